This design comes from an exercise in tuning for small area and a short achievable clock period on the open sky130 flow, not from production work. Where RTL was checked, it was by simulation tests only, not by an equivalence proof against the original. Runs are listed by start time; runs that overlapped did not see each other's results, and the first one shown may already differ from the original design. Not every run is shown, and edits may drop behaviour that the tests do not exercise. No functional check of the RTL was part of runs 3, 9 and 10.

$ cat design/flow/design.v
`timescale 1ns / 1ps
module shift_reg(xin,clk,rst,x0,x1,x2,x3);
    input signed [7:0] xin;
    input clk,rst;
    output reg signed [7:0] x0,x1,x2,x3;
    always@(posedge clk or posedge rst)
    if(rst)
    begin
        x3<=8'd0; 
        x2<=8'd0;
        x1<=8'd0;
        x0<=8'd0;
    end
    else
    begin
        x3<=x2; 
        x2<=x1;
        x1<=x0;
        x0<=xin;
    end
endmodule
`timescale 1ns / 1ps
module dff8(Din,Q,clk,rst); 
    input signed  [7:0]Din;
    input clk,rst;
    output reg signed [7:0] Q;
    always@(posedge clk or posedge rst)
    begin
    if(rst)
    Q<=0;
    else
    Q<=Din;
    end
endmodule
`timescale 1ns / 1ps
module filt_weight_update( clk,rst,xd0,xd1,xd2,xd3,hn0,hn1,hn2,hn3, errr);
    input signed [9:0] errr;
    input clk,rst;
    input signed [7:0] xd0, xd1, xd2, xd3;
    output reg signed [7:0] hn0, hn1, hn2, hn3;
    always@( posedge clk or posedge rst)
    begin
    if(rst)
        begin
         hn0 <= 8'd1;
         hn1 <= 8'd1;
         hn2 <= 8'd1;
         hn3 <= 8'd1;
        end
     else
        begin
         hn0 <= hn0 + (((errr*xd0)>>>4) - ((errr*xd0)>>>6));
         hn1 <= hn1 + (((errr*xd1)>>>4) - ((errr*xd1)>>>6));
         hn2 <= hn2 + (((errr*xd2)>>>4) - ((errr*xd2)>>>6));
         hn3 <= hn3 + (((errr*xd3)>>>4) - ((errr*xd3)>>>6));
        end
    end
endmodule
`timescale 1ns / 1ps
module da8 (clk,rst,x0,x1,x2,x3,h0,h1,h2,h3,filter_out);
	input clk,rst;
    wire [79:0]yy;   
    reg signed [18:0] y_out;   
    input signed [7:0] x0,x1,x2,x3;    
	input signed [7:0] h0,h1,h2,h3;   
	integer i;
	integer j;
	reg signed [18:0] acc;   
	output signed [9:0] filter_out;
	 wire	[3:0]	lut_addr [0:7]  ;
	 assign	lut_addr[0]  = {x3[0],x2[0], x1[0], x0[0]};
     assign	lut_addr[1]  = {x3[1],x2[1], x1[1], x0[1]};
     assign	lut_addr[2]  = {x3[2],x2[2], x1[2], x0[2]};
     assign	lut_addr[3]  = {x3[3],x2[3], x1[3], x0[3]};
     assign	lut_addr[4]  = {x3[4],x2[4], x1[4], x0[4]};
     assign	lut_addr[5]  = {x3[5],x2[5], x1[5], x0[5]};
     assign	lut_addr[6]  = {x3[6],x2[6], x1[6], x0[6]};
     assign lut_addr[7]  = {x3[7],x2[7], x1[7], x0[7]};
      reg signed  [9:0]	C_out [0:7];
	 always @(*)
        begin
            for (i=0 ; i<8 ; i=i+1 )
              begin
                case(lut_addr[i])
                4'b0000:	C_out[i] = 0;
                4'b0001:	C_out[i] = h0;	
                4'b0010:	C_out[i] = h1;
                4'b0011:	C_out[i] = h1+h0;
                4'b0100:	C_out[i] = h2;
                4'b0101:	C_out[i] = h2+h0;
                4'b0110:	C_out[i] = h2+h1;
                4'b0111:	C_out[i] = h2+h1+h0;
                4'b1000:	C_out[i] = h3;
                4'b1001:	C_out[i] = h3+h0;
                4'b1010:	C_out[i] = h3+h1;
                4'b1011:	C_out[i] = h3+h1+h0;
                4'b1100:	C_out[i] = h3+h2;
                4'b1101:	C_out[i] = h3+h2+h0;
                4'b1110:	C_out[i] = h3+h2+h1;
                4'b1111:	C_out[i] = h3+h2+h1+h0;
                default:    C_out[i] = 0;
                endcase
                if( i == 7 )
                 C_out[7] = -C_out[7];
            end
        end
	 assign yy = {C_out[7],C_out[6],C_out[5],C_out[4],C_out[3],C_out[2],C_out[1],C_out[0]};
	 always @(*)
	        begin  
	          acc = 0;
              for(j=10;j<81;j=j+10)
                 begin
                   case(j) 
	                  10: begin
	                       acc = (({yy[10-1:10-10],8'b0})+acc) ;
	                       acc = acc >>> 1;
	                     end  
	                  20: begin
	                       acc = (({yy[20-1:20-10],8'b0})+acc) ;
	                       acc = acc >>> 1;
	                      end  
	                  30: begin
	                        acc = (({yy[30-1:30-10],8'b0})+acc) ;
	                        acc = acc >>> 1;
	                      end  
	                  40: begin
	                        acc = (({yy[40-1:40-10],8'b0})+acc) ;
	                        acc = acc >>> 1;
	                      end  
	                  50: begin
	                       acc = (({yy[50-1:50-10],8'b0})+acc) ;
	                       acc = acc >>> 1;
	                     end  
	                  60: begin
	                       acc = (({yy[60-1:60-10],8'b0})+acc) ;
	                       acc = acc >>> 1;
	                      end  
	                  70: begin
	                        acc = (({yy[70-1:70-10],8'b0})+acc) ;
	                        acc = acc >>> 1;
	                      end  
	                  80: begin
	                        acc = (({yy[80-1:80-10],8'b0})+acc) ;
	                        acc = acc >>> 1;
	                      end
	                  default: acc = acc;
	               endcase
	             end
	        end
	 always @ (posedge clk or posedge rst)
	 begin
	      if(rst)
	       y_out <= 0;
	      else
	       y_out <= acc;
	  end
    assign filter_out = y_out[9:0];
endmodule
`timescale 1ns / 1ps
module lms_adapt_filt_4tap (clk,rst,xin,din,errr,filt_out);
    input signed [7:0] xin;
    input signed [9:0] din;
    input clk,rst;
    output signed [9:0] filt_out;
    output signed [9:0] errr;
    wire signed [7:0] x[0:3] ,xd[0:3];
    wire signed [7:0] hn[0:3], h[0:3];
    wire signed [9:0] y_out0;
    shift_reg ad16(xin,clk,rst,x[0],x[1],x[2],x[3]);
    filt_weight_update co_eff( clk,rst,xd[0],xd[1],xd[2],xd[3],hn[0],hn[1],hn[2],hn[3], errr);
    da8 block0(clk,rst,x[0],x[1],x[2],x[3],hn[0],hn[1],hn[2],hn[3],y_out0);
    dff8 D0(x[0],xd[0],clk,rst);
    dff8 D1(x[1],xd[1],clk,rst);
    dff8 D2(x[2],xd[2],clk,rst);
    dff8 D3(x[3],xd[3],clk,rst);
    assign filt_out = y_out0;
    assign errr = din - filt_out;
endmodule
$ cat design/flow/run.sh
#!/bin/bash
# synth_recipe.tcl (not shown) runs the flow's synth.tcl, then flattens the netlist and writes it again
# the make line also repeats each setting of config.mk as NAME=value (left out here)
make -C /OpenROAD-flow-scripts/flow DESIGN_CONFIG=/design/flow/config.mk WORK_HOME=/design/flow/orfs CLKGATE_MAP_FILE= SYNTH_SCRIPT=/design/flow/synth_recipe.tcl finish
$ cat design/flow/config.mk
export PLATFORM = sky130hd
export DESIGN_NAME = lms_adapt_filt_4tap
export DESIGN_NICKNAME = lms_adapt_filt_4tap
export VERILOG_FILES = /design/flow/design.v
export SDC_FILE = /design/flow/constraint.sdc
export NUM_CORES = 4
export LEC_CHECK = 0
export CAP_MARGIN = 20
export CORE_MARGIN = 2
export CORE_UTILIZATION = 40
export SLEW_MARGIN = 20
$ cat design/flow/constraint.sdc
create_clock -name core_clock -period 12.0 [get_ports {clk}]
set_input_delay 2.4000 -clock core_clock [delete_from_list [all_inputs] [get_ports {clk}]]
set_output_delay 2.4000 -clock core_clock [all_outputs]
set_load 0.01 [all_outputs]
==> reports/qor.yml, run 1 <==
ys_async_sr_fraction_pct: 100.0
synth_xor_area_share_pct: 8.586
cts.clk_slew.worst_paths_ns: 0.09
slew_violations: 0
row_count: 85
cts_buffers: 9
ios: 40
synthCells: 2837
ys_seq_area_share_pct: 9.416
largest_reg_flops: 10
grt_use_met2_pct: 57.28
dieArea_um2: 56500
drtIter0Drc: 3192
clk_latency_ns: 0.42
clock_sinks: 82
dr.pass1.iters: 7
routed-via-count: 23626
synth_area_um2: 21840
min_period_ns: 10.93
area_delta_synth_final_pct: 10.60
tritoncts: "yes"
routed_wl_um: 111500
synth-seq-cells: 82
met3_usage_pct: 11.06
synth_cell_types: 97
hold_viol_final: 0
synthFlopType: "dfrtp_1"
outcome: "timing/DRC/antenna clean"
fin_worst_skew_ns: 0.02448
cp_common_cell: "xnor2_1"
layout-drive-gt1-share_pct: 9.141
muxShareOfSynthArea_pct: 3.334
core_area_um2: 53920
ctsHoldBuffers: 0
grt_pass1_vias: 22773
grt_first_pass_wirelength_um: 160400
start_kind: "primary input"
cts-htree-levels: 3
fmax_ghz: 0.09152
grt_overflow: 0
dieWidth_um: 237.7
critPathArrivalTime_ns: 11.26
cp_slowest_stage_delay_ns: 0.56
top_register: "block0.y_out"
grt_busiest_layer: "met2"
synth_edf_count: 0
finalSetupTns_ns: 0
slew_headroom_pct: 19.26
synth_compound_area_share_pct: 23.98
layout_commonest_cell: "inv_1"
place.gp.congestion: 1.110
portBuffers: 39
finalSetupViolations: 0
final_cell_mix: "inv_1, ha_1, nand2_1"
grt_max_degree: 57
drc_errors: 0
ys_warn_count: 6
critPathSlowestCell: "fa_1"
antenna_found_initial: 3
cts_root_buffer: "clkbuf_16"
post_cts_buffers: 0
via_per_inst: 6.548
wire_per_inst_um: 30.91
synthSimpleGateAreaFrac_pct: 19.20
path_class: "primary input to flip-flop"
grtUsageTotal_pct: 39.27
hp-class: "flip-flop to flip-flop"
synthAdderAreaFrac_pct: 26.98
nets: 3315
use_met1_pct: 48.00
avgSynthCellArea_um2: 7.700
worst_slew_pin_slew_ns: 1.211
hpwl_um: 85550
ant_nets: 0
endpoint_kind: "flip-flop"
clk_path_buf_depth: 2
initial_core_util_pct: 40.51
ctsResizeCount: 0
ff2ff_setup_slack_ns: 1.17
synth_top_family_by_area: "adder cells"
crit_fanout: 13
die_h_um: 237.7
drv_cap: 0
period_share_pct: 91.06
crit_required_ns: 12.33
rsz0062_at_grt: "false"
## synthesized netlist by cell type, types with 43 or more instances
cell type  instances  share of area, %
a21oi_1          188               4.3
a221oi_1          43               1.7
a22oi_1           64               2.2
a31oi_1           44               1.3
and2_1            98               2.8
clkbuf_1         123               2.1
dfrtp_1           78               8.9
fa_1             135                12
ha_1             255                15
inv_1            320               5.5
nand2_1          216               3.7
nand2b_1          52               1.5
nand3_1           58               1.3
nor2_1           202               3.5
nor2b_1           72               2.1
nor3_1            49               1.1
o21ai_0           91               2.1
xnor2_1          152               6.1
## worst max-delay path: cells and delay by family
family,cells,cell delay [ns]
AOI/OAI and AO/OA,10,1.90
adders and majority gates,9,3.80
and+or+nand+nor,1,0.18
xor gates and xnor gates,9,2.15
buffers and inverters,7,0.80
## logic make-up after synthesis
| group | count (synthesis) |
|---|---|
| fa+ha+maj | 390 |
| mux | 59 |
| simple gates | 842 |
| xor+xnor | 201 |
| compound gates | 776 |
| flops | 82 |
| buf+inv | 487 |
## worst paths after layout
path,startpoint,endpoint,cells past startpoint
setup reg to reg,co_eff.hn3[1],block0.y_out[9],42
min in group asynchronous,rst,ad16.x0[0],2
setup / recovery,din[0],co_eff.hn3[7],36
hold / removal,D2.Q[2],D3.Q[2],0
hold reg to reg,D2.Q[2],D3.Q[2],0
max in group asynchronous,rst,D3.Q[2],3
## layer usage
layer | share of wire [%] | routed length (um)
met1 | 37 | 41660
met2 | 41 | 46040
met3 | 11 | 12320
met4 | 10 | 11480
met5 | 0.022 | 25
## area by class of cell
cell class	count	area, um2
antenna	2	5.005
timing repair buffer	211	1682
sequential	82	2058
tap	696	870.8
inverter	333	1252
clock buffer	9	225.2
clock inverter	7	77.57
multi-input combinational	2268	17990
fill	5459	29760
## per-stage QoR
| stage | setup slack, ns | utilization [%] | std cells | instance area, um2 | hold WS (ns) |
|---|---|---|---|---|---|
| after CTS | 0.9487 | 44.77 | 3605 | 24140 | 0.6108 |
| after global placement | 0.9128 | 44.18 | 3589 | 23820 | 0.6055 |
| after detailed placement | 0.5808 | 44.21 | 3589 | 23840 | 0.6013 |
| after global routing | 0.5316 | 44.80 | 3606 | 24150 | 0.6344 |
| final | 1.073 | 44.81 | 3608 | 24160 | 0.6152 |
| after floorplan | 2.005 | - | 2837 | 21840 | 0.3487 |
Power of run 1 is not shown: default switching activity piles up to over one toggle a cycle in this logic, so the estimate is an artifact.
==> run 2, diff against run 1 <==
==> design/flow/design.v (replaced) <==
`timescale 1ns / 1ps
module lms_adapt_filt_4tap (clk,rst,xin,din,errr,filt_out);
    input signed [7:0] xin;
    input signed [9:0] din;
    input clk,rst;
    output signed [9:0] filt_out;
    output signed [9:0] errr;
    reg [7:0] x0, x1, x2, x3, x4;
    reg [9:0] y;
    reg [7:0] hb0, hb1, hb2, hb3;    
    reg [5:0] q0, q1, q2, q3;        
    assign filt_out = y;
    assign errr = din - y;
    wire n1 = x0[0] ^ 1'b0;
    wire n2 = (x0[1] & ~x0[0] & ~1'b0) | (~x0[1] & x0[0] & 1'b0);
    wire n3 = x0[2] ^ x0[1];
    wire n4 = (x0[3] & ~x0[2] & ~x0[1]) | (~x0[3] & x0[2] & x0[1]);
    wire n5 = x0[4] ^ x0[3];
    wire n6 = (x0[5] & ~x0[4] & ~x0[3]) | (~x0[5] & x0[4] & x0[3]);
    wire n7 = x0[6] ^ x0[5];
    wire n8 = (x0[7] & ~x0[6] & ~x0[5]) | (~x0[7] & x0[6] & x0[5]);
    wire n9 = x1[0] ^ 1'b0;
    wire n10 = (x1[1] & ~x1[0] & ~1'b0) | (~x1[1] & x1[0] & 1'b0);
    wire n11 = x1[2] ^ x1[1];
    wire n12 = (x1[3] & ~x1[2] & ~x1[1]) | (~x1[3] & x1[2] & x1[1]);
    wire n13 = x1[4] ^ x1[3];
    wire n14 = (x1[5] & ~x1[4] & ~x1[3]) | (~x1[5] & x1[4] & x1[3]);
    wire n15 = x1[6] ^ x1[5];
    wire n16 = (x1[7] & ~x1[6] & ~x1[5]) | (~x1[7] & x1[6] & x1[5]);
    wire n17 = x2[0] ^ 1'b0;
    wire n18 = (x2[1] & ~x2[0] & ~1'b0) | (~x2[1] & x2[0] & 1'b0);
    wire n19 = x2[2] ^ x2[1];
    wire n20 = (x2[3] & ~x2[2] & ~x2[1]) | (~x2[3] & x2[2] & x2[1]);
    wire n21 = x2[4] ^ x2[3];
    wire n22 = (x2[5] & ~x2[4] & ~x2[3]) | (~x2[5] & x2[4] & x2[3]);
    wire n23 = x2[6] ^ x2[5];
    wire n24 = (x2[7] & ~x2[6] & ~x2[5]) | (~x2[7] & x2[6] & x2[5]);
    wire n25 = x3[0] ^ 1'b0;
    wire n26 = (x3[1] & ~x3[0] & ~1'b0) | (~x3[1] & x3[0] & 1'b0);
    wire n27 = x3[2] ^ x3[1];
    wire n28 = (x3[3] & ~x3[2] & ~x3[1]) | (~x3[3] & x3[2] & x3[1]);
    wire n29 = x3[4] ^ x3[3];
    wire n30 = (x3[5] & ~x3[4] & ~x3[3]) | (~x3[5] & x3[4] & x3[3]);
    wire n31 = x3[6] ^ x3[5];
    wire n32 = (x3[7] & ~x3[6] & ~x3[5]) | (~x3[7] & x3[6] & x3[5]);
    wire n33 = x4[0] ^ 1'b0;
    wire n34 = (x4[1] & ~x4[0] & ~1'b0) | (~x4[1] & x4[0] & 1'b0);
    wire n35 = x4[2] ^ x4[1];
    wire n36 = (x4[3] & ~x4[2] & ~x4[1]) | (~x4[3] & x4[2] & x4[1]);
    wire n37 = x4[4] ^ x4[3];
    wire n38 = (x4[5] & ~x4[4] & ~x4[3]) | (~x4[5] & x4[4] & x4[3]);
    wire n39 = x4[6] ^ x4[5];
    wire n40 = (x4[7] & ~x4[6] & ~x4[5]) | (~x4[7] & x4[6] & x4[5]);
    wire n41 = ~q0[2];
    wire n42 = ~q0[3];
    wire n43 = ~q0[4];
    wire n44 = ~q0[5];
    wire n45s, n45c;
    lms_ha u45 (hb0[0], q0[0], n45s, n45c);
    wire n46s, n46c;
    lms_ha u46 (hb0[1], q0[1], n46s, n46c);
    wire n47s, n47c;
    lms_ha u47 (hb0[2], q0[2], n47s, n47c);
    wire n48s, n48c;
    lms_ha u48 (hb0[3], q0[3], n48s, n48c);
    wire n49s, n49c;
    lms_fa u49 (hb0[4], q0[4], q0[5], n49s, n49c);
    wire n50s, n50c;
    lms_ha u50 (hb0[5], q0[5], n50s, n50c);
    wire n51s, n51c;
    lms_ha u51 (hb0[6], q0[5], n51s, n51c);
    wire n52 = hb0[7] ^ q0[5];
    wire n53s, n53c;
    lms_ha u53 (n41, 1'b1, n53s, n53c);
    wire n54s, n54c;
    lms_fa u54 (n42, n45c, n46s, n54s, n54c);
    wire n55s, n55c;
    lms_fa u55 (n43, n46c, n47s, n55s, n55c);
    wire n56s, n56c;
    lms_fa u56 (n44, n47c, n48s, n56s, n56c);
    wire n57s, n57c;
    lms_fa u57 (1'b1, n48c, n49s, n57s, n57c);
    wire n58s, n58c;
    lms_fa u58 (1'b1, n49c, n50s, n58s, n58c);
    wire n59s, n59c;
    lms_fa u59 (1'b1, n50c, n51s, n59s, n59c);
    wire n60 = 1'b1 ^ n52;
    wire n61 = n51c ^ n60;
    wire [7:0] n62 = {n61, n58c, n57c, n56c, n55c, n54c, n53c, n45s} + {n59c, n59s, n58s, n57s, n56s, n55s, n54s, n53s};
    wire n63 = ~q1[2];
    wire n64 = ~q1[3];
    wire n65 = ~q1[4];
    wire n66 = ~q1[5];
    wire n67s, n67c;
    lms_ha u67 (hb1[0], q1[0], n67s, n67c);
    wire n68s, n68c;
    lms_ha u68 (hb1[1], q1[1], n68s, n68c);
    wire n69s, n69c;
    lms_ha u69 (hb1[2], q1[2], n69s, n69c);
    wire n70s, n70c;
    lms_ha u70 (hb1[3], q1[3], n70s, n70c);
    wire n71s, n71c;
    lms_fa u71 (hb1[4], q1[4], q1[5], n71s, n71c);
    wire n72s, n72c;
    lms_ha u72 (hb1[5], q1[5], n72s, n72c);
    wire n73s, n73c;
    lms_ha u73 (hb1[6], q1[5], n73s, n73c);
    wire n74 = hb1[7] ^ q1[5];
    wire n75s, n75c;
    lms_ha u75 (n63, 1'b1, n75s, n75c);
    wire n76s, n76c;
    lms_fa u76 (n64, n67c, n68s, n76s, n76c);
    wire n77s, n77c;
    lms_fa u77 (n65, n68c, n69s, n77s, n77c);
    wire n78s, n78c;
    lms_fa u78 (n66, n69c, n70s, n78s, n78c);
    wire n79s, n79c;
    lms_fa u79 (1'b1, n70c, n71s, n79s, n79c);
    wire n80s, n80c;
    lms_fa u80 (1'b1, n71c, n72s, n80s, n80c);
    wire n81s, n81c;
    lms_fa u81 (1'b1, n72c, n73s, n81s, n81c);
    wire n82 = 1'b1 ^ n74;
    wire n83 = n73c ^ n82;
    wire [7:0] n84 = {n83, n80c, n79c, n78c, n77c, n76c, n75c, n67s} + {n81c, n81s, n80s, n79s, n78s, n77s, n76s, n75s};
    wire n85 = ~q2[2];
    wire n86 = ~q2[3];
    wire n87 = ~q2[4];
    wire n88 = ~q2[5];
    wire n89s, n89c;
    lms_ha u89 (hb2[0], q2[0], n89s, n89c);
    wire n90s, n90c;
    lms_ha u90 (hb2[1], q2[1], n90s, n90c);
    wire n91s, n91c;
    lms_ha u91 (hb2[2], q2[2], n91s, n91c);
    wire n92s, n92c;
    lms_ha u92 (hb2[3], q2[3], n92s, n92c);
    wire n93s, n93c;
    lms_fa u93 (hb2[4], q2[4], q2[5], n93s, n93c);
    wire n94s, n94c;
    lms_ha u94 (hb2[5], q2[5], n94s, n94c);
    wire n95s, n95c;
    lms_ha u95 (hb2[6], q2[5], n95s, n95c);
    wire n96 = hb2[7] ^ q2[5];
    wire n97s, n97c;
    lms_ha u97 (n85, 1'b1, n97s, n97c);
    wire n98s, n98c;
    lms_fa u98 (n86, n89c, n90s, n98s, n98c);
    wire n99s, n99c;
    lms_fa u99 (n87, n90c, n91s, n99s, n99c);
    wire n100s, n100c;
    lms_fa u100 (n88, n91c, n92s, n100s, n100c);
    wire n101s, n101c;
    lms_fa u101 (1'b1, n92c, n93s, n101s, n101c);
    wire n102s, n102c;
    lms_fa u102 (1'b1, n93c, n94s, n102s, n102c);
    wire n103s, n103c;
    lms_fa u103 (1'b1, n94c, n95s, n103s, n103c);
    wire n104 = 1'b1 ^ n96;
    wire n105 = n95c ^ n104;
    wire [7:0] n106 = {n105, n102c, n101c, n100c, n99c, n98c, n97c, n89s} + {n103c, n103s, n102s, n101s, n100s, n99s, n98s, n97s};
    wire n107 = ~q3[2];
    wire n108 = ~q3[3];
    wire n109 = ~q3[4];
    wire n110 = ~q3[5];
    wire n111s, n111c;
    lms_ha u111 (hb3[0], q3[0], n111s, n111c);
    wire n112s, n112c;
    lms_ha u112 (hb3[1], q3[1], n112s, n112c);
    wire n113s, n113c;
    lms_ha u113 (hb3[2], q3[2], n113s, n113c);
    wire n114s, n114c;
    lms_ha u114 (hb3[3], q3[3], n114s, n114c);
    wire n115s, n115c;
    lms_fa u115 (hb3[4], q3[4], q3[5], n115s, n115c);
    wire n116s, n116c;
    lms_ha u116 (hb3[5], q3[5], n116s, n116c);
    wire n117s, n117c;
    lms_ha u117 (hb3[6], q3[5], n117s, n117c);
    wire n118 = hb3[7] ^ q3[5];
    wire n119s, n119c;
    lms_ha u119 (n107, 1'b1, n119s, n119c);
    wire n120s, n120c;
    lms_fa u120 (n108, n111c, n112s, n120s, n120c);
    wire n121s, n121c;
    lms_fa u121 (n109, n112c, n113s, n121s, n121c);
    wire n122s, n122c;
    lms_fa u122 (n110, n113c, n114s, n122s, n122c);
    wire n123s, n123c;
    lms_fa u123 (1'b1, n114c, n115s, n123s, n123c);
    wire n124s, n124c;
    lms_fa u124 (1'b1, n115c, n116s, n124s, n124c);
    wire n125s, n125c;
    lms_fa u125 (1'b1, n116c, n117s, n125s, n125c);
    wire n126 = 1'b1 ^ n118;
    wire n127 = n117c ^ n126;
    wire [7:0] n128 = {n127, n124c, n123c, n122c, n121c, n120c, n119c, n111s} + {n125c, n125s, n124s, n123s, n122s, n121s, n120s, n119s};
    wire n129;
    lms_bpp u129 (n1, n2, x0[1], n62[0], 1'b0, n129);
    wire n130;
    lms_bpp u130 (n1, n2, x0[1], n62[1], n62[0], n130);
    wire n131;
    lms_bpp u131 (n1, n2, x0[1], n62[2], n62[1], n131);
    wire n132;
    lms_bpp u132 (n1, n2, x0[1], n62[3], n62[2], n132);
    wire n133;
    lms_bpp u133 (n1, n2, x0[1], n62[4], n62[3], n133);
    wire n134;
    lms_bpp u134 (n1, n2, x0[1], n62[5], n62[4], n134);
    wire n135;
    lms_bpp u135 (n1, n2, x0[1], n62[6], n62[5], n135);
    wire n136;
    lms_bpp u136 (n1, n2, x0[1], n62[7], n62[6], n136);
    wire n137;
    lms_bpp u137 (n1, n2, x0[1], n62[7], n62[7], n137);
    wire n138;
    lms_bpp u138 (n1, n2, x0[1], n62[7], n62[7], n138);
    wire n139;
    lms_bpp u139 (n3, n4, x0[3], n62[0], 1'b0, n139);
    wire n140;
    lms_bpp u140 (n3, n4, x0[3], n62[1], n62[0], n140);
    wire n141;
    lms_bpp u141 (n3, n4, x0[3], n62[2], n62[1], n141);
    wire n142;
    lms_bpp u142 (n3, n4, x0[3], n62[3], n62[2], n142);
    wire n143;
    lms_bpp u143 (n3, n4, x0[3], n62[4], n62[3], n143);
    wire n144;
    lms_bpp u144 (n3, n4, x0[3], n62[5], n62[4], n144);
    wire n145;
    lms_bpp u145 (n3, n4, x0[3], n62[6], n62[5], n145);
    wire n146;
    lms_bpp u146 (n3, n4, x0[3], n62[7], n62[6], n146);
    wire n147;
    lms_bpp u147 (n5, n6, x0[5], n62[0], 1'b0, n147);
    wire n148;
    lms_bpp u148 (n5, n6, x0[5], n62[1], n62[0], n148);
    wire n149;
    lms_bpp u149 (n5, n6, x0[5], n62[2], n62[1], n149);
    wire n150;
    lms_bpp u150 (n5, n6, x0[5], n62[3], n62[2], n150);
    wire n151;
    lms_bpp u151 (n5, n6, x0[5], n62[4], n62[3], n151);
    wire n152;
    lms_bpp u152 (n5, n6, x0[5], n62[5], n62[4], n152);
    wire n153;
    lms_bpp u153 (n7, n8, x0[7], n62[0], 1'b0, n153);
    wire n154;
    lms_bpp u154 (n7, n8, x0[7], n62[1], n62[0], n154);
    wire n155;
    lms_bpp u155 (n7, n8, x0[7], n62[2], n62[1], n155);
    wire n156;
    lms_bpp u156 (n7, n8, x0[7], n62[3], n62[2], n156);
    wire n157;
    lms_bpp u157 (n9, n10, x1[1], n84[0], 1'b0, n157);
    wire n158;
    lms_bpp u158 (n9, n10, x1[1], n84[1], n84[0], n158);
    wire n159;
    lms_bpp u159 (n9, n10, x1[1], n84[2], n84[1], n159);
    wire n160;
    lms_bpp u160 (n9, n10, x1[1], n84[3], n84[2], n160);
    wire n161;
    lms_bpp u161 (n9, n10, x1[1], n84[4], n84[3], n161);
    wire n162;
    lms_bpp u162 (n9, n10, x1[1], n84[5], n84[4], n162);
    wire n163;
    lms_bpp u163 (n9, n10, x1[1], n84[6], n84[5], n163);
    wire n164;
    lms_bpp u164 (n9, n10, x1[1], n84[7], n84[6], n164);
    wire n165;
    lms_bpp u165 (n9, n10, x1[1], n84[7], n84[7], n165);
    wire n166;
    lms_bpp u166 (n9, n10, x1[1], n84[7], n84[7], n166);
    wire n167;
    lms_bpp u167 (n11, n12, x1[3], n84[0], 1'b0, n167);
    wire n168;
    lms_bpp u168 (n11, n12, x1[3], n84[1], n84[0], n168);
    wire n169;
    lms_bpp u169 (n11, n12, x1[3], n84[2], n84[1], n169);
    wire n170;
    lms_bpp u170 (n11, n12, x1[3], n84[3], n84[2], n170);
    wire n171;
    lms_bpp u171 (n11, n12, x1[3], n84[4], n84[3], n171);
    wire n172;
    lms_bpp u172 (n11, n12, x1[3], n84[5], n84[4], n172);
    wire n173;
    lms_bpp u173 (n11, n12, x1[3], n84[6], n84[5], n173);
    wire n174;
    lms_bpp u174 (n11, n12, x1[3], n84[7], n84[6], n174);
    wire n175;
    lms_bpp u175 (n13, n14, x1[5], n84[0], 1'b0, n175);
    wire n176;
    lms_bpp u176 (n13, n14, x1[5], n84[1], n84[0], n176);
    wire n177;
    lms_bpp u177 (n13, n14, x1[5], n84[2], n84[1], n177);
    wire n178;
    lms_bpp u178 (n13, n14, x1[5], n84[3], n84[2], n178);
    wire n179;
    lms_bpp u179 (n13, n14, x1[5], n84[4], n84[3], n179);
    wire n180;
    lms_bpp u180 (n13, n14, x1[5], n84[5], n84[4], n180);
    wire n181;
    lms_bpp u181 (n15, n16, x1[7], n84[0], 1'b0, n181);
    wire n182;
    lms_bpp u182 (n15, n16, x1[7], n84[1], n84[0], n182);
    wire n183;
    lms_bpp u183 (n15, n16, x1[7], n84[2], n84[1], n183);
    wire n184;
    lms_bpp u184 (n15, n16, x1[7], n84[3], n84[2], n184);
    wire n185;
    lms_bpp u185 (n17, n18, x2[1], n106[0], 1'b0, n185);
    wire n186;
    lms_bpp u186 (n17, n18, x2[1], n106[1], n106[0], n186);
    wire n187;
    lms_bpp u187 (n17, n18, x2[1], n106[2], n106[1], n187);
    wire n188;
    lms_bpp u188 (n17, n18, x2[1], n106[3], n106[2], n188);
    wire n189;
    lms_bpp u189 (n17, n18, x2[1], n106[4], n106[3], n189);
    wire n190;
    lms_bpp u190 (n17, n18, x2[1], n106[5], n106[4], n190);
    wire n191;
    lms_bpp u191 (n17, n18, x2[1], n106[6], n106[5], n191);
    wire n192;
    lms_bpp u192 (n17, n18, x2[1], n106[7], n106[6], n192);
    wire n193;
    lms_bpp u193 (n17, n18, x2[1], n106[7], n106[7], n193);
    wire n194;
    lms_bpp u194 (n17, n18, x2[1], n106[7], n106[7], n194);
    wire n195;
    lms_bpp u195 (n19, n20, x2[3], n106[0], 1'b0, n195);
    wire n196;
    lms_bpp u196 (n19, n20, x2[3], n106[1], n106[0], n196);
    wire n197;
    lms_bpp u197 (n19, n20, x2[3], n106[2], n106[1], n197);
    wire n198;
    lms_bpp u198 (n19, n20, x2[3], n106[3], n106[2], n198);
    wire n199;
    lms_bpp u199 (n19, n20, x2[3], n106[4], n106[3], n199);
    wire n200;
    lms_bpp u200 (n19, n20, x2[3], n106[5], n106[4], n200);
    wire n201;
    lms_bpp u201 (n19, n20, x2[3], n106[6], n106[5], n201);
    wire n202;
    lms_bpp u202 (n19, n20, x2[3], n106[7], n106[6], n202);
    wire n203;
    lms_bpp u203 (n21, n22, x2[5], n106[0], 1'b0, n203);
    wire n204;
    lms_bpp u204 (n21, n22, x2[5], n106[1], n106[0], n204);
    wire n205;
    lms_bpp u205 (n21, n22, x2[5], n106[2], n106[1], n205);
    wire n206;
    lms_bpp u206 (n21, n22, x2[5], n106[3], n106[2], n206);
    wire n207;
    lms_bpp u207 (n21, n22, x2[5], n106[4], n106[3], n207);
    wire n208;
    lms_bpp u208 (n21, n22, x2[5], n106[5], n106[4], n208);
    wire n209;
    lms_bpp u209 (n23, n24, x2[7], n106[0], 1'b0, n209);
    wire n210;
    lms_bpp u210 (n23, n24, x2[7], n106[1], n106[0], n210);
    wire n211;
    lms_bpp u211 (n23, n24, x2[7], n106[2], n106[1], n211);
    wire n212;
    lms_bpp u212 (n23, n24, x2[7], n106[3], n106[2], n212);
    wire n213;
    lms_bpp u213 (n25, n26, x3[1], n128[0], 1'b0, n213);
    wire n214;
    lms_bpp u214 (n25, n26, x3[1], n128[1], n128[0], n214);
    wire n215;
    lms_bpp u215 (n25, n26, x3[1], n128[2], n128[1], n215);
    wire n216;
    lms_bpp u216 (n25, n26, x3[1], n128[3], n128[2], n216);
    wire n217;
    lms_bpp u217 (n25, n26, x3[1], n128[4], n128[3], n217);
    wire n218;
    lms_bpp u218 (n25, n26, x3[1], n128[5], n128[4], n218);
    wire n219;
    lms_bpp u219 (n25, n26, x3[1], n128[6], n128[5], n219);
    wire n220;
    lms_bpp u220 (n25, n26, x3[1], n128[7], n128[6], n220);
    wire n221;
    lms_bpp u221 (n25, n26, x3[1], n128[7], n128[7], n221);
    wire n222;
    lms_bpp u222 (n25, n26, x3[1], n128[7], n128[7], n222);
    wire n223;
    lms_bpp u223 (n27, n28, x3[3], n128[0], 1'b0, n223);
    wire n224;
    lms_bpp u224 (n27, n28, x3[3], n128[1], n128[0], n224);
    wire n225;
    lms_bpp u225 (n27, n28, x3[3], n128[2], n128[1], n225);
    wire n226;
    lms_bpp u226 (n27, n28, x3[3], n128[3], n128[2], n226);
    wire n227;
    lms_bpp u227 (n27, n28, x3[3], n128[4], n128[3], n227);
    wire n228;
    lms_bpp u228 (n27, n28, x3[3], n128[5], n128[4], n228);
    wire n229;
    lms_bpp u229 (n27, n28, x3[3], n128[6], n128[5], n229);
    wire n230;
    lms_bpp u230 (n27, n28, x3[3], n128[7], n128[6], n230);
    wire n231;
    lms_bpp u231 (n29, n30, x3[5], n128[0], 1'b0, n231);
    wire n232;
    lms_bpp u232 (n29, n30, x3[5], n128[1], n128[0], n232);
    wire n233;
    lms_bpp u233 (n29, n30, x3[5], n128[2], n128[1], n233);
    wire n234;
    lms_bpp u234 (n29, n30, x3[5], n128[3], n128[2], n234);
    wire n235;
    lms_bpp u235 (n29, n30, x3[5], n128[4], n128[3], n235);
    wire n236;
    lms_bpp u236 (n29, n30, x3[5], n128[5], n128[4], n236);
    wire n237;
    lms_bpp u237 (n31, n32, x3[7], n128[0], 1'b0, n237);
    wire n238;
    lms_bpp u238 (n31, n32, x3[7], n128[1], n128[0], n238);
    wire n239;
    lms_bpp u239 (n31, n32, x3[7], n128[2], n128[1], n239);
    wire n240;
    lms_bpp u240 (n31, n32, x3[7], n128[3], n128[2], n240);
    wire n241s, n241c;
    lms_ha u241 (n135, n143, n241s, n241c);
    wire n242s, n242c;
    lms_fa u242 (n133, n141, n147, n242s, n242c);
    wire n243s, n243c;
    lms_ha u243 (x0[5], n161, n243s, n243c);
    wire n244s, n244c;
    lms_ha u244 (n134, n142, n244s, n244c);
    wire n245s, n245c;
    lms_fa u245 (n149, n153, x0[7], n245s, n245c);
    wire n246s, n246c;
    lms_fa u246 (n163, n171, n177, n246s, n246c);
    wire n247s, n247c;
    lms_fa u247 (n181, x1[7], n191, n247s, n247c);
    wire n248s, n248c;
    lms_ha u248 (n199, n205, n248s, n248c);
    wire n249s, n249c;
    lms_fa u249 (n136, n144, n150, n249s, n249c);
    wire n250s, n250c;
    lms_fa u250 (n154, n164, n172, n250s, n250c);
    wire n251s, n251c;
    lms_fa u251 (n178, n182, n192, n251s, n251c);
    wire n252s, n252c;
    lms_fa u252 (n200, n206, n210, n252s, n252c);
    wire n253s, n253c;
    lms_fa u253 (n137, n145, n151, n253s, n253c);
    wire n254s, n254c;
    lms_fa u254 (n155, n165, n173, n254s, n254c);
    wire n255s, n255c;
    lms_fa u255 (n179, n183, n193, n255s, n255c);
    wire n256s, n256c;
    lms_ha u256 (n201, n207, n256s, n256c);
    wire n257 = n138 ^ n146;
    wire n258 = n152 ^ n156;
    wire n259 = n166 ^ n174;
    wire n260 = n180 ^ n184;
    wire n261 = n194 ^ n202;
    wire n262 = n208 ^ n212;
    wire n263 = n222 ^ n230;
    wire n264s, n264c;
    lms_fa u264 (n131, n139, x0[3], n264s, n264c);
    wire n265s, n265c;
    lms_ha u265 (n159, n167, n265s, n265c);
    wire n266s, n266c;
    lms_ha u266 (n132, n140, n266s, n266c);
    wire n267s, n267c;
    lms_fa u267 (n169, n175, x1[5], n267s, n267c);
    wire n268s, n268c;
    lms_fa u268 (n189, n197, n203, n268s, n268c);
    wire n269s, n269c;
    lms_ha u269 (x2[5], n217, n269s, n269c);
    wire n270s, n270c;
    lms_fa u270 (n148, n162, n170, n270s, n270c);
    wire n271s, n271c;
    lms_fa u271 (n176, n190, n198, n271s, n271c);
    wire n272s, n272c;
    lms_fa u272 (n204, n218, n226, n272s, n272c);
    wire n273s, n273c;
    lms_ha u273 (n232, n242c, n273s, n273c);
    wire n274s, n274c;
    lms_fa u274 (n209, x2[7], n219, n274s, n274c);
    wire n275s, n275c;
    lms_fa u275 (n227, n233, n237, n275s, n275c);
    wire n276s, n276c;
    lms_fa u276 (x3[7], n241s, n244c, n276s, n276c);
    wire n277s, n277c;
    lms_fa u277 (n245s, n246s, n247s, n277s, n277c);
    wire n278s, n278c;
    lms_fa u278 (n220, n228, n234, n278s, n278c);
    wire n279s, n279c;
    lms_fa u279 (n238, n241c, n245c, n279s, n279c);
    wire n280s, n280c;
    lms_fa u280 (n246c, n247c, n248c, n280s, n280c);
    wire n281s, n281c;
    lms_fa u281 (n249s, n250s, n251s, n281s, n281c);
    wire n282s, n282c;
    lms_fa u282 (n211, n221, n229, n282s, n282c);
    wire n283s, n283c;
    lms_fa u283 (n235, n239, n249c, n283s, n283c);
    wire n284s, n284c;
    lms_fa u284 (n250c, n251c, n252c, n284s, n284c);
    wire n285s, n285c;
    lms_fa u285 (n253s, n254s, n255s, n285s, n285c);
    wire n286 = n236 ^ n240;
    wire n287 = n257 ^ n258;
    wire n288 = n259 ^ n260;
    wire n289 = n261 ^ n262;
    wire n290 = n263 ^ n253c;
    wire n291 = n254c ^ n255c;
    wire n292 = n256c ^ n286;
    wire n293 = n287 ^ n288;
    wire n294s, n294c;
    lms_fa u294 (n129, x0[1], n157, n294s, n294c);
    wire n295s, n295c;
    lms_fa u295 (x1[3], n187, n195, n295s, n295c);
    wire n296s, n296c;
    lms_ha u296 (x2[3], n215, n296s, n296c);
    wire n297s, n297c;
    lms_fa u297 (n160, n168, n188, n297s, n297c);
    wire n298s, n298c;
    lms_fa u298 (n196, n216, n224, n298s, n298c);
    wire n299s, n299c;
    lms_ha u299 (n264c, n265c, n299s, n299c);
    wire n300s, n300c;
    lms_fa u300 (n225, n231, x3[5], n300s, n300c);
    wire n301s, n301c;
    lms_fa u301 (n242s, n243s, n266c, n301s, n301c);
    wire n302s, n302c;
    lms_fa u302 (n267s, n268s, n269s, n302s, n302c);
    wire n303s, n303c;
    lms_fa u303 (n243c, n244s, n267c, n303s, n303c);
    wire n304s, n304c;
    lms_fa u304 (n268c, n269c, n270s, n304s, n304c);
    wire n305s, n305c;
    lms_fa u305 (n271s, n272s, n273s, n305s, n305c);
    wire n306s, n306c;
    lms_fa u306 (n248s, n270c, n271c, n306s, n306c);
    wire n307s, n307c;
    lms_fa u307 (n272c, n273c, n274s, n307s, n307c);
    wire n308s, n308c;
    lms_fa u308 (n275s, n276s, n277s, n308s, n308c);
    wire n309s, n309c;
    lms_fa u309 (n252s, n274c, n275c, n309s, n309c);
    wire n310s, n310c;
    lms_fa u310 (n276c, n277c, n278s, n310s, n310c);
    wire n311s, n311c;
    lms_fa u311 (n279s, n280s, n281s, n311s, n311c);
    wire n312s, n312c;
    lms_fa u312 (n256s, n278c, n279c, n312s, n312c);
    wire n313s, n313c;
    lms_fa u313 (n280c, n281c, n282s, n313s, n313c);
    wire n314s, n314c;
    lms_fa u314 (n283s, n284s, n285s, n314s, n314c);
    wire n315 = n289 ^ n290;
    wire n316 = n291 ^ n292;
    wire n317 = n293 ^ n282c;
    wire n318 = n283c ^ n284c;
    wire n319 = n285c ^ n315;
    wire n320 = n316 ^ n317;
    wire n321s, n321c;
    lms_fa u321 (x1[1], n185, x2[1], n321s, n321c);
    wire n322s, n322c;
    lms_fa u322 (n130, n158, n186, n322s, n322c);
    wire n323s, n323c;
    lms_fa u323 (n223, x3[3], n264s, n323s, n323c);
    wire n324s, n324c;
    lms_ha u324 (n265s, n295s, n324s, n324c);
    wire n325s, n325c;
    lms_fa u325 (n266s, n295c, n296c, n325s, n325c);
    wire n326s, n326c;
    lms_fa u326 (n297s, n298s, n299s, n326s, n326c);
    wire n327s, n327c;
    lms_fa u327 (n297c, n298c, n299c, n327s, n327c);
    wire n328s, n328c;
    lms_fa u328 (n300s, n301s, n302s, n328s, n328c);
    wire n329s, n329c;
    lms_fa u329 (n300c, n301c, n302c, n329s, n329c);
    wire n330s, n330c;
    lms_fa u330 (n303s, n304s, n305s, n330s, n330c);
    wire n331s, n331c;
    lms_fa u331 (n303c, n304c, n305c, n331s, n331c);
    wire n332s, n332c;
    lms_fa u332 (n306s, n307s, n308s, n332s, n332c);
    wire n333s, n333c;
    lms_fa u333 (n306c, n307c, n308c, n333s, n333c);
    wire n334s, n334c;
    lms_fa u334 (n309s, n310s, n311s, n334s, n334c);
    wire n335s, n335c;
    lms_fa u335 (n309c, n310c, n311c, n335s, n335c);
    wire n336s, n336c;
    lms_fa u336 (n312s, n313s, n314s, n336s, n336c);
    wire n337 = n318 ^ n319;
    wire n338 = n320 ^ n312c;
    wire n339 = n313c ^ n314c;
    wire n340 = n337 ^ n338;
    wire n341s, n341c;
    lms_ha u341 (n213, x3[1], n341s, n341c);
    wire n342s, n342c;
    lms_fa u342 (n214, n294c, n321c, n342s, n342c);
    wire n343s, n343c;
    lms_fa u343 (n296s, n322c, n323s, n343s, n343c);
    wire n344s, n344c;
    lms_fa u344 (n323c, n324c, n325s, n344s, n344c);
    wire n345s, n345c;
    lms_fa u345 (n325c, n326c, n327s, n345s, n345c);
    wire n346s, n346c;
    lms_fa u346 (n327c, n328c, n329s, n346s, n346c);
    wire n347s, n347c;
    lms_fa u347 (n329c, n330c, n331s, n347s, n347c);
    wire n348s, n348c;
    lms_fa u348 (n331c, n332c, n333s, n348s, n348c);
    wire n349s, n349c;
    lms_fa u349 (n333c, n334c, n335s, n349s, n349c);
    wire n350 = n339 ^ n340;
    wire n351 = n335c ^ n336c;
    wire n352s, n352c;
    lms_ha u352 (n294s, n321s, n352s, n352c);
    wire n353s, n353c;
    lms_fa u353 (n322s, n341c, n342s, n353s, n353c);
    wire n354s, n354c;
    lms_fa u354 (n324s, n342c, n343s, n354s, n354c);
    wire n355s, n355c;
    lms_fa u355 (n326s, n343c, n344s, n355s, n355c);
    wire n356s, n356c;
    lms_fa u356 (n328s, n344c, n345s, n356s, n356c);
    wire n357s, n357c;
    lms_fa u357 (n330s, n345c, n346s, n357s, n357c);
    wire n358s, n358c;
    lms_fa u358 (n332s, n346c, n347s, n358s, n358c);
    wire n359s, n359c;
    lms_fa u359 (n334s, n347c, n348s, n359s, n359c);
    wire n360s, n360c;
    lms_fa u360 (n336s, n348c, n349s, n360s, n360c);
    wire n361 = n350 ^ n351;
    wire n362 = n349c ^ n361;
    wire [9:0] n363 = {n362, n359c, n358c, n357c, n356c, n355c, n354c, n353c, n352c, n341s} + {n360c, n360s, n359s, n358s, n357s, n356s, n355s, n354s, n353s, n352s};
    wire n364;
    lms_bpp u364 (n9, n10, x1[1], errr[0], 1'b0, n364);
    wire n365;
    lms_bpp u365 (n9, n10, x1[1], errr[1], errr[0], n365);
    wire n366;
    lms_bpp u366 (n9, n10, x1[1], errr[2], errr[1], n366);
    wire n367;
    lms_bpp u367 (n9, n10, x1[1], errr[3], errr[2], n367);
    wire n368;
    lms_bpp u368 (n9, n10, x1[1], errr[4], errr[3], n368);
    wire n369;
    lms_bpp u369 (n9, n10, x1[1], errr[5], errr[4], n369);
    wire n370;
    lms_bpp u370 (n9, n10, x1[1], errr[6], errr[5], n370);
    wire n371;
    lms_bpp u371 (n9, n10, x1[1], errr[7], errr[6], n371);
    wire n372;
    lms_bpp u372 (n9, n10, x1[1], errr[8], errr[7], n372);
    wire n373;
    lms_bpp u373 (n9, n10, x1[1], errr[9], errr[8], n373);
    wire n374;
    lms_bpp u374 (n11, n12, x1[3], errr[0], 1'b0, n374);
    wire n375;
    lms_bpp u375 (n11, n12, x1[3], errr[1], errr[0], n375);
    wire n376;
    lms_bpp u376 (n11, n12, x1[3], errr[2], errr[1], n376);
    wire n377;
    lms_bpp u377 (n11, n12, x1[3], errr[3], errr[2], n377);
    wire n378;
    lms_bpp u378 (n11, n12, x1[3], errr[4], errr[3], n378);
    wire n379;
    lms_bpp u379 (n11, n12, x1[3], errr[5], errr[4], n379);
    wire n380;
    lms_bpp u380 (n11, n12, x1[3], errr[6], errr[5], n380);
    wire n381;
    lms_bpp u381 (n11, n12, x1[3], errr[7], errr[6], n381);
    wire n382;
    lms_bpp u382 (n13, n14, x1[5], errr[0], 1'b0, n382);
    wire n383;
    lms_bpp u383 (n13, n14, x1[5], errr[1], errr[0], n383);
    wire n384;
    lms_bpp u384 (n13, n14, x1[5], errr[2], errr[1], n384);
    wire n385;
    lms_bpp u385 (n13, n14, x1[5], errr[3], errr[2], n385);
    wire n386;
    lms_bpp u386 (n13, n14, x1[5], errr[4], errr[3], n386);
    wire n387;
    lms_bpp u387 (n13, n14, x1[5], errr[5], errr[4], n387);
    wire n388;
    lms_bpp u388 (n15, n16, x1[7], errr[0], 1'b0, n388);
    wire n389;
    lms_bpp u389 (n15, n16, x1[7], errr[1], errr[0], n389);
    wire n390;
    lms_bpp u390 (n15, n16, x1[7], errr[2], errr[1], n390);
    wire n391;
    lms_bpp u391 (n15, n16, x1[7], errr[3], errr[2], n391);
    wire n392s, n392c;
    lms_ha u392 (n370, n378, n392s, n392c);
    wire n393s, n393c;
    lms_ha u393 (n371, n379, n393s, n393c);
    wire n394s, n394c;
    lms_ha u394 (n372, n380, n394s, n394c);
    wire n395 = n373 ^ n381;
    wire n396s, n396c;
    lms_ha u396 (n368, n376, n396s, n396c);
    wire n397s, n397c;
    lms_ha u397 (n369, n377, n397s, n397c);
    wire n398s, n398c;
    lms_fa u398 (n384, n388, x1[7], n398s, n398c);
    wire n399s, n399c;
    lms_fa u399 (n385, n389, n392c, n399s, n399c);
    wire n400s, n400c;
    lms_fa u400 (n386, n390, n393c, n400s, n400c);
    wire n401 = n387 ^ n391;
    wire n402 = n395 ^ n394c;
    wire n403s, n403c;
    lms_ha u403 (n366, n374, n403s, n403c);
    wire n404s, n404c;
    lms_ha u404 (n367, n375, n404s, n404c);
    wire n405s, n405c;
    lms_fa u405 (n382, x1[5], n396s, n405s, n405c);
    wire n406s, n406c;
    lms_fa u406 (n383, n396c, n397s, n406s, n406c);
    wire n407s, n407c;
    lms_fa u407 (n392s, n397c, n398s, n407s, n407c);
    wire n408s, n408c;
    lms_fa u408 (n393s, n398c, n399s, n408s, n408c);
    wire n409s, n409c;
    lms_fa u409 (n394s, n399c, n400s, n409s, n409c);
    wire n410 = n401 ^ n402;
    wire n411 = n400c ^ n410;
    wire [9:0] n412 = {n411, n408c, n407c, n406c, n405c, n404c, n403c, x1[3], n365, n364} + {n409c, n409s, n408s, n407s, n406s, n405s, n404s, n403s, 1'b0, x1[1]};
    wire [5:0] n413 = n412[9:4];
    wire n414;
    lms_bpp u414 (n17, n18, x2[1], errr[0], 1'b0, n414);
    wire n415;
    lms_bpp u415 (n17, n18, x2[1], errr[1], errr[0], n415);
    wire n416;
    lms_bpp u416 (n17, n18, x2[1], errr[2], errr[1], n416);
    wire n417;
    lms_bpp u417 (n17, n18, x2[1], errr[3], errr[2], n417);
    wire n418;
    lms_bpp u418 (n17, n18, x2[1], errr[4], errr[3], n418);
    wire n419;
    lms_bpp u419 (n17, n18, x2[1], errr[5], errr[4], n419);
    wire n420;
    lms_bpp u420 (n17, n18, x2[1], errr[6], errr[5], n420);
    wire n421;
    lms_bpp u421 (n17, n18, x2[1], errr[7], errr[6], n421);
    wire n422;
    lms_bpp u422 (n17, n18, x2[1], errr[8], errr[7], n422);
    wire n423;
    lms_bpp u423 (n17, n18, x2[1], errr[9], errr[8], n423);
    wire n424;
    lms_bpp u424 (n19, n20, x2[3], errr[0], 1'b0, n424);
    wire n425;
    lms_bpp u425 (n19, n20, x2[3], errr[1], errr[0], n425);
    wire n426;
    lms_bpp u426 (n19, n20, x2[3], errr[2], errr[1], n426);
    wire n427;
    lms_bpp u427 (n19, n20, x2[3], errr[3], errr[2], n427);
    wire n428;
    lms_bpp u428 (n19, n20, x2[3], errr[4], errr[3], n428);
    wire n429;
    lms_bpp u429 (n19, n20, x2[3], errr[5], errr[4], n429);
    wire n430;
    lms_bpp u430 (n19, n20, x2[3], errr[6], errr[5], n430);
    wire n431;
    lms_bpp u431 (n19, n20, x2[3], errr[7], errr[6], n431);
    wire n432;
    lms_bpp u432 (n21, n22, x2[5], errr[0], 1'b0, n432);
    wire n433;
    lms_bpp u433 (n21, n22, x2[5], errr[1], errr[0], n433);
    wire n434;
    lms_bpp u434 (n21, n22, x2[5], errr[2], errr[1], n434);
    wire n435;
    lms_bpp u435 (n21, n22, x2[5], errr[3], errr[2], n435);
    wire n436;
    lms_bpp u436 (n21, n22, x2[5], errr[4], errr[3], n436);
    wire n437;
    lms_bpp u437 (n21, n22, x2[5], errr[5], errr[4], n437);
    wire n438;
    lms_bpp u438 (n23, n24, x2[7], errr[0], 1'b0, n438);
    wire n439;
    lms_bpp u439 (n23, n24, x2[7], errr[1], errr[0], n439);
    wire n440;
    lms_bpp u440 (n23, n24, x2[7], errr[2], errr[1], n440);
    wire n441;
    lms_bpp u441 (n23, n24, x2[7], errr[3], errr[2], n441);
    wire n442s, n442c;
    lms_ha u442 (n420, n428, n442s, n442c);
    wire n443s, n443c;
    lms_ha u443 (n421, n429, n443s, n443c);
    wire n444s, n444c;
    lms_ha u444 (n422, n430, n444s, n444c);
    wire n445 = n423 ^ n431;
    wire n446s, n446c;
    lms_ha u446 (n418, n426, n446s, n446c);
    wire n447s, n447c;
    lms_ha u447 (n419, n427, n447s, n447c);
    wire n448s, n448c;
    lms_fa u448 (n434, n438, x2[7], n448s, n448c);
    wire n449s, n449c;
    lms_fa u449 (n435, n439, n442c, n449s, n449c);
    wire n450s, n450c;
    lms_fa u450 (n436, n440, n443c, n450s, n450c);
    wire n451 = n437 ^ n441;
    wire n452 = n445 ^ n444c;
    wire n453s, n453c;
    lms_ha u453 (n416, n424, n453s, n453c);
    wire n454s, n454c;
    lms_ha u454 (n417, n425, n454s, n454c);
    wire n455s, n455c;
    lms_fa u455 (n432, x2[5], n446s, n455s, n455c);
    wire n456s, n456c;
    lms_fa u456 (n433, n446c, n447s, n456s, n456c);
    wire n457s, n457c;
    lms_fa u457 (n442s, n447c, n448s, n457s, n457c);
    wire n458s, n458c;
    lms_fa u458 (n443s, n448c, n449s, n458s, n458c);
    wire n459s, n459c;
    lms_fa u459 (n444s, n449c, n450s, n459s, n459c);
    wire n460 = n451 ^ n452;
    wire n461 = n450c ^ n460;
    wire [9:0] n462 = {n461, n458c, n457c, n456c, n455c, n454c, n453c, x2[3], n415, n414} + {n459c, n459s, n458s, n457s, n456s, n455s, n454s, n453s, 1'b0, x2[1]};
    wire [5:0] n463 = n462[9:4];
    wire n464;
    lms_bpp u464 (n25, n26, x3[1], errr[0], 1'b0, n464);
    wire n465;
    lms_bpp u465 (n25, n26, x3[1], errr[1], errr[0], n465);
    wire n466;
    lms_bpp u466 (n25, n26, x3[1], errr[2], errr[1], n466);
    wire n467;
    lms_bpp u467 (n25, n26, x3[1], errr[3], errr[2], n467);
    wire n468;
    lms_bpp u468 (n25, n26, x3[1], errr[4], errr[3], n468);
    wire n469;
    lms_bpp u469 (n25, n26, x3[1], errr[5], errr[4], n469);
    wire n470;
    lms_bpp u470 (n25, n26, x3[1], errr[6], errr[5], n470);
    wire n471;
    lms_bpp u471 (n25, n26, x3[1], errr[7], errr[6], n471);
    wire n472;
    lms_bpp u472 (n25, n26, x3[1], errr[8], errr[7], n472);
    wire n473;
    lms_bpp u473 (n25, n26, x3[1], errr[9], errr[8], n473);
    wire n474;
    lms_bpp u474 (n27, n28, x3[3], errr[0], 1'b0, n474);
    wire n475;
    lms_bpp u475 (n27, n28, x3[3], errr[1], errr[0], n475);
    wire n476;
    lms_bpp u476 (n27, n28, x3[3], errr[2], errr[1], n476);
    wire n477;
    lms_bpp u477 (n27, n28, x3[3], errr[3], errr[2], n477);
    wire n478;
    lms_bpp u478 (n27, n28, x3[3], errr[4], errr[3], n478);
    wire n479;
    lms_bpp u479 (n27, n28, x3[3], errr[5], errr[4], n479);
    wire n480;
    lms_bpp u480 (n27, n28, x3[3], errr[6], errr[5], n480);
    wire n481;
    lms_bpp u481 (n27, n28, x3[3], errr[7], errr[6], n481);
    wire n482;
    lms_bpp u482 (n29, n30, x3[5], errr[0], 1'b0, n482);
    wire n483;
    lms_bpp u483 (n29, n30, x3[5], errr[1], errr[0], n483);
    wire n484;
    lms_bpp u484 (n29, n30, x3[5], errr[2], errr[1], n484);
    wire n485;
    lms_bpp u485 (n29, n30, x3[5], errr[3], errr[2], n485);
    wire n486;
    lms_bpp u486 (n29, n30, x3[5], errr[4], errr[3], n486);
    wire n487;
    lms_bpp u487 (n29, n30, x3[5], errr[5], errr[4], n487);
    wire n488;
    lms_bpp u488 (n31, n32, x3[7], errr[0], 1'b0, n488);
    wire n489;
    lms_bpp u489 (n31, n32, x3[7], errr[1], errr[0], n489);
    wire n490;
    lms_bpp u490 (n31, n32, x3[7], errr[2], errr[1], n490);
    wire n491;
    lms_bpp u491 (n31, n32, x3[7], errr[3], errr[2], n491);
    wire n492s, n492c;
    lms_ha u492 (n470, n478, n492s, n492c);
    wire n493s, n493c;
    lms_ha u493 (n471, n479, n493s, n493c);
    wire n494s, n494c;
    lms_ha u494 (n472, n480, n494s, n494c);
    wire n495 = n473 ^ n481;
    wire n496s, n496c;
    lms_ha u496 (n468, n476, n496s, n496c);
    wire n497s, n497c;
    lms_ha u497 (n469, n477, n497s, n497c);
    wire n498s, n498c;
    lms_fa u498 (n484, n488, x3[7], n498s, n498c);
    wire n499s, n499c;
    lms_fa u499 (n485, n489, n492c, n499s, n499c);
    wire n500s, n500c;
    lms_fa u500 (n486, n490, n493c, n500s, n500c);
    wire n501 = n487 ^ n491;
    wire n502 = n495 ^ n494c;
    wire n503s, n503c;
    lms_ha u503 (n466, n474, n503s, n503c);
    wire n504s, n504c;
    lms_ha u504 (n467, n475, n504s, n504c);
    wire n505s, n505c;
    lms_fa u505 (n482, x3[5], n496s, n505s, n505c);
    wire n506s, n506c;
    lms_fa u506 (n483, n496c, n497s, n506s, n506c);
    wire n507s, n507c;
    lms_fa u507 (n492s, n497c, n498s, n507s, n507c);
    wire n508s, n508c;
    lms_fa u508 (n493s, n498c, n499s, n508s, n508c);
    wire n509s, n509c;
    lms_fa u509 (n494s, n499c, n500s, n509s, n509c);
    wire n510 = n501 ^ n502;
    wire n511 = n500c ^ n510;
    wire [9:0] n512 = {n511, n508c, n507c, n506c, n505c, n504c, n503c, x3[3], n465, n464} + {n509c, n509s, n508s, n507s, n506s, n505s, n504s, n503s, 1'b0, x3[1]};
    wire [5:0] n513 = n512[9:4];
    wire n514;
    lms_bpp u514 (n33, n34, x4[1], errr[0], 1'b0, n514);
    wire n515;
    lms_bpp u515 (n33, n34, x4[1], errr[1], errr[0], n515);
    wire n516;
    lms_bpp u516 (n33, n34, x4[1], errr[2], errr[1], n516);
    wire n517;
    lms_bpp u517 (n33, n34, x4[1], errr[3], errr[2], n517);
    wire n518;
    lms_bpp u518 (n33, n34, x4[1], errr[4], errr[3], n518);
    wire n519;
    lms_bpp u519 (n33, n34, x4[1], errr[5], errr[4], n519);
    wire n520;
    lms_bpp u520 (n33, n34, x4[1], errr[6], errr[5], n520);
    wire n521;
    lms_bpp u521 (n33, n34, x4[1], errr[7], errr[6], n521);
    wire n522;
    lms_bpp u522 (n33, n34, x4[1], errr[8], errr[7], n522);
    wire n523;
    lms_bpp u523 (n33, n34, x4[1], errr[9], errr[8], n523);
    wire n524;
    lms_bpp u524 (n35, n36, x4[3], errr[0], 1'b0, n524);
    wire n525;
    lms_bpp u525 (n35, n36, x4[3], errr[1], errr[0], n525);
    wire n526;
    lms_bpp u526 (n35, n36, x4[3], errr[2], errr[1], n526);
    wire n527;
    lms_bpp u527 (n35, n36, x4[3], errr[3], errr[2], n527);
    wire n528;
    lms_bpp u528 (n35, n36, x4[3], errr[4], errr[3], n528);
    wire n529;
    lms_bpp u529 (n35, n36, x4[3], errr[5], errr[4], n529);
    wire n530;
    lms_bpp u530 (n35, n36, x4[3], errr[6], errr[5], n530);
    wire n531;
    lms_bpp u531 (n35, n36, x4[3], errr[7], errr[6], n531);
    wire n532;
    lms_bpp u532 (n37, n38, x4[5], errr[0], 1'b0, n532);
    wire n533;
    lms_bpp u533 (n37, n38, x4[5], errr[1], errr[0], n533);
    wire n534;
    lms_bpp u534 (n37, n38, x4[5], errr[2], errr[1], n534);
    wire n535;
    lms_bpp u535 (n37, n38, x4[5], errr[3], errr[2], n535);
    wire n536;
    lms_bpp u536 (n37, n38, x4[5], errr[4], errr[3], n536);
    wire n537;
    lms_bpp u537 (n37, n38, x4[5], errr[5], errr[4], n537);
    wire n538;
    lms_bpp u538 (n39, n40, x4[7], errr[0], 1'b0, n538);
    wire n539;
    lms_bpp u539 (n39, n40, x4[7], errr[1], errr[0], n539);
    wire n540;
    lms_bpp u540 (n39, n40, x4[7], errr[2], errr[1], n540);
    wire n541;
    lms_bpp u541 (n39, n40, x4[7], errr[3], errr[2], n541);
    wire n542s, n542c;
    lms_ha u542 (n520, n528, n542s, n542c);
    wire n543s, n543c;
    lms_ha u543 (n521, n529, n543s, n543c);
    wire n544s, n544c;
    lms_ha u544 (n522, n530, n544s, n544c);
    wire n545 = n523 ^ n531;
    wire n546s, n546c;
    lms_ha u546 (n518, n526, n546s, n546c);
    wire n547s, n547c;
    lms_ha u547 (n519, n527, n547s, n547c);
    wire n548s, n548c;
    lms_fa u548 (n534, n538, x4[7], n548s, n548c);
    wire n549s, n549c;
    lms_fa u549 (n535, n539, n542c, n549s, n549c);
    wire n550s, n550c;
    lms_fa u550 (n536, n540, n543c, n550s, n550c);
    wire n551 = n537 ^ n541;
    wire n552 = n545 ^ n544c;
    wire n553s, n553c;
    lms_ha u553 (n516, n524, n553s, n553c);
    wire n554s, n554c;
    lms_ha u554 (n517, n525, n554s, n554c);
    wire n555s, n555c;
    lms_fa u555 (n532, x4[5], n546s, n555s, n555c);
    wire n556s, n556c;
    lms_fa u556 (n533, n546c, n547s, n556s, n556c);
    wire n557s, n557c;
    lms_fa u557 (n542s, n547c, n548s, n557s, n557c);
    wire n558s, n558c;
    lms_fa u558 (n543s, n548c, n549s, n558s, n558c);
    wire n559s, n559c;
    lms_fa u559 (n544s, n549c, n550s, n559s, n559c);
    wire n560 = n551 ^ n552;
    wire n561 = n550c ^ n560;
    wire [9:0] n562 = {n561, n558c, n557c, n556c, n555c, n554c, n553c, x4[3], n515, n514} + {n559c, n559s, n558s, n557s, n556s, n555s, n554s, n553s, 1'b0, x4[1]};
    wire [5:0] n563 = n562[9:4];
    always @(posedge clk or posedge rst)
    if (rst) begin
        x0 <= 8'd0; x1 <= 8'd0; x2 <= 8'd0; x3 <= 8'd0; x4 <= 8'd0;
        y  <= 10'd0;
        hb0 <= 8'd1; hb1 <= 8'd1; hb2 <= 8'd1; hb3 <= 8'd1;
        q0 <= 6'd0; q1 <= 6'd0; q2 <= 6'd0; q3 <= 6'd0;
    end else begin
        x0 <= xin; x1 <= x0; x2 <= x1; x3 <= x2; x4 <= x3;
        y  <= n363;
        hb0 <= n62; q0 <= n413;
        hb1 <= n84; q1 <= n463;
        hb2 <= n106; q2 <= n513;
        hb3 <= n128; q3 <= n563;
    end
endmodule
module lms_fa (a, b, c, s, co);
    input a, b, c;
    output s, co;
    assign s = a ^ b ^ c;
    assign co = (a & b) | (a & c) | (b & c);
endmodule
module lms_bpp (one, two, neg, a, a1, pp);
    input one, two, neg, a, a1;
    output pp;
    assign pp = ((one & a) | (two & a1)) ^ neg;
endmodule
module lms_ha (a, b, s, co);
    input a, b;
    output s, co;
    assign s = a ^ b;
    assign co = a & b;
endmodule
--- a/design/flow/config.mk
+++ b/design/flow/config.mk
@@ -11 +11,2 @@
 export SLEW_MARGIN = 20
+export SYNTH_HIERARCHICAL = 1
==> reports/qor.yml, run 2 <==
outcome: "timing/DRC/antenna clean"
cp_slowest_stage_delay_ns: 0.87
core_area_um2: 36520
via_per_inst: 5.361
ctsHoldBuffers: 0
final_cell_mix: "xnor2_1, a22oi_2, fa_1"
initial_core_util_pct: 40.47
slew_headroom_pct: 27.65
synth_cell_types: 33
synth_common_cells: "xnor2_1, a22oi_2, fa_1"
synthFlopType: "dfrtp_1"
dp.cells: 1848
start_kind: "primary input"
antenna_found_initial: 0
drtIter0Drc: 492
ant_nets: 0
cts-htree-levels: 3
pre_cts_slack_ns: 3.950
clock_sinks: 106
dieWidth_um: 196.2
synthTopCellsByArea: "fa_1, a22oi_2, xnor2_1"
grt_overflow: 0
num_antenna_cells: 0
layout-drive-gt1-share_pct: 23.57
fin_cells: 1864
die_h_um: 196.2
dr.pass1.iters: 5
endpoint_kind: "output port"
grtUsageTotal_pct: 19.77
crit_required_ns: 9.60
clk_latency_ns: 0.38
finalSetupTns_ns: 0
ios: 40
dpl-instance-area_um2: 16440
post_cts_buffers: 0
cts.clk_slew.worst_paths_ns: 0.09
synth_area_um2: 14780
dieArea_um2: 38500
slew_violations: 0
yosys.area.top_type: "fa_1"
fin_worst_skew_ns: 0.02158
drv_cap: 0
period_share_pct: 66.94
finalWorstSetupSlack_ns: 3.968
layout_commonest_cell: "xnor2_1"
grt_first_pass_wirelength_um: 58850
finalSetupViolations: 0
worst_slew_pin_slew_ns: 1.084
hp-class: "flip-flop to flip-flop"
synthCells: 1240
hold_viol_final: 0
critPathArrivalTime_ns: 5.63
area_delta_synth_final_pct: 13.56
row_count: 70
finalInstanceArea_um2: 16780
routed_wl_um: 36100
crit_path_cell_trace: "clkdlybuf4s50_1 -> inv_1 -> ha_1 -> nor2b_1 -> o21ai_1 -> a21boi_1 -> o21ai_1 -> a21oi_1 -> xor2_2 -> clkdlybuf4s50_1"
avgSynthCellArea_um2: 11.92
drc_errors: 0
yosys.area.top_type_share_pct: 19.64
synth_edf_count: 0
portBuffers: 39
place.gp.congestion: 0.8034
wire_per_inst_um: 19.37
ys_warn_count: 7
ys_seq_area_share_pct: 17.98
ctsResizeCount: 0
largest_reg_flops: 10
fmax_ghz: 0.1245
grt_max_degree: 59
rsz0062_at_grt: "false"
min_period_ns: 8.032
crit_fanout: 13
cts_buffers: 9
synth-seq-cells: 106
path_class: "primary input to output port"
critPathSlowestCell: "xor2_2"
clk_path_buf_depth: 2
nets: 1700
grt_pass1_vias: 10592
cts_root_buffer: "clkbuf_16"
ys_async_sr_fraction_pct: 100.0
hpwl_um: 27510
top_register: "y"
routed-via-count: 9992
tritoncts: "yes"
synthMostInstantiatedCell: "xnor2_1"
[run 2: cell count changes after synthesis, moves of 156 or more]
cell / previous run / this run
a22oi_2: 0 / 224
xnor2_1: 152 / 314
inv_1: 320 / 55
nor2_1: 202 / 16
a21oi_1: 188 / 32
nand2_1: 216 / 14
[run 2: cells by family after synthesis]
logic type               Yosys count  share of synthesized area, %
other                              2                       0.05081
AO/OA/AOI/OAI                    335                         23.94
buffers and inverters             55                         1.397
XOR/XNOR                         360                         21.33
flip-flops                       106                         17.98
AND/OR/NAND/NOR                   93                         3.471
adder cells (fa/ha/maj)          289                         31.83
[run 2: stage by stage]
step	hold slack, ns	utilization (%)
floorplan	0.4033	-
global placement	0.4269	45.01
detailed placement	0.4324	45.01
CTS	0.4540	45.96
global route	0.4846	45.96
finish	0.4473	45.96
[run 2: path summary, 6_finish.rpt]
kind | startpoint | to | slack (ns) | cells past startpoint
setup reg to reg | hb0[1] | y[9] | 4.58 | 23
max in group asynchronous | rst | hb3[7] | 8.31 | 3
hold reg to reg | x0[4] | x1[4] | 0.45 | 0
min in group asynchronous | rst | x1[1] | 2.46 | 2
hold / removal | x0[4] | x1[4] | 0.45 | 0
setup / recovery | din[0] | errr[7] | 3.97 | 10
[run 2: metal layers]
layer	GRT usage, %	wire length [um]
met1	25.95	16110
met2	33.62	17620
met3	1.685	1049
met4	8.249	1319
met5	0	0
[run 2: worst max-delay path, delay by kind of cell]
family	cells	cell delay, ns
XOR/XNOR	1	0.87
buffers and inverters	3	1.20
AND/OR/NAND/NOR	1	0.12
AO/OA/AOI/OAI	4	0.82
adder cells (fa/ha/maj)	1	0.22
[run 2: final cells by class]
type / count / area, um2
clock buffers: 9 / 225.2
clock inverters: 7 / 121.4
repair buffers: 94 / 803.3
well taps: 468 / 585.6
inverters: 55 / 209.0
multi-input cells: 1125 / 12180
fillers: 3335 / 19740
flip-flops and latches: 106 / 2658
[run 2: per-module statistics from Yosys (local to each module, per instance)]
module               cell area, um2  copies in the design  flops+latches  cells inside
lms_bpp                       21.27                   224              0             2
lms_adapt_filt_4tap            6357                     1            106           583
lms_ha                        12.51                    70              0             1
lms_fa                        20.02                   139              0             1
Power of run 2 is left out for the same reason.
--- run 3: outline of the changes from run 2 ---
design/flow/design.v: 1041 -> 2205 lines; modules unchanged: 3
  lms_adapt_filt_4tap: edited, 1023 -> 2077 lines, shown in part
  lms_ustep: new, 72 lines
  lms_hupd: new, 8 lines
  lms_esub: new, 5 lines
  lms_nsub: new, 5 lines
  lms_aoi: new, 5 lines
  lms_oai: new, 5 lines
  lms_xor: new, 5 lines
  lms_xnor: new, 5 lines
==> module lms_adapt_filt_4tap as of run 3, first 43 of 2077 lines <==
module lms_adapt_filt_4tap (clk,rst,xin,din,errr,filt_out);
    input signed [7:0] xin;
    input signed [9:0] din;
    input clk,rst;
    output signed [9:0] filt_out;
    output signed [9:0] errr;
    reg [7:0] x0, x1, x2, x3, x4;
    reg [9:0] y;
    reg [7:0] hb0, hb1, hb2, hb3;    
    reg [5:0] q0, q1, q2, q3;        
    assign filt_out = y;
    lms_esub se (din, y, errr);
    wire [9:0] errn;
    lms_nsub sn (din, y, errn);
    wire n1 = x0[1] & ~x0[0];
    wire n2 = x0[2] ^ x0[1];
    wire n3 = (x0[3] & ~x0[2] & ~x0[1]) | (~x0[3] & x0[2] & x0[1]);
    wire n4 = x0[4] ^ x0[3];
    wire n5 = (x0[5] & ~x0[4] & ~x0[3]) | (~x0[5] & x0[4] & x0[3]);
    wire n6 = x0[6] ^ x0[5];
    wire n7 = (x0[7] & ~x0[6] & ~x0[5]) | (~x0[7] & x0[6] & x0[5]);
    wire n8 = x1[1] & ~x1[0];
    wire n9 = x1[2] ^ x1[1];
    wire n10 = (x1[3] & ~x1[2] & ~x1[1]) | (~x1[3] & x1[2] & x1[1]);
    wire n11 = x1[4] ^ x1[3];
    wire n12 = (x1[5] & ~x1[4] & ~x1[3]) | (~x1[5] & x1[4] & x1[3]);
    wire n13 = x1[6] ^ x1[5];
    wire n14 = (x1[7] & ~x1[6] & ~x1[5]) | (~x1[7] & x1[6] & x1[5]);
    wire n15 = x2[1] & ~x2[0];
    wire n16 = x2[2] ^ x2[1];
    wire n17 = (x2[3] & ~x2[2] & ~x2[1]) | (~x2[3] & x2[2] & x2[1]);
    wire n18 = x2[4] ^ x2[3];
    wire n19 = (x2[5] & ~x2[4] & ~x2[3]) | (~x2[5] & x2[4] & x2[3]);
    wire n20 = x2[6] ^ x2[5];
    wire n21 = (x2[7] & ~x2[6] & ~x2[5]) | (~x2[7] & x2[6] & x2[5]);
    wire n22 = x3[1] & ~x3[0];
    wire n23 = x3[2] ^ x3[1];
    wire n24 = (x3[3] & ~x3[2] & ~x3[1]) | (~x3[3] & x3[2] & x3[1]);
    wire n25 = x3[4] ^ x3[3];
    wire n26 = (x3[5] & ~x3[4] & ~x3[3]) | (~x3[5] & x3[4] & x3[3]);
    wire n27 = x3[6] ^ x3[5];
    wire n28 = (x3[7] & ~x3[6] & ~x3[5]) | (~x3[7] & x3[6] & x3[5]);
    wire n29 = x4[1] & ~x4[0];
==> module lms_ustep as of run 3 <==
module lms_ustep (q, u);
    input [5:0] q;
    output reg [5:0] u;
    always @(*)
        case (q)
            6'd0: u = 6'd0;
            6'd1: u = 6'd1;
            6'd2: u = 6'd2;
            6'd3: u = 6'd3;
            6'd4: u = 6'd3;
            6'd5: u = 6'd4;
            6'd6: u = 6'd5;
            6'd7: u = 6'd6;
            6'd8: u = 6'd6;
            6'd9: u = 6'd7;
            6'd10: u = 6'd8;
            6'd11: u = 6'd9;
            6'd12: u = 6'd9;
            6'd13: u = 6'd10;
            6'd14: u = 6'd11;
            6'd15: u = 6'd12;
            6'd16: u = 6'd12;
            6'd17: u = 6'd13;
            6'd18: u = 6'd14;
            6'd19: u = 6'd15;
            6'd20: u = 6'd15;
            6'd21: u = 6'd16;
            6'd22: u = 6'd17;
            6'd23: u = 6'd18;
            6'd24: u = 6'd18;
            6'd25: u = 6'd19;
            6'd26: u = 6'd20;
            6'd27: u = 6'd21;
            6'd28: u = 6'd21;
            6'd29: u = 6'd22;
            6'd30: u = 6'd23;
            6'd31: u = 6'd24;
            6'd32: u = 6'd40;
            6'd33: u = 6'd41;
            6'd34: u = 6'd42;
            6'd35: u = 6'd43;
            6'd36: u = 6'd43;
            6'd37: u = 6'd44;
            6'd38: u = 6'd45;
            6'd39: u = 6'd46;
            6'd40: u = 6'd46;
            6'd41: u = 6'd47;
            6'd42: u = 6'd48;
            6'd43: u = 6'd49;
            6'd44: u = 6'd49;
            6'd45: u = 6'd50;
            6'd46: u = 6'd51;
            6'd47: u = 6'd52;
            6'd48: u = 6'd52;
            6'd49: u = 6'd53;
            6'd50: u = 6'd54;
            6'd51: u = 6'd55;
            6'd52: u = 6'd55;
            6'd53: u = 6'd56;
            6'd54: u = 6'd57;
            6'd55: u = 6'd58;
            6'd56: u = 6'd58;
            6'd57: u = 6'd59;
            6'd58: u = 6'd60;
            6'd59: u = 6'd61;
            6'd60: u = 6'd61;
            6'd61: u = 6'd62;
            6'd62: u = 6'd63;
            6'd63: u = 6'd0;
            default: u = 6'd0;
        endcase
endmodule
==> module lms_hupd as of run 3 <==
module lms_hupd (hb, q, h);
    input [7:0] hb;
    input [5:0] q;
    output [7:0] h;
    wire [5:0] u;
    lms_ustep st (q, u);
    assign h = hb + {{2{u[5]}}, u};
endmodule
==> module lms_esub as of run 3 <==
module lms_esub (din, y, e);
    input [9:0] din, y;
    output [9:0] e;
    assign e = din - y;
endmodule
==> module lms_nsub as of run 3 <==
module lms_nsub (din, y, en);
    input [9:0] din, y;
    output [9:0] en;
    assign en = y + ~din;
endmodule
==> module lms_aoi as of run 3 <==
module lms_aoi (a, b, c, d, y);
    input a, b, c, d;
    output y;
    assign y = ~((a & b) | (c & d));
endmodule
==> module lms_oai as of run 3 <==
module lms_oai (a, b, c, d, y);
    input a, b, c, d;
    output y;
    assign y = ~((a | b) & (c | d));
endmodule
==> module lms_xor as of run 3 <==
module lms_xor (a, b, y);
    input a, b;
    output y;
    assign y = a ^ b;
endmodule
==> module lms_xnor as of run 3 <==
module lms_xnor (a, b, y);
    input a, b;
    output y;
    assign y = ~(a ^ b);
endmodule
--- a/design/flow/config.mk
+++ b/design/flow/config.mk
@@ -10,2 +10,3 @@
 export CORE_UTILIZATION = 40
+export SETUP_SLACK_MARGIN = 5
 export SLEW_MARGIN = 20
==> reports/qor.yml, run 3 <==
outcome: "timing/DRC/antenna clean"
initial_core_util_pct: 40.48
crit_required_ns: 12.29
finalSetupTns_ns: 0
drv_cap: 0
top_register: "y"
cts_buffers: 9
core_area_um2: 32450
synthMostInstantiatedCell: "xor2_1"
synthTopCellsByArea: "xor2_1, fa_1, dfrtp_1"
critPathArrivalTime_ns: 7.48
grt_first_pass_wirelength_um: 53490
worst_slew_pin_slew_ns: 1.058
finalSetupViolations: 0
synth-seq-cells: 106
clk_path_buf_depth: 2
routed-via-count: 10046
ys_async_sr_fraction_pct: 100.0
antenna_found_initial: 0
fin_worst_skew_ns: 0.01128
min_period_ns: 7.192
synthAdderAreaFrac_pct: 26.14
fmax_ghz: 0.1391
dr.pass1.iters: 5
ys_warn_count: 7
grt_overflow: 0
hp-class: "flip-flop to flip-flop"
synth_cell_types: 51
largest_reg_flops: 10
drc_errors: 0
layout_commonest_cell: "xor2_1"
period_share_pct: 59.93
cp_common_cell: "xor2_1"
ys_seq_area_share_pct: 20.23
place.gp.congestion: 0.8524
wire_per_inst_um: 18.08
start_kind: "flip-flop"
dieArea_um2: 34310
num_antenna_cells: 0
cts.clk_slew.worst_paths_ns: 0.08
cp_slowest_stage_delay_ns: 0.58
critPathSlowestCell: "fa_1"
tritoncts: "yes"
synth_common_cells: "xor2_1, o22ai_1, fa_1"
cts_root_buffer: "clkbuf_16"
die_h_um: 185.2
synth_xor_area_share_pct: 29.07
hpwl_um: 24980
slew_violations: 0
path_class: "flip-flop to flip-flop"
synthCells: 1312
routed_wl_um: 33270
portBuffers: 39
dp.cells: 1809
grt_pass1_vias: 9963
synth_top_family_by_area: "XOR/XNOR gates"
synth_area_um2: 13140
muxShareOfSynthArea_pct: 0
synth_compound_area_share_pct: 16.39
synth_edf_count: 0
drtIter0Drc: 698
nets: 1610
area_delta_synth_final_pct: 12.66
via_per_inst: 5.460
holdWs_ns: 0.4672
layout-drive-gt1-share_pct: 7.797
ios: 40
yosys.area.top_type_share_pct: 26.94
clock_sinks: 106
dieWidth_um: 185.2
grtUsageTotal_pct: 20.07
synthFlopType: "dfrtp_1"
row_count: 66
cts-htree-levels: 3
synthSimpleGateAreaFrac_pct: 5.058
rsz0062_at_grt: "true"
fin_cells: 1840
crit_fanout: 3
clk_latency_ns: 0.37
final_cell_mix: "xor2_1, o22ai_1, fa_1"
endpoint_kind: "flip-flop"
ant_nets: 0
cp.buffers_inverters: 1
grt_max_degree: 68
avgSynthCellArea_um2: 10.01
crit_family: "adder cells"
yosys.area.top_type: "xor2_1"
hold_viol_final: 0
slew_headroom_pct: 28.97
==> run 3: cell families after synthesis <==
kind of cell               count (synthesis)
xor gates and xnor gates                 436
AOI/OAI and AO/OA                        314
adders and majority gates                197
and+or+nand+nor                          151
buffers and inverters                    107
DFF                                      106
other                                      1
==> run 3: final timing paths <==
kind                          to  startpoint  slack (ns)  cells after the start
hold / removal             x4[2]       x3[2]        0.47                      0
hold reg to reg            x4[2]       x3[2]        0.47                      0
setup reg to reg            y[9]      hb2[1]        4.81                     25
setup / recovery            y[9]      hb2[1]        4.81                     25
min in group asynchronous  x0[1]         rst        2.50                      2
max in group asynchronous  q3[1]         rst        8.18                      3
==> run 3: per-module statistics from Yosys (local to each module, per instance), a selection <==
module               flip-flops and latches  cells  copies in the design  area, um2
lms_oai                                   0      1                   192      6.256
lms_ha                                    0      1                    46      12.51
lms_fa                                    0      1                   127      20.02
lms_nsub                                  0     57                     1      436.7
lms_xor                                   0      1                   376      8.758
lms_adapt_filt_4tap                     106    452                     1       4643
==> run 3: cell type report <==
cell class / instances / area, um2
Inverter: 93 / 351.6
Fill cell: 3108 / 17650
Timing Repair Buffer: 81 / 704.4
Multi-Input combinational cell: 1102 / 10240
Tap cell: 442 / 553.0
Clock buffer: 9 / 225.2
Sequential cell: 106 / 2658
Clock inverter: 7 / 67.56
==> run 3: per-stage QoR <==
step                instance area, um2  setup WS [ns]  util (%)
global route                     14800          4.444     45.60
CTS                              14700          4.776     45.30
floorplan                        13150          5.004         -
global placement                 14260          4.683     43.95
detailed placement               14260          4.580     43.95
finish                           14800          4.808     45.60
==> run 3: routing by layer <==
| layer | vias up | global-route usage (%) | share of wire, % |
|---|---|---|---|
| li1 | 4734 | - | - |
| met5 | - | 0 | 0 |
| met2 | 292 | 32.97 | 47 |
| met3 | 31 | 2.064 | 4.9 |
| met4 | 0 | 4.413 | 1.4 |
| met1 | 4989 | 28.57 | 46 |
==> run 3: timing repair <==
| item | CTS | global route |
|---|---|---|
| pin swaps | 21 | 15 |
| gates resized for setup | 18 | 16 |
| hold buffers | 0 | 0 |
| setup endpoints to repair | 4 | 7 |
| buffers inserted | 12 | 3 |
Power of run 3 is left out for the same reason.
==> run 4, diff against run 3 <==
==> design/flow/design.v (replaced) <==
`timescale 1ns / 1ps
module lms_adapt_filt_4tap (clk,rst,xin,din,errr,filt_out);
    input signed [7:0] xin;
    input signed [9:0] din;
    input clk,rst;
    output signed [9:0] filt_out;
    output signed [9:0] errr;
    reg [7:0] x0, x1, x2, x3, x4;
    reg [9:0] y;
    reg [7:0] hb0, hb1, hb2, hb3;    
    reg [5:0] q0, q1, q2, q3;        
    assign filt_out = y;
    lms_esub se (din, y, errr);
    wire [9:0] errn;
    lms_nsub sn (din, y, errn);
    wire n1 = x0[1] & ~x0[0];
    wire n2 = x0[2] ^ x0[1];
    wire n3 = (x0[3] & ~x0[2] & ~x0[1]) | (~x0[3] & x0[2] & x0[1]);
    wire n4 = x0[4] ^ x0[3];
    wire n5 = (x0[5] & ~x0[4] & ~x0[3]) | (~x0[5] & x0[4] & x0[3]);
    wire n6 = x0[6] ^ x0[5];
    wire n7 = (x0[7] & ~x0[6] & ~x0[5]) | (~x0[7] & x0[6] & x0[5]);
    wire n8 = x1[1] & ~x1[0];
    wire n9 = x1[2] ^ x1[1];
    wire n10 = (x1[3] & ~x1[2] & ~x1[1]) | (~x1[3] & x1[2] & x1[1]);
    wire n11 = x1[4] ^ x1[3];
    wire n12 = (x1[5] & ~x1[4] & ~x1[3]) | (~x1[5] & x1[4] & x1[3]);
    wire n13 = x1[6] ^ x1[5];
    wire n14 = (x1[7] & ~x1[6] & ~x1[5]) | (~x1[7] & x1[6] & x1[5]);
    wire n15 = x2[1] & ~x2[0];
    wire n16 = x2[2] ^ x2[1];
    wire n17 = (x2[3] & ~x2[2] & ~x2[1]) | (~x2[3] & x2[2] & x2[1]);
    wire n18 = x2[4] ^ x2[3];
    wire n19 = (x2[5] & ~x2[4] & ~x2[3]) | (~x2[5] & x2[4] & x2[3]);
    wire n20 = x2[6] ^ x2[5];
    wire n21 = (x2[7] & ~x2[6] & ~x2[5]) | (~x2[7] & x2[6] & x2[5]);
    wire n22 = x3[1] & ~x3[0];
    wire n23 = x3[2] ^ x3[1];
    wire n24 = (x3[3] & ~x3[2] & ~x3[1]) | (~x3[3] & x3[2] & x3[1]);
    wire n25 = x3[4] ^ x3[3];
    wire n26 = (x3[5] & ~x3[4] & ~x3[3]) | (~x3[5] & x3[4] & x3[3]);
    wire n27 = x3[6] ^ x3[5];
    wire n28 = (x3[7] & ~x3[6] & ~x3[5]) | (~x3[7] & x3[6] & x3[5]);
    wire n29 = x4[1] & ~x4[0];
    wire n30 = x4[2] ^ x4[1];
    wire n31 = (x4[3] & ~x4[2] & ~x4[1]) | (~x4[3] & x4[2] & x4[1]);
    wire n32 = x4[4] ^ x4[3];
    wire n33 = (x4[5] & ~x4[4] & ~x4[3]) | (~x4[5] & x4[4] & x4[3]);
    wire n34 = x4[6] ^ x4[5];
    wire n35 = (x4[7] & ~x4[6] & ~x4[5]) | (~x4[7] & x4[6] & x4[5]);
    wire n36 = ~q0[2];
    wire n37 = ~q0[3];
    wire n38 = ~q0[4];
    wire n39 = ~q0[5];
    wire n40_0, n40_1;
    lms_ha u40 (hb0[0], q0[0], n40_0, n40_1);
    wire n41_0, n41_1;
    lms_fa u41 (hb0[1], q0[1], n37, n41_0, n41_1);
    wire n42_0, n42_1;
    lms_fa u42 (hb0[2], q0[2], n38, n42_0, n42_1);
    wire n43_0, n43_1;
    lms_fa u43 (hb0[3], q0[3], n39, n43_0, n43_1);
    wire n44_0, n44_1;
    lms_fa u44 (hb0[4], q0[4], n39, n44_0, n44_1);
    wire n45 = ~hb0[5];
    wire n46 = ~hb0[6];
    wire n47_0;
    lms_xor u47 (hb0[7], 1'b1, n47_0);
    wire n48_0;
    lms_xor u48 (n47_0, hb0[6], n48_0);
    wire n49 = ~(n36 ^ n40_0);
    wire n50 = n36 | n40_0;
    wire n51_0;
    lms_xor u51 (n40_1, n41_0, n51_0);
    wire n52 = n40_1 & n41_0;
    wire n53_0;
    lms_xor u53 (n41_1, n42_0, n53_0);
    wire n54 = n41_1 & n42_0;
    wire n55_0;
    lms_xor u55 (n42_1, n43_0, n55_0);
    wire n56 = n42_1 & n43_0;
    wire n57_0;
    lms_xor u57 (n43_1, n44_0, n57_0);
    wire n58 = n43_1 & n44_0;
    wire n59_0;
    lms_xor u59 (n44_1, n45, n59_0);
    wire n60 = n44_1 & n45;
    wire n61_0;
    lms_xor u61 (hb0[5], n46, n61_0);
    wire n62 = hb0[5] & n46;
    wire n63 = n52 | (n51_0 & n50);
    wire n64 = n54 | (n53_0 & n52);
    wire n65 = n53_0 & n51_0;
    wire n66 = n56 | (n55_0 & n54);
    wire n67 = n55_0 & n53_0;
    wire n68 = n58 | (n57_0 & n56);
    wire n69 = n57_0 & n55_0;
    wire n70 = n60 | (n59_0 & n58);
    wire n71 = n59_0 & n57_0;
    wire n72 = n62 | (n61_0 & n60);
    wire n73 = n61_0 & n59_0;
    wire n74 = n64 | (n65 & n50);
    wire n75 = n66 | (n67 & n63);
    wire n76 = n68 | (n69 & n64);
    wire n77 = n69 & n65;
    wire n78 = n70 | (n71 & n66);
    wire n79 = n71 & n67;
    wire n80 = n72 | (n73 & n68);
    wire n81 = n73 & n69;
    wire n82 = n76 | (n77 & n50);
    wire n83 = n78 | (n79 & n63);
    wire n84 = n80 | (n81 & n74);
    wire n85_0;
    lms_xor u85 (n51_0, n50, n85_0);
    wire n86_0;
    lms_xor u86 (n53_0, n63, n86_0);
    wire n87_0;
    lms_xor u87 (n55_0, n74, n87_0);
    wire n88_0;
    lms_xor u88 (n57_0, n75, n88_0);
    wire n89_0;
    lms_xor u89 (n59_0, n82, n89_0);
    wire n90_0;
    lms_xor u90 (n61_0, n83, n90_0);
    wire n91_0;
    lms_xor u91 (n48_0, n84, n91_0);
    wire [7:0] n92 = {n91_0, n90_0, n89_0, n88_0, n87_0, n86_0, n85_0, n49};
    wire n93 = ~q1[2];
    wire n94 = ~q1[3];
    wire n95 = ~q1[4];
    wire n96 = ~q1[5];
    wire n97_0, n97_1;
    lms_ha u97 (hb1[0], q1[0], n97_0, n97_1);
    wire n98_0, n98_1;
    lms_fa u98 (hb1[1], q1[1], n94, n98_0, n98_1);
    wire n99_0, n99_1;
    lms_fa u99 (hb1[2], q1[2], n95, n99_0, n99_1);
    wire n100_0, n100_1;
    lms_fa u100 (hb1[3], q1[3], n96, n100_0, n100_1);
    wire n101_0, n101_1;
    lms_fa u101 (hb1[4], q1[4], n96, n101_0, n101_1);
    wire n102 = ~hb1[5];
    wire n103 = ~hb1[6];
    wire n104_0;
    lms_xor u104 (hb1[7], 1'b1, n104_0);
    wire n105_0;
    lms_xor u105 (n104_0, hb1[6], n105_0);
    wire n106 = ~(n93 ^ n97_0);
    wire n107 = n93 | n97_0;
    wire n108_0;
    lms_xor u108 (n97_1, n98_0, n108_0);
    wire n109 = n97_1 & n98_0;
    wire n110_0;
    lms_xor u110 (n98_1, n99_0, n110_0);
    wire n111 = n98_1 & n99_0;
    wire n112_0;
    lms_xor u112 (n99_1, n100_0, n112_0);
    wire n113 = n99_1 & n100_0;
    wire n114_0;
    lms_xor u114 (n100_1, n101_0, n114_0);
    wire n115 = n100_1 & n101_0;
    wire n116_0;
    lms_xor u116 (n101_1, n102, n116_0);
    wire n117 = n101_1 & n102;
    wire n118_0;
    lms_xor u118 (hb1[5], n103, n118_0);
    wire n119 = hb1[5] & n103;
    wire n120 = n109 | (n108_0 & n107);
    wire n121 = n111 | (n110_0 & n109);
    wire n122 = n110_0 & n108_0;
    wire n123 = n113 | (n112_0 & n111);
    wire n124 = n112_0 & n110_0;
    wire n125 = n115 | (n114_0 & n113);
    wire n126 = n114_0 & n112_0;
    wire n127 = n117 | (n116_0 & n115);
    wire n128 = n116_0 & n114_0;
    wire n129 = n119 | (n118_0 & n117);
    wire n130 = n118_0 & n116_0;
    wire n131 = n121 | (n122 & n107);
    wire n132 = n123 | (n124 & n120);
    wire n133 = n125 | (n126 & n121);
    wire n134 = n126 & n122;
    wire n135 = n127 | (n128 & n123);
    wire n136 = n128 & n124;
    wire n137 = n129 | (n130 & n125);
    wire n138 = n130 & n126;
    wire n139 = n133 | (n134 & n107);
    wire n140 = n135 | (n136 & n120);
    wire n141 = n137 | (n138 & n131);
    wire n142_0;
    lms_xor u142 (n108_0, n107, n142_0);
    wire n143_0;
    lms_xor u143 (n110_0, n120, n143_0);
    wire n144_0;
    lms_xor u144 (n112_0, n131, n144_0);
    wire n145_0;
    lms_xor u145 (n114_0, n132, n145_0);
    wire n146_0;
    lms_xor u146 (n116_0, n139, n146_0);
    wire n147_0;
    lms_xor u147 (n118_0, n140, n147_0);
    wire n148_0;
    lms_xor u148 (n105_0, n141, n148_0);
    wire [7:0] n149 = {n148_0, n147_0, n146_0, n145_0, n144_0, n143_0, n142_0, n106};
    wire n150 = ~q2[2];
    wire n151 = ~q2[3];
    wire n152 = ~q2[4];
    wire n153 = ~q2[5];
    wire n154_0, n154_1;
    lms_ha u154 (hb2[0], q2[0], n154_0, n154_1);
    wire n155_0, n155_1;
    lms_fa u155 (hb2[1], q2[1], n151, n155_0, n155_1);
    wire n156_0, n156_1;
    lms_fa u156 (hb2[2], q2[2], n152, n156_0, n156_1);
    wire n157_0, n157_1;
    lms_fa u157 (hb2[3], q2[3], n153, n157_0, n157_1);
    wire n158_0, n158_1;
    lms_fa u158 (hb2[4], q2[4], n153, n158_0, n158_1);
    wire n159 = ~hb2[5];
    wire n160 = ~hb2[6];
    wire n161_0;
    lms_xor u161 (hb2[7], 1'b1, n161_0);
    wire n162_0;
    lms_xor u162 (n161_0, hb2[6], n162_0);
    wire n163 = ~(n150 ^ n154_0);
    wire n164 = n150 | n154_0;
    wire n165_0;
    lms_xor u165 (n154_1, n155_0, n165_0);
    wire n166 = n154_1 & n155_0;
    wire n167_0;
    lms_xor u167 (n155_1, n156_0, n167_0);
    wire n168 = n155_1 & n156_0;
    wire n169_0;
    lms_xor u169 (n156_1, n157_0, n169_0);
    wire n170 = n156_1 & n157_0;
    wire n171_0;
    lms_xor u171 (n157_1, n158_0, n171_0);
    wire n172 = n157_1 & n158_0;
    wire n173_0;
    lms_xor u173 (n158_1, n159, n173_0);
    wire n174 = n158_1 & n159;
    wire n175_0;
    lms_xor u175 (hb2[5], n160, n175_0);
    wire n176 = hb2[5] & n160;
    wire n177 = n166 | (n165_0 & n164);
    wire n178 = n168 | (n167_0 & n166);
    wire n179 = n167_0 & n165_0;
    wire n180 = n170 | (n169_0 & n168);
    wire n181 = n169_0 & n167_0;
    wire n182 = n172 | (n171_0 & n170);
    wire n183 = n171_0 & n169_0;
    wire n184 = n174 | (n173_0 & n172);
    wire n185 = n173_0 & n171_0;
    wire n186 = n176 | (n175_0 & n174);
    wire n187 = n175_0 & n173_0;
    wire n188 = n178 | (n179 & n164);
    wire n189 = n180 | (n181 & n177);
    wire n190 = n182 | (n183 & n178);
    wire n191 = n183 & n179;
    wire n192 = n184 | (n185 & n180);
    wire n193 = n185 & n181;
    wire n194 = n186 | (n187 & n182);
    wire n195 = n187 & n183;
    wire n196 = n190 | (n191 & n164);
    wire n197 = n192 | (n193 & n177);
    wire n198 = n194 | (n195 & n188);
    wire n199_0;
    lms_xor u199 (n165_0, n164, n199_0);
    wire n200_0;
    lms_xor u200 (n167_0, n177, n200_0);
    wire n201_0;
    lms_xor u201 (n169_0, n188, n201_0);
    wire n202_0;
    lms_xor u202 (n171_0, n189, n202_0);
    wire n203_0;
    lms_xor u203 (n173_0, n196, n203_0);
    wire n204_0;
    lms_xor u204 (n175_0, n197, n204_0);
    wire n205_0;
    lms_xor u205 (n162_0, n198, n205_0);
    wire [7:0] n206 = {n205_0, n204_0, n203_0, n202_0, n201_0, n200_0, n199_0, n163};
    wire n207 = ~q3[2];
    wire n208 = ~q3[3];
    wire n209 = ~q3[4];
    wire n210 = ~q3[5];
    wire n211_0, n211_1;
    lms_ha u211 (hb3[0], q3[0], n211_0, n211_1);
    wire n212_0, n212_1;
    lms_fa u212 (hb3[1], q3[1], n208, n212_0, n212_1);
    wire n213_0, n213_1;
    lms_fa u213 (hb3[2], q3[2], n209, n213_0, n213_1);
    wire n214_0, n214_1;
    lms_fa u214 (hb3[3], q3[3], n210, n214_0, n214_1);
    wire n215_0, n215_1;
    lms_fa u215 (hb3[4], q3[4], n210, n215_0, n215_1);
    wire n216 = ~hb3[5];
    wire n217 = ~hb3[6];
    wire n218_0;
    lms_xor u218 (hb3[7], 1'b1, n218_0);
    wire n219_0;
    lms_xor u219 (n218_0, hb3[6], n219_0);
    wire n220 = ~(n207 ^ n211_0);
    wire n221 = n207 | n211_0;
    wire n222_0;
    lms_xor u222 (n211_1, n212_0, n222_0);
    wire n223 = n211_1 & n212_0;
    wire n224_0;
    lms_xor u224 (n212_1, n213_0, n224_0);
    wire n225 = n212_1 & n213_0;
    wire n226_0;
    lms_xor u226 (n213_1, n214_0, n226_0);
    wire n227 = n213_1 & n214_0;
    wire n228_0;
    lms_xor u228 (n214_1, n215_0, n228_0);
    wire n229 = n214_1 & n215_0;
    wire n230_0;
    lms_xor u230 (n215_1, n216, n230_0);
    wire n231 = n215_1 & n216;
    wire n232_0;
    lms_xor u232 (hb3[5], n217, n232_0);
    wire n233 = hb3[5] & n217;
    wire n234 = n223 | (n222_0 & n221);
    wire n235 = n225 | (n224_0 & n223);
    wire n236 = n224_0 & n222_0;
    wire n237 = n227 | (n226_0 & n225);
    wire n238 = n226_0 & n224_0;
    wire n239 = n229 | (n228_0 & n227);
    wire n240 = n228_0 & n226_0;
    wire n241 = n231 | (n230_0 & n229);
    wire n242 = n230_0 & n228_0;
    wire n243 = n233 | (n232_0 & n231);
    wire n244 = n232_0 & n230_0;
    wire n245 = n235 | (n236 & n221);
    wire n246 = n237 | (n238 & n234);
    wire n247 = n239 | (n240 & n235);
    wire n248 = n240 & n236;
    wire n249 = n241 | (n242 & n237);
    wire n250 = n242 & n238;
    wire n251 = n243 | (n244 & n239);
    wire n252 = n244 & n240;
    wire n253 = n247 | (n248 & n221);
    wire n254 = n249 | (n250 & n234);
    wire n255 = n251 | (n252 & n245);
    wire n256_0;
    lms_xor u256 (n222_0, n221, n256_0);
    wire n257_0;
    lms_xor u257 (n224_0, n234, n257_0);
    wire n258_0;
    lms_xor u258 (n226_0, n245, n258_0);
    wire n259_0;
    lms_xor u259 (n228_0, n246, n259_0);
    wire n260_0;
    lms_xor u260 (n230_0, n253, n260_0);
    wire n261_0;
    lms_xor u261 (n232_0, n254, n261_0);
    wire n262_0;
    lms_xor u262 (n219_0, n255, n262_0);
    wire [7:0] n263 = {n262_0, n261_0, n260_0, n259_0, n258_0, n257_0, n256_0, n220};
    wire n264 = (x0[0] & n92[0]) ^ x0[1];
    wire n265 = ~n92[1];
    wire n266 = ~x0[0];
    wire n267 = ~n92[0];
    wire n268 = ~n1;
    wire n269_0;
    lms_oai u269 (n265, n266, n267, n268, n269_0);
    wire n270_0;
    lms_xor u270 (n269_0, x0[1], n270_0);
    wire n271 = ~n92[2];
    wire n272_0;
    lms_oai u272 (n271, n266, n265, n268, n272_0);
    wire n273_0;
    lms_xor u273 (n272_0, x0[1], n273_0);
    wire n274 = ~n92[3];
    wire n275_0;
    lms_oai u275 (n274, n266, n271, n268, n275_0);
    wire n276_0;
    lms_xor u276 (n275_0, x0[1], n276_0);
    wire n277 = ~n92[4];
    wire n278_0;
    lms_oai u278 (n277, n266, n274, n268, n278_0);
    wire n279_0;
    lms_xor u279 (n278_0, x0[1], n279_0);
    wire n280 = ~n92[5];
    wire n281_0;
    lms_oai u281 (n280, n266, n277, n268, n281_0);
    wire n282_0;
    lms_xor u282 (n281_0, x0[1], n282_0);
    wire n283 = ~n92[6];
    wire n284_0;
    lms_oai u284 (n283, n266, n280, n268, n284_0);
    wire n285_0;
    lms_xor u285 (n284_0, x0[1], n285_0);
    wire n286 = ~n92[7];
    wire n287_0;
    lms_oai u287 (n286, n266, n283, n268, n287_0);
    wire n288_0;
    lms_xor u288 (n287_0, x0[1], n288_0);
    wire n289_0;
    lms_oai u289 (n286, n266, n286, n268, n289_0);
    wire n290_0;
    lms_xor u290 (n289_0, x0[1], n290_0);
    wire n291_0;
    lms_oai u291 (n286, n266, n286, n268, n291_0);
    wire n292_0;
    lms_xor u292 (n291_0, x0[1], n292_0);
    wire n293 = (n2 & ~n267) ^ x0[3];
    wire n294 = ~n2;
    wire n295 = ~n3;
    wire n296_0;
    lms_oai u296 (n265, n294, n267, n295, n296_0);
    wire n297_0;
    lms_xor u297 (n296_0, x0[3], n297_0);
    wire n298_0;
    lms_oai u298 (n271, n294, n265, n295, n298_0);
    wire n299_0;
    lms_xor u299 (n298_0, x0[3], n299_0);
    wire n300_0;
    lms_oai u300 (n274, n294, n271, n295, n300_0);
    wire n301_0;
    lms_xor u301 (n300_0, x0[3], n301_0);
    wire n302_0;
    lms_oai u302 (n277, n294, n274, n295, n302_0);
    wire n303_0;
    lms_xor u303 (n302_0, x0[3], n303_0);
    wire n304_0;
    lms_oai u304 (n280, n294, n277, n295, n304_0);
    wire n305_0;
    lms_xor u305 (n304_0, x0[3], n305_0);
    wire n306_0;
    lms_oai u306 (n283, n294, n280, n295, n306_0);
    wire n307_0;
    lms_xor u307 (n306_0, x0[3], n307_0);
    wire n308_0;
    lms_oai u308 (n286, n294, n283, n295, n308_0);
    wire n309_0;
    lms_xor u309 (n308_0, x0[3], n309_0);
    wire n310 = (n4 & ~n267) ^ x0[5];
    wire n311 = ~n4;
    wire n312 = ~n5;
    wire n313_0;
    lms_oai u313 (n265, n311, n267, n312, n313_0);
    wire n314_0;
    lms_xor u314 (n313_0, x0[5], n314_0);
    wire n315_0;
    lms_oai u315 (n271, n311, n265, n312, n315_0);
    wire n316_0;
    lms_xor u316 (n315_0, x0[5], n316_0);
    wire n317_0;
    lms_oai u317 (n274, n311, n271, n312, n317_0);
    wire n318_0;
    lms_xor u318 (n317_0, x0[5], n318_0);
    wire n319_0;
    lms_oai u319 (n277, n311, n274, n312, n319_0);
    wire n320_0;
    lms_xor u320 (n319_0, x0[5], n320_0);
    wire n321_0;
    lms_oai u321 (n280, n311, n277, n312, n321_0);
    wire n322_0;
    lms_xor u322 (n321_0, x0[5], n322_0);
    wire n323 = (n6 & ~n267) ^ x0[7];
    wire n324 = ~n6;
    wire n325 = ~n7;
    wire n326_0;
    lms_oai u326 (n265, n324, n267, n325, n326_0);
    wire n327_0;
    lms_xor u327 (n326_0, x0[7], n327_0);
    wire n328_0;
    lms_oai u328 (n271, n324, n265, n325, n328_0);
    wire n329_0;
    lms_xor u329 (n328_0, x0[7], n329_0);
    wire n330_0;
    lms_oai u330 (n274, n324, n271, n325, n330_0);
    wire n331_0;
    lms_xor u331 (n330_0, x0[7], n331_0);
    wire n332 = (x1[0] & n149[0]) ^ x1[1];
    wire n333 = ~n149[1];
    wire n334 = ~x1[0];
    wire n335 = ~n149[0];
    wire n336 = ~n8;
    wire n337_0;
    lms_oai u337 (n333, n334, n335, n336, n337_0);
    wire n338_0;
    lms_xor u338 (n337_0, x1[1], n338_0);
    wire n339 = ~n149[2];
    wire n340_0;
    lms_oai u340 (n339, n334, n333, n336, n340_0);
    wire n341_0;
    lms_xor u341 (n340_0, x1[1], n341_0);
    wire n342 = ~n149[3];
    wire n343_0;
    lms_oai u343 (n342, n334, n339, n336, n343_0);
    wire n344_0;
    lms_xor u344 (n343_0, x1[1], n344_0);
    wire n345 = ~n149[4];
    wire n346_0;
    lms_oai u346 (n345, n334, n342, n336, n346_0);
    wire n347_0;
    lms_xor u347 (n346_0, x1[1], n347_0);
    wire n348 = ~n149[5];
    wire n349_0;
    lms_oai u349 (n348, n334, n345, n336, n349_0);
    wire n350_0;
    lms_xor u350 (n349_0, x1[1], n350_0);
    wire n351 = ~n149[6];
    wire n352_0;
    lms_oai u352 (n351, n334, n348, n336, n352_0);
    wire n353_0;
    lms_xor u353 (n352_0, x1[1], n353_0);
    wire n354 = ~n149[7];
    wire n355_0;
    lms_oai u355 (n354, n334, n351, n336, n355_0);
    wire n356_0;
    lms_xor u356 (n355_0, x1[1], n356_0);
    wire n357_0;
    lms_oai u357 (n354, n334, n354, n336, n357_0);
    wire n358_0;
    lms_xor u358 (n357_0, x1[1], n358_0);
    wire n359_0;
    lms_oai u359 (n354, n334, n354, n336, n359_0);
    wire n360_0;
    lms_xor u360 (n359_0, x1[1], n360_0);
    wire n361 = (n9 & ~n335) ^ x1[3];
    wire n362 = ~n9;
    wire n363 = ~n10;
    wire n364_0;
    lms_oai u364 (n333, n362, n335, n363, n364_0);
    wire n365_0;
    lms_xor u365 (n364_0, x1[3], n365_0);
    wire n366_0;
    lms_oai u366 (n339, n362, n333, n363, n366_0);
    wire n367_0;
    lms_xor u367 (n366_0, x1[3], n367_0);
    wire n368_0;
    lms_oai u368 (n342, n362, n339, n363, n368_0);
    wire n369_0;
    lms_xor u369 (n368_0, x1[3], n369_0);
    wire n370_0;
    lms_oai u370 (n345, n362, n342, n363, n370_0);
    wire n371_0;
    lms_xor u371 (n370_0, x1[3], n371_0);
    wire n372_0;
    lms_oai u372 (n348, n362, n345, n363, n372_0);
    wire n373_0;
    lms_xor u373 (n372_0, x1[3], n373_0);
    wire n374_0;
    lms_oai u374 (n351, n362, n348, n363, n374_0);
    wire n375_0;
    lms_xor u375 (n374_0, x1[3], n375_0);
    wire n376_0;
    lms_oai u376 (n354, n362, n351, n363, n376_0);
    wire n377_0;
    lms_xor u377 (n376_0, x1[3], n377_0);
    wire n378 = (n11 & ~n335) ^ x1[5];
    wire n379 = ~n11;
    wire n380 = ~n12;
    wire n381_0;
    lms_oai u381 (n333, n379, n335, n380, n381_0);
    wire n382_0;
    lms_xor u382 (n381_0, x1[5], n382_0);
    wire n383_0;
    lms_oai u383 (n339, n379, n333, n380, n383_0);
    wire n384_0;
    lms_xor u384 (n383_0, x1[5], n384_0);
    wire n385_0;
    lms_oai u385 (n342, n379, n339, n380, n385_0);
    wire n386_0;
    lms_xor u386 (n385_0, x1[5], n386_0);
    wire n387_0;
    lms_oai u387 (n345, n379, n342, n380, n387_0);
    wire n388_0;
    lms_xor u388 (n387_0, x1[5], n388_0);
    wire n389_0;
    lms_oai u389 (n348, n379, n345, n380, n389_0);
    wire n390_0;
    lms_xor u390 (n389_0, x1[5], n390_0);
    wire n391 = (n13 & ~n335) ^ x1[7];
    wire n392 = ~n13;
    wire n393 = ~n14;
    wire n394_0;
    lms_oai u394 (n333, n392, n335, n393, n394_0);
    wire n395_0;
    lms_xor u395 (n394_0, x1[7], n395_0);
    wire n396_0;
    lms_oai u396 (n339, n392, n333, n393, n396_0);
    wire n397_0;
    lms_xor u397 (n396_0, x1[7], n397_0);
    wire n398_0;
    lms_oai u398 (n342, n392, n339, n393, n398_0);
    wire n399_0;
    lms_xor u399 (n398_0, x1[7], n399_0);
    wire n400 = (x2[0] & n206[0]) ^ x2[1];
    wire n401 = ~n206[1];
    wire n402 = ~x2[0];
    wire n403 = ~n206[0];
    wire n404 = ~n15;
    wire n405_0;
    lms_oai u405 (n401, n402, n403, n404, n405_0);
    wire n406_0;
    lms_xor u406 (n405_0, x2[1], n406_0);
    wire n407 = ~n206[2];
    wire n408_0;
    lms_oai u408 (n407, n402, n401, n404, n408_0);
    wire n409_0;
    lms_xor u409 (n408_0, x2[1], n409_0);
    wire n410 = ~n206[3];
    wire n411_0;
    lms_oai u411 (n410, n402, n407, n404, n411_0);
    wire n412_0;
    lms_xor u412 (n411_0, x2[1], n412_0);
    wire n413 = ~n206[4];
    wire n414_0;
    lms_oai u414 (n413, n402, n410, n404, n414_0);
    wire n415_0;
    lms_xor u415 (n414_0, x2[1], n415_0);
    wire n416 = ~n206[5];
    wire n417_0;
    lms_oai u417 (n416, n402, n413, n404, n417_0);
    wire n418_0;
    lms_xor u418 (n417_0, x2[1], n418_0);
    wire n419 = ~n206[6];
    wire n420_0;
    lms_oai u420 (n419, n402, n416, n404, n420_0);
    wire n421_0;
    lms_xor u421 (n420_0, x2[1], n421_0);
    wire n422 = ~n206[7];
    wire n423_0;
    lms_oai u423 (n422, n402, n419, n404, n423_0);
    wire n424_0;
    lms_xor u424 (n423_0, x2[1], n424_0);
    wire n425_0;
    lms_oai u425 (n422, n402, n422, n404, n425_0);
    wire n426_0;
    lms_xor u426 (n425_0, x2[1], n426_0);
    wire n427_0;
    lms_oai u427 (n422, n402, n422, n404, n427_0);
    wire n428_0;
    lms_xor u428 (n427_0, x2[1], n428_0);
    wire n429 = (n16 & ~n403) ^ x2[3];
    wire n430 = ~n16;
    wire n431 = ~n17;
    wire n432_0;
    lms_oai u432 (n401, n430, n403, n431, n432_0);
    wire n433_0;
    lms_xor u433 (n432_0, x2[3], n433_0);
    wire n434_0;
    lms_oai u434 (n407, n430, n401, n431, n434_0);
    wire n435_0;
    lms_xor u435 (n434_0, x2[3], n435_0);
    wire n436_0;
    lms_oai u436 (n410, n430, n407, n431, n436_0);
    wire n437_0;
    lms_xor u437 (n436_0, x2[3], n437_0);
    wire n438_0;
    lms_oai u438 (n413, n430, n410, n431, n438_0);
    wire n439_0;
    lms_xor u439 (n438_0, x2[3], n439_0);
    wire n440_0;
    lms_oai u440 (n416, n430, n413, n431, n440_0);
    wire n441_0;
    lms_xor u441 (n440_0, x2[3], n441_0);
    wire n442_0;
    lms_oai u442 (n419, n430, n416, n431, n442_0);
    wire n443_0;
    lms_xor u443 (n442_0, x2[3], n443_0);
    wire n444_0;
    lms_oai u444 (n422, n430, n419, n431, n444_0);
    wire n445_0;
    lms_xor u445 (n444_0, x2[3], n445_0);
    wire n446 = (n18 & ~n403) ^ x2[5];
    wire n447 = ~n18;
    wire n448 = ~n19;
    wire n449_0;
    lms_oai u449 (n401, n447, n403, n448, n449_0);
    wire n450_0;
    lms_xor u450 (n449_0, x2[5], n450_0);
    wire n451_0;
    lms_oai u451 (n407, n447, n401, n448, n451_0);
    wire n452_0;
    lms_xor u452 (n451_0, x2[5], n452_0);
    wire n453_0;
    lms_oai u453 (n410, n447, n407, n448, n453_0);
    wire n454_0;
    lms_xor u454 (n453_0, x2[5], n454_0);
    wire n455_0;
    lms_oai u455 (n413, n447, n410, n448, n455_0);
    wire n456_0;
    lms_xor u456 (n455_0, x2[5], n456_0);
    wire n457_0;
    lms_oai u457 (n416, n447, n413, n448, n457_0);
    wire n458_0;
    lms_xor u458 (n457_0, x2[5], n458_0);
    wire n459 = (n20 & ~n403) ^ x2[7];
    wire n460 = ~n20;
    wire n461 = ~n21;
    wire n462_0;
    lms_oai u462 (n401, n460, n403, n461, n462_0);
    wire n463_0;
    lms_xor u463 (n462_0, x2[7], n463_0);
    wire n464_0;
    lms_oai u464 (n407, n460, n401, n461, n464_0);
    wire n465_0;
    lms_xor u465 (n464_0, x2[7], n465_0);
    wire n466_0;
    lms_oai u466 (n410, n460, n407, n461, n466_0);
    wire n467_0;
    lms_xor u467 (n466_0, x2[7], n467_0);
    wire n468 = (x3[0] & n263[0]) ^ x3[1];
    wire n469 = ~n263[1];
    wire n470 = ~x3[0];
    wire n471 = ~n263[0];
    wire n472 = ~n22;
    wire n473_0;
    lms_oai u473 (n469, n470, n471, n472, n473_0);
    wire n474_0;
    lms_xor u474 (n473_0, x3[1], n474_0);
    wire n475 = ~n263[2];
    wire n476_0;
    lms_oai u476 (n475, n470, n469, n472, n476_0);
    wire n477_0;
    lms_xor u477 (n476_0, x3[1], n477_0);
    wire n478 = ~n263[3];
    wire n479_0;
    lms_oai u479 (n478, n470, n475, n472, n479_0);
    wire n480_0;
    lms_xor u480 (n479_0, x3[1], n480_0);
    wire n481 = ~n263[4];
    wire n482_0;
    lms_oai u482 (n481, n470, n478, n472, n482_0);
    wire n483_0;
    lms_xor u483 (n482_0, x3[1], n483_0);
    wire n484 = ~n263[5];
    wire n485_0;
    lms_oai u485 (n484, n470, n481, n472, n485_0);
    wire n486_0;
    lms_xor u486 (n485_0, x3[1], n486_0);
    wire n487 = ~n263[6];
    wire n488_0;
    lms_oai u488 (n487, n470, n484, n472, n488_0);
    wire n489_0;
    lms_xor u489 (n488_0, x3[1], n489_0);
    wire n490 = ~n263[7];
    wire n491_0;
    lms_oai u491 (n490, n470, n487, n472, n491_0);
    wire n492_0;
    lms_xor u492 (n491_0, x3[1], n492_0);
    wire n493_0;
    lms_oai u493 (n490, n470, n490, n472, n493_0);
    wire n494_0;
    lms_xor u494 (n493_0, x3[1], n494_0);
    wire n495_0;
    lms_oai u495 (n490, n470, n490, n472, n495_0);
    wire n496_0;
    lms_xor u496 (n495_0, x3[1], n496_0);
    wire n497 = (n23 & ~n471) ^ x3[3];
    wire n498 = ~n23;
    wire n499 = ~n24;
    wire n500_0;
    lms_oai u500 (n469, n498, n471, n499, n500_0);
    wire n501_0;
    lms_xor u501 (n500_0, x3[3], n501_0);
    wire n502_0;
    lms_oai u502 (n475, n498, n469, n499, n502_0);
    wire n503_0;
    lms_xor u503 (n502_0, x3[3], n503_0);
    wire n504_0;
    lms_oai u504 (n478, n498, n475, n499, n504_0);
    wire n505_0;
    lms_xor u505 (n504_0, x3[3], n505_0);
    wire n506_0;
    lms_oai u506 (n481, n498, n478, n499, n506_0);
    wire n507_0;
    lms_xor u507 (n506_0, x3[3], n507_0);
    wire n508_0;
    lms_oai u508 (n484, n498, n481, n499, n508_0);
    wire n509_0;
    lms_xor u509 (n508_0, x3[3], n509_0);
    wire n510_0;
    lms_oai u510 (n487, n498, n484, n499, n510_0);
    wire n511_0;
    lms_xor u511 (n510_0, x3[3], n511_0);
    wire n512_0;
    lms_oai u512 (n490, n498, n487, n499, n512_0);
    wire n513_0;
    lms_xor u513 (n512_0, x3[3], n513_0);
    wire n514 = (n25 & ~n471) ^ x3[5];
    wire n515 = ~n25;
    wire n516 = ~n26;
    wire n517_0;
    lms_oai u517 (n469, n515, n471, n516, n517_0);
    wire n518_0;
    lms_xor u518 (n517_0, x3[5], n518_0);
    wire n519_0;
    lms_oai u519 (n475, n515, n469, n516, n519_0);
    wire n520_0;
    lms_xor u520 (n519_0, x3[5], n520_0);
    wire n521_0;
    lms_oai u521 (n478, n515, n475, n516, n521_0);
    wire n522_0;
    lms_xor u522 (n521_0, x3[5], n522_0);
    wire n523_0;
    lms_oai u523 (n481, n515, n478, n516, n523_0);
    wire n524_0;
    lms_xor u524 (n523_0, x3[5], n524_0);
    wire n525_0;
    lms_oai u525 (n484, n515, n481, n516, n525_0);
    wire n526_0;
    lms_xor u526 (n525_0, x3[5], n526_0);
    wire n527 = (n27 & ~n471) ^ x3[7];
    wire n528 = ~n27;
    wire n529 = ~n28;
    wire n530_0;
    lms_oai u530 (n469, n528, n471, n529, n530_0);
    wire n531_0;
    lms_xor u531 (n530_0, x3[7], n531_0);
    wire n532_0;
    lms_oai u532 (n475, n528, n469, n529, n532_0);
    wire n533_0;
    lms_xor u533 (n532_0, x3[7], n533_0);
    wire n534_0;
    lms_oai u534 (n478, n528, n475, n529, n534_0);
    wire n535_0;
    lms_xor u535 (n534_0, x3[7], n535_0);
    wire n536_0, n536_1;
    lms_fa u536 (x0[1], x1[1], x2[1], n536_0, n536_1);
    wire n537_0, n537_1;
    lms_fa u537 (x3[1], n536_0, n264, n537_0, n537_1);
    wire n538_0, n538_1;
    lms_fa u538 (n332, n400, n468, n538_0, n538_1);
    wire n539_0, n539_1;
    lms_fa u539 (n536_1, n270_0, n338_0, n539_0, n539_1);
    wire n540_0, n540_1;
    lms_fa u540 (n406_0, n474_0, n537_1, n540_0, n540_1);
    wire n541_0, n541_1;
    lms_ha u541 (n538_1, n539_0, n541_0, n541_1);
    wire n542_0, n542_1;
    lms_fa u542 (x0[3], x1[3], x2[3], n542_0, n542_1);
    wire n543_0, n543_1;
    lms_fa u543 (x3[3], n542_0, n273_0, n543_0, n543_1);
    wire n544_0, n544_1;
    lms_fa u544 (n293, n341_0, n361, n544_0, n544_1);
    wire n545_0, n545_1;
    lms_fa u545 (n409_0, n429, n477_0, n545_0, n545_1);
    wire n546_0, n546_1;
    lms_fa u546 (n497, n539_1, n543_0, n546_0, n546_1);
    wire n547_0, n547_1;
    lms_fa u547 (n544_0, n545_0, n541_1, n547_0, n547_1);
    wire n548_0, n548_1;
    lms_ha u548 (n540_1, n546_0, n548_0, n548_1);
    wire n549_0, n549_1;
    lms_fa u549 (n542_1, n276_0, n297_0, n549_0, n549_1);
    wire n550_0, n550_1;
    lms_fa u550 (n344_0, n365_0, n412_0, n550_0, n550_1);
    wire n551_0, n551_1;
    lms_fa u551 (n433_0, n480_0, n501_0, n551_0, n551_1);
    wire n552_0, n552_1;
    lms_fa u552 (n543_1, n544_1, n545_1, n552_0, n552_1);
    wire n553_0, n553_1;
    lms_fa u553 (n549_0, n550_0, n551_0, n553_0, n553_1);
    wire n554_0, n554_1;
    lms_fa u554 (n546_1, n552_0, n553_0, n554_0, n554_1);
    wire n555_0, n555_1;
    lms_ha u555 (n547_1, n548_1, n555_0, n555_1);
    wire n556_0, n556_1;
    lms_fa u556 (x0[5], x1[5], x2[5], n556_0, n556_1);
    wire n557_0, n557_1;
    lms_fa u557 (x3[5], n556_0, n279_0, n557_0, n557_1);
    wire n558_0, n558_1;
    lms_fa u558 (n299_0, n310, n347_0, n558_0, n558_1);
    wire n559_0, n559_1;
    lms_fa u559 (n367_0, n378, n415_0, n559_0, n559_1);
    wire n560_0, n560_1;
    lms_fa u560 (n435_0, n446, n483_0, n560_0, n560_1);
    wire n561_0, n561_1;
    lms_fa u561 (n503_0, n514, n549_1, n561_0, n561_1);
    wire n562_0, n562_1;
    lms_fa u562 (n550_1, n551_1, n557_0, n562_0, n562_1);
    wire n563_0, n563_1;
    lms_fa u563 (n558_0, n559_0, n560_0, n563_0, n563_1);
    wire n564_0, n564_1;
    lms_fa u564 (n552_1, n553_1, n561_0, n564_0, n564_1);
    wire n565_0, n565_1;
    lms_fa u565 (n562_0, n563_0, n554_1, n565_0, n565_1);
    wire n566_0, n566_1;
    lms_ha u566 (n564_0, n555_1, n566_0, n566_1);
    wire n567_0, n567_1;
    lms_fa u567 (n556_1, n282_0, n301_0, n567_0, n567_1);
    wire n568_0, n568_1;
    lms_fa u568 (n314_0, n350_0, n369_0, n568_0, n568_1);
    wire n569_0, n569_1;
    lms_fa u569 (n382_0, n418_0, n437_0, n569_0, n569_1);
    wire n570_0, n570_1;
    lms_fa u570 (n450_0, n486_0, n505_0, n570_0, n570_1);
    wire n571_0, n571_1;
    lms_fa u571 (n518_0, n557_1, n558_1, n571_0, n571_1);
    wire n572_0, n572_1;
    lms_fa u572 (n559_1, n560_1, n567_0, n572_0, n572_1);
    wire n573_0, n573_1;
    lms_fa u573 (n568_0, n569_0, n570_0, n573_0, n573_1);
    wire n574_0, n574_1;
    lms_fa u574 (n561_1, n562_1, n563_1, n574_0, n574_1);
    wire n575_0, n575_1;
    lms_fa u575 (n571_0, n572_0, n573_0, n575_0, n575_1);
    wire n576_0, n576_1;
    lms_fa u576 (n564_1, n574_0, n575_0, n576_0, n576_1);
    wire n577_0, n577_1;
    lms_ha u577 (n565_1, n566_1, n577_0, n577_1);
    wire n578_0, n578_1;
    lms_fa u578 (x0[7], x1[7], x2[7], n578_0, n578_1);
    wire n579_0, n579_1;
    lms_fa u579 (x3[7], n578_0, n285_0, n579_0, n579_1);
    wire n580_0, n580_1;
    lms_fa u580 (n303_0, n316_0, n323, n580_0, n580_1);
    wire n581_0, n581_1;
    lms_fa u581 (n353_0, n371_0, n384_0, n581_0, n581_1);
    wire n582_0, n582_1;
    lms_fa u582 (n391, n421_0, n439_0, n582_0, n582_1);
    wire n583_0, n583_1;
    lms_fa u583 (n452_0, n459, n489_0, n583_0, n583_1);
    wire n584_0, n584_1;
    lms_fa u584 (n507_0, n520_0, n527, n584_0, n584_1);
    wire n585_0, n585_1;
    lms_fa u585 (n567_1, n568_1, n569_1, n585_0, n585_1);
    wire n586_0, n586_1;
    lms_fa u586 (n570_1, n579_0, n580_0, n586_0, n586_1);
    wire n587_0, n587_1;
    lms_fa u587 (n581_0, n582_0, n583_0, n587_0, n587_1);
    wire n588_0, n588_1;
    lms_fa u588 (n584_0, n571_1, n572_1, n588_0, n588_1);
    wire n589_0, n589_1;
    lms_fa u589 (n573_1, n585_0, n586_0, n589_0, n589_1);
    wire n590_0, n590_1;
    lms_fa u590 (n587_0, n574_1, n575_1, n590_0, n590_1);
    wire n591_0, n591_1;
    lms_fa u591 (n588_0, n589_0, n576_1, n591_0, n591_1);
    wire n592_0, n592_1;
    lms_ha u592 (n590_0, n577_1, n592_0, n592_1);
    wire n593_0, n593_1;
    lms_fa u593 (n578_1, n288_0, n305_0, n593_0, n593_1);
    wire n594_0, n594_1;
    lms_fa u594 (n318_0, n327_0, n356_0, n594_0, n594_1);
    wire n595_0, n595_1;
    lms_fa u595 (n373_0, n386_0, n395_0, n595_0, n595_1);
    wire n596_0, n596_1;
    lms_fa u596 (n424_0, n441_0, n454_0, n596_0, n596_1);
    wire n597_0, n597_1;
    lms_fa u597 (n463_0, n492_0, n509_0, n597_0, n597_1);
    wire n598_0, n598_1;
    lms_fa u598 (n522_0, n531_0, n579_1, n598_0, n598_1);
    wire n599_0, n599_1;
    lms_fa u599 (n580_1, n581_1, n582_1, n599_0, n599_1);
    wire n600_0, n600_1;
    lms_fa u600 (n583_1, n584_1, n593_0, n600_0, n600_1);
    wire n601_0, n601_1;
    lms_fa u601 (n594_0, n595_0, n596_0, n601_0, n601_1);
    wire n602_0, n602_1;
    lms_fa u602 (n597_0, n585_1, n586_1, n602_0, n602_1);
    wire n603_0, n603_1;
    lms_fa u603 (n587_1, n598_0, n599_0, n603_0, n603_1);
    wire n604_0, n604_1;
    lms_fa u604 (n600_0, n601_0, n588_1, n604_0, n604_1);
    wire n605_0, n605_1;
    lms_fa u605 (n589_1, n602_0, n603_0, n605_0, n605_1);
    wire n606_0, n606_1;
    lms_fa u606 (n590_1, n604_0, n605_0, n606_0, n606_1);
    wire n607_0, n607_1;
    lms_ha u607 (n591_1, n606_0, n607_0, n607_1);
    wire n608_0, n608_1;
    lms_fa u608 (n290_0, n307_0, n320_0, n608_0, n608_1);
    wire n609_0, n609_1;
    lms_fa u609 (n329_0, n358_0, n375_0, n609_0, n609_1);
    wire n610_0, n610_1;
    lms_fa u610 (n388_0, n397_0, n426_0, n610_0, n610_1);
    wire n611_0, n611_1;
    lms_fa u611 (n443_0, n456_0, n465_0, n611_0, n611_1);
    wire n612_0, n612_1;
    lms_fa u612 (n494_0, n511_0, n524_0, n612_0, n612_1);
    wire n613_0, n613_1;
    lms_fa u613 (n533_0, n593_1, n594_1, n613_0, n613_1);
    wire n614_0, n614_1;
    lms_fa u614 (n595_1, n596_1, n597_1, n614_0, n614_1);
    wire n615_0, n615_1;
    lms_fa u615 (n608_0, n609_0, n610_0, n615_0, n615_1);
    wire n616_0, n616_1;
    lms_fa u616 (n611_0, n612_0, n598_1, n616_0, n616_1);
    wire n617_0, n617_1;
    lms_fa u617 (n599_1, n600_1, n601_1, n617_0, n617_1);
    wire n618_0, n618_1;
    lms_fa u618 (n613_0, n614_0, n615_0, n618_0, n618_1);
    wire n619_0, n619_1;
    lms_fa u619 (n602_1, n603_1, n616_0, n619_0, n619_1);
    wire n620_0, n620_1;
    lms_fa u620 (n617_0, n618_0, n604_1, n620_0, n620_1);
    wire n621_0, n621_1;
    lms_fa u621 (n605_1, n619_0, n620_0, n621_0, n621_1);
    wire n622_0, n622_1;
    lms_ha u622 (n606_1, n607_1, n622_0, n622_1);
    wire n623_0;
    lms_xor u623 (n292_0, n309_0, n623_0);
    wire n624_0;
    lms_xor u624 (n322_0, n331_0, n624_0);
    wire n625_0;
    lms_xor u625 (n360_0, n377_0, n625_0);
    wire n626_0;
    lms_xor u626 (n390_0, n399_0, n626_0);
    wire n627_0;
    lms_xor u627 (n428_0, n445_0, n627_0);
    wire n628_0;
    lms_xor u628 (n458_0, n467_0, n628_0);
    wire n629_0;
    lms_xor u629 (n496_0, n513_0, n629_0);
    wire n630_0;
    lms_xor u630 (n526_0, n535_0, n630_0);
    wire n631_0;
    lms_xor u631 (n623_0, n624_0, n631_0);
    wire n632_0;
    lms_xor u632 (n625_0, n626_0, n632_0);
    wire n633_0;
    lms_xor u633 (n627_0, n628_0, n633_0);
    wire n634_0;
    lms_xor u634 (n629_0, n630_0, n634_0);
    wire n635_0;
    lms_xor u635 (n608_1, n609_1, n635_0);
    wire n636_0;
    lms_xor u636 (n610_1, n611_1, n636_0);
    wire n637_0;
    lms_xor u637 (n612_1, n631_0, n637_0);
    wire n638_0;
    lms_xor u638 (n632_0, n633_0, n638_0);
    wire n639_0;
    lms_xor u639 (n634_0, n635_0, n639_0);
    wire n640_0;
    lms_xor u640 (n636_0, n637_0, n640_0);
    wire n641_0;
    lms_xor u641 (n638_0, n613_1, n641_0);
    wire n642_0;
    lms_xor u642 (n614_1, n639_0, n642_0);
    wire n643_0;
    lms_xor u643 (n640_0, n615_1, n643_0);
    wire n644_0;
    lms_xor u644 (n641_0, n642_0, n644_0);
    wire n645_0;
    lms_xor u645 (n643_0, n616_1, n645_0);
    wire n646_0;
    lms_xor u646 (n644_0, n617_1, n646_0);
    wire n647_0;
    lms_xor u647 (n618_1, n645_0, n647_0);
    wire n648_0;
    lms_xor u648 (n646_0, n647_0, n648_0);
    wire n649_0;
    lms_xor u649 (n619_1, n648_0, n649_0);
    wire n650_0;
    lms_xor u650 (n649_0, n620_1, n650_0);
    wire n651_0;
    lms_xor u651 (n650_0, n621_1, n651_0);
    wire n652_0;
    lms_xor u652 (n651_0, n622_1, n652_0);
    wire n653_0;
    lms_xor u653 (n537_0, n538_0, n653_0);
    wire n654 = n537_0 & n538_0;
    wire n655_0;
    lms_xor u655 (n540_0, n541_0, n655_0);
    wire n656 = n540_0 & n541_0;
    wire n657_0;
    lms_xor u657 (n547_0, n548_0, n657_0);
    wire n658 = n547_0 & n548_0;
    wire n659_0;
    lms_xor u659 (n554_0, n555_0, n659_0);
    wire n660 = n554_0 & n555_0;
    wire n661_0;
    lms_xor u661 (n565_0, n566_0, n661_0);
    wire n662 = n565_0 & n566_0;
    wire n663_0;
    lms_xor u663 (n576_0, n577_0, n663_0);
    wire n664 = n576_0 & n577_0;
    wire n665_0;
    lms_xor u665 (n591_0, n592_0, n665_0);
    wire n666 = n591_0 & n592_0;
    wire n667_0;
    lms_xor u667 (n592_1, n607_0, n667_0);
    wire n668 = n592_1 & n607_0;
    wire n669_0;
    lms_xor u669 (n621_0, n622_0, n669_0);
    wire n670 = n621_0 & n622_0;
    wire n671 = n656 | (n655_0 & n654);
    wire n672 = n655_0 & n653_0;
    wire n673 = n658 | (n657_0 & n656);
    wire n674 = n657_0 & n655_0;
    wire n675 = n660 | (n659_0 & n658);
    wire n676 = n659_0 & n657_0;
    wire n677 = n662 | (n661_0 & n660);
    wire n678 = n661_0 & n659_0;
    wire n679 = n664 | (n663_0 & n662);
    wire n680 = n663_0 & n661_0;
    wire n681 = n666 | (n665_0 & n664);
    wire n682 = n665_0 & n663_0;
    wire n683 = n668 | (n667_0 & n666);
    wire n684 = n667_0 & n665_0;
    wire n685 = n670 | (n669_0 & n668);
    wire n686 = n669_0 & n667_0;
    wire n687 = n673 | (n674 & n654);
    wire n688 = n674 & n653_0;
    wire n689 = n675 | (n676 & n671);
    wire n690 = n676 & n672;
    wire n691 = n677 | (n678 & n673);
    wire n692 = n678 & n674;
    wire n693 = n679 | (n680 & n675);
    wire n694 = n680 & n676;
    wire n695 = n681 | (n682 & n677);
    wire n696 = n682 & n678;
    wire n697 = n683 | (n684 & n679);
    wire n698 = n684 & n680;
    wire n699 = n685 | (n686 & n681);
    wire n700 = n686 & n682;
    wire n701 = n691 | (n692 & n654);
    wire n702 = n692 & n653_0;
    wire n703 = n693 | (n694 & n671);
    wire n704 = n694 & n672;
    wire n705 = n695 | (n696 & n687);
    wire n706 = n696 & n688;
    wire n707 = n697 | (n698 & n689);
    wire n708 = n698 & n690;
    wire n709 = n699 | (n700 & n691);
    wire n710 = n700 & n692;
    wire n711 = n709 | (n710 & n654);
    wire n712 = n710 & n653_0;
    wire n713_0;
    lms_xor u713 (n655_0, n654, n713_0);
    wire n714_0;
    lms_xor u714 (n657_0, n671, n714_0);
    wire n715_0;
    lms_xor u715 (n659_0, n687, n715_0);
    wire n716_0;
    lms_xor u716 (n661_0, n689, n716_0);
    wire n717_0;
    lms_xor u717 (n663_0, n701, n717_0);
    wire n718_0;
    lms_xor u718 (n665_0, n703, n718_0);
    wire n719_0;
    lms_xor u719 (n667_0, n705, n719_0);
    wire n720_0;
    lms_xor u720 (n669_0, n707, n720_0);
    wire n721_0;
    lms_xor u721 (n652_0, n711, n721_0);
    wire n722 = (x1[0] & ~errn[0]) ^ x1[1];
    wire n723_0;
    lms_oai u723 (errn[1], n334, errn[0], n336, n723_0);
    wire n724_0;
    lms_xor u724 (n723_0, x1[1], n724_0);
    wire n725_0;
    lms_oai u725 (errn[2], n334, errn[1], n336, n725_0);
    wire n726_0;
    lms_xor u726 (n725_0, x1[1], n726_0);
    wire n727_0;
    lms_oai u727 (errn[3], n334, errn[2], n336, n727_0);
    wire n728_0;
    lms_xor u728 (n727_0, x1[1], n728_0);
    wire n729_0;
    lms_oai u729 (errn[4], n334, errn[3], n336, n729_0);
    wire n730_0;
    lms_xor u730 (n729_0, x1[1], n730_0);
    wire n731_0;
    lms_oai u731 (errn[5], n334, errn[4], n336, n731_0);
    wire n732_0;
    lms_xor u732 (n731_0, x1[1], n732_0);
    wire n733_0;
    lms_oai u733 (errn[6], n334, errn[5], n336, n733_0);
    wire n734_0;
    lms_xor u734 (n733_0, x1[1], n734_0);
    wire n735_0;
    lms_oai u735 (errn[7], n334, errn[6], n336, n735_0);
    wire n736_0;
    lms_xor u736 (n735_0, x1[1], n736_0);
    wire n737_0;
    lms_oai u737 (errn[8], n334, errn[7], n336, n737_0);
    wire n738_0;
    lms_xor u738 (n737_0, x1[1], n738_0);
    wire n739_0;
    lms_oai u739 (errn[9], n334, errn[8], n336, n739_0);
    wire n740_0;
    lms_xor u740 (n739_0, x1[1], n740_0);
    wire n741 = (n9 & ~errn[0]) ^ x1[3];
    wire n742_0;
    lms_oai u742 (errn[1], n362, errn[0], n363, n742_0);
    wire n743_0;
    lms_xor u743 (n742_0, x1[3], n743_0);
    wire n744_0;
    lms_oai u744 (errn[2], n362, errn[1], n363, n744_0);
    wire n745_0;
    lms_xor u745 (n744_0, x1[3], n745_0);
    wire n746_0;
    lms_oai u746 (errn[3], n362, errn[2], n363, n746_0);
    wire n747_0;
    lms_xor u747 (n746_0, x1[3], n747_0);
    wire n748_0;
    lms_oai u748 (errn[4], n362, errn[3], n363, n748_0);
    wire n749_0;
    lms_xor u749 (n748_0, x1[3], n749_0);
    wire n750_0;
    lms_oai u750 (errn[5], n362, errn[4], n363, n750_0);
    wire n751_0;
    lms_xor u751 (n750_0, x1[3], n751_0);
    wire n752_0;
    lms_oai u752 (errn[6], n362, errn[5], n363, n752_0);
    wire n753_0;
    lms_xor u753 (n752_0, x1[3], n753_0);
    wire n754_0;
    lms_oai u754 (errn[7], n362, errn[6], n363, n754_0);
    wire n755_0;
    lms_xor u755 (n754_0, x1[3], n755_0);
    wire n756 = (n11 & ~errn[0]) ^ x1[5];
    wire n757_0;
    lms_oai u757 (errn[1], n379, errn[0], n380, n757_0);
    wire n758_0;
    lms_xor u758 (n757_0, x1[5], n758_0);
    wire n759_0;
    lms_oai u759 (errn[2], n379, errn[1], n380, n759_0);
    wire n760_0;
    lms_xor u760 (n759_0, x1[5], n760_0);
    wire n761_0;
    lms_oai u761 (errn[3], n379, errn[2], n380, n761_0);
    wire n762_0;
    lms_xor u762 (n761_0, x1[5], n762_0);
    wire n763_0;
    lms_oai u763 (errn[4], n379, errn[3], n380, n763_0);
    wire n764_0;
    lms_xor u764 (n763_0, x1[5], n764_0);
    wire n765_0;
    lms_oai u765 (errn[5], n379, errn[4], n380, n765_0);
    wire n766_0;
    lms_xor u766 (n765_0, x1[5], n766_0);
    wire n767 = (n13 & ~errn[0]) ^ x1[7];
    wire n768_0;
    lms_oai u768 (errn[1], n392, errn[0], n393, n768_0);
    wire n769_0;
    lms_xor u769 (n768_0, x1[7], n769_0);
    wire n770_0;
    lms_oai u770 (errn[2], n392, errn[1], n393, n770_0);
    wire n771_0;
    lms_xor u771 (n770_0, x1[7], n771_0);
    wire n772_0;
    lms_oai u772 (errn[3], n392, errn[2], n393, n772_0);
    wire n773_0;
    lms_xor u773 (n772_0, x1[7], n773_0);
    wire n774_0, n774_1;
    lms_ha u774 (x1[3], n726_0, n774_0, n774_1);
    wire n775_0, n775_1;
    lms_ha u775 (n728_0, n743_0, n775_0, n775_1);
    wire n776_0, n776_1;
    lms_fa u776 (x1[5], n730_0, n745_0, n776_0, n776_1);
    wire n777_0, n777_1;
    lms_ha u777 (n756, n775_1, n777_0, n777_1);
    wire n778_0, n778_1;
    lms_fa u778 (n732_0, n747_0, n758_0, n778_0, n778_1);
    wire n779_0, n779_1;
    lms_ha u779 (n776_1, n778_0, n779_0, n779_1);
    wire n780_0, n780_1;
    lms_fa u780 (x1[7], n734_0, n749_0, n780_0, n780_1);
    wire n781_0, n781_1;
    lms_fa u781 (n760_0, n767, n778_1, n781_0, n781_1);
    wire n782_0, n782_1;
    lms_ha u782 (n780_0, n779_1, n782_0, n782_1);
    wire n783_0, n783_1;
    lms_fa u783 (n736_0, n751_0, n762_0, n783_0, n783_1);
    wire n784_0, n784_1;
    lms_fa u784 (n769_0, n780_1, n783_0, n784_0, n784_1);
    wire n785_0, n785_1;
    lms_ha u785 (n781_1, n784_0, n785_0, n785_1);
    wire n786_0, n786_1;
    lms_fa u786 (n738_0, n753_0, n764_0, n786_0, n786_1);
    wire n787_0, n787_1;
    lms_fa u787 (n771_0, n783_1, n786_0, n787_0, n787_1);
    wire n788_0, n788_1;
    lms_ha u788 (n784_1, n787_0, n788_0, n788_1);
    wire n789_0;
    lms_xor u789 (n740_0, n755_0, n789_0);
    wire n790_0;
    lms_xor u790 (n766_0, n773_0, n790_0);
    wire n791_0;
    lms_xor u791 (n789_0, n790_0, n791_0);
    wire n792_0;
    lms_xor u792 (n786_1, n791_0, n792_0);
    wire n793_0;
    lms_xor u793 (n792_0, n787_1, n793_0);
    wire n794_0;
    lms_xor u794 (n793_0, n788_1, n794_0);
    wire n795_0;
    lms_xor u795 (n722, x1[1], n795_0);
    wire n796 = n722 & x1[1];
    wire n797_0;
    lms_xor u797 (n741, n774_0, n797_0);
    wire n798 = n741 & n774_0;
    wire n799_0;
    lms_xor u799 (n774_1, n775_0, n799_0);
    wire n800 = n774_1 & n775_0;
    wire n801_0;
    lms_xor u801 (n776_0, n777_0, n801_0);
    wire n802 = n776_0 & n777_0;
    wire n803_0;
    lms_xor u803 (n777_1, n779_0, n803_0);
    wire n804 = n777_1 & n779_0;
    wire n805_0;
    lms_xor u805 (n781_0, n782_0, n805_0);
    wire n806 = n781_0 & n782_0;
    wire n807_0;
    lms_xor u807 (n782_1, n785_0, n807_0);
    wire n808 = n782_1 & n785_0;
    wire n809_0;
    lms_xor u809 (n785_1, n788_0, n809_0);
    wire n810 = n785_1 & n788_0;
    wire n811 = n724_0 & n796;
    wire n812 = n724_0 & n795_0;
    wire n813 = n797_0 & n724_0;
    wire n814 = n800 | (n799_0 & n798);
    wire n815 = n799_0 & n797_0;
    wire n816 = n802 | (n801_0 & n800);
    wire n817 = n801_0 & n799_0;
    wire n818 = n804 | (n803_0 & n802);
    wire n819 = n803_0 & n801_0;
    wire n820 = n806 | (n805_0 & n804);
    wire n821 = n805_0 & n803_0;
    wire n822 = n808 | (n807_0 & n806);
    wire n823 = n807_0 & n805_0;
    wire n824 = n810 | (n809_0 & n808);
    wire n825 = n809_0 & n807_0;
    wire n826 = n798 | (n813 & n796);
    wire n827 = n813 & n795_0;
    wire n828 = n814 | (n815 & n811);
    wire n829 = n815 & n812;
    wire n830 = n816 | (n817 & n798);
    wire n831 = n817 & n813;
    wire n832 = n818 | (n819 & n814);
    wire n833 = n819 & n815;
    wire n834 = n820 | (n821 & n816);
    wire n835 = n821 & n817;
    wire n836 = n822 | (n823 & n818);
    wire n837 = n823 & n819;
    wire n838 = n824 | (n825 & n820);
    wire n839 = n825 & n821;
    wire n840 = n830 | (n831 & n796);
    wire n841 = n831 & n795_0;
    wire n842 = n832 | (n833 & n811);
    wire n843 = n833 & n812;
    wire n844 = n834 | (n835 & n826);
    wire n845 = n835 & n827;
    wire n846 = n836 | (n837 & n828);
    wire n847 = n837 & n829;
    wire n848 = n838 | (n839 & n830);
    wire n849 = n839 & n831;
    wire n850 = n848 | (n849 & n796);
    wire n851 = n849 & n795_0;
    wire n852_0;
    lms_xor u852 (n724_0, n796, n852_0);
    wire n853_0;
    lms_xor u853 (n797_0, n811, n853_0);
    wire n854_0;
    lms_xor u854 (n799_0, n826, n854_0);
    wire n855_0;
    lms_xor u855 (n801_0, n828, n855_0);
    wire n856_0;
    lms_xor u856 (n803_0, n840, n856_0);
    wire n857_0;
    lms_xor u857 (n805_0, n842, n857_0);
    wire n858_0;
    lms_xor u858 (n807_0, n844, n858_0);
    wire n859_0;
    lms_xor u859 (n809_0, n846, n859_0);
    wire n860_0;
    lms_xor u860 (n794_0, n850, n860_0);
    wire n861 = (x2[0] & ~errn[0]) ^ x2[1];
    wire n862_0;
    lms_oai u862 (errn[1], n402, errn[0], n404, n862_0);
    wire n863_0;
    lms_xor u863 (n862_0, x2[1], n863_0);
    wire n864_0;
    lms_oai u864 (errn[2], n402, errn[1], n404, n864_0);
    wire n865_0;
    lms_xor u865 (n864_0, x2[1], n865_0);
    wire n866_0;
    lms_oai u866 (errn[3], n402, errn[2], n404, n866_0);
    wire n867_0;
    lms_xor u867 (n866_0, x2[1], n867_0);
    wire n868_0;
    lms_oai u868 (errn[4], n402, errn[3], n404, n868_0);
    wire n869_0;
    lms_xor u869 (n868_0, x2[1], n869_0);
    wire n870_0;
    lms_oai u870 (errn[5], n402, errn[4], n404, n870_0);
    wire n871_0;
    lms_xor u871 (n870_0, x2[1], n871_0);
    wire n872_0;
    lms_oai u872 (errn[6], n402, errn[5], n404, n872_0);
    wire n873_0;
    lms_xor u873 (n872_0, x2[1], n873_0);
    wire n874_0;
    lms_oai u874 (errn[7], n402, errn[6], n404, n874_0);
    wire n875_0;
    lms_xor u875 (n874_0, x2[1], n875_0);
    wire n876_0;
    lms_oai u876 (errn[8], n402, errn[7], n404, n876_0);
    wire n877_0;
    lms_xor u877 (n876_0, x2[1], n877_0);
    wire n878_0;
    lms_oai u878 (errn[9], n402, errn[8], n404, n878_0);
    wire n879_0;
    lms_xor u879 (n878_0, x2[1], n879_0);
    wire n880 = (n16 & ~errn[0]) ^ x2[3];
    wire n881_0;
    lms_oai u881 (errn[1], n430, errn[0], n431, n881_0);
    wire n882_0;
    lms_xor u882 (n881_0, x2[3], n882_0);
    wire n883_0;
    lms_oai u883 (errn[2], n430, errn[1], n431, n883_0);
    wire n884_0;
    lms_xor u884 (n883_0, x2[3], n884_0);
    wire n885_0;
    lms_oai u885 (errn[3], n430, errn[2], n431, n885_0);
    wire n886_0;
    lms_xor u886 (n885_0, x2[3], n886_0);
    wire n887_0;
    lms_oai u887 (errn[4], n430, errn[3], n431, n887_0);
    wire n888_0;
    lms_xor u888 (n887_0, x2[3], n888_0);
    wire n889_0;
    lms_oai u889 (errn[5], n430, errn[4], n431, n889_0);
    wire n890_0;
    lms_xor u890 (n889_0, x2[3], n890_0);
    wire n891_0;
    lms_oai u891 (errn[6], n430, errn[5], n431, n891_0);
    wire n892_0;
    lms_xor u892 (n891_0, x2[3], n892_0);
    wire n893_0;
    lms_oai u893 (errn[7], n430, errn[6], n431, n893_0);
    wire n894_0;
    lms_xor u894 (n893_0, x2[3], n894_0);
    wire n895 = (n18 & ~errn[0]) ^ x2[5];
    wire n896_0;
    lms_oai u896 (errn[1], n447, errn[0], n448, n896_0);
    wire n897_0;
    lms_xor u897 (n896_0, x2[5], n897_0);
    wire n898_0;
    lms_oai u898 (errn[2], n447, errn[1], n448, n898_0);
    wire n899_0;
    lms_xor u899 (n898_0, x2[5], n899_0);
    wire n900_0;
    lms_oai u900 (errn[3], n447, errn[2], n448, n900_0);
    wire n901_0;
    lms_xor u901 (n900_0, x2[5], n901_0);
    wire n902_0;
    lms_oai u902 (errn[4], n447, errn[3], n448, n902_0);
    wire n903_0;
    lms_xor u903 (n902_0, x2[5], n903_0);
    wire n904_0;
    lms_oai u904 (errn[5], n447, errn[4], n448, n904_0);
    wire n905_0;
    lms_xor u905 (n904_0, x2[5], n905_0);
    wire n906 = (n20 & ~errn[0]) ^ x2[7];
    wire n907_0;
    lms_oai u907 (errn[1], n460, errn[0], n461, n907_0);
    wire n908_0;
    lms_xor u908 (n907_0, x2[7], n908_0);
    wire n909_0;
    lms_oai u909 (errn[2], n460, errn[1], n461, n909_0);
    wire n910_0;
    lms_xor u910 (n909_0, x2[7], n910_0);
    wire n911_0;
    lms_oai u911 (errn[3], n460, errn[2], n461, n911_0);
    wire n912_0;
    lms_xor u912 (n911_0, x2[7], n912_0);
    wire n913_0, n913_1;
    lms_ha u913 (x2[3], n865_0, n913_0, n913_1);
    wire n914_0, n914_1;
    lms_ha u914 (n867_0, n882_0, n914_0, n914_1);
    wire n915_0, n915_1;
    lms_fa u915 (x2[5], n869_0, n884_0, n915_0, n915_1);
    wire n916_0, n916_1;
    lms_ha u916 (n895, n914_1, n916_0, n916_1);
    wire n917_0, n917_1;
    lms_fa u917 (n871_0, n886_0, n897_0, n917_0, n917_1);
    wire n918_0, n918_1;
    lms_ha u918 (n915_1, n917_0, n918_0, n918_1);
    wire n919_0, n919_1;
    lms_fa u919 (x2[7], n873_0, n888_0, n919_0, n919_1);
    wire n920_0, n920_1;
    lms_fa u920 (n899_0, n906, n917_1, n920_0, n920_1);
    wire n921_0, n921_1;
    lms_ha u921 (n919_0, n918_1, n921_0, n921_1);
    wire n922_0, n922_1;
    lms_fa u922 (n875_0, n890_0, n901_0, n922_0, n922_1);
    wire n923_0, n923_1;
    lms_fa u923 (n908_0, n919_1, n922_0, n923_0, n923_1);
    wire n924_0, n924_1;
    lms_ha u924 (n920_1, n923_0, n924_0, n924_1);
    wire n925_0, n925_1;
    lms_fa u925 (n877_0, n892_0, n903_0, n925_0, n925_1);
    wire n926_0, n926_1;
    lms_fa u926 (n910_0, n922_1, n925_0, n926_0, n926_1);
    wire n927_0, n927_1;
    lms_ha u927 (n923_1, n926_0, n927_0, n927_1);
    wire n928_0;
    lms_xor u928 (n879_0, n894_0, n928_0);
    wire n929_0;
    lms_xor u929 (n905_0, n912_0, n929_0);
    wire n930_0;
    lms_xor u930 (n928_0, n929_0, n930_0);
    wire n931_0;
    lms_xor u931 (n925_1, n930_0, n931_0);
    wire n932_0;
    lms_xor u932 (n931_0, n926_1, n932_0);
    wire n933_0;
    lms_xor u933 (n932_0, n927_1, n933_0);
    wire n934_0;
    lms_xor u934 (n861, x2[1], n934_0);
    wire n935 = n861 & x2[1];
    wire n936_0;
    lms_xor u936 (n880, n913_0, n936_0);
    wire n937 = n880 & n913_0;
    wire n938_0;
    lms_xor u938 (n913_1, n914_0, n938_0);
    wire n939 = n913_1 & n914_0;
    wire n940_0;
    lms_xor u940 (n915_0, n916_0, n940_0);
    wire n941 = n915_0 & n916_0;
    wire n942_0;
    lms_xor u942 (n916_1, n918_0, n942_0);
    wire n943 = n916_1 & n918_0;
    wire n944_0;
    lms_xor u944 (n920_0, n921_0, n944_0);
    wire n945 = n920_0 & n921_0;
    wire n946_0;
    lms_xor u946 (n921_1, n924_0, n946_0);
    wire n947 = n921_1 & n924_0;
    wire n948_0;
    lms_xor u948 (n924_1, n927_0, n948_0);
    wire n949 = n924_1 & n927_0;
    wire n950 = n863_0 & n935;
    wire n951 = n863_0 & n934_0;
    wire n952 = n936_0 & n863_0;
    wire n953 = n939 | (n938_0 & n937);
    wire n954 = n938_0 & n936_0;
    wire n955 = n941 | (n940_0 & n939);
    wire n956 = n940_0 & n938_0;
    wire n957 = n943 | (n942_0 & n941);
    wire n958 = n942_0 & n940_0;
    wire n959 = n945 | (n944_0 & n943);
    wire n960 = n944_0 & n942_0;
    wire n961 = n947 | (n946_0 & n945);
    wire n962 = n946_0 & n944_0;
    wire n963 = n949 | (n948_0 & n947);
    wire n964 = n948_0 & n946_0;
    wire n965 = n937 | (n952 & n935);
    wire n966 = n952 & n934_0;
    wire n967 = n953 | (n954 & n950);
    wire n968 = n954 & n951;
    wire n969 = n955 | (n956 & n937);
    wire n970 = n956 & n952;
    wire n971 = n957 | (n958 & n953);
    wire n972 = n958 & n954;
    wire n973 = n959 | (n960 & n955);
    wire n974 = n960 & n956;
    wire n975 = n961 | (n962 & n957);
    wire n976 = n962 & n958;
    wire n977 = n963 | (n964 & n959);
    wire n978 = n964 & n960;
    wire n979 = n969 | (n970 & n935);
    wire n980 = n970 & n934_0;
    wire n981 = n971 | (n972 & n950);
    wire n982 = n972 & n951;
    wire n983 = n973 | (n974 & n965);
    wire n984 = n974 & n966;
    wire n985 = n975 | (n976 & n967);
    wire n986 = n976 & n968;
    wire n987 = n977 | (n978 & n969);
    wire n988 = n978 & n970;
    wire n989 = n987 | (n988 & n935);
    wire n990 = n988 & n934_0;
    wire n991_0;
    lms_xor u991 (n863_0, n935, n991_0);
    wire n992_0;
    lms_xor u992 (n936_0, n950, n992_0);
    wire n993_0;
    lms_xor u993 (n938_0, n965, n993_0);
    wire n994_0;
    lms_xor u994 (n940_0, n967, n994_0);
    wire n995_0;
    lms_xor u995 (n942_0, n979, n995_0);
    wire n996_0;
    lms_xor u996 (n944_0, n981, n996_0);
    wire n997_0;
    lms_xor u997 (n946_0, n983, n997_0);
    wire n998_0;
    lms_xor u998 (n948_0, n985, n998_0);
    wire n999_0;
    lms_xor u999 (n933_0, n989, n999_0);
    wire n1000 = (x3[0] & ~errn[0]) ^ x3[1];
    wire n1001_0;
    lms_oai u1001 (errn[1], n470, errn[0], n472, n1001_0);
    wire n1002_0;
    lms_xor u1002 (n1001_0, x3[1], n1002_0);
    wire n1003_0;
    lms_oai u1003 (errn[2], n470, errn[1], n472, n1003_0);
    wire n1004_0;
    lms_xor u1004 (n1003_0, x3[1], n1004_0);
    wire n1005_0;
    lms_oai u1005 (errn[3], n470, errn[2], n472, n1005_0);
    wire n1006_0;
    lms_xor u1006 (n1005_0, x3[1], n1006_0);
    wire n1007_0;
    lms_oai u1007 (errn[4], n470, errn[3], n472, n1007_0);
    wire n1008_0;
    lms_xor u1008 (n1007_0, x3[1], n1008_0);
    wire n1009_0;
    lms_oai u1009 (errn[5], n470, errn[4], n472, n1009_0);
    wire n1010_0;
    lms_xor u1010 (n1009_0, x3[1], n1010_0);
    wire n1011_0;
    lms_oai u1011 (errn[6], n470, errn[5], n472, n1011_0);
    wire n1012_0;
    lms_xor u1012 (n1011_0, x3[1], n1012_0);
    wire n1013_0;
    lms_oai u1013 (errn[7], n470, errn[6], n472, n1013_0);
    wire n1014_0;
    lms_xor u1014 (n1013_0, x3[1], n1014_0);
    wire n1015_0;
    lms_oai u1015 (errn[8], n470, errn[7], n472, n1015_0);
    wire n1016_0;
    lms_xor u1016 (n1015_0, x3[1], n1016_0);
    wire n1017_0;
    lms_oai u1017 (errn[9], n470, errn[8], n472, n1017_0);
    wire n1018_0;
    lms_xor u1018 (n1017_0, x3[1], n1018_0);
    wire n1019 = (n23 & ~errn[0]) ^ x3[3];
    wire n1020_0;
    lms_oai u1020 (errn[1], n498, errn[0], n499, n1020_0);
    wire n1021_0;
    lms_xor u1021 (n1020_0, x3[3], n1021_0);
    wire n1022_0;
    lms_oai u1022 (errn[2], n498, errn[1], n499, n1022_0);
    wire n1023_0;
    lms_xor u1023 (n1022_0, x3[3], n1023_0);
    wire n1024_0;
    lms_oai u1024 (errn[3], n498, errn[2], n499, n1024_0);
    wire n1025_0;
    lms_xor u1025 (n1024_0, x3[3], n1025_0);
    wire n1026_0;
    lms_oai u1026 (errn[4], n498, errn[3], n499, n1026_0);
    wire n1027_0;
    lms_xor u1027 (n1026_0, x3[3], n1027_0);
    wire n1028_0;
    lms_oai u1028 (errn[5], n498, errn[4], n499, n1028_0);
    wire n1029_0;
    lms_xor u1029 (n1028_0, x3[3], n1029_0);
    wire n1030_0;
    lms_oai u1030 (errn[6], n498, errn[5], n499, n1030_0);
    wire n1031_0;
    lms_xor u1031 (n1030_0, x3[3], n1031_0);
    wire n1032_0;
    lms_oai u1032 (errn[7], n498, errn[6], n499, n1032_0);
    wire n1033_0;
    lms_xor u1033 (n1032_0, x3[3], n1033_0);
    wire n1034 = (n25 & ~errn[0]) ^ x3[5];
    wire n1035_0;
    lms_oai u1035 (errn[1], n515, errn[0], n516, n1035_0);
    wire n1036_0;
    lms_xor u1036 (n1035_0, x3[5], n1036_0);
    wire n1037_0;
    lms_oai u1037 (errn[2], n515, errn[1], n516, n1037_0);
    wire n1038_0;
    lms_xor u1038 (n1037_0, x3[5], n1038_0);
    wire n1039_0;
    lms_oai u1039 (errn[3], n515, errn[2], n516, n1039_0);
    wire n1040_0;
    lms_xor u1040 (n1039_0, x3[5], n1040_0);
    wire n1041_0;
    lms_oai u1041 (errn[4], n515, errn[3], n516, n1041_0);
    wire n1042_0;
    lms_xor u1042 (n1041_0, x3[5], n1042_0);
    wire n1043_0;
    lms_oai u1043 (errn[5], n515, errn[4], n516, n1043_0);
    wire n1044_0;
    lms_xor u1044 (n1043_0, x3[5], n1044_0);
    wire n1045 = (n27 & ~errn[0]) ^ x3[7];
    wire n1046_0;
    lms_oai u1046 (errn[1], n528, errn[0], n529, n1046_0);
    wire n1047_0;
    lms_xor u1047 (n1046_0, x3[7], n1047_0);
    wire n1048_0;
    lms_oai u1048 (errn[2], n528, errn[1], n529, n1048_0);
    wire n1049_0;
    lms_xor u1049 (n1048_0, x3[7], n1049_0);
    wire n1050_0;
    lms_oai u1050 (errn[3], n528, errn[2], n529, n1050_0);
    wire n1051_0;
    lms_xor u1051 (n1050_0, x3[7], n1051_0);
    wire n1052_0, n1052_1;
    lms_ha u1052 (x3[3], n1004_0, n1052_0, n1052_1);
    wire n1053_0, n1053_1;
    lms_ha u1053 (n1006_0, n1021_0, n1053_0, n1053_1);
    wire n1054_0, n1054_1;
    lms_fa u1054 (x3[5], n1008_0, n1023_0, n1054_0, n1054_1);
    wire n1055_0, n1055_1;
    lms_ha u1055 (n1034, n1053_1, n1055_0, n1055_1);
    wire n1056_0, n1056_1;
    lms_fa u1056 (n1010_0, n1025_0, n1036_0, n1056_0, n1056_1);
    wire n1057_0, n1057_1;
    lms_ha u1057 (n1054_1, n1056_0, n1057_0, n1057_1);
    wire n1058_0, n1058_1;
    lms_fa u1058 (x3[7], n1012_0, n1027_0, n1058_0, n1058_1);
    wire n1059_0, n1059_1;
    lms_fa u1059 (n1038_0, n1045, n1056_1, n1059_0, n1059_1);
    wire n1060_0, n1060_1;
    lms_ha u1060 (n1058_0, n1057_1, n1060_0, n1060_1);
    wire n1061_0, n1061_1;
    lms_fa u1061 (n1014_0, n1029_0, n1040_0, n1061_0, n1061_1);
    wire n1062_0, n1062_1;
    lms_fa u1062 (n1047_0, n1058_1, n1061_0, n1062_0, n1062_1);
    wire n1063_0, n1063_1;
    lms_ha u1063 (n1059_1, n1062_0, n1063_0, n1063_1);
    wire n1064_0, n1064_1;
    lms_fa u1064 (n1016_0, n1031_0, n1042_0, n1064_0, n1064_1);
    wire n1065_0, n1065_1;
    lms_fa u1065 (n1049_0, n1061_1, n1064_0, n1065_0, n1065_1);
    wire n1066_0, n1066_1;
    lms_ha u1066 (n1062_1, n1065_0, n1066_0, n1066_1);
    wire n1067_0;
    lms_xor u1067 (n1018_0, n1033_0, n1067_0);
    wire n1068_0;
    lms_xor u1068 (n1044_0, n1051_0, n1068_0);
    wire n1069_0;
    lms_xor u1069 (n1067_0, n1068_0, n1069_0);
    wire n1070_0;
    lms_xor u1070 (n1064_1, n1069_0, n1070_0);
    wire n1071_0;
    lms_xor u1071 (n1070_0, n1065_1, n1071_0);
    wire n1072_0;
    lms_xor u1072 (n1071_0, n1066_1, n1072_0);
    wire n1073_0;
    lms_xor u1073 (n1000, x3[1], n1073_0);
    wire n1074 = n1000 & x3[1];
    wire n1075_0;
    lms_xor u1075 (n1019, n1052_0, n1075_0);
    wire n1076 = n1019 & n1052_0;
    wire n1077_0;
    lms_xor u1077 (n1052_1, n1053_0, n1077_0);
    wire n1078 = n1052_1 & n1053_0;
    wire n1079_0;
    lms_xor u1079 (n1054_0, n1055_0, n1079_0);
    wire n1080 = n1054_0 & n1055_0;
    wire n1081_0;
    lms_xor u1081 (n1055_1, n1057_0, n1081_0);
    wire n1082 = n1055_1 & n1057_0;
    wire n1083_0;
    lms_xor u1083 (n1059_0, n1060_0, n1083_0);
    wire n1084 = n1059_0 & n1060_0;
    wire n1085_0;
    lms_xor u1085 (n1060_1, n1063_0, n1085_0);
    wire n1086 = n1060_1 & n1063_0;
    wire n1087_0;
    lms_xor u1087 (n1063_1, n1066_0, n1087_0);
    wire n1088 = n1063_1 & n1066_0;
    wire n1089 = n1002_0 & n1074;
    wire n1090 = n1002_0 & n1073_0;
    wire n1091 = n1075_0 & n1002_0;
    wire n1092 = n1078 | (n1077_0 & n1076);
    wire n1093 = n1077_0 & n1075_0;
    wire n1094 = n1080 | (n1079_0 & n1078);
    wire n1095 = n1079_0 & n1077_0;
    wire n1096 = n1082 | (n1081_0 & n1080);
    wire n1097 = n1081_0 & n1079_0;
    wire n1098 = n1084 | (n1083_0 & n1082);
    wire n1099 = n1083_0 & n1081_0;
    wire n1100 = n1086 | (n1085_0 & n1084);
    wire n1101 = n1085_0 & n1083_0;
    wire n1102 = n1088 | (n1087_0 & n1086);
    wire n1103 = n1087_0 & n1085_0;
    wire n1104 = n1076 | (n1091 & n1074);
    wire n1105 = n1091 & n1073_0;
    wire n1106 = n1092 | (n1093 & n1089);
    wire n1107 = n1093 & n1090;
    wire n1108 = n1094 | (n1095 & n1076);
    wire n1109 = n1095 & n1091;
    wire n1110 = n1096 | (n1097 & n1092);
    wire n1111 = n1097 & n1093;
    wire n1112 = n1098 | (n1099 & n1094);
    wire n1113 = n1099 & n1095;
    wire n1114 = n1100 | (n1101 & n1096);
    wire n1115 = n1101 & n1097;
    wire n1116 = n1102 | (n1103 & n1098);
    wire n1117 = n1103 & n1099;
    wire n1118 = n1108 | (n1109 & n1074);
    wire n1119 = n1109 & n1073_0;
    wire n1120 = n1110 | (n1111 & n1089);
    wire n1121 = n1111 & n1090;
    wire n1122 = n1112 | (n1113 & n1104);
    wire n1123 = n1113 & n1105;
    wire n1124 = n1114 | (n1115 & n1106);
    wire n1125 = n1115 & n1107;
    wire n1126 = n1116 | (n1117 & n1108);
    wire n1127 = n1117 & n1109;
    wire n1128 = n1126 | (n1127 & n1074);
    wire n1129 = n1127 & n1073_0;
    wire n1130_0;
    lms_xor u1130 (n1002_0, n1074, n1130_0);
    wire n1131_0;
    lms_xor u1131 (n1075_0, n1089, n1131_0);
    wire n1132_0;
    lms_xor u1132 (n1077_0, n1104, n1132_0);
    wire n1133_0;
    lms_xor u1133 (n1079_0, n1106, n1133_0);
    wire n1134_0;
    lms_xor u1134 (n1081_0, n1118, n1134_0);
    wire n1135_0;
    lms_xor u1135 (n1083_0, n1120, n1135_0);
    wire n1136_0;
    lms_xor u1136 (n1085_0, n1122, n1136_0);
    wire n1137_0;
    lms_xor u1137 (n1087_0, n1124, n1137_0);
    wire n1138_0;
    lms_xor u1138 (n1072_0, n1128, n1138_0);
    wire n1139 = (x4[0] & ~errn[0]) ^ x4[1];
    wire n1140 = ~x4[0];
    wire n1141 = ~n29;
    wire n1142_0;
    lms_oai u1142 (errn[1], n1140, errn[0], n1141, n1142_0);
    wire n1143_0;
    lms_xor u1143 (n1142_0, x4[1], n1143_0);
    wire n1144_0;
    lms_oai u1144 (errn[2], n1140, errn[1], n1141, n1144_0);
    wire n1145_0;
    lms_xor u1145 (n1144_0, x4[1], n1145_0);
    wire n1146_0;
    lms_oai u1146 (errn[3], n1140, errn[2], n1141, n1146_0);
    wire n1147_0;
    lms_xor u1147 (n1146_0, x4[1], n1147_0);
    wire n1148_0;
    lms_oai u1148 (errn[4], n1140, errn[3], n1141, n1148_0);
    wire n1149_0;
    lms_xor u1149 (n1148_0, x4[1], n1149_0);
    wire n1150_0;
    lms_oai u1150 (errn[5], n1140, errn[4], n1141, n1150_0);
    wire n1151_0;
    lms_xor u1151 (n1150_0, x4[1], n1151_0);
    wire n1152_0;
    lms_oai u1152 (errn[6], n1140, errn[5], n1141, n1152_0);
    wire n1153_0;
    lms_xor u1153 (n1152_0, x4[1], n1153_0);
    wire n1154_0;
    lms_oai u1154 (errn[7], n1140, errn[6], n1141, n1154_0);
    wire n1155_0;
    lms_xor u1155 (n1154_0, x4[1], n1155_0);
    wire n1156_0;
    lms_oai u1156 (errn[8], n1140, errn[7], n1141, n1156_0);
    wire n1157_0;
    lms_xor u1157 (n1156_0, x4[1], n1157_0);
    wire n1158_0;
    lms_oai u1158 (errn[9], n1140, errn[8], n1141, n1158_0);
    wire n1159_0;
    lms_xor u1159 (n1158_0, x4[1], n1159_0);
    wire n1160 = (n30 & ~errn[0]) ^ x4[3];
    wire n1161 = ~n30;
    wire n1162 = ~n31;
    wire n1163_0;
    lms_oai u1163 (errn[1], n1161, errn[0], n1162, n1163_0);
    wire n1164_0;
    lms_xor u1164 (n1163_0, x4[3], n1164_0);
    wire n1165_0;
    lms_oai u1165 (errn[2], n1161, errn[1], n1162, n1165_0);
    wire n1166_0;
    lms_xor u1166 (n1165_0, x4[3], n1166_0);
    wire n1167_0;
    lms_oai u1167 (errn[3], n1161, errn[2], n1162, n1167_0);
    wire n1168_0;
    lms_xor u1168 (n1167_0, x4[3], n1168_0);
    wire n1169_0;
    lms_oai u1169 (errn[4], n1161, errn[3], n1162, n1169_0);
    wire n1170_0;
    lms_xor u1170 (n1169_0, x4[3], n1170_0);
    wire n1171_0;
    lms_oai u1171 (errn[5], n1161, errn[4], n1162, n1171_0);
    wire n1172_0;
    lms_xor u1172 (n1171_0, x4[3], n1172_0);
    wire n1173_0;
    lms_oai u1173 (errn[6], n1161, errn[5], n1162, n1173_0);
    wire n1174_0;
    lms_xor u1174 (n1173_0, x4[3], n1174_0);
    wire n1175_0;
    lms_oai u1175 (errn[7], n1161, errn[6], n1162, n1175_0);
    wire n1176_0;
    lms_xor u1176 (n1175_0, x4[3], n1176_0);
    wire n1177 = (n32 & ~errn[0]) ^ x4[5];
    wire n1178 = ~n32;
    wire n1179 = ~n33;
    wire n1180_0;
    lms_oai u1180 (errn[1], n1178, errn[0], n1179, n1180_0);
    wire n1181_0;
    lms_xor u1181 (n1180_0, x4[5], n1181_0);
    wire n1182_0;
    lms_oai u1182 (errn[2], n1178, errn[1], n1179, n1182_0);
    wire n1183_0;
    lms_xor u1183 (n1182_0, x4[5], n1183_0);
    wire n1184_0;
    lms_oai u1184 (errn[3], n1178, errn[2], n1179, n1184_0);
    wire n1185_0;
    lms_xor u1185 (n1184_0, x4[5], n1185_0);
    wire n1186_0;
    lms_oai u1186 (errn[4], n1178, errn[3], n1179, n1186_0);
    wire n1187_0;
    lms_xor u1187 (n1186_0, x4[5], n1187_0);
    wire n1188_0;
    lms_oai u1188 (errn[5], n1178, errn[4], n1179, n1188_0);
    wire n1189_0;
    lms_xor u1189 (n1188_0, x4[5], n1189_0);
    wire n1190 = (n34 & ~errn[0]) ^ x4[7];
    wire n1191 = ~n34;
    wire n1192 = ~n35;
    wire n1193_0;
    lms_oai u1193 (errn[1], n1191, errn[0], n1192, n1193_0);
    wire n1194_0;
    lms_xor u1194 (n1193_0, x4[7], n1194_0);
    wire n1195_0;
    lms_oai u1195 (errn[2], n1191, errn[1], n1192, n1195_0);
    wire n1196_0;
    lms_xor u1196 (n1195_0, x4[7], n1196_0);
    wire n1197_0;
    lms_oai u1197 (errn[3], n1191, errn[2], n1192, n1197_0);
    wire n1198_0;
    lms_xor u1198 (n1197_0, x4[7], n1198_0);
    wire n1199_0, n1199_1;
    lms_ha u1199 (x4[3], n1145_0, n1199_0, n1199_1);
    wire n1200_0, n1200_1;
    lms_ha u1200 (n1147_0, n1164_0, n1200_0, n1200_1);
    wire n1201_0, n1201_1;
    lms_fa u1201 (x4[5], n1149_0, n1166_0, n1201_0, n1201_1);
    wire n1202_0, n1202_1;
    lms_ha u1202 (n1177, n1200_1, n1202_0, n1202_1);
    wire n1203_0, n1203_1;
    lms_fa u1203 (n1151_0, n1168_0, n1181_0, n1203_0, n1203_1);
    wire n1204_0, n1204_1;
    lms_ha u1204 (n1201_1, n1203_0, n1204_0, n1204_1);
    wire n1205_0, n1205_1;
    lms_fa u1205 (x4[7], n1153_0, n1170_0, n1205_0, n1205_1);
    wire n1206_0, n1206_1;
    lms_fa u1206 (n1183_0, n1190, n1203_1, n1206_0, n1206_1);
    wire n1207_0, n1207_1;
    lms_ha u1207 (n1205_0, n1204_1, n1207_0, n1207_1);
    wire n1208_0, n1208_1;
    lms_fa u1208 (n1155_0, n1172_0, n1185_0, n1208_0, n1208_1);
    wire n1209_0, n1209_1;
    lms_fa u1209 (n1194_0, n1205_1, n1208_0, n1209_0, n1209_1);
    wire n1210_0, n1210_1;
    lms_ha u1210 (n1206_1, n1209_0, n1210_0, n1210_1);
    wire n1211_0, n1211_1;
    lms_fa u1211 (n1157_0, n1174_0, n1187_0, n1211_0, n1211_1);
    wire n1212_0, n1212_1;
    lms_fa u1212 (n1196_0, n1208_1, n1211_0, n1212_0, n1212_1);
    wire n1213_0, n1213_1;
    lms_ha u1213 (n1209_1, n1212_0, n1213_0, n1213_1);
    wire n1214_0;
    lms_xor u1214 (n1159_0, n1176_0, n1214_0);
    wire n1215_0;
    lms_xor u1215 (n1189_0, n1198_0, n1215_0);
    wire n1216_0;
    lms_xor u1216 (n1214_0, n1215_0, n1216_0);
    wire n1217_0;
    lms_xor u1217 (n1211_1, n1216_0, n1217_0);
    wire n1218_0;
    lms_xor u1218 (n1217_0, n1212_1, n1218_0);
    wire n1219_0;
    lms_xor u1219 (n1218_0, n1213_1, n1219_0);
    wire n1220_0;
    lms_xor u1220 (n1139, x4[1], n1220_0);
    wire n1221 = n1139 & x4[1];
    wire n1222_0;
    lms_xor u1222 (n1160, n1199_0, n1222_0);
    wire n1223 = n1160 & n1199_0;
    wire n1224_0;
    lms_xor u1224 (n1199_1, n1200_0, n1224_0);
    wire n1225 = n1199_1 & n1200_0;
    wire n1226_0;
    lms_xor u1226 (n1201_0, n1202_0, n1226_0);
    wire n1227 = n1201_0 & n1202_0;
    wire n1228_0;
    lms_xor u1228 (n1202_1, n1204_0, n1228_0);
    wire n1229 = n1202_1 & n1204_0;
    wire n1230_0;
    lms_xor u1230 (n1206_0, n1207_0, n1230_0);
    wire n1231 = n1206_0 & n1207_0;
    wire n1232_0;
    lms_xor u1232 (n1207_1, n1210_0, n1232_0);
    wire n1233 = n1207_1 & n1210_0;
    wire n1234_0;
    lms_xor u1234 (n1210_1, n1213_0, n1234_0);
    wire n1235 = n1210_1 & n1213_0;
    wire n1236 = n1143_0 & n1221;
    wire n1237 = n1143_0 & n1220_0;
    wire n1238 = n1222_0 & n1143_0;
    wire n1239 = n1225 | (n1224_0 & n1223);
    wire n1240 = n1224_0 & n1222_0;
    wire n1241 = n1227 | (n1226_0 & n1225);
    wire n1242 = n1226_0 & n1224_0;
    wire n1243 = n1229 | (n1228_0 & n1227);
    wire n1244 = n1228_0 & n1226_0;
    wire n1245 = n1231 | (n1230_0 & n1229);
    wire n1246 = n1230_0 & n1228_0;
    wire n1247 = n1233 | (n1232_0 & n1231);
    wire n1248 = n1232_0 & n1230_0;
    wire n1249 = n1235 | (n1234_0 & n1233);
    wire n1250 = n1234_0 & n1232_0;
    wire n1251 = n1223 | (n1238 & n1221);
    wire n1252 = n1238 & n1220_0;
    wire n1253 = n1239 | (n1240 & n1236);
    wire n1254 = n1240 & n1237;
    wire n1255 = n1241 | (n1242 & n1223);
    wire n1256 = n1242 & n1238;
    wire n1257 = n1243 | (n1244 & n1239);
    wire n1258 = n1244 & n1240;
    wire n1259 = n1245 | (n1246 & n1241);
    wire n1260 = n1246 & n1242;
    wire n1261 = n1247 | (n1248 & n1243);
    wire n1262 = n1248 & n1244;
    wire n1263 = n1249 | (n1250 & n1245);
    wire n1264 = n1250 & n1246;
    wire n1265 = n1255 | (n1256 & n1221);
    wire n1266 = n1256 & n1220_0;
    wire n1267 = n1257 | (n1258 & n1236);
    wire n1268 = n1258 & n1237;
    wire n1269 = n1259 | (n1260 & n1251);
    wire n1270 = n1260 & n1252;
    wire n1271 = n1261 | (n1262 & n1253);
    wire n1272 = n1262 & n1254;
    wire n1273 = n1263 | (n1264 & n1255);
    wire n1274 = n1264 & n1256;
    wire n1275 = n1273 | (n1274 & n1221);
    wire n1276 = n1274 & n1220_0;
    wire n1277_0;
    lms_xor u1277 (n1143_0, n1221, n1277_0);
    wire n1278_0;
    lms_xor u1278 (n1222_0, n1236, n1278_0);
    wire n1279_0;
    lms_xor u1279 (n1224_0, n1251, n1279_0);
    wire n1280_0;
    lms_xor u1280 (n1226_0, n1253, n1280_0);
    wire n1281_0;
    lms_xor u1281 (n1228_0, n1265, n1281_0);
    wire n1282_0;
    lms_xor u1282 (n1230_0, n1267, n1282_0);
    wire n1283_0;
    lms_xor u1283 (n1232_0, n1269, n1283_0);
    wire n1284_0;
    lms_xor u1284 (n1234_0, n1271, n1284_0);
    wire n1285_0;
    lms_xor u1285 (n1219_0, n1275, n1285_0);
    always @(posedge clk or posedge rst)
    if (rst) begin
        x0 <= 8'd0; x1 <= 8'd0; x2 <= 8'd0; x3 <= 8'd0; x4 <= 8'd0;
        y  <= 10'd0;
        hb0 <= 8'd1; hb1 <= 8'd1; hb2 <= 8'd1; hb3 <= 8'd1;
        q0 <= 6'd0; q1 <= 6'd0; q2 <= 6'd0; q3 <= 6'd0;
    end else begin
        x0 <= xin; x1 <= x0; x2 <= x1; x3 <= x2; x4 <= x3;
        y  <= {n721_0, n720_0, n719_0, n718_0, n717_0, n716_0, n715_0, n714_0, n713_0, n653_0};
        hb0 <= n92; q0 <= {n860_0, n859_0, n858_0, n857_0, n856_0, n855_0};
        hb1 <= n149; q1 <= {n999_0, n998_0, n997_0, n996_0, n995_0, n994_0};
        hb2 <= n206; q2 <= {n1138_0, n1137_0, n1136_0, n1135_0, n1134_0, n1133_0};
        hb3 <= n263; q3 <= {n1285_0, n1284_0, n1283_0, n1282_0, n1281_0, n1280_0};
    end
endmodule
module lms_ustep (q, u);
    input [5:0] q;
    output reg [5:0] u;
    always @(*)
        case (q)
            6'd0: u = 6'd0;
            6'd1: u = 6'd1;
            6'd2: u = 6'd2;
            6'd3: u = 6'd3;
            6'd4: u = 6'd3;
            6'd5: u = 6'd4;
            6'd6: u = 6'd5;
            6'd7: u = 6'd6;
            6'd8: u = 6'd6;
            6'd9: u = 6'd7;
            6'd10: u = 6'd8;
            6'd11: u = 6'd9;
            6'd12: u = 6'd9;
            6'd13: u = 6'd10;
            6'd14: u = 6'd11;
            6'd15: u = 6'd12;
            6'd16: u = 6'd12;
            6'd17: u = 6'd13;
            6'd18: u = 6'd14;
            6'd19: u = 6'd15;
            6'd20: u = 6'd15;
            6'd21: u = 6'd16;
            6'd22: u = 6'd17;
            6'd23: u = 6'd18;
            6'd24: u = 6'd18;
            6'd25: u = 6'd19;
            6'd26: u = 6'd20;
            6'd27: u = 6'd21;
            6'd28: u = 6'd21;
            6'd29: u = 6'd22;
            6'd30: u = 6'd23;
            6'd31: u = 6'd24;
            6'd32: u = 6'd40;
            6'd33: u = 6'd41;
            6'd34: u = 6'd42;
            6'd35: u = 6'd43;
            6'd36: u = 6'd43;
            6'd37: u = 6'd44;
            6'd38: u = 6'd45;
            6'd39: u = 6'd46;
            6'd40: u = 6'd46;
            6'd41: u = 6'd47;
            6'd42: u = 6'd48;
            6'd43: u = 6'd49;
            6'd44: u = 6'd49;
            6'd45: u = 6'd50;
            6'd46: u = 6'd51;
            6'd47: u = 6'd52;
            6'd48: u = 6'd52;
            6'd49: u = 6'd53;
            6'd50: u = 6'd54;
            6'd51: u = 6'd55;
            6'd52: u = 6'd55;
            6'd53: u = 6'd56;
            6'd54: u = 6'd57;
            6'd55: u = 6'd58;
            6'd56: u = 6'd58;
            6'd57: u = 6'd59;
            6'd58: u = 6'd60;
            6'd59: u = 6'd61;
            6'd60: u = 6'd61;
            6'd61: u = 6'd62;
            6'd62: u = 6'd63;
            6'd63: u = 6'd0;
            default: u = 6'd0;
        endcase
endmodule
module lms_hupd (hb, q, h);
    input [7:0] hb;
    input [5:0] q;
    output [7:0] h;
    wire [5:0] u;
    lms_ustep st (q, u);
    assign h = hb + {{2{u[5]}}, u};
endmodule
module lms_esub (din, y, e);
    input [9:0] din, y;
    output [9:0] e;
    assign e = din - y;
endmodule
module lms_nsub (din, y, en);
    input [9:0] din, y;
    output [9:0] en;
    assign en = y + ~din;
endmodule
module lms_fa (a, b, c, s, co);
    input a, b, c;
    output s, co;
    assign s = a ^ b ^ c;
    assign co = (a & b) | (a & c) | (b & c);
endmodule
module lms_ha (a, b, s, co);
    input a, b;
    output s, co;
    assign s = a ^ b;
    assign co = a & b;
endmodule
module lms_aoi (a, b, c, d, y);
    input a, b, c, d;
    output y;
    assign y = ~((a & b) | (c & d));
endmodule
module lms_oai (a, b, c, d, y);
    input a, b, c, d;
    output y;
    assign y = ~((a | b) & (c | d));
endmodule
module lms_xor (a, b, y);
    input a, b;
    output y;
    assign y = a ^ b;
endmodule
module lms_xnor (a, b, y);
    input a, b;
    output y;
    assign y = ~(a ^ b);
endmodule
module lms_bpp (one, two, neg, a, a1, pp);
    input one, two, neg, a, a1;
    output pp;
    assign pp = ((one & a) | (two & a1)) ^ neg;
endmodule
==> reports/qor.yml, run 4 <==
outcome: "timing/DRC/antenna clean"
slew_violations: 0
yosys.area.top_type: "xor2_1"
critPathSlowestCell: "clkdlybuf4s50_1"
drv_cap: 0
min_from: "x3[6]"
drc_errors: 0
wire_per_inst_um: 18.45
fmax_ghz: 0.1473
core_area_um2: 32620
synth_edf_count: 0
clk_latency_ns: 0.37
grt_overflow: 0
cts_buffers: 9
crit_path_start: "din[2]"
endpoint_kind: "output port"
row_count: 66
synth_area_um2: 13260
synth_cell_types: 57
die_h_um: 186.0
min_path_cells: 0
synthMostInstantiatedCell: "xor2_1"
initial_core_util_pct: 40.64
cts_root_buffer: "clkbuf_16"
grt_pass1_vias: 10391
clk_path_buf_depth: 2
tritoncts: "yes"
synthFlopType: "dfrtp_1"
hp-class: "flip-flop to flip-flop"
grt_max_degree: 57
synthCells: 1344
slew_headroom_pct: 30.08
ys_warn_count: 7
portBuffers: 39
crit_fanout: 4
worst_slew_pin_slew_ns: 1.049
ys_seq_area_share_pct: 20.05
finalSetupTns_ns: 0
routed_wl_um: 34380
crit_required_ns: 9.60
fin_worst_skew_ns: 0.01246
avgSynthCellArea_um2: 9.863
final-seq-area_um2: 2658
largest_reg_flops: 10
place.gp.congestion: 0.9099
min_period_ns: 6.789
synth_common_cells: "xor2_1, o22ai_1, fa_1"
dr.pass1.iters: 5
dieArea_um2: 34610
r2r-start: "hb2[1]"
antenna_found_initial: 0
via_per_inst: 5.465
r2r_cells: 21
top_register: "y"
start_kind: "primary input"
num_antenna_cells: 0
synthTopCellsByArea: "xor2_1, fa_1, dfrtp_1"
synth-seq-cells: 106
path_class: "primary input to output port"
grtUsageTotal_pct: 20.62
crit_family: "buffers and inverters"
critPathArrivalTime_ns: 4.39
cp_common_cell: "clkdlybuf4s50_1"
routed-via-count: 10182
hold_viol_final: 0
drtIter0Drc: 590
layout_commonest_cell: "xor2_1"
nets: 1627
fillers: 3073
ios: 40
area_delta_synth_final_pct: 12.45
grt_first_pass_wirelength_um: 55590
ys_async_sr_fraction_pct: 100.0
ctsHoldBuffers: 0
cts-htree-levels: 3
period_share_pct: 56.57
final_util_pct: 45.70
rsz0062_at_grt: "false"
clock_sinks: 106
dieWidth_um: 186.0
cp.buffers_inverters: 2
layout-drive-gt1-share_pct: 7.530
ant_nets: 0
hpwl_um: 25790
final_cell_mix: "xor2_1, o22ai_1, fa_1"
cts.clk_slew.worst_paths_ns: 0.08
yosys.area.top_type_share_pct: 26.30
multi_input_area_um2: 10360
finalSetupViolations: 0
cp_slowest_stage_delay_ns: 0.56
cp.depth: 8
crit_path_cell_trace: "clkdlybuf4s50_1 -> ha_4 -> o21ai_2 -> a21oi_2 -> o21a_1 -> nor2_1 -> xnor2_1 -> clkdlybuf4s50_1"
==> run 4: cell count changes after synthesis, moves of 4 or more <==
cell       change
o31a_1         -4
a22o_1         -9
xor2_1         -6
o21ai_0        +6
o2111ai_1      +4
nand2_1       +24
inv_1          +7
a21oi_1        +4
a22oi_1        -8
o21a_1         +4
a31oi_1        -4
nor4_2         +4
ha_1           -6
==> run 4: layout make-up <==
type / instances / area share (%)
multi-input cells: 1126 / 69.49
flip-flops and latches: 106 / 17.83
repair buffers: 73 / 4.365
well taps: 442 / 3.710
inverters: 100 / 2.535
clock buffers: 10 / 1.603
clock inverters: 6 / 0.4701
==> run 4: cells by family (layout without fill, tap and decap cells) <==
family,count (synthesis),after routing,share of synthesized area [%]
xor gates and xnor gates,436,436,28.98
AOI/OAI and AO/OA,314,314,16.05
adders and majority gates,191,191,25.34
and+or+nand+nor,181,181,6.239
buffers and inverters,115,189,3.323
DFF,106,106,20.05
other,1,4,0.02829
==> run 4: final timing paths <==
path | end | slack, ns
max | errr[5] | 5.21
min | x4[6] | 0.47
max reg2reg | y[9] | 5.35
min reg2reg | x4[6] | 0.47
max in group asynchronous | hb0[7] | 8.32
min in group asynchronous | hb2[3] | 2.50
==> run 4: per-module statistics from Yosys, one instance, submodules excluded <==
module | cells inside | times used | flip-flops and latches
lms_adapt_filt_4tap | 490 | 1 | 106
lms_ha | 1 | 40 | 0
lms_oai | 1 | 192 | 0
lms_xor | 1 | 376 | 0
lms_esub | 62 | 1 | 0
lms_fa | 1 | 127 | 0
lms_nsub | 57 | 1 | 0
==> run 4: routing by layer <==
metal	track usage (%)	vias to the layer above	part of all wire [%]	routed length, um
met4	4.945	0	2.0	686
met5	0	-	0	0
met3	2.367	44	3.8	1298
met2	35.87	277	50	17030
met1	27.39	5067	45	15360
li1	-	4794	-	-
==> run 4: per-stage QoR <==
step	setup WS (ns)	std cells	hold slack, ns	area, um2
floorplan	5.011	1347	0.3741	13270
global placement	4.800	1838	0.4375	14370
detailed placement	4.708	1838	0.4449	14370
CTS	5.049	1854	0.4734	14690
global route	4.998	1863	0.4903	14910
finish	5.211	1863	0.4724	14910
==> run 4: repair_timing <==
action,4_1_cts,5_1_grt
setup buffers,0,8
pin swaps,0,17
resized for setup,5,29
cloned,0,1
endpoints found under the setup margin,3,12
Power of run 4 is left out for the same reason.
==> run 5, diff against run 4 <==
==> design/flow/flow/run.sh (new file) <==
#!/bin/bash
# The standard layout, with buf_1 cells as the port buffers (the timing
# repair upsizes the ones on critical paths).
set -euo pipefail
bash standard.sh "BUFFER_PORTS_ARGS=-buffer_cell sky130_fd_sc_hd__buf_1" finish > standard.log 2>&1
==> design/flow/standard.sh (new file) <==
#!/bin/bash
# synth_recipe.tcl (not shown) runs the flow's synth.tcl, then flattens the netlist and writes it again
# the make line also repeats each setting of config.mk as NAME=value (left out here)
make -C /OpenROAD-flow-scripts/flow DESIGN_CONFIG=/design/flow/config.mk WORK_HOME=/design/flow/orfs CLKGATE_MAP_FILE= SYNTH_SCRIPT=/design/flow/synth_recipe.tcl "${@:-finish}"
--- a/design/flow/config.mk
+++ b/design/flow/config.mk
@@ -10,2 +10,3 @@
 export CORE_UTILIZATION = 40
+export CTS_BUF_LIST = sky130_fd_sc_hd__clkbuf_8
 export SETUP_SLACK_MARGIN = 5
removed: design/flow/run.sh
==> reports/qor.yml, run 5 <==
grtUsageTotal_pct: 20.38
yosys.area.top_type: "xor2_1"
yosys.area.top_type_share_pct: 26.30
ant_nets: 0
fin_worst_skew_ns: 0.01253
synth_area_um2: 13260
routed_wl_um: 34170
initial_core_util_pct: 40.64
dieArea_um2: 34610
critPathArrivalTime_ns: 6.99
cts_buffers: 9
fillers: 3226
path_class: "flip-flop to flip-flop"
synthTopCellsByArea: "xor2_1, fa_1, dfrtp_1"
finalInstanceArea_um2: 14380
drv_cap: 0
fmax_ghz: 0.1501
core_area_um2: 32620
grt_overflow: 0
clk_path_buf_depth: 2
die_h_um: 186.0
crit_fanout: 4
hpwl_um: 25970
wire_per_inst_um: 18.43
routed-via-count: 10129
row_count: 66
top_register: "y"
period_share_pct: 55.53
rsz0062_at_grt: "false"
drc_errors: 0
grt_max_degree: 56
dr.pass1.iters: 6
nets: 1618
tritoncts: "yes"
slew_headroom_pct: 28.08
hold_viol_final: 0
synthMostInstantiatedCell: "xor2_1"
grt_pass1_vias: 10160
antenna_found_initial: 0
finalSetupTns_ns: 0
ys_warn_count: 7
dieWidth_um: 186.0
place.gp.congestion: 0.9095
crit_required_ns: 12.33
outcome: "timing/DRC/antenna clean"
dpl-instance-area_um2: 14120
synthFlopType: "dfrtp_1"
start_kind: "flip-flop"
worst_slew_pin_slew_ns: 1.071
ys_async_sr_fraction_pct: 100.0
hp-class: "flip-flop to flip-flop"
ys_seq_area_share_pct: 20.05
slew_violations: 0
synth_edf_count: 0
largest_reg_flops: 10
synth_common_cells: "xor2_1, o22ai_1, fa_1"
clk_latency_ns: 0.41
num_antenna_cells: 0
cts.clk_slew.worst_paths_ns: 0.12
cts_root_buffer: "clkbuf_8"
endpoint_kind: "flip-flop"
ctsHoldBuffers: 0
clock_sinks: 106
min_period_ns: 6.663
final_cell_mix: "xor2_1, o22ai_1, fa_1"
avgSynthCellArea_um2: 9.863
via_per_inst: 5.463
layout_commonest_cell: "xor2_1"
portBuffers: 39
grt_first_pass_wirelength_um: 54720
synth-seq-cells: 106
ios: 40
layout-drive-gt1-share_pct: 5.524
area_delta_synth_final_pct: 8.448
drtIter0Drc: 761
finalSetupViolations: 0
synth_cell_types: 57
synthCells: 1344
cts-htree-levels: 3
==> run 5: critical path, stage by stage, from the launching register on <==
cell and delay (ns):
dfrtp_1 0.41, inv_1 0.07, fa_1 0.43, xor2_1 0.20
a22o_1 0.27, a22o_1 0.24, a311o_1 0.42, a22o_1 0.23
xor2_1 0.18, inv_1 0.12, o22ai_1 0.19, xor2_1 0.26
fa_1 0.50, fa_1 0.49, fa_1 0.41, fa_1 0.57
fa_1 0.41, ha_1 0.19, ha_1 0.35, xor2_2 0.17
o21ai_0 0.10, a32oi_1 0.20, xor2_1 0.16
==> run 5: final timing paths <==
path	startpoint	end	slack [ns]	depth (start not counted)
max	q0[3]	y[9]	5.34	22
min	x2[4]	x3[4]	0.47	0
max reg2reg	q0[3]	y[9]	5.34	22
min reg2reg	x2[4]	x3[4]	0.47	0
max in group asynchronous	rst	x0[1]	8.68	3
min in group asynchronous	rst	hb2[7]	2.11	2
==> run 5: final cells by class <==
class                           count  area [um2]  area share [%]
Multi-Input combinational cell   1126       10220           71.09
Sequential cell                   106        2658           18.49
Inverter                          100       377.9           2.629
Tap cell                          442       553.0           3.847
Clock inverter                      6       95.09          0.6615
Clock buffer                       10       137.6          0.9574
Timing Repair Buffer               64       334.1           2.324
==> run 5: through the flow <==
| step | setup WS [ns] | util (%) | hold slack, ns | instances |
|---|---|---|---|---|
| after floorplan | 5.011 | - | 0.3741 | 1347 |
| after global placement | 5.190 | 43.28 | 0.4341 | 1837 |
| after detailed placement | 5.102 | 43.28 | 0.4402 | 1837 |
| after CTS | 5.205 | 43.99 | 0.4631 | 1853 |
| after global routing | 5.028 | 44.07 | 0.4672 | 1854 |
| final | 5.337 | 44.07 | 0.4697 | 1854 |
==> run 5: kinds of logic after synthesis <==
kind of cell / synth area share (%)
AO/OA/AOI/OAI: 16.05
XOR/XNOR: 28.98
adder cells (fa/ha/maj): 25.34
buffers and inverters: 3.323
flip-flops: 20.05
other: 0.02829
AND/OR/NAND/NOR: 6.239
==> run 5: layer usage <==
layer	track usage, %	share of wire [%]	vias to the layer above
li1	-	-	4771
met1	27.51	45	5051
met2	35.27	49	264
met3	2.328	4.1	43
met4	4.157	1.5	0
met5	0	0	-
==> run 5: modules after synthesis, one instance, submodules excluded <==
| module | copies in the design | flip-flops and latches | cells |
|---|---|---|---|
| lms_adapt_filt_4tap | 1 | 106 | 490 |
| lms_esub | 1 | 0 | 62 |
| lms_fa | 127 | 0 | 1 |
| lms_ha | 40 | 0 | 1 |
| lms_nsub | 1 | 0 | 57 |
| lms_oai | 192 | 0 | 1 |
| lms_xor | 376 | 0 | 1 |
==> run 5: what timing repair did <==
| item | in CTS | in global routing |
|---|---|---|
| setup buffers | 0 | 1 |
| setup endpoints to repair | 0 | 1 |
| resized for setup | 0 | 4 |
Power of run 5 is left out for the same reason.
==> run 6, diff against run 5 <==
==> design/flow/flow/run.sh (replaced) <==
#!/bin/bash
# The standard layout, with buf_1 cells as the port buffers (the timing
# repair upsizes the ones on critical paths) and the repair aiming 5.8 ns
# below the clock period.
set -euo pipefail
bash standard.sh SETUP_SLACK_MARGIN=5.8 "BUFFER_PORTS_ARGS=-buffer_cell sky130_fd_sc_hd__buf_1" finish > standard.log 2>&1
--- a/design/flow/config.mk
+++ b/design/flow/config.mk
@@ -10,4 +10,2 @@
 export CORE_UTILIZATION = 40
-export CTS_BUF_LIST = sky130_fd_sc_hd__clkbuf_8
-export SETUP_SLACK_MARGIN = 5
 export SLEW_MARGIN = 20
==> reports/qor.yml, run 6 <==
nets: 1659
synth-seq-cells: 106
routed-via-count: 10386
rsz0062_at_grt: "true"
via_per_inst: 5.481
synthFlopType: "dfrtp_1"
synth_cell_types: 57
hp-class: "flip-flop to flip-flop"
portBuffers: 39
antenna_found_initial: 0
synth_area_um2: 13260
fin_worst_skew_ns: 0.01740
critPathArrivalTime_ns: 6.72
path_class: "flip-flop to flip-flop"
synthTopCellsByArea: "xor2_1, fa_1, dfrtp_1"
ys_seq_area_share_pct: 20.05
final_cell_mix: "xor2_1, o22ai_1, fa_1"
ff2ff_setup_slack_ns: 5.56
row_count: 66
routed_wl_um: 35980
fmax_ghz: 0.1552
endpoint_kind: "flip-flop"
ctsHoldBuffers: 0
dieWidth_um: 186.0
layout-drive-gt1-share_pct: 14.52
top_register: "y"
slew_headroom_pct: 40.43
crit_required_ns: 12.28
grt_pass1_vias: 10365
finalSetupTns_ns: 0
min_period_ns: 6.444
outcome: "timing/DRC/antenna clean"
dieArea_um2: 34610
yosys.area.top_type: "xor2_1"
grtUsageTotal_pct: 21.24
grt_max_degree: 59
synthCells: 1344
dr.pass1.iters: 7
avgSynthCellArea_um2: 9.863
num_antenna_cells: 0
core_area_um2: 32620
finalSetupViolations: 0
drv_cap: 0
slew_violations: 0
hpwl_um: 26490
ant_nets: 0
largest_reg_flops: 10
grt_first_pass_wirelength_um: 56580
clock_sinks: 106
clk_latency_ns: 0.37
tritoncts: "yes"
hold_viol_final: 0
area_delta_synth_final_pct: 16.97
grt_overflow: 0
layout_commonest_cell: "xor2_1"
initial_core_util_pct: 40.64
ys_warn_count: 7
synth_edf_count: 0
synthMostInstantiatedCell: "xor2_1"
crit_fanout: 4
cts_buffers: 9
drtIter0Drc: 700
wire_per_inst_um: 18.99
cts-htree-levels: 3
ios: 40
yosys.area.top_type_share_pct: 26.30
cts.clk_slew.worst_paths_ns: 0.09
synth_common_cells: "xor2_1, o22ai_1, fa_1"
clk_path_buf_depth: 2
drc_errors: 0
period_share_pct: 53.70
cts_root_buffer: "clkbuf_16"
die_h_um: 186.0
place.gp.congestion: 0.8909
ys_async_sr_fraction_pct: 100.0
start_kind: "flip-flop"
worst_slew_pin_slew_ns: 0.8936
[run 6: cell families (layout without fill, tap and decap cells)]
logic type / Yosys count / after routing / synth area share (%)
adders and majority gates: 191 / 191 / 25.34
buffers and inverters: 115 / 220 / 3.323
other: 1 / 4 / 0.02829
and+or+nand+nor: 181 / 181 / 6.239
xor gates and xnor gates: 436 / 437 / 28.98
AOI/OAI and AO/OA: 314 / 314 / 16.05
DFF: 106 / 106 / 20.05
[run 6: layer usage]
layer | part of all wire [%] | track usage (%)
met5 | 0 | 0
met4 | 2.4 | 5.890
met3 | 5.2 | 2.817
met2 | 49 | 36.31
met1 | 44 | 28.18
[run 6: final timing paths]
kind,endpoint,depth (start not counted),from
max,y[9],22,q2[3]
max in group asynchronous,q3[3],3,rst
max reg2reg,y[9],22,q2[3]
min in group asynchronous,hb2[5],2,rst
min,x2[0],0,x1[0]
min reg2reg,x2[0],0,x1[0]
[run 6: area by class of cell]
cell class,instances,area (um2)
Clock buffer,10,229.0
Sequential cell,106,2659
Tap cell,442,553.0
Multi-Input combinational cell,1127,10840
Timing Repair Buffer,104,770.7
Fill cell,3013,17110
Clock inverter,6,55.05
Inverter,100,395.4
[run 6: what timing repair did]
action	4_1_cts	5_1_grt
gates resized for setup	49	48
pin swaps	41	53
endpoints found under the setup margin	20	19
setup buffers	32	12
gates cloned	1	1
[run 6: stage by stage]
step / util [%] / setup WS [ns] / area (um2) / std cells / hold WS [ns]
final: 47.53 / 5.556 / 15500 / 1895 / 0.4623
after global routing: 47.53 / 5.343 / 15500 / 1895 / 0.4713
after CTS: 46.29 / 5.574 / 15100 / 1882 / 0.4553
after detailed placement: 43.85 / 4.971 / 14300 / 1833 / 0.4425
after global placement: 43.85 / 5.045 / 14300 / 1833 / 0.4318
after floorplan: - / 5.635 / 13520 / 1347 / 0.3741
[run 6: Yosys stat by module (local to each module, per instance)]
module               area, um2  copies in the design  flops+latches
lms_xor                  8.758                   376              0
lms_nsub                 436.7                     1              0
lms_adapt_filt_4tap       4837                     1            106
lms_oai                  6.256                   192              0
lms_fa                   20.02                   127              0
lms_esub                 444.2                     1              0
lms_ha                   12.51                    40              0
[run 6: critical path, stage by stage, from the launching register on]
cell and delay [ns]:
dfrtp_1 0.40, inv_1 0.07, fa_1 0.44, xor2_1 0.20, a22o_1 0.22, a22o_1 0.26
a311o_1 0.31, a22o_1 0.24, xor2_2 0.21, inv_2 0.10, o22ai_2 0.16, xor2_1 0.24
fa_2 0.49, fa_2 0.43, fa_1 0.54, fa_1 0.44, fa_1 0.48, ha_2 0.20
ha_4 0.28, xor2_2 0.15, o21ai_1 0.09, a32oi_1 0.18, xor2_1 0.21
Power of run 6 is left out for the same reason.
==> run 7, diff against run 6 <==
==> design/flow/flow/run.sh (replaced) <==
#!/bin/bash
# The standard layout, with buf_1 cells as the port buffers (the timing
# repair upsizes the ones on critical paths).
set -euo pipefail
bash standard.sh "BUFFER_PORTS_ARGS=-buffer_cell sky130_fd_sc_hd__buf_1" finish > standard.log 2>&1
--- a/design/flow/config.mk
+++ b/design/flow/config.mk
@@ -10,2 +10,3 @@
 export CORE_UTILIZATION = 40
+export SETUP_SLACK_MARGIN = 5
 export SLEW_MARGIN = 20
==> reports/qor.yml, run 7 <==
outcome: "timing/DRC/antenna clean"
critPathSlowestCell: "fa_1"
slew_headroom_pct: 27.64
grtUsageTotal_pct: 20.42
grt_pass1_vias: 10161
num_antenna_cells: 0
fmax_ghz: 0.1502
dr.pass1.iters: 5
grt_first_pass_wirelength_um: 54830
largest_reg_flops: 10
synthFlopType: "dfrtp_1"
drv_cap: 0
cts-htree-levels: 3
cp.buffers_inverters: 2
hold_viol_final: 0
min_period_ns: 6.659
synth_cell_types: 57
synth_edf_count: 0
period_share_pct: 55.49
crit_required_ns: 12.29
layout-drive-gt1-share_pct: 5.524
ys_seq_area_share_pct: 20.05
cp.depth: 22
clock_sinks: 106
top_register: "y"
clk_latency_ns: 0.37
start_kind: "flip-flop"
tritoncts: "yes"
endpoint_kind: "flip-flop"
cp_common_cell: "fa_1"
synth_area_um2: 13260
synth-seq-cells: 106
fillers: 3211
ys_async_sr_fraction_pct: 100.0
hpwl_um: 25970
crit_path_cell_trace: "inv_1 -> fa_1 -> xor2_1 -> a22o_1 -> a22o_1 -> a311o_1 -> a22o_1 -> xor2_1 -> inv_1 -> o22ai_1 -> xor2_1 -> fa_1 -> fa_1 -> fa_1 -> fa_1 -> fa_1 -> ha_1 -> ha_1 -> xor2_2 -> o21ai_0 -> a32oi_1 -> xor2_1"
r2r_cells: 22
cp_slowest_stage_delay_ns: 0.57
core_area_um2: 32620
crit_fanout: 4
cts.clk_slew.worst_paths_ns: 0.08
routed_wl_um: 34120
rsz0062_at_grt: "false"
synthMostInstantiatedCell: "xor2_1"
via_per_inst: 5.465
dieWidth_um: 186.0
worst_slew_pin_slew_ns: 1.078
grt_overflow: 0
clk_path_buf_depth: 2
yosys.area.top_type: "xor2_1"
hp-class: "flip-flop to flip-flop"
layout_commonest_cell: "xor2_1"
initial_core_util_pct: 40.64
cts_root_buffer: "clkbuf_16"
drtIter0Drc: 761
antenna_found_initial: 0
dieArea_um2: 34610
ios: 40
avgSynthCellArea_um2: 9.863
final_cell_mix: "xor2_1, o22ai_1, fa_1"
wire_per_inst_um: 18.40
synthCells: 1344
portBuffers: 39
ys_warn_count: 7
drc_errors: 0
routed-via-count: 10133
die_h_um: 186.0
area_delta_synth_final_pct: 9.213
multi_input_area_um2: 10220
crit_family: "adder cells"
row_count: 66
ant_nets: 0
place.gp.congestion: 0.9095
ctsHoldBuffers: 0
slew_violations: 0
finalSetupTns_ns: 0
nets: 1618
path_class: "flip-flop to flip-flop"
yosys.area.top_type_share_pct: 26.30
final-seq-area_um2: 2658
grt_max_degree: 56
fin_worst_skew_ns: 0.009911
synth_common_cells: "xor2_1, o22ai_1, fa_1"
synthTopCellsByArea: "xor2_1, fa_1, dfrtp_1"
critPathArrivalTime_ns: 6.94
min_path_cells: 0
cts_buffers: 9
finalSetupViolations: 0
## run 7: cell types whose count changed in the layout (fill, tap and decap cells not counted), sizes merged
cell    change
clkinv      -2
buf        -37
xnor2       -1
clkbuf      -3
bufinv      +2
## run 7: final timing paths
| kind | startpoint | endpoint | slack [ns] |
|---|---|---|---|
| worst min register to register | x2[4] | x3[4] | 0.46 |
| min in group asynchronous | rst | hb2[7] | 2.16 |
| worst max-delay path | q0[3] | y[9] | 5.34 |
| max in group asynchronous | rst | x0[1] | 8.66 |
| worst min-delay path | x2[4] | x3[4] | 0.46 |
| worst max register to register | q0[3] | y[9] | 5.34 |
## run 7: timing repair
item                       in CTS  in global routing
buffers inserted                0                  1
setup endpoints to repair       0                  1
gates resized for setup         0                  4
## run 7: kinds of logic (layout without fill, tap and decap cells)
| kind of cell | count (synthesis) | after routing | share of synthesized area, % |
|---|---|---|---|
| adder cells (fa/ha/maj) | 191 | 191 | 25.34 |
| AND/OR/NAND/NOR | 181 | 181 | 6.239 |
| buffers and inverters | 115 | 180 | 3.323 |
| other | 1 | 4 | 0.02829 |
| AO/OA/AOI/OAI | 314 | 314 | 16.05 |
| flip-flops | 106 | 106 | 20.05 |
| XOR/XNOR | 436 | 436 | 28.98 |
## run 7: Yosys stat by module (local to each module, per instance)
module,copies in the design,flops+latches
lms_adapt_filt_4tap,1,106
lms_esub,1,0
lms_nsub,1,0
lms_fa,127,0
lms_ha,40,0
lms_xor,376,0
lms_oai,192,0
## run 7: area by class of cell
type                       instances  share of cell area (%)
multi-input combinational       1126                   70.60
sequential                       106                   18.36
tap                              442                   3.820
inverter                         100                   2.610
timing repair buffer              64                   2.308
clock buffer                      10                   1.651
clock inverter                     6                  0.6569
## run 7: metal layers
metal | routed length (um) | part of all wire, % | global-route usage [%] | vias up
met3 | 1579 | 4.6 | 2.054 | 31
met5 | 0 | 0 | 0 | -
met4 | 452 | 1.3 | 4.189 | 0
met2 | 16980 | 50 | 35.45 | 296
met1 | 15110 | 44 | 27.66 | 5029
li1 | - | - | - | 4777
## run 7: through the flow
stage	instances	hold WS [ns]	utilization [%]	setup slack (ns)	area, um2
floorplan	1347	0.3741	-	5.011	13270
global placement	1837	0.4341	43.28	5.190	14120
detailed placement	1837	0.4402	43.28	5.102	14120
CTS	1853	0.4562	44.30	5.216	14450
global route	1854	0.4665	44.38	5.040	14480
finish	1854	0.4581	44.38	5.341	14480
Power of run 7 is left out for the same reason.
## Run 8: large edit since run 7, in outline
design/flow/design.v: 2193 -> 2305 lines; modules unchanged: 11
  lms_adapt_filt_4tap: edited, 2065 -> 2147 lines, shown in part
  lms_aoi21: new, 5 lines
  lms_oai21: new, 5 lines
  lms_nand: new, 5 lines
  lms_nor: new, 5 lines
  lms_and: new, 5 lines
  lms_ao21: new, 5 lines
==> module lms_adapt_filt_4tap as of run 8, first 63 of 2147 lines <==
module lms_adapt_filt_4tap (clk,rst,xin,din,errr,filt_out);
    input signed [7:0] xin;
    input signed [9:0] din;
    input clk,rst;
    output signed [9:0] filt_out;
    output signed [9:0] errr;
    reg [7:0] x0, x1, x2, x3, x4;
    reg [9:0] y;
    reg [7:0] hb0, hb1, hb2, hb3;    
    reg [5:0] q0, q1, q2, q3;        
    assign filt_out = y;
    wire n1 = ~y[0];
    wire n2 = ~y[1];
    wire n3 = ~y[2];
    wire n4 = ~y[3];
    wire n5 = ~y[4];
    wire n6 = ~y[5];
    wire n7 = ~y[6];
    wire n8 = ~y[7];
    wire n9 = ~y[8];
    wire n10 = ~y[9];
    wire n11_0;
    lms_xor u11 (din[9], n10, n11_0);
    wire n12 = ~(din[0] ^ n1);
    wire n13 = din[0] | n1;
    wire n14_0;
    lms_xor u14 (din[1], n2, n14_0);
    wire n15 = din[1] & n2;
    wire n16_0;
    lms_xor u16 (din[2], n3, n16_0);
    wire n17 = din[2] & n3;
    wire n18_0;
    lms_xor u18 (din[3], n4, n18_0);
    wire n19 = din[3] & n4;
    wire n20_0;
    lms_xor u20 (din[4], n5, n20_0);
    wire n21 = din[4] & n5;
    wire n22_0;
    lms_xor u22 (din[5], n6, n22_0);
    wire n23 = din[5] & n6;
    wire n24_0;
    lms_xor u24 (din[6], n7, n24_0);
    wire n25 = din[6] & n7;
    wire n26_0;
    lms_xor u26 (din[7], n8, n26_0);
    wire n27 = din[7] & n8;
    wire n28_0;
    lms_xor u28 (din[8], n9, n28_0);
    wire n29 = din[8] & n9;
    wire n30 = n15 | (n14_0 & n13);
    wire n31 = n19 | (n18_0 & n17);
    wire n32 = n18_0 & n16_0;
    wire n33 = n23 | (n22_0 & n21);
    wire n34 = n22_0 & n20_0;
    wire n35 = n27 | (n26_0 & n25);
    wire n36 = n26_0 & n24_0;
    wire n37 = n17 | (n16_0 & n30);
    wire n38 = n31 | (n32 & n30);
    wire n39 = n25 | (n24_0 & n33);
    wire n40 = n24_0 & n34;
    wire n41 = n35 | (n36 & n33);
    wire n42 = n36 & n34;
    wire n43 = n21 | (n20_0 & n38);
==> module lms_aoi21 as of run 8 <==
module lms_aoi21 (gj, p, g, y);
    input gj, p, g;
    output y;
    assign y = ~(g | (p & gj));
endmodule
==> module lms_oai21 as of run 8 <==
module lms_oai21 (gjn, pn, gn, y);
    input gjn, pn, gn;
    output y;
    assign y = ~(gn & (pn | gjn));
endmodule
==> module lms_nand as of run 8 <==
module lms_nand (a, b, y);
    input a, b;
    output y;
    assign y = ~(a & b);
endmodule
==> module lms_nor as of run 8 <==
module lms_nor (a, b, y);
    input a, b;
    output y;
    assign y = ~(a | b);
endmodule
==> module lms_and as of run 8 <==
module lms_and (a, b, y);
    input a, b;
    output y;
    assign y = a & b;
endmodule
==> module lms_ao21 as of run 8 <==
module lms_ao21 (g, p, gj, y);
    input g, p, gj;
    output y;
    assign y = g | (p & gj);
endmodule
==> reports/qor.yml, run 8 <==
start_kind: "flip-flop"
slew_violations: 0
final_util_pct: 44.00
finalSetupViolations: 0
fin_worst_skew_ns: 0.01324
final_cell_mix: "xor2_1, o22ai_1, fa_1"
fillers: 3007
grt_overflow: 0
drv_cap: 0
via_per_inst: 5.505
grt_pass1_vias: 9902
ys_warn_count: 7
routed-via-count: 9645
nets: 1537
cts.clk_slew.worst_paths_ns: 0.07
row_count: 65
hold_viol_final: 0
fmax_ghz: 0.1472
ant_nets: 0
synthFlopType: "dfrtp_1"
r2r_cells: 21
finalInstanceArea_um2: 13880
finalSetupTns_ns: 0
synth-seq-cells: 106
avgSynthCellArea_um2: 9.882
area_delta_synth_final_pct: 8.158
dieArea_um2: 33540
top_register: "y"
cts-htree-levels: 3
antenna_found_initial: 0
synth_common_cells: "xor2_1, o22ai_1, fa_1"
holdWs_ns: 0.4437
clk_latency_ns: 0.36
ys_async_sr_fraction_pct: 100.0
slew_headroom_pct: 29.25
ios: 40
min_path_cells: 0
synthCells: 1299
dieWidth_um: 183.1
worst_slew_pin_slew_ns: 1.054
rsz0062_at_grt: "true"
cts_buffers: 9
core_area_um2: 31560
crit_fanout: 4
ys_seq_area_share_pct: 20.70
hp-class: "flip-flop to flip-flop"
place.gp.congestion: 0.8639
routed_wl_um: 32920
endpoint_kind: "flip-flop"
die_h_um: 183.1
critPathArrivalTime_ns: 7.04
yosys.area.top_type_share_pct: 28.11
path_class: "flip-flop to flip-flop"
period_share_pct: 56.63
synthMostInstantiatedCell: "xor2_1"
drc_errors: 0
num_antenna_cells: 0
grtUsageTotal_pct: 20.23
yosys.area.top_type: "xor2_1"
synth_cell_types: 48
grt_max_degree: 62
outcome: "timing/DRC/antenna clean"
synthTopCellsByArea: "xor2_1, dfrtp_1, fa_1"
grt_first_pass_wirelength_um: 53600
portBuffers: 39
dr.pass1.iters: 6
layout_commonest_cell: "xor2_1"
min_period_ns: 6.795
ctsHoldBuffers: 0
layout-drive-gt1-share_pct: 5.333
clk_path_buf_depth: 2
dpl-instance-area_um2: 13480
crit_required_ns: 12.24
synth_edf_count: 0
cts_root_buffer: "clkbuf_16"
initial_core_util_pct: 40.68
tritoncts: "yes"
largest_reg_flops: 10
drtIter0Drc: 668
hpwl_um: 25050
wire_per_inst_um: 18.79
clock_sinks: 106
synth_area_um2: 12840
==> run 8: cell families after synthesis <==
group	synth area share, %
AND/OR/NAND/NOR	5.741
other	0.02921
flip-flops	20.70
XOR/XNOR	29.99
AO/OA/AOI/OAI	15.42
adder cells (fa/ha/maj)	24.19
buffers and inverters	3.928
==> run 8: final timing paths <==
| kind | start | end | slack, ns |
|---|---|---|---|
| max | q2[0] | y[9] | 5.20 |
| min | x1[6] | x2[6] | 0.44 |
| max reg2reg | q2[0] | y[9] | 5.20 |
| min reg2reg | x1[6] | x2[6] | 0.44 |
| max in group asynchronous | rst | x1[1] | 8.66 |
| min in group asynchronous | rst | q1[3] | 2.12 |
==> run 8: modules after synthesis, one instance, submodules excluded <==
module,flip-flops and latches,copies in the design,cells inside
lms_adapt_filt_4tap,106,1,546
lms_fa,0,127,1
lms_ha,0,40,1
lms_xor,0,394,1
lms_oai,0,192,1
==> run 8: final cells by class <==
cell class | count | area, um2 | area share, %
Clock inverter | 2 | 35.03 | 0.2523
Timing Repair Buffer | 57 | 281.5 | 2.028
Multi-Input combinational cell | 1074 | 9777 | 70.42
Sequential cell | 106 | 2658 | 19.14
Tap cell | 402 | 503.0 | 3.623
Clock buffer | 14 | 264.0 | 1.901
Inverter | 97 | 366.6 | 2.640
==> run 8: worst max-delay path, stage by stage, from the launching register on <==
cell and delay (ns):
dfrtp_1 0.38, ha_1 0.19, fa_1 0.38, fa_1 0.48, xor2_1 0.20, a22o_1 0.23
a311o_1 0.35, a21o_1 0.23, xor2_2 0.26, inv_1 0.14, o22ai_1 0.19, xor2_1 0.23
fa_1 0.48, fa_2 0.40, fa_1 0.57, fa_1 0.43, fa_1 0.44, ha_1 0.31
xor2_1 0.19, a22o_1 0.22, a22o_1 0.22, xor2_1 0.15
==> run 8: metrics by stage <==
stage	std cells	setup WS, ns
final	1752	5.205
after CTS	1750	5.043
after global placement	1734	5.081
after detailed placement	1734	4.957
after floorplan	1302	5.540
after global routing	1752	4.937
==> run 8: per-layer routing <==
metal | part of all wire, % | global-route usage, % | wire length, um
met5 | 0 | 0 | 0
met3 | 4.7 | 2.760 | 1558
met4 | 2.0 | 5.184 | 658
met2 | 49 | 34.26 | 16000
met1 | 45 | 27.37 | 14700
==> run 8: what timing repair did <==
item,CTS,global route
setup buffers,0,2
resized for setup,2,14
pin swaps,0,10
setup endpoints to repair,1,6
Power of run 8 is left out for the same reason.
==> run 9, diff against run 8 <==
--- a/design/flow/design.v
+++ b/design/flow/design.v
@@ -901,7 +901,7 @@
     wire n595_0, n595_1;
-    lms_fa u595 (n592_1, n326_0, n394_0, n595_0, n595_1);
+    lms_fa u595 (n592_1, n593_1, n594_1, n595_0, n595_1);
     wire n596_0, n596_1;
-    lms_fa u596 (n462_0, n530_0, n593_1, n596_0, n596_1);
+    lms_fa u596 (n326_0, n394_0, n462_0, n596_0, n596_1);
     wire n597_0, n597_1;
-    lms_ha u597 (n594_1, n595_0, n597_0, n597_1);
+    lms_ha u597 (n530_0, n595_0, n597_0, n597_1);
     wire n598_0, n598_1;
@@ -909,13 +909,13 @@
     wire n599_0, n599_1;
-    lms_fa u599 (x3[3], n598_0, n329_0, n599_0, n599_1);
+    lms_fa u599 (x3[3], n598_0, n349, n599_0, n599_1);
     wire n600_0, n600_1;
-    lms_fa u600 (n349, n397_0, n417, n600_0, n600_1);
+    lms_fa u600 (n417, n485, n553, n600_0, n600_1);
     wire n601_0, n601_1;
-    lms_fa u601 (n465_0, n485, n533_0, n601_0, n601_1);
+    lms_fa u601 (n329_0, n397_0, n465_0, n601_0, n601_1);
     wire n602_0, n602_1;
-    lms_fa u602 (n553, n595_1, n599_0, n602_0, n602_1);
+    lms_fa u602 (n533_0, n599_0, n600_0, n602_0, n602_1);
     wire n603_0, n603_1;
-    lms_fa u603 (n600_0, n601_0, n597_1, n603_0, n603_1);
+    lms_fa u603 (n595_1, n596_1, n601_0, n603_0, n603_1);
     wire n604_0, n604_1;
-    lms_ha u604 (n596_1, n602_0, n604_0, n604_1);
+    lms_ha u604 (n602_0, n597_1, n604_0, n604_1);
     wire n605_0, n605_1;
@@ -931,5 +931,5 @@
     wire n610_0, n610_1;
-    lms_fa u610 (n602_1, n608_0, n609_0, n610_0, n610_1);
+    lms_fa u610 (n602_1, n603_1, n608_0, n610_0, n610_1);
     wire n611_0, n611_1;
-    lms_ha u611 (n603_1, n604_1, n611_0, n611_1);
+    lms_ha u611 (n609_0, n604_1, n611_0, n611_1);
     wire n612_0, n612_1;
@@ -937,17 +937,17 @@
     wire n613_0, n613_1;
-    lms_fa u613 (x3[5], n612_0, n335_0, n613_0, n613_1);
+    lms_fa u613 (x3[5], n612_0, n366, n613_0, n613_1);
     wire n614_0, n614_1;
-    lms_fa u614 (n355_0, n366, n403_0, n614_0, n614_1);
+    lms_fa u614 (n434, n502, n570, n614_0, n614_1);
     wire n615_0, n615_1;
-    lms_fa u615 (n423_0, n434, n471_0, n615_0, n615_1);
+    lms_fa u615 (n335_0, n355_0, n403_0, n615_0, n615_1);
     wire n616_0, n616_1;
-    lms_fa u616 (n491_0, n502, n539_0, n616_0, n616_1);
+    lms_fa u616 (n423_0, n471_0, n491_0, n616_0, n616_1);
     wire n617_0, n617_1;
-    lms_fa u617 (n559_0, n570, n605_1, n617_0, n617_1);
+    lms_fa u617 (n539_0, n559_0, n613_0, n617_0, n617_1);
     wire n618_0, n618_1;
-    lms_fa u618 (n606_1, n607_1, n613_0, n618_0, n618_1);
+    lms_fa u618 (n614_0, n605_1, n606_1, n618_0, n618_1);
     wire n619_0, n619_1;
-    lms_fa u619 (n614_0, n615_0, n616_0, n619_0, n619_1);
+    lms_fa u619 (n607_1, n615_0, n616_0, n619_0, n619_1);
     wire n620_0, n620_1;
-    lms_fa u620 (n608_1, n609_1, n617_0, n620_0, n620_1);
+    lms_fa u620 (n617_0, n608_1, n609_1, n620_0, n620_1);
     wire n621_0, n621_1;
@@ -971,5 +971,5 @@
     wire n630_0, n630_1;
-    lms_fa u630 (n617_1, n618_1, n619_1, n630_0, n630_1);
+    lms_fa u630 (n627_0, n617_1, n618_1, n630_0, n630_1);
     wire n631_0, n631_1;
-    lms_fa u631 (n627_0, n628_0, n629_0, n631_0, n631_1);
+    lms_fa u631 (n619_1, n628_0, n629_0, n631_0, n631_1);
     wire n632_0, n632_1;
@@ -977,3 +977,3 @@
     wire n633_0, n633_1;
-    lms_ha u633 (n621_1, n622_1, n633_0, n633_1);
+    lms_ha u633 (n622_1, n621_1, n633_0, n633_1);
     wire n634_0, n634_1;
@@ -981,17 +981,17 @@
     wire n635_0, n635_1;
-    lms_fa u635 (x3[7], n634_0, n341_0, n635_0, n635_1);
+    lms_fa u635 (x3[7], n634_0, n379, n635_0, n635_1);
     wire n636_0, n636_1;
-    lms_fa u636 (n359_0, n372_0, n379, n636_0, n636_1);
+    lms_fa u636 (n447, n515, n583, n636_0, n636_1);
     wire n637_0, n637_1;
-    lms_fa u637 (n409_0, n427_0, n440_0, n637_0, n637_1);
+    lms_fa u637 (n341_0, n359_0, n372_0, n637_0, n637_1);
     wire n638_0, n638_1;
-    lms_fa u638 (n447, n477_0, n495_0, n638_0, n638_1);
+    lms_fa u638 (n409_0, n427_0, n440_0, n638_0, n638_1);
     wire n639_0, n639_1;
-    lms_fa u639 (n508_0, n515, n545_0, n639_0, n639_1);
+    lms_fa u639 (n477_0, n495_0, n508_0, n639_0, n639_1);
     wire n640_0, n640_1;
-    lms_fa u640 (n563_0, n576_0, n583, n640_0, n640_1);
+    lms_fa u640 (n545_0, n563_0, n576_0, n640_0, n640_1);
     wire n641_0, n641_1;
-    lms_fa u641 (n623_1, n624_1, n625_1, n641_0, n641_1);
+    lms_fa u641 (n635_0, n636_0, n623_1, n641_0, n641_1);
     wire n642_0, n642_1;
-    lms_fa u642 (n626_1, n635_0, n636_0, n642_0, n642_1);
+    lms_fa u642 (n624_1, n625_1, n626_1, n642_0, n642_1);
     wire n643_0, n643_1;
@@ -1027,5 +1027,5 @@
     wire n658_0, n658_1;
-    lms_fa u658 (n653_0, n641_1, n642_1, n658_0, n658_1);
+    lms_fa u658 (n653_0, n654_0, n641_1, n658_0, n658_1);
     wire n659_0, n659_1;
-    lms_fa u659 (n643_1, n654_0, n655_0, n659_0, n659_1);
+    lms_fa u659 (n642_1, n643_1, n655_0, n659_0, n659_1);
     wire n660_0, n660_1;
@@ -1061,3 +1061,3 @@
     wire n675_0, n675_1;
-    lms_fa u675 (n658_1, n659_1, n672_0, n675_0, n675_1);
+    lms_fa u675 (n672_0, n658_1, n659_1, n675_0, n675_1);
     wire n676_0, n676_1;
@@ -1111,5 +1111,5 @@
     wire n700_0;
-    lms_xor u700 (n697_0, n698_0, n700_0);
+    lms_xor u700 (n672_1, n697_0, n700_0);
     wire n701_0;
-    lms_xor u701 (n699_0, n672_1, n701_0);
+    lms_xor u701 (n698_0, n699_0, n701_0);
     wire n702_0;
@@ -1117,3 +1117,3 @@
     wire n703_0;
-    lms_xor u703 (n674_1, n701_0, n703_0);
+    lms_xor u703 (n701_0, n674_1, n703_0);
     wire n704_0;
@@ -1326,29 +1326,29 @@
     wire n840_0, n840_1;
-    lms_ha u840 (x1[3], n785_0, n840_0, n840_1);
+    lms_ha u840 (x1[3], n807, n840_0, n840_1);
     wire n841_0, n841_1;
-    lms_ha u841 (n788_0, n809_0, n841_0, n841_1);
+    lms_ha u841 (n840_1, n809_0, n841_0, n841_1);
     wire n842_0, n842_1;
-    lms_fa u842 (x1[5], n791_0, n811_0, n842_0, n842_1);
+    lms_fa u842 (x1[5], n822, n811_0, n842_0, n842_1);
     wire n843_0, n843_1;
-    lms_ha u843 (n822, n841_1, n843_0, n843_1);
+    lms_ha u843 (n791_0, n841_1, n843_0, n843_1);
     wire n844_0, n844_1;
-    lms_fa u844 (n794_0, n813_0, n824_0, n844_0, n844_1);
+    lms_fa u844 (n824_0, n813_0, n794_0, n844_0, n844_1);
     wire n845_0, n845_1;
-    lms_ha u845 (n842_1, n844_0, n845_0, n845_1);
+    lms_ha u845 (n842_1, n843_1, n845_0, n845_1);
     wire n846_0, n846_1;
-    lms_fa u846 (x1[7], n797_0, n815_0, n846_0, n846_1);
+    lms_fa u846 (x1[7], n833, n826_0, n846_0, n846_1);
     wire n847_0, n847_1;
-    lms_fa u847 (n826_0, n833, n844_1, n847_0, n847_1);
+    lms_fa u847 (n815_0, n797_0, n846_0, n847_0, n847_1);
     wire n848_0, n848_1;
-    lms_ha u848 (n846_0, n845_1, n848_0, n848_1);
+    lms_ha u848 (n844_1, n845_1, n848_0, n848_1);
     wire n849_0, n849_1;
-    lms_fa u849 (n800_0, n817_0, n828_0, n849_0, n849_1);
+    lms_fa u849 (n835_0, n828_0, n800_0, n849_0, n849_1);
     wire n850_0, n850_1;
-    lms_fa u850 (n835_0, n846_1, n849_0, n850_0, n850_1);
+    lms_fa u850 (n817_0, n846_1, n849_0, n850_0, n850_1);
     wire n851_0, n851_1;
-    lms_ha u851 (n847_1, n850_0, n851_0, n851_1);
+    lms_ha u851 (n847_1, n848_1, n851_0, n851_1);
     wire n852_0, n852_1;
-    lms_fa u852 (n803_0, n819_0, n830_0, n852_0, n852_1);
+    lms_fa u852 (n837_0, n830_0, n803_0, n852_0, n852_1);
     wire n853_0, n853_1;
-    lms_fa u853 (n837_0, n849_1, n852_0, n853_0, n853_1);
+    lms_fa u853 (n819_0, n849_1, n852_0, n853_0, n853_1);
     wire n854_0, n854_1;
@@ -1356,5 +1356,5 @@
     wire n855_0;
-    lms_xor u855 (n806_0, n821_0, n855_0);
+    lms_xor u855 (n839_0, n821_0, n855_0);
     wire n856_0;
-    lms_xor u856 (n832_0, n839_0, n856_0);
+    lms_xor u856 (n832_0, n806_0, n856_0);
     wire n857_0;
@@ -1371,7 +1371,7 @@
     wire n863_0;
-    lms_xor u863 (n807, n840_0, n863_0);
-    wire n864 = n807 & n840_0;
+    lms_xor u863 (n785_0, n840_0, n863_0);
+    wire n864 = n785_0 & n840_0;
     wire n865_0;
-    lms_xor u865 (n840_1, n841_0, n865_0);
-    wire n866 = n840_1 & n841_0;
+    lms_xor u865 (n788_0, n841_0, n865_0);
+    wire n866 = n788_0 & n841_0;
     wire n867_0;
@@ -1380,4 +1380,4 @@
     wire n869_0;
-    lms_xor u869 (n843_1, n845_0, n869_0);
-    wire n870 = n843_1 & n845_0;
+    lms_xor u869 (n844_0, n845_0, n869_0);
+    wire n870 = n844_0 & n845_0;
     wire n871_0;
@@ -1386,4 +1386,4 @@
     wire n873_0;
-    lms_xor u873 (n848_1, n851_0, n873_0);
-    wire n874 = n848_1 & n851_0;
+    lms_xor u873 (n850_0, n851_0, n873_0);
+    wire n874 = n850_0 & n851_0;
     wire n875_0;
@@ -1551,29 +1551,29 @@
     wire n979_0, n979_1;
-    lms_ha u979 (x2[3], n931_0, n979_0, n979_1);
+    lms_ha u979 (x2[3], n946, n979_0, n979_1);
     wire n980_0, n980_1;
-    lms_ha u980 (n933_0, n948_0, n980_0, n980_1);
+    lms_ha u980 (n979_1, n948_0, n980_0, n980_1);
     wire n981_0, n981_1;
-    lms_fa u981 (x2[5], n935_0, n950_0, n981_0, n981_1);
+    lms_fa u981 (x2[5], n961, n950_0, n981_0, n981_1);
     wire n982_0, n982_1;
-    lms_ha u982 (n961, n980_1, n982_0, n982_1);
+    lms_ha u982 (n935_0, n980_1, n982_0, n982_1);
     wire n983_0, n983_1;
-    lms_fa u983 (n937_0, n952_0, n963_0, n983_0, n983_1);
+    lms_fa u983 (n963_0, n952_0, n937_0, n983_0, n983_1);
     wire n984_0, n984_1;
-    lms_ha u984 (n981_1, n983_0, n984_0, n984_1);
+    lms_ha u984 (n981_1, n982_1, n984_0, n984_1);
     wire n985_0, n985_1;
-    lms_fa u985 (x2[7], n939_0, n954_0, n985_0, n985_1);
+    lms_fa u985 (x2[7], n972, n965_0, n985_0, n985_1);
     wire n986_0, n986_1;
-    lms_fa u986 (n965_0, n972, n983_1, n986_0, n986_1);
+    lms_fa u986 (n954_0, n939_0, n985_0, n986_0, n986_1);
     wire n987_0, n987_1;
-    lms_ha u987 (n985_0, n984_1, n987_0, n987_1);
+    lms_ha u987 (n983_1, n984_1, n987_0, n987_1);
     wire n988_0, n988_1;
-    lms_fa u988 (n941_0, n956_0, n967_0, n988_0, n988_1);
+    lms_fa u988 (n974_0, n967_0, n941_0, n988_0, n988_1);
     wire n989_0, n989_1;
-    lms_fa u989 (n974_0, n985_1, n988_0, n989_0, n989_1);
+    lms_fa u989 (n956_0, n985_1, n988_0, n989_0, n989_1);
     wire n990_0, n990_1;
-    lms_ha u990 (n986_1, n989_0, n990_0, n990_1);
+    lms_ha u990 (n986_1, n987_1, n990_0, n990_1);
     wire n991_0, n991_1;
-    lms_fa u991 (n943_0, n958_0, n969_0, n991_0, n991_1);
+    lms_fa u991 (n976_0, n969_0, n943_0, n991_0, n991_1);
     wire n992_0, n992_1;
-    lms_fa u992 (n976_0, n988_1, n991_0, n992_0, n992_1);
+    lms_fa u992 (n958_0, n988_1, n991_0, n992_0, n992_1);
     wire n993_0, n993_1;
@@ -1581,5 +1581,5 @@
     wire n994_0;
-    lms_xor u994 (n945_0, n960_0, n994_0);
+    lms_xor u994 (n978_0, n960_0, n994_0);
     wire n995_0;
-    lms_xor u995 (n971_0, n978_0, n995_0);
+    lms_xor u995 (n971_0, n945_0, n995_0);
     wire n996_0;
@@ -1596,7 +1596,7 @@
     wire n1002_0;
-    lms_xor u1002 (n946, n979_0, n1002_0);
-    wire n1003 = n946 & n979_0;
+    lms_xor u1002 (n931_0, n979_0, n1002_0);
+    wire n1003 = n931_0 & n979_0;
     wire n1004_0;
-    lms_xor u1004 (n979_1, n980_0, n1004_0);
-    wire n1005 = n979_1 & n980_0;
+    lms_xor u1004 (n933_0, n980_0, n1004_0);
+    wire n1005 = n933_0 & n980_0;
     wire n1006_0;
@@ -1605,4 +1605,4 @@
     wire n1008_0;
-    lms_xor u1008 (n982_1, n984_0, n1008_0);
-    wire n1009 = n982_1 & n984_0;
+    lms_xor u1008 (n983_0, n984_0, n1008_0);
+    wire n1009 = n983_0 & n984_0;
     wire n1010_0;
@@ -1611,4 +1611,4 @@
     wire n1012_0;
-    lms_xor u1012 (n987_1, n990_0, n1012_0);
-    wire n1013 = n987_1 & n990_0;
+    lms_xor u1012 (n989_0, n990_0, n1012_0);
+    wire n1013 = n989_0 & n990_0;
     wire n1014_0;
@@ -1776,29 +1776,29 @@
     wire n1118_0, n1118_1;
-    lms_ha u1118 (x3[3], n1070_0, n1118_0, n1118_1);
+    lms_ha u1118 (x3[3], n1085, n1118_0, n1118_1);
     wire n1119_0, n1119_1;
-    lms_ha u1119 (n1072_0, n1087_0, n1119_0, n1119_1);
+    lms_ha u1119 (n1118_1, n1087_0, n1119_0, n1119_1);
     wire n1120_0, n1120_1;
-    lms_fa u1120 (x3[5], n1074_0, n1089_0, n1120_0, n1120_1);
+    lms_fa u1120 (x3[5], n1100, n1089_0, n1120_0, n1120_1);
     wire n1121_0, n1121_1;
-    lms_ha u1121 (n1100, n1119_1, n1121_0, n1121_1);
+    lms_ha u1121 (n1074_0, n1119_1, n1121_0, n1121_1);
     wire n1122_0, n1122_1;
-    lms_fa u1122 (n1076_0, n1091_0, n1102_0, n1122_0, n1122_1);
+    lms_fa u1122 (n1102_0, n1091_0, n1076_0, n1122_0, n1122_1);
     wire n1123_0, n1123_1;
-    lms_ha u1123 (n1120_1, n1122_0, n1123_0, n1123_1);
+    lms_ha u1123 (n1120_1, n1121_1, n1123_0, n1123_1);
     wire n1124_0, n1124_1;
-    lms_fa u1124 (x3[7], n1078_0, n1093_0, n1124_0, n1124_1);
+    lms_fa u1124 (x3[7], n1111, n1104_0, n1124_0, n1124_1);
     wire n1125_0, n1125_1;
-    lms_fa u1125 (n1104_0, n1111, n1122_1, n1125_0, n1125_1);
+    lms_fa u1125 (n1093_0, n1078_0, n1124_0, n1125_0, n1125_1);
     wire n1126_0, n1126_1;
-    lms_ha u1126 (n1124_0, n1123_1, n1126_0, n1126_1);
+    lms_ha u1126 (n1122_1, n1123_1, n1126_0, n1126_1);
     wire n1127_0, n1127_1;
-    lms_fa u1127 (n1080_0, n1095_0, n1106_0, n1127_0, n1127_1);
+    lms_fa u1127 (n1113_0, n1106_0, n1080_0, n1127_0, n1127_1);
     wire n1128_0, n1128_1;
-    lms_fa u1128 (n1113_0, n1124_1, n1127_0, n1128_0, n1128_1);
+    lms_fa u1128 (n1095_0, n1124_1, n1127_0, n1128_0, n1128_1);
     wire n1129_0, n1129_1;
-    lms_ha u1129 (n1125_1, n1128_0, n1129_0, n1129_1);
+    lms_ha u1129 (n1125_1, n1126_1, n1129_0, n1129_1);
     wire n1130_0, n1130_1;
-    lms_fa u1130 (n1082_0, n1097_0, n1108_0, n1130_0, n1130_1);
+    lms_fa u1130 (n1115_0, n1108_0, n1082_0, n1130_0, n1130_1);
     wire n1131_0, n1131_1;
-    lms_fa u1131 (n1115_0, n1127_1, n1130_0, n1131_0, n1131_1);
+    lms_fa u1131 (n1097_0, n1127_1, n1130_0, n1131_0, n1131_1);
     wire n1132_0, n1132_1;
@@ -1806,5 +1806,5 @@
     wire n1133_0;
-    lms_xor u1133 (n1084_0, n1099_0, n1133_0);
+    lms_xor u1133 (n1117_0, n1099_0, n1133_0);
     wire n1134_0;
-    lms_xor u1134 (n1110_0, n1117_0, n1134_0);
+    lms_xor u1134 (n1110_0, n1084_0, n1134_0);
     wire n1135_0;
@@ -1821,7 +1821,7 @@
     wire n1141_0;
-    lms_xor u1141 (n1085, n1118_0, n1141_0);
-    wire n1142 = n1085 & n1118_0;
+    lms_xor u1141 (n1070_0, n1118_0, n1141_0);
+    wire n1142 = n1070_0 & n1118_0;
     wire n1143_0;
-    lms_xor u1143 (n1118_1, n1119_0, n1143_0);
-    wire n1144 = n1118_1 & n1119_0;
+    lms_xor u1143 (n1072_0, n1119_0, n1143_0);
+    wire n1144 = n1072_0 & n1119_0;
     wire n1145_0;
@@ -1830,4 +1830,4 @@
     wire n1147_0;
-    lms_xor u1147 (n1121_1, n1123_0, n1147_0);
-    wire n1148 = n1121_1 & n1123_0;
+    lms_xor u1147 (n1122_0, n1123_0, n1147_0);
+    wire n1148 = n1122_0 & n1123_0;
     wire n1149_0;
@@ -1836,4 +1836,4 @@
     wire n1151_0;
-    lms_xor u1151 (n1126_1, n1129_0, n1151_0);
-    wire n1152 = n1126_1 & n1129_0;
+    lms_xor u1151 (n1128_0, n1129_0, n1151_0);
+    wire n1152 = n1128_0 & n1129_0;
     wire n1153_0;
@@ -2009,29 +2009,29 @@
     wire n1265_0, n1265_1;
-    lms_ha u1265 (x4[3], n1211_0, n1265_0, n1265_1);
+    lms_ha u1265 (x4[3], n1226, n1265_0, n1265_1);
     wire n1266_0, n1266_1;
-    lms_ha u1266 (n1213_0, n1230_0, n1266_0, n1266_1);
+    lms_ha u1266 (n1265_1, n1230_0, n1266_0, n1266_1);
     wire n1267_0, n1267_1;
-    lms_fa u1267 (x4[5], n1215_0, n1232_0, n1267_0, n1267_1);
+    lms_fa u1267 (x4[5], n1243, n1232_0, n1267_0, n1267_1);
     wire n1268_0, n1268_1;
-    lms_ha u1268 (n1243, n1266_1, n1268_0, n1268_1);
+    lms_ha u1268 (n1215_0, n1266_1, n1268_0, n1268_1);
     wire n1269_0, n1269_1;
-    lms_fa u1269 (n1217_0, n1234_0, n1247_0, n1269_0, n1269_1);
+    lms_fa u1269 (n1247_0, n1234_0, n1217_0, n1269_0, n1269_1);
     wire n1270_0, n1270_1;
-    lms_ha u1270 (n1267_1, n1269_0, n1270_0, n1270_1);
+    lms_ha u1270 (n1267_1, n1268_1, n1270_0, n1270_1);
     wire n1271_0, n1271_1;
-    lms_fa u1271 (x4[7], n1219_0, n1236_0, n1271_0, n1271_1);
+    lms_fa u1271 (x4[7], n1256, n1249_0, n1271_0, n1271_1);
     wire n1272_0, n1272_1;
-    lms_fa u1272 (n1249_0, n1256, n1269_1, n1272_0, n1272_1);
+    lms_fa u1272 (n1236_0, n1219_0, n1271_0, n1272_0, n1272_1);
     wire n1273_0, n1273_1;
-    lms_ha u1273 (n1271_0, n1270_1, n1273_0, n1273_1);
+    lms_ha u1273 (n1269_1, n1270_1, n1273_0, n1273_1);
     wire n1274_0, n1274_1;
-    lms_fa u1274 (n1221_0, n1238_0, n1251_0, n1274_0, n1274_1);
+    lms_fa u1274 (n1260_0, n1251_0, n1221_0, n1274_0, n1274_1);
     wire n1275_0, n1275_1;
-    lms_fa u1275 (n1260_0, n1271_1, n1274_0, n1275_0, n1275_1);
+    lms_fa u1275 (n1238_0, n1271_1, n1274_0, n1275_0, n1275_1);
     wire n1276_0, n1276_1;
-    lms_ha u1276 (n1272_1, n1275_0, n1276_0, n1276_1);
+    lms_ha u1276 (n1272_1, n1273_1, n1276_0, n1276_1);
     wire n1277_0, n1277_1;
-    lms_fa u1277 (n1223_0, n1240_0, n1253_0, n1277_0, n1277_1);
+    lms_fa u1277 (n1262_0, n1253_0, n1223_0, n1277_0, n1277_1);
     wire n1278_0, n1278_1;
-    lms_fa u1278 (n1262_0, n1274_1, n1277_0, n1278_0, n1278_1);
+    lms_fa u1278 (n1240_0, n1274_1, n1277_0, n1278_0, n1278_1);
     wire n1279_0, n1279_1;
@@ -2039,5 +2039,5 @@
     wire n1280_0;
-    lms_xor u1280 (n1225_0, n1242_0, n1280_0);
+    lms_xor u1280 (n1264_0, n1242_0, n1280_0);
     wire n1281_0;
-    lms_xor u1281 (n1255_0, n1264_0, n1281_0);
+    lms_xor u1281 (n1255_0, n1225_0, n1281_0);
     wire n1282_0;
@@ -2054,7 +2054,7 @@
     wire n1288_0;
-    lms_xor u1288 (n1226, n1265_0, n1288_0);
-    wire n1289 = n1226 & n1265_0;
+    lms_xor u1288 (n1211_0, n1265_0, n1288_0);
+    wire n1289 = n1211_0 & n1265_0;
     wire n1290_0;
-    lms_xor u1290 (n1265_1, n1266_0, n1290_0);
-    wire n1291 = n1265_1 & n1266_0;
+    lms_xor u1290 (n1213_0, n1266_0, n1290_0);
+    wire n1291 = n1213_0 & n1266_0;
     wire n1292_0;
@@ -2063,4 +2063,4 @@
     wire n1294_0;
-    lms_xor u1294 (n1268_1, n1270_0, n1294_0);
-    wire n1295 = n1268_1 & n1270_0;
+    lms_xor u1294 (n1269_0, n1270_0, n1294_0);
+    wire n1295 = n1269_0 & n1270_0;
     wire n1296_0;
@@ -2069,4 +2069,4 @@
     wire n1298_0;
-    lms_xor u1298 (n1273_1, n1276_0, n1298_0);
-    wire n1299 = n1273_1 & n1276_0;
+    lms_xor u1298 (n1275_0, n1276_0, n1298_0);
+    wire n1299 = n1275_0 & n1276_0;
     wire n1300_0;
==> reports/qor.yml, run 9 <==
outcome: "timing/DRC/antenna clean"
cp_common_cell: "fa_1"
cts_root_buffer: "clkbuf_16"
clk_latency_ns: 0.36
dr.pass1.iters: 6
crit_required_ns: 12.24
routed-via-count: 9521
cts-htree-levels: 3
crit_family: "adder cells"
grt_overflow: 0
dieWidth_um: 182.2
rsz0062_at_grt: "false"
ios: 40
crit_fanout: 6
finalInstanceArea_um2: 13770
hold_viol_final: 0
ys_async_sr_fraction_pct: 100.0
tritoncts: "yes"
row_count: 65
synth_area_um2: 12700
yosys.area.top_type_share_pct: 28.82
finalSetupTns_ns: 0
grt_max_degree: 71
core_area_um2: 31390
critPathArrivalTime_ns: 6.97
dieArea_um2: 33200
period_share_pct: 56.07
synthTopCellsByArea: "xor2_1, dfrtp_1, fa_1"
cts.clk_slew.worst_paths_ns: 0.08
synth-seq-cells: 106
layout_commonest_cell: "xor2_1"
grt_first_pass_wirelength_um: 52690
num_antenna_cells: 0
antenna_found_initial: 0
crit_path_cell_trace: "ha_1 -> fa_1 -> fa_1 -> xor2_1 -> a21boi_2 -> or2_1 -> a22o_1 -> xor2_2 -> inv_2 -> o22ai_1 -> xor2_1 -> fa_1 -> fa_1 -> fa_1 -> fa_1 -> fa_2 -> xor2_2 -> nand3_1 -> o221ai_1 -> a31o_1 -> a22o_1 -> a22o_1 -> xor2_1"
die_h_um: 182.2
grt_pass1_vias: 9856
clk_path_buf_depth: 2
slew_headroom_pct: 28.75
drc_errors: 0
worst_slew_pin_slew_ns: 1.069
ys_warn_count: 7
yosys.area.top_type: "xor2_1"
synth_edf_count: 0
cp_slowest_stage_delay_ns: 0.58
cts_buffers: 9
endpoint_kind: "flip-flop"
synthMostInstantiatedCell: "xor2_1"
path_class: "flip-flop to flip-flop"
ys_seq_area_share_pct: 20.92
synth_cell_types: 43
critPathSlowestCell: "fa_2"
fmax_ghz: 0.1486
drtIter0Drc: 863
nets: 1522
start_kind: "flip-flop"
wire_per_inst_um: 18.48
portBuffers: 39
routed_wl_um: 32100
fillers: 3004
via_per_inst: 5.481
initial_core_util_pct: 40.47
hpwl_um: 24120
slew_violations: 0
largest_reg_flops: 10
final_cell_mix: "xor2_1, o22ai_1, fa_1"
clock_sinks: 106
cp.buffers_inverters: 1
place.gp.congestion: 0.8490
area_delta_synth_final_pct: 8.371
fin_worst_skew_ns: 0.01031
top_register: "y"
drv_cap: 0
hp-class: "flip-flop to flip-flop"
layout-drive-gt1-share_pct: 5.019
min_period_ns: 6.729
dpl-instance-area_um2: 13410
synthFlopType: "dfrtp_1"
grtUsageTotal_pct: 19.96
ant_nets: 0
synthCells: 1276
avgSynthCellArea_um2: 9.957
final_util_pct: 43.86
finalSetupViolations: 0
synth_common_cells: "xor2_1, o22ai_1, fa_1"
-- run 9: changes by cell type after synthesis, sizes merged, moves of 5 or more --
cell and delta:
nor2 +5, nand2 -25, o31ai -6, a32o +5
nand3 +13, a31oi +5, nand2b +11, o21ai -12
inv -9
-- run 9: cell families after synthesis --
group / Yosys count / synth area share, %
other cells: 1 / 0.02952
flops: 106 / 20.92
buf+inv: 112 / 3.634
xor+xnor: 437 / 30.13
compound gates: 287 / 15.03
fa+ha+maj: 172 / 24.44
simple gates: 161 / 5.820
-- run 9: metal layers --
metal  vias to the layer above  track usage, %  share of wire [%]
li1                       4482               -                  -
met1                      4759           27.44                 45
met5                         -               0                  0
met3                        29           2.834                4.9
met4                         0           4.097                1.4
met2                       251           33.69                 49
-- run 9: layout make-up --
cell class | instances | area [um2] | share of cell area [%]
multi-input combinational | 1061 | 9669 | 70.23
clock buffer | 11 | 232.7 | 1.690
sequential | 106 | 2658 | 19.30
timing repair buffer | 64 | 334.1 | 2.426
tap | 402 | 503.0 | 3.653
clock inverter | 5 | 38.79 | 0.2817
inverter | 88 | 332.8 | 2.417
-- run 9: final timing paths --
check | start | to | slack [ns] | cells after the start
setup / recovery | q1[0] | y[9] | 5.27 | 23
hold / removal | x1[6] | x2[6] | 0.44 | 0
setup reg to reg | q1[0] | y[9] | 5.27 | 23
hold reg to reg | x1[6] | x2[6] | 0.44 | 0
max in group asynchronous | rst | hb3[7] | 8.63 | 3
min in group asynchronous | rst | hb1[2] | 2.06 | 2
-- run 9: worst reg2reg max path: cells and delay by family (launching register included) --
family | cells | cell delay, ns
adders and majority gates | 8 | 3.50
AOI/OAI and AO/OA | 7 | 1.37
xor gates and xnor gates | 5 | 0.91
DFF | 1 | 0.38
and+or+nand+nor | 2 | 0.36
buffers and inverters | 1 | 0.11
-- run 9: stage by stage --
stage               hold WS (ns)  instances  setup slack, ns
floorplan                 0.3741       1279            5.672
CTS                       0.4424       1735            5.139
global placement          0.4289       1719            5.254
global route              0.4668       1737            4.973
finish                    0.4427       1737            5.271
detailed placement        0.4311       1719            5.120
-- run 9: modules after synthesis, one instance, submodules excluded --
module               copies in the design  flip-flops and latches
lms_ha                                 40                       0
lms_oai                               192                       0
lms_adapt_filt_4tap                     1                     106
lms_fa                                127                       0
lms_xor                               394                       0
-- run 9: timing repair --
action | CTS | global route
endpoints found under the setup margin | 0 | 2
hold buffers | 0 | 0
resized for setup | 0 | 17
buffers inserted | 0 | 2
Power of run 9 is left out for the same reason.
==> run 10, diff against run 9 <==
--- a/design/flow/design.v
+++ b/design/flow/design.v
@@ -23,3 +23,3 @@
     wire n11_0;
-    lms_xor u11 (din[9], n10, n11_0);
+    lms_xor u11 (n10, din[9], n11_0);
     wire n12 = ~(din[0] ^ n1);
@@ -129,5 +129,5 @@
     wire n97_0, n97_1;
-    lms_fa u97 (hb0[1], q0[1], n96_1, n97_0, n97_1);
+    lms_fa u97 (hb0[1], q0[1], n93, n97_0, n97_1);
     wire n98_0, n98_1;
-    lms_fa u98 (hb0[2], q0[2], n97_1, n98_0, n98_1);
+    lms_fa u98 (hb0[2], q0[2], n94, n98_0, n98_1);
     wire n99_0, n99_1;
@@ -138,6 +138,5 @@
     wire n102 = ~hb0[6];
-    wire n103_0;
-    lms_xor u103 (hb0[7], 1'b1, n103_0);
+    wire n103 = ~hb0[7];
     wire n104_0;
-    lms_xor u104 (n103_0, hb0[6], n104_0);
+    lms_xor u104 (n103, hb0[6], n104_0);
     wire n105 = ~(n92 ^ n96_0);
@@ -145,7 +144,7 @@
     wire n107_0;
-    lms_xor u107 (n93, n97_0, n107_0);
-    wire n108 = n93 & n97_0;
+    lms_xor u107 (n96_1, n97_0, n107_0);
+    wire n108 = n96_1 & n97_0;
     wire n109_0;
-    lms_xor u109 (n94, n98_0, n109_0);
-    wire n110 = n94 & n98_0;
+    lms_xor u109 (n97_1, n98_0, n109_0);
+    wire n110 = n97_1 & n98_0;
     wire n111_0;
@@ -206,5 +205,5 @@
     wire n154_0, n154_1;
-    lms_fa u154 (hb1[1], q1[1], n153_1, n154_0, n154_1);
+    lms_fa u154 (hb1[1], q1[1], n150, n154_0, n154_1);
     wire n155_0, n155_1;
-    lms_fa u155 (hb1[2], q1[2], n154_1, n155_0, n155_1);
+    lms_fa u155 (hb1[2], q1[2], n151, n155_0, n155_1);
     wire n156_0, n156_1;
@@ -215,6 +214,5 @@
     wire n159 = ~hb1[6];
-    wire n160_0;
-    lms_xor u160 (hb1[7], 1'b1, n160_0);
+    wire n160 = ~hb1[7];
     wire n161_0;
-    lms_xor u161 (n160_0, hb1[6], n161_0);
+    lms_xor u161 (n160, hb1[6], n161_0);
     wire n162 = ~(n149 ^ n153_0);
@@ -222,7 +220,7 @@
     wire n164_0;
-    lms_xor u164 (n150, n154_0, n164_0);
-    wire n165 = n150 & n154_0;
+    lms_xor u164 (n153_1, n154_0, n164_0);
+    wire n165 = n153_1 & n154_0;
     wire n166_0;
-    lms_xor u166 (n151, n155_0, n166_0);
-    wire n167 = n151 & n155_0;
+    lms_xor u166 (n154_1, n155_0, n166_0);
+    wire n167 = n154_1 & n155_0;
     wire n168_0;
@@ -283,5 +281,5 @@
     wire n211_0, n211_1;
-    lms_fa u211 (hb2[1], q2[1], n210_1, n211_0, n211_1);
+    lms_fa u211 (hb2[1], q2[1], n207, n211_0, n211_1);
     wire n212_0, n212_1;
-    lms_fa u212 (hb2[2], q2[2], n211_1, n212_0, n212_1);
+    lms_fa u212 (hb2[2], q2[2], n208, n212_0, n212_1);
     wire n213_0, n213_1;
@@ -292,6 +290,5 @@
     wire n216 = ~hb2[6];
-    wire n217_0;
-    lms_xor u217 (hb2[7], 1'b1, n217_0);
+    wire n217 = ~hb2[7];
     wire n218_0;
-    lms_xor u218 (n217_0, hb2[6], n218_0);
+    lms_xor u218 (n217, hb2[6], n218_0);
     wire n219 = ~(n206 ^ n210_0);
@@ -299,7 +296,7 @@
     wire n221_0;
-    lms_xor u221 (n207, n211_0, n221_0);
-    wire n222 = n207 & n211_0;
+    lms_xor u221 (n210_1, n211_0, n221_0);
+    wire n222 = n210_1 & n211_0;
     wire n223_0;
-    lms_xor u223 (n208, n212_0, n223_0);
-    wire n224 = n208 & n212_0;
+    lms_xor u223 (n211_1, n212_0, n223_0);
+    wire n224 = n211_1 & n212_0;
     wire n225_0;
@@ -360,5 +357,5 @@
     wire n268_0, n268_1;
-    lms_fa u268 (hb3[1], q3[1], n267_1, n268_0, n268_1);
+    lms_fa u268 (hb3[1], q3[1], n264, n268_0, n268_1);
     wire n269_0, n269_1;
-    lms_fa u269 (hb3[2], q3[2], n268_1, n269_0, n269_1);
+    lms_fa u269 (hb3[2], q3[2], n265, n269_0, n269_1);
     wire n270_0, n270_1;
@@ -369,6 +366,5 @@
     wire n273 = ~hb3[6];
-    wire n274_0;
-    lms_xor u274 (hb3[7], 1'b1, n274_0);
+    wire n274 = ~hb3[7];
     wire n275_0;
-    lms_xor u275 (n274_0, hb3[6], n275_0);
+    lms_xor u275 (n274, hb3[6], n275_0);
     wire n276 = ~(n263 ^ n267_0);
@@ -376,7 +372,7 @@
     wire n278_0;
-    lms_xor u278 (n264, n268_0, n278_0);
-    wire n279 = n264 & n268_0;
+    lms_xor u278 (n267_1, n268_0, n278_0);
+    wire n279 = n267_1 & n268_0;
     wire n280_0;
-    lms_xor u280 (n265, n269_0, n280_0);
-    wire n281 = n265 & n269_0;
+    lms_xor u280 (n268_1, n269_0, n280_0);
+    wire n281 = n268_1 & n269_0;
     wire n282_0;
@@ -897,11 +893,11 @@
     wire n593_0, n593_1;
-    lms_fa u593 (x3[1], n592_0, n320, n593_0, n593_1);
+    lms_fa u593 (x3[1], n320, n388, n593_0, n593_1);
     wire n594_0, n594_1;
-    lms_fa u594 (n388, n456, n524, n594_0, n594_1);
+    lms_fa u594 (n456, n524, n592_0, n594_0, n594_1);
     wire n595_0, n595_1;
-    lms_fa u595 (n592_1, n593_1, n594_1, n595_0, n595_1);
+    lms_fa u595 (n592_1, n593_1, n326_0, n595_0, n595_1);
     wire n596_0, n596_1;
-    lms_fa u596 (n326_0, n394_0, n462_0, n596_0, n596_1);
+    lms_fa u596 (n394_0, n462_0, n530_0, n596_0, n596_1);
     wire n597_0, n597_1;
-    lms_ha u597 (n530_0, n595_0, n597_0, n597_1);
+    lms_ha u597 (n594_1, n595_0, n597_0, n597_1);
     wire n598_0, n598_1;
@@ -909,5 +905,5 @@
     wire n599_0, n599_1;
-    lms_fa u599 (x3[3], n598_0, n349, n599_0, n599_1);
+    lms_fa u599 (x3[3], n349, n417, n599_0, n599_1);
     wire n600_0, n600_1;
-    lms_fa u600 (n417, n485, n553, n600_0, n600_1);
+    lms_fa u600 (n485, n553, n598_0, n600_0, n600_1);
     wire n601_0, n601_1;
@@ -919,3 +915,3 @@
     wire n604_0, n604_1;
-    lms_ha u604 (n602_0, n597_1, n604_0, n604_1);
+    lms_ha u604 (n597_1, n602_0, n604_0, n604_1);
     wire n605_0, n605_1;
@@ -937,5 +933,5 @@
     wire n613_0, n613_1;
-    lms_fa u613 (x3[5], n612_0, n366, n613_0, n613_1);
+    lms_fa u613 (x3[5], n366, n434, n613_0, n613_1);
     wire n614_0, n614_1;
-    lms_fa u614 (n434, n502, n570, n614_0, n614_1);
+    lms_fa u614 (n502, n570, n612_0, n614_0, n614_1);
     wire n615_0, n615_1;
@@ -971,3 +967,3 @@
     wire n630_0, n630_1;
-    lms_fa u630 (n627_0, n617_1, n618_1, n630_0, n630_1);
+    lms_fa u630 (n617_1, n627_0, n618_1, n630_0, n630_1);
     wire n631_0, n631_1;
@@ -977,3 +973,3 @@
     wire n633_0, n633_1;
-    lms_ha u633 (n622_1, n621_1, n633_0, n633_1);
+    lms_ha u633 (n621_1, n622_1, n633_0, n633_1);
     wire n634_0, n634_1;
@@ -981,5 +977,5 @@
     wire n635_0, n635_1;
-    lms_fa u635 (x3[7], n634_0, n379, n635_0, n635_1);
+    lms_fa u635 (x3[7], n379, n447, n635_0, n635_1);
     wire n636_0, n636_1;
-    lms_fa u636 (n447, n515, n583, n636_0, n636_1);
+    lms_fa u636 (n515, n583, n634_0, n636_0, n636_1);
     wire n637_0, n637_1;
==> reports/qor.yml, run 10 <==
outcome: "timing/DRC/antenna clean"
cts_buffers: 9
clk_path_buf_depth: 2
slew_headroom_pct: 31.87
num_antenna_cells: 0
ys_warn_count: 7
ios: 40
antenna_found_initial: 0
start_kind: "primary input"
crit_required_ns: 9.60
top_register: "y"
hp-class: "flip-flop to flip-flop"
dieWidth_um: 182.2
ctsHoldBuffers: 0
clk_latency_ns: 0.37
dieArea_um2: 33190
r2r-end: "y[9]"
r2r-start: "q1[3]"
worst_slew_pin_slew_ns: 1.015
final_cell_mix: "xor2_1, o22ai_1, fa_1"
wire_per_inst_um: 18.70
finalSetupViolations: 0
synthMostInstantiatedCell: "xor2_1"
yosys.area.top_type: "xor2_1"
min_from: "x1[6]"
synth_cell_types: 40
largest_reg_flops: 10
drtIter0Drc: 699
path_class: "primary input to output port"
synth_edf_count: 0
ff2ff_setup_slack_ns: 5.38
clock_sinks: 106
synthTopCellsByArea: "xor2_1, dfrtp_1, fa_1"
fmax_ghz: 0.1486
holdPathEnd: "x2[6]"
synthFlopType: "dfrtp_1"
avgSynthCellArea_um2: 9.976
crit_fanout: 3
nets: 1517
synth_common_cells: "xor2_1, o22ai_1, fa_1"
dr.pass1.iters: 5
fin_worst_skew_ns: 0.009922
finalSetupTns_ns: 0
critPathArrivalTime_ns: 4.33
initial_core_util_pct: 40.45
rsz0062_at_grt: "false"
row_count: 65
grt_overflow: 0
holdWs_ns: 0.4455
drc_errors: 0
portBuffers: 39
period_share_pct: 56.06
cts_root_buffer: "clkbuf_16"
cts.clk_slew.worst_paths_ns: 0.08
synthCells: 1273
min_period_ns: 6.727
area_delta_synth_final_pct: 8.079
tritoncts: "yes"
synth-seq-cells: 106
hpwl_um: 24120
layout_commonest_cell: "xor2_1"
synth_area_um2: 12700
layout-drive-gt1-share_pct: 4.286
slew_violations: 0
place.gp.congestion: 0.8593
grtUsageTotal_pct: 20.23
r2r_cells: 23
grt_pass1_vias: 9641
ant_nets: 0
grt_first_pass_wirelength_um: 52920
core_area_um2: 31390
routed-via-count: 9516
via_per_inst: 5.494
die_h_um: 182.2
endpoint_kind: "output port"
routed_wl_um: 32400
min_path_cells: 0
ys_seq_area_share_pct: 20.93
hold_viol_final: 0
cts-htree-levels: 3
grt_max_degree: 58
yosys.area.top_type_share_pct: 28.55
ys_async_sr_fraction_pct: 100.0
drv_cap: 0
run 10: changes by cell type in the layout (fill, tap and decap cells not counted), moves of 4 or more:
| cell | previous run | this run |
|---|---|---|
| nor2b_1 | 13 | 9 |
| o211ai_1 | 4 | 0 |
| xor2_2 | 5 | 1 |
| a311o_1 | 0 | 4 |
| a22o_1 | 24 | 30 |
| nand3_1 | 14 | 8 |
| nand2b_1 | 12 | 5 |
| conb_1 | 4 | 0 |
| and3_1 | 3 | 8 |
| or2_1 | 5 | 1 |
| nand2_1 | 45 | 40 |
| and2_0 | 2 | 6 |
| inv_1 | 81 | 94 |
run 10: worst max path at each step:
stage                     startpoint      end  cells after the start
after CTS                     din[2]  errr[9]                      9
after global placement        din[0]    q1[5]                     18
final                         din[2]  errr[9]                      9
after global routing           q1[3]     y[9]                     23
after floorplan               din[3]    q2[5]                     16
after detailed placement      din[2]    q1[5]                     17
run 10: what timing repair did:
item,in CTS,in global routing
endpoints found under the setup margin,0,1
buffers inserted,0,0
gates resized for setup,0,1
hold endpoints to repair,0,0
run 10: modules after synthesis (local to each module, per instance):
module               area (um2)  cells inside  copies in the design
lms_fa                    20.02             1                   127
lms_oai                   6.256             1                   192
lms_ha                    12.51             1                    40
lms_adapt_filt_4tap        5040           524                     1
lms_xor                   8.758             1                   390
run 10: area by class of cell:
type	count	area, um2
repair buffers	65	341.6
fillers	3032	17670
flip-flops and latches	106	2658
multi-input cells	1043	9547
inverters	100	377.9
clock inverters	7	73.82
clock buffers	9	225.2
well taps	402	503.0
run 10: stage by stage:
step,setup slack [ns],utilization [%],instances,instance area (um2)
after floorplan,5.732,-,1273,12700
after global placement,5.223,42.75,1716,13420
after detailed placement,5.121,42.75,1716,13420
after CTS,5.279,43.70,1732,13720
after global routing,5.037,43.72,1732,13730
final,5.273,43.72,1732,13730
run 10: metal layers:
metal,global-route usage [%],wire (um),vias up
li1,-,-,4469
met5,0,0,-
met2,31.34,15000,281
met3,3.353,1888,35
met1,28.92,14750,4731
met4,6.452,762,0
run 10: cell families after synthesis:
kind of cell             count (synthesis)  share of synthesized area, %
flip-flops                             106                         20.93
buffers and inverters                  124                         3.961
AND/OR/NAND/NOR                        147                         5.320
XOR/XNOR                               433                         29.86
adder cells (fa/ha/maj)                172                         24.45
AO/OA/AOI/OAI                          291                         15.48
run 10: critical path, cell delays in order:
cell and delay [ns]:
buf_1 0.14, xor2_1 0.28, nand2_1 0.09, a21oi_1 0.16, o2111ai_1 0.19, a31oi_1 0.49
a22o_1 0.23, xor2_1 0.18, buf_1 0.18
Power of run 10 is left out for the same reason.
==> run 11, diff against run 10 <==
--- a/design/flow/design.v
+++ b/design/flow/design.v
@@ -1322,809 +1322,725 @@
     wire n840_0, n840_1;
-    lms_ha u840 (x1[3], n807, n840_0, n840_1);
+    lms_ha u840 (n778, x1[1], n840_0, n840_1);
     wire n841_0, n841_1;
-    lms_ha u841 (n840_1, n809_0, n841_0, n841_1);
+    lms_ha u841 (n782_0, n840_1, n841_0, n841_1);
     wire n842_0, n842_1;
-    lms_fa u842 (x1[5], n822, n811_0, n842_0, n842_1);
+    lms_fa u842 (x1[3], n807, n785_0, n842_0, n842_1);
     wire n843_0, n843_1;
-    lms_ha u843 (n791_0, n841_1, n843_0, n843_1);
+    lms_ha u843 (n841_1, n842_0, n843_0, n843_1);
     wire n844_0, n844_1;
-    lms_fa u844 (n824_0, n813_0, n794_0, n844_0, n844_1);
+    lms_fa u844 (n809_0, n788_0, n842_1, n844_0, n844_1);
     wire n845_0, n845_1;
-    lms_ha u845 (n842_1, n843_1, n845_0, n845_1);
+    lms_ha u845 (n843_1, n844_0, n845_0, n845_1);
     wire n846_0, n846_1;
-    lms_fa u846 (x1[7], n833, n826_0, n846_0, n846_1);
+    lms_fa u846 (x1[5], n822, n811_0, n846_0, n846_1);
     wire n847_0, n847_1;
-    lms_fa u847 (n815_0, n797_0, n846_0, n847_0, n847_1);
+    lms_fa u847 (n791_0, n846_0, n844_1, n847_0, n847_1);
     wire n848_0, n848_1;
-    lms_ha u848 (n844_1, n845_1, n848_0, n848_1);
+    lms_fa u848 (n824_0, n813_0, n794_0, n848_0, n848_1);
     wire n849_0, n849_1;
-    lms_fa u849 (n835_0, n828_0, n800_0, n849_0, n849_1);
+    lms_ha u849 (n846_1, n848_0, n849_0, n849_1);
     wire n850_0, n850_1;
-    lms_fa u850 (n817_0, n846_1, n849_0, n850_0, n850_1);
+    lms_fa u850 (x1[7], n833, n826_0, n850_0, n850_1);
     wire n851_0, n851_1;
-    lms_ha u851 (n847_1, n848_1, n851_0, n851_1);
+    lms_fa u851 (n815_0, n797_0, n850_0, n851_0, n851_1);
     wire n852_0, n852_1;
-    lms_fa u852 (n837_0, n830_0, n803_0, n852_0, n852_1);
+    lms_ha u852 (n848_1, n851_0, n852_0, n852_1);
     wire n853_0, n853_1;
-    lms_fa u853 (n819_0, n849_1, n852_0, n853_0, n853_1);
+    lms_fa u853 (n835_0, n828_0, n800_0, n853_0, n853_1);
     wire n854_0, n854_1;
-    lms_ha u854 (n850_1, n853_0, n854_0, n854_1);
-    wire n855_0;
-    lms_xor u855 (n839_0, n821_0, n855_0);
-    wire n856_0;
-    lms_xor u856 (n832_0, n806_0, n856_0);
-    wire n857_0;
-    lms_xor u857 (n855_0, n856_0, n857_0);
-    wire n858_0;
-    lms_xor u858 (n852_1, n857_0, n858_0);
+    lms_fa u854 (n817_0, n850_1, n853_0, n854_0, n854_1);
+    wire n855_0, n855_1;
+    lms_ha u855 (n851_1, n852_1, n855_0, n855_1);
+    wire n856_0, n856_1;
+    lms_fa u856 (n837_0, n830_0, n803_0, n856_0, n856_1);
+    wire n857_0, n857_1;
+    lms_fa u857 (n819_0, n853_1, n856_0, n857_0, n857_1);
+    wire n858_0, n858_1;
+    lms_ha u858 (n854_1, n857_0, n858_0, n858_1);
     wire n859_0;
-    lms_xor u859 (n858_0, n853_1, n859_0);
+    lms_xor u859 (n839_0, n821_0, n859_0);
     wire n860_0;
-    lms_xor u860 (n859_0, n854_1, n860_0);
+    lms_xor u860 (n832_0, n806_0, n860_0);
     wire n861_0;
-    lms_xor u861 (n778, x1[1], n861_0);
-    wire n862 = n778 & x1[1];
+    lms_xor u861 (n859_0, n860_0, n861_0);
+    wire n862_0;
+    lms_xor u862 (n856_1, n861_0, n862_0);
     wire n863_0;
-    lms_xor u863 (n785_0, n840_0, n863_0);
-    wire n864 = n785_0 & n840_0;
+    lms_xor u863 (n862_0, n857_1, n863_0);
+    wire n864_0;
+    lms_xor u864 (n863_0, n858_1, n864_0);
     wire n865_0;
-    lms_xor u865 (n788_0, n841_0, n865_0);
-    wire n866 = n788_0 & n841_0;
+    lms_xor u865 (n845_1, n847_0, n865_0);
+    wire n866 = n845_1 & n847_0;
     wire n867_0;
-    lms_xor u867 (n842_0, n843_0, n867_0);
-    wire n868 = n842_0 & n843_0;
+    lms_xor u867 (n847_1, n849_0, n867_0);
+    wire n868 = n847_1 & n849_0;
     wire n869_0;
-    lms_xor u869 (n844_0, n845_0, n869_0);
-    wire n870 = n844_0 & n845_0;
+    lms_xor u869 (n849_1, n852_0, n869_0);
+    wire n870 = n849_1 & n852_0;
     wire n871_0;
-    lms_xor u871 (n847_0, n848_0, n871_0);
-    wire n872 = n847_0 & n848_0;
+    lms_xor u871 (n854_0, n855_0, n871_0);
+    wire n872 = n854_0 & n855_0;
     wire n873_0;
-    lms_xor u873 (n850_0, n851_0, n873_0);
-    wire n874 = n850_0 & n851_0;
-    wire n875_0;
-    lms_xor u875 (n851_1, n854_0, n875_0);
-    wire n876 = n851_1 & n854_0;
-    wire n877 = n782_0 & n862;
-    wire n878 = n782_0 & n861_0;
-    wire n879 = n863_0 & n782_0;
-    wire n880 = n866 | (n865_0 & n864);
-    wire n881 = n865_0 & n863_0;
-    wire n882 = n868 | (n867_0 & n866);
-    wire n883 = n867_0 & n865_0;
-    wire n884 = n870 | (n869_0 & n868);
-    wire n885 = n869_0 & n867_0;
-    wire n886 = n872 | (n871_0 & n870);
-    wire n887 = n871_0 & n869_0;
-    wire n888 = n874 | (n873_0 & n872);
-    wire n889 = n873_0 & n871_0;
-    wire n890 = n876 | (n875_0 & n874);
-    wire n891 = n875_0 & n873_0;
-    wire n892 = n864 | (n879 & n862);
-    wire n893 = n879 & n861_0;
-    wire n894 = n880 | (n881 & n877);
-    wire n895 = n881 & n878;
-    wire n896 = n882 | (n883 & n864);
-    wire n897 = n883 & n879;
-    wire n898 = n884 | (n885 & n880);
-    wire n899 = n885 & n881;
-    wire n900 = n886 | (n887 & n882);
-    wire n901 = n887 & n883;
-    wire n902 = n888 | (n889 & n884);
-    wire n903 = n889 & n885;
-    wire n904 = n890 | (n891 & n886);
-    wire n905 = n891 & n887;
-    wire n906 = n896 | (n897 & n862);
-    wire n907 = n897 & n861_0;
-    wire n908 = n898 | (n899 & n877);
-    wire n909 = n899 & n878;
-    wire n910 = n900 | (n901 & n892);
-    wire n911 = n901 & n893;
-    wire n912 = n902 | (n903 & n894);
-    wire n913 = n903 & n895;
-    wire n914 = n904 | (n905 & n896);
-    wire n915 = n905 & n897;
-    wire n916 = n914 | (n915 & n862);
-    wire n917 = n915 & n861_0;
+    lms_xor u873 (n855_1, n858_0, n873_0);
+    wire n874 = n855_1 & n858_0;
+    wire n875 = n841_0 & n840_0;
+    wire n876 = n843_0 & n841_0;
+    wire n877 = n845_0 & n843_0;
+    wire n878 = n865_0 & n845_0;
+    wire n879 = n868 | (n867_0 & n866);
+    wire n880 = n867_0 & n865_0;
+    wire n881 = n870 | (n869_0 & n868);
+    wire n882 = n869_0 & n867_0;
+    wire n883 = n872 | (n871_0 & n870);
+    wire n884 = n871_0 & n869_0;
+    wire n885 = n874 | (n873_0 & n872);
+    wire n886 = n873_0 & n871_0;
+    wire n887 = n876 & n840_0;
+    wire n888 = n877 & n875;
+    wire n889 = n878 & n876;
+    wire n890 = n880 & n877;
+    wire n891 = n881 | (n882 & n866);
+    wire n892 = n882 & n878;
+    wire n893 = n883 | (n884 & n879);
+    wire n894 = n884 & n880;
+    wire n895 = n885 | (n886 & n881);
+    wire n896 = n886 & n882;
+    wire n897 = n889 & n840_0;
+    wire n898 = n890 & n875;
+    wire n899 = n892 & n887;
+    wire n900 = n894 & n888;
+    wire n901 = n895 | (n896 & n866);
+    wire n902 = n896 & n889;
+    wire n903 = n902 & n840_0;
+    wire n904_0;
+    lms_xor u904 (n867_0, n866, n904_0);
+    wire n905_0;
+    lms_xor u905 (n869_0, n879, n905_0);
+    wire n906_0;
+    lms_xor u906 (n871_0, n891, n906_0);
+    wire n907_0;
+    lms_xor u907 (n873_0, n893, n907_0);
+    wire n908_0;
+    lms_xor u908 (n864_0, n901, n908_0);
+    wire n909 = (x2[0] & ~n780) ^ x2[1];
+    wire n910_0;
+    lms_oai u910 (n779, n458, n780, n460, n910_0);
+    wire n911_0;
+    lms_xor u911 (n910_0, x2[1], n911_0);
+    wire n912_0;
+    lms_oai u912 (n783, n458, n779, n460, n912_0);
+    wire n913_0;
+    lms_xor u913 (n912_0, x2[1], n913_0);
+    wire n914_0;
+    lms_oai u914 (n786, n458, n783, n460, n914_0);
+    wire n915_0;
+    lms_xor u915 (n914_0, x2[1], n915_0);
+    wire n916_0;
+    lms_oai u916 (n789, n458, n786, n460, n916_0);
+    wire n917_0;
+    lms_xor u917 (n916_0, x2[1], n917_0);
     wire n918_0;
-    lms_xor u918 (n782_0, n862, n918_0);
+    lms_oai u918 (n792, n458, n789, n460, n918_0);
     wire n919_0;
-    lms_xor u919 (n863_0, n877, n919_0);
+    lms_xor u919 (n918_0, x2[1], n919_0);
     wire n920_0;
-    lms_xor u920 (n865_0, n892, n920_0);
+    lms_oai u920 (n795, n458, n792, n460, n920_0);
     wire n921_0;
-    lms_xor u921 (n867_0, n894, n921_0);
+    lms_xor u921 (n920_0, x2[1], n921_0);
     wire n922_0;
-    lms_xor u922 (n869_0, n906, n922_0);
+    lms_oai u922 (n798, n458, n795, n460, n922_0);
     wire n923_0;
-    lms_xor u923 (n871_0, n908, n923_0);
+    lms_xor u923 (n922_0, x2[1], n923_0);
     wire n924_0;
-    lms_xor u924 (n873_0, n910, n924_0);
+    lms_oai u924 (n801, n458, n798, n460, n924_0);
     wire n925_0;
-    lms_xor u925 (n875_0, n912, n925_0);
+    lms_xor u925 (n924_0, x2[1], n925_0);
     wire n926_0;
-    lms_xor u926 (n860_0, n916, n926_0);
-    wire n927 = (x2[0] & ~n780) ^ x2[1];
-    wire n928_0;
-    lms_oai u928 (n779, n458, n780, n460, n928_0);
+    lms_oai u926 (n804, n458, n801, n460, n926_0);
+    wire n927_0;
+    lms_xor u927 (n926_0, x2[1], n927_0);
+    wire n928 = (n72 & ~n780) ^ x2[3];
     wire n929_0;
-    lms_xor u929 (n928_0, x2[1], n929_0);
+    lms_oai u929 (n779, n486, n780, n487, n929_0);
     wire n930_0;
-    lms_oai u930 (n783, n458, n779, n460, n930_0);
+    lms_xor u930 (n929_0, x2[3], n930_0);
     wire n931_0;
-    lms_xor u931 (n930_0, x2[1], n931_0);
+    lms_oai u931 (n783, n486, n779, n487, n931_0);
     wire n932_0;
-    lms_oai u932 (n786, n458, n783, n460, n932_0);
+    lms_xor u932 (n931_0, x2[3], n932_0);
     wire n933_0;
-    lms_xor u933 (n932_0, x2[1], n933_0);
+    lms_oai u933 (n786, n486, n783, n487, n933_0);
     wire n934_0;
-    lms_oai u934 (n789, n458, n786, n460, n934_0);
+    lms_xor u934 (n933_0, x2[3], n934_0);
     wire n935_0;
-    lms_xor u935 (n934_0, x2[1], n935_0);
+    lms_oai u935 (n789, n486, n786, n487, n935_0);
     wire n936_0;
-    lms_oai u936 (n792, n458, n789, n460, n936_0);
+    lms_xor u936 (n935_0, x2[3], n936_0);
     wire n937_0;
-    lms_xor u937 (n936_0, x2[1], n937_0);
+    lms_oai u937 (n792, n486, n789, n487, n937_0);
     wire n938_0;
-    lms_oai u938 (n795, n458, n792, n460, n938_0);
+    lms_xor u938 (n937_0, x2[3], n938_0);
     wire n939_0;
-    lms_xor u939 (n938_0, x2[1], n939_0);
+    lms_oai u939 (n795, n486, n792, n487, n939_0);
     wire n940_0;
-    lms_oai u940 (n798, n458, n795, n460, n940_0);
+    lms_xor u940 (n939_0, x2[3], n940_0);
     wire n941_0;
-    lms_xor u941 (n940_0, x2[1], n941_0);
+    lms_oai u941 (n798, n486, n795, n487, n941_0);
     wire n942_0;
-    lms_oai u942 (n801, n458, n798, n460, n942_0);
-    wire n943_0;
-    lms_xor u943 (n942_0, x2[1], n943_0);
+    lms_xor u942 (n941_0, x2[3], n942_0);
+    wire n943 = (n74 & ~n780) ^ x2[5];
     wire n944_0;
-    lms_oai u944 (n804, n458, n801, n460, n944_0);
+    lms_oai u944 (n779, n503, n780, n504, n944_0);
     wire n945_0;
-    lms_xor u945 (n944_0, x2[1], n945_0);
-    wire n946 = (n72 & ~n780) ^ x2[3];
+    lms_xor u945 (n944_0, x2[5], n945_0);
+    wire n946_0;
+    lms_oai u946 (n783, n503, n779, n504, n946_0);
     wire n947_0;
-    lms_oai u947 (n779, n486, n780, n487, n947_0);
+    lms_xor u947 (n946_0, x2[5], n947_0);
     wire n948_0;
-    lms_xor u948 (n947_0, x2[3], n948_0);
+    lms_oai u948 (n786, n503, n783, n504, n948_0);
     wire n949_0;
-    lms_oai u949 (n783, n486, n779, n487, n949_0);
+    lms_xor u949 (n948_0, x2[5], n949_0);
     wire n950_0;
-    lms_xor u950 (n949_0, x2[3], n950_0);
+    lms_oai u950 (n789, n503, n786, n504, n950_0);
     wire n951_0;
-    lms_oai u951 (n786, n486, n783, n487, n951_0);
+    lms_xor u951 (n950_0, x2[5], n951_0);
     wire n952_0;
-    lms_xor u952 (n951_0, x2[3], n952_0);
+    lms_oai u952 (n792, n503, n789, n504, n952_0);
     wire n953_0;
-    lms_oai u953 (n789, n486, n786, n487, n953_0);
-    wire n954_0;
-    lms_xor u954 (n953_0, x2[3], n954_0);
+    lms_xor u953 (n952_0, x2[5], n953_0);
+    wire n954 = (n76 & ~n780) ^ x2[7];
     wire n955_0;
-    lms_oai u955 (n792, n486, n789, n487, n955_0);
+    lms_oai u955 (n779, n516, n780, n517, n955_0);
     wire n956_0;
-    lms_xor u956 (n955_0, x2[3], n956_0);
+    lms_xor u956 (n955_0, x2[7], n956_0);
     wire n957_0;
-    lms_oai u957 (n795, n486, n792, n487, n957_0);
+    lms_oai u957 (n783, n516, n779, n517, n957_0);
     wire n958_0;
-    lms_xor u958 (n957_0, x2[3], n958_0);
+    lms_xor u958 (n957_0, x2[7], n958_0);
     wire n959_0;
-    lms_oai u959 (n798, n486, n795, n487, n959_0);
+    lms_oai u959 (n786, n516, n783, n517, n959_0);
     wire n960_0;
-    lms_xor u960 (n959_0, x2[3], n960_0);
-    wire n961 = (n74 & ~n780) ^ x2[5];
-    wire n962_0;
-    lms_oai u962 (n779, n503, n780, n504, n962_0);
-    wire n963_0;
-    lms_xor u963 (n962_0, x2[5], n963_0);
-    wire n964_0;
-    lms_oai u964 (n783, n503, n779, n504, n964_0);
-    wire n965_0;
-    lms_xor u965 (n964_0, x2[5], n965_0);
-    wire n966_0;
-    lms_oai u966 (n786, n503, n783, n504, n966_0);
-    wire n967_0;
-    lms_xor u967 (n966_0, x2[5], n967_0);
-    wire n968_0;
-    lms_oai u968 (n789, n503, n786, n504, n968_0);
-    wire n969_0;
-    lms_xor u969 (n968_0, x2[5], n969_0);
-    wire n970_0;
-    lms_oai u970 (n792, n503, n789, n504, n970_0);
-    wire n971_0;
-    lms_xor u971 (n970_0, x2[5], n971_0);
-    wire n972 = (n76 & ~n780) ^ x2[7];
-    wire n973_0;
-    lms_oai u973 (n779, n516, n780, n517, n973_0);
-    wire n974_0;
-    lms_xor u974 (n973_0, x2[7], n974_0);
-    wire n975_0;
-    lms_oai u975 (n783, n516, n779, n517, n975_0);
-    wire n976_0;
-    lms_xor u976 (n975_0, x2[7], n976_0);
-    wire n977_0;
-    lms_oai u977 (n786, n516, n783, n517, n977_0);
-    wire n978_0;
-    lms_xor u978 (n977_0, x2[7], n978_0);
+    lms_xor u960 (n959_0, x2[7], n960_0);
+    wire n961_0, n961_1;
+    lms_ha u961 (n909, x2[1], n961_0, n961_1);
+    wire n962_0, n962_1;
+    lms_ha u962 (n911_0, n961_1, n962_0, n962_1);
+    wire n963_0, n963_1;
+    lms_fa u963 (x2[3], n928, n913_0, n963_0, n963_1);
+    wire n964_0, n964_1;
+    lms_ha u964 (n962_1, n963_0, n964_0, n964_1);
+    wire n965_0, n965_1;
+    lms_fa u965 (n930_0, n915_0, n963_1, n965_0, n965_1);
+    wire n966_0, n966_1;
+    lms_ha u966 (n964_1, n965_0, n966_0, n966_1);
+    wire n967_0, n967_1;
+    lms_fa u967 (x2[5], n943, n932_0, n967_0, n967_1);
+    wire n968_0, n968_1;
+    lms_fa u968 (n917_0, n967_0, n965_1, n968_0, n968_1);
+    wire n969_0, n969_1;
+    lms_fa u969 (n945_0, n934_0, n919_0, n969_0, n969_1);
+    wire n970_0, n970_1;
+    lms_ha u970 (n967_1, n969_0, n970_0, n970_1);
+    wire n971_0, n971_1;
+    lms_fa u971 (x2[7], n954, n947_0, n971_0, n971_1);
+    wire n972_0, n972_1;
+    lms_fa u972 (n936_0, n921_0, n971_0, n972_0, n972_1);
+    wire n973_0, n973_1;
+    lms_ha u973 (n969_1, n972_0, n973_0, n973_1);
+    wire n974_0, n974_1;
+    lms_fa u974 (n956_0, n949_0, n923_0, n974_0, n974_1);
+    wire n975_0, n975_1;
+    lms_fa u975 (n938_0, n971_1, n974_0, n975_0, n975_1);
+    wire n976_0, n976_1;
+    lms_ha u976 (n972_1, n973_1, n976_0, n976_1);
+    wire n977_0, n977_1;
+    lms_fa u977 (n958_0, n951_0, n925_0, n977_0, n977_1);
+    wire n978_0, n978_1;
+    lms_fa u978 (n940_0, n974_1, n977_0, n978_0, n978_1);
     wire n979_0, n979_1;
-    lms_ha u979 (x2[3], n946, n979_0, n979_1);
-    wire n980_0, n980_1;
-    lms_ha u980 (n979_1, n948_0, n980_0, n980_1);
-    wire n981_0, n981_1;
-    lms_fa u981 (x2[5], n961, n950_0, n981_0, n981_1);
-    wire n982_0, n982_1;
-    lms_ha u982 (n935_0, n980_1, n982_0, n982_1);
-    wire n983_0, n983_1;
-    lms_fa u983 (n963_0, n952_0, n937_0, n983_0, n983_1);
-    wire n984_0, n984_1;
-    lms_ha u984 (n981_1, n982_1, n984_0, n984_1);
-    wire n985_0, n985_1;
-    lms_fa u985 (x2[7], n972, n965_0, n985_0, n985_1);
-    wire n986_0, n986_1;
-    lms_fa u986 (n954_0, n939_0, n985_0, n986_0, n986_1);
-    wire n987_0, n987_1;
-    lms_ha u987 (n983_1, n984_1, n987_0, n987_1);
-    wire n988_0, n988_1;
-    lms_fa u988 (n974_0, n967_0, n941_0, n988_0, n988_1);
-    wire n989_0, n989_1;
-    lms_fa u989 (n956_0, n985_1, n988_0, n989_0, n989_1);
-    wire n990_0, n990_1;
-    lms_ha u990 (n986_1, n987_1, n990_0, n990_1);
-    wire n991_0, n991_1;
-    lms_fa u991 (n976_0, n969_0, n943_0, n991_0, n991_1);
-    wire n992_0, n992_1;
-    lms_fa u992 (n958_0, n988_1, n991_0, n992_0, n992_1);
-    wire n993_0, n993_1;
-    lms_ha u993 (n989_1, n992_0, n993_0, n993_1);
+    lms_ha u979 (n975_1, n978_0, n979_0, n979_1);
+    wire n980_0;
+    lms_xor u980 (n960_0, n942_0, n980_0);
+    wire n981_0;
+    lms_xor u981 (n953_0, n927_0, n981_0);
+    wire n982_0;
+    lms_xor u982 (n980_0, n981_0, n982_0);
+    wire n983_0;
+    lms_xor u983 (n977_1, n982_0, n983_0);
+    wire n984_0;
+    lms_xor u984 (n983_0, n978_1, n984_0);
+    wire n985_0;
+    lms_xor u985 (n984_0, n979_1, n985_0);
+    wire n986_0;
+    lms_xor u986 (n966_1, n968_0, n986_0);
+    wire n987 = n966_1 & n968_0;
+    wire n988_0;
+    lms_xor u988 (n968_1, n970_0, n988_0);
+    wire n989 = n968_1 & n970_0;
+    wire n990_0;
+    lms_xor u990 (n970_1, n973_0, n990_0);
+    wire n991 = n970_1 & n973_0;
+    wire n992_0;
+    lms_xor u992 (n975_0, n976_0, n992_0);
+    wire n993 = n975_0 & n976_0;
     wire n994_0;
-    lms_xor u994 (n978_0, n960_0, n994_0);
-    wire n995_0;
-    lms_xor u995 (n971_0, n945_0, n995_0);
-    wire n996_0;
-    lms_xor u996 (n994_0, n995_0, n996_0);
-    wire n997_0;
-    lms_xor u997 (n991_1, n996_0, n997_0);
-    wire n998_0;
-    lms_xor u998 (n997_0, n992_1, n998_0);
-    wire n999_0;
-    lms_xor u999 (n998_0, n993_1, n999_0);
-    wire n1000_0;
-    lms_xor u1000 (n927, x2[1], n1000_0);
-    wire n1001 = n927 & x2[1];
-    wire n1002_0;
-    lms_xor u1002 (n931_0, n979_0, n1002_0);
-    wire n1003 = n931_0 & n979_0;
-    wire n1004_0;
-    lms_xor u1004 (n933_0, n980_0, n1004_0);
-    wire n1005 = n933_0 & n980_0;
-    wire n1006_0;
-    lms_xor u1006 (n981_0, n982_0, n1006_0);
-    wire n1007 = n981_0 & n982_0;
-    wire n1008_0;
-    lms_xor u1008 (n983_0, n984_0, n1008_0);
-    wire n1009 = n983_0 & n984_0;
-    wire n1010_0;
-    lms_xor u1010 (n986_0, n987_0, n1010_0);
-    wire n1011 = n986_0 & n987_0;
-    wire n1012_0;
-    lms_xor u1012 (n989_0, n990_0, n1012_0);
-    wire n1013 = n989_0 & n990_0;
-    wire n1014_0;
-    lms_xor u1014 (n990_1, n993_0, n1014_0);
-    wire n1015 = n990_1 & n993_0;
-    wire n1016 = n929_0 & n1001;
-    wire n1017 = n929_0 & n1000_0;
-    wire n1018 = n1002_0 & n929_0;
-    wire n1019 = n1005 | (n1004_0 & n1003);
-    wire n1020 = n1004_0 & n1002_0;
-    wire n1021 = n1007 | (n1006_0 & n1005);
-    wire n1022 = n1006_0 & n1004_0;
-    wire n1023 = n1009 | (n1008_0 & n1007);
-    wire n1024 = n1008_0 & n1006_0;
-    wire n1025 = n1011 | (n1010_0 & n1009);
-    wire n1026 = n1010_0 & n1008_0;
-    wire n1027 = n1013 | (n1012_0 & n1011);
-    wire n1028 = n1012_0 & n1010_0;
-    wire n1029 = n1015 | (n1014_0 & n1013);
-    wire n1030 = n1014_0 & n1012_0;
-    wire n1031 = n1003 | (n1018 & n1001);
-    wire n1032 = n1018 & n1000_0;
-    wire n1033 = n1019 | (n1020 & n1016);
-    wire n1034 = n1020 & n1017;
-    wire n1035 = n1021 | (n1022 & n1003);
-    wire n1036 = n1022 & n1018;
-    wire n1037 = n1023 | (n1024 & n1019);
-    wire n1038 = n1024 & n1020;
-    wire n1039 = n1025 | (n1026 & n1021);
-    wire n1040 = n1026 & n1022;
-    wire n1041 = n1027 | (n1028 & n1023);
-    wire n1042 = n1028 & n1024;
-    wire n1043 = n1029 | (n1030 & n1025);
-    wire n1044 = n1030 & n1026;
-    wire n1045 = n1035 | (n1036 & n1001);
-    wire n1046 = n1036 & n1000_0;
-    wire n1047 = n1037 | (n1038 & n1016);
-    wire n1048 = n1038 & n1017;
-    wire n1049 = n1039 | (n1040 & n1031);
-    wire n1050 = n1040 & n1032;
-    wire n1051 = n1041 | (n1042 & n1033);
-    wire n1052 = n1042 & n1034;
-    wire n1053 = n1043 | (n1044 & n1035);
-    wire n1054 = n1044 & n1036;
-    wire n1055 = n1053 | (n1054 & n1001);
-    wire n1056 = n1054 & n1000_0;
+    lms_xor u994 (n976_1, n979_0, n994_0);
+    wire n995 = n976_1 & n979_0;
+    wire n996 = n962_0 & n961_0;
+    wire n997 = n964_0 & n962_0;
+    wire n998 = n966_0 & n964_0;
+    wire n999 = n986_0 & n966_0;
+    wire n1000 = n989 | (n988_0 & n987);
+    wire n1001 = n988_0 & n986_0;
+    wire n1002 = n991 | (n990_0 & n989);
+    wire n1003 = n990_0 & n988_0;
+    wire n1004 = n993 | (n992_0 & n991);
+    wire n1005 = n992_0 & n990_0;
+    wire n1006 = n995 | (n994_0 & n993);
+    wire n1007 = n994_0 & n992_0;
+    wire n1008 = n997 & n961_0;
+    wire n1009 = n998 & n996;
+    wire n1010 = n999 & n997;
+    wire n1011 = n1001 & n998;
+    wire n1012 = n1002 | (n1003 & n987);
+    wire n1013 = n1003 & n999;
+    wire n1014 = n1004 | (n1005 & n1000);
+    wire n1015 = n1005 & n1001;
+    wire n1016 = n1006 | (n1007 & n1002);
+    wire n1017 = n1007 & n1003;
+    wire n1018 = n1010 & n961_0;
+    wire n1019 = n1011 & n996;
+    wire n1020 = n1013 & n1008;
+    wire n1021 = n1015 & n1009;
+    wire n1022 = n1016 | (n1017 & n987);
+    wire n1023 = n1017 & n1010;
+    wire n1024 = n1023 & n961_0;
+    wire n1025_0;
+    lms_xor u1025 (n988_0, n987, n1025_0);
+    wire n1026_0;
+    lms_xor u1026 (n990_0, n1000, n1026_0);
+    wire n1027_0;
+    lms_xor u1027 (n992_0, n1012, n1027_0);
+    wire n1028_0;
+    lms_xor u1028 (n994_0, n1014, n1028_0);
+    wire n1029_0;
+    lms_xor u1029 (n985_0, n1022, n1029_0);
+    wire n1030 = (x3[0] & ~n780) ^ x3[1];
+    wire n1031_0;
+    lms_oai u1031 (n779, n526, n780, n528, n1031_0);
+    wire n1032_0;
+    lms_xor u1032 (n1031_0, x3[1], n1032_0);
+    wire n1033_0;
+    lms_oai u1033 (n783, n526, n779, n528, n1033_0);
+    wire n1034_0;
+    lms_xor u1034 (n1033_0, x3[1], n1034_0);
+    wire n1035_0;
+    lms_oai u1035 (n786, n526, n783, n528, n1035_0);
+    wire n1036_0;
+    lms_xor u1036 (n1035_0, x3[1], n1036_0);
+    wire n1037_0;
+    lms_oai u1037 (n789, n526, n786, n528, n1037_0);
+    wire n1038_0;
+    lms_xor u1038 (n1037_0, x3[1], n1038_0);
+    wire n1039_0;
+    lms_oai u1039 (n792, n526, n789, n528, n1039_0);
+    wire n1040_0;
+    lms_xor u1040 (n1039_0, x3[1], n1040_0);
+    wire n1041_0;
+    lms_oai u1041 (n795, n526, n792, n528, n1041_0);
+    wire n1042_0;
+    lms_xor u1042 (n1041_0, x3[1], n1042_0);
+    wire n1043_0;
+    lms_oai u1043 (n798, n526, n795, n528, n1043_0);
+    wire n1044_0;
+    lms_xor u1044 (n1043_0, x3[1], n1044_0);
+    wire n1045_0;
+    lms_oai u1045 (n801, n526, n798, n528, n1045_0);
+    wire n1046_0;
+    lms_xor u1046 (n1045_0, x3[1], n1046_0);
+    wire n1047_0;
+    lms_oai u1047 (n804, n526, n801, n528, n1047_0);
+    wire n1048_0;
+    lms_xor u1048 (n1047_0, x3[1], n1048_0);
+    wire n1049 = (n79 & ~n780) ^ x3[3];
+    wire n1050_0;
+    lms_oai u1050 (n779, n554, n780, n555, n1050_0);
+    wire n1051_0;
+    lms_xor u1051 (n1050_0, x3[3], n1051_0);
+    wire n1052_0;
+    lms_oai u1052 (n783, n554, n779, n555, n1052_0);
+    wire n1053_0;
+    lms_xor u1053 (n1052_0, x3[3], n1053_0);
+    wire n1054_0;
+    lms_oai u1054 (n786, n554, n783, n555, n1054_0);
+    wire n1055_0;
+    lms_xor u1055 (n1054_0, x3[3], n1055_0);
+    wire n1056_0;
+    lms_oai u1056 (n789, n554, n786, n555, n1056_0);
     wire n1057_0;
-    lms_xor u1057 (n929_0, n1001, n1057_0);
+    lms_xor u1057 (n1056_0, x3[3], n1057_0);
     wire n1058_0;
-    lms_xor u1058 (n1002_0, n1016, n1058_0);
+    lms_oai u1058 (n792, n554, n789, n555, n1058_0);
     wire n1059_0;
-    lms_xor u1059 (n1004_0, n1031, n1059_0);
+    lms_xor u1059 (n1058_0, x3[3], n1059_0);
     wire n1060_0;
-    lms_xor u1060 (n1006_0, n1033, n1060_0);
+    lms_oai u1060 (n795, n554, n792, n555, n1060_0);
     wire n1061_0;
-    lms_xor u1061 (n1008_0, n1045, n1061_0);
+    lms_xor u1061 (n1060_0, x3[3], n1061_0);
     wire n1062_0;
-    lms_xor u1062 (n1010_0, n1047, n1062_0);
+    lms_oai u1062 (n798, n554, n795, n555, n1062_0);
     wire n1063_0;
-    lms_xor u1063 (n1012_0, n1049, n1063_0);
-    wire n1064_0;
-    lms_xor u1064 (n1014_0, n1051, n1064_0);
+    lms_xor u1063 (n1062_0, x3[3], n1063_0);
+    wire n1064 = (n81 & ~n780) ^ x3[5];
     wire n1065_0;
-    lms_xor u1065 (n999_0, n1055, n1065_0);
-    wire n1066 = (x3[0] & ~n780) ^ x3[1];
+    lms_oai u1065 (n779, n571, n780, n572, n1065_0);
+    wire n1066_0;
+    lms_xor u1066 (n1065_0, x3[5], n1066_0);
     wire n1067_0;
-    lms_oai u1067 (n779, n526, n780, n528, n1067_0);
+    lms_oai u1067 (n783, n571, n779, n572, n1067_0);
     wire n1068_0;
-    lms_xor u1068 (n1067_0, x3[1], n1068_0);
+    lms_xor u1068 (n1067_0, x3[5], n1068_0);
     wire n1069_0;
-    lms_oai u1069 (n783, n526, n779, n528, n1069_0);
+    lms_oai u1069 (n786, n571, n783, n572, n1069_0);
     wire n1070_0;
-    lms_xor u1070 (n1069_0, x3[1], n1070_0);
+    lms_xor u1070 (n1069_0, x3[5], n1070_0);
     wire n1071_0;
-    lms_oai u1071 (n786, n526, n783, n528, n1071_0);
+    lms_oai u1071 (n789, n571, n786, n572, n1071_0);
     wire n1072_0;
-    lms_xor u1072 (n1071_0, x3[1], n1072_0);
+    lms_xor u1072 (n1071_0, x3[5], n1072_0);
     wire n1073_0;
-    lms_oai u1073 (n789, n526, n786, n528, n1073_0);
+    lms_oai u1073 (n792, n571, n789, n572, n1073_0);
     wire n1074_0;
-    lms_xor u1074 (n1073_0, x3[1], n1074_0);
-    wire n1075_0;
-    lms_oai u1075 (n792, n526, n789, n528, n1075_0);
+    lms_xor u1074 (n1073_0, x3[5], n1074_0);
+    wire n1075 = (n83 & ~n780) ^ x3[7];
     wire n1076_0;
-    lms_xor u1076 (n1075_0, x3[1], n1076_0);
+    lms_oai u1076 (n779, n584, n780, n585, n1076_0);
     wire n1077_0;
-    lms_oai u1077 (n795, n526, n792, n528, n1077_0);
+    lms_xor u1077 (n1076_0, x3[7], n1077_0);
     wire n1078_0;
-    lms_xor u1078 (n1077_0, x3[1], n1078_0);
+    lms_oai u1078 (n783, n584, n779, n585, n1078_0);
     wire n1079_0;
-    lms_oai u1079 (n798, n526, n795, n528, n1079_0);
+    lms_xor u1079 (n1078_0, x3[7], n1079_0);
     wire n1080_0;
-    lms_xor u1080 (n1079_0, x3[1], n1080_0);
+    lms_oai u1080 (n786, n584, n783, n585, n1080_0);
     wire n1081_0;
-    lms_oai u1081 (n801, n526, n798, n528, n1081_0);
-    wire n1082_0;
-    lms_xor u1082 (n1081_0, x3[1], n1082_0);
-    wire n1083_0;
-    lms_oai u1083 (n804, n526, n801, n528, n1083_0);
-    wire n1084_0;
-    lms_xor u1084 (n1083_0, x3[1], n1084_0);
-    wire n1085 = (n79 & ~n780) ^ x3[3];
-    wire n1086_0;
-    lms_oai u1086 (n779, n554, n780, n555, n1086_0);
-    wire n1087_0;
-    lms_xor u1087 (n1086_0, x3[3], n1087_0);
-    wire n1088_0;
-    lms_oai u1088 (n783, n554, n779, n555, n1088_0);
-    wire n1089_0;
-    lms_xor u1089 (n1088_0, x3[3], n1089_0);
-    wire n1090_0;
-    lms_oai u1090 (n786, n554, n783, n555, n1090_0);
-    wire n1091_0;
-    lms_xor u1091 (n1090_0, x3[3], n1091_0);
-    wire n1092_0;
-    lms_oai u1092 (n789, n554, n786, n555, n1092_0);
-    wire n1093_0;
-    lms_xor u1093 (n1092_0, x3[3], n1093_0);
-    wire n1094_0;
-    lms_oai u1094 (n792, n554, n789, n555, n1094_0);
-    wire n1095_0;
-    lms_xor u1095 (n1094_0, x3[3], n1095_0);
-    wire n1096_0;
-    lms_oai u1096 (n795, n554, n792, n555, n1096_0);
-    wire n1097_0;
-    lms_xor u1097 (n1096_0, x3[3], n1097_0);
-    wire n1098_0;
-    lms_oai u1098 (n798, n554, n795, n555, n1098_0);
-    wire n1099_0;
-    lms_xor u1099 (n1098_0, x3[3], n1099_0);
-    wire n1100 = (n81 & ~n780) ^ x3[5];
+    lms_xor u1081 (n1080_0, x3[7], n1081_0);
+    wire n1082_0, n1082_1;
+    lms_ha u1082 (n1030, x3[1], n1082_0, n1082_1);
+    wire n1083_0, n1083_1;
+    lms_ha u1083 (n1032_0, n1082_1, n1083_0, n1083_1);
+    wire n1084_0, n1084_1;
+    lms_fa u1084 (x3[3], n1049, n1034_0, n1084_0, n1084_1);
+    wire n1085_0, n1085_1;
+    lms_ha u1085 (n1083_1, n1084_0, n1085_0, n1085_1);
+    wire n1086_0, n1086_1;
+    lms_fa u1086 (n1051_0, n1036_0, n1084_1, n1086_0, n1086_1);
+    wire n1087_0, n1087_1;
+    lms_ha u1087 (n1085_1, n1086_0, n1087_0, n1087_1);
+    wire n1088_0, n1088_1;
+    lms_fa u1088 (x3[5], n1064, n1053_0, n1088_0, n1088_1);
+    wire n1089_0, n1089_1;
+    lms_fa u1089 (n1038_0, n1088_0, n1086_1, n1089_0, n1089_1);
+    wire n1090_0, n1090_1;
+    lms_fa u1090 (n1066_0, n1055_0, n1040_0, n1090_0, n1090_1);
+    wire n1091_0, n1091_1;
+    lms_ha u1091 (n1088_1, n1090_0, n1091_0, n1091_1);
+    wire n1092_0, n1092_1;
+    lms_fa u1092 (x3[7], n1075, n1068_0, n1092_0, n1092_1);
+    wire n1093_0, n1093_1;
+    lms_fa u1093 (n1057_0, n1042_0, n1092_0, n1093_0, n1093_1);
+    wire n1094_0, n1094_1;
+    lms_ha u1094 (n1090_1, n1093_0, n1094_0, n1094_1);
+    wire n1095_0, n1095_1;
+    lms_fa u1095 (n1077_0, n1070_0, n1044_0, n1095_0, n1095_1);
+    wire n1096_0, n1096_1;
+    lms_fa u1096 (n1059_0, n1092_1, n1095_0, n1096_0, n1096_1);
+    wire n1097_0, n1097_1;
+    lms_ha u1097 (n1093_1, n1094_1, n1097_0, n1097_1);
+    wire n1098_0, n1098_1;
+    lms_fa u1098 (n1079_0, n1072_0, n1046_0, n1098_0, n1098_1);
+    wire n1099_0, n1099_1;
+    lms_fa u1099 (n1061_0, n1095_1, n1098_0, n1099_0, n1099_1);
+    wire n1100_0, n1100_1;
+    lms_ha u1100 (n1096_1, n1099_0, n1100_0, n1100_1);
     wire n1101_0;
-    lms_oai u1101 (n779, n571, n780, n572, n1101_0);
+    lms_xor u1101 (n1081_0, n1063_0, n1101_0);
     wire n1102_0;
-    lms_xor u1102 (n1101_0, x3[5], n1102_0);
+    lms_xor u1102 (n1074_0, n1048_0, n1102_0);
     wire n1103_0;
-    lms_oai u1103 (n783, n571, n779, n572, n1103_0);
+    lms_xor u1103 (n1101_0, n1102_0, n1103_0);
     wire n1104_0;
-    lms_xor u1104 (n1103_0, x3[5], n1104_0);
+    lms_xor u1104 (n1098_1, n1103_0, n1104_0);
     wire n1105_0;
-    lms_oai u1105 (n786, n571, n783, n572, n1105_0);
+    lms_xor u1105 (n1104_0, n1099_1, n1105_0);
     wire n1106_0;
-    lms_xor u1106 (n1105_0, x3[5], n1106_0);
+    lms_xor u1106 (n1105_0, n1100_1, n1106_0);
     wire n1107_0;
-    lms_oai u1107 (n789, n571, n786, n572, n1107_0);
-    wire n1108_0;
-    lms_xor u1108 (n1107_0, x3[5], n1108_0);
+    lms_xor u1107 (n1087_1, n1089_0, n1107_0);
+    wire n1108 = n1087_1 & n1089_0;
     wire n1109_0;
-    lms_oai u1109 (n792, n571, n789, n572, n1109_0);
-    wire n1110_0;
-    lms_xor u1110 (n1109_0, x3[5], n1110_0);
-    wire n1111 = (n83 & ~n780) ^ x3[7];
-    wire n1112_0;
-    lms_oai u1112 (n779, n584, n780, n585, n1112_0);
+    lms_xor u1109 (n1089_1, n1091_0, n1109_0);
+    wire n1110 = n1089_1 & n1091_0;
+    wire n1111_0;
+    lms_xor u1111 (n1091_1, n1094_0, n1111_0);
+    wire n1112 = n1091_1 & n1094_0;
     wire n1113_0;
-    lms_xor u1113 (n1112_0, x3[7], n1113_0);
-    wire n1114_0;
-    lms_oai u1114 (n783, n584, n779, n585, n1114_0);
+    lms_xor u1113 (n1096_0, n1097_0, n1113_0);
+    wire n1114 = n1096_0 & n1097_0;
     wire n1115_0;
-    lms_xor u1115 (n1114_0, x3[7], n1115_0);
-    wire n1116_0;
-    lms_oai u1116 (n786, n584, n783, n585, n1116_0);
-    wire n1117_0;
-    lms_xor u1117 (n1116_0, x3[7], n1117_0);
-    wire n1118_0, n1118_1;
-    lms_ha u1118 (x3[3], n1085, n1118_0, n1118_1);
-    wire n1119_0, n1119_1;
-    lms_ha u1119 (n1118_1, n1087_0, n1119_0, n1119_1);
-    wire n1120_0, n1120_1;
-    lms_fa u1120 (x3[5], n1100, n1089_0, n1120_0, n1120_1);
-    wire n1121_0, n1121_1;
-    lms_ha u1121 (n1074_0, n1119_1, n1121_0, n1121_1);
-    wire n1122_0, n1122_1;
-    lms_fa u1122 (n1102_0, n1091_0, n1076_0, n1122_0, n1122_1);
-    wire n1123_0, n1123_1;
-    lms_ha u1123 (n1120_1, n1121_1, n1123_0, n1123_1);
-    wire n1124_0, n1124_1;
-    lms_fa u1124 (x3[7], n1111, n1104_0, n1124_0, n1124_1);
-    wire n1125_0, n1125_1;
-    lms_fa u1125 (n1093_0, n1078_0, n1124_0, n1125_0, n1125_1);
-    wire n1126_0, n1126_1;
-    lms_ha u1126 (n1122_1, n1123_1, n1126_0, n1126_1);
-    wire n1127_0, n1127_1;
-    lms_fa u1127 (n1113_0, n1106_0, n1080_0, n1127_0, n1127_1);
-    wire n1128_0, n1128_1;
-    lms_fa u1128 (n1095_0, n1124_1, n1127_0, n1128_0, n1128_1);
-    wire n1129_0, n1129_1;
-    lms_ha u1129 (n1125_1, n1126_1, n1129_0, n1129_1);
-    wire n1130_0, n1130_1;
-    lms_fa u1130 (n1115_0, n1108_0, n1082_0, n1130_0, n1130_1);
-    wire n1131_0, n1131_1;
-    lms_fa u1131 (n1097_0, n1127_1, n1130_0, n1131_0, n1131_1);
-    wire n1132_0, n1132_1;
-    lms_ha u1132 (n1128_1, n1131_0, n1132_0, n1132_1);
-    wire n1133_0;
-    lms_xor u1133 (n1117_0, n1099_0, n1133_0);
-    wire n1134_0;
-    lms_xor u1134 (n1110_0, n1084_0, n1134_0);
-    wire n1135_0;
-    lms_xor u1135 (n1133_0, n1134_0, n1135_0);
-    wire n1136_0;
-    lms_xor u1136 (n1130_1, n1135_0, n1136_0);
-    wire n1137_0;
-    lms_xor u1137 (n1136_0, n1131_1, n1137_0);
-    wire n1138_0;
-    lms_xor u1138 (n1137_0, n1132_1, n1138_0);
-    wire n1139_0;
-    lms_xor u1139 (n1066, x3[1], n1139_0);
-    wire n1140 = n1066 & x3[1];
-    wire n1141_0;
-    lms_xor u1141 (n1070_0, n1118_0, n1141_0);
-    wire n1142 = n1070_0 & n1118_0;
-    wire n1143_0;
-    lms_xor u1143 (n1072_0, n1119_0, n1143_0);
-    wire n1144 = n1072_0 & n1119_0;
-    wire n1145_0;
-    lms_xor u1145 (n1120_0, n1121_0, n1145_0);
-    wire n1146 = n1120_0 & n1121_0;
+    lms_xor u1115 (n1097_1, n1100_0, n1115_0);
+    wire n1116 = n1097_1 & n1100_0;
+    wire n1117 = n1083_0 & n1082_0;
+    wire n1118 = n1085_0 & n1083_0;
+    wire n1119 = n1087_0 & n1085_0;
+    wire n1120 = n1107_0 & n1087_0;
+    wire n1121 = n1110 | (n1109_0 & n1108);
+    wire n1122 = n1109_0 & n1107_0;
+    wire n1123 = n1112 | (n1111_0 & n1110);
+    wire n1124 = n1111_0 & n1109_0;
+    wire n1125 = n1114 | (n1113_0 & n1112);
+    wire n1126 = n1113_0 & n1111_0;
+    wire n1127 = n1116 | (n1115_0 & n1114);
+    wire n1128 = n1115_0 & n1113_0;
+    wire n1129 = n1118 & n1082_0;
+    wire n1130 = n1119 & n1117;
+    wire n1131 = n1120 & n1118;
+    wire n1132 = n1122 & n1119;
+    wire n1133 = n1123 | (n1124 & n1108);
+    wire n1134 = n1124 & n1120;
+    wire n1135 = n1125 | (n1126 & n1121);
+    wire n1136 = n1126 & n1122;
+    wire n1137 = n1127 | (n1128 & n1123);
+    wire n1138 = n1128 & n1124;
+    wire n1139 = n1131 & n1082_0;
+    wire n1140 = n1132 & n1117;
+    wire n1141 = n1134 & n1129;
+    wire n1142 = n1136 & n1130;
+    wire n1143 = n1137 | (n1138 & n1108);
+    wire n1144 = n1138 & n1131;
+    wire n1145 = n1144 & n1082_0;
+    wire n1146_0;
+    lms_xor u1146 (n1109_0, n1108, n1146_0);
     wire n1147_0;
-    lms_xor u1147 (n1122_0, n1123_0, n1147_0);
-    wire n1148 = n1122_0 & n1123_0;
+    lms_xor u1147 (n1111_0, n1121, n1147_0);
+    wire n1148_0;
+    lms_xor u1148 (n1113_0, n1133, n1148_0);
     wire n1149_0;
-    lms_xor u1149 (n1125_0, n1126_0, n1149_0);
-    wire n1150 = n1125_0 & n1126_0;
-    wire n1151_0;
-    lms_xor u1151 (n1128_0, n1129_0, n1151_0);
-    wire n1152 = n1128_0 & n1129_0;
-    wire n1153_0;
-    lms_xor u1153 (n1129_1, n1132_0, n1153_0);
-    wire n1154 = n1129_1 & n1132_0;
-    wire n1155 = n1068_0 & n1140;
-    wire n1156 = n1068_0 & n1139_0;
-    wire n1157 = n1141_0 & n1068_0;
-    wire n1158 = n1144 | (n1143_0 & n1142);
-    wire n1159 = n1143_0 & n1141_0;
-    wire n1160 = n1146 | (n1145_0 & n1144);
-    wire n1161 = n1145_0 & n1143_0;
-    wire n1162 = n1148 | (n1147_0 & n1146);
-    wire n1163 = n1147_0 & n1145_0;
-    wire n1164 = n1150 | (n1149_0 & n1148);
-    wire n1165 = n1149_0 & n1147_0;
-    wire n1166 = n1152 | (n1151_0 & n1150);
-    wire n1167 = n1151_0 & n1149_0;
-    wire n1168 = n1154 | (n1153_0 & n1152);
-    wire n1169 = n1153_0 & n1151_0;
-    wire n1170 = n1142 | (n1157 & n1140);
-    wire n1171 = n1157 & n1139_0;
-    wire n1172 = n1158 | (n1159 & n1155);
-    wire n1173 = n1159 & n1156;
-    wire n1174 = n1160 | (n1161 & n1142);
-    wire n1175 = n1161 & n1157;
-    wire n1176 = n1162 | (n1163 & n1158);
-    wire n1177 = n1163 & n1159;
-    wire n1178 = n1164 | (n1165 & n1160);
-    wire n1179 = n1165 & n1161;
-    wire n1180 = n1166 | (n1167 & n1162);
-    wire n1181 = n1167 & n1163;
-    wire n1182 = n1168 | (n1169 & n1164);
-    wire n1183 = n1169 & n1165;
-    wire n1184 = n1174 | (n1175 & n1140);
-    wire n1185 = n1175 & n1139_0;
-    wire n1186 = n1176 | (n1177 & n1155);
-    wire n1187 = n1177 & n1156;
-    wire n1188 = n1178 | (n1179 & n1170);
-    wire n1189 = n1179 & n1171;
-    wire n1190 = n1180 | (n1181 & n1172);
-    wire n1191 = n1181 & n1173;
-    wire n1192 = n1182 | (n1183 & n1174);
-    wire n1193 = n1183 & n1175;
-    wire n1194 = n1192 | (n1193 & n1140);
-    wire n1195 = n1193 & n1139_0;
+    lms_xor u1149 (n1115_0, n1135, n1149_0);
+    wire n1150_0;
+    lms_xor u1150 (n1106_0, n1143, n1150_0);
+    wire n1151 = (x4[0] & ~n780) ^ x4[1];
+    wire n1152 = ~x4[0];
+    wire n1153 = ~n85;
+    wire n1154_0;
+    lms_oai u1154 (n779, n1152, n780, n1153, n1154_0);
+    wire n1155_0;
+    lms_xor u1155 (n1154_0, x4[1], n1155_0);
+    wire n1156_0;
+    lms_oai u1156 (n783, n1152, n779, n1153, n1156_0);
+    wire n1157_0;
+    lms_xor u1157 (n1156_0, x4[1], n1157_0);
+    wire n1158_0;
+    lms_oai u1158 (n786, n1152, n783, n1153, n1158_0);
+    wire n1159_0;
+    lms_xor u1159 (n1158_0, x4[1], n1159_0);
+    wire n1160_0;
+    lms_oai u1160 (n789, n1152, n786, n1153, n1160_0);
+    wire n1161_0;
+    lms_xor u1161 (n1160_0, x4[1], n1161_0);
+    wire n1162_0;
+    lms_oai u1162 (n792, n1152, n789, n1153, n1162_0);
+    wire n1163_0;
+    lms_xor u1163 (n1162_0, x4[1], n1163_0);
+    wire n1164_0;
+    lms_oai u1164 (n795, n1152, n792, n1153, n1164_0);
+    wire n1165_0;
+    lms_xor u1165 (n1164_0, x4[1], n1165_0);
+    wire n1166_0;
+    lms_oai u1166 (n798, n1152, n795, n1153, n1166_0);
+    wire n1167_0;
+    lms_xor u1167 (n1166_0, x4[1], n1167_0);
+    wire n1168_0;
+    lms_oai u1168 (n801, n1152, n798, n1153, n1168_0);
+    wire n1169_0;
+    lms_xor u1169 (n1168_0, x4[1], n1169_0);
+    wire n1170_0;
+    lms_oai u1170 (n804, n1152, n801, n1153, n1170_0);
+    wire n1171_0;
+    lms_xor u1171 (n1170_0, x4[1], n1171_0);
+    wire n1172 = (n86 & ~n780) ^ x4[3];
+    wire n1173 = ~n86;
+    wire n1174 = ~n87;
+    wire n1175_0;
+    lms_oai u1175 (n779, n1173, n780, n1174, n1175_0);
+    wire n1176_0;
+    lms_xor u1176 (n1175_0, x4[3], n1176_0);
+    wire n1177_0;
+    lms_oai u1177 (n783, n1173, n779, n1174, n1177_0);
+    wire n1178_0;
+    lms_xor u1178 (n1177_0, x4[3], n1178_0);
+    wire n1179_0;
+    lms_oai u1179 (n786, n1173, n783, n1174, n1179_0);
+    wire n1180_0;
+    lms_xor u1180 (n1179_0, x4[3], n1180_0);
+    wire n1181_0;
+    lms_oai u1181 (n789, n1173, n786, n1174, n1181_0);
+    wire n1182_0;
+    lms_xor u1182 (n1181_0, x4[3], n1182_0);
+    wire n1183_0;
+    lms_oai u1183 (n792, n1173, n789, n1174, n1183_0);
+    wire n1184_0;
+    lms_xor u1184 (n1183_0, x4[3], n1184_0);
+    wire n1185_0;
+    lms_oai u1185 (n795, n1173, n792, n1174, n1185_0);
+    wire n1186_0;
+    lms_xor u1186 (n1185_0, x4[3], n1186_0);
+    wire n1187_0;
+    lms_oai u1187 (n798, n1173, n795, n1174, n1187_0);
+    wire n1188_0;
+    lms_xor u1188 (n1187_0, x4[3], n1188_0);
+    wire n1189 = (n88 & ~n780) ^ x4[5];
+    wire n1190 = ~n88;
+    wire n1191 = ~n89;
+    wire n1192_0;
+    lms_oai u1192 (n779, n1190, n780, n1191, n1192_0);
+    wire n1193_0;
+    lms_xor u1193 (n1192_0, x4[5], n1193_0);
+    wire n1194_0;
+    lms_oai u1194 (n783, n1190, n779, n1191, n1194_0);
+    wire n1195_0;
+    lms_xor u1195 (n1194_0, x4[5], n1195_0);
     wire n1196_0;
-    lms_xor u1196 (n1068_0, n1140, n1196_0);
+    lms_oai u1196 (n786, n1190, n783, n1191, n1196_0);
     wire n1197_0;
-    lms_xor u1197 (n1141_0, n1155, n1197_0);
+    lms_xor u1197 (n1196_0, x4[5], n1197_0);
     wire n1198_0;
-    lms_xor u1198 (n1143_0, n1170, n1198_0);
+    lms_oai u1198 (n789, n1190, n786, n1191, n1198_0);
     wire n1199_0;
-    lms_xor u1199 (n1145_0, n1172, n1199_0);
+    lms_xor u1199 (n1198_0, x4[5], n1199_0);
     wire n1200_0;
-    lms_xor u1200 (n1147_0, n1184, n1200_0);
+    lms_oai u1200 (n792, n1190, n789, n1191, n1200_0);
     wire n1201_0;
-    lms_xor u1201 (n1149_0, n1186, n1201_0);
-    wire n1202_0;
-    lms_xor u1202 (n1151_0, n1188, n1202_0);
-    wire n1203_0;
-    lms_xor u1203 (n1153_0, n1190, n1203_0);
-    wire n1204_0;
-    lms_xor u1204 (n1138_0, n1194, n1204_0);
-    wire n1205 = (x4[0] & ~n780) ^ x4[1];
-    wire n1206 = ~x4[0];
-    wire n1207 = ~n85;
+    lms_xor u1201 (n1200_0, x4[5], n1201_0);
+    wire n1202 = (n90 & ~n780) ^ x4[7];
+    wire n1203 = ~n90;
+    wire n1204 = ~n91;
+    wire n1205_0;
+    lms_oai u1205 (n779, n1203, n780, n1204, n1205_0);
+    wire n1206_0;
+    lms_xor u1206 (n1205_0, x4[7], n1206_0);
+    wire n1207_0;
+    lms_oai u1207 (n783, n1203, n779, n1204, n1207_0);
     wire n1208_0;
-    lms_oai u1208 (n779, n1206, n780, n1207, n1208_0);
+    lms_xor u1208 (n1207_0, x4[7], n1208_0);
     wire n1209_0;
-    lms_xor u1209 (n1208_0, x4[1], n1209_0);
+    lms_oai u1209 (n786, n1203, n783, n1204, n1209_0);
     wire n1210_0;
-    lms_oai u1210 (n783, n1206, n779, n1207, n1210_0);
-    wire n1211_0;
-    lms_xor u1211 (n1210_0, x4[1], n1211_0);
-    wire n1212_0;
-    lms_oai u1212 (n786, n1206, n783, n1207, n1212_0);
-    wire n1213_0;
-    lms_xor u1213 (n1212_0, x4[1], n1213_0);
-    wire n1214_0;
-    lms_oai u1214 (n789, n1206, n786, n1207, n1214_0);
-    wire n1215_0;
-    lms_xor u1215 (n1214_0, x4[1], n1215_0);
-    wire n1216_0;
-    lms_oai u1216 (n792, n1206, n789, n1207, n1216_0);
-    wire n1217_0;
-    lms_xor u1217 (n1216_0, x4[1], n1217_0);
-    wire n1218_0;
-    lms_oai u1218 (n795, n1206, n792, n1207, n1218_0);
-    wire n1219_0;
-    lms_xor u1219 (n1218_0, x4[1], n1219_0);
-    wire n1220_0;
-    lms_oai u1220 (n798, n1206, n795, n1207, n1220_0);
-    wire n1221_0;
-    lms_xor u1221 (n1220_0, x4[1], n1221_0);
-    wire n1222_0;
-    lms_oai u1222 (n801, n1206, n798, n1207, n1222_0);
-    wire n1223_0;
-    lms_xor u1223 (n1222_0, x4[1], n1223_0);
-    wire n1224_0;
-    lms_oai u1224 (n804, n1206, n801, n1207, n1224_0);
-    wire n1225_0;
-    lms_xor u1225 (n1224_0, x4[1], n1225_0);
-    wire n1226 = (n86 & ~n780) ^ x4[3];
-    wire n1227 = ~n86;
-    wire n1228 = ~n87;
-    wire n1229_0;
-    lms_oai u1229 (n779, n1227, n780, n1228, n1229_0);
+    lms_xor u1210 (n1209_0, x4[7], n1210_0);
+    wire n1211_0, n1211_1;
+    lms_ha u1211 (n1151, x4[1], n1211_0, n1211_1);
+    wire n1212_0, n1212_1;
+    lms_ha u1212 (n1155_0, n1211_1, n1212_0, n1212_1);
+    wire n1213_0, n1213_1;
+    lms_fa u1213 (x4[3], n1172, n1157_0, n1213_0, n1213_1);
+    wire n1214_0, n1214_1;
+    lms_ha u1214 (n1212_1, n1213_0, n1214_0, n1214_1);
+    wire n1215_0, n1215_1;
+    lms_fa u1215 (n1176_0, n1159_0, n1213_1, n1215_0, n1215_1);
+    wire n1216_0, n1216_1;
+    lms_ha u1216 (n1214_1, n1215_0, n1216_0, n1216_1);
+    wire n1217_0, n1217_1;
+    lms_fa u1217 (x4[5], n1189, n1178_0, n1217_0, n1217_1);
+    wire n1218_0, n1218_1;
+    lms_fa u1218 (n1161_0, n1217_0, n1215_1, n1218_0, n1218_1);
+    wire n1219_0, n1219_1;
+    lms_fa u1219 (n1193_0, n1180_0, n1163_0, n1219_0, n1219_1);
+    wire n1220_0, n1220_1;
+    lms_ha u1220 (n1217_1, n1219_0, n1220_0, n1220_1);
+    wire n1221_0, n1221_1;
+    lms_fa u1221 (x4[7], n1202, n1195_0, n1221_0, n1221_1);
+    wire n1222_0, n1222_1;
+    lms_fa u1222 (n1182_0, n1165_0, n1221_0, n1222_0, n1222_1);
+    wire n1223_0, n1223_1;
+    lms_ha u1223 (n1219_1, n1222_0, n1223_0, n1223_1);
+    wire n1224_0, n1224_1;
+    lms_fa u1224 (n1206_0, n1197_0, n1167_0, n1224_0, n1224_1);
+    wire n1225_0, n1225_1;
+    lms_fa u1225 (n1184_0, n1221_1, n1224_0, n1225_0, n1225_1);
+    wire n1226_0, n1226_1;
+    lms_ha u1226 (n1222_1, n1223_1, n1226_0, n1226_1);
+    wire n1227_0, n1227_1;
+    lms_fa u1227 (n1208_0, n1199_0, n1169_0, n1227_0, n1227_1);
+    wire n1228_0, n1228_1;
+    lms_fa u1228 (n1186_0, n1224_1, n1227_0, n1228_0, n1228_1);
+    wire n1229_0, n1229_1;
+    lms_ha u1229 (n1225_1, n1228_0, n1229_0, n1229_1);
     wire n1230_0;
-    lms_xor u1230 (n1229_0, x4[3], n1230_0);
+    lms_xor u1230 (n1210_0, n1188_0, n1230_0);
     wire n1231_0;
-    lms_oai u1231 (n783, n1227, n779, n1228, n1231_0);
+    lms_xor u1231 (n1201_0, n1171_0, n1231_0);
     wire n1232_0;
-    lms_xor u1232 (n1231_0, x4[3], n1232_0);
+    lms_xor u1232 (n1230_0, n1231_0, n1232_0);
     wire n1233_0;
-    lms_oai u1233 (n786, n1227, n783, n1228, n1233_0);
+    lms_xor u1233 (n1227_1, n1232_0, n1233_0);
     wire n1234_0;
-    lms_xor u1234 (n1233_0, x4[3], n1234_0);
+    lms_xor u1234 (n1233_0, n1228_1, n1234_0);
     wire n1235_0;
-    lms_oai u1235 (n789, n1227, n786, n1228, n1235_0);
+    lms_xor u1235 (n1234_0, n1229_1, n1235_0);
     wire n1236_0;
-    lms_xor u1236 (n1235_0, x4[3], n1236_0);
-    wire n1237_0;
-    lms_oai u1237 (n792, n1227, n789, n1228, n1237_0);
+    lms_xor u1236 (n1216_1, n1218_0, n1236_0);
+    wire n1237 = n1216_1 & n1218_0;
     wire n1238_0;
-    lms_xor u1238 (n1237_0, x4[3], n1238_0);
-    wire n1239_0;
-    lms_oai u1239 (n795, n1227, n792, n1228, n1239_0);
+    lms_xor u1238 (n1218_1, n1220_0, n1238_0);
+    wire n1239 = n1218_1 & n1220_0;
     wire n1240_0;
-    lms_xor u1240 (n1239_0, x4[3], n1240_0);
-    wire n1241_0;
-    lms_oai u1241 (n798, n1227, n795, n1228, n1241_0);
+    lms_xor u1240 (n1220_1, n1223_0, n1240_0);
+    wire n1241 = n1220_1 & n1223_0;
     wire n1242_0;
-    lms_xor u1242 (n1241_0, x4[3], n1242_0);
-    wire n1243 = (n88 & ~n780) ^ x4[5];
-    wire n1244 = ~n88;
-    wire n1245 = ~n89;
-    wire n1246_0;
-    lms_oai u1246 (n779, n1244, n780, n1245, n1246_0);
-    wire n1247_0;
-    lms_xor u1247 (n1246_0, x4[5], n1247_0);
-    wire n1248_0;
-    lms_oai u1248 (n783, n1244, n779, n1245, n1248_0);
-    wire n1249_0;
-    lms_xor u1249 (n1248_0, x4[5], n1249_0);
-    wire n1250_0;
-    lms_oai u1250 (n786, n1244, n783, n1245, n1250_0);
-    wire n1251_0;
-    lms_xor u1251 (n1250_0, x4[5], n1251_0);
-    wire n1252_0;
-    lms_oai u1252 (n789, n1244, n786, n1245, n1252_0);
-    wire n1253_0;
-    lms_xor u1253 (n1252_0, x4[5], n1253_0);
-    wire n1254_0;
-    lms_oai u1254 (n792, n1244, n789, n1245, n1254_0);
-    wire n1255_0;
-    lms_xor u1255 (n1254_0, x4[5], n1255_0);
-    wire n1256 = (n90 & ~n780) ^ x4[7];
-    wire n1257 = ~n90;
-    wire n1258 = ~n91;
-    wire n1259_0;
-    lms_oai u1259 (n779, n1257, n780, n1258, n1259_0);
-    wire n1260_0;
-    lms_xor u1260 (n1259_0, x4[7], n1260_0);
-    wire n1261_0;
-    lms_oai u1261 (n783, n1257, n779, n1258, n1261_0);
-    wire n1262_0;
-    lms_xor u1262 (n1261_0, x4[7], n1262_0);
-    wire n1263_0;
-    lms_oai u1263 (n786, n1257, n783, n1258, n1263_0);
-    wire n1264_0;
-    lms_xor u1264 (n1263_0, x4[7], n1264_0);
-    wire n1265_0, n1265_1;
-    lms_ha u1265 (x4[3], n1226, n1265_0, n1265_1);
-    wire n1266_0, n1266_1;
-    lms_ha u1266 (n1265_1, n1230_0, n1266_0, n1266_1);
-    wire n1267_0, n1267_1;
-    lms_fa u1267 (x4[5], n1243, n1232_0, n1267_0, n1267_1);
-    wire n1268_0, n1268_1;
-    lms_ha u1268 (n1215_0, n1266_1, n1268_0, n1268_1);
-    wire n1269_0, n1269_1;
-    lms_fa u1269 (n1247_0, n1234_0, n1217_0, n1269_0, n1269_1);
-    wire n1270_0, n1270_1;
-    lms_ha u1270 (n1267_1, n1268_1, n1270_0, n1270_1);
-    wire n1271_0, n1271_1;
-    lms_fa u1271 (x4[7], n1256, n1249_0, n1271_0, n1271_1);
-    wire n1272_0, n1272_1;
-    lms_fa u1272 (n1236_0, n1219_0, n1271_0, n1272_0, n1272_1);
-    wire n1273_0, n1273_1;
-    lms_ha u1273 (n1269_1, n1270_1, n1273_0, n1273_1);
-    wire n1274_0, n1274_1;
-    lms_fa u1274 (n1260_0, n1251_0, n1221_0, n1274_0, n1274_1);
-    wire n1275_0, n1275_1;
-    lms_fa u1275 (n1238_0, n1271_1, n1274_0, n1275_0, n1275_1);
-    wire n1276_0, n1276_1;
-    lms_ha u1276 (n1272_1, n1273_1, n1276_0, n1276_1);
-    wire n1277_0, n1277_1;
-    lms_fa u1277 (n1262_0, n1253_0, n1223_0, n1277_0, n1277_1);
-    wire n1278_0, n1278_1;
-    lms_fa u1278 (n1240_0, n1274_1, n1277_0, n1278_0, n1278_1);
-    wire n1279_0, n1279_1;
-    lms_ha u1279 (n1275_1, n1278_0, n1279_0, n1279_1);
-    wire n1280_0;
-    lms_xor u1280 (n1264_0, n1242_0, n1280_0);
-    wire n1281_0;
-    lms_xor u1281 (n1255_0, n1225_0, n1281_0);
-    wire n1282_0;
-    lms_xor u1282 (n1280_0, n1281_0, n1282_0);
-    wire n1283_0;
-    lms_xor u1283 (n1277_1, n1282_0, n1283_0);
-    wire n1284_0;
-    lms_xor u1284 (n1283_0, n1278_1, n1284_0);
-    wire n1285_0;
-    lms_xor u1285 (n1284_0, n1279_1, n1285_0);
-    wire n1286_0;
-    lms_xor u1286 (n1205, x4[1], n1286_0);
-    wire n1287 = n1205 & x4[1];
-    wire n1288_0;
-    lms_xor u1288 (n1211_0, n1265_0, n1288_0);
-    wire n1289 = n1211_0 & n1265_0;
-    wire n1290_0;
-    lms_xor u1290 (n1213_0, n1266_0, n1290_0);
-    wire n1291 = n1213_0 & n1266_0;
-    wire n1292_0;
-    lms_xor u1292 (n1267_0, n1268_0, n1292_0);
-    wire n1293 = n1267_0 & n1268_0;
-    wire n1294_0;
-    lms_xor u1294 (n1269_0, n1270_0, n1294_0);
-    wire n1295 = n1269_0 & n1270_0;
-    wire n1296_0;
-    lms_xor u1296 (n1272_0, n1273_0, n1296_0);
-    wire n1297 = n1272_0 & n1273_0;
-    wire n1298_0;
-    lms_xor u1298 (n1275_0, n1276_0, n1298_0);
-    wire n1299 = n1275_0 & n1276_0;
-    wire n1300_0;
-    lms_xor u1300 (n1276_1, n1279_0, n1300_0);
-    wire n1301 = n1276_1 & n1279_0;
-    wire n1302 = n1209_0 & n1287;
-    wire n1303 = n1209_0 & n1286_0;
-    wire n1304 = n1288_0 & n1209_0;
-    wire n1305 = n1291 | (n1290_0 & n1289);
-    wire n1306 = n1290_0 & n1288_0;
-    wire n1307 = n1293 | (n1292_0 & n1291);
-    wire n1308 = n1292_0 & n1290_0;
-    wire n1309 = n1295 | (n1294_0 & n1293);
-    wire n1310 = n1294_0 & n1292_0;
-    wire n1311 = n1297 | (n1296_0 & n1295);
-    wire n1312 = n1296_0 & n1294_0;
-    wire n1313 = n1299 | (n1298_0 & n1297);
-    wire n1314 = n1298_0 & n1296_0;
-    wire n1315 = n1301 | (n1300_0 & n1299);
-    wire n1316 = n1300_0 & n1298_0;
-    wire n1317 = n1289 | (n1304 & n1287);
-    wire n1318 = n1304 & n1286_0;
-    wire n1319 = n1305 | (n1306 & n1302);
-    wire n1320 = n1306 & n1303;
-    wire n1321 = n1307 | (n1308 & n1289);
-    wire n1322 = n1308 & n1304;
-    wire n1323 = n1309 | (n1310 & n1305);
-    wire n1324 = n1310 & n1306;
-    wire n1325 = n1311 | (n1312 & n1307);
-    wire n1326 = n1312 & n1308;
-    wire n1327 = n1313 | (n1314 & n1309);
-    wire n1328 = n1314 & n1310;
-    wire n1329 = n1315 | (n1316 & n1311);
-    wire n1330 = n1316 & n1312;
-    wire n1331 = n1321 | (n1322 & n1287);
-    wire n1332 = n1322 & n1286_0;
-    wire n1333 = n1323 | (n1324 & n1302);
-    wire n1334 = n1324 & n1303;
-    wire n1335 = n1325 | (n1326 & n1317);
-    wire n1336 = n1326 & n1318;
-    wire n1337 = n1327 | (n1328 & n1319);
-    wire n1338 = n1328 & n1320;
-    wire n1339 = n1329 | (n1330 & n1321);
-    wire n1340 = n1330 & n1322;
-    wire n1341 = n1339 | (n1340 & n1287);
-    wire n1342 = n1340 & n1286_0;
-    wire n1343_0;
-    lms_xor u1343 (n1209_0, n1287, n1343_0);
-    wire n1344_0;
-    lms_xor u1344 (n1288_0, n1302, n1344_0);
-    wire n1345_0;
-    lms_xor u1345 (n1290_0, n1317, n1345_0);
-    wire n1346_0;
-    lms_xor u1346 (n1292_0, n1319, n1346_0);
-    wire n1347_0;
-    lms_xor u1347 (n1294_0, n1331, n1347_0);
-    wire n1348_0;
-    lms_xor u1348 (n1296_0, n1333, n1348_0);
-    wire n1349_0;
-    lms_xor u1349 (n1298_0, n1335, n1349_0);
-    wire n1350_0;
-    lms_xor u1350 (n1300_0, n1337, n1350_0);
-    wire n1351_0;
-    lms_xor u1351 (n1285_0, n1341, n1351_0);
+    lms_xor u1242 (n1225_0, n1226_0, n1242_0);
+    wire n1243 = n1225_0 & n1226_0;
+    wire n1244_0;
+    lms_xor u1244 (n1226_1, n1229_0, n1244_0);
+    wire n1245 = n1226_1 & n1229_0;
+    wire n1246 = n1212_0 & n1211_0;
+    wire n1247 = n1214_0 & n1212_0;
+    wire n1248 = n1216_0 & n1214_0;
+    wire n1249 = n1236_0 & n1216_0;
+    wire n1250 = n1239 | (n1238_0 & n1237);
+    wire n1251 = n1238_0 & n1236_0;
+    wire n1252 = n1241 | (n1240_0 & n1239);
+    wire n1253 = n1240_0 & n1238_0;
+    wire n1254 = n1243 | (n1242_0 & n1241);
+    wire n1255 = n1242_0 & n1240_0;
+    wire n1256 = n1245 | (n1244_0 & n1243);
+    wire n1257 = n1244_0 & n1242_0;
+    wire n1258 = n1247 & n1211_0;
+    wire n1259 = n1248 & n1246;
+    wire n1260 = n1249 & n1247;
+    wire n1261 = n1251 & n1248;
+    wire n1262 = n1252 | (n1253 & n1237);
+    wire n1263 = n1253 & n1249;
+    wire n1264 = n1254 | (n1255 & n1250);
+    wire n1265 = n1255 & n1251;
+    wire n1266 = n1256 | (n1257 & n1252);
+    wire n1267 = n1257 & n1253;
+    wire n1268 = n1260 & n1211_0;
+    wire n1269 = n1261 & n1246;
+    wire n1270 = n1263 & n1258;
+    wire n1271 = n1265 & n1259;
+    wire n1272 = n1266 | (n1267 & n1237);
+    wire n1273 = n1267 & n1260;
+    wire n1274 = n1273 & n1211_0;
+    wire n1275_0;
+    lms_xor u1275 (n1238_0, n1237, n1275_0);
+    wire n1276_0;
+    lms_xor u1276 (n1240_0, n1250, n1276_0);
+    wire n1277_0;
+    lms_xor u1277 (n1242_0, n1262, n1277_0);
+    wire n1278_0;
+    lms_xor u1278 (n1244_0, n1264, n1278_0);
+    wire n1279_0;
+    lms_xor u1279 (n1235_0, n1272, n1279_0);
     always @(posedge clk or posedge rst)
@@ -2138,6 +2054,6 @@
         y  <= {n777_0, n776_0, n775_0, n774_0, n773_0, n772_0, n771_0, n770_0, n769_0, n709_0};
-        hb0 <= n148; q0 <= {n926_0, n925_0, n924_0, n923_0, n922_0, n921_0};
-        hb1 <= n205; q1 <= {n1065_0, n1064_0, n1063_0, n1062_0, n1061_0, n1060_0};
-        hb2 <= n262; q2 <= {n1204_0, n1203_0, n1202_0, n1201_0, n1200_0, n1199_0};
-        hb3 <= n319; q3 <= {n1351_0, n1350_0, n1349_0, n1348_0, n1347_0, n1346_0};
+        hb0 <= n148; q0 <= {n908_0, n907_0, n906_0, n905_0, n904_0, n865_0};
+        hb1 <= n205; q1 <= {n1029_0, n1028_0, n1027_0, n1026_0, n1025_0, n986_0};
+        hb2 <= n262; q2 <= {n1150_0, n1149_0, n1148_0, n1147_0, n1146_0, n1107_0};
+        hb3 <= n319; q3 <= {n1279_0, n1278_0, n1277_0, n1276_0, n1275_0, n1236_0};
     end
==> reports/qor.yml, run 11 <==
dieWidth_um: 182.6
fin_cells: 1741
synth_cell_types: 37
grt_first_pass_wirelength_um: 52440
portBuffers: 39
synthMostInstantiatedCell: "xor2_1"
area_delta_synth_final_pct: 7.885
finalWorstSetupSlack_ns: 5.553
hp-class: "flip-flop to flip-flop"
place.gp.congestion: 0.8919
min_from: "x3[1]"
row_count: 65
via_per_inst: 5.438
core_area_um2: 31470
finalSetupViolations: 0
avgSynthCellArea_um2: 9.952
post_cts_buffers: 0
nets: 1542
antenna_found_initial: 0
yosys.area.top_type: "xor2_1"
dr.pass1.iters: 5
synth_common_cells: "xor2_1, o22ai_1, fa_1"
slew_violations: 0
routed_wl_um: 32550
critPathSlowestCell: "fa_1"
ant_nets: 0
layout_commonest_cell: "xor2_1"
crit_path_cell_trace: "fa_1 -> xor2_1 -> nand2_1 -> a21oi_1 -> o21ai_1 -> a21oi_1 -> xor2_1 -> inv_1 -> o22ai_1 -> xor2_1 -> fa_1 -> fa_1 -> fa_1 -> fa_1 -> fa_1 -> ha_1 -> ha_1 -> xor2_1 -> nand2b_1 -> o21ai_0 -> a21oi_1 -> xor2_1"
final_cell_mix: "xor2_1, o22ai_1, fa_1"
synth-seq-cells: 106
largest_reg_flops: 10
wire_per_inst_um: 18.70
dp.cells: 1725
hpwl_um: 24640
worst_slew_pin_slew_ns: 1.114
cts_root_buffer: "clkbuf_16"
outcome: "timing/DRC/antenna clean"
tritoncts: "yes"
fmax_ghz: 0.1551
clk_latency_ns: 0.37
drv_cap: 0
num_antenna_cells: 0
ys_warn_count: 7
synthFlopType: "dfrtp_1"
crit_path_start: "hb1[2]"
drtIter0Drc: 646
die_h_um: 182.6
cp_common_cell: "fa_1"
synth_area_um2: 12760
crit_required_ns: 12.28
slew_headroom_pct: 25.22
cp_slowest_stage_delay_ns: 0.61
routed-via-count: 9468
rsz0062_at_grt: "false"
grtUsageTotal_pct: 20.13
ys_async_sr_fraction_pct: 100.0
grt_pass1_vias: 9610
initial_core_util_pct: 40.54
r2r-start: "hb1[2]"
ctsHoldBuffers: 0
finalInstanceArea_um2: 13760
crit_fanout: 4
grt_overflow: 0
path_class: "flip-flop to flip-flop"
yosys.area.top_type_share_pct: 27.60
min_period_ns: 6.447
synth_edf_count: 0
finalSetupTns_ns: 0
hold_viol_final: 0
dieArea_um2: 33340
ys_seq_area_share_pct: 20.83
top_register: "y"
grt_max_degree: 67
synthCells: 1282
critPathArrivalTime_ns: 6.73
layout-drive-gt1-share_pct: 3.809
pre_cts_slack_ns: 5.473
cts.clk_slew.worst_paths_ns: 0.08
period_share_pct: 53.73
drc_errors: 0
cts-htree-levels: 3
clock_sinks: 106
endpoint_kind: "flip-flop"
synthTopCellsByArea: "xor2_1, fa_1, dfrtp_1"
start_kind: "flip-flop"
clk_path_buf_depth: 2
ctsResizeCount: 0
cts_buffers: 9
dpl-instance-area_um2: 13470
fin_worst_skew_ns: 0.01139
ios: 40
-- run 11: cell count changes in the layout (fill, tap and decap cells not counted), sizes merged, moves of 5 or more --
cell   previous run  this run
a21o             10         2
a21oi            21        32
a22o             30        19
and2             11         5
and3              8         1
fa              127       139
inv             103        97
nand2            40        60
nand3            11         3
nor2             58        70
o21ai             7        12
xor2            414       402
-- run 11: final timing paths --
| kind | endpoint | slack, ns | cells after the start |
|---|---|---|---|
| worst max-delay path | y[9] | 5.55 | 22 |
| worst min-delay path | x4[1] | 0.42 | 0 |
| worst max register to register | y[9] | 5.55 | 22 |
| worst min register to register | x4[1] | 0.42 | 0 |
| max in group asynchronous | y[8] | 8.64 | 3 |
| min in group asynchronous | q1[3] | 2.09 | 2 |
-- run 11: routing by layer --
layer	wire, um	GRT usage [%]
met1	14970	27.94
met2	15290	32.40
met3	1474	2.874
met4	818	6.677
met5	0	0
-- run 11: cell type report --
class,count,area [um2]
fillers,3080,17710
multi-input cells,1058,9609
flip-flops and latches,106,2658
well taps,402,503.0
inverters,94,355.3
repair buffers,65,341.6
clock buffers,9,225.2
clock inverters,7,72.57
-- run 11: critical path: cells and delay by family, from the launching register on --
kind | cells | cell delay [ns]
AO/OA/AOI/OAI | 6 | 0.89
buffers and inverters | 1 | 0.15
adder cells (fa/ha/maj) | 8 | 3.47
AND/OR/NAND/NOR | 2 | 0.21
XOR/XNOR | 5 | 1.24
flip-flops | 1 | 0.40
-- run 11: cell families (layout without fill, tap and decap cells) --
group / Yosys count / after routing / synth area share (%)
buffers and inverters: 118 / 175 / 3.854
XOR/XNOR: 425 / 425 / 29.18
flip-flops: 106 / 106 / 20.83
AO/OA/AOI/OAI: 275 / 275 / 13.78
AND/OR/NAND/NOR: 170 / 170 / 5.747
adder cells (fa/ha/maj): 188 / 188 / 26.62
-- run 11: Yosys stat by module (local to each module, per instance) --
module,cells,times used,flip-flops and latches,area (um2)
lms_fa,1,139,0,20.02
lms_xor,1,378,0,8.758
lms_oai,1,192,0,6.256
lms_adapt_filt_4tap,529,1,106,4913
lms_ha,1,44,0,12.51
-- run 11: stage by stage --
step / hold slack, ns / utilization [%]
final: 0.4212 / 43.73
after CTS: 0.4223 / 43.73
after floorplan: 0.3741 / -
after detailed placement: 0.4048 / 42.79
after global routing: 0.4487 / 43.73
after global placement: 0.4003 / 42.79
Power of run 11 is left out for the same reason.
==> run 12, diff against run 11 <==
==> design/flow/flow/run.sh (replaced) <==
#!/bin/bash
# The standard layout, with buf_1 cells as the port buffers (the timing
# repair upsizes the ones on critical paths) and the repair aiming 5.4 ns
# below the clock period.
set -euo pipefail
bash standard.sh SETUP_SLACK_MARGIN=5.4 "BUFFER_PORTS_ARGS=-buffer_cell sky130_fd_sc_hd__buf_1" finish > standard.log 2>&1
--- a/design/flow/config.mk
+++ b/design/flow/config.mk
@@ -10,3 +10,2 @@
 export CORE_UTILIZATION = 40
-export SETUP_SLACK_MARGIN = 5
 export SLEW_MARGIN = 20
==> reports/qor.yml, run 12 <==
dr.pass1.iters: 5
synthAdderAreaFrac_pct: 26.62
cts-htree-levels: 3
drt-met1-wl_um: 14900
synth_edf_count: 0
drv_cap: 0
critPathArrivalTime_ns: 3.95
fin_worst_skew_ns: 0.01136
hpwl_um: 24640
start_kind: "primary input"
endpoint_kind: "output port"
cp_slowest_stage_delay_ns: 0.35
synthCells: 1282
core_area_um2: 31470
layout_commonest_cell: "xor2_1"
via_per_inst: 5.433
crit_path_start: "din[5]"
synthSimpleGateAreaFrac_pct: 5.747
outcome: "timing/DRC/antenna clean"
die_h_um: 182.6
initial_core_util_pct: 40.54
synth_compound_area_share_pct: 13.78
crit_required_ns: 9.60
grt_first_pass_wirelength_um: 52440
ys_seq_area_share_pct: 20.83
wire_per_inst_um: 18.79
dr.max_layer_used: "met4"
cts.clk_slew.worst_paths_ns: 0.08
route.met2.wl_um: 15430
grt_overflow: 0
hold_viol_final: 0
synth_area_um2: 12760
synth_xor_area_share_pct: 29.18
clk_path_buf_depth: 2
synth-seq-cells: 106
synth_common_cells: "xor2_1, o22ai_1, fa_1"
finalWorstSetupSlack_ns: 5.651
yosys.area.top_type: "xor2_1"
final_cell_mix: "xor2_1, o22ai_1, fa_1"
slew_headroom_pct: 26.72
final_util_pct: 44.26
synth_cell_types: 37
critPathSlowestCell: "xor2_1"
slew_violations: 0
finalSetupViolations: 0
antenna_found_initial: 0
row_count: 65
clock_sinks: 106
nets: 1544
drc_errors: 0
ys_warn_count: 7
dp.cells: 1725
largest_reg_flops: 10
path_class: "primary input to output port"
avgSynthCellArea_um2: 9.952
ios: 40
crit_path_cell_trace: "buf_1 -> xor2_1 -> nand3b_1 -> a21boi_1 -> o21ai_1 -> a41oi_1 -> xor2_1 -> buf_1"
place.gp.congestion: 0.8919
dieWidth_um: 182.6
r2r-start: "q2[3]"
synthTopCellsByArea: "xor2_1, fa_1, dfrtp_1"
routed-via-count: 9469
synthFlopType: "dfrtp_1"
area_delta_synth_final_pct: 9.189
rsz0062_at_grt: "false"
r2r_cells: 21
num_antenna_cells: 0
grtUsageTotal_pct: 20.13
min_from: "x3[1]"
met3_length_um: 1592
crit_fanout: 5
period_share_pct: 52.91
min_path_cells: 0
finalSetupTns_ns: 0
cts_buffers: 9
dieArea_um2: 33340
synthMostInstantiatedCell: "xor2_1"
tritoncts: "yes"
ant_nets: 0
cts_root_buffer: "clkbuf_16"
clk_latency_ns: 0.37
ys_async_sr_fraction_pct: 100.0
fin_cells: 1743
fmax_ghz: 0.1575
yosys.area.top_type_share_pct: 27.60
min_period_ns: 6.349
hp-class: "flip-flop to flip-flop"
worst_slew_pin_slew_ns: 1.091
top_register: "y"
layout-drive-gt1-share_pct: 5.817
pre_cts_slack_ns: 5.473
grt_max_degree: 67
drtIter0Drc: 621
muxShareOfSynthArea_pct: 0
synth_top_family_by_area: "XOR/XNOR gates"
routed_wl_um: 32760
portBuffers: 39
grt_pass1_vias: 9610
fillers: 3060
[run 12: cells by family after synthesis]
group | count (synthesis)
flip-flops | 106
AND/OR/NAND/NOR | 170
buffers and inverters | 118
adder cells (fa/ha/maj) | 188
AO/OA/AOI/OAI | 275
XOR/XNOR | 425
[run 12: final cells by class]
class	count	area [um2]	area share [%]
clock buffer	9	225.2	1.617
clock inverter	7	72.57	0.5209
inverter	94	355.3	2.551
multi-input combinational	1058	9761	70.06
sequential	106	2658	19.08
tap	402	503.0	3.611
timing repair buffer	67	356.6	2.560
[run 12: final timing paths]
check / to / slack, ns
worst min register to register: x4[1] / 0.42
worst max register to register: y[9] / 5.71
max in group asynchronous: y[6] / 8.65
worst min-delay path: x4[1] / 0.42
min in group asynchronous: q1[3] / 2.09
worst max-delay path: errr[9] / 5.65
[run 12: Yosys stat by module, one instance, submodules excluded]
module	cells inside	area, um2	flops+latches
lms_oai	1	6.256	0
lms_xor	1	8.758	0
lms_fa	1	20.02	0
lms_ha	1	12.51	0
lms_adapt_filt_4tap	529	4913	106
[run 12: timing repair]
action / in CTS / in global routing
endpoints found under the hold margin: 0 / 0
buffers inserted: 0 / 2
hold buffers: 0 / 0
endpoints found under the setup margin: 0 / 2
gates resized for setup: 0 / 26
[run 12: stage by stage]
stage / hold WS, ns / area, um2
after floorplan: 0.3741 / 12760
after global placement: 0.4003 / 13470
after detailed placement: 0.4048 / 13470
after CTS: 0.4223 / 13760
after global routing: 0.4487 / 13930
final: 0.4220 / 13930
[run 12: worst max-delay path: cells and delay by family]
| family | cells | cell delay (ns) |
|---|---|---|
| AND/OR/NAND/NOR | 1 | 0.17 |
| XOR/XNOR | 2 | 0.56 |
| buffers and inverters | 2 | 0.30 |
| AO/OA/AOI/OAI | 3 | 0.52 |
[run 12: metal layers]
layer | global-route usage, % | up-vias
met5 | 0 | -
met4 | 6.677 | 0
met3 | 2.874 | 44
met2 | 32.40 | 263
met1 | 27.94 | 4739
li1 | - | 4423
Power of run 12 is left out for the same reason.
==> run 13, diff against run 12 <==
==> design/flow/flow/run.sh (replaced) <==
#!/bin/bash
# The standard layout, with buf_1 cells as the port buffers (the timing
# repair upsizes the ones on critical paths) and the repair aiming 5.7 ns
# below the clock period.
set -euo pipefail
bash standard.sh SETUP_SLACK_MARGIN=5.7 "BUFFER_PORTS_ARGS=-buffer_cell sky130_fd_sc_hd__buf_1" finish > standard.log 2>&1
==> reports/qor.yml, run 13 <==
synthTopCellsByArea: "xor2_1, fa_1, dfrtp_1"
ys_warn_count: 7
wire_per_inst_um: 18.93
synthFlopType: "dfrtp_1"
finalSetupViolations: 0
grt_overflow: 0
synthCells: 1282
routed_wl_um: 33340
critPathSlowestCell: "a41oi_1"
critPathArrivalTime_ns: 3.81
hpwl_um: 24760
crit_path_cell_trace: "buf_1 -> xor2_1 -> nand2b_1 -> a21oi_2 -> o21ai_1 -> a41oi_1 -> xor2_1 -> buf_1"
drtIter0Drc: 716
hold_viol_final: 0
layout-drive-gt1-share_pct: 12.36
portBuffers: 39
path_class: "primary input to output port"
holdWs_ns: 0.4299
cts-htree-levels: 3
synth_xor_area_share_pct: 29.18
clk_latency_ns: 0.36
dieArea_um2: 33340
finalInstanceArea_um2: 14450
area_delta_synth_final_pct: 13.28
tritoncts: "yes"
synthMostInstantiatedCell: "xor2_1"
core_area_um2: 31470
via_per_inst: 5.500
layout_commonest_cell: "xor2_1"
synthAdderAreaFrac_pct: 26.62
hp-class: "flip-flop to flip-flop"
row_count: 65
outcome: "timing/DRC/antenna clean"
top_register: "y"
min_period_ns: 6.206
clock_sinks: 106
crit_fanout: 3
final_cell_mix: "xor2_1, o22ai_1, fa_1"
drc_errors: 0
ys_async_sr_fraction_pct: 100.0
grt_pass1_vias: 9880
grtUsageTotal_pct: 20.45
synth_cell_types: 37
routed-via-count: 9686
synth_compound_area_share_pct: 13.78
worst_slew_pin_slew_ns: 1.101
ios: 40
rsz0062_at_grt: "true"
cts.clk_slew.worst_paths_ns: 0.07
synthSimpleGateAreaFrac_pct: 5.747
fmax_ghz: 0.1611
ant_nets: 0
yosys.area.top_type_share_pct: 27.60
crit_family: "compound AO/OA/AOI/OAI gates"
antenna_found_initial: 0
pre_cts_slack_ns: 5.445
synth_top_family_by_area: "XOR/XNOR gates"
finalWorstSetupSlack_ns: 5.794
drv_cap: 0
ys_seq_area_share_pct: 20.83
largest_reg_flops: 10
num_antenna_cells: 0
period_share_pct: 51.71
die_h_um: 182.6
finalSetupTns_ns: 0
fin_worst_skew_ns: 0.01260
synth_common_cells: "xor2_1, o22ai_1, fa_1"
cts_root_buffer: "clkbuf_16"
cp.buffers_inverters: 2
start_kind: "primary input"
grt_max_degree: 74
place.gp.congestion: 0.8716
yosys.area.top_type: "xor2_1"
dr.pass1.iters: 6
dpl-instance-area_um2: 13440
dieWidth_um: 182.6
muxShareOfSynthArea_pct: 0
endpoint_kind: "output port"
cts_buffers: 9
synth_area_um2: 12760
clk_path_buf_depth: 2
initial_core_util_pct: 40.54
crit_required_ns: 9.60
synth-seq-cells: 106
grt_first_pass_wirelength_um: 53480
ctsHoldBuffers: 0
synth_edf_count: 0
nets: 1562
cp_slowest_stage_delay_ns: 0.26
slew_headroom_pct: 26.05
slew_violations: 0
avgSynthCellArea_um2: 9.952
-- run 13: changes by cell type in the layout (fill, tap and decap cells not counted), moves of 3 or more --
| cell | delta |
|---|---|
| o22ai_2 | +14 |
| fa_1 | -12 |
| xor2_1 | -24 |
| inv_2 | +10 |
| inv_1 | -12 |
| a21oi_2 | +4 |
| o22ai_1 | -15 |
| fa_2 | +12 |
| a211oi_1 | -3 |
| a21oi_1 | -4 |
| a211oi_2 | +3 |
| buf_4 | +16 |
| xor2_2 | +22 |
-- run 13: kinds of logic after synthesis --
kind of cell | count (synthesis)
compound gates | 275
xor+xnor | 425
simple gates | 170
fa+ha+maj | 188
buf+inv | 118
flops | 106
-- run 13: per-stage QoR --
stage	util [%]	instances
global route	45.92	1761
global placement	42.72	1722
CTS	43.81	1739
finish	45.92	1761
detailed placement	42.72	1722
floorplan	-	1282
-- run 13: timing repair --
action,in CTS,in global routing
endpoints found under the setup margin,3,11
gates resized for setup,7,97
buffers inserted,1,22
pin swaps,0,38
-- run 13: final timing paths --
check	from	end	slack (ns)	cells past startpoint
max reg2reg	q2[5]	y[9]	5.87	21
min reg2reg	x3[1]	x4[1]	0.43	0
min in group asynchronous	rst	hb1[4]	2.05	2
min	x3[1]	x4[1]	0.43	0
max	din[1]	errr[9]	5.79	8
max in group asynchronous	rst	y[8]	8.65	3
-- run 13: layout make-up --
cell class                      count  area (um2)
Tap cell                          402       503.0
Timing Repair Buffer               85       503.0
Fill cell                        2946       17020
Sequential cell                   106        2658
Clock inverter                      7       60.06
Clock buffer                        9       225.2
Inverter                           94       362.8
Multi-Input combinational cell   1058       10140
-- run 13: worst register-to-register path, stage by stage (launching register included) --
cell,delay (ns)
dfrtp_1,0.36
inv_1,0.10
fa_1,0.48
xor2_2,0.22
a32o_1,0.29
or2_2,0.30
xor2_2,0.27
inv_2,0.12
o22ai_1,0.19
xor2_1,0.22
fa_1,0.50
fa_2,0.38
fa_1,0.48
fa_1,0.52
fa_1,0.42
ha_1,0.22
ha_4,0.29
xor2_2,0.16
nand2b_1,0.12
o21ai_0,0.07
a21oi_1,0.16
xor2_1,0.18
-- run 13: per-module statistics from Yosys (local to each module, per instance) --
module	cells	cell area [um2]
lms_adapt_filt_4tap	529	4913
lms_xor	1	8.758
lms_oai	1	6.256
lms_fa	1	20.02
lms_ha	1	12.51
-- run 13: routing by layer --
layer | up-vias | global-route usage, % | share of wire, %
li1 | 4453 | - | -
met1 | 4895 | 28.03 | 45
met2 | 288 | 34.10 | 48
met3 | 50 | 2.834 | 4.9
met4 | 0 | 5.323 | 2.2
met5 | - | 0 | 0
Power of run 13 is left out for the same reason.
==> run 14, diff against run 13 <==
==> design/flow/flow/run.sh (replaced) <==
#!/bin/bash
# The standard layout, with buf_1 cells as the port buffers (the timing
# repair upsizes the ones on critical paths) and the repair aiming 5.4 ns
# below the clock period.
set -euo pipefail
bash standard.sh SETUP_SLACK_MARGIN=5.4 "BUFFER_PORTS_ARGS=-buffer_cell sky130_fd_sc_hd__buf_1" finish > standard.log 2>&1
--- a/design/flow/config.mk
+++ b/design/flow/config.mk
@@ -9,3 +9,3 @@
 export CORE_MARGIN = 2
-export CORE_UTILIZATION = 40
+export CORE_UTILIZATION = 70
 export SLEW_MARGIN = 20
==> reports/qor.yml, run 14 <==
synthFlopType: "dfrtp_1"
synth_edf_count: 0
start_kind: "flip-flop"
hold_viol_final: 0
layout-drive-gt1-share_pct: 4.723
num_antenna_cells: 0
met3_length_um: 1929
grt_first_pass_wirelength_um: 50250
min_period_ns: 6.360
synth_cell_types: 37
drv_cap: 0
antenna_found_initial: 0
worst_slew_pin_slew_ns: 1.041
drt-met1-wl_um: 12770
crit_path_start: "q1[5]"
top_register: "y"
final_cell_mix: "xor2_1, o22ai_1, fa_1"
grt_overflow: 0
final_util_pct: 76.35
yosys.area.top_type_share_pct: 27.60
fmax_ghz: 0.1572
endpoint: "y[9]"
r2r-start: "q1[5]"
slew_violations: 0
dpl-instance-area_um2: 13200
critPathArrivalTime_ns: 6.60
layout_commonest_cell: "xor2_1"
core_area_um2: 17900
hp-class: "flip-flop to flip-flop"
finalSetupTns_ns: 0
grt_pass1_vias: 9739
clock_sinks: 106
endpoint_kind: "flip-flop"
dieArea_um2: 19320
drtIter0Drc: 845
avgSynthCellArea_um2: 9.952
synthTopCellsByArea: "xor2_1, fa_1, dfrtp_1"
routed_wl_um: 30870
rsz0062_at_grt: "false"
route.met2.wl_um: 14960
clk_path_buf_depth: 2
ff2ff_setup_slack_ns: 5.64
ys_seq_area_share_pct: 20.83
routed-via-count: 9724
place.gp.congestion: 0.9195
ant_nets: 0
nets: 1537
wire_per_inst_um: 19.75
dr.max_layer_used: "met4"
synth-seq-cells: 106
hpwl_um: 23070
ys_warn_count: 7
r2r-end: "y[9]"
cts_buffers: 9
portBuffers: 39
synthMostInstantiatedCell: "xor2_1"
yosys.area.top_type: "xor2_1"
clk_latency_ns: 0.36
min_from: "x0[0]"
via_per_inst: 6.221
cts.clk_slew.worst_paths_ns: 0.08
ys_async_sr_fraction_pct: 100.0
area_delta_synth_final_pct: 7.129
drc_errors: 0
finalSetupViolations: 0
tritoncts: "yes"
die_h_um: 139.0
synth_area_um2: 12760
path_class: "flip-flop to flip-flop"
period_share_pct: 53.00
synth_common_cells: "xor2_1, o22ai_1, fa_1"
cts_root_buffer: "clkbuf_16"
grtUsageTotal_pct: 32.84
synthCells: 1282
r2r_cells: 22
cts-htree-levels: 3
crit_fanout: 5
ctsHoldBuffers: 0
row_count: 49
dieWidth_um: 139.0
fin_worst_skew_ns: 0.007819
finalInstanceArea_um2: 13670
ios: 40
outcome: "timing/DRC/antenna clean"
slew_headroom_pct: 30.09
initial_core_util_pct: 71.27
dr.pass1.iters: 7
crit_required_ns: 12.24
grt_max_degree: 58
largest_reg_flops: 10
## run 14: cell counts after synthesis
Identical to the previous run, type by type.
## run 14: what timing repair did
action,4_1_cts,5_1_grt
gates resized for setup,0,16
buffers inserted,0,2
endpoints found under the setup margin,0,1
## run 14: cells by family (layout without fill, tap and decap cells)
| logic type | after synthesis | count (layout) | synth area share (%) |
|---|---|---|---|
| AOI/OAI and AO/OA | 275 | 275 | 13.78 |
| xor gates and xnor gates | 425 | 425 | 29.18 |
| adders and majority gates | 188 | 188 | 26.62 |
| buffers and inverters | 118 | 170 | 3.854 |
| DFF | 106 | 106 | 20.83 |
| and+or+nand+nor | 170 | 170 | 5.747 |
## run 14: per-layer routing
| layer | up-vias | global-route usage, % |
|---|---|---|
| met5 | - | 0 |
| met3 | 81 | 4.696 |
| met1 | 4869 | 45.29 |
| met2 | 360 | 52.97 |
| li1 | 4414 | - |
| met4 | 0 | 13.45 |
## run 14: how the worst min path moves through the flow
stage,end,slack [ns],depth (start not counted)
final,x1[0],0.43,0
after global routing,x1[0],0.46,0
after CTS,x1[0],0.43,0
after detailed placement,x1[0],0.41,0
after global placement,x3[0],0.40,0
after floorplan,x1[0],0.37,0
## run 14: critical path, stage by stage, from the launching register on
cell and delay (ns):
dfrtp_1 0.41, inv_1 0.12, fa_1 0.49, xor2_2 0.22, a32o_1 0.30, o21ai_2 0.22, nand2_1 0.10, xor2_1 0.24
inv_2 0.11, o22ai_1 0.20, xor2_1 0.22, fa_1 0.48, fa_1 0.46, fa_1 0.46, fa_1 0.60, fa_1 0.43
ha_1 0.19, ha_1 0.32, xor2_2 0.20, nand2b_1 0.15, o21ai_0 0.07, a21oi_1 0.07, xor2_1 0.17
## run 14: metrics by stage
step           hold slack, ns  std cells  worst slack [ns]
2_1_floorplan          0.3741       1282             5.687
3_3_place_gp           0.4050       1545             5.550
3_5_place_dp           0.4114       1545             5.381
4_1_cts                0.4280       1561             5.560
5_1_grt                0.4577       1563             5.369
6_report               0.4252       1563             5.640
## run 14: area by class of cell
class | count | area, um2
inverters | 94 | 355.3
multi-input cells | 1058 | 9692
flip-flops and latches | 106 | 2659
clock inverters | 7 | 146.4
well taps | 229 | 286.5
clock buffers | 9 | 225.2
fillers | 1289 | 4234
repair buffers | 60 | 304.0
## run 14: per-module statistics from Yosys, one instance, submodules excluded
module | area, um2 | cells
lms_fa | 20.02 | 1
lms_ha | 12.51 | 1
lms_adapt_filt_4tap | 4913 | 529
lms_oai | 6.256 | 1
lms_xor | 8.758 | 1
Power of run 14 is left out for the same reason.

==> static timing again, ports no longer ideal <==
How much do the figures lean on ideal ports? The routed layouts below were timed once more, with nothing changed but the port constraints.
Step 1: set_driving_cell puts a clkbuf_16 on clk and a buf_2 on each other input, an assumption about the parent block.
Step 2 also shifts input and output timing later by t, the mid clock arrival at the registers, as if the neighbouring blocks saw the same clock.
a / b / c = ideal ports / drivers / drivers and shift; a / b = the first two.
| run | shift t [ns] | slack for setup (ns) | worst setup path at the end |
|---|---|---|---|
| run 1 | 0.468 | 1.073 / 1.101 / 0.634 | input to register |
| run 2 | 0.421 | 3.968 / 3.946 / 3.946 | input to output |
| run 3 | 0.413 | 4.808 / 4.808 / 4.808 | register to register |
| run 4 | 0.417 | 5.211 / 5.180 / 4.902 | input to register |
| run 5 | 0.449 | 5.337 / 5.337 / 5.038 | input to register |
| run 6 | 0.418 | 5.556 / 5.556 / 5.192 | input to register |
| run 7 | 0.411 | 5.341 / 5.341 / 5.030 | input to register |
| run 8 | 0.401 | 5.205 / 5.205 / 4.890 | input to register |
| run 9 | 0.405 | 5.271 / 5.271 / 5.064 | input to register |
| run 10 | 0.410 | 5.273 / 5.250 / 5.003 | input to register |
| run 11 | 0.407 | 5.553 / 5.553 / 5.428 | input to register |
| run 12 | 0.408 | 5.651 / 5.628 / 5.419 | input to register |
| run 13 | 0.401 | 5.794 / 5.770 / 5.501 | input to register |
| run 14 | 0.406 | 5.640 / 5.640 / 5.341 | input to register |
After both steps every run listed still meets setup and hold. The setup slack of run 1, which loses most, moves by +0.028 ns with the drivers and by -0.439 ns with both steps.
